From an optimization exercise on the open Yosys and OpenROAD flow, aimed at small area; shortcuts taken in it are not production practice. RTL that was checked went through simulation tests only; none was proved equivalent to the original. Order is by start time. A run may have started before the one above it ended, and the first run may already hold edits. Some runs may be left out. An edit can pass the tests and still lose a function that they never use. No functional check of the RTL was part of runs 3 to 8, 11 and 12.

==> flow/design.v <==
module Debounce_Array #(
    parameter WIDTH = 8
)(
    input wire clk,
    input wire rst_n,
    input wire [WIDTH-1:0] btn_in,
    output reg [WIDTH-1:0] btn_out
);
    localparam CNT_MAX = 1000;
    reg [WIDTH-1:0] btn_prev;
    reg [19:0] cnt [WIDTH-1:0]; 
    genvar i;
    generate
        for (i = 0; i < WIDTH; i = i + 1) begin : db_loop
            always @(posedge clk or negedge rst_n) begin
                if (!rst_n) begin
                    cnt[i] <= 0;
                    btn_out[i] <= 0;
                    btn_prev[i] <= 0;
                end else begin
                    if (btn_in[i] != btn_prev[i]) begin
                        cnt[i] <= 0;
                        btn_prev[i] <= btn_in[i];
                    end else if (cnt[i] < CNT_MAX) begin
                        cnt[i] <= cnt[i] + 1;
                    end else begin
                        btn_out[i] <= btn_prev[i];
                    end
                end
            end
        end
    endgenerate
endmodule
module Debounce (
    input wire clk,
    input wire rst_n,
    input wire btn_in,
    output reg btn_out
);
    localparam CNT_MAX = 1000;  
    reg btn_prev;
    reg [19:0] cnt;
    always @(posedge clk or negedge rst_n) begin
        if (!rst_n) begin
            cnt <= 0;
            btn_out <= 0;
            btn_prev <= 0;
        end else begin
            if (btn_in != btn_prev) begin
                cnt <= 0;
                btn_prev <= btn_in;
            end else if (cnt < CNT_MAX) begin
                cnt <= cnt + 1;
            end else begin
                btn_out <= btn_prev;
            end
        end
    end
endmodule
module Reg1_Random_Gen (
    input clk,
    input rst_n,
    input en_gen,
    input [3:0] difficulty_k,
    output reg [31:0] answer_seq,
    output reg seq_ready
);
    reg [15:0] lfsr_reg;
    wire feedback;
    assign feedback = lfsr_reg[15] ^ lfsr_reg[13] ^ lfsr_reg[12] ^ lfsr_reg[10];
    always @(posedge clk or negedge rst_n) begin
        if (!rst_n) lfsr_reg <= 16'hACE1;
        else        lfsr_reg <= {lfsr_reg[14:0], feedback};
    end
    wire [3:0] random_val;
    assign random_val = {1'b0, lfsr_reg[2:0]} + 4'd1;
    reg [3:0] gen_cnt;
    reg [1:0] state;
    reg [3:0] last_val;
    reg [1:0] same_cnt;
    always @(posedge clk or negedge rst_n) begin
        if (!rst_n) begin
            answer_seq <= 32'd0; seq_ready <= 1'b0; gen_cnt <= 4'd0;
            state <= 2'd0; last_val <= 4'd0; same_cnt <= 2'd0;
        end else begin
            case (state)
                2'd0: begin
                    seq_ready <= 1'b0;
                    if (en_gen) begin
                        gen_cnt <= 4'd0; answer_seq <= 32'd0;
                        last_val <= 4'd0; same_cnt <= 2'd0;
                        state <= 2'd1;
                    end
                end
                2'd1: begin
                    if (gen_cnt < difficulty_k) begin
                        if ((gen_cnt > 0) && (random_val == last_val) && (same_cnt >= 2'd2)) begin
                        end else begin
                            if (gen_cnt == 0) same_cnt <= 2'd1;
                            else if (random_val == last_val) same_cnt <= same_cnt + 1;
                            else same_cnt <= 2'd1;
                            last_val <= random_val;
                            case (gen_cnt)
                                4'd0: answer_seq[3:0]   <= random_val;
                                4'd1: answer_seq[7:4]   <= random_val;
                                4'd2: answer_seq[11:8]  <= random_val;
                                4'd3: answer_seq[15:12] <= random_val;
                                4'd4: answer_seq[19:16] <= random_val;
                                4'd5: answer_seq[23:20] <= random_val;
                                4'd6: answer_seq[27:24] <= random_val;
                                4'd7: answer_seq[31:28] <= random_val;
                            endcase
                            gen_cnt <= gen_cnt + 1;
                        end
                    end else begin
                        seq_ready <= 1'b1; state <= 2'd0;
                    end
                end
            endcase
        end
    end
endmodule
module Reg2_Input_Sync (
    input clk,
    input rst_n,
    input [7:0] btn_clean,
    input enable_input,
    input start_clear,
    input [3:0] difficulty_k,
    input time_up,
    output reg [3:0] current_key,
    output reg key_valid,
    output reg [31:0] user_seq,
    output reg input_done,
    output reg [3:0] input_cnt
);
    reg [7:0] btn_prev;
    wire [7:0] btn_posedge;
    assign btn_posedge = btn_clean & ~btn_prev;
    always @(posedge clk or negedge rst_n) begin
        if (!rst_n) btn_prev <= 8'd0;
        else        btn_prev <= btn_clean;
    end
    reg enable_prev;
    wire enable_posedge;
    assign enable_posedge = enable_input & ~enable_prev;
    always @(posedge clk or negedge rst_n) begin
        if (!rst_n) enable_prev <= 1'b0;
        else        enable_prev <= enable_input;
    end
    always @(posedge clk or negedge rst_n) begin
        if (!rst_n) begin
            current_key <= 4'd0; key_valid <= 1'b0;
            user_seq <= 32'd0; input_done <= 1'b0; input_cnt <= 4'd0;
        end else begin
            key_valid <= 1'b0;
            if (start_clear || enable_posedge) begin
                input_cnt <= 4'd0;
                input_done <= 1'b0;
                user_seq <= 32'd0;
                current_key <= 4'd0;
            end
            else if (enable_input && !time_up && !input_done) begin
                if ((btn_posedge != 8'd0) && (input_cnt < difficulty_k)) begin
                    key_valid <= 1'b1;
                    if (btn_posedge[0]) save_sequence(input_cnt, 4'd1);
                    else if (btn_posedge[1]) save_sequence(input_cnt, 4'd2);
                    else if (btn_posedge[2]) save_sequence(input_cnt, 4'd3);
                    else if (btn_posedge[3]) save_sequence(input_cnt, 4'd4);
                    else if (btn_posedge[4]) save_sequence(input_cnt, 4'd5);
                    else if (btn_posedge[5]) save_sequence(input_cnt, 4'd6);
                    else if (btn_posedge[6]) save_sequence(input_cnt, 4'd7);
                    else if (btn_posedge[7]) save_sequence(input_cnt, 4'd8);
                    input_cnt <= input_cnt + 1;
                    if (input_cnt + 1 == difficulty_k) begin
                        input_done <= 1'b1;
                    end
                end
            end
            else if (enable_input && time_up) begin
                input_done <= 1'b1;  
            end
            else if (!enable_input) begin
                 input_done <= 1'b0;
            end
        end
    end
    task save_sequence;
        input [3:0] idx;
        input [3:0] val;
        begin
            case (idx)
                4'd0: user_seq[3:0]   <= val;
                4'd1: user_seq[7:4]   <= val;
                4'd2: user_seq[11:8]  <= val;
                4'd3: user_seq[15:12] <= val;
                4'd4: user_seq[19:16] <= val;
                4'd5: user_seq[23:20] <= val;
                4'd6: user_seq[27:24] <= val;
                4'd7: user_seq[31:28] <= val;
            endcase
        end
    endtask
endmodule
module Reg3_Game_State (
    input wire clk,
    input wire rst_n,
    input wire round_clear,
    input wire game_fail,
    input wire game_reset,
    output reg [2:0] current_round,
    output reg [3:0] difficulty_k,
    output reg [15:0] total_score
);
    reg game_fail_prev;
    wire game_fail_posedge;
    assign game_fail_posedge = game_fail & ~game_fail_prev;
    always @(posedge clk or negedge rst_n) begin
        if (!rst_n) game_fail_prev <= 0;
        else        game_fail_prev <= game_fail;
    end
    always @(posedge clk or negedge rst_n) begin
        if (!rst_n) begin
            current_round <= 3'd1;
            total_score <= 16'd0;
            difficulty_k <= 4'd4;
        end
        else if (game_reset) begin
            current_round <= 3'd1;
            total_score <= 16'd0;
            difficulty_k <= 4'd4;
        end
        else begin
            if (round_clear) begin
                if (current_round <= 5) begin
                    current_round <= current_round + 1;
                    difficulty_k <= difficulty_k + 1;
                end
                case (current_round)
                    3'd1: total_score <= total_score + 16'd10;  
                    3'd2: total_score <= total_score + 16'd15;  
                    3'd3: total_score <= total_score + 16'd20;  
                    3'd4: total_score <= total_score + 16'd25;  
                    3'd5: total_score <= total_score + 16'd30;  
                    default: total_score <= total_score + 16'd10;
                endcase
            end
            else if (game_fail_posedge) begin
                if (current_round <= 5) begin
                    current_round <= current_round + 1;
                    difficulty_k <= difficulty_k + 1;
                end
            end
        end
    end
endmodule
module Reg4_Servo_Timer (
    input wire clk,               
    input wire rst_n,
    input wire timer_run,         
    output reg time_up,          
    output reg pwm_servo          
);
    parameter PWM_PERIOD = 1000;
    parameter MIN_DUTY = 50;    
    parameter MAX_DUTY = 100;   
    parameter GAME_TIME_LIMIT = 500000;
    reg [31:0] main_counter;     
    reg [19:0] pwm_counter;       
    reg [19:0] current_duty;     
    always @(posedge clk or negedge rst_n) begin
        if (!rst_n) begin
            main_counter <= GAME_TIME_LIMIT;
            time_up <= 0;
        end
        else if (timer_run) begin
            if (main_counter > 0) begin
                main_counter <= main_counter - 1;
                time_up <= 0;
            end else begin
                main_counter <= 0;
                time_up <= 1;  
            end
        end
        else begin
            main_counter <= GAME_TIME_LIMIT;
            time_up <= 0;
        end
    end
    wire [31:0] elapsed_time;
    assign elapsed_time = GAME_TIME_LIMIT - main_counter; 
    always @(posedge clk) begin
        current_duty <= MIN_DUTY + (elapsed_time / 10000);
    end
    always @(posedge clk or negedge rst_n) begin
        if (!rst_n) begin
            pwm_counter <= 0;
            pwm_servo <= 0;
        end else begin
            if (pwm_counter < PWM_PERIOD - 1)
                pwm_counter <= pwm_counter + 1;
            else
                pwm_counter <= 0;
            if (pwm_counter < current_duty)
                pwm_servo <= 1;
            else
                pwm_servo <= 0;
        end
    end
endmodule
module Game_FSM (
    input wire clk,
    input wire rst_n,
    input wire seq_ready,
    input wire [31:0] answer_seq,
    input wire input_done,
    input wire [31:0] user_seq,
    input wire play_done,
    input wire time_up,
    input wire [2:0] current_round,
    output reg en_gen,
    output reg start_play,
    output reg enable_input,
    output reg timer_run,
    output wire [2:0] state_out,
    output reg round_clear,
    output reg game_fail,
    output reg game_clear,
    output reg is_correct
);
    localparam S_IDLE       = 3'd0;
    localparam S_GEN_SEQ    = 3'd1;
    localparam S_SHOW_SEQ   = 3'd2;
    localparam S_WAIT_INPUT = 3'd3;
    localparam S_CHECK      = 3'd4;
    localparam S_PASS       = 3'd5;
    localparam S_FAIL       = 3'd6;
    localparam S_DONE       = 3'd7;
    reg [2:0] state, next_state;
    assign state_out = state;
    reg [27:0] auto_timer;
    localparam TIME_3SEC = 150000;       
    localparam TIME_DELAY_CHECK = 25000;  
    always @(posedge clk or negedge rst_n) begin
        if(!rst_n) auto_timer <= 0;
        else begin
            if (state == S_IDLE || state == S_FAIL || state == S_PASS || state == S_CHECK) begin
                if (auto_timer < TIME_3SEC) auto_timer <= auto_timer + 1;
            end else begin
                auto_timer <= 0;
            end
        end
    end
    always @(posedge clk or negedge rst_n) begin
        if (!rst_n) state <= S_IDLE;
        else        state <= next_state;
    end
    always @(*) begin
        next_state = state;
        case (state)
            S_IDLE: begin
                if (auto_timer >= TIME_3SEC) next_state = S_GEN_SEQ;
            end
            S_GEN_SEQ: begin
                if (seq_ready) next_state = S_SHOW_SEQ;
            end
            S_SHOW_SEQ: begin
                if (play_done && !start_play) next_state = S_WAIT_INPUT;
            end
            S_WAIT_INPUT: begin
                if (time_up)         next_state = S_FAIL;
                else if (input_done) next_state = S_CHECK;
            end
            S_CHECK: begin
                if (auto_timer >= TIME_DELAY_CHECK) begin
                    if (answer_seq == user_seq) next_state = S_PASS;
                    else                        next_state = S_FAIL;
                end
            end
            S_PASS: begin
                if (auto_timer >= TIME_3SEC) begin
                    if (current_round >= 6) next_state = S_DONE;
                    else                    next_state = S_GEN_SEQ;
                end
            end
            S_FAIL: begin
                if (auto_timer >= TIME_3SEC) begin
                    if (current_round <= 5) next_state = S_GEN_SEQ;
                    else                    next_state = S_DONE;
                end
            end
            S_DONE: begin
                next_state = S_DONE;
            end
        endcase
    end
    always @(posedge clk or negedge rst_n) begin
        if(!rst_n) begin
            en_gen <= 0; start_play <= 0; enable_input <= 0;
            timer_run <= 0; round_clear <= 0; game_fail <= 0;
            game_clear <= 0; is_correct <= 0;
        end else begin
            en_gen <= 0; start_play <= 0;
            round_clear <= 0;
            game_fail <= 0;
            game_clear <= 0;
            case (next_state)
                S_GEN_SEQ: begin
                    if(state == S_IDLE || state == S_PASS || state == S_FAIL) en_gen <= 1;
                end
                S_SHOW_SEQ: begin
                    if(state == S_GEN_SEQ) start_play <= 1;
                end
                S_WAIT_INPUT: begin
                    enable_input <= 1; timer_run <= 1;
                end
                S_CHECK: begin
                    enable_input <= 0; timer_run <= 0;
                end
                S_PASS: begin
                    is_correct <= 1;
                    if (state == S_CHECK) round_clear <= 1;
                    else                  round_clear <= 0;
                end
                S_FAIL: begin
                    is_correct <= 0;
                    enable_input <= 0; timer_run <= 0;
                    if (state == S_CHECK || state == S_WAIT_INPUT) game_fail <= 1;
                    else                                           game_fail <= 0;
                end
                S_DONE: begin
                    is_correct <= 1;
                    game_clear <= 1;
                end
                S_IDLE: begin
                    game_fail <= 0; game_clear <= 0; is_correct <= 0;
                end
            endcase
        end
    end
endmodule
module LED_Player (
    input clk,
    input rst_n,
    input start_play,
    input [3:0] difficulty_k,
    input [31:0] answer_seq,
    input [2:0] current_round,
    output reg [7:0] led_out,
    output reg play_done
);
    reg [25:0] blink_period;
    reg [25:0] on_duration;
    always @(*) begin
        case (current_round)
            3'd1: blink_period = 26'd50000;  
            3'd2: blink_period = 26'd40000;
            3'd3: blink_period = 26'd30000;
            3'd4: blink_period = 26'd20000;
            3'd5: blink_period = 26'd10000;
            default: blink_period = 26'd50000;
        endcase
        on_duration = blink_period - (blink_period >> 2);  
    end
    reg [25:0] timer;
    reg [3:0] play_cnt;
    reg is_running;
    reg [3:0] target_num;
    always @(*) begin
        case (play_cnt)
            4'd0: target_num = answer_seq[3:0];
            4'd1: target_num = answer_seq[7:4];
            4'd2: target_num = answer_seq[11:8];
            4'd3: target_num = answer_seq[15:12];
            4'd4: target_num = answer_seq[19:16];
            4'd5: target_num = answer_seq[23:20];
            4'd6: target_num = answer_seq[27:24];
            4'd7: target_num = answer_seq[31:28];
            default: target_num = 4'd0;
        endcase
    end
    always @(posedge clk or negedge rst_n) begin
        if (!rst_n) begin
            led_out <= 8'd0;
            play_done <= 1'b0; timer <= 26'd0;
            play_cnt <= 4'd0; is_running <= 1'b0;
        end else begin
            if (start_play) begin
                is_running <= 1'b1; play_cnt <= 4'd0;
                timer <= 26'd0; play_done <= 1'b0;
                led_out <= 8'd0; 
            end
            if (is_running) begin
                if (timer < blink_period) begin
                    timer <= timer + 1;
                    if (timer < on_duration) begin
                        if (target_num != 0) led_out <= (1 << (target_num - 1));
                        else led_out <= 8'd0;
                    end else begin
                        led_out <= 8'd0;
                    end
                end else begin
                    timer <= 26'd0;
                    if (play_cnt < difficulty_k - 1) begin
                        play_cnt <= play_cnt + 1;
                    end else begin
                        is_running <= 1'b0;
                        play_done <= 1'b1;
                        led_out <= 8'd0;  
                    end
                end
            end else begin
                led_out <= 8'd0;
            end
        end
    end
endmodule
module Display_7Seg (
    input clk,
    input rst_n,
    input [31:0] user_seq,
    input [3:0] input_cnt,
    output reg [7:0] seg_data,
    output reg [7:0] seg_sel
);
    reg [19:0] scan_cnt;
    wire [2:0] scan_idx;
    always @(posedge clk or negedge rst_n) begin
        if (!rst_n) scan_cnt <= 20'd0;
        else        scan_cnt <= scan_cnt + 1;
    end
    assign scan_idx = scan_cnt[9:7];
    reg [3:0] display_num;
    always @(*) begin
        seg_sel = 8'hFF;
        display_num = 4'd15;  
        case (scan_idx)
            3'd0: begin
                seg_sel = ~8'b00000001;
                if (input_cnt >= 1) display_num = user_seq[3:0];
            end
            3'd1: begin
                seg_sel = ~8'b00000010;
                if (input_cnt >= 2) display_num = user_seq[7:4];
            end
            3'd2: begin
                seg_sel = ~8'b00000100;
                if (input_cnt >= 3) display_num = user_seq[11:8];
            end
            3'd3: begin
                seg_sel = ~8'b00001000;
                if (input_cnt >= 4) display_num = user_seq[15:12];
            end
            3'd4: begin
                seg_sel = ~8'b00010000;
                if (input_cnt >= 5) display_num = user_seq[19:16];
            end
            3'd5: begin
                seg_sel = ~8'b00100000;
                if (input_cnt >= 6) display_num = user_seq[23:20];
            end
            3'd6: begin
                seg_sel = ~8'b01000000;
                if (input_cnt >= 7) display_num = user_seq[27:24];
            end
            3'd7: begin
                seg_sel = ~8'b10000000;
                if (input_cnt >= 8) display_num = user_seq[31:28];
            end
        endcase
    end
    reg [7:0] decode_out;
    always @(*) begin
        case (display_num)
            4'd0: decode_out = 8'b1100_0000;
            4'd1: decode_out = 8'b1111_1001;
            4'd2: decode_out = 8'b1010_0100;
            4'd3: decode_out = 8'b1011_0000;
            4'd4: decode_out = 8'b1001_1001;
            4'd5: decode_out = 8'b1001_0010;
            4'd6: decode_out = 8'b1000_0010;
            4'd7: decode_out = 8'b1111_1000;
            4'd8: decode_out = 8'b1000_0000;
            4'd9: decode_out = 8'b1001_0000;
            default: decode_out = 8'b1111_1111;  
        endcase
        seg_data = ~decode_out;
    end
endmodule
module LCD_Text_Gen (
    input [2:0] state,             
    input [2:0] current_round,    
    input [15:0] total_score,     
    input is_success,              
    output reg [127:0] line_1,
    output reg [127:0] line_2
);
    wire [7:0] ascii_round;
    wire [7:0] ascii_score_100, ascii_score_10, ascii_score_1;
    assign ascii_round = {5'd0, current_round} + 8'h30;
    assign ascii_score_100 = ((total_score / 100) % 10) + 8'h30;
    assign ascii_score_10  = ((total_score / 10) % 10)  + 8'h30;
    assign ascii_score_1   = (total_score % 10)         + 8'h30;
    localparam S_IDLE       = 3'd0;
    localparam S_GEN_SEQ    = 3'd1;
    localparam S_SHOW_SEQ   = 3'd2;
    localparam S_WAIT_INPUT = 3'd3;
    localparam S_CHECK      = 3'd4;
    localparam S_PASS       = 3'd5;
    localparam S_FAIL       = 3'd6;
    localparam S_DONE       = 3'd7;
    always @(*) begin
        line_1 = "                ";
        line_2 = "                ";
        case (state)
            S_IDLE: begin
                line_1 = "   Game Start   ";
                line_2 = "                ";
            end
            S_GEN_SEQ, S_SHOW_SEQ, S_WAIT_INPUT, S_CHECK: begin
                line_1[127:96] = "Lv. ";
                line_1[95:88]  = ascii_round;
                line_2[127:72] = "Score: ";
                line_2[71:64]  = ascii_score_100;
                line_2[63:56]  = ascii_score_10;
                line_2[55:48]  = ascii_score_1;
            end
            S_PASS, S_FAIL: begin
                if (state == S_FAIL) begin
                    line_1 = "     Fail...    ";
                    line_2 = "  Try Again...  ";
                end else begin
                    line_1 = "    Success!    ";
                    line_2 = " Next Level...  ";
                end
            end
            S_DONE: begin
                line_1 = "  FINAL SCORE   ";
                line_2[127:72] = "    Total: ";
                line_2[71:64]  = ascii_score_100;
                line_2[63:56]  = ascii_score_10;
                line_2[55:48]  = ascii_score_1;
            end
            default: begin
                line_1 = "   System Err   ";
                line_2 = "  Check State   ";
            end
        endcase
    end
endmodule
module LCD_Display_Controller (
    input wire clk,              
    input wire rst_n,
    input wire [127:0] line_1,   
    input wire [127:0] line_2,   
    output reg lcd_rs,           
    output reg lcd_rw,           
    output reg lcd_en,           
    output reg [7:0] lcd_data    
);
    localparam S_IDLE       = 4'd0;
    localparam S_INIT       = 4'd1;  
    localparam S_LINE1      = 4'd2;  
    localparam S_LINE2      = 4'd3;  
    localparam S_DELAY      = 4'd4;  
    reg [3:0] state;
    reg [3:0] next_state;
    reg [2:0] init_idx;      
    reg [3:0] char_idx;       
    reg [19:0] delay_cnt;    
    localparam DELAY_TIME = 100;
    function [7:0] get_init_cmd;
        input [2:0] idx;
        begin
            case (idx)
                3'd0: get_init_cmd = 8'h38;  
                3'd1: get_init_cmd = 8'h0C;  
                3'd2: get_init_cmd = 8'h06;  
                3'd3: get_init_cmd = 8'h01;  
                3'd4: get_init_cmd = 8'h80;  
                default: get_init_cmd = 8'h00;
            endcase
        end
    endfunction
    always @(posedge clk or negedge rst_n) begin
        if (!rst_n) begin
            state <= S_INIT;
            init_idx <= 0;
            char_idx <= 0;
            lcd_en <= 0;
            lcd_rs <= 0;
            lcd_rw <= 0;
            lcd_data <= 0;
            delay_cnt <= 0;
        end else begin
            case (state)
                S_INIT: begin
                    lcd_rs <= 0; 
                    lcd_rw <= 0;
                    lcd_data <= get_init_cmd(init_idx); 
                    if (delay_cnt == 0) lcd_en <= 1;  
                    if (delay_cnt == 5) lcd_en <= 0;  
                    if (delay_cnt < DELAY_TIME) begin
                        delay_cnt <= delay_cnt + 1;
                    end else begin
                        delay_cnt <= 0;
                        if (init_idx < 4) begin
                            init_idx <= init_idx + 1;
                        end else begin
                            state <= S_LINE1;  
                            char_idx <= 0;
                        end
                    end
                end
                S_LINE1: begin
                    lcd_rs <= 1;  
                    lcd_rw <= 0;
                    lcd_data <= line_1[127 - (char_idx * 8) -: 8];
                    if (delay_cnt == 0) lcd_en <= 1;
                    if (delay_cnt == 2) lcd_en <= 0;
                    if (delay_cnt < 5) begin
                        delay_cnt <= delay_cnt + 1;
                    end else begin
                        delay_cnt <= 0;
                        if (char_idx < 15) begin
                            char_idx <= char_idx + 1;
                        end else begin
                            state <= S_DELAY;
                            next_state <= S_LINE2;
                            lcd_rs <= 0; 
                            lcd_data <= 8'hC0;
                        end
                    end
                end
                S_DELAY: begin
                      if (delay_cnt == 0) lcd_en <= 1;
                      if (delay_cnt == 5) lcd_en <= 0;
                      if (delay_cnt < DELAY_TIME) delay_cnt <= delay_cnt + 1;
                      else begin
                          delay_cnt <= 0;
                          state <= next_state;
                          char_idx <= 0;
                      end
                end
                S_LINE2: begin
                    lcd_rs <= 1;
                    lcd_data <= line_2[127 - (char_idx * 8) -: 8];
                    if (delay_cnt == 0) lcd_en <= 1;
                    if (delay_cnt == 2) lcd_en <= 0;
                    if (delay_cnt < 5) begin
                        delay_cnt <= delay_cnt + 1;
                    end else begin
                        delay_cnt <= 0;
                        if (char_idx < 15) begin
                            char_idx <= char_idx + 1;
                        end else begin
                            state <= S_DELAY;
                            next_state <= S_LINE1; 
                            lcd_rs <= 0;
                            lcd_data <= 8'h80;
                        end
                    end
                end
            endcase
        end
    end
endmodule
module Top_Memory_Game (
    input wire clk,
    input wire rst_n,
    input wire [7:0] btn_raw,
    output wire [7:0] led_out,
    output wire [7:0] seg_data,
    output wire [7:0] seg_sel,
    output wire pwm_servo,
    output wire lcd_rs,
    output wire lcd_rw,
    output wire lcd_en,
    output wire [7:0] lcd_data
);
    wire [7:0] btn_clean;
    wire en_gen, start_play, enable_input, timer_run;
    wire [2:0] state;
    wire round_clear, game_fail, game_clear, is_correct;
    wire [31:0] answer_seq, user_seq;
    wire seq_ready, input_done, key_valid, time_up, play_done;
    wire [3:0] input_cnt, current_key, difficulty_k;
    wire [2:0] current_round;
    wire [15:0] total_score;
    wire [127:0] w_line_1, w_line_2;
    Debounce_Array #(.WIDTH(8)) u_Debounce_Keys (
        .clk(clk), .rst_n(rst_n), .btn_in(~btn_raw), .btn_out(btn_clean)
    );
    Game_FSM u_FSM (
        .clk(clk), .rst_n(rst_n),
        .seq_ready(seq_ready), .answer_seq(answer_seq),
        .input_done(input_done), .user_seq(user_seq),
        .play_done(play_done), .time_up(time_up),
        .current_round(current_round),
        .en_gen(en_gen), .start_play(start_play), .enable_input(enable_input),
        .timer_run(timer_run), .state_out(state),
        .round_clear(round_clear), .game_fail(game_fail),
        .game_clear(game_clear), .is_correct(is_correct)
    );
    Reg1_Random_Gen u_Reg1 (
        .clk(clk), .rst_n(rst_n), .en_gen(en_gen),
        .difficulty_k(difficulty_k),
        .answer_seq(answer_seq), .seq_ready(seq_ready)
    );
    Reg2_Input_Sync u_Reg2 (
        .clk(clk), .rst_n(rst_n), .btn_clean(btn_clean),
        .enable_input(enable_input), .start_clear(en_gen),
        .difficulty_k(difficulty_k), .time_up(time_up),
        .user_seq(user_seq), .current_key(current_key),
        .input_done(input_done), .key_valid(key_valid), .input_cnt(input_cnt)
    );
    Reg3_Game_State u_Reg3 (
        .clk(clk), .rst_n(rst_n),
        .round_clear(round_clear),
        .game_fail(game_fail),        
        .game_reset(state == 3'd0),
        .current_round(current_round),
        .difficulty_k(difficulty_k),
        .total_score(total_score)
    );
    Reg4_Servo_Timer u_Reg4 (
        .clk(clk), .rst_n(rst_n), .timer_run(timer_run),
        .time_up(time_up), .pwm_servo(pwm_servo)
    );
    LED_Player u_LED_Player (
        .clk(clk), .rst_n(rst_n), .start_play(start_play),
        .difficulty_k(difficulty_k), .current_round(current_round),
        .answer_seq(answer_seq), .led_out(led_out), .play_done(play_done)
    );
    Display_7Seg u_Disp_7Seg (
        .clk(clk), .rst_n(rst_n), .user_seq(user_seq),
        .input_cnt(input_cnt),
        .seg_data(seg_data), .seg_sel(seg_sel)
    );
    LCD_Text_Gen u_LCD_Gen (
        .state(state), .current_round(current_round),
        .total_score(total_score), .is_success(is_correct),
        .line_1(w_line_1), .line_2(w_line_2)
    );
    LCD_Display_Controller u_LCD_Driver (
        .clk(clk), .rst_n(rst_n), .line_1(w_line_1), .line_2(w_line_2),
        .lcd_rs(lcd_rs), .lcd_rw(lcd_rw), .lcd_en(lcd_en), .lcd_data(lcd_data)
    );
endmodule
==> flow/run.sh <==
#!/bin/bash
# synth_recipe.tcl (not shown) runs the flow's synth.tcl, then flattens the netlist and writes it again
# the make line also repeats each setting of config.mk as NAME=value (left out here)
make -C /OpenROAD-flow-scripts/flow DESIGN_CONFIG=/design/flow/config.mk WORK_HOME=/design/flow/orfs CLKGATE_MAP_FILE= SYNTH_SCRIPT=/design/flow/synth_recipe.tcl finish
==> flow/config.mk <==
export PLATFORM = sky130hd
export DESIGN_NAME = Top_Memory_Game
export DESIGN_NICKNAME = Top_Memory_Game
export VERILOG_FILES = /design/flow/design.v
export SDC_FILE = /design/flow/constraint.sdc
export NUM_CORES = 4
export LEC_CHECK = 0
export CAP_MARGIN = 20
export CORE_MARGIN = 2
export CORE_UTILIZATION = 40
export SLEW_MARGIN = 20
==> flow/constraint.sdc <==
create_clock -name core_clock -period 25.0 [get_ports {clk}]
set_input_delay 5.0000 -clock core_clock [delete_from_list [all_inputs] [get_ports {clk}]]
set_output_delay 5.0000 -clock core_clock [all_outputs]
set_load 0.01 [all_outputs]
==> summary.md, run 1 <==
| Metric | Value |
|---|---|
| Kind of critical path | `flop to flop` |
| M1 WL | `a little over 50000 µm` |
| XOR/XNOR Fraction of Synth Area | `8.979%` |
| Fin area | `45730 µm²` |
| Die W | `327.7 µm` |
| WL/cell | `around 17 µm` |
| Hold buffer count at CTS | `0` |
| Synthesized area | `41900 µm²` |
| Status | `timing/DRC/antenna clean` |
| Clock root buffer | `clkbuf_16` |
| Worst Path Max Fanout | `13` |
| Vias | `38.83k` |
| Commonest non-fill, non-tap cells in the layout | `593 x nor2_1, 500 x nand2_1, 468 x dfrtp_1` |
| Highest clock rate | `around 0.048 GHz` |
| Post-DP HPWL | `81670 µm` |
| Setup Fix Bufs, Post-CTS | `0` |
| Antenna cells | `0` |
| Main synth FF type | `dfrtp_1` |
| Largest family of logic cells by synthesized area | `compound AO/OA/AOI/OAI gates` |
| Clk slew on worst S/H paths | `0.06 ns` |
| Routed wl met3 | `~4500 µm` |
| TritonCTS clock tree | `done` |
| R2R depth | `64` |
| Initial DRC Count | `2845` |
| Critical R2R Launch | `u_Reg4.main_counter[0]` |
| Post-route minimum period | `20.75 ns` |
| Slowest stage delay, CP | `roughly 0.83 ns` |
| Final hold violation count | `0` |
| Largest register FFs | `160` |
| Total Routing Usage GR | `20.17%` |
| Worst skew pair latency | `between 0.6 and 0.7 ns` |
| Highest routing layer actually used | `met4` |
| Max-slew violations | `0` |
| CORE AREA | `a little over 100000 µm²` |
| Synth cell types | `137` |
| Synth Area in Compound Gates | `25.23%` |
| Final period util | `82.98%` |
| Gr ovfl total | `0` |
| Port Buf Inserts | `between 40 and 50` |
| Detailed Routing Iterations Pass 1 | `6` |
| WL final | `111100 µm` |
| Largest net degree at the start of global routing | `between 150 and 200` |
| Adder and majority cell fraction of the synthesized area | `4.503%` |
| IO Pins | `46` |
| Die Y | `roughly 330 µm` |
| #FFs+latches synth | `507` |
| Simple-Gate Fraction of Synth Area | `24.58%` |
| CP startpoint kind | `flop` |
| Routability congestion estimate | `0.8965` |
| Synth Area per Inst | `7.984 µm²` |
| Hold WC Path Type | `flop to flop` |
| Routed vias/inst | `a little under 6` |
| Worst setup EP type | `flop` |
| Max-capacitance violation count | `0` |
| Worst path required time | `25.46 ns` |
| Initial antenna violation count | `0` |
| Max Root-Sink Buffers | `3` |
| Worst Max-Slew Pin Slew | `1.036 ns` |
| Worst EP arrival | `around 21 ns` |
| Setup TNS | `0 ns` |
| DRC violations left | `0` |
| Fraction of layout cells with a size suffix above 1 | `7.251%` |
| YS warnings | `11` |
| Area after DPL | `43590 µm²` |
| Final setup violation count | `0` |
| Area growth, synth to finish | `9.143%` |
| # nets final | `between 5k and 6k` |
| CTS sink cnt | `507` |
| Number of enable flip-flop cells after synthesis | `1` |
| CP Buf/Inv Count | `2` |
| Crit-path slowest cell | `a2111oi_0` |
| CTS Buf Count | `57` |
| CTS resizes | `0` |
| Sequential-to-total area share from yosys stat | `30.11%` |
| Async SR Flop Fraction | `95.86%` |
| Mux cell area share after synthesis | `under 10%` |
| Site Rows | `between 100 and 150` |
| Critical R2R Capture | `u_Reg4.current_duty[17]` |
| Worst Hold Path EP | `u_Reg1.lfsr_reg[4]` |
| First-pass GRT wire length | `185900 µm` |
| Worst Skew | `0.07517 ns` |
| Commonest non-fill, non-tap cell in the layout | `nor2_1` |
| Met2 WL | `52390 µm` |
| Reg with most FFs | `u_Debounce_Keys.cnt` |
| Max-Slew Margin vs Limit | `30.39%` |
| # H-tree levels | `2` |
| ANT nets after route | `0` |
| Hold Path Depth | `0` |
| CP delay by family, top | `compound AO/OA/AOI/OAI gates` |
| Initial Utilization | `40.43%` |
| Total die area | `approximately 110000 µm²` |
| Flop-to-flop setup slack | `4.25 ns` |
| Synth Instances | `~5.2k` |
| Vias in the first global route | `36.38k` |
| Unrepaired setup endpoints after global routing | `false` |
| Hold Path Origin | `u_Reg1.lfsr_reg[3]` |
[worst max-delay path by stage]
| stage | from | to | slack, ns | cells past startpoint |
|---|---|---|---|---|
| after floorplan | u_Reg4.main_counter[0] | u_Reg4.current_duty[13] | 7.75 | 67 |
| after global placement | u_Reg4.main_counter[9] | u_Reg4.current_duty[17] | 5.20 | 62 |
| after detailed placement | u_Reg4.main_counter[0] | u_Reg4.current_duty[17] | 4.67 | 64 |
| after CTS | u_Reg4.main_counter[0] | u_Reg4.current_duty[17] | 4.53 | 64 |
| after global routing | u_Reg4.main_counter[9] | u_Reg4.current_duty[17] | 2.77 | 62 |
| final | u_Reg4.main_counter[0] | u_Reg4.current_duty[17] | 4.25 | 64 |
[routing by layer]
metal | track usage, % | vias up
li1 | - | 19071
met1 | 27.82 | 18661
met2 | 33.90 | 923
met3 | 1.769 | 174
met4 | 5.275 | 0
met5 | 0 | -
[kinds of logic after synthesis]
| kind of cell | count (synthesis) |
|---|---|
| AND/OR/NAND/NOR | 2107 |
| other | 1 |
| multiplexers | 112 |
| XOR/XNOR | 421 |
| buffers and inverters | 402 |
| adder cells (fa/ha/maj) | 153 |
| AO/OA/AOI/OAI | 1545 |
| flip-flops | 507 |
[synth_stat cells (all sizes together) (75+ instances only)]
cell      n  area, µm²
nor2    594       2230
nand2   503       1901
dfrtp   468      11710
o21ai   455       2349
a21oi   332       1714
xnor2   233       2086
nand3   200       1001
clkbuf  191      716.9
xor2    188       1677
inv     167      626.9
nor3    144      740.7
ha      134       1677
nor2b    97      606.8
and2     91      569.3
nor4     81      555.5
a31oi    75      563.0
[through the flow]
stage	worst slack, ns	hold WS (ns)	std cells	utilization, %
floorplan	7.746	0.3312	5260	-
global placement	5.199	0.3361	6499	42.05
detailed placement	4.665	0.3347	6499	42.06
CTS	4.528	0.3504	6607	44.10
global route	2.770	0.3491	6607	44.12
finish	4.254	0.3486	6607	44.12
[cell type report]
| cell class | count | area, µm² |
|---|---|---|
| fill | 10344 | 57910 |
| clock inverter | 30 | 505.5 |
| multi-input combinational | 4351 | 27820 |
| sequential | 507 | 12610 |
| timing repair buffer | 88 | 798.3 |
| inverter | 173 | 649.4 |
| tap | 1380 | 1727 |
| clock buffer | 78 | 1615 |
Power of run 1 is not shown: the default activity estimate is doubtful for this run.
==> run 2, diff against run 1 <==
==> flow/design.v (replaced) <==
module Top_Memory_Game (
    input wire clk,
    input wire rst_n,
    input wire [7:0] btn_raw,
    output wire [7:0] led_out,
    output wire [7:0] seg_data,
    output wire [7:0] seg_sel,
    output reg pwm_servo,
    output wire lcd_rs,
    output wire lcd_rw,
    output wire lcd_en,
    output reg [7:0] lcd_data
);
    integer i;
    wire [7:0] btn_in = ~btn_raw;
    reg  [7:0] db_prev, db_out;
    reg  [9:0] db_cnt [0:7];
    wire [7:0] db_hit;
    genvar g;
    generate
        for (g = 0; g < 8; g = g + 1) begin : db
            assign db_hit[g] = (db_cnt[g] == 10'd712);
            always @(posedge clk)
                db_cnt[g] <= (btn_in[g] ^ db_prev[g]) ? 10'd0
                           : {db_cnt[g][8:0], ~(db_cnt[g][9] ^ db_cnt[g][6])};
        end
    endgenerate
    always @(posedge clk or negedge rst_n) begin
        if (!rst_n) begin
            db_prev <= 8'd0;
            db_out  <= 8'd0;
        end else begin
            db_prev <= btn_in;
            db_out  <= (db_hit & db_prev) | (~db_hit & db_out);
        end
    end
    wire [7:0] btn_pos = db_hit & db_prev & ~db_out;
    wire       any_key = |btn_pos;
    reg  [2:0] key;
    always @(*) begin
        casez (btn_pos)
            8'b???????1: key = 3'd0;
            8'b??????10: key = 3'd1;
            8'b?????100: key = 3'd2;
            8'b????1000: key = 3'd3;
            8'b???10000: key = 3'd4;
            8'b??100000: key = 3'd5;
            8'b?1000000: key = 3'd6;
            default:     key = 3'd7;
        endcase
    end
    reg [15:0] lfsr;
    always @(posedge clk or negedge rst_n) begin
        if (!rst_n) lfsr <= 16'hACE1;
        else        lfsr <= {lfsr[14:0], lfsr[15] ^ lfsr[13] ^ lfsr[12] ^ lfsr[10]};
    end
    wire [2:0] rv = lfsr[2:0];
    localparam S_IDLE = 4'd0;
    localparam S_GA   = 4'd1;    
    localparam S_GB   = 4'd2;    
    localparam S_GC   = 4'd3;    
    localparam S_SA   = 4'd4;    
    localparam S_SB   = 4'd5;    
    localparam S_SC   = 4'd6;    
    localparam S_WT   = 4'd7;    
    localparam S_CK   = 4'd8;
    localparam S_PS   = 4'd9;
    localparam S_FL   = 4'd10;
    localparam S_DN   = 4'd11;
    reg [3:0]  st;
    reg [11:0] ph;               
    reg [7:0]  cq;               
    reg [3:0]  idx;              
    reg [2:0]  round;            
    reg [4:0]  score;            
    reg [2:0]  ans [0:7];
    reg [2:0]  usr [0:7];
    reg [2:0]  last;
    reg        rep;
    reg        match;
    wire ph0    = (ph == 12'd0);
    wire phlast = (ph == 12'd2499);
    wire [11:0] ph_inc = phlast ? 12'd0 : ph + 12'd1;
    wire [7:0]  cq_inc = cq + {7'd0, phlast};
    wire [3:0] k     = {1'b0, round} + 4'd3;
    wire [2:0] a_cur = ans[idx[2:0]];
    reg [4:0] per_q, on_q;
    always @(*) begin
        case (round)
            3'd2: begin per_q = 5'd16; on_q = 5'd12; end
            3'd3: begin per_q = 5'd12; on_q = 5'd9;  end
            3'd4: begin per_q = 5'd8;  on_q = 5'd6;  end
            3'd5: begin per_q = 5'd4;  on_q = 5'd3;  end
            default: begin per_q = 5'd20; on_q = 5'd15; end
        endcase
    end
    wire t150  = (cq == 8'd60) && ph0;
    wire t25   = (cq == 8'd10) && ph0;
    wire tper  = (cq == {3'd0, per_q}) && ph0;
    wire tup   = (cq == 8'd200) && (ph == 12'd1);
    wire first = (cq == 8'd0) && ph0;
    wire skip  = (idx != 4'd0) && (rv == last) && rep;
    always @(posedge clk or negedge rst_n) begin
        if (!rst_n) begin
            st <= S_IDLE; ph <= 12'd0; cq <= 8'd0; idx <= 4'd0;
            round <= 3'd1; score <= 5'd0;
        end else begin
            ph <= ph_inc; cq <= cq_inc;
            case (st)
                S_IDLE: if (t150) st <= S_GA;
                S_GA: begin idx <= 4'd0; st <= S_GB; end
                S_GB: begin
                    if (idx == k) st <= S_GC;
                    else if (!skip) idx <= idx + 4'd1;
                end
                S_GC: st <= S_SA;
                S_SA: begin ph <= 12'd0; cq <= 8'd0; idx <= 4'd0; st <= S_SB; end
                S_SB: begin
                    if (tper) begin
                        ph <= 12'd0; cq <= 8'd0;
                        if (idx == k - 4'd1) st <= S_SC;
                        else idx <= idx + 4'd1;
                    end
                end
                S_SC: begin ph <= 12'd0; cq <= 8'd0; idx <= 4'd0; st <= S_WT; end
                S_WT: begin
                    if (tup) begin
                        ph <= 12'd0; cq <= 8'd0; round <= round + 3'd1; st <= S_FL;
                    end else if (idx == k) begin
                        ph <= 12'd0; cq <= 8'd0; st <= S_CK;
                    end else if (!first && any_key) begin
                        idx <= idx + 4'd1;
                    end
                end
                S_CK: if (t25) begin
                    round <= round + 3'd1;
                    if (match) begin
                        score <= score + {2'd0, round} + 5'd1;
                        st <= S_PS;
                    end else st <= S_FL;
                end
                S_PS, S_FL: if (t150) st <= (round == 3'd6) ? S_DN : S_GA;
                default: st <= S_DN;
            endcase
        end
    end
    always @(posedge clk) begin
        if (st == S_GB && idx != k && !skip) begin
            ans[idx[2:0]] <= rv;
            last <= rv;
            rep  <= (idx != 4'd0) && (rv == last);
        end
        if (st == S_SC) match <= 1'b1;
        if (st == S_WT && !tup && idx != k && !first && any_key) begin
            usr[idx[2:0]] <= key;
            match <= match & (key == a_cur);
        end
    end
    wire led_on = (st == S_SB) && !first &&
                  ((cq < {3'd0, on_q}) || ((cq == {3'd0, on_q}) && ph0));
    assign led_out = led_on ? (8'd1 << a_cur) : 8'd0;
    reg [9:0] pcnt;
    reg [5:0] e;
    reg       pre;
    always @(posedge clk or negedge rst_n) begin
        if (!rst_n) begin
            pcnt <= 10'd0;
            pwm_servo <= 1'b0;
        end else begin
            pcnt <= (pcnt == 10'd999) ? 10'd0 : pcnt + 10'd1;
            pwm_servo <= pre;
        end
    end
    always @(posedge clk) begin
        e   <= (st == S_WT) ? cq_inc[7:2] : 6'd0;
        pre <= (pcnt == 10'd999) || (pcnt < {4'd0, e} + 10'd49);
    end
    reg [9:0] scan;
    always @(posedge clk or negedge rst_n) begin
        if (!rst_n) scan <= 10'd0;
        else        scan <= scan + 10'd1;
    end
    wire [2:0] sidx = scan[9:7];
    assign seg_sel = ~(8'd1 << sidx);
    wire blank_st = (st == S_GB) || (st == S_GC) || (st == S_SA) ||
                    (st == S_SB) || (st == S_SC);
    wire show = !blank_st && (idx > {1'b0, sidx});
    reg [7:0] seg;
    always @(*) begin
        case (usr[sidx])
            3'd0: seg = 8'h06;
            3'd1: seg = 8'h5B;
            3'd2: seg = 8'h4F;
            3'd3: seg = 8'h66;
            3'd4: seg = 8'h6D;
            3'd5: seg = 8'h7D;
            3'd6: seg = 8'h07;
            default: seg = 8'h7F;
        endcase
    end
    assign seg_data = show ? seg : 8'h00;
    wire c_idle = (st == S_IDLE);
    wire c_ps   = (st == S_PS);
    wire c_fl   = (st == S_FL);
    wire c_dn   = (st == S_DN);
    wire [7:0] d_h = (score >= 5'd20) ? "1" : "0";
    wire [3:0] tens = (score >= 5'd20) ? 4'd0 : score[4:1];
    wire [7:0] d_t = {4'h3, tens};
    wire [7:0] d_o = score[0] ? "5" : "0";
    reg [1:0]  lph;              
    reg        lln;              
    reg [6:0]  dcnt;
    reg [3:0]  ci;
    reg [127:0] l1, l2;
    always @(*) begin
        if (c_idle) begin
            l1 = "   Game Start   ";
            l2 = "                ";
        end else if (c_ps) begin
            l1 = "    Success!    ";
            l2 = " Next Level...  ";
        end else if (c_fl) begin
            l1 = "     Fail...    ";
            l2 = "  Try Again...  ";
        end else if (c_dn) begin
            l1 = "  FINAL SCORE   ";
            l2 = {"Total: ", d_h, d_t, d_o, "      "};
        end else begin
            l1 = {"Lv. ", 5'd6, round, "           "};
            l2 = {"Score: ", d_h, d_t, d_o, "      "};
        end
    end
    wire [127:0] lsel = lln ? l2 : l1;
    wire [7:0] txt = lsel[127 - ci*8 -: 8];
    reg [7:0] icmd;
    always @(*) begin
        case (ci[2:0])
            3'd0: icmd = 8'h38;
            3'd1: icmd = 8'h0C;
            3'd2: icmd = 8'h06;
            3'd3: icmd = 8'h01;
            default: icmd = 8'h80;
        endcase
    end
    wire l_line = (lph == 2'd1);
    wire dend = l_line ? (dcnt == 7'd5) : (dcnt == 7'd100);
    always @(posedge clk or negedge rst_n) begin
        if (!rst_n) begin
            lph <= 2'd0; lln <= 1'b0; dcnt <= 7'd0; ci <= 4'd0; lcd_data <= 8'd0;
        end else begin
            dcnt <= dend ? 7'd0 : dcnt + 7'd1;
            case (lph)
                2'd0: begin
                    lcd_data <= icmd;
                    if (dend) begin
                        if (ci == 4'd4) begin ci <= 4'd0; lph <= 2'd1; end
                        else ci <= ci + 4'd1;
                    end
                end
                2'd1: begin
                    if (dend && ci == 4'd15) begin
                        lcd_data <= lln ? 8'h80 : 8'hC0;
                        lph <= 2'd2;
                    end else lcd_data <= txt;
                    if (dend) ci <= ci + 4'd1;
                end
                default: begin
                    if (dend) begin lph <= 2'd1; lln <= ~lln; end
                end
            endcase
        end
    end
    assign lcd_en = (dcnt != 7'd0) && (dcnt <= (l_line ? 7'd2 : 7'd5));
    assign lcd_rs = l_line && !(dcnt == 7'd0 && ci == 4'd0);
    assign lcd_rw = 1'b0;
endmodule
==> run 2 against run 1 <==
Clock skew decreased by 0.054 ns. Final cell count fell by 74%. Sequential cell count is 256 lower. Critical path depth is 53 lower. Synthesized cell count fell by 75%. Cell area shrank 68%.
==> summary.md, run 2 <==
| Metric | Value |
|---|---|
| Status | `timing/DRC/antenna clean` |
| Hold buffer count at CTS | `0 (unchanged)` |
| Routability congestion estimate | `0.9394 (+4.8%)` |
| Count leader, synth | `nor2_1` |
| # nets final | `1371 (-74%)` |
| Worst skew pair latency | `0.57 ns (-0.08 ns)` |
| Number of enable flip-flop cells after synthesis | `53 (+52)` |
| Max-capacitance violation count | `0 (unchanged)` |
| Initial DRC Count | `732 (-74%)` |
| Worst Max-Slew Pin Slew | `0.8951 ns (-0.1412 ns)` |
| Port Buf Inserts | `43 (unchanged)` |
| #FFs+latches synth | `251 (-50%)` |
| Final period util | `36.89% (-46 points)` |
| Routed vias/inst | `5.464 (-7.0%)` |
| IO Pins | `46 (unchanged)` |
| Die Y | `182.0 µm (-44%)` |
| Sequential-to-total area share from yosys stat | `48.33% (+18 points)` |
| Largest net degree at the start of global routing | `62 (-60%)` |
| Post-route minimum period | `9.222 ns (-11.52 ns)` |
| CORE AREA | `31390 µm² (-70%)` |
| Final setup violation count | `0 (unchanged)` |
| CP startpoint kind | `flop` |
| Non-filler cells, final | `1739 (-74%)` |
| WL/cell | `16.56 µm (-1.5%)` |
| Worst Skew | `0.02104 ns (-0.05413 ns)` |
| Async SR Flop Fraction | `44.22% (-52 points)` |
| TritonCTS clock tree | `done` |
| Max Root-Sink Buffers | `3 (unchanged)` |
| Vias in the first global route | `9325 (-74%)` |
| Worst path required time | `20.00 ns (-5.46 ns)` |
| First-pass GRT wire length | `48200 µm (-74%)` |
| Largest register FFs | `80 (-50%)` |
| Die W | `182.0 µm (-44%)` |
| Commonest non-fill, non-tap cells in the layout | `121 x nor2_1, 102 x dfrtp_1, 87 x and2_1, 87 x dfxtp_1, 80 x nand2_1` |
| YS warnings | `2 (-9)` |
| Hold WC Path Type | `flop to flop` |
| Final hold violation count | `0 (unchanged)` |
| Placement Setup Slack | `16.38 ns (+11.71 ns)` |
| Total placed cells including tap cells | `1686 (-74%)` |
| Initial Utilization | `40.35% (-0.073 points)` |
| Fraction of layout cells with a size suffix above 1 | `7.853% (+0.60 points)` |
| CTS sink cnt | `251 (-50%)` |
| Post-synth top cells | `121 x nor2_1, 102 x dfrtp_1, 87 x and2_1, 87 x dfxtp_1, 80 x nand2_1` |
| Share of the synthesized area in the top cell type | `20.15% (-7.8 points)` |
| Clock root buffer | `clkbuf_16` |
| Setup TNS | `0 ns (unchanged)` |
| Site Rows | `65 (-45%)` |
| Area growth, synth to finish | `14.44%` |
| Post-DP HPWL | `19820 µm (-76%)` |
| Worst EP arrival | `4.22 ns (-16.99 ns)` |
| Worst setup EP type | `primary output` |
| Max-Slew Margin vs Limit | `40.14% (+9.8 points)` |
| Synth Instances | `1290 (-75%)` |
| Commonest non-fill, non-tap cell in the layout | `nor2_1` |
| CTS Buf Count | `29 (-49%)` |
| Worst Path Max Fanout | `9 (-4)` |
| Main synth FF type | `dfrtp_1` |
| Setup Fix Bufs, Post-CTS | `0 (unchanged)` |
| Unrepaired setup endpoints after global routing | `false` |
| Synth area leaders | `dfrtp_1 20%, dfxtp_1 14%, edfxtp_1 13%` |
| Setup ws final | `15.78 ns (+11.52 ns)` |
| Synth cell types | `83 (-39%)` |
| Detailed Routing Iterations Pass 1 | `5 (-1)` |
| Synth area leader | `dfrtp_1` |
| Antenna cells | `0 (unchanged)` |
| Reg with most FFs | `db_cnt` |
| DRC violations left | `0 (unchanged)` |
| Highest clock rate | `0.1084 GHz (+120%)` |
| CTS resizes | `0 (unchanged)` |
| Synthesized area | `12670 µm² (-70%)` |
| Kind of critical path | `flop to primary output` |
| Gr ovfl total | `0 (unchanged)` |
| Worst hold slack | `0.3283 ns (-0.02034 ns)` |
| Clk slew on worst S/H paths | `0.06 ns (about the same)` |
| WL final | `28800 µm (-74%)` |
| # H-tree levels | `1 (-1)` |
| Total Routing Usage GR | `17.61% (-2.6 points)` |
| Max-slew violations | `0 (unchanged)` |
| Initial antenna violation count | `0 (unchanged)` |
| Synth Area per Inst | `9.820 µm² (+23%)` |
| ANT nets after route | `0 (unchanged)` |
| Total die area | `33110 µm² (-69%)` |
| Vias | `9502 (-76%)` |
-- run 2: changes by cell type in the layout (fill, tap and decap cells not counted), sizes merged, moves of 89 or more --
cell   before  now
nor2      594  121
nand2     503   80
o21ai     455   53
dfrtp     468  102
a21oi     332   57
xnor2     233   44
xor2      188   41
nand3     200   59
inv       170   47
nor3      144   29
ha        134   45
-- run 2: area by class of cell --
cell class / instances / area (µm²)
Sequential cell: 251 / 6122
Timing Repair Buffer: 56 / 525.5
Multi-Input combinational cell: 930 / 6122
Tap cell: 402 / 503.0
Fill cell: 2990 / 16900
Clock inverter: 13 / 230.2
Clock buffer: 40 / 818.3
Inverter: 47 / 176.4
-- run 2: path summary, 6_finish.rpt --
path / cells past startpoint / slack [ns] / to / start
hold reg to reg: 0 / 0.33 / pwm_servo / pre
max in group asynchronous: 2 / 19.26 / ph[8] / rst_n
min in group asynchronous: 1 / 4.54 / lcd_data[4] / rst_n
hold / removal: 0 / 0.33 / pwm_servo / pre
setup reg to reg: 8 / 21.66 / ans[1][1] / idx[1]
setup / recovery: 11 / 15.78 / led_out[3] / round[1]
-- run 2: worst max-delay path, cell delays in order, from the launching register on --
cell and delay [ns]:
dfrtp_1 0.55, inv_1 0.19, ha_1 0.39, a211oi_1 0.27, ha_1 0.29, o21a_1 0.11
o21a_1 0.16, o32a_1 0.17, a311oi_1 0.60, nand2_1 0.22, nor2_1 0.16, clkdlybuf4s50_1 0.54
-- run 2: cell families (layout without fill, tap and decap cells) --
logic type / Yosys count / after routing / synth area share (%)
and+or+nand+nor: 528 / 528 / 22.13
DFF: 251 / 251 / 48.33
AOI/OAI and AO/OA: 238 / 238 / 12.33
buffers and inverters: 110 / 156 / 3.427
xor gates and xnor gates: 85 / 85 / 5.877
adders and majority gates: 46 / 46 / 4.602
muxes: 31 / 31 / 3.279
other: 1 / 2 / 0.02960
-- run 2: routing by layer --
metal / vias to the layer above / global-route usage [%] / share of wire, %
met5: - / 0 / 0
met4: 0 / 6.484 / 3.8
met3: 76 / 2.948 / 5.3
met2: 260 / 28.34 / 45
met1: 4516 / 23.96 / 46
li1: 4650 / - / -
-- run 2: metrics by stage --
stage | cell area, µm² | util, %
2_1_floorplan | 12670 | -
3_3_place_gp | 13440 | 42.82
3_5_place_dp | 13450 | 42.84
4_1_cts | 14500 | 46.18
5_1_grt | 14500 | 46.18
6_report | 14500 | 46.18
Power of run 2 is not shown: the default activity estimate is doubtful for this run.
==> run 3, diff against run 2 <==
==> flow/design.v (replaced) <==
module Top_Memory_Game (
    input wire clk,
    input wire rst_n,
    input wire [7:0] btn_raw,
    output wire [7:0] led_out,
    output wire [7:0] seg_data,
    output wire [7:0] seg_sel,
    output wire pwm_servo,
    output wire lcd_rs,
    output wire lcd_rw,
    output wire lcd_en,
    output wire [7:0] lcd_data
);
    wire       any_key;
    wire [2:0] key;
    wire [2:0] sidx;
    wire [9:0] pcnt;
    wire [5:0] e;
    wire [2:0] cls;
    wire [2:0] round;
    wire [4:0] score;
    mg_debounce u_db (
        .clk(clk), .rst_n(rst_n), .btn_raw(btn_raw),
        .any_key(any_key), .key(key)
    );
    mg_timebase u_tb (
        .clk(clk), .rst_n(rst_n), .e(e),
        .sidx(sidx), .seg_sel(seg_sel), .pwm_servo(pwm_servo)
    );
    mg_core u_core (
        .clk(clk), .rst_n(rst_n), .any_key(any_key), .key(key), .sidx(sidx),
        .led_out(led_out), .seg_data(seg_data), .e(e),
        .cls(cls), .round(round), .score(score)
    );
    mg_lcd u_lcd (
        .clk(clk), .rst_n(rst_n), .cls(cls), .round(round), .score(score),
        .lcd_rs(lcd_rs), .lcd_rw(lcd_rw), .lcd_en(lcd_en), .lcd_data(lcd_data)
    );
endmodule
module mg_debounce (
    input wire clk,
    input wire rst_n,
    input wire [7:0] btn_raw,
    output wire any_key,
    output reg [2:0] key
);
    localparam [9:0] MASK = 10'b1010101010;
    localparam [9:0] HIT  = 10'd712;
    wire [7:0] btn_in = ~btn_raw;
    reg  [7:0] db_prev, db_out;
    wire [7:0] db_hit;
    genvar g;
    generate
        for (g = 0; g < 8; g = g + 1) begin : db
            reg  [9:0] d;            
            wire [9:0] c = d ^ MASK;
            wire       clr = btn_in[g] ^ db_prev[g];
            assign db_hit[g] = (d == (HIT ^ MASK));
            always @(posedge clk)
                d <= (clr ? 10'd0 : {c[8:0], ~(c[9] ^ c[6])}) ^ MASK;
        end
    endgenerate
    always @(posedge clk or negedge rst_n) begin
        if (!rst_n) begin
            db_prev <= 8'd0;
            db_out  <= 8'd0;
        end else begin
            db_prev <= btn_in;
            db_out  <= (db_hit & db_prev) | (~db_hit & db_out);
        end
    end
    wire [7:0] btn_pos = db_hit & db_prev & ~db_out;
    assign any_key = |btn_pos;
    always @(*) begin
        casez (btn_pos)
            8'b???????1: key = 3'd0;
            8'b??????10: key = 3'd1;
            8'b?????100: key = 3'd2;
            8'b????1000: key = 3'd3;
            8'b???10000: key = 3'd4;
            8'b??100000: key = 3'd5;
            8'b?1000000: key = 3'd6;
            default:     key = 3'd7;
        endcase
    end
endmodule
module mg_timebase (
    input wire clk,
    input wire rst_n,
    input wire [5:0] e,
    output wire [2:0] sidx,
    output wire [7:0] seg_sel,
    output reg pwm_servo
);
    reg [2:0] lo;
    reg [6:0] ph7;       
    reg [6:0] sh7;       
    reg       pre;
    wire [9:0] pcnt = {ph7, lo};
    wire p999 = (ph7 == 7'd124) && (lo == 3'd7);
    always @(posedge clk or negedge rst_n) begin
        if (!rst_n) begin
            lo <= 3'd0; ph7 <= 7'd0; sh7 <= 7'd0; pwm_servo <= 1'b0;
        end else begin
            lo <= lo + 3'd1;
            if (lo == 3'd7) begin
                ph7 <= (ph7 == 7'd124) ? 7'd0 : ph7 + 7'd1;
                sh7 <= sh7 + 7'd1;
            end
            pwm_servo <= pre;
        end
    end
    always @(posedge clk)
        pre <= p999 || (pcnt < {4'd0, e} + 10'd49);
    assign sidx = sh7[6:4];
    assign seg_sel = ~(8'd1 << sidx);
endmodule
module mg_core (
    input wire clk,
    input wire rst_n,
    input wire any_key,
    input wire [2:0] key,
    input wire [2:0] sidx,
    output wire [7:0] led_out,
    output wire [7:0] seg_data,
    output wire [5:0] e,
    output wire [2:0] cls,           
    output reg [2:0] round,
    output reg [4:0] score
);
    localparam S_IDLE = 4'd0;
    localparam S_GA   = 4'd1;    
    localparam S_GB   = 4'd2;    
    localparam S_GC   = 4'd3;    
    localparam S_SA   = 4'd4;    
    localparam S_SB   = 4'd5;    
    localparam S_SC   = 4'd6;    
    localparam S_WT   = 4'd7;    
    localparam S_XC   = 4'd8;    
    localparam S_XF   = 4'd9;    
    localparam S_CK   = 4'd10;
    localparam S_PS   = 4'd11;
    localparam S_FL   = 4'd12;
    localparam S_DN   = 4'd13;
    localparam [11:0] PH0 = 12'd0;
    localparam [11:0] PH1 = 12'd1;
    localparam [11:0] PHL = 12'd3386;    
    reg [3:0]  st;
    reg [11:0] ph;
    reg [7:0]  cq;
    reg [3:0]  idx;
    reg [2:0]  A [0:7];
    reg        rep;
    reg        match;
    wire ph0    = (ph == PH0);
    wire phlast = (ph == PHL);
    wire [11:0] ph_step = phlast ? PH0 : {ph[10:0], ~(ph[11] ^ ph[10] ^ ph[9] ^ ph[3])};
    wire [7:0]  cq_step = cq + {7'd0, phlast};
    wire [3:0] k     = {1'b0, round} + 4'd3;
    wire [2:0] a_cur = A[idx[2:0]];
    reg [4:0] per_q, on_q;
    always @(*) begin
        case (round)
            3'd2: begin per_q = 5'd16; on_q = 5'd12; end
            3'd3: begin per_q = 5'd12; on_q = 5'd9;  end
            3'd4: begin per_q = 5'd8;  on_q = 5'd6;  end
            3'd5: begin per_q = 5'd4;  on_q = 5'd3;  end
            default: begin per_q = 5'd20; on_q = 5'd15; end
        endcase
    end
    wire first   = (cq == 8'd0) && ph0;
    wire t_idle  = (cq == 8'd60) && ph0;             
    wire t_check = (cq == 8'd9) && phlast;           
    wire t_end   = (cq == 8'd59) && phlast;          
    wire t_per   = (cq == {3'd0, per_q}) && ph0;
    wire t_up    = (cq == 8'd200) && (ph == PH1);    
    wire g_first = (idx == 4'd15);
    wire rv_eq;
    wire skip    = !g_first && rv_eq && rep;
    reg [15:0] lfsr;
    always @(posedge clk or negedge rst_n) begin
        if (!rst_n) lfsr <= 16'hACE1;
        else        lfsr <= {lfsr[14:0], lfsr[15] ^ lfsr[13] ^ lfsr[12] ^ lfsr[10]};
    end
    wire [2:0] rv = lfsr[2:0];
    assign rv_eq = (rv == a_cur);
    wire gen_wr = (st == S_GB) && (idx != k - 4'd1) && !skip;
    wire key_wr = (st == S_WT) && !t_up && (idx != k) && !first && any_key;
    always @(posedge clk or negedge rst_n) begin
        if (!rst_n) begin
            st <= S_IDLE; ph <= PH0; cq <= 8'd0; idx <= 4'd0;
            round <= 3'd1; score <= 5'd0;
        end else begin
            ph <= ph_step; cq <= cq_step;
            case (st)
                S_IDLE: if (t_idle) st <= S_GA;
                S_GA: begin idx <= 4'd15; st <= S_GB; end
                S_GB: begin
                    if (idx == k - 4'd1) st <= S_GC;
                    else if (!skip) idx <= idx + 4'd1;
                end
                S_GC: st <= S_SA;
                S_SA: begin ph <= PH0; cq <= 8'd0; idx <= 4'd0; st <= S_SB; end
                S_SB: begin
                    if (t_per) begin
                        ph <= PH0; cq <= 8'd0;
                        if (idx == k - 4'd1) st <= S_SC;
                        else idx <= idx + 4'd1;
                    end
                end
                S_SC: begin ph <= PH0; cq <= 8'd0; idx <= 4'd0; st <= S_WT; end
                S_WT: begin
                    if (t_up) st <= S_XF;
                    else if (idx == k) st <= S_XC;
                    else if (key_wr) idx <= idx + 4'd1;
                end
                S_XC: begin ph <= PH0; cq <= 8'd0; st <= S_CK; end
                S_XF: begin ph <= PH0; cq <= 8'd0; round <= round + 3'd1; st <= S_FL; end
                S_CK: if (t_check) begin
                    round <= round + 3'd1;
                    if (match) begin
                        score <= score + {2'd0, round} + 5'd1;
                        st <= S_PS;
                    end else st <= S_FL;
                end
                S_PS, S_FL: if (t_end) st <= (round == 3'd6) ? S_DN : S_GA;
                default: st <= S_DN;
            endcase
        end
    end
    integer j;
    always @(posedge clk) begin
        for (j = 0; j < 8; j = j + 1) begin
            if (gen_wr && idx[2:0] == j[2:0] - 3'd1) A[j] <= rv;
            if (key_wr && idx[2:0] == j[2:0])        A[j] <= key;
        end
        if (gen_wr) rep <= !g_first && rv_eq;
        if (st == S_SC) match <= 1'b1;
        if (key_wr) match <= match & (key == a_cur);
    end
    wire led_on = (st == S_SB) && !first &&
                  ((cq < {3'd0, on_q}) || ((cq == {3'd0, on_q}) && ph0));
    assign led_out = led_on ? (8'd1 << a_cur) : 8'd0;
    assign e = (st == S_WT || st == S_XC || st == S_XF) ? cq[7:2] : 6'd0;
    wire blank_st = (st == S_GB) || (st == S_GC) || (st == S_SA) ||
                    (st == S_SB) || (st == S_SC);
    wire show = !blank_st && (idx > {1'b0, sidx});
    reg [7:0] seg;
    always @(*) begin
        case (A[sidx])
            3'd0: seg = 8'h06;
            3'd1: seg = 8'h5B;
            3'd2: seg = 8'h4F;
            3'd3: seg = 8'h66;
            3'd4: seg = 8'h6D;
            3'd5: seg = 8'h7D;
            3'd6: seg = 8'h07;
            default: seg = 8'h7F;
        endcase
    end
    assign seg_data = show ? seg : 8'h00;
    assign cls = (st == S_IDLE) ? 3'd1 :
                 (st == S_PS)   ? 3'd2 :
                 (st == S_FL || st == S_XF) ? 3'd3 :
                 (st == S_DN)   ? 3'd4 : 3'd0;
endmodule
module mg_lcd (
    input wire clk,
    input wire rst_n,
    input wire [2:0] cls,
    input wire [2:0] round,
    input wire [4:0] score,
    output wire lcd_rs,
    output wire lcd_rw,
    output wire lcd_en,
    output reg [7:0] lcd_data
);
    wire [7:0] d_h = (score >= 5'd20) ? "1" : "0";
    wire [3:0] tens = (score >= 5'd20) ? 4'd0 : score[4:1];
    wire [7:0] d_t = {4'h3, tens};
    wire [7:0] d_o = score[0] ? "5" : "0";
    reg [1:0]  lph;              
    reg        lln;              
    reg [2:0]  sub;
    reg [3:0]  ci;
    wire [7:0] rch = {5'd6, round};
    reg [7:0] txt;
    always @(*) begin
        case ({cls, lln, ci})
            {3'd0, 1'b0, 4'd0}: txt = 8'h4C;
            {3'd0, 1'b0, 4'd1}: txt = 8'h76;
            {3'd0, 1'b0, 4'd2}: txt = 8'h2E;
            {3'd0, 1'b0, 4'd3}: txt = 8'h20;
            {3'd0, 1'b0, 4'd4}: txt = rch;
            {3'd0, 1'b0, 4'd5}: txt = 8'h20;
            {3'd0, 1'b0, 4'd6}: txt = 8'h20;
            {3'd0, 1'b0, 4'd7}: txt = 8'h20;
            {3'd0, 1'b0, 4'd8}: txt = 8'h20;
            {3'd0, 1'b0, 4'd9}: txt = 8'h20;
            {3'd0, 1'b0, 4'd10}: txt = 8'h20;
            {3'd0, 1'b0, 4'd11}: txt = 8'h20;
            {3'd0, 1'b0, 4'd12}: txt = 8'h20;
            {3'd0, 1'b0, 4'd13}: txt = 8'h20;
            {3'd0, 1'b0, 4'd14}: txt = 8'h20;
            {3'd0, 1'b0, 4'd15}: txt = 8'h20;
            {3'd0, 1'b1, 4'd0}: txt = 8'h53;
            {3'd0, 1'b1, 4'd1}: txt = 8'h63;
            {3'd0, 1'b1, 4'd2}: txt = 8'h6F;
            {3'd0, 1'b1, 4'd3}: txt = 8'h72;
            {3'd0, 1'b1, 4'd4}: txt = 8'h65;
            {3'd0, 1'b1, 4'd5}: txt = 8'h3A;
            {3'd0, 1'b1, 4'd6}: txt = 8'h20;
            {3'd0, 1'b1, 4'd7}: txt = d_h;
            {3'd0, 1'b1, 4'd8}: txt = d_t;
            {3'd0, 1'b1, 4'd9}: txt = d_o;
            {3'd0, 1'b1, 4'd10}: txt = 8'h20;
            {3'd0, 1'b1, 4'd11}: txt = 8'h20;
            {3'd0, 1'b1, 4'd12}: txt = 8'h20;
            {3'd0, 1'b1, 4'd13}: txt = 8'h20;
            {3'd0, 1'b1, 4'd14}: txt = 8'h20;
            {3'd0, 1'b1, 4'd15}: txt = 8'h20;
            {3'd1, 1'b0, 4'd0}: txt = 8'h20;
            {3'd1, 1'b0, 4'd1}: txt = 8'h20;
            {3'd1, 1'b0, 4'd2}: txt = 8'h20;
            {3'd1, 1'b0, 4'd3}: txt = 8'h47;
            {3'd1, 1'b0, 4'd4}: txt = 8'h61;
            {3'd1, 1'b0, 4'd5}: txt = 8'h6D;
            {3'd1, 1'b0, 4'd6}: txt = 8'h65;
            {3'd1, 1'b0, 4'd7}: txt = 8'h20;
            {3'd1, 1'b0, 4'd8}: txt = 8'h53;
            {3'd1, 1'b0, 4'd9}: txt = 8'h74;
            {3'd1, 1'b0, 4'd10}: txt = 8'h61;
            {3'd1, 1'b0, 4'd11}: txt = 8'h72;
            {3'd1, 1'b0, 4'd12}: txt = 8'h74;
            {3'd1, 1'b0, 4'd13}: txt = 8'h20;
            {3'd1, 1'b0, 4'd14}: txt = 8'h20;
            {3'd1, 1'b0, 4'd15}: txt = 8'h20;
            {3'd1, 1'b1, 4'd0}: txt = 8'h20;
            {3'd1, 1'b1, 4'd1}: txt = 8'h20;
            {3'd1, 1'b1, 4'd2}: txt = 8'h20;
            {3'd1, 1'b1, 4'd3}: txt = 8'h20;
            {3'd1, 1'b1, 4'd4}: txt = 8'h20;
            {3'd1, 1'b1, 4'd5}: txt = 8'h20;
            {3'd1, 1'b1, 4'd6}: txt = 8'h20;
            {3'd1, 1'b1, 4'd7}: txt = 8'h20;
            {3'd1, 1'b1, 4'd8}: txt = 8'h20;
            {3'd1, 1'b1, 4'd9}: txt = 8'h20;
            {3'd1, 1'b1, 4'd10}: txt = 8'h20;
            {3'd1, 1'b1, 4'd11}: txt = 8'h20;
            {3'd1, 1'b1, 4'd12}: txt = 8'h20;
            {3'd1, 1'b1, 4'd13}: txt = 8'h20;
            {3'd1, 1'b1, 4'd14}: txt = 8'h20;
            {3'd1, 1'b1, 4'd15}: txt = 8'h20;
            {3'd2, 1'b0, 4'd0}: txt = 8'h20;
            {3'd2, 1'b0, 4'd1}: txt = 8'h20;
            {3'd2, 1'b0, 4'd2}: txt = 8'h20;
            {3'd2, 1'b0, 4'd3}: txt = 8'h20;
            {3'd2, 1'b0, 4'd4}: txt = 8'h53;
            {3'd2, 1'b0, 4'd5}: txt = 8'h75;
            {3'd2, 1'b0, 4'd6}: txt = 8'h63;
            {3'd2, 1'b0, 4'd7}: txt = 8'h63;
            {3'd2, 1'b0, 4'd8}: txt = 8'h65;
            {3'd2, 1'b0, 4'd9}: txt = 8'h73;
            {3'd2, 1'b0, 4'd10}: txt = 8'h73;
            {3'd2, 1'b0, 4'd11}: txt = 8'h21;
            {3'd2, 1'b0, 4'd12}: txt = 8'h20;
            {3'd2, 1'b0, 4'd13}: txt = 8'h20;
            {3'd2, 1'b0, 4'd14}: txt = 8'h20;
            {3'd2, 1'b0, 4'd15}: txt = 8'h20;
            {3'd2, 1'b1, 4'd0}: txt = 8'h20;
            {3'd2, 1'b1, 4'd1}: txt = 8'h4E;
            {3'd2, 1'b1, 4'd2}: txt = 8'h65;
            {3'd2, 1'b1, 4'd3}: txt = 8'h78;
            {3'd2, 1'b1, 4'd4}: txt = 8'h74;
            {3'd2, 1'b1, 4'd5}: txt = 8'h20;
            {3'd2, 1'b1, 4'd6}: txt = 8'h4C;
            {3'd2, 1'b1, 4'd7}: txt = 8'h65;
            {3'd2, 1'b1, 4'd8}: txt = 8'h76;
            {3'd2, 1'b1, 4'd9}: txt = 8'h65;
            {3'd2, 1'b1, 4'd10}: txt = 8'h6C;
            {3'd2, 1'b1, 4'd11}: txt = 8'h2E;
            {3'd2, 1'b1, 4'd12}: txt = 8'h2E;
            {3'd2, 1'b1, 4'd13}: txt = 8'h2E;
            {3'd2, 1'b1, 4'd14}: txt = 8'h20;
            {3'd2, 1'b1, 4'd15}: txt = 8'h20;
            {3'd3, 1'b0, 4'd0}: txt = 8'h20;
            {3'd3, 1'b0, 4'd1}: txt = 8'h20;
            {3'd3, 1'b0, 4'd2}: txt = 8'h20;
            {3'd3, 1'b0, 4'd3}: txt = 8'h20;
            {3'd3, 1'b0, 4'd4}: txt = 8'h20;
            {3'd3, 1'b0, 4'd5}: txt = 8'h46;
            {3'd3, 1'b0, 4'd6}: txt = 8'h61;
            {3'd3, 1'b0, 4'd7}: txt = 8'h69;
            {3'd3, 1'b0, 4'd8}: txt = 8'h6C;
            {3'd3, 1'b0, 4'd9}: txt = 8'h2E;
            {3'd3, 1'b0, 4'd10}: txt = 8'h2E;
            {3'd3, 1'b0, 4'd11}: txt = 8'h2E;
            {3'd3, 1'b0, 4'd12}: txt = 8'h20;
            {3'd3, 1'b0, 4'd13}: txt = 8'h20;
            {3'd3, 1'b0, 4'd14}: txt = 8'h20;
            {3'd3, 1'b0, 4'd15}: txt = 8'h20;
            {3'd3, 1'b1, 4'd0}: txt = 8'h20;
            {3'd3, 1'b1, 4'd1}: txt = 8'h20;
            {3'd3, 1'b1, 4'd2}: txt = 8'h54;
            {3'd3, 1'b1, 4'd3}: txt = 8'h72;
            {3'd3, 1'b1, 4'd4}: txt = 8'h79;
            {3'd3, 1'b1, 4'd5}: txt = 8'h20;
            {3'd3, 1'b1, 4'd6}: txt = 8'h41;
            {3'd3, 1'b1, 4'd7}: txt = 8'h67;
            {3'd3, 1'b1, 4'd8}: txt = 8'h61;
            {3'd3, 1'b1, 4'd9}: txt = 8'h69;
            {3'd3, 1'b1, 4'd10}: txt = 8'h6E;
            {3'd3, 1'b1, 4'd11}: txt = 8'h2E;
            {3'd3, 1'b1, 4'd12}: txt = 8'h2E;
            {3'd3, 1'b1, 4'd13}: txt = 8'h2E;
            {3'd3, 1'b1, 4'd14}: txt = 8'h20;
            {3'd3, 1'b1, 4'd15}: txt = 8'h20;
            {3'd4, 1'b0, 4'd0}: txt = 8'h20;
            {3'd4, 1'b0, 4'd1}: txt = 8'h20;
            {3'd4, 1'b0, 4'd2}: txt = 8'h46;
            {3'd4, 1'b0, 4'd3}: txt = 8'h49;
            {3'd4, 1'b0, 4'd4}: txt = 8'h4E;
            {3'd4, 1'b0, 4'd5}: txt = 8'h41;
            {3'd4, 1'b0, 4'd6}: txt = 8'h4C;
            {3'd4, 1'b0, 4'd7}: txt = 8'h20;
            {3'd4, 1'b0, 4'd8}: txt = 8'h53;
            {3'd4, 1'b0, 4'd9}: txt = 8'h43;
            {3'd4, 1'b0, 4'd10}: txt = 8'h4F;
            {3'd4, 1'b0, 4'd11}: txt = 8'h52;
            {3'd4, 1'b0, 4'd12}: txt = 8'h45;
            {3'd4, 1'b0, 4'd13}: txt = 8'h20;
            {3'd4, 1'b0, 4'd14}: txt = 8'h20;
            {3'd4, 1'b0, 4'd15}: txt = 8'h20;
            {3'd4, 1'b1, 4'd0}: txt = 8'h54;
            {3'd4, 1'b1, 4'd1}: txt = 8'h6F;
            {3'd4, 1'b1, 4'd2}: txt = 8'h74;
            {3'd4, 1'b1, 4'd3}: txt = 8'h61;
            {3'd4, 1'b1, 4'd4}: txt = 8'h6C;
            {3'd4, 1'b1, 4'd5}: txt = 8'h3A;
            {3'd4, 1'b1, 4'd6}: txt = 8'h20;
            {3'd4, 1'b1, 4'd7}: txt = d_h;
            {3'd4, 1'b1, 4'd8}: txt = d_t;
            {3'd4, 1'b1, 4'd9}: txt = d_o;
            {3'd4, 1'b1, 4'd10}: txt = 8'h20;
            {3'd4, 1'b1, 4'd11}: txt = 8'h20;
            {3'd4, 1'b1, 4'd12}: txt = 8'h20;
            {3'd4, 1'b1, 4'd13}: txt = 8'h20;
            {3'd4, 1'b1, 4'd14}: txt = 8'h20;
            {3'd4, 1'b1, 4'd15}: txt = 8'h20;
            default: txt = 8'h20;
        endcase
    end
    reg [7:0] icmd;
    always @(*) begin
        casez (lcd_data)
            8'b??1?????: icmd = 8'h0C;
            8'b????1???: icmd = 8'h06;
            8'b??????1?: icmd = 8'h01;
            8'b???????1: icmd = 8'h80;
            default:     icmd = 8'h38;
        endcase
    end
    wire is_line = (lph == 2'd1);
    wire lwrap = (sub == 3'd5);
    wire dend  = (ci == 4'd12) && (sub == 3'd4);
    wire pos0  = (ci == 4'd0) && (sub == 3'd0);
    always @(posedge clk or negedge rst_n) begin
        if (!rst_n) begin
            lph <= 2'd0; lln <= 1'b0; sub <= 3'd0; ci <= 4'd0; lcd_data <= 8'd0;
        end else begin
            case (lph)
                2'd1: begin
                    if (lwrap) begin
                        sub <= 3'd0; ci <= ci + 4'd1;
                        if (ci == 4'd15) lph <= 2'd2;
                    end else sub <= sub + 3'd1;
                    if (lwrap && ci == 4'd15) lcd_data <= lln ? 8'h80 : 8'hC0;
                    else lcd_data <= txt;
                end
                default: begin
                    if (lph == 2'd0 && pos0) lcd_data <= icmd;
                    if (dend) begin
                        sub <= 3'd0; ci <= 4'd0;
                        if (lph == 2'd2) begin lph <= 2'd1; lln <= ~lln; end
                        else if (lcd_data[7]) lph <= 2'd1;
                    end else begin
                        sub <= sub + 3'd1;
                        if (sub == 3'd7) ci <= ci + 4'd1;
                    end
                end
            endcase
        end
    end
    assign lcd_en = is_line ? (sub == 3'd1 || sub == 3'd2)
                            : (ci == 4'd0 && sub != 3'd0 && sub <= 3'd5);
    assign lcd_rs = is_line && !pos0;
    assign lcd_rw = 1'b0;
endmodule
--- a/flow/config.mk
+++ b/flow/config.mk
@@ -9,3 +9,5 @@
 export CORE_MARGIN = 2
-export CORE_UTILIZATION = 40
+export CORE_UTILIZATION = 60
+export CTS_BUF_LIST = sky130_fd_sc_hd__clkbuf_2 sky130_fd_sc_hd__clkbuf_4
+export CTS_CLUSTER_SIZE = 20
 export SLEW_MARGIN = 20
==> run 3 against run 2 <==
Still clean on timing, DRC and antenna. Clock skew up 0.032 ns. First-iteration DRC count increased by 18%. Cell area is 14% lower. Worst hold slack worse by 0.0080 ns. Die area decreased by 40%. Via count is 3.9% lower. Synthesized cell count down 7.7%. Count of clock-buffer cells in the layout is 36 higher. Critical path depth up 3. Critical path type unchanged. Highest routed layer unchanged.
==> summary.md, run 3 <==
| Metric | Value |
|---|---|
| Status | `timing/DRC/antenna clean` |
| Port Buf Inserts | `43 (unchanged)` |
| Sequential-to-total area share from yosys stat | `44.52% (-3.8 points)` |
| Worst Hold Path EP | `u_tb.pwm_servo` |
| Total die area | `19890 µm² (-40%)` |
| Worst Skew | `0.05324 ns (+0.03220 ns)` |
| CTS Buf Count | `53 (+83%)` |
| Max Root-Sink Buffers | `3 (unchanged)` |
| Synth cell types | `86 (+3.6%)` |
| Synthesized area | `11270 µm² (-11%)` |
| Reg with most FFs | `u_db.db.d` |
| Fill count | `1551 (-48%)` |
| IO Pins | `46 (unchanged)` |
| Detailed Routing Iterations Pass 1 | `6 (+1)` |
| Routed vias/inst | `5.975 (+9.4%)` |
| Final period util | `36.36% (-0.53 points)` |
| Initial Utilization | `60.64% (+20 points)` |
| Main synth FF type | `dfrtp_1` |
| Worst Path Max Fanout | `15 (+6)` |
| Clk slew on worst S/H paths | `0.07 ns (about the same)` |
| Post-route minimum period | `9.089 ns (-0.1329 ns)` |
| Max-capacitance violation count | `0 (unchanged)` |
| Critical R2R Launch | `u_core.idx[2]` |
| Share of the synthesized area in the top cell type | `21.10% (+0.95 points)` |
| Max-Slew Margin vs Limit | `38.47% (-1.7 points)` |
| WL final | `25630 µm (-11%)` |
| Unrepaired setup endpoints after global routing | `false` |
| #FFs+latches synth | `211 (-16%)` |
| Initial antenna violation count | `1 (+1)` |
| Area growth, synth to finish | `11.27%` |
| Final hold violation count | `0 (unchanged)` |
| Highest clock rate | `0.1100 GHz (+1.5%)` |
| Critical path origin | `u_core.round[0]` |
| Worst EP arrival | `4.09 ns (-0.13 ns)` |
| CTS sink cnt | `211 (-16%)` |
| Commonest non-fill, non-tap cells in the layout | `142 x nor2_1, 116 x nand2_1, 95 x dfrtp_1` |
| Vias in the first global route | `8767 (-6.0%)` |
| Synth area leaders | `dfrtp_1 21%, dfxtp_1 14%, edfxtp_1 6.9%` |
| Post-synth top cells | `142 x nor2_1, 116 x nand2_1, 95 x dfrtp_1, 81 x dfxtp_1, 52 x inv_1` |
| CORE AREA | `18580 µm² (-41%)` |
| WL/cell | `16.77 µm (+1.3%)` |
| Hold Path Depth | `0 (unchanged)` |
| Routability congestion estimate | `0.9355 (-0.42%)` |
| Count leader, synth | `nor2_1` |
| Post-DP HPWL | `18570 µm (-6.3%)` |
| Largest register FFs | `80 (unchanged)` |
| Flop-to-flop setup slack | `20.83 ns (-0.83 ns)` |
| Kind of critical path | `flop to primary output` |
| Final setup violation count | `0 (unchanged)` |
| Commonest non-fill, non-tap cell in the layout | `nor2_1` |
| Die Y | `141.0 µm (-22%)` |
| Hold WC Path Type | `flop to flop` |
| R2R depth | `10 (+2)` |
| # nets final | `1308 (-4.6%)` |
| ANT nets after route | `0 (unchanged)` |
| TritonCTS clock tree | `done` |
| YS warnings | `5 (+3)` |
| Worst path required time | `20.00 ns (about the same)` |
| Worst skew pair latency | `0.67 ns (+0.10 ns)` |
| Gr ovfl total | `0 (unchanged)` |
| Worst setup EP type | `primary output` |
| Number of enable flip-flop cells after synthesis | `26 (-51%)` |
| Seq. cell area | `5016 µm² (-18%)` |
| Synth area leader | `dfrtp_1` |
| Critical R2R Capture | `u_core.A[1][2]` |
| Worst Max-Slew Pin Slew | `0.8997 ns (+0.004623 ns)` |
| Setup TNS | `0 ns (unchanged)` |
| Max-slew violations | `0 (unchanged)` |
| DRC violations left | `0 (unchanged)` |
| Vias | `9130 (-3.9%)` |
| Synth Area per Inst | `9.460 µm² (-3.7%)` |
| Initial DRC Count | `865 (+18%)` |
| Async SR Flop Fraction | `49.29% (+5.1 points)` |
| Fraction of layout cells with a size suffix above 1 | `10.37% (+2.5 points)` |
| Hold buffer count at CTS | `0 (unchanged)` |
| Synth Instances | `1191 (-7.7%)` |
| Setup Fix Bufs, Post-CTS | `0 (unchanged)` |
| First-pass GRT wire length | `43210 µm (-10%)` |
| Die W | `141.0 µm (-22%)` |
| Total Routing Usage GR | `26.49% (+8.9 points)` |
| Multi-input logic area | `5863 µm² (-4.2%)` |
| Largest net degree at the start of global routing | `61 (-1.6%)` |
| CTS resizes | `0 (unchanged)` |
| Clock root buffer | `clkbuf_4` |
| # H-tree levels | `2 (+1)` |
| Fin util | `67.47% (+21 points)` |
| Site Rows | `50 (-23%)` |
| Hold Path Origin | `u_tb.pre` |
| CP startpoint kind | `flop` |
[run 3: final cells by class]
type / instances / share of cell area, %
multi-input cells: 881 / 46.77
flip-flops and latches: 211 / 40.01
clock buffers: 76 / 4.551
repair buffers: 48 / 3.713
well taps: 234 / 2.335
inverters: 52 / 1.557
clock inverters: 24 / 1.028
diodes: 2 / 0.03992
[run 3: cell families (layout without fill, tap and decap cells)]
| family | after synthesis | after routing | share of synthesized area, % |
|---|---|---|---|
| buffers and inverters | 100 | 200 | 3.476 |
| and+or+nand+nor | 498 | 498 | 23.20 |
| DFF | 211 | 211 | 44.52 |
| other | 1 | 4 | 0.03328 |
| muxes | 46 | 46 | 4.642 |
| adders and majority gates | 51 | 51 | 5.730 |
| AOI/OAI and AO/OA | 213 | 213 | 12.88 |
| xor gates and xnor gates | 71 | 71 | 5.519 |
[run 3: per-layer routing]
layer	vias up	global-route usage, %	part of all wire [%]
met5	-	0	0
met4	0	9.316	2.3
met3	59	5.707	6.8
met2	328	40.77	45
met1	4321	37.28	46
li1	4422	-	-
[run 3: worst max-delay path, cell delays in order, from the launching register on]
cell and delay [ns]:
dfstp_2 0.68, inv_1 0.13, ha_1 0.25, nor2b_1 0.19
a21oi_1 0.16, nor2_1 0.06, ha_1 0.29, nor2b_1 0.13
o21ai_0 0.15, nand2b_1 0.07, a21oi_1 0.14, o211ai_1 0.15
or2_2 0.36, nor2_1 0.11, clkdlybuf4s50_1 0.54
[run 3: worst max path at each step]
stage          cells past startpoint    endpoint
2_1_floorplan                     14  led_out[3]
3_3_place_gp                      14  led_out[3]
3_5_place_dp                      14  led_out[3]
4_1_cts                           14  led_out[3]
5_1_grt                           14  led_out[3]
6_report                          14  led_out[3]
[run 3: stage by stage]
step / setup slack [ns] / area [µm²] / std cells / hold WS (ns)
2_1_floorplan: 17.30 / 11270 / 1192 / 0.3163
4_1_cts: 15.87 / 12530 / 1526 / 0.3226
3_3_place_gp: 16.69 / 11830 / 1426 / 0.3240
5_1_grt: 15.57 / 12540 / 1528 / 0.3252
6_report: 15.91 / 12540 / 1528 / 0.3203
3_5_place_dp: 16.61 / 11830 / 1426 / 0.3204
Power of run 3 is not shown: the default activity estimate is doubtful for this run.
==> run 4, diff against run 3 <==
--- a/flow/config.mk
+++ b/flow/config.mk
@@ -10,4 +10,4 @@
 export CORE_UTILIZATION = 60
-export CTS_BUF_LIST = sky130_fd_sc_hd__clkbuf_2 sky130_fd_sc_hd__clkbuf_4
-export CTS_CLUSTER_SIZE = 20
+export CTS_BUF_LIST = sky130_fd_sc_hd__clkbuf_8 sky130_fd_sc_hd__clkbuf_16
+export CTS_CLUSTER_SIZE = 30
 export SLEW_MARGIN = 20
==> run 4 against run 3 <==
Still clean on timing, DRC and antenna. Worst setup slack gained 0.15 ns. Sequential share of layout area shrank 0.25 points. Die area is the same. Count of clock-buffer cells in the layout shrank 44. Final cell count shrank 4.0%. Critical endpoint unchanged.
==> summary.md, run 4 <==
| Metric | Value |
|---|---|
| Reg with most FFs | `u_db.db.d` |
| ANT nets after route | `0 (unchanged)` |
| Fraction of layout cells with a size suffix above 1 | `7.218% (-3.2 points)` |
| Gr ovfl total | `0 (unchanged)` |
| R2R depth | `10 (unchanged)` |
| CP startpoint kind | `flop` |
| Worst EP arrival | `3.94 ns (-0.15 ns)` |
| Worst Path Max Fanout | `15 (unchanged)` |
| Max-capacitance violation count | `0 (unchanged)` |
| #FFs+latches synth | `211 (unchanged)` |
| Post-route minimum period | `8.938 ns (-0.1517 ns)` |
| Commonest non-fill, non-tap cell in the layout | `nor2_1` |
| Initial antenna violation count | `0 (-1)` |
| First-pass GRT wire length | `42880 µm (-0.75%)` |
| Initial DRC Count | `848 (-2.0%)` |
| Fin area | `12620 µm² (+0.64%)` |
| Worst path cell trace | `inv_1 -> ha_1 -> nor2b_1 -> a21oi_1 -> nor2_1 -> ha_1 -> nor2b_1 -> o21ai_0 -> nand2b_1 -> a21oi_1 -> o211ai_1 -> or2_2 -> nor2_1 -> clkdlybuf4s50_1` |
| Slowest stage delay, CP | `0.68 ns (about the same)` |
| Commonest non-fill, non-tap cells in the layout | `142 x nor2_1, 116 x nand2_1, 95 x dfrtp_1` |
| IO Pins | `46 (unchanged)` |
| Max-slew violations | `0 (unchanged)` |
| Final setup violation count | `0 (unchanged)` |
| Hold Path Depth | `0 (unchanged)` |
| Hold buffer count at CTS | `0 (unchanged)` |
| Worst Skew | `0.01165 ns (-0.04159 ns)` |
| Area growth, synth to finish | `11.98%` |
| Unrepaired setup endpoints after global routing | `false` |
| Main synth FF type | `dfrtp_1` |
| Sequential-to-total area share from yosys stat | `44.52% (unchanged)` |
| Die W | `141.0 µm (unchanged)` |
| Total placed cells including tap cells | `1426 (unchanged)` |
| Detailed Routing Iterations Pass 1 | `6 (unchanged)` |
| Final period util | `35.75% (-0.61 points)` |
| Share of the synthesized area in the top cell type | `21.10% (unchanged)` |
| TritonCTS clock tree | `done` |
| Hold WC Path Type | `flop to flop` |
| Async SR Flop Fraction | `49.29% (unchanged)` |
| Largest register FFs | `80 (unchanged)` |
| Worst hold slack | `0.3268 ns (+0.006573 ns)` |
| Post-DP HPWL | `18570 µm (unchanged)` |
| Port Buf Inserts | `43 (unchanged)` |
| Synth cell types | `86 (unchanged)` |
| Largest net degree at the start of global routing | `61 (unchanged)` |
| Synth Area per Inst | `9.460 µm² (unchanged)` |
| Antenna cells | `0 (-2)` |
| Max Root-Sink Buffers | `3 (unchanged)` |
| # nets final | `1278 (-2.3%)` |
| Synth Instances | `1191 (unchanged)` |
| Fill count | `1519 (-2.1%)` |
| Clock root buffer | `clkbuf_16` |
| Total die area | `19890 µm² (unchanged)` |
| Synthesized area | `11270 µm² (unchanged)` |
| Clk slew on worst S/H paths | `0.06 ns (about the same)` |
| WL/cell | `17.52 µm (+4.4%)` |
| Number of enable flip-flop cells after synthesis | `26 (unchanged)` |
| WL final | `25700 µm (+0.26%)` |
| YS warnings | `5 (unchanged)` |
| Initial Utilization | `60.64% (unchanged)` |
| Max-Slew Margin vs Limit | `37.78% (-0.68 points)` |
| Total Routing Usage GR | `26.20% (-0.28 points)` |
| Area after DPL | `11830 µm² (unchanged)` |
| Worst skew pair latency | `0.51 ns (-0.16 ns)` |
| CTS Buf Count | `23 (-57%)` |
| Setup TNS | `0 ns (unchanged)` |
| Worst setup EP type | `primary output` |
| Status | `timing/DRC/antenna clean` |
| Synth area leader | `dfrtp_1` |
| Count leader, synth | `nor2_1` |
| # H-tree levels | `1 (-1)` |
| Site Rows | `50 (unchanged)` |
| Synth area leaders | `dfrtp_1 21%, dfxtp_1 14%, edfxtp_1 6.9%` |
| CORE AREA | `18580 µm² (unchanged)` |
| Highest clock rate | `0.1119 GHz (+1.7%)` |
| Setup Fix Bufs, Post-CTS | `0 (unchanged)` |
| Routability congestion estimate | `0.9355 (unchanged)` |
| Kind of critical path | `flop to primary output` |
| Final hold violation count | `0 (unchanged)` |
| Vias in the first global route | `8539 (-2.6%)` |
| Worst path required time | `20.00 ns (about the same)` |
| Crit-path slowest cell | `dfstp_2` |
| CTS sink cnt | `211 (unchanged)` |
| Worst Max-Slew Pin Slew | `0.9261 ns (+0.02641 ns)` |
| DRC violations left | `0 (unchanged)` |
| CTS resizes | `0 (unchanged)` |
| Routed vias/inst | `6.130 (+2.6%)` |
| Non-filler cells, final | `1467 (-4.0%)` |
| Post-synth top cells | `142 x nor2_1, 116 x nand2_1, 95 x dfrtp_1, 81 x dfxtp_1, 52 x inv_1` |
| Die Y | `141.0 µm (unchanged)` |
| Vias | `8992 (-1.5%)` |
==> run 4: changes by cell type in the layout (fill, tap and decap cells not counted), sizes merged <==
cell and delta:
bufinv -1, clkinvlp -1, clkinv -18, clkbuf -44, diode -2, inv +5
==> run 4: worst paths after layout <==
check                               endpoint             from  slack, ns
max in group asynchronous    u_core.lfsr[14]            rst_n      19.31
max                               led_out[3]  u_core.round[0]      16.06
max reg2reg                   u_core.A[1][1]    u_core.idx[2]      20.81
min                           u_tb.pwm_servo         u_tb.pre       0.33
min in group asynchronous  u_lcd.lcd_data[3]            rst_n       4.51
min reg2reg                   u_tb.pwm_servo         u_tb.pre       0.33
==> run 4: kinds of logic after synthesis <==
group	share of synthesized area, %
flip-flops	44.52
AND/OR/NAND/NOR	23.20
multiplexers	4.642
buffers and inverters	3.476
AO/OA/AOI/OAI	12.88
other	0.03328
adder cells (fa/ha/maj)	5.730
XOR/XNOR	5.519
==> run 4: metal layers <==
metal  part of all wire, %  GRT usage, %  wire length [µm]  vias up
li1                      -             -                 -     4314
met1                    45         37.19             11670     4262
met2                    45         41.21             11510      342
met3                   7.2         4.959              1855       74
met4                   2.6         7.789               661        0
met5                     0             0                 0        -
==> run 4: stage by stage <==
stage	utilization, %	setup WS (ns)
6_report	67.91	16.06
5_1_grt	67.91	15.75
4_1_cts	67.91	16.02
3_5_place_dp	63.68	16.61
3_3_place_gp	63.68	16.69
2_1_floorplan	-	17.30
==> run 4: area by class of cell <==
type	count	area (µm²)	share of cell area (%)
clock buffers	32	733.2	5.811
clock inverters	9	51.30	0.4066
inverters	52	195.2	1.547
multi-input cells	881	5863	46.47
flip-flops and latches	211	5016	39.76
well taps	234	292.8	2.321
repair buffers	48	465.4	3.689
==> run 4: worst max-delay path, delay by kind of cell, from the launching register on <==
kind	cells	cell delay, ns
buffers and inverters	2	0.66
DFF	1	0.68
AOI/OAI and AO/OA	4	0.62
adders and majority gates	2	0.54
and+or+nand+nor	6	0.93
Power of run 4 is not shown: the default activity estimate is doubtful for this run.
==> run 5, diff against run 4 <==
--- a/flow/config.mk
+++ b/flow/config.mk
@@ -10,4 +10,4 @@
 export CORE_UTILIZATION = 60
-export CTS_BUF_LIST = sky130_fd_sc_hd__clkbuf_8 sky130_fd_sc_hd__clkbuf_16
-export CTS_CLUSTER_SIZE = 30
+export CTS_BUF_LIST = sky130_fd_sc_hd__clkbuf_4 sky130_fd_sc_hd__clkbuf_8
+export CTS_CLUSTER_SIZE = 12
 export SLEW_MARGIN = 20
==> run 5 against run 4 <==
Worst hold slack worse by 0.00067 ns. Sequential share of layout area grew 0.067 points. Synthesized cell count unchanged. Core utilization shrank 0.11 points.
==> summary.md, run 5 <==
| Metric | Value |
|---|---|
| Status | `timing/DRC/antenna clean` |
| Synthesized area | `11270 µm² (unchanged)` |
| Async SR Flop Fraction | `49.29% (unchanged)` |
| Final setup violation count | `0 (unchanged)` |
| Antenna cells | `0 (unchanged)` |
| Worst EP arrival | `3.95 ns (about the same)` |
| Final hold violation count | `0 (unchanged)` |
| Port Buf Inserts | `43 (unchanged)` |
| Commonest non-fill, non-tap cells in the layout | `142 x nor2_1, 116 x nand2_1, 95 x dfrtp_1` |
| Initial antenna violation count | `0 (unchanged)` |
| WL final | `25850 µm (+0.60%)` |
| Critical path origin | `u_core.round[0]` |
| WL/cell | `17.35 µm (-0.95%)` |
| Reg with most FFs | `u_db.db.d` |
| Die Y | `141.0 µm (unchanged)` |
| ANT nets after route | `0 (unchanged)` |
| Sequential-to-total area share from yosys stat | `44.52% (unchanged)` |
| CTS Buf Count | `35 (+52%)` |
| # H-tree levels | `2 (+1)` |
| CTS resizes | `0 (unchanged)` |
| Synth Instances | `1191 (unchanged)` |
| Count leader, synth | `nor2_1` |
| TritonCTS clock tree | `done` |
| Die W | `141.0 µm (unchanged)` |
| Clock root buffer | `clkbuf_8` |
| Initial Utilization | `60.64% (unchanged)` |
| CTS sink cnt | `211 (unchanged)` |
| Share of the synthesized area in the top cell type | `21.10% (unchanged)` |
| Post-DP HPWL | `18570 µm (unchanged)` |
| CORE AREA | `18580 µm² (unchanged)` |
| Hold Path Origin | `u_tb.pre` |
| Fraction of layout cells with a size suffix above 1 | `9.076% (+1.9 points)` |
| Setup TNS | `0 ns (unchanged)` |
| CP startpoint kind | `flop` |
| Seq. cell area | `5016 µm² (unchanged)` |
| Kind of critical path | `flop to primary output` |
| Post-synth top cells | `142 x nor2_1, 116 x nand2_1, 95 x dfrtp_1, 81 x dfxtp_1, 52 x inv_1` |
| Unrepaired setup endpoints after global routing | `false` |
| Synth area leader | `dfrtp_1` |
| Routability congestion estimate | `0.9355 (unchanged)` |
| Total die area | `19890 µm² (unchanged)` |
| Commonest non-fill, non-tap cell in the layout | `nor2_1` |
| First-pass GRT wire length | `43300 µm (+0.98%)` |
| Highest clock rate | `0.1117 GHz (-0.15%)` |
| Hold buffer count at CTS | `0 (unchanged)` |
| #FFs+latches synth | `211 (unchanged)` |
| Max-slew violations | `0 (unchanged)` |
| # nets final | `1290 (+0.94%)` |
| Critical R2R Launch | `u_core.idx[2]` |
| Largest register FFs | `80 (unchanged)` |
| YS warnings | `5 (unchanged)` |
| Max Root-Sink Buffers | `3 (unchanged)` |
| Largest net degree at the start of global routing | `61 (unchanged)` |
| Detailed Routing Iterations Pass 1 | `6 (unchanged)` |
| Max-capacitance violation count | `0 (unchanged)` |
| Setup Fix Bufs, Post-CTS | `0 (unchanged)` |
| Gr ovfl total | `0 (unchanged)` |
| DRC violations left | `0 (unchanged)` |
| Multi-input logic area | `5863 µm² (unchanged)` |
| Number of enable flip-flop cells after synthesis | `26 (unchanged)` |
| Initial DRC Count | `862 (+1.7%)` |
| Routed vias/inst | `6.099 (-0.49%)` |
| Area growth, synth to finish | `11.79%` |
| Vias in the first global route | `8686 (+1.7%)` |
| Worst path required time | `20.00 ns (about the same)` |
| Total Routing Usage GR | `26.64% (+0.44 points)` |
| Main synth FF type | `dfrtp_1` |
| Fill count | `1539 (+1.3%)` |
| Worst skew pair latency | `0.53 ns (+0.02 ns)` |
| Synth area leaders | `dfrtp_1 21%, dfxtp_1 14%, edfxtp_1 6.9%` |
| Non-filler cells, final | `1490 (+1.6%)` |
| Hold WC Path Type | `flop to flop` |
| Total placed cells including tap cells | `1426 (unchanged)` |
| Worst Path Max Fanout | `15 (unchanged)` |
| Vias | `9088 (+1.1%)` |
| Final period util | `35.80% (+0.053 points)` |
| Max-Slew Margin vs Limit | `34.55% (-3.2 points)` |
| Synth Area per Inst | `9.460 µm² (unchanged)` |
| Worst Skew | `0.02732 ns (+0.01567 ns)` |
| Clk slew on worst S/H paths | `0.07 ns (about the same)` |
| Site Rows | `50 (unchanged)` |
| IO Pins | `46 (unchanged)` |
| Synth cell types | `86 (unchanged)` |
| Worst Max-Slew Pin Slew | `0.9570 ns (+0.03088 ns)` |
| Post-route minimum period | `8.951 ns (+0.01330 ns)` |
| Worst setup EP type | `primary output` |
==> run 5: cells by family (layout without fill, tap and decap cells) <==
kind of cell,after synthesis,count (layout),synth area share (%)
buffers and inverters,100,164,3.476
flip-flops,211,211,44.52
multiplexers,46,46,4.642
XOR/XNOR,71,71,5.519
AND/OR/NAND/NOR,498,498,23.20
other,1,2,0.03328
adder cells (fa/ha/maj),51,51,5.730
AO/OA/AOI/OAI,213,213,12.88
==> run 5: area by class of cell <==
| type | count | area share [%] |
|---|---|---|
| Clock inverter | 9 | 0.5960 |
| Tap cell | 234 | 2.324 |
| Inverter | 52 | 1.550 |
| Multi-Input combinational cell | 881 | 46.55 |
| Timing Repair Buffer | 48 | 3.695 |
| Sequential cell | 211 | 39.82 |
| Clock buffer | 55 | 5.463 |
==> run 5: critical path: stages (launching register included) <==
cell,delay (ns)
dfstp_2,0.69
inv_1,0.13
ha_1,0.26
nor2b_1,0.19
a21oi_1,0.16
nor2_1,0.06
ha_1,0.29
nor2b_1,0.13
o21ai_0,0.15
nand2b_1,0.07
a21oi_1,0.14
o211ai_1,0.15
or2_2,0.36
nor2_1,0.11
clkdlybuf4s50_1,0.54
==> run 5: worst paths after layout <==
path                                     endpoint  slack (ns)  depth (start not counted)
worst max-delay path                   led_out[3]       16.05                         14
worst min-delay path               u_tb.pwm_servo        0.33                          0
worst max register to register     u_core.A[1][2]       20.86                         10
worst min register to register     u_tb.pwm_servo        0.33                          0
max in group asynchronous         u_db.db_prev[1]       19.30                          2
min in group asynchronous       u_lcd.lcd_data[6]        4.49                          1
==> run 5: through the flow <==
stage          area [µm²]  utilization (%)  hold WS, ns  worst slack, ns
2_1_floorplan       11270                -       0.3163            17.30
3_3_place_gp        11830            63.68       0.3240            16.69
3_5_place_dp        11830            63.68       0.3204            16.61
4_1_cts             12600            67.79       0.3281            16.01
5_1_grt             12600            67.79       0.3413            15.70
6_report            12600            67.79       0.3262            16.05
==> run 5: routing by layer <==
layer	part of all wire (%)	vias up	track usage (%)	wire length, µm
li1	-	4349	-	-
met1	45	4329	37.66	11720
met2	45	341	41.64	11590
met3	7.4	69	5.231	1915
met4	2.4	0	8.474	625
met5	0	-	0	0
Power of run 5 is not shown: the default activity estimate is doubtful for this run.
==> run 6, diff against run 5 <==
==> flow/design.v (replaced) <==
module Top_Memory_Game (
    input wire clk,
    input wire rst_n,
    input wire [7:0] btn_raw,
    output wire [7:0] led_out,
    output wire [7:0] seg_data,
    output wire [7:0] seg_sel,
    output wire pwm_servo,
    output wire lcd_rs,
    output wire lcd_rw,
    output wire lcd_en,
    output wire [7:0] lcd_data
);
    wire       any_key;
    wire [2:0] key;
    wire [7:0] sdec;
    wire [5:0] e;
    wire [3:0] st;
    wire [2:0] round;
    wire [4:0] score;
    mg_debounce u_db (
        .clk(clk), .rst_n(rst_n), .btn_raw(btn_raw),
        .any_key(any_key), .key(key)
    );
    mg_timebase u_tb (
        .clk(clk), .rst_n(rst_n), .e(e),
        .sdec(sdec), .pwm_servo(pwm_servo)
    );
    assign seg_sel = ~sdec;
    mg_core u_core (
        .clk(clk), .rst_n(rst_n), .any_key(any_key), .key(key), .sdec(sdec),
        .led_out(led_out), .seg_data(seg_data), .e(e),
        .st(st), .round(round), .score(score)
    );
    mg_lcd u_lcd (
        .clk(clk), .rst_n(rst_n), .st(st), .round(round), .score(score),
        .lcd_rs(lcd_rs), .lcd_rw(lcd_rw), .lcd_en(lcd_en), .lcd_data(lcd_data)
    );
endmodule
module mg_debounce (
    input wire clk,
    input wire rst_n,
    input wire [7:0] btn_raw,
    output wire any_key,
    output reg [2:0] key
);
    localparam [9:0] MASK = 10'b1010101010;
    localparam [9:0] HIT  = 10'd712;
    wire [7:0] btn_in = ~btn_raw;
    reg  [7:0] db_prev, db_out;
    wire [7:0] db_hit;
    genvar g;
    generate
        for (g = 0; g < 8; g = g + 1) begin : db
            reg  [9:0] d;            
            wire [9:0] c = d ^ MASK;
            wire       clr = btn_in[g] ^ db_prev[g];
            assign db_hit[g] = (d == (HIT ^ MASK));
            always @(posedge clk)
                d <= (clr ? 10'd0 : {c[8:0], ~(c[9] ^ c[6])}) ^ MASK;
        end
    endgenerate
    always @(posedge clk or negedge rst_n) begin
        if (!rst_n) begin
            db_prev <= 8'd0;
            db_out  <= 8'd0;
        end else begin
            db_prev <= btn_in;
            db_out  <= (db_hit & db_prev) | (~db_hit & db_out);
        end
    end
    wire [7:0] btn_pos = db_hit & db_prev & ~db_out;
    assign any_key = |btn_pos;
    always @(*) begin
        casez (btn_pos)
            8'b???????1: key = 3'd0;
            8'b??????10: key = 3'd1;
            8'b?????100: key = 3'd2;
            8'b????1000: key = 3'd3;
            8'b???10000: key = 3'd4;
            8'b??100000: key = 3'd5;
            8'b?1000000: key = 3'd6;
            default:     key = 3'd7;
        endcase
    end
endmodule
module mg_timebase (
    input wire clk,
    input wire rst_n,
    input wire [5:0] e,
    output wire [7:0] sdec,      
    output reg pwm_servo
);
    reg [2:0] lo;
    reg [6:0] ph7;       
    reg [6:0] sh7;       
    reg       pre;
    wire [9:0] pcnt = {ph7, lo};
    wire p999 = (ph7 == 7'd124) && (lo == 3'd7);
    always @(posedge clk or negedge rst_n) begin
        if (!rst_n) begin
            lo <= 3'd0; ph7 <= 7'd0; sh7 <= 7'd0; pwm_servo <= 1'b0;
        end else begin
            lo <= lo + 3'd1;
            if (lo == 3'd7) begin
                ph7 <= (ph7 == 7'd124) ? 7'd0 : ph7 + 7'd1;
                sh7 <= sh7 + 7'd1;
            end
            pwm_servo <= pre;
        end
    end
    always @(posedge clk)
        pre <= p999 || (pcnt < {4'd0, e} + 10'd49);
    assign sdec = 8'd1 << sh7[6:4];
endmodule
module mg_core (
    input wire clk,
    input wire rst_n,
    input wire any_key,
    input wire [2:0] key,
    input wire [7:0] sdec,
    output wire [7:0] led_out,
    output wire [7:0] seg_data,
    output wire [5:0] e,
    output reg [3:0] st,
    output reg [2:0] round,
    output reg [4:0] score
);
    localparam S_GB   = 4'd0;    
    localparam S_GS   = 4'd1;    
    localparam S_SB   = 4'd2;    
    localparam S_SC   = 4'd3;    
    localparam S_GA   = 4'd4;    
    localparam S_WT   = 4'd5;    
    localparam S_XC   = 4'd6;    
    localparam S_CK   = 4'd7;
    localparam S_IDLE = 4'd8;
    localparam S_PS   = 4'd9;
    localparam S_FL   = 4'd10;
    localparam S_XF   = 4'd11;   
    localparam S_DN   = 4'd12;
    localparam [11:0] PH0 = 12'd0;
    localparam [11:0] PH1 = 12'd1;
    localparam [11:0] PHL = 12'd3386;    
    reg [11:0] ph;
    reg [7:0]  cq;
    reg [3:0]  idx;
    reg [2:0]  A [0:7];
    reg        rep;
    reg        match;
    wire ph0    = (ph == PH0);
    wire phlast = (ph == PHL);
    wire [3:0] k = {1'b0, round} + 4'd3;
    reg [4:0] per_q, on_q;
    always @(*) begin
        case (round)
            3'd2: begin per_q = 5'd16; on_q = 5'd12; end
            3'd3: begin per_q = 5'd12; on_q = 5'd9;  end
            3'd4: begin per_q = 5'd8;  on_q = 5'd6;  end
            3'd5: begin per_q = 5'd4;  on_q = 5'd3;  end
            default: begin per_q = 5'd20; on_q = 5'd15; end
        endcase
    end
    wire first   = (cq == 8'd0) && ph0;
    wire t_idle  = (cq == 8'd60) && ph0;             
    wire t_check = (cq == 8'd9) && phlast;           
    wire t_end   = (cq == 8'd59) && phlast;          
    wire t_per   = (cq == {3'd0, per_q}) && ph0;
    wire t_up    = (cq == 8'd200) && (ph == PH1);    
    wire last_i  = (idx == k - 4'd1);
    reg [15:0] lfsr;
    always @(posedge clk or negedge rst_n) begin
        if (!rst_n) lfsr <= 16'hACE1;
        else        lfsr <= {lfsr[14:0], lfsr[15] ^ lfsr[13] ^ lfsr[12] ^ lfsr[10]};
    end
    wire [2:0] rv = lfsr[2:0];
    wire [7:0] dec = 8'd1 << idx[2:0];
    reg  [2:0] a_cur, a_disp;
    integer j;
    always @(*) begin
        a_cur = 3'd0; a_disp = 3'd0;
        for (j = 0; j < 8; j = j + 1) begin
            a_cur  = a_cur  | ({3{dec[j]}}  & A[j]);
            a_disp = a_disp | ({3{sdec[j]}} & A[j]);
        end
    end
    wire g_first = (idx == 4'd15);
    wire skip    = !g_first && (rv == a_cur) && rep;
    wire gen_wr  = (st == S_GB) && !last_i && !skip;
    wire key_wr  = (st == S_WT) && !t_up && (idx != k) && !first && any_key;
    wire [2:0] wd = (st == S_GB) ? rv : key;
    wire [7:0] we = ({8{gen_wr}} & {dec[6:0], dec[7]}) | ({8{key_wr}} & dec);
    wire t_clr = (st == S_GB) || (st == S_SC) || (st == S_XC) || (st == S_XF) ||
                 ((st == S_SB) && t_per) || ((st == S_GS) && (ph == PH1));
    always @(posedge clk or negedge rst_n) begin
        if (!rst_n) begin
            st <= S_IDLE; ph <= PH0; cq <= 8'd0; idx <= 4'd0;
            round <= 3'd1; score <= 5'd0;
        end else begin
            if (t_clr) begin
                ph <= PH0; cq <= 8'd0;
            end else begin
                ph <= phlast ? PH0 : {ph[10:0], ~(ph[11] ^ ph[10] ^ ph[9] ^ ph[3])};
                cq <= cq + {7'd0, phlast};
            end
            case (st)
                S_IDLE: if (t_idle) st <= S_GA;
                S_GA: begin idx <= 4'd15; st <= S_GB; end
                S_GB: begin
                    if (last_i) st <= S_GS;
                    else if (!skip) idx <= idx + 4'd1;
                end
                S_GS: if (ph == PH1) begin idx <= 4'd0; st <= S_SB; end
                S_SB: if (t_per) begin
                    if (last_i) st <= S_SC;
                    else idx <= idx + 4'd1;
                end
                S_SC: begin idx <= 4'd0; st <= S_WT; end
                S_WT: begin
                    if (t_up) st <= S_XF;
                    else if (idx == k) st <= S_XC;
                    else if (key_wr) idx <= idx + 4'd1;
                end
                S_XC: st <= S_CK;
                S_XF: begin round <= round + 3'd1; st <= S_FL; end
                S_CK: if (t_check) begin
                    round <= round + 3'd1;
                    if (match) begin
                        score <= score + {2'd0, round} + 5'd1;
                        st <= S_PS;
                    end else st <= S_FL;
                end
                S_PS, S_FL: if (t_end) st <= (round == 3'd6) ? S_DN : S_GA;
                default: st <= S_DN;
            endcase
        end
    end
    always @(posedge clk) begin
        for (j = 0; j < 8; j = j + 1)
            if (we[j]) A[j] <= wd;
        if (gen_wr) rep <= !g_first && (rv == a_cur);
        if (st == S_SC) match <= 1'b1;
        if (key_wr) match <= match & (key == a_cur);
    end
    wire led_on = (st == S_SB) && !first &&
                  ((cq < {3'd0, on_q}) || ((cq == {3'd0, on_q}) && ph0));
    assign led_out = led_on ? (8'd1 << a_cur) : 8'd0;
    assign e = (st == S_WT || st == S_XC || st == S_XF) ? cq[7:2] : 6'd0;
    reg [7:0] cnt_gt;
    always @(*)
        for (j = 0; j < 8; j = j + 1)
            cnt_gt[j] = (idx > j);
    wire show = (st[3:2] != 2'b00) && |(cnt_gt & sdec);
    reg [7:0] seg;
    always @(*) begin
        case (a_disp)
            3'd0: seg = 8'h06;
            3'd1: seg = 8'h5B;
            3'd2: seg = 8'h4F;
            3'd3: seg = 8'h66;
            3'd4: seg = 8'h6D;
            3'd5: seg = 8'h7D;
            3'd6: seg = 8'h07;
            default: seg = 8'h7F;
        endcase
    end
    assign seg_data = show ? seg : 8'h00;
endmodule
module mg_lcd (
    input wire clk,
    input wire rst_n,
    input wire [3:0] st,
    input wire [2:0] round,
    input wire [4:0] score,
    output wire lcd_rs,
    output wire lcd_rw,
    output wire lcd_en,
    output reg [7:0] lcd_data
);
    reg [1:0]  lph;              
    reg        lln;              
    reg [2:0]  sub;
    reg [3:0]  ci;
    wire [2:0] scr = !st[3] ? 3'd0 :
                     st[2]  ? 3'd4 :
                     st[1]  ? 3'd3 :
                     st[0]  ? 3'd2 : 3'd1;
    reg [7:0] txt;
    reg [3:0] dsel;
    always @(*) begin
        dsel = 4'd0;
        case ({scr, lln, ci})
            {3'd0, 1'b0, 4'd0}: begin txt = 8'h4C; end
            {3'd0, 1'b0, 4'd1}: begin txt = 8'h76; end
            {3'd0, 1'b0, 4'd2}: begin txt = 8'h2E; end
            {3'd0, 1'b0, 4'd3}: begin txt = 8'h20; end
            {3'd0, 1'b0, 4'd4}: begin txt = 8'h30; dsel[0] = 1'b1; end
            {3'd0, 1'b0, 4'd5}: begin txt = 8'h20; end
            {3'd0, 1'b0, 4'd6}: begin txt = 8'h20; end
            {3'd0, 1'b0, 4'd7}: begin txt = 8'h20; end
            {3'd0, 1'b0, 4'd8}: begin txt = 8'h20; end
            {3'd0, 1'b0, 4'd9}: begin txt = 8'h20; end
            {3'd0, 1'b0, 4'd10}: begin txt = 8'h20; end
            {3'd0, 1'b0, 4'd11}: begin txt = 8'h20; end
            {3'd0, 1'b0, 4'd12}: begin txt = 8'h20; end
            {3'd0, 1'b0, 4'd13}: begin txt = 8'h20; end
            {3'd0, 1'b0, 4'd14}: begin txt = 8'h20; end
            {3'd0, 1'b0, 4'd15}: begin txt = 8'h20; end
            {3'd0, 1'b1, 4'd0}: begin txt = 8'h53; end
            {3'd0, 1'b1, 4'd1}: begin txt = 8'h63; end
            {3'd0, 1'b1, 4'd2}: begin txt = 8'h6F; end
            {3'd0, 1'b1, 4'd3}: begin txt = 8'h72; end
            {3'd0, 1'b1, 4'd4}: begin txt = 8'h65; end
            {3'd0, 1'b1, 4'd5}: begin txt = 8'h3A; end
            {3'd0, 1'b1, 4'd6}: begin txt = 8'h20; end
            {3'd0, 1'b1, 4'd7}: begin txt = 8'h30; dsel[1] = 1'b1; end
            {3'd0, 1'b1, 4'd8}: begin txt = 8'h30; dsel[2] = 1'b1; end
            {3'd0, 1'b1, 4'd9}: begin txt = 8'h30; dsel[3] = 1'b1; end
            {3'd0, 1'b1, 4'd10}: begin txt = 8'h20; end
            {3'd0, 1'b1, 4'd11}: begin txt = 8'h20; end
            {3'd0, 1'b1, 4'd12}: begin txt = 8'h20; end
            {3'd0, 1'b1, 4'd13}: begin txt = 8'h20; end
            {3'd0, 1'b1, 4'd14}: begin txt = 8'h20; end
            {3'd0, 1'b1, 4'd15}: begin txt = 8'h20; end
            {3'd1, 1'b0, 4'd0}: begin txt = 8'h20; end
            {3'd1, 1'b0, 4'd1}: begin txt = 8'h20; end
            {3'd1, 1'b0, 4'd2}: begin txt = 8'h20; end
            {3'd1, 1'b0, 4'd3}: begin txt = 8'h47; end
            {3'd1, 1'b0, 4'd4}: begin txt = 8'h61; end
            {3'd1, 1'b0, 4'd5}: begin txt = 8'h6D; end
            {3'd1, 1'b0, 4'd6}: begin txt = 8'h65; end
            {3'd1, 1'b0, 4'd7}: begin txt = 8'h20; end
            {3'd1, 1'b0, 4'd8}: begin txt = 8'h53; end
            {3'd1, 1'b0, 4'd9}: begin txt = 8'h74; end
            {3'd1, 1'b0, 4'd10}: begin txt = 8'h61; end
            {3'd1, 1'b0, 4'd11}: begin txt = 8'h72; end
            {3'd1, 1'b0, 4'd12}: begin txt = 8'h74; end
            {3'd1, 1'b0, 4'd13}: begin txt = 8'h20; end
            {3'd1, 1'b0, 4'd14}: begin txt = 8'h20; end
            {3'd1, 1'b0, 4'd15}: begin txt = 8'h20; end
            {3'd1, 1'b1, 4'd0}: begin txt = 8'h20; end
            {3'd1, 1'b1, 4'd1}: begin txt = 8'h20; end
            {3'd1, 1'b1, 4'd2}: begin txt = 8'h20; end
            {3'd1, 1'b1, 4'd3}: begin txt = 8'h20; end
            {3'd1, 1'b1, 4'd4}: begin txt = 8'h20; end
            {3'd1, 1'b1, 4'd5}: begin txt = 8'h20; end
            {3'd1, 1'b1, 4'd6}: begin txt = 8'h20; end
            {3'd1, 1'b1, 4'd7}: begin txt = 8'h20; end
            {3'd1, 1'b1, 4'd8}: begin txt = 8'h20; end
            {3'd1, 1'b1, 4'd9}: begin txt = 8'h20; end
            {3'd1, 1'b1, 4'd10}: begin txt = 8'h20; end
            {3'd1, 1'b1, 4'd11}: begin txt = 8'h20; end
            {3'd1, 1'b1, 4'd12}: begin txt = 8'h20; end
            {3'd1, 1'b1, 4'd13}: begin txt = 8'h20; end
            {3'd1, 1'b1, 4'd14}: begin txt = 8'h20; end
            {3'd1, 1'b1, 4'd15}: begin txt = 8'h20; end
            {3'd2, 1'b0, 4'd0}: begin txt = 8'h20; end
            {3'd2, 1'b0, 4'd1}: begin txt = 8'h20; end
            {3'd2, 1'b0, 4'd2}: begin txt = 8'h20; end
            {3'd2, 1'b0, 4'd3}: begin txt = 8'h20; end
            {3'd2, 1'b0, 4'd4}: begin txt = 8'h53; end
            {3'd2, 1'b0, 4'd5}: begin txt = 8'h75; end
            {3'd2, 1'b0, 4'd6}: begin txt = 8'h63; end
            {3'd2, 1'b0, 4'd7}: begin txt = 8'h63; end
            {3'd2, 1'b0, 4'd8}: begin txt = 8'h65; end
            {3'd2, 1'b0, 4'd9}: begin txt = 8'h73; end
            {3'd2, 1'b0, 4'd10}: begin txt = 8'h73; end
            {3'd2, 1'b0, 4'd11}: begin txt = 8'h21; end
            {3'd2, 1'b0, 4'd12}: begin txt = 8'h20; end
            {3'd2, 1'b0, 4'd13}: begin txt = 8'h20; end
            {3'd2, 1'b0, 4'd14}: begin txt = 8'h20; end
            {3'd2, 1'b0, 4'd15}: begin txt = 8'h20; end
            {3'd2, 1'b1, 4'd0}: begin txt = 8'h20; end
            {3'd2, 1'b1, 4'd1}: begin txt = 8'h4E; end
            {3'd2, 1'b1, 4'd2}: begin txt = 8'h65; end
            {3'd2, 1'b1, 4'd3}: begin txt = 8'h78; end
            {3'd2, 1'b1, 4'd4}: begin txt = 8'h74; end
            {3'd2, 1'b1, 4'd5}: begin txt = 8'h20; end
            {3'd2, 1'b1, 4'd6}: begin txt = 8'h4C; end
            {3'd2, 1'b1, 4'd7}: begin txt = 8'h65; end
            {3'd2, 1'b1, 4'd8}: begin txt = 8'h76; end
            {3'd2, 1'b1, 4'd9}: begin txt = 8'h65; end
            {3'd2, 1'b1, 4'd10}: begin txt = 8'h6C; end
            {3'd2, 1'b1, 4'd11}: begin txt = 8'h2E; end
            {3'd2, 1'b1, 4'd12}: begin txt = 8'h2E; end
            {3'd2, 1'b1, 4'd13}: begin txt = 8'h2E; end
            {3'd2, 1'b1, 4'd14}: begin txt = 8'h20; end
            {3'd2, 1'b1, 4'd15}: begin txt = 8'h20; end
            {3'd3, 1'b0, 4'd0}: begin txt = 8'h20; end
            {3'd3, 1'b0, 4'd1}: begin txt = 8'h20; end
            {3'd3, 1'b0, 4'd2}: begin txt = 8'h20; end
            {3'd3, 1'b0, 4'd3}: begin txt = 8'h20; end
            {3'd3, 1'b0, 4'd4}: begin txt = 8'h20; end
            {3'd3, 1'b0, 4'd5}: begin txt = 8'h46; end
            {3'd3, 1'b0, 4'd6}: begin txt = 8'h61; end
            {3'd3, 1'b0, 4'd7}: begin txt = 8'h69; end
            {3'd3, 1'b0, 4'd8}: begin txt = 8'h6C; end
            {3'd3, 1'b0, 4'd9}: begin txt = 8'h2E; end
            {3'd3, 1'b0, 4'd10}: begin txt = 8'h2E; end
            {3'd3, 1'b0, 4'd11}: begin txt = 8'h2E; end
            {3'd3, 1'b0, 4'd12}: begin txt = 8'h20; end
            {3'd3, 1'b0, 4'd13}: begin txt = 8'h20; end
            {3'd3, 1'b0, 4'd14}: begin txt = 8'h20; end
            {3'd3, 1'b0, 4'd15}: begin txt = 8'h20; end
            {3'd3, 1'b1, 4'd0}: begin txt = 8'h20; end
            {3'd3, 1'b1, 4'd1}: begin txt = 8'h20; end
            {3'd3, 1'b1, 4'd2}: begin txt = 8'h54; end
            {3'd3, 1'b1, 4'd3}: begin txt = 8'h72; end
            {3'd3, 1'b1, 4'd4}: begin txt = 8'h79; end
            {3'd3, 1'b1, 4'd5}: begin txt = 8'h20; end
            {3'd3, 1'b1, 4'd6}: begin txt = 8'h41; end
            {3'd3, 1'b1, 4'd7}: begin txt = 8'h67; end
            {3'd3, 1'b1, 4'd8}: begin txt = 8'h61; end
            {3'd3, 1'b1, 4'd9}: begin txt = 8'h69; end
            {3'd3, 1'b1, 4'd10}: begin txt = 8'h6E; end
            {3'd3, 1'b1, 4'd11}: begin txt = 8'h2E; end
            {3'd3, 1'b1, 4'd12}: begin txt = 8'h2E; end
            {3'd3, 1'b1, 4'd13}: begin txt = 8'h2E; end
            {3'd3, 1'b1, 4'd14}: begin txt = 8'h20; end
            {3'd3, 1'b1, 4'd15}: begin txt = 8'h20; end
            {3'd4, 1'b0, 4'd0}: begin txt = 8'h20; end
            {3'd4, 1'b0, 4'd1}: begin txt = 8'h20; end
            {3'd4, 1'b0, 4'd2}: begin txt = 8'h46; end
            {3'd4, 1'b0, 4'd3}: begin txt = 8'h49; end
            {3'd4, 1'b0, 4'd4}: begin txt = 8'h4E; end
            {3'd4, 1'b0, 4'd5}: begin txt = 8'h41; end
            {3'd4, 1'b0, 4'd6}: begin txt = 8'h4C; end
            {3'd4, 1'b0, 4'd7}: begin txt = 8'h20; end
            {3'd4, 1'b0, 4'd8}: begin txt = 8'h53; end
            {3'd4, 1'b0, 4'd9}: begin txt = 8'h43; end
            {3'd4, 1'b0, 4'd10}: begin txt = 8'h4F; end
            {3'd4, 1'b0, 4'd11}: begin txt = 8'h52; end
            {3'd4, 1'b0, 4'd12}: begin txt = 8'h45; end
            {3'd4, 1'b0, 4'd13}: begin txt = 8'h20; end
            {3'd4, 1'b0, 4'd14}: begin txt = 8'h20; end
            {3'd4, 1'b0, 4'd15}: begin txt = 8'h20; end
            {3'd4, 1'b1, 4'd0}: begin txt = 8'h54; end
            {3'd4, 1'b1, 4'd1}: begin txt = 8'h6F; end
            {3'd4, 1'b1, 4'd2}: begin txt = 8'h74; end
            {3'd4, 1'b1, 4'd3}: begin txt = 8'h61; end
            {3'd4, 1'b1, 4'd4}: begin txt = 8'h6C; end
            {3'd4, 1'b1, 4'd5}: begin txt = 8'h3A; end
            {3'd4, 1'b1, 4'd6}: begin txt = 8'h20; end
            {3'd4, 1'b1, 4'd7}: begin txt = 8'h30; dsel[1] = 1'b1; end
            {3'd4, 1'b1, 4'd8}: begin txt = 8'h30; dsel[2] = 1'b1; end
            {3'd4, 1'b1, 4'd9}: begin txt = 8'h30; dsel[3] = 1'b1; end
            {3'd4, 1'b1, 4'd10}: begin txt = 8'h20; end
            {3'd4, 1'b1, 4'd11}: begin txt = 8'h20; end
            {3'd4, 1'b1, 4'd12}: begin txt = 8'h20; end
            {3'd4, 1'b1, 4'd13}: begin txt = 8'h20; end
            {3'd4, 1'b1, 4'd14}: begin txt = 8'h20; end
            {3'd4, 1'b1, 4'd15}: begin txt = 8'h20; end
            default: txt = 8'h20;
        endcase
    end
    wire [7:0] d_h = (score >= 5'd20) ? 8'd1 : 8'd0;
    wire [3:0] tens = (score >= 5'd20) ? 4'd0 : score[4:1];
    wire [7:0] dig = ({8{dsel[0]}} & {5'd0, round}) |
                     ({8{dsel[1]}} & d_h) |
                     ({8{dsel[2]}} & {4'd0, tens}) |
                     ({8{dsel[3]}} & {5'd0, score[0], 1'b0, score[0]});
    wire [7:0] chr = txt | dig;
    reg [7:0] icmd;
    always @(*) begin
        casez (lcd_data)
            8'b??1?????: icmd = 8'h0C;
            8'b????1???: icmd = 8'h06;
            8'b??????1?: icmd = 8'h01;
            8'b???????1: icmd = 8'h80;
            default:     icmd = 8'h38;
        endcase
    end
    wire is_line = (lph == 2'd1);
    wire lwrap = (sub == 3'd5);
    wire dend  = (ci == 4'd12) && (sub == 3'd4);
    wire pos0  = (ci == 4'd0) && (sub == 3'd0);
    always @(posedge clk or negedge rst_n) begin
        if (!rst_n) begin
            lph <= 2'd0; lln <= 1'b0; sub <= 3'd0; ci <= 4'd0; lcd_data <= 8'd0;
        end else begin
            case (lph)
                2'd1: begin
                    if (lwrap) begin
                        sub <= 3'd0; ci <= ci + 4'd1;
                        if (ci == 4'd15) lph <= 2'd2;
                    end else sub <= sub + 3'd1;
                    if (lwrap && ci == 4'd15) lcd_data <= lln ? 8'h80 : 8'hC0;
                    else lcd_data <= chr;
                end
                default: begin
                    if (lph == 2'd0 && pos0) lcd_data <= icmd;
                    if (dend) begin
                        sub <= 3'd0; ci <= 4'd0;
                        if (lph == 2'd2) begin lph <= 2'd1; lln <= ~lln; end
                        else if (lcd_data[7]) lph <= 2'd1;
                    end else begin
                        sub <= sub + 3'd1;
                        if (sub == 3'd7) ci <= ci + 4'd1;
                    end
                end
            endcase
        end
    end
    assign lcd_en = is_line ? (sub == 3'd1 || sub == 3'd2)
                            : (ci == 4'd0 && sub != 3'd0 && sub <= 3'd5);
    assign lcd_rs = is_line && !pos0;
    assign lcd_rw = 1'b0;
endmodule
--- a/flow/config.mk
+++ b/flow/config.mk
@@ -10,4 +10,5 @@
 export CORE_UTILIZATION = 60
-export CTS_BUF_LIST = sky130_fd_sc_hd__clkbuf_4 sky130_fd_sc_hd__clkbuf_8
-export CTS_CLUSTER_SIZE = 12
+export CTS_BUF_LIST = sky130_fd_sc_hd__clkbuf_8
+export CTS_CLUSTER_DIAMETER = 40
+export CTS_CLUSTER_SIZE = 20
 export SLEW_MARGIN = 20
==> run 6 against run 5 <==
Sequential cell count unchanged. Cell area up 0.24%. First-iteration DRC count rose by 4.6%. Core utilization shrank 0.29 points. Area after synthesis is 1.5% higher. Maximum frequency is 2.6% lower. Sequential share of layout area is 0.085 points lower. Worst hold slack gained 0.0015 ns. Highest routed layer unchanged. Critical path depth shrank 1. Non-clock buffer count up 4.
==> summary.md, run 6 <==
| Metric | Value |
|---|---|
| Final hold violation count | `0 (unchanged)` |
| Setup Fix Bufs, Post-CTS | `0 (unchanged)` |
| Synth area leaders | `dfrtp_1 21%, dfxtp_1 14%, edfxtp_1 6.8%` |
| Site Rows | `50 (unchanged)` |
| Number of enable flip-flop cells after synthesis | `26 (unchanged)` |
| Worst skew pair latency | `0.58 ns (+0.05 ns)` |
| Max-capacitance violation count | `0 (unchanged)` |
| Hold buffer count at CTS | `0 (unchanged)` |
| Worst Skew | `0.03253 ns (+0.005210 ns)` |
| ANT nets after route | `0 (unchanged)` |
| First-pass GRT wire length | `41830 µm (-3.4%)` |
| Final setup violation count | `0 (unchanged)` |
| CTS sink cnt | `211 (unchanged)` |
| Total Routing Usage GR | `25.16% (-1.5 points)` |
| Main synth FF type | `dfrtp_1` |
| YS warnings | `5 (unchanged)` |
| Clk slew on worst S/H paths | `0.08 ns (about the same)` |
| Kind of critical path | `flop to primary output` |
| CP startpoint kind | `flop` |
| # H-tree levels | `1 (-1)` |
| Synth area leader | `dfrtp_1` |
| WL final | `25310 µm (-2.1%)` |
| Unrepaired setup endpoints after global routing | `false` |
| Initial DRC Count | `902 (+4.6%)` |
| Max-slew violations | `0 (unchanged)` |
| Async SR Flop Fraction | `49.29% (unchanged)` |
| Port Buf Inserts | `43 (unchanged)` |
| Initial antenna violation count | `0 (unchanged)` |
| Vias | `9056 (-0.35%)` |
| Worst Max-Slew Pin Slew | `1.002 ns (+0.04477 ns)` |
| IO Pins | `46 (unchanged)` |
| Met2 WL | `11440 µm (-1.3%)` |
| Count leader, synth | `nor2_1` |
| Highest clock rate | `0.1089 GHz (-2.6%)` |
| Hold WC Path Type | `flop to flop` |
| Highest routing layer actually used | `met4` |
| Area growth, synth to finish | `10.44%` |
| Initial Utilization | `61.12% (+0.48 points)` |
| Max-Slew Margin vs Limit | `32.51% (-2.0 points)` |
| Die Y | `142.0 µm (+0.71%)` |
| Seq. cell area | `5017 µm² (about the same)` |
| Share of the synthesized area in the top cell type | `20.58% (-0.52 points)` |
| Largest register FFs | `80 (unchanged)` |
| TritonCTS clock tree | `done` |
| Final period util | `36.74% (+0.94 points)` |
| # nets final | `1303 (+1.0%)` |
| Routed vias/inst | `6.082 (-0.29%)` |
| Worst EP arrival | `4.19 ns (+0.24 ns)` |
| Max Root-Sink Buffers | `3 (unchanged)` |
| Commonest non-fill, non-tap cells in the layout | `120 x nor2_1, 118 x nand2_1, 94 x dfrtp_1` |
| DRC violations left | `0 (unchanged)` |
| Detailed Routing Iterations Pass 1 | `6 (unchanged)` |
| Fill count | `1482 (-3.7%)` |
| Post-route minimum period | `9.185 ns (+0.2344 ns)` |
| Clock root buffer | `clkbuf_8` |
| Post-DP HPWL | `17830 µm (-4.0%)` |
| Synthesized area | `11430 µm² (+1.5%)` |
| Setup ws final | `15.81 ns (-0.2344 ns)` |
| Gr ovfl total | `0 (unchanged)` |
| Routed wl met3 | `1696 µm (-11%)` |
| #FFs+latches synth | `211 (unchanged)` |
| Worst setup EP type | `primary output` |
| Post-synth top cells | `120 x nor2_1, 118 x nand2_1, 94 x dfrtp_1, 81 x dfxtp_1, 62 x ha_1` |
| Placement Setup Slack | `16.42 ns (-0.1897 ns)` |
| Worst path required time | `20.00 ns (about the same)` |
| Routability congestion estimate | `0.9035 (-3.4%)` |
| Synth cell types | `101 (+17%)` |
| Vias in the first global route | `8439 (-2.8%)` |
| M1 WL | `11700 µm (-0.16%)` |
| Fraction of layout cells with a size suffix above 1 | `10.04% (+0.96 points)` |
| Worst hold slack | `0.3276 ns (+0.001454 ns)` |
| Status | `timing/DRC/antenna clean` |
| Total die area | `20170 µm² (+1.4%)` |
| CORE AREA | `18710 µm² (+0.67%)` |
| Die W | `142.0 µm (+0.71%)` |
| CTS Buf Count | `31 (-11%)` |
| Antenna cells | `0 (unchanged)` |
| Multi-input logic area | `5906 µm² (+0.73%)` |
| WL/cell | `17.00 µm (-2.0%)` |
| Commonest non-fill, non-tap cell in the layout | `nor2_1` |
| Setup TNS | `0 ns (unchanged)` |
| Synth Instances | `1201 (+0.84%)` |
| Worst Path Max Fanout | `10 (-5)` |
| Synth Area per Inst | `9.519 µm² (+0.62%)` |
| Largest net degree at the start of global routing | `69 (+13%)` |
| CTS resizes | `0 (unchanged)` |
| Sequential-to-total area share from yosys stat | `43.89% (-0.63 points)` |
| Reg with most FFs | `u_db.db.d` |
==> run 6: cell types whose count changed after synthesis, sizes merged, moves of 8 or more <==
| cell | change |
|---|---|
| ha | +12 |
| a21oi | +16 |
| nor2 | -22 |
| mux2 | -24 |
| nand4 | +9 |
| nor4 | -8 |
| clkbuf | +12 |
| and3 | +16 |
==> run 6: final timing paths <==
path	from	to	slack, ns	cells past startpoint
max	u_core.round[0]	led_out[1]	15.81	13
min	u_tb.pre	u_tb.pwm_servo	0.33	0
max reg2reg	u_core.idx[0]	u_core.A[7][2]	21.16	9
min reg2reg	u_tb.pre	u_tb.pwm_servo	0.33	0
min in group asynchronous	rst_n	u_core.idx[3]	4.40	1
max in group asynchronous	rst_n	u_lcd.lph[0]	19.35	2
==> run 6: layer usage <==
| metal | track usage, % | up-vias |
|---|---|---|
| li1 | - | 4372 |
| met1 | 36.60 | 4313 |
| met3 | 3.735 | 44 |
| met4 | 6.684 | 0 |
| met2 | 39.49 | 327 |
| met5 | 0 | - |
==> run 6: stage by stage <==
step                      util, %  area, µm²  cells
after global routing        67.50      12630   1489
after global placement      63.61      11900   1430
after CTS                   67.43      12610   1488
final                       67.50      12630   1489
after floorplan                 -      11440   1202
after detailed placement    63.61      11900   1430
==> run 6: logic make-up (layout without fill, tap and decap cells) <==
kind of cell,after synthesis,after routing,synth area share [%]
simple gates,473,473,21.56
compound gates,243,243,14.61
flops,211,211,43.89
buf+inv,111,164,4.553
xor+xnor,71,71,5.439
fa+ha+maj,63,63,6.961
mux,28,28,2.955
other cells,1,2,0.03280
==> run 6: final cells by class <==
cell class,count,share of cell area (%)
clock buffers,37,4.033
clock inverters,21,1.625
inverters,54,1.605
multi-input cells,880,46.77
flip-flops and latches,211,39.74
well taps,234,2.319
repair buffers,52,3.904
==> run 6: worst max-delay path: stages, from the launching register on <==
cell	delay (ns)
dfstp_2	0.65
inv_1	0.14
ha_1	0.25
ha_1	0.29
nor3_1	0.29
o22ai_1	0.16
ha_1	0.30
o21ai_0	0.07
nand2b_1	0.07
a21oi_1	0.15
o2111a_1	0.32
nand2_1	0.13
nor3b_1	0.23
clkdlybuf4s50_1	0.56
Power of run 6 is not shown: the default activity estimate is doubtful for this run.
==> run 7, diff against run 6 <==
--- a/flow/config.mk
+++ b/flow/config.mk
@@ -10,3 +10,3 @@
 export CORE_UTILIZATION = 60
-export CTS_BUF_LIST = sky130_fd_sc_hd__clkbuf_8
+export CTS_BUF_LIST = sky130_fd_sc_hd__clkbuf_8 sky130_fd_sc_hd__clkbuf_16
 export CTS_CLUSTER_DIAMETER = 40
==> run 7 against run 6 <==
Still clean. Die area is the same. Global-route usage grew 0.57 points. Routed wire length grew 1.9%. Area after synthesis is the same. Final cell count is the same. Count of clock-buffer cells in the layout is the same.
==> summary.md, run 7 <==
| Metric | Value |
|---|---|
| Post-synth top cells | `120 x nor2_1, 118 x nand2_1, 94 x dfrtp_1, 81 x dfxtp_1, 62 x ha_1` |
| Routed vias/inst | `6.077 (about the same)` |
| Max-Slew Margin vs Limit | `32.44% (-0.068 points)` |
| Final period util | `36.59% (-0.15 points)` |
| Clock root buffer | `clkbuf_16` |
| Count leader, synth | `nor2_1` |
| #FFs+latches synth | `211 (unchanged)` |
| First-pass GRT wire length | `42750 µm (+2.2%)` |
| Routability congestion estimate | `0.9035 (unchanged)` |
| WL final | `25780 µm (+1.9%)` |
| Post-route minimum period | `9.148 ns (-0.03730 ns)` |
| IO Pins | `46 (unchanged)` |
| Status | `timing/DRC/antenna clean` |
| Initial DRC Count | `924 (+2.4%)` |
| Kind of critical path | `flop to primary output` |
| CORE AREA | `18710 µm² (unchanged)` |
| YS warnings | `5 (unchanged)` |
| Reg with most FFs | `u_db.db.d` |
| Synth area leaders | `dfrtp_1 21%, dfxtp_1 14%, edfxtp_1 6.8%` |
| Die W | `142.0 µm (unchanged)` |
| Antenna cells | `0 (unchanged)` |
| CTS resizes | `0 (unchanged)` |
| Seq. cell area | `5017 µm² (unchanged)` |
| # nets final | `1303 (unchanged)` |
| WL/cell | `17.32 µm (+1.9%)` |
| Main synth FF type | `dfrtp_1` |
| Initial antenna violation count | `0 (unchanged)` |
| Multi-input logic area | `5906 µm² (unchanged)` |
| Synth cell types | `101 (unchanged)` |
| Worst Skew | `0.02311 ns (-0.009415 ns)` |
| Port Buf Inserts | `43 (unchanged)` |
| Site Rows | `50 (unchanged)` |
| Worst skew pair latency | `0.56 ns (-0.02 ns)` |
| Commonest non-fill, non-tap cell in the layout | `nor2_1` |
| Worst path required time | `20.00 ns (about the same)` |
| CTS Buf Count | `31 (unchanged)` |
| TritonCTS clock tree | `done` |
| Fraction of layout cells with a size suffix above 1 | `10.04% (unchanged)` |
| # H-tree levels | `1 (unchanged)` |
| Setup TNS | `0 ns (unchanged)` |
| Hold buffer count at CTS | `0 (unchanged)` |
| Detailed Routing Iterations Pass 1 | `8 (+2)` |
| Max-slew violations | `0 (unchanged)` |
| Area growth, synth to finish | `13.57%` |
| Synth area leader | `dfrtp_1` |
| Synth Instances | `1201 (unchanged)` |
| Hold WC Path Type | `flop to flop` |
| Largest register FFs | `80 (unchanged)` |
| CP startpoint kind | `flop` |
| Die Y | `142.0 µm (unchanged)` |
| Clk slew on worst S/H paths | `0.06 ns (-0.02 ns)` |
| Worst setup EP type | `primary output` |
| Fill count | `1439 (-2.9%)` |
| Initial Utilization | `61.12% (unchanged)` |
| DRC violations left | `0 (unchanged)` |
| Post-DP HPWL | `17830 µm (unchanged)` |
| Worst EP arrival | `4.15 ns (-0.04 ns)` |
| Vias | `9049 (-0.077%)` |
| Setup Fix Bufs, Post-CTS | `0 (unchanged)` |
| Max-capacitance violation count | `0 (unchanged)` |
| Async SR Flop Fraction | `49.29% (unchanged)` |
| Commonest non-fill, non-tap cells in the layout | `120 x nor2_1, 118 x nand2_1, 94 x dfrtp_1` |
| Synthesized area | `11430 µm² (unchanged)` |
| Synth Area per Inst | `9.519 µm² (unchanged)` |
| ANT nets after route | `0 (unchanged)` |
| Unrepaired setup endpoints after global routing | `false` |
| CTS sink cnt | `211 (unchanged)` |
| Total die area | `20170 µm² (unchanged)` |
| Share of the synthesized area in the top cell type | `20.58% (unchanged)` |
| Highest clock rate | `0.1093 GHz (+0.41%)` |
| Max Root-Sink Buffers | `3 (unchanged)` |
| Largest net degree at the start of global routing | `69 (unchanged)` |
| Final hold violation count | `0 (unchanged)` |
| Sequential-to-total area share from yosys stat | `43.89% (unchanged)` |
| Worst Max-Slew Pin Slew | `1.003 ns (+0.001013 ns)` |
| Vias in the first global route | `8625 (+2.2%)` |
| Final setup violation count | `0 (unchanged)` |
| Number of enable flip-flop cells after synthesis | `26 (unchanged)` |
| Gr ovfl total | `0 (unchanged)` |
| Total Routing Usage GR | `25.73% (+0.57 points)` |
| Worst Path Max Fanout | `10 (unchanged)` |
[run 7: cell counts after synthesis]
No cell type changed its count.
[run 7: cells by family (layout without fill, tap and decap cells)]
kind of cell    count (synthesis)  count (layout)  synth area share [%]
xor+xnor                       71              71                 5.439
compound gates                243             243                 14.61
buf+inv                       111             164                 4.553
other cells                     1               2               0.03280
flops                         211             211                 43.89
mux                            28              28                 2.955
simple gates                  473             473                 21.56
fa+ha+maj                      63              63                 6.961
[run 7: area by class of cell]
type                       instances  area share, %
clock buffer                      37          6.611
clock inverter                    21          1.648
inverter                          54          1.561
multi-input combinational        880          45.49
sequential                       211          38.64
tap                              234          2.255
timing repair buffer              52          3.797
[run 7: metrics by stage]
| step | std cells | util (%) | cell area (µm²) | hold slack [ns] | setup slack [ns] |
|---|---|---|---|---|---|
| 2_1_floorplan | 1202 | - | 11440 | 0.3163 | 17.09 |
| 3_3_place_gp | 1430 | 63.61 | 11900 | 0.3166 | 16.51 |
| 3_5_place_dp | 1430 | 63.61 | 11900 | 0.3195 | 16.42 |
| 4_1_cts | 1488 | 69.34 | 12970 | 0.3260 | 15.81 |
| 5_1_grt | 1489 | 69.41 | 12980 | 0.3287 | 15.50 |
| 6_report | 1489 | 69.41 | 12980 | 0.3259 | 15.85 |
[run 7: critical path: stages (launching register included)]
cell and delay (ns):
dfstp_2 0.64, inv_1 0.14, ha_1 0.25, ha_1 0.29, nor3_1 0.29, o22ai_1 0.16, ha_1 0.30, o21ai_0 0.07
nand2b_1 0.07, a21oi_1 0.15, o2111a_1 0.30, nand2_1 0.13, nor3b_1 0.23, clkdlybuf4s50_1 0.56
[run 7: routing by layer]
metal / GRT usage (%) / vias up / part of all wire (%)
met4: 7.000 / 0 / 2.2
met2: 41.19 / 313 / 46
met1: 36.70 / 4315 / 46
met3: 3.802 / 44 / 6.2
met5: 0 / - / 0
li1: - / 4377 / -
[run 7: final timing paths]
| check | slack, ns | from | cells after the start | to |
|---|---|---|---|---|
| setup / recovery | 15.85 | u_core.round[0] | 13 | led_out[1] |
| hold / removal | 0.33 | u_tb.pre | 0 | u_tb.pwm_servo |
| setup reg to reg | 21.19 | u_core.idx[0] | 9 | u_core.A[7][2] |
| hold reg to reg | 0.33 | u_tb.pre | 0 | u_tb.pwm_servo |
| max in group asynchronous | 19.34 | rst_n | 2 | u_lcd.lcd_data[6] |
| min in group asynchronous | 4.42 | rst_n | 1 | u_core.idx[3] |
Power of run 7 is not shown: the default activity estimate is doubtful for this run.
==> run 8, diff against run 7 <==
--- a/flow/config.mk
+++ b/flow/config.mk
@@ -10,5 +10,5 @@
 export CORE_UTILIZATION = 60
-export CTS_BUF_LIST = sky130_fd_sc_hd__clkbuf_8 sky130_fd_sc_hd__clkbuf_16
-export CTS_CLUSTER_DIAMETER = 40
-export CTS_CLUSTER_SIZE = 20
+export CTS_BUF_LIST = sky130_fd_sc_hd__clkbuf_8
+export CTS_CLUSTER_DIAMETER = 60
+export CTS_CLUSTER_SIZE = 16
 export SLEW_MARGIN = 20
==> run 8 against run 7 <==
Still clean on timing, DRC and antenna. Worst setup slack got worse by 0.038 ns. Die area unchanged. Clock skew increased by 0.0025 ns. Sequential share of layout area increased by 2.0 points. Highest routed layer unchanged.
==> summary.md, run 8 <==
| Metric | Value |
|---|---|
| Status | `timing/DRC/antenna clean` |
| Detailed Routing Iterations Pass 1 | `7 (-1)` |
| # H-tree levels | `1 (unchanged)` |
| Synth Instances | `1201 (unchanged)` |
| Main synth FF type | `dfrtp_1` |
| Final hold violation count | `0 (unchanged)` |
| Met2 WL | `11570 µm (-1.9%)` |
| Routability congestion estimate | `0.9035 (unchanged)` |
| Fill count | `1525 (+6.0%)` |
| Highest routing layer actually used | `met4` |
| Fraction of layout cells with a size suffix above 1 | `8.097% (-1.9 points)` |
| Max-capacitance violation count | `0 (unchanged)` |
| Die W | `142.0 µm (unchanged)` |
| Total die area | `20170 µm² (unchanged)` |
| Gr ovfl total | `0 (unchanged)` |
| Clk slew on worst S/H paths | `0.10 ns (+0.04 ns)` |
| Worst Skew | `0.02558 ns (+0.002471 ns)` |
| Slowest stage delay, CP | `0.65 ns (about the same)` |
| Total Routing Usage GR | `25.31% (-0.43 points)` |
| TritonCTS clock tree | `done` |
| Kind of critical path | `flop to primary output` |
| Reg with most FFs | `u_db.db.d` |
| Worst EP arrival | `4.19 ns (+0.04 ns)` |
| Vias | `8992 (-0.63%)` |
| Antenna cells | `0 (unchanged)` |
| Post-route minimum period | `9.186 ns (+0.03830 ns)` |
| CP startpoint kind | `flop` |
| Initial Utilization | `61.12% (unchanged)` |
| Highest clock rate | `0.1089 GHz (-0.42%)` |
| Worst path cell trace | `inv_1 -> ha_1 -> ha_1 -> nor3_1 -> o22ai_1 -> ha_1 -> o21ai_0 -> nand2b_1 -> a21oi_1 -> o2111a_1 -> nand2_1 -> nor3b_1 -> clkdlybuf4s50_1` |
| Initial DRC Count | `909 (-1.6%)` |
| Port Buf Inserts | `43 (unchanged)` |
| Routed vias/inst | `6.121 (+0.72%)` |
| Initial antenna violation count | `0 (unchanged)` |
| M1 WL | `11830 µm (+0.13%)` |
| Number of enable flip-flop cells after synthesis | `26 (unchanged)` |
| Final setup violation count | `0 (unchanged)` |
| CTS resizes | `0 (unchanged)` |
| Max-Slew Margin vs Limit | `32.78% (+0.33 points)` |
| Vias in the first global route | `8413 (-2.5%)` |
| CTS sink cnt | `211 (unchanged)` |
| Hold buffer count at CTS | `0 (unchanged)` |
| Commonest non-fill, non-tap cell in the layout | `nor2_1` |
| Max Root-Sink Buffers | `3 (unchanged)` |
| Synth Area per Inst | `9.519 µm² (unchanged)` |
| Largest net degree at the start of global routing | `69 (unchanged)` |
| Synth area leaders | `dfrtp_1 21%, dfxtp_1 14%, edfxtp_1 6.8%` |
| Synth area leader | `dfrtp_1` |
| WL/cell | `17.33 µm (about the same)` |
| Fin area | `12340 µm² (-4.9%)` |
| Commonest non-fill, non-tap cells in the layout | `120 x nor2_1, 118 x nand2_1, 94 x dfrtp_1` |
| Max-slew violations | `0 (unchanged)` |
| Site Rows | `50 (unchanged)` |
| Worst path required time | `20.00 ns (about the same)` |
| YS warnings | `5 (unchanged)` |
| Setup TNS | `0 ns (unchanged)` |
| Post-DP HPWL | `17830 µm (unchanged)` |
| Sequential-to-total area share from yosys stat | `43.89% (unchanged)` |
| Worst setup EP type | `primary output` |
| CORE AREA | `18710 µm² (unchanged)` |
| IO Pins | `46 (unchanged)` |
| Setup Fix Bufs, Post-CTS | `0 (unchanged)` |
| Final period util | `36.75% (+0.15 points)` |
| # nets final | `1293 (-0.77%)` |
| #FFs+latches synth | `211 (unchanged)` |
| Cell mode on critical path | `ha_1` |
| Worst Path Max Fanout | `10 (unchanged)` |
| Worst skew pair latency | `0.55 ns (about the same)` |
| Crit-path slowest cell | `dfstp_2` |
| Worst Max-Slew Pin Slew | `0.9978 ns (-0.004968 ns)` |
| Count leader, synth | `nor2_1` |
| First-pass GRT wire length | `41990 µm (-1.8%)` |
| Area after DPL | `11900 µm² (unchanged)` |
| Routed wl met3 | `1607 µm (about the same)` |
| WL final | `25450 µm (-1.3%)` |
| CTS Buf Count | `21 (-32%)` |
| DRC violations left | `0 (unchanged)` |
| Async SR Flop Fraction | `49.29% (unchanged)` |
| Area growth, synth to finish | `7.978%` |
| Die Y | `142.0 µm (unchanged)` |
| Hold WC Path Type | `flop to flop` |
| Synth cell types | `101 (unchanged)` |
| ANT nets after route | `0 (unchanged)` |
| Clock root buffer | `clkbuf_8` |
| Post-synth top cells | `120 x nor2_1, 118 x nand2_1, 94 x dfrtp_1, 81 x dfxtp_1, 62 x ha_1` |
| Unrepaired setup endpoints after global routing | `false` |
| Synthesized area | `11430 µm² (unchanged)` |
| Share of the synthesized area in the top cell type | `20.58% (unchanged)` |
| Largest register FFs | `80 (unchanged)` |
==> run 8: cell counts after synthesis <==
No cell type changed its count.
==> run 8: final timing paths <==
path	slack, ns	cells after the start	endpoint	startpoint
setup / recovery	15.81	13	led_out[1]	u_core.round[0]
hold / removal	0.35	0	u_tb.pwm_servo	u_tb.pre
setup reg to reg	21.15	9	u_core.A[7][0]	u_core.idx[0]
hold reg to reg	0.35	0	u_tb.pwm_servo	u_tb.pre
max in group asynchronous	19.31	2	asynchronous set/reset pin	rst_n
min in group asynchronous	4.40	1	u_tb.ph7[4]	rst_n
==> run 8: routing by layer <==
layer | track usage [%] | vias up
li1 | - | 4349
met1 | 36.78 | 4301
met2 | 39.94 | 302
met3 | 3.668 | 40
met4 | 6.474 | 0
met5 | 0 | -
==> run 8: cell type report <==
type	count	area [µm²]	share of cell area (%)
tap	234	292.8	2.372
timing repair buffer	52	493.0	3.994
multi-input combinational	880	5906	47.84
inverter	54	202.7	1.642
sequential	211	5017	40.64
clock buffer	21	289.0	2.341
clock inverter	17	143.9	1.166
==> run 8: per-stage QoR <==
stage	setup WS (ns)	cells	util [%]	hold WS, ns
2_1_floorplan	17.09	1202	-	0.3163
3_3_place_gp	16.51	1430	63.61	0.3166
3_5_place_dp	16.42	1430	63.61	0.3195
4_1_cts	15.78	1468	65.93	0.3416
5_1_grt	15.47	1469	65.99	0.3483
6_report	15.81	1469	65.99	0.3483
==> run 8: kinds of logic after synthesis <==
group	Yosys count	share of synthesized area [%]
other	1	0.03280
xor gates and xnor gates	71	5.439
DFF	211	43.89
muxes	28	2.955
adders and majority gates	63	6.961
AOI/OAI and AO/OA	243	14.61
and+or+nand+nor	473	21.56
buffers and inverters	111	4.553
==> run 8: worst max-delay path, delay by kind of cell (launching register included) <==
kind	cells	cell delay, ns
buffers and inverters	2	0.70
flip-flops	1	0.65
AND/OR/NAND/NOR	4	0.73
AO/OA/AOI/OAI	4	0.71
adder cells (fa/ha/maj)	3	0.86
Power of run 8 is not shown: the default activity estimate is doubtful for this run.
==> run 9, diff against run 8 <==
--- a/flow/design.v
+++ b/flow/design.v
@@ -7,3 +7,3 @@
     output wire [7:0] seg_sel,
-    output wire pwm_servo,
+    output reg pwm_servo,
     output wire lcd_rs,
@@ -11,39 +11,6 @@
     output wire lcd_en,
-    output wire [7:0] lcd_data
-);
-    wire       any_key;
-    wire [2:0] key;
-    wire [7:0] sdec;
-    wire [5:0] e;
-    wire [3:0] st;
-    wire [2:0] round;
-    wire [4:0] score;
-    mg_debounce u_db (
-        .clk(clk), .rst_n(rst_n), .btn_raw(btn_raw),
-        .any_key(any_key), .key(key)
-    );
-    mg_timebase u_tb (
-        .clk(clk), .rst_n(rst_n), .e(e),
-        .sdec(sdec), .pwm_servo(pwm_servo)
-    );
-    assign seg_sel = ~sdec;
-    mg_core u_core (
-        .clk(clk), .rst_n(rst_n), .any_key(any_key), .key(key), .sdec(sdec),
-        .led_out(led_out), .seg_data(seg_data), .e(e),
-        .st(st), .round(round), .score(score)
-    );
-    mg_lcd u_lcd (
-        .clk(clk), .rst_n(rst_n), .st(st), .round(round), .score(score),
-        .lcd_rs(lcd_rs), .lcd_rw(lcd_rw), .lcd_en(lcd_en), .lcd_data(lcd_data)
-    );
-endmodule
-module mg_debounce (
-    input wire clk,
-    input wire rst_n,
-    input wire [7:0] btn_raw,
-    output wire any_key,
-    output reg [2:0] key
+    output reg [7:0] lcd_data
 );
-    localparam [9:0] MASK = 10'b1010101010;
-    localparam [9:0] HIT  = 10'd712;
+    integer j;
+    localparam [9:0] DB_HIT = 10'd440;
     wire [7:0] btn_in = ~btn_raw;
@@ -55,7 +22,6 @@
             reg  [9:0] d;            
-            wire [9:0] c = d ^ MASK;
             wire       clr = btn_in[g] ^ db_prev[g];
-            assign db_hit[g] = (d == (HIT ^ MASK));
+            assign db_hit[g] = (d == DB_HIT);
             always @(posedge clk)
-                d <= (clr ? 10'd0 : {c[8:0], ~(c[9] ^ c[6])}) ^ MASK;
+                d <= clr ? 10'd0 : {~d[8:0], ~(d[9] ^ d[6])};
         end
@@ -72,3 +38,4 @@
     wire [7:0] btn_pos = db_hit & db_prev & ~db_out;
-    assign any_key = |btn_pos;
+    wire       any_key = |btn_pos;
+    reg  [2:0] key;
     always @(*) begin
@@ -85,10 +52,2 @@
     end
-endmodule
-module mg_timebase (
-    input wire clk,
-    input wire rst_n,
-    input wire [5:0] e,
-    output wire [7:0] sdec,      
-    output reg pwm_servo
-);
     reg [2:0] lo;
@@ -97,2 +56,3 @@
     reg       pre;
+    wire [5:0] e;
     wire [9:0] pcnt = {ph7, lo};
@@ -113,17 +73,4 @@
         pre <= p999 || (pcnt < {4'd0, e} + 10'd49);
-    assign sdec = 8'd1 << sh7[6:4];
-endmodule
-module mg_core (
-    input wire clk,
-    input wire rst_n,
-    input wire any_key,
-    input wire [2:0] key,
-    input wire [7:0] sdec,
-    output wire [7:0] led_out,
-    output wire [7:0] seg_data,
-    output wire [5:0] e,
-    output reg [3:0] st,
-    output reg [2:0] round,
-    output reg [4:0] score
-);
+    wire [7:0] sdec = 8'd1 << sh7[6:4];      
+    assign seg_sel = ~sdec;
     localparam S_GB   = 4'd0;    
@@ -144,2 +91,5 @@
     localparam [11:0] PHL = 12'd3386;    
+    reg [3:0]  st;
+    reg [2:0]  round;
+    reg [4:0]  score;
     reg [11:0] ph;
@@ -178,3 +128,2 @@
     reg  [2:0] a_cur, a_disp;
-    integer j;
     always @(*) begin
@@ -244,2 +193,3 @@
     end
+    assign e = (st == S_WT || st == S_XC || st == S_XF) ? cq[7:2] : 6'd0;
     wire led_on = (st == S_SB) && !first &&
@@ -247,3 +197,2 @@
     assign led_out = led_on ? (8'd1 << a_cur) : 8'd0;
-    assign e = (st == S_WT || st == S_XC || st == S_XF) ? cq[7:2] : 6'd0;
     reg [7:0] cnt_gt;
@@ -267,14 +216,2 @@
     assign seg_data = show ? seg : 8'h00;
-endmodule
-module mg_lcd (
-    input wire clk,
-    input wire rst_n,
-    input wire [3:0] st,
-    input wire [2:0] round,
-    input wire [4:0] score,
-    output wire lcd_rs,
-    output wire lcd_rw,
-    output wire lcd_en,
-    output reg [7:0] lcd_data
-);
     reg [1:0]  lph;              
==> flow/flow/run.sh (new file) <==
#!/bin/bash
# Own layout flow: the standard ORFS flow (standard.sh) with two changes:
#  - Yosys's ABC technology mapping uses an area-oriented script
#    (flow/abc_area_deep.script) in place of ORFS's delay-oriented one;
#  - the port buffers are buf_1 cells.
# Everything else (synthesis script, floorplan, power grid, CTS, routing) is
# ORFS's own. Each tool's output goes to its own log under orfs/logs/, and
# make's output to flow_make.log.
set -euo pipefail
W=$(pwd)
rm -rf "$W/orfs_scripts"
mkdir -p "$W/orfs_scripts"
cp -r "$FLOW_HOME/scripts/." "$W/orfs_scripts/"
cp "$W/flow/abc_area_deep.script" "$W/orfs_scripts/abc_speed.script"
bash "$W/standard.sh" "SCRIPTS_DIR=$W/orfs_scripts" \
    "BUFFER_PORTS_ARGS=-buffer_cell sky130_fd_sc_hd__buf_1" finish > "$W/flow_make.log" 2>&1
test -f "$W/out/final.def"
==> flow/flow/abc_area_deep.script (new file) <==
strash
&get -n
&deepsyn -T 120
&put
dch
amap
==> flow/standard.sh (new file) <==
#!/bin/bash
# synth_recipe.tcl (not shown) runs the flow's synth.tcl, then flattens the netlist and writes it again
# the make line also repeats each setting of config.mk as NAME=value (left out here)
make -C /OpenROAD-flow-scripts/flow DESIGN_CONFIG=/design/flow/config.mk WORK_HOME=/design/flow/orfs CLKGATE_MAP_FILE= SYNTH_SCRIPT=/design/flow/synth_recipe.tcl "${@:-finish}"
removed: flow/run.sh
==> run 9 against run 8 <==
Area after synthesis decreased by 11%. Via count is 4.5% lower. Count of clock-buffer cells in the layout is 1 lower. Critical endpoint is now led_out[5]. Still clean. First-iteration DRC count down 15%. Critical path depth is the same. Highest routed layer unchanged. Sequential share of layout area is 5.0 points higher. Die area down 11%.
==> summary.md, run 9 <==
| Metric | Value |
|---|---|
| Critical R2R Capture | `idx[3]` |
| Reg with most FFs | `db.d` |
| Clk slew on worst S/H paths | `0.10 ns (about the same)` |
| Commonest non-fill, non-tap cells in the layout | `265 x nor2_1, 146 x clkinv_1, 94 x dfrtp_1` |
| CP startpoint kind | `flop` |
| Post-DP HPWL | `17880 µm (+0.27%)` |
| Site Rows | `47 (-6.0%)` |
| Final period util | `35.38% (-1.4 points)` |
| Largest net degree at the start of global routing | `60 (-13%)` |
| Status | `timing/DRC/antenna clean` |
| Hold WC Path Type | `flop to flop` |
| WL/cell | `16.48 µm (-4.9%)` |
| Die W | `134.1 µm (-5.6%)` |
| Area growth, synth to finish | `8.332%` |
| Detailed Routing Iterations Pass 1 | `5 (-2)` |
| Highest clock rate | `0.1131 GHz (+3.9%)` |
| Critical R2R Launch | `idx[2]` |
| Synth cell types | `50 (-50%)` |
| Worst setup EP type | `primary output` |
| Synth area leaders | `dfrtp_1 23%, dfxtp_1 16%, nor2_1 9.8%` |
| DRC violations left | `0 (unchanged)` |
| ANT nets after route | `0 (unchanged)` |
| Critical path origin | `round[1]` |
| Fraction of layout cells with a size suffix above 1 | `3.393% (-4.7 points)` |
| Sequential-to-total area share from yosys stat | `49.43% (+5.5 points)` |
| Flop-to-flop setup slack | `19.84 ns (-1.31 ns)` |
| Setup TNS | `0 ns (unchanged)` |
| Commonest non-fill, non-tap cell in the layout | `nor2_1` |
| R2R depth | `17 (+8)` |
| WL final | `24040 µm (-5.6%)` |
| Total Routing Usage GR | `27.12% (+1.8 points)` |
| Routed vias/inst | `5.889 (-3.8%)` |
| Max Root-Sink Buffers | `3 (unchanged)` |
| Total die area | `17970 µm² (-11%)` |
| Hold buffer count at CTS | `0 (unchanged)` |
| Main synth FF type | `dfrtp_1` |
| Post-synth top cells | `265 x nor2_1, 146 x clkinv_1, 94 x dfrtp_1, 81 x dfxtp_1, 78 x nand2_1` |
| Worst EP arrival | `3.84 ns (-0.35 ns)` |
| CTS sink cnt | `211 (unchanged)` |
| Async SR Flop Fraction | `49.29% (unchanged)` |
| Post-route minimum period | `8.844 ns (-0.3421 ns)` |
| Fin area | `11000 µm² (-11%)` |
| Initial Utilization | `61.21% (+0.095 points)` |
| Vias in the first global route | `8045 (-4.4%)` |
| First-pass GRT wire length | `39810 µm (-5.2%)` |
| Worst Max-Slew Pin Slew | `0.9307 ns (-0.06712 ns)` |
| Die Y | `134.1 µm (-5.6%)` |
| Port Buf Inserts | `43 (unchanged)` |
| YS warnings | `2 (-3)` |
| Worst Path Max Fanout | `8 (-2)` |
| Synth Area per Inst | `8.766 µm² (-7.9%)` |
| Max-capacitance violation count | `0 (unchanged)` |
| Initial DRC Count | `774 (-15%)` |
| Worst path required time | `20.00 ns (about the same)` |
| CTS resizes | `0 (unchanged)` |
| Max-slew violations | `0 (unchanged)` |
| Final hold violation count | `0 (unchanged)` |
| Number of enable flip-flop cells after synthesis | `26 (unchanged)` |
| Setup Fix Bufs, Post-CTS | `0 (unchanged)` |
| Largest register FFs | `80 (unchanged)` |
| Synth Instances | `1158 (-3.6%)` |
| Vias | `8586 (-4.5%)` |
| Max-Slew Margin vs Limit | `37.30% (+4.5 points)` |
| Count leader, synth | `nor2_1` |
| CORE AREA | `16580 µm² (-11%)` |
| Unrepaired setup endpoints after global routing | `false` |
| #FFs+latches synth | `211 (unchanged)` |
| Kind of critical path | `flop to primary output` |
| Antenna cells | `0 (unchanged)` |
| Share of the synthesized area in the top cell type | `23.17% (+2.6 points)` |
| Worst skew pair latency | `0.53 ns (-0.02 ns)` |
| TritonCTS clock tree | `done` |
| Synth area leader | `dfrtp_1` |
| Critical Path End | `led_out[5]` |
| Final setup violation count | `0 (unchanged)` |
| # nets final | `1298 (+0.39%)` |
| Synthesized area | `10150 µm² (-11%)` |
| CTS Buf Count | `19 (-9.5%)` |
| Initial antenna violation count | `0 (unchanged)` |
| Gr ovfl total | `0 (unchanged)` |
| Worst Skew | `0.02278 ns (-0.002806 ns)` |
| Clock root buffer | `clkbuf_8` |
| IO Pins | `46 (unchanged)` |
| Area after DPL | `10610 µm² (-11%)` |
| Routability congestion estimate | `1.030 (+14%)` |
| # H-tree levels | `1 (unchanged)` |
[run 9: changes by cell type in the layout (fill, tap and decap cells not counted), sizes merged, moves of 13 or more]
| cell | before | now |
|---|---|---|
| buf | 9 | 46 |
| nand2b | 19 | 1 |
| o22ai | 5 | 30 |
| mux2 | 16 | 0 |
| and3 | 25 | 6 |
| nand3 | 34 | 19 |
| clkinv | 2 | 147 |
| xnor2 | 41 | 0 |
| nor2b | 25 | 12 |
| nor2 | 120 | 265 |
| clkdlybuf4s50 | 42 | 0 |
| xor2 | 30 | 1 |
| nand2 | 118 | 78 |
| inv | 67 | 10 |
[run 9: metal layers]
| layer | global-route usage [%] | wire [µm] | up-vias |
|---|---|---|---|
| li1 | - | - | 4197 |
| met1 | 38.86 | 10950 | 4039 |
| met2 | 42.54 | 10820 | 303 |
| met3 | 5.329 | 1685 | 47 |
| met4 | 7.368 | 575 | 0 |
| met5 | 0 | 0 | - |
[run 9: through the flow]
| step | setup slack [ns] | util [%] | std cells | hold WS [ns] |
|---|---|---|---|---|
| after floorplan | 17.11 | - | 1159 | 0.3163 |
| after global placement | 16.92 | 63.98 | 1424 | 0.3193 |
| after detailed placement | 16.71 | 63.98 | 1424 | 0.3215 |
| after CTS | 16.16 | 66.31 | 1458 | 0.3360 |
| after global routing | 15.76 | 66.31 | 1458 | 0.3427 |
| final | 16.16 | 66.31 | 1458 | 0.3345 |
[run 9: worst min-delay path by stage]
stage | start | to | slack, ns | cells after the start
floorplan | pre | pwm_servo | 0.32 | 0
global placement | pre | pwm_servo | 0.32 | 0
detailed placement | pre | pwm_servo | 0.32 | 0
CTS | pre | pwm_servo | 0.34 | 0
global route | pre | pwm_servo | 0.34 | 0
finish | pre | pwm_servo | 0.33 | 0
[run 9: kinds of logic after synthesis]
| family | after synthesis | synth area share (%) |
|---|---|---|
| DFF | 211 | 49.43 |
| AOI/OAI and AO/OA | 260 | 16.68 |
| buffers and inverters | 148 | 5.547 |
| adders and majority gates | 63 | 7.839 |
| xor gates and xnor gates | 1 | 0.08630 |
| other | 1 | 0.03694 |
| and+or+nand+nor | 474 | 20.39 |
[run 9: final cells by class]
cell class | instances | area (µm²)
Clock inverter | 14 | 111.4
Multi-Input combinational cell | 800 | 4574
Tap cell | 220 | 275.3
Sequential cell | 211 | 5017
Clock buffer | 20 | 275.3
Inverter | 146 | 548.0
Fill cell | 1407 | 5587
Timing Repair Buffer | 47 | 195.2
[run 9: worst max-delay path, stage by stage (launching register included)]
cell and delay [ns]:
dfrtp_1 0.57, clkinv_1 0.31, ha_1 0.42, a21oi_1 0.19, clkinv_1 0.11, a21oi_1 0.14
ha_1 0.16, nand4_1 0.10, nor3_1 0.20, a21oi_1 0.06, or3_1 0.37, or3_1 0.42
nor2_1 0.10, buf_1 0.17
Power of run 9 is not shown: the default activity estimate is doubtful for this run.
==> run 10, diff against run 9 <==
==> flow/run.sh (new file) <==
#!/bin/bash
# synth_recipe.tcl (not shown) runs the flow's synth.tcl, then flattens the netlist and writes it again
# the make line also repeats each setting of config.mk as NAME=value (left out here)
make -C /OpenROAD-flow-scripts/flow DESIGN_CONFIG=/design/flow/config.mk WORK_HOME=/design/flow/orfs CLKGATE_MAP_FILE= SYNTH_SCRIPT=/design/flow/synth_recipe.tcl finish
removed: flow/flow/run.sh
removed: flow/flow/abc_area_deep.script
removed: flow/standard.sh
==> run 10 against run 9 <==
Still clean on timing, DRC and antenna. Die area up 9.3%. Maximum frequency down 1.3%. First-iteration DRC count up 13%. Clock skew up 0.024 ns. Worst hold slack worse by 0.0082 ns. Area after synthesis up 9.5%. Via count down 1.2%. Count of clock-buffer cells in the layout unchanged. Cell area up 9.7%. Core utilization up 0.37 points. Non-clock buffer count up 1. Critical endpoint is now led_out[7].
==> summary.md, run 10 <==
| Metric | Value |
|---|---|
| Clock root buffer | `clkbuf_8` |
| Total Routing Usage GR | `25.28% (-1.8 points)` |
| Final period util | `35.85% (+0.47 points)` |
| Total die area | `19640 µm² (+9.3%)` |
| Port Buf Inserts | `43 (unchanged)` |
| # nets final | `1249 (-3.8%)` |
| Setup TNS | `0 ns (unchanged)` |
| Max-capacitance violation count | `0 (unchanged)` |
| CTS Buf Count | `20 (+1)` |
| Post-synth top cells | `159 x nor2_1, 94 x dfrtp_1, 81 x dfxtp_1, 80 x nand2_1, 62 x ha_1` |
| Setup Fix Bufs, Post-CTS | `0 (unchanged)` |
| Largest register FFs | `80 (unchanged)` |
| Flop-to-flop setup slack | `21.62 ns (+1.78 ns)` |
| Clk slew on worst S/H paths | `0.09 ns (about the same)` |
| Initial antenna violation count | `0 (unchanged)` |
| CORE AREA | `18090 µm² (+9.1%)` |
| Final setup violation count | `0 (unchanged)` |
| Worst EP arrival | `3.96 ns (+0.12 ns)` |
| WL/cell | `17.13 µm (+3.9%)` |
| Worst skew pair latency | `0.57 ns (+0.04 ns)` |
| ANT nets after route | `0 (unchanged)` |
| Number of enable flip-flop cells after synthesis | `26 (unchanged)` |
| R2R depth | `8 (-9)` |
| Gr ovfl total | `0 (unchanged)` |
| Vias in the first global route | `8071 (+0.32%)` |
| WL final | `24300 µm (+1.1%)` |
| CTS resizes | `0 (unchanged)` |
| Worst Path Max Fanout | `9 (+1)` |
| Hold Path Origin | `pre` |
| Area growth, synth to finish | `8.462%` |
| Synth Area per Inst | `9.577 µm² (+9.3%)` |
| Fraction of layout cells with a size suffix above 1 | `7.059% (+3.7 points)` |
| Synth area leader | `dfrtp_1` |
| Reg with most FFs | `db.d` |
| Hold buffer count at CTS | `0 (unchanged)` |
| Critical R2R Launch | `round[1]` |
| CP startpoint kind | `flop` |
| Synthesized area | `11120 µm² (+9.5%)` |
| Kind of critical path | `flop to primary output` |
| Async SR Flop Fraction | `49.29% (unchanged)` |
| Slowest stage delay, CP | `0.57 ns (about the same)` |
| Critical R2R Capture | `ph[4]` |
| Commonest non-fill, non-tap cells in the layout | `159 x nor2_1, 94 x dfrtp_1, 81 x dfxtp_1` |
| Synth cell types | `98 (+96%)` |
| Hold WC Path Type | `flop to flop` |
| DRC violations left | `0 (unchanged)` |
| Commonest non-fill, non-tap cell in the layout | `nor2_1` |
| Antenna cells | `0 (unchanged)` |
| Die W | `140.1 µm (+4.5%)` |
| Fin util | `66.68% (+0.37 points)` |
| Worst Skew | `0.04635 ns (+0.02357 ns)` |
| Worst Hold Path EP | `pwm_servo` |
| Unrepaired setup endpoints after global routing | `false` |
| #FFs+latches synth | `211 (unchanged)` |
| Max-slew violations | `0 (unchanged)` |
| Max Root-Sink Buffers | `3 (unchanged)` |
| Detailed Routing Iterations Pass 1 | `8 (+3)` |
| Status | `timing/DRC/antenna clean` |
| Main synth FF type | `dfrtp_1` |
| Worst Max-Slew Pin Slew | `0.9186 ns (-0.01211 ns)` |
| Share of the synthesized area in the top cell type | `21.15% (-2.0 points)` |
| Initial DRC Count | `872 (+13%)` |
| # H-tree levels | `1 (unchanged)` |
| Crit-path slowest cell | `dfrtp_1` |
| Highest clock rate | `0.1116 GHz (-1.3%)` |
| Cell mode on critical path | `ha_1` |
| Routability congestion estimate | `0.9646 (-6.3%)` |
| YS warnings | `2 (unchanged)` |
| Synth Instances | `1161 (+0.26%)` |
| Count leader, synth | `nor2_1` |
| Setup ws final | `16.04 ns (-0.1182 ns)` |
| CTS sink cnt | `211 (unchanged)` |
| Vias | `8486 (-1.2%)` |
| TritonCTS clock tree | `done` |
| Initial Utilization | `61.48% (+0.27 points)` |
| IO Pins | `46 (unchanged)` |
| Die Y | `140.1 µm (+4.5%)` |
| Largest net degree at the start of global routing | `72 (+20%)` |
| Worst path required time | `20.00 ns (about the same)` |
| CP delay by family, top | `simple AND/OR/NAND/NOR gates` |
| Routed vias/inst | `5.980 (+1.6%)` |
| Placement Setup Slack | `16.62 ns (-0.08590 ns)` |
| Max-Slew Margin vs Limit | `37.93% (+0.63 points)` |
| CP Buf/Inv Count | `2 (-1)` |
| Post-route minimum period | `8.962 ns (+0.1182 ns)` |
| Worst path cell trace | `inv_1 -> ha_1 -> a21o_1 -> or2_2 -> ha_1 -> nand4_1 -> o22ai_1 -> and3_1 -> o21ai_0 -> nor3_1 -> clkdlybuf4s50_1` |
| Hold Path Depth | `0 (unchanged)` |
| Post-DP HPWL | `17250 µm (-3.5%)` |
| Synth area leaders | `dfrtp_1 21%, dfxtp_1 15%, edfxtp_1 7.0%` |
| First-pass GRT wire length | `40940 µm (+2.9%)` |
| Final hold violation count | `0 (unchanged)` |
| Worst setup EP type | `primary output` |
| Site Rows | `49 (+4.3%)` |
| Sequential-to-total area share from yosys stat | `45.12% (-4.3 points)` |
run 10: changes by cell type after synthesis, sizes merged, moves of 17 or more:
cell    previous run  this run
buf                2        22
xnor2              0        31
xor2               1        30
nor2             265       160
o22ai             30         4
and2               0        22
nor3              37        20
clkinv           146         1
clkbuf             0        34
inv                0        56
run 10: worst max-delay path by stage:
stage	from	to	cells past startpoint
2_1_floorplan	round[1]	led_out[6]	10
3_3_place_gp	round[1]	led_out[7]	11
3_5_place_dp	round[1]	led_out[7]	11
4_1_cts	round[1]	led_out[7]	11
5_1_grt	round[1]	led_out[6]	11
6_report	round[1]	led_out[7]	11
run 10: worst reg2reg max path: stages, from the launching register on:
cell,delay [ns]
dfrtp_1,0.57
inv_1,0.19
ha_1,0.42
or3_1,0.45
a2111oi_2,0.43
a31oi_1,0.15
o21ai_2,0.63
nor2_1,0.21
and2_1,0.21
run 10: per-stage QoR:
stage / hold slack [ns] / cell area (µm²) / cells
after floorplan: 0.3163 / 11120 / 1162
after global placement: 0.3172 / 11610 / 1383
after detailed placement: 0.3276 / 11610 / 1383
after CTS: 0.3293 / 12060 / 1419
after global routing: 0.3434 / 12060 / 1419
final: 0.3263 / 12060 / 1419
run 10: metal layers:
| layer | global-route usage [%] | up-vias | share of wire, % |
|---|---|---|---|
| met3 | 3.966 | 65 | 5.5 |
| li1 | - | 4168 | - |
| met5 | 0 | - | 0 |
| met1 | 35.65 | 4001 | 45 |
| met2 | 40.16 | 252 | 46 |
| met4 | 8.612 | 0 | 2.9 |
run 10: cell families after synthesis:
logic type,Yosys count,synth area share (%)
other cells,1,0.03372
mux,23,2.397
xor+xnor,61,4.805
fa+ha+maj,63,7.156
buf+inv,113,4.287
compound gates,240,15.38
simple gates,449,20.82
flops,211,45.12
run 10: final cells by class:
type | instances | area [µm²]
multi-input combinational | 838 | 5629
inverter | 57 | 214.0
fill | 1477 | 6026
tap | 229 | 286.5
sequential | 211 | 5017
clock inverter | 16 | 172.7
clock buffer | 20 | 275.3
timing repair buffer | 48 | 465.4
Power of run 10 is not shown: the default activity estimate is doubtful for this run.
==> run 11, diff against run 10 <==
--- a/flow/design.v
+++ b/flow/design.v
@@ -59,11 +59,15 @@
     wire p999 = (ph7 == 7'd124) && (lo == 3'd7);
-    always @(posedge clk or negedge rst_n) begin
+    always @(posedge clk) begin
         if (!rst_n) begin
-            lo <= 3'd0; ph7 <= 7'd0; sh7 <= 7'd0; pwm_servo <= 1'b0;
+            lo <= 3'd0; ph7 <= 7'd0;
         end else begin
             lo <= lo + 3'd1;
-            if (lo == 3'd7) begin
-                ph7 <= (ph7 == 7'd124) ? 7'd0 : ph7 + 7'd1;
-                sh7 <= sh7 + 7'd1;
-            end
+            if (lo == 3'd7) ph7 <= (ph7 == 7'd124) ? 7'd0 : ph7 + 7'd1;
+        end
+    end
+    always @(posedge clk or negedge rst_n) begin
+        if (!rst_n) begin
+            sh7 <= 7'd0; pwm_servo <= 1'b0;
+        end else begin
+            if (lo == 3'd7) sh7 <= sh7 + 7'd1;
             pwm_servo <= pre;
@@ -143,13 +147,15 @@
                  ((st == S_SB) && t_per) || ((st == S_GS) && (ph == PH1));
+    always @(posedge clk) begin
+        if (t_clr || !rst_n) begin
+            ph <= PH0; cq <= 8'd0;
+        end else begin
+            ph <= phlast ? PH0 : {ph[10:0], ~(ph[11] ^ ph[10] ^ ph[9] ^ ph[3])};
+            cq <= cq + {7'd0, phlast};
+        end
+    end
     always @(posedge clk or negedge rst_n) begin
         if (!rst_n) begin
-            st <= S_IDLE; ph <= PH0; cq <= 8'd0; idx <= 4'd0;
+            st <= S_IDLE; idx <= 4'd0;
             round <= 3'd1; score <= 5'd0;
         end else begin
-            if (t_clr) begin
-                ph <= PH0; cq <= 8'd0;
-            end else begin
-                ph <= phlast ? PH0 : {ph[10:0], ~(ph[11] ^ ph[10] ^ ph[9] ^ ph[3])};
-                cq <= cq + {7'd0, phlast};
-            end
             case (st)
==> flow/flow/run.sh (new file) <==
#!/bin/bash
# Own layout flow: the standard ORFS flow (standard.sh) with three changes:
#  - Yosys's ABC technology mapping uses an area-oriented script
#    (flow/abc_area.script) in place of ORFS's delay-oriented one;
#  - adders are left to ABC (no ORFS half/full-adder cell mapping);
#  - the port buffers are buf_1 cells.
# Everything else (synthesis script, floorplan, power grid, CTS, routing) is
# ORFS's own. Each tool's output goes to its own log under orfs/logs/, and
# make's output to flow_make.log.
set -euo pipefail
W=$(pwd)
rm -rf "$W/orfs_scripts"
mkdir -p "$W/orfs_scripts"
cp -r "$FLOW_HOME/scripts/." "$W/orfs_scripts/"
cp "$W/flow/abc_area.script" "$W/orfs_scripts/abc_speed.script"
bash "$W/standard.sh" "SCRIPTS_DIR=$W/orfs_scripts" "ADDER_MAP_FILE=" \
    "BUFFER_PORTS_ARGS=-buffer_cell sky130_fd_sc_hd__buf_1" finish > "$W/flow_make.log" 2>&1
test -f "$W/out/final.def"
==> flow/flow/abc_area.script (new file) <==
strash
&get -n
&deepsyn -T 60
&put
dch
&get -n
&nf -a -R 200
&put
==> flow/standard.sh (new file) <==
#!/bin/bash
# synth_recipe.tcl (not shown) runs the flow's synth.tcl, then flattens the netlist and writes it again
# the make line also repeats each setting of config.mk as NAME=value (left out here)
make -C /OpenROAD-flow-scripts/flow DESIGN_CONFIG=/design/flow/config.mk WORK_HOME=/design/flow/orfs CLKGATE_MAP_FILE= SYNTH_SCRIPT=/design/flow/synth_recipe.tcl "${@:-finish}"
removed: flow/run.sh
==> run 11 against run 10 <==
Still clean. Via count is 12% lower. Global-route usage fell by 0.55 points. Register-to-register slack worse by 1.1 ns. Die area shrank 17%. Highest routed layer unchanged.
==> summary.md, run 11 <==
| Metric | Value |
|---|---|
| Total die area | `16250 µm² (-17%)` |
| Share of the synthesized area in the top cell type | `24.29% (+3.1 points)` |
| Kind of critical path | `flop to primary output` |
| Crit-path slowest cell | `dfrtp_1` |
| Critical path origin | `idx[1]` |
| CORE AREA | `15030 µm² (-17%)` |
| Hold WC Path Type | `flop to flop` |
| # nets final | `1068 (-14%)` |
| Async SR Flop Fraction | `35.07% (-14 points)` |
| Port Buf Inserts | `43 (unchanged)` |
| Synth Instances | `995 (-14%)` |
| Worst Path Max Fanout | `21 (+12)` |
| Die W | `127.5 µm (-9.0%)` |
| Synth area leaders | `dfxtp_1 24%, dfrtp_1 18%, edfxtp_1 8.5%` |
| Status | `timing/DRC/antenna clean` |
| Vias | `7480 (-12%)` |
| Final setup violation count | `0 (unchanged)` |
| Worst path cell trace | `clkinv_1 -> nor2_1 -> a22oi_1 -> nand2_1 -> a311oi_1 -> a41o_1 -> or2_0 -> nor2_1 -> buf_1` |
| WL/cell | `16.00 µm (-6.6%)` |
| Synth area leader | `dfxtp_1` |
| Main synth FF type | `dfxtp_1` |
| Busiest metal layer after global routing | `met2` |
| Gr ovfl total | `0 (unchanged)` |
| Hold buffer count at CTS | `0 (unchanged)` |
| WL final | `20110 µm (-17%)` |
| Final hold violation count | `0 (unchanged)` |
| Largest register FFs | `80 (unchanged)` |
| # H-tree levels | `1 (unchanged)` |
| Antenna cells | `0 (unchanged)` |
| Worst skew pair latency | `0.54 ns (-0.03 ns)` |
| Initial Utilization | `60.86% (-0.62 points)` |
| Max Root-Sink Buffers | `3 (unchanged)` |
| Fill count | `1285 (-13%)` |
| Unrepaired setup endpoints after global routing | `false` |
| Largest net degree at the start of global routing | `58 (-19%)` |
| IO Pins | `46 (unchanged)` |
| ANT nets after route | `0 (unchanged)` |
| Placement Setup Slack | `17.60 ns (+0.9817 ns)` |
| Die Y | `127.5 µm (-9.0%)` |
| GR Util met1 | `34.97% (-0.68 points)` |
| Setup TNS | `0 ns (unchanged)` |
| CP startpoint kind | `flop` |
| First-pass GRT wire length | `33320 µm (-19%)` |
| Hold Path Origin | `pre` |
| Slowest stage delay, CP | `0.76 ns (+0.19 ns)` |
| Highest clock rate | `0.1250 GHz (+12%)` |
| Worst setup EP type | `primary output` |
| Detailed Routing Iterations Pass 1 | `6 (-2)` |
| Commonest non-fill, non-tap cell in the layout | `nor2_1` |
| Commonest non-fill, non-tap cells in the layout | `191 x nor2_1, 111 x dfxtp_1, 76 x nand2_1` |
| Initial DRC Count | `705 (-19%)` |
| Synth Area per Inst | `9.195 µm² (-4.0%)` |
| Grt met3 use | `4.355% (+0.39 points)` |
| Reg with most FFs | `db.d` |
| Routability congestion estimate | `1.026 (+6.4%)` |
| Post-DP HPWL | `14460 µm (-16%)` |
| DRC violations left | `0 (unchanged)` |
| Post-synth top cells | `191 x nor2_1, 111 x dfxtp_1, 76 x nand2_1, 64 x dfrtp_1, 53 x o21ai_0` |
| Clock root buffer | `clkbuf_8` |
| Site Rows | `45 (-8.2%)` |
| Max-capacitance violation count | `0 (unchanged)` |
| Final period util | `32.01% (-3.8 points)` |
| Clk slew on worst S/H paths | `0.10 ns (about the same)` |
| YS warnings | `2 (unchanged)` |
| Max-slew violations | `0 (unchanged)` |
| Area growth, synth to finish | `7.919%` |
| Vias in the first global route | `6922 (-14%)` |
| Setup Fix Bufs, Post-CTS | `0 (unchanged)` |
| Setup ws final | `17.00 ns (+0.9601 ns)` |
| TritonCTS clock tree | `done` |
| Sequential-to-total area share from yosys stat | `53.20% (+8.1 points)` |
| Worst path required time | `20.00 ns (about the same)` |
| Number of enable flip-flop cells after synthesis | `26 (unchanged)` |
| CTS resizes | `0 (unchanged)` |
| GR met2 Demand/Resource | `38.88% (-1.3 points)` |
| Count leader, synth | `nor2_1` |
| Fraction of layout cells with a size suffix above 1 | `3.368% (-3.7 points)` |
| Post-route minimum period | `8.002 ns (-0.9601 ns)` |
| Critical R2R Launch | `idx[1]` |
| Worst EP arrival | `3.00 ns (-0.96 ns)` |
| CTS Buf Count | `18 (-10%)` |
| Max-Slew Margin vs Limit | `44.35% (+6.4 points)` |
| Synth cell types | `62 (-37%)` |
| CTS sink cnt | `211 (unchanged)` |
| Total Routing Usage GR | `24.73% (-0.55 points)` |
| Cell mode on critical path | `nor2_1` |
| Fin util | `65.68% (-1.0 points)` |
| Worst Max-Slew Pin Slew | `0.8137 ns (-0.1048 ns)` |
| Initial antenna violation count | `0 (unchanged)` |
| Routed vias/inst | `5.951 (-0.49%)` |
| #FFs+latches synth | `211 (unchanged)` |
| Worst Skew | `0.04772 ns (+0.001369 ns)` |
| Synthesized area | `9149 µm² (-18%)` |
## run 11: kinds of logic after synthesis
logic type / count (synthesis) / synth area share, %
muxes: 2 / 0.2188
buffers and inverters: 51 / 2.174
other: 1 / 0.04099
AOI/OAI and AO/OA: 204 / 14.63
xor gates and xnor gates: 44 / 4.212
DFF: 211 / 53.20
adders and majority gates: 2 / 0.2188
and+or+nand+nor: 480 / 25.30
## run 11: final cells by class
type	count	area (µm²)	share of cell area, %
clock buffers	18	247.7	2.509
clock inverters	13	80.08	0.8111
inverters	49	183.9	1.863
multi-input cells	734	4086	41.39
flip-flops and latches	211	4867	49.30
well taps	188	235.2	2.382
repair buffers	44	172.7	1.749
## run 11: worst paths after layout
path | endpoint | cells past startpoint | slack, ns
hold / removal | pwm_servo | 0 | 0.35
setup reg to reg | A[3][0] | 11 | 20.51
max in group asynchronous | sh7[4] | 2 | 19.56
hold reg to reg | pwm_servo | 0 | 0.35
min in group asynchronous | db_prev[6] | 1 | 4.39
setup / recovery | led_out[4] | 9 | 17.00
## run 11: stage by stage
| stage | cells | cell area [µm²] | hold WS, ns |
|---|---|---|---|
| floorplan | 996 | 9153 | 0.3163 |
| global placement | 1226 | 9545 | 0.3183 |
| detailed placement | 1226 | 9545 | 0.3454 |
| CTS | 1257 | 9873 | 0.3542 |
| global route | 1257 | 9873 | 0.3686 |
| finish | 1257 | 9873 | 0.3503 |
## run 11: critical path: cells and delay by family, from the launching register on
kind | cells | cell delay [ns]
AOI/OAI and AO/OA | 3 | 0.46
buffers and inverters | 2 | 0.52
and+or+nand+nor | 4 | 0.73
DFF | 1 | 0.76
## run 11: routing by layer
layer | wire length (µm) | vias up
met1 | 9299 | 3438
met5 | 0 | -
met4 | 630 | 0
met2 | 8840 | 298
li1 | - | 3692
met3 | 1339 | 52
Power of run 11 is not shown: the default activity estimate is doubtful for this run.
==> run 12, diff against run 11 <==
--- a/flow/config.mk
+++ b/flow/config.mk
@@ -10,5 +10,5 @@
 export CORE_UTILIZATION = 60
-export CTS_BUF_LIST = sky130_fd_sc_hd__clkbuf_8
-export CTS_CLUSTER_DIAMETER = 60
-export CTS_CLUSTER_SIZE = 16
+export CTS_BUF_LIST = sky130_fd_sc_hd__clkbuf_16
+export CTS_CLUSTER_DIAMETER = 80
+export CTS_CLUSTER_SIZE = 30
 export SLEW_MARGIN = 20
==> run 12 against run 11 <==
Global-route usage is 0.066 points lower. Critical endpoint unchanged. Register-to-register slack gained 0.09 ns. Die area unchanged. Final cell count shrank 0.88%. Core utilization rose by 0.67 points. Routed wire length is 0.38% lower. Maximum frequency is 1.2% higher. Worst setup slack gained 0.094 ns. Still clean. Clock skew shrank 0.030 ns. Critical path depth is the same. Worst hold slack worse by 0.0099 ns.
==> summary.md, run 12 <==
| Metric | Value |
|---|---|
| Status | `timing/DRC/antenna clean` |
| Worst EP arrival | `2.91 ns (-0.09 ns)` |
| CTS Buf Count | `12 (-6)` |
| Fill count | `1261 (-1.9%)` |
| Slowest stage delay, CP | `0.75 ns (about the same)` |
| Critical Path End | `led_out[4]` |
| Main synth FF type | `dfxtp_1` |
| First-pass GRT wire length | `33290 µm (-0.11%)` |
| Synth area leaders | `dfxtp_1 24%, dfrtp_1 18%, edfxtp_1 8.5%` |
| Highest clock rate | `0.1265 GHz (+1.2%)` |
| R2R depth | `11 (unchanged)` |
| CP Buf/Inv Count | `2 (unchanged)` |
| Worst Path Max Fanout | `21 (unchanged)` |
| CORE AREA | `15030 µm² (unchanged)` |
| Worst setup EP type | `primary output` |
| Worst skew pair latency | `0.47 ns (-0.07 ns)` |
| WL final | `20030 µm (-0.38%)` |
| Antenna cells | `0 (unchanged)` |
| Worst Skew | `0.01816 ns (-0.02956 ns)` |
| Critical path origin | `idx[1]` |
| Largest net degree at the start of global routing | `58 (unchanged)` |
| YS warnings | `2 (unchanged)` |
| CTS resizes | `0 (unchanged)` |
| Fraction of layout cells with a size suffix above 1 | `2.836% (-0.53 points)` |
| CP startpoint kind | `flop` |
| Largest register FFs | `80 (unchanged)` |
| Hold WC Path Type | `flop to flop` |
| Die W | `127.5 µm (unchanged)` |
| Final hold violation count | `0 (unchanged)` |
| TritonCTS clock tree | `done` |
| Max-slew violations | `0 (unchanged)` |
| Synth area leader | `dfxtp_1` |
| #FFs+latches synth | `211 (unchanged)` |
| WL/cell | `16.08 µm (+0.50%)` |
| Setup Fix Bufs, Post-CTS | `0 (unchanged)` |
| Initial Utilization | `60.86% (unchanged)` |
| Routability congestion estimate | `1.026 (unchanged)` |
| # H-tree levels | `1 (unchanged)` |
| Total die area | `16250 µm² (unchanged)` |
| Clk slew on worst S/H paths | `0.11 ns (about the same)` |
| Critical R2R Capture | `A[3][0]` |
| Hold buffer count at CTS | `0 (unchanged)` |
| Initial DRC Count | `711 (+0.85%)` |
| Share of the synthesized area in the top cell type | `24.29% (unchanged)` |
| Max Root-Sink Buffers | `3 (unchanged)` |
| Synthesized area | `9149 µm² (unchanged)` |
| Vias | `7431 (-0.66%)` |
| Commonest non-fill, non-tap cell in the layout | `nor2_1` |
| Area growth, synth to finish | `9.026%` |
| DRC violations left | `0 (unchanged)` |
| Hold Path Origin | `pre` |
| Synth Instances | `995 (unchanged)` |
| Max-Slew Margin vs Limit | `45.47% (+1.1 points)` |
| Async SR Flop Fraction | `35.07% (unchanged)` |
| Post-route minimum period | `7.908 ns (-0.09430 ns)` |
| Flop-to-flop setup slack | `20.60 ns (+0.09 ns)` |
| Number of enable flip-flop cells after synthesis | `26 (unchanged)` |
| IO Pins | `46 (unchanged)` |
| # nets final | `1062 (-0.56%)` |
| Final setup violation count | `0 (unchanged)` |
| Final period util | `31.63% (-0.38 points)` |
| Detailed Routing Iterations Pass 1 | `5 (-1)` |
| Setup TNS | `0 ns (unchanged)` |
| ANT nets after route | `0 (unchanged)` |
| Gr ovfl total | `0 (unchanged)` |
| Critical R2R Launch | `idx[1]` |
| Vias in the first global route | `6848 (-1.1%)` |
| Commonest non-fill, non-tap cells in the layout | `191 x nor2_1, 111 x dfxtp_1, 76 x nand2_1` |
| Worst path cell trace | `clkinv_1 -> nor2_1 -> a22oi_1 -> nand2_1 -> a311oi_1 -> a41o_1 -> or2_0 -> nor2_1 -> buf_1` |
| Cell mode on critical path | `nor2_1` |
| Post-DP HPWL | `14460 µm (unchanged)` |
| Reg with most FFs | `db.d` |
| Port Buf Inserts | `43 (unchanged)` |
| Worst Max-Slew Pin Slew | `0.7974 ns (-0.01634 ns)` |
| Count leader, synth | `nor2_1` |
| Unrepaired setup endpoints after global routing | `false` |
| Post-synth top cells | `191 x nor2_1, 111 x dfxtp_1, 76 x nand2_1, 64 x dfrtp_1, 53 x o21ai_0` |
| Synth Area per Inst | `9.195 µm² (unchanged)` |
| Max-capacitance violation count | `0 (unchanged)` |
| Total Routing Usage GR | `24.67% (-0.066 points)` |
| Die Y | `127.5 µm (unchanged)` |
| CP delay by family, top | `flip-flops` |
| Sequential-to-total area share from yosys stat | `53.20% (unchanged)` |
| Crit-path slowest cell | `dfrtp_1` |
| Routed vias/inst | `5.964 (+0.22%)` |
| CTS sink cnt | `211 (unchanged)` |
| CP Depth | `9 (unchanged)` |
| Synth cell types | `62 (unchanged)` |
| Clock root buffer | `clkbuf_16` |
| Site Rows | `45 (unchanged)` |
| Kind of critical path | `flop to primary output` |
| Initial antenna violation count | `0 (unchanged)` |
| Worst path required time | `20.00 ns (about the same)` |
## run 12: changes by cell type in the layout (fill, tap and decap cells not counted)
cell	previous run	this run
bufinv_16	0	1
clkbuf_16	0	14
clkbuf_8	18	0
clkinvlp_2	1	0
inv_1	7	2
inv_12	0	1
inv_4	1	0
inv_6	2	0
## run 12: cell families after synthesis
logic type	Yosys count	share of synthesized area [%]
simple gates	480	25.30
fa+ha+maj	2	0.2188
xor+xnor	44	4.212
other cells	1	0.04099
flops	211	53.20
mux	2	0.2188
compound gates	204	14.63
buf+inv	51	2.174
## run 12: how the worst min path moves through the flow
stage / end / slack [ns] / cells past startpoint
2_1_floorplan: pwm_servo / 0.32 / 0
3_3_place_gp: pwm_servo / 0.32 / 0
3_5_place_dp: pwm_servo / 0.35 / 0
4_1_cts: pwm_servo / 0.35 / 0
5_1_grt: pwm_servo / 0.37 / 0
6_report: pwm_servo / 0.34 / 0
## run 12: final cells by class
type	instances	area [µm²]	share of cell area [%]
well taps	188	235.2	2.358
inverters	49	183.9	1.844
repair buffers	44	172.7	1.731
multi-input cells	734	4086	40.97
flip-flops and latches	211	4867	48.80
clock inverters	6	78.83	0.7903
clock buffers	14	350.3	3.512
## run 12: worst reg2reg max path: stages (launching register included)
cell	delay, ns
dfrtp_1	0.75
clkinv_1	0.36
nand2_1	0.19
o21ai_0	0.10
nor3_1	0.44
nor2_1	0.18
a21oi_1	0.16
o21ai_0	0.09
a2111oi_0	0.73
a211oi_1	0.31
o21ai_0	0.56
nor3_1	0.21
## run 12: per-stage QoR
stage	cells	instance area (µm²)	hold WS, ns	setup slack [ns]	util, %
6_report	1246	9975	0.3405	17.09	66.35
5_1_grt	1246	9975	0.3663	16.76	66.35
4_1_cts	1246	9975	0.3476	17.08	66.35
3_5_place_dp	1226	9545	0.3454	17.60	63.50
3_3_place_gp	1226	9545	0.3183	17.71	63.50
2_1_floorplan	996	9153	0.3163	17.76	-
## run 12: layer usage
metal	share of wire, %	vias to the layer above	global-route usage (%)
met1	46	3444	35.30
met3	6.8	50	3.727
met5	0	-	0
met2	44	267	38.88
li1	-	3670	-
met4	2.7	0	8.016
Power of run 12 is not shown: the default activity estimate is doubtful for this run.
==> run 13, diff against run 12 <==
--- a/flow/design.v
+++ b/flow/design.v
@@ -34,3 +34,4 @@
             db_prev <= btn_in;
-            db_out  <= (db_hit & db_prev) | (~db_hit & db_out);
+            for (j = 0; j < 8; j = j + 1)
+                if (db_hit[j]) db_out[j] <= db_prev[j];
         end
@@ -234,163 +235,163 @@
         dsel = 4'd0;
-        case ({scr, lln, ci})
-            {3'd0, 1'b0, 4'd0}: begin txt = 8'h4C; end
-            {3'd0, 1'b0, 4'd1}: begin txt = 8'h76; end
-            {3'd0, 1'b0, 4'd2}: begin txt = 8'h2E; end
-            {3'd0, 1'b0, 4'd3}: begin txt = 8'h20; end
-            {3'd0, 1'b0, 4'd4}: begin txt = 8'h30; dsel[0] = 1'b1; end
-            {3'd0, 1'b0, 4'd5}: begin txt = 8'h20; end
-            {3'd0, 1'b0, 4'd6}: begin txt = 8'h20; end
-            {3'd0, 1'b0, 4'd7}: begin txt = 8'h20; end
-            {3'd0, 1'b0, 4'd8}: begin txt = 8'h20; end
-            {3'd0, 1'b0, 4'd9}: begin txt = 8'h20; end
-            {3'd0, 1'b0, 4'd10}: begin txt = 8'h20; end
-            {3'd0, 1'b0, 4'd11}: begin txt = 8'h20; end
-            {3'd0, 1'b0, 4'd12}: begin txt = 8'h20; end
-            {3'd0, 1'b0, 4'd13}: begin txt = 8'h20; end
-            {3'd0, 1'b0, 4'd14}: begin txt = 8'h20; end
-            {3'd0, 1'b0, 4'd15}: begin txt = 8'h20; end
-            {3'd0, 1'b1, 4'd0}: begin txt = 8'h53; end
-            {3'd0, 1'b1, 4'd1}: begin txt = 8'h63; end
-            {3'd0, 1'b1, 4'd2}: begin txt = 8'h6F; end
-            {3'd0, 1'b1, 4'd3}: begin txt = 8'h72; end
-            {3'd0, 1'b1, 4'd4}: begin txt = 8'h65; end
-            {3'd0, 1'b1, 4'd5}: begin txt = 8'h3A; end
-            {3'd0, 1'b1, 4'd6}: begin txt = 8'h20; end
-            {3'd0, 1'b1, 4'd7}: begin txt = 8'h30; dsel[1] = 1'b1; end
-            {3'd0, 1'b1, 4'd8}: begin txt = 8'h30; dsel[2] = 1'b1; end
-            {3'd0, 1'b1, 4'd9}: begin txt = 8'h30; dsel[3] = 1'b1; end
-            {3'd0, 1'b1, 4'd10}: begin txt = 8'h20; end
-            {3'd0, 1'b1, 4'd11}: begin txt = 8'h20; end
-            {3'd0, 1'b1, 4'd12}: begin txt = 8'h20; end
-            {3'd0, 1'b1, 4'd13}: begin txt = 8'h20; end
-            {3'd0, 1'b1, 4'd14}: begin txt = 8'h20; end
-            {3'd0, 1'b1, 4'd15}: begin txt = 8'h20; end
-            {3'd1, 1'b0, 4'd0}: begin txt = 8'h20; end
-            {3'd1, 1'b0, 4'd1}: begin txt = 8'h20; end
-            {3'd1, 1'b0, 4'd2}: begin txt = 8'h20; end
-            {3'd1, 1'b0, 4'd3}: begin txt = 8'h47; end
-            {3'd1, 1'b0, 4'd4}: begin txt = 8'h61; end
-            {3'd1, 1'b0, 4'd5}: begin txt = 8'h6D; end
-            {3'd1, 1'b0, 4'd6}: begin txt = 8'h65; end
-            {3'd1, 1'b0, 4'd7}: begin txt = 8'h20; end
-            {3'd1, 1'b0, 4'd8}: begin txt = 8'h53; end
-            {3'd1, 1'b0, 4'd9}: begin txt = 8'h74; end
-            {3'd1, 1'b0, 4'd10}: begin txt = 8'h61; end
-            {3'd1, 1'b0, 4'd11}: begin txt = 8'h72; end
-            {3'd1, 1'b0, 4'd12}: begin txt = 8'h74; end
-            {3'd1, 1'b0, 4'd13}: begin txt = 8'h20; end
-            {3'd1, 1'b0, 4'd14}: begin txt = 8'h20; end
-            {3'd1, 1'b0, 4'd15}: begin txt = 8'h20; end
-            {3'd1, 1'b1, 4'd0}: begin txt = 8'h20; end
-            {3'd1, 1'b1, 4'd1}: begin txt = 8'h20; end
-            {3'd1, 1'b1, 4'd2}: begin txt = 8'h20; end
-            {3'd1, 1'b1, 4'd3}: begin txt = 8'h20; end
-            {3'd1, 1'b1, 4'd4}: begin txt = 8'h20; end
-            {3'd1, 1'b1, 4'd5}: begin txt = 8'h20; end
-            {3'd1, 1'b1, 4'd6}: begin txt = 8'h20; end
-            {3'd1, 1'b1, 4'd7}: begin txt = 8'h20; end
-            {3'd1, 1'b1, 4'd8}: begin txt = 8'h20; end
-            {3'd1, 1'b1, 4'd9}: begin txt = 8'h20; end
-            {3'd1, 1'b1, 4'd10}: begin txt = 8'h20; end
-            {3'd1, 1'b1, 4'd11}: begin txt = 8'h20; end
-            {3'd1, 1'b1, 4'd12}: begin txt = 8'h20; end
-            {3'd1, 1'b1, 4'd13}: begin txt = 8'h20; end
-            {3'd1, 1'b1, 4'd14}: begin txt = 8'h20; end
-            {3'd1, 1'b1, 4'd15}: begin txt = 8'h20; end
-            {3'd2, 1'b0, 4'd0}: begin txt = 8'h20; end
-            {3'd2, 1'b0, 4'd1}: begin txt = 8'h20; end
-            {3'd2, 1'b0, 4'd2}: begin txt = 8'h20; end
-            {3'd2, 1'b0, 4'd3}: begin txt = 8'h20; end
-            {3'd2, 1'b0, 4'd4}: begin txt = 8'h53; end
-            {3'd2, 1'b0, 4'd5}: begin txt = 8'h75; end
-            {3'd2, 1'b0, 4'd6}: begin txt = 8'h63; end
-            {3'd2, 1'b0, 4'd7}: begin txt = 8'h63; end
-            {3'd2, 1'b0, 4'd8}: begin txt = 8'h65; end
-            {3'd2, 1'b0, 4'd9}: begin txt = 8'h73; end
-            {3'd2, 1'b0, 4'd10}: begin txt = 8'h73; end
-            {3'd2, 1'b0, 4'd11}: begin txt = 8'h21; end
-            {3'd2, 1'b0, 4'd12}: begin txt = 8'h20; end
-            {3'd2, 1'b0, 4'd13}: begin txt = 8'h20; end
-            {3'd2, 1'b0, 4'd14}: begin txt = 8'h20; end
-            {3'd2, 1'b0, 4'd15}: begin txt = 8'h20; end
-            {3'd2, 1'b1, 4'd0}: begin txt = 8'h20; end
-            {3'd2, 1'b1, 4'd1}: begin txt = 8'h4E; end
-            {3'd2, 1'b1, 4'd2}: begin txt = 8'h65; end
-            {3'd2, 1'b1, 4'd3}: begin txt = 8'h78; end
-            {3'd2, 1'b1, 4'd4}: begin txt = 8'h74; end
-            {3'd2, 1'b1, 4'd5}: begin txt = 8'h20; end
-            {3'd2, 1'b1, 4'd6}: begin txt = 8'h4C; end
-            {3'd2, 1'b1, 4'd7}: begin txt = 8'h65; end
-            {3'd2, 1'b1, 4'd8}: begin txt = 8'h76; end
-            {3'd2, 1'b1, 4'd9}: begin txt = 8'h65; end
-            {3'd2, 1'b1, 4'd10}: begin txt = 8'h6C; end
-            {3'd2, 1'b1, 4'd11}: begin txt = 8'h2E; end
-            {3'd2, 1'b1, 4'd12}: begin txt = 8'h2E; end
-            {3'd2, 1'b1, 4'd13}: begin txt = 8'h2E; end
-            {3'd2, 1'b1, 4'd14}: begin txt = 8'h20; end
-            {3'd2, 1'b1, 4'd15}: begin txt = 8'h20; end
-            {3'd3, 1'b0, 4'd0}: begin txt = 8'h20; end
-            {3'd3, 1'b0, 4'd1}: begin txt = 8'h20; end
-            {3'd3, 1'b0, 4'd2}: begin txt = 8'h20; end
-            {3'd3, 1'b0, 4'd3}: begin txt = 8'h20; end
-            {3'd3, 1'b0, 4'd4}: begin txt = 8'h20; end
-            {3'd3, 1'b0, 4'd5}: begin txt = 8'h46; end
-            {3'd3, 1'b0, 4'd6}: begin txt = 8'h61; end
-            {3'd3, 1'b0, 4'd7}: begin txt = 8'h69; end
-            {3'd3, 1'b0, 4'd8}: begin txt = 8'h6C; end
-            {3'd3, 1'b0, 4'd9}: begin txt = 8'h2E; end
-            {3'd3, 1'b0, 4'd10}: begin txt = 8'h2E; end
-            {3'd3, 1'b0, 4'd11}: begin txt = 8'h2E; end
-            {3'd3, 1'b0, 4'd12}: begin txt = 8'h20; end
-            {3'd3, 1'b0, 4'd13}: begin txt = 8'h20; end
-            {3'd3, 1'b0, 4'd14}: begin txt = 8'h20; end
-            {3'd3, 1'b0, 4'd15}: begin txt = 8'h20; end
-            {3'd3, 1'b1, 4'd0}: begin txt = 8'h20; end
-            {3'd3, 1'b1, 4'd1}: begin txt = 8'h20; end
-            {3'd3, 1'b1, 4'd2}: begin txt = 8'h54; end
-            {3'd3, 1'b1, 4'd3}: begin txt = 8'h72; end
-            {3'd3, 1'b1, 4'd4}: begin txt = 8'h79; end
-            {3'd3, 1'b1, 4'd5}: begin txt = 8'h20; end
-            {3'd3, 1'b1, 4'd6}: begin txt = 8'h41; end
-            {3'd3, 1'b1, 4'd7}: begin txt = 8'h67; end
-            {3'd3, 1'b1, 4'd8}: begin txt = 8'h61; end
-            {3'd3, 1'b1, 4'd9}: begin txt = 8'h69; end
-            {3'd3, 1'b1, 4'd10}: begin txt = 8'h6E; end
-            {3'd3, 1'b1, 4'd11}: begin txt = 8'h2E; end
-            {3'd3, 1'b1, 4'd12}: begin txt = 8'h2E; end
-            {3'd3, 1'b1, 4'd13}: begin txt = 8'h2E; end
-            {3'd3, 1'b1, 4'd14}: begin txt = 8'h20; end
-            {3'd3, 1'b1, 4'd15}: begin txt = 8'h20; end
-            {3'd4, 1'b0, 4'd0}: begin txt = 8'h20; end
-            {3'd4, 1'b0, 4'd1}: begin txt = 8'h20; end
-            {3'd4, 1'b0, 4'd2}: begin txt = 8'h46; end
-            {3'd4, 1'b0, 4'd3}: begin txt = 8'h49; end
-            {3'd4, 1'b0, 4'd4}: begin txt = 8'h4E; end
-            {3'd4, 1'b0, 4'd5}: begin txt = 8'h41; end
-            {3'd4, 1'b0, 4'd6}: begin txt = 8'h4C; end
-            {3'd4, 1'b0, 4'd7}: begin txt = 8'h20; end
-            {3'd4, 1'b0, 4'd8}: begin txt = 8'h53; end
-            {3'd4, 1'b0, 4'd9}: begin txt = 8'h43; end
-            {3'd4, 1'b0, 4'd10}: begin txt = 8'h4F; end
-            {3'd4, 1'b0, 4'd11}: begin txt = 8'h52; end
-            {3'd4, 1'b0, 4'd12}: begin txt = 8'h45; end
-            {3'd4, 1'b0, 4'd13}: begin txt = 8'h20; end
-            {3'd4, 1'b0, 4'd14}: begin txt = 8'h20; end
-            {3'd4, 1'b0, 4'd15}: begin txt = 8'h20; end
-            {3'd4, 1'b1, 4'd0}: begin txt = 8'h54; end
-            {3'd4, 1'b1, 4'd1}: begin txt = 8'h6F; end
-            {3'd4, 1'b1, 4'd2}: begin txt = 8'h74; end
-            {3'd4, 1'b1, 4'd3}: begin txt = 8'h61; end
-            {3'd4, 1'b1, 4'd4}: begin txt = 8'h6C; end
-            {3'd4, 1'b1, 4'd5}: begin txt = 8'h3A; end
-            {3'd4, 1'b1, 4'd6}: begin txt = 8'h20; end
-            {3'd4, 1'b1, 4'd7}: begin txt = 8'h30; dsel[1] = 1'b1; end
-            {3'd4, 1'b1, 4'd8}: begin txt = 8'h30; dsel[2] = 1'b1; end
-            {3'd4, 1'b1, 4'd9}: begin txt = 8'h30; dsel[3] = 1'b1; end
-            {3'd4, 1'b1, 4'd10}: begin txt = 8'h20; end
-            {3'd4, 1'b1, 4'd11}: begin txt = 8'h20; end
-            {3'd4, 1'b1, 4'd12}: begin txt = 8'h20; end
-            {3'd4, 1'b1, 4'd13}: begin txt = 8'h20; end
-            {3'd4, 1'b1, 4'd14}: begin txt = 8'h20; end
-            {3'd4, 1'b1, 4'd15}: begin txt = 8'h20; end
+        casez ({st, lln, ci})
+            {4'b0???, 1'b0, 4'd0}: begin txt = 8'h4C; end
+            {4'b0???, 1'b0, 4'd1}: begin txt = 8'h76; end
+            {4'b0???, 1'b0, 4'd2}: begin txt = 8'h2E; end
+            {4'b0???, 1'b0, 4'd3}: begin txt = 8'h20; end
+            {4'b0???, 1'b0, 4'd4}: begin txt = 8'h30; dsel[0] = 1'b1; end
+            {4'b0???, 1'b0, 4'd5}: begin txt = 8'h20; end
+            {4'b0???, 1'b0, 4'd6}: begin txt = 8'h20; end
+            {4'b0???, 1'b0, 4'd7}: begin txt = 8'h20; end
+            {4'b0???, 1'b0, 4'd8}: begin txt = 8'h20; end
+            {4'b0???, 1'b0, 4'd9}: begin txt = 8'h20; end
+            {4'b0???, 1'b0, 4'd10}: begin txt = 8'h20; end
+            {4'b0???, 1'b0, 4'd11}: begin txt = 8'h20; end
+            {4'b0???, 1'b0, 4'd12}: begin txt = 8'h20; end
+            {4'b0???, 1'b0, 4'd13}: begin txt = 8'h20; end
+            {4'b0???, 1'b0, 4'd14}: begin txt = 8'h20; end
+            {4'b0???, 1'b0, 4'd15}: begin txt = 8'h20; end
+            {4'b0???, 1'b1, 4'd0}: begin txt = 8'h53; end
+            {4'b0???, 1'b1, 4'd1}: begin txt = 8'h63; end
+            {4'b0???, 1'b1, 4'd2}: begin txt = 8'h6F; end
+            {4'b0???, 1'b1, 4'd3}: begin txt = 8'h72; end
+            {4'b0???, 1'b1, 4'd4}: begin txt = 8'h65; end
+            {4'b0???, 1'b1, 4'd5}: begin txt = 8'h3A; end
+            {4'b0???, 1'b1, 4'd6}: begin txt = 8'h20; end
+            {4'b0???, 1'b1, 4'd7}: begin txt = 8'h30; dsel[1] = 1'b1; end
+            {4'b0???, 1'b1, 4'd8}: begin txt = 8'h30; dsel[2] = 1'b1; end
+            {4'b0???, 1'b1, 4'd9}: begin txt = 8'h30; dsel[3] = 1'b1; end
+            {4'b0???, 1'b1, 4'd10}: begin txt = 8'h20; end
+            {4'b0???, 1'b1, 4'd11}: begin txt = 8'h20; end
+            {4'b0???, 1'b1, 4'd12}: begin txt = 8'h20; end
+            {4'b0???, 1'b1, 4'd13}: begin txt = 8'h20; end
+            {4'b0???, 1'b1, 4'd14}: begin txt = 8'h20; end
+            {4'b0???, 1'b1, 4'd15}: begin txt = 8'h20; end
+            {4'b1000, 1'b0, 4'd0}: begin txt = 8'h20; end
+            {4'b1000, 1'b0, 4'd1}: begin txt = 8'h20; end
+            {4'b1000, 1'b0, 4'd2}: begin txt = 8'h20; end
+            {4'b1000, 1'b0, 4'd3}: begin txt = 8'h47; end
+            {4'b1000, 1'b0, 4'd4}: begin txt = 8'h61; end
+            {4'b1000, 1'b0, 4'd5}: begin txt = 8'h6D; end
+            {4'b1000, 1'b0, 4'd6}: begin txt = 8'h65; end
+            {4'b1000, 1'b0, 4'd7}: begin txt = 8'h20; end
+            {4'b1000, 1'b0, 4'd8}: begin txt = 8'h53; end
+            {4'b1000, 1'b0, 4'd9}: begin txt = 8'h74; end
+            {4'b1000, 1'b0, 4'd10}: begin txt = 8'h61; end
+            {4'b1000, 1'b0, 4'd11}: begin txt = 8'h72; end
+            {4'b1000, 1'b0, 4'd12}: begin txt = 8'h74; end
+            {4'b1000, 1'b0, 4'd13}: begin txt = 8'h20; end
+            {4'b1000, 1'b0, 4'd14}: begin txt = 8'h20; end
+            {4'b1000, 1'b0, 4'd15}: begin txt = 8'h20; end
+            {4'b1000, 1'b1, 4'd0}: begin txt = 8'h20; end
+            {4'b1000, 1'b1, 4'd1}: begin txt = 8'h20; end
+            {4'b1000, 1'b1, 4'd2}: begin txt = 8'h20; end
+            {4'b1000, 1'b1, 4'd3}: begin txt = 8'h20; end
+            {4'b1000, 1'b1, 4'd4}: begin txt = 8'h20; end
+            {4'b1000, 1'b1, 4'd5}: begin txt = 8'h20; end
+            {4'b1000, 1'b1, 4'd6}: begin txt = 8'h20; end
+            {4'b1000, 1'b1, 4'd7}: begin txt = 8'h20; end
+            {4'b1000, 1'b1, 4'd8}: begin txt = 8'h20; end
+            {4'b1000, 1'b1, 4'd9}: begin txt = 8'h20; end
+            {4'b1000, 1'b1, 4'd10}: begin txt = 8'h20; end
+            {4'b1000, 1'b1, 4'd11}: begin txt = 8'h20; end
+            {4'b1000, 1'b1, 4'd12}: begin txt = 8'h20; end
+            {4'b1000, 1'b1, 4'd13}: begin txt = 8'h20; end
+            {4'b1000, 1'b1, 4'd14}: begin txt = 8'h20; end
+            {4'b1000, 1'b1, 4'd15}: begin txt = 8'h20; end
+            {4'b1001, 1'b0, 4'd0}: begin txt = 8'h20; end
+            {4'b1001, 1'b0, 4'd1}: begin txt = 8'h20; end
+            {4'b1001, 1'b0, 4'd2}: begin txt = 8'h20; end
+            {4'b1001, 1'b0, 4'd3}: begin txt = 8'h20; end
+            {4'b1001, 1'b0, 4'd4}: begin txt = 8'h53; end
+            {4'b1001, 1'b0, 4'd5}: begin txt = 8'h75; end
+            {4'b1001, 1'b0, 4'd6}: begin txt = 8'h63; end
+            {4'b1001, 1'b0, 4'd7}: begin txt = 8'h63; end
+            {4'b1001, 1'b0, 4'd8}: begin txt = 8'h65; end
+            {4'b1001, 1'b0, 4'd9}: begin txt = 8'h73; end
+            {4'b1001, 1'b0, 4'd10}: begin txt = 8'h73; end
+            {4'b1001, 1'b0, 4'd11}: begin txt = 8'h21; end
+            {4'b1001, 1'b0, 4'd12}: begin txt = 8'h20; end
+            {4'b1001, 1'b0, 4'd13}: begin txt = 8'h20; end
+            {4'b1001, 1'b0, 4'd14}: begin txt = 8'h20; end
+            {4'b1001, 1'b0, 4'd15}: begin txt = 8'h20; end
+            {4'b1001, 1'b1, 4'd0}: begin txt = 8'h20; end
+            {4'b1001, 1'b1, 4'd1}: begin txt = 8'h4E; end
+            {4'b1001, 1'b1, 4'd2}: begin txt = 8'h65; end
+            {4'b1001, 1'b1, 4'd3}: begin txt = 8'h78; end
+            {4'b1001, 1'b1, 4'd4}: begin txt = 8'h74; end
+            {4'b1001, 1'b1, 4'd5}: begin txt = 8'h20; end
+            {4'b1001, 1'b1, 4'd6}: begin txt = 8'h4C; end
+            {4'b1001, 1'b1, 4'd7}: begin txt = 8'h65; end
+            {4'b1001, 1'b1, 4'd8}: begin txt = 8'h76; end
+            {4'b1001, 1'b1, 4'd9}: begin txt = 8'h65; end
+            {4'b1001, 1'b1, 4'd10}: begin txt = 8'h6C; end
+            {4'b1001, 1'b1, 4'd11}: begin txt = 8'h2E; end
+            {4'b1001, 1'b1, 4'd12}: begin txt = 8'h2E; end
+            {4'b1001, 1'b1, 4'd13}: begin txt = 8'h2E; end
+            {4'b1001, 1'b1, 4'd14}: begin txt = 8'h20; end
+            {4'b1001, 1'b1, 4'd15}: begin txt = 8'h20; end
+            {4'b1010, 1'b0, 4'd0}, {4'b1011, 1'b0, 4'd0}: begin txt = 8'h20; end
+            {4'b1010, 1'b0, 4'd1}, {4'b1011, 1'b0, 4'd1}: begin txt = 8'h20; end
+            {4'b1010, 1'b0, 4'd2}, {4'b1011, 1'b0, 4'd2}: begin txt = 8'h20; end
+            {4'b1010, 1'b0, 4'd3}, {4'b1011, 1'b0, 4'd3}: begin txt = 8'h20; end
+            {4'b1010, 1'b0, 4'd4}, {4'b1011, 1'b0, 4'd4}: begin txt = 8'h20; end
+            {4'b1010, 1'b0, 4'd5}, {4'b1011, 1'b0, 4'd5}: begin txt = 8'h46; end
+            {4'b1010, 1'b0, 4'd6}, {4'b1011, 1'b0, 4'd6}: begin txt = 8'h61; end
+            {4'b1010, 1'b0, 4'd7}, {4'b1011, 1'b0, 4'd7}: begin txt = 8'h69; end
+            {4'b1010, 1'b0, 4'd8}, {4'b1011, 1'b0, 4'd8}: begin txt = 8'h6C; end
+            {4'b1010, 1'b0, 4'd9}, {4'b1011, 1'b0, 4'd9}: begin txt = 8'h2E; end
+            {4'b1010, 1'b0, 4'd10}, {4'b1011, 1'b0, 4'd10}: begin txt = 8'h2E; end
+            {4'b1010, 1'b0, 4'd11}, {4'b1011, 1'b0, 4'd11}: begin txt = 8'h2E; end
+            {4'b1010, 1'b0, 4'd12}, {4'b1011, 1'b0, 4'd12}: begin txt = 8'h20; end
+            {4'b1010, 1'b0, 4'd13}, {4'b1011, 1'b0, 4'd13}: begin txt = 8'h20; end
+            {4'b1010, 1'b0, 4'd14}, {4'b1011, 1'b0, 4'd14}: begin txt = 8'h20; end
+            {4'b1010, 1'b0, 4'd15}, {4'b1011, 1'b0, 4'd15}: begin txt = 8'h20; end
+            {4'b1010, 1'b1, 4'd0}, {4'b1011, 1'b1, 4'd0}: begin txt = 8'h20; end
+            {4'b1010, 1'b1, 4'd1}, {4'b1011, 1'b1, 4'd1}: begin txt = 8'h20; end
+            {4'b1010, 1'b1, 4'd2}, {4'b1011, 1'b1, 4'd2}: begin txt = 8'h54; end
+            {4'b1010, 1'b1, 4'd3}, {4'b1011, 1'b1, 4'd3}: begin txt = 8'h72; end
+            {4'b1010, 1'b1, 4'd4}, {4'b1011, 1'b1, 4'd4}: begin txt = 8'h79; end
+            {4'b1010, 1'b1, 4'd5}, {4'b1011, 1'b1, 4'd5}: begin txt = 8'h20; end
+            {4'b1010, 1'b1, 4'd6}, {4'b1011, 1'b1, 4'd6}: begin txt = 8'h41; end
+            {4'b1010, 1'b1, 4'd7}, {4'b1011, 1'b1, 4'd7}: begin txt = 8'h67; end
+            {4'b1010, 1'b1, 4'd8}, {4'b1011, 1'b1, 4'd8}: begin txt = 8'h61; end
+            {4'b1010, 1'b1, 4'd9}, {4'b1011, 1'b1, 4'd9}: begin txt = 8'h69; end
+            {4'b1010, 1'b1, 4'd10}, {4'b1011, 1'b1, 4'd10}: begin txt = 8'h6E; end
+            {4'b1010, 1'b1, 4'd11}, {4'b1011, 1'b1, 4'd11}: begin txt = 8'h2E; end
+            {4'b1010, 1'b1, 4'd12}, {4'b1011, 1'b1, 4'd12}: begin txt = 8'h2E; end
+            {4'b1010, 1'b1, 4'd13}, {4'b1011, 1'b1, 4'd13}: begin txt = 8'h2E; end
+            {4'b1010, 1'b1, 4'd14}, {4'b1011, 1'b1, 4'd14}: begin txt = 8'h20; end
+            {4'b1010, 1'b1, 4'd15}, {4'b1011, 1'b1, 4'd15}: begin txt = 8'h20; end
+            {4'b1100, 1'b0, 4'd0}: begin txt = 8'h20; end
+            {4'b1100, 1'b0, 4'd1}: begin txt = 8'h20; end
+            {4'b1100, 1'b0, 4'd2}: begin txt = 8'h46; end
+            {4'b1100, 1'b0, 4'd3}: begin txt = 8'h49; end
+            {4'b1100, 1'b0, 4'd4}: begin txt = 8'h4E; end
+            {4'b1100, 1'b0, 4'd5}: begin txt = 8'h41; end
+            {4'b1100, 1'b0, 4'd6}: begin txt = 8'h4C; end
+            {4'b1100, 1'b0, 4'd7}: begin txt = 8'h20; end
+            {4'b1100, 1'b0, 4'd8}: begin txt = 8'h53; end
+            {4'b1100, 1'b0, 4'd9}: begin txt = 8'h43; end
+            {4'b1100, 1'b0, 4'd10}: begin txt = 8'h4F; end
+            {4'b1100, 1'b0, 4'd11}: begin txt = 8'h52; end
+            {4'b1100, 1'b0, 4'd12}: begin txt = 8'h45; end
+            {4'b1100, 1'b0, 4'd13}: begin txt = 8'h20; end
+            {4'b1100, 1'b0, 4'd14}: begin txt = 8'h20; end
+            {4'b1100, 1'b0, 4'd15}: begin txt = 8'h20; end
+            {4'b1100, 1'b1, 4'd0}: begin txt = 8'h54; end
+            {4'b1100, 1'b1, 4'd1}: begin txt = 8'h6F; end
+            {4'b1100, 1'b1, 4'd2}: begin txt = 8'h74; end
+            {4'b1100, 1'b1, 4'd3}: begin txt = 8'h61; end
+            {4'b1100, 1'b1, 4'd4}: begin txt = 8'h6C; end
+            {4'b1100, 1'b1, 4'd5}: begin txt = 8'h3A; end
+            {4'b1100, 1'b1, 4'd6}: begin txt = 8'h20; end
+            {4'b1100, 1'b1, 4'd7}: begin txt = 8'h30; dsel[1] = 1'b1; end
+            {4'b1100, 1'b1, 4'd8}: begin txt = 8'h30; dsel[2] = 1'b1; end
+            {4'b1100, 1'b1, 4'd9}: begin txt = 8'h30; dsel[3] = 1'b1; end
+            {4'b1100, 1'b1, 4'd10}: begin txt = 8'h20; end
+            {4'b1100, 1'b1, 4'd11}: begin txt = 8'h20; end
+            {4'b1100, 1'b1, 4'd12}: begin txt = 8'h20; end
+            {4'b1100, 1'b1, 4'd13}: begin txt = 8'h20; end
+            {4'b1100, 1'b1, 4'd14}: begin txt = 8'h20; end
+            {4'b1100, 1'b1, 4'd15}: begin txt = 8'h20; end
             default: txt = 8'h20;
--- a/flow/config.mk
+++ b/flow/config.mk
@@ -10,5 +10,5 @@
 export CORE_UTILIZATION = 60
-export CTS_BUF_LIST = sky130_fd_sc_hd__clkbuf_16
-export CTS_CLUSTER_DIAMETER = 80
-export CTS_CLUSTER_SIZE = 30
+export CTS_BUF_LIST = sky130_fd_sc_hd__clkbuf_8
+export CTS_CLUSTER_DIAMETER = 60
+export CTS_CLUSTER_SIZE = 16
 export SLEW_MARGIN = 20
==> run 13 against run 12 <==
Sequential share of layout area is 0.68 points higher. Critical path type unchanged. Worst hold slack worse by 0.018 ns. Worst setup slack worse by 0.33 ns. First-iteration DRC count shrank 7.3%. Highest routed layer unchanged. Critical path depth is 1 lower.
==> summary.md, run 13 <==
| Metric | Value |
|---|---|
| Status | `timing/DRC/antenna clean` |
| Sequential-to-total area share from yosys stat | `53.65% (+0.45 points)` |
| Routed vias/inst | `5.911 (-0.89%)` |
| Vias | `7359 (-0.97%)` |
| WL final | `19790 µm (-1.2%)` |
| CORE AREA | `14640 µm² (-2.6%)` |
| Post-route minimum period | `8.243 ns (+0.3350 ns)` |
| Reg with most FFs | `db.d` |
| Worst path required time | `20.00 ns (about the same)` |
| Setup TNS | `0 ns (unchanged)` |
| Worst EP arrival | `3.24 ns (+0.33 ns)` |
| Synth Instances | `986 (-0.90%)` |
| Multi-input logic area | `4040 µm² (-1.1%)` |
| # nets final | `1060 (-0.19%)` |
| Antenna cells | `0 (unchanged)` |
| Number of enable flip-flop cells after synthesis | `26 (unchanged)` |
| Site Rows | `44 (-2.2%)` |
| Fill count | `1234 (-2.1%)` |
| WL/cell | `15.90 µm (-1.1%)` |
| Die W | `127.0 µm (-0.40%)` |
| CTS sink cnt | `211 (unchanged)` |
| Setup Fix Bufs, Post-CTS | `0 (unchanged)` |
| Kind of critical path | `flop to primary output` |
| IO Pins | `46 (unchanged)` |
| Largest net degree at the start of global routing | `58 (unchanged)` |
| TritonCTS clock tree | `done` |
| YS warnings | `2 (unchanged)` |
| Count leader, synth | `nor2_1` |
| Final setup violation count | `0 (unchanged)` |
| Largest register FFs | `80 (unchanged)` |
| Highest clock rate | `0.1213 GHz (-4.1%)` |
| Max Root-Sink Buffers | `3 (unchanged)` |
| Worst Max-Slew Pin Slew | `0.9539 ns (+0.1565 ns)` |
| Share of the synthesized area in the top cell type | `24.49% (+0.20 points)` |
| Initial antenna violation count | `0 (unchanged)` |
| Synth area leader | `dfxtp_1` |
| Post-synth top cells | `184 x nor2_1, 111 x dfxtp_1, 89 x nand2_1, 64 x dfrtp_1, 53 x o21ai_0` |
| Max-Slew Margin vs Limit | `35.73% (-9.7 points)` |
| Fraction of layout cells with a size suffix above 1 | `3.487% (+0.65 points)` |
| Worst Path Max Fanout | `12 (-43%)` |
| Commonest non-fill, non-tap cell in the layout | `nor2_1` |
| GR met2 Demand/Resource | `39.56% (+0.68 points)` |
| Routability congestion estimate | `0.9681 (-5.6%)` |
| Synth area leaders | `dfxtp_1 24%, dfrtp_1 18%, edfxtp_1 8.6%` |
| Initial DRC Count | `659 (-7.3%)` |
| Synth cell types | `61 (-1.6%)` |
| R2R depth | `11 (unchanged)` |
| Commonest non-fill, non-tap cells in the layout | `184 x nor2_1, 111 x dfxtp_1, 89 x nand2_1` |
| Initial Utilization | `61.95% (+1.1 points)` |
| Gr ovfl total | `0 (unchanged)` |
| Hold WC Path Type | `flop to flop` |
| Area growth, synth to finish | `8.426%` |
| Max-slew violations | `0 (unchanged)` |
| Max-capacitance violation count | `0 (unchanged)` |
| Synthesized area | `9072 µm² (-0.83%)` |
| Worst skew pair latency | `0.51 ns (+0.04 ns)` |
| Seq. cell area | `4867 µm² (unchanged)` |
| Hold Path Depth | `0 (unchanged)` |
| Port Buf Inserts | `43 (unchanged)` |
| ANT nets after route | `0 (unchanged)` |
| #FFs+latches synth | `211 (unchanged)` |
| Final period util | `32.97% (+1.3 points)` |
| Worst Skew | `0.02360 ns (+0.005439 ns)` |
| CP startpoint kind | `flop` |
| Vias in the first global route | `6808 (-0.58%)` |
| CTS Buf Count | `18 (+6)` |
| Grt met3 use | `3.796% (+0.069 points)` |
| Final hold violation count | `0 (unchanged)` |
| # H-tree levels | `1 (unchanged)` |
| Worst setup EP type | `primary output` |
| Clock root buffer | `clkbuf_8` |
| GR Util met1 | `35.89% (+0.59 points)` |
| Main synth FF type | `dfxtp_1` |
| Clk slew on worst S/H paths | `0.11 ns (about the same)` |
| DRC violations left | `0 (unchanged)` |
| Async SR Flop Fraction | `35.07% (unchanged)` |
| Detailed Routing Iterations Pass 1 | `6 (+1)` |
| Unrepaired setup endpoints after global routing | `false` |
| CTS resizes | `0 (unchanged)` |
| Total Routing Usage GR | `24.93% (+0.26 points)` |
| Hold buffer count at CTS | `0 (unchanged)` |
| Post-DP HPWL | `14280 µm (-1.3%)` |
| Total die area | `16120 µm² (-0.81%)` |
| Busiest metal layer after global routing | `met2` |
| Synth Area per Inst | `9.201 µm² (about the same)` |
| First-pass GRT wire length | `33280 µm (about the same)` |
| Die Y | `127.0 µm (-0.40%)` |
run 13: changes by cell type in the layout (fill, tap and decap cells not counted), sizes merged, moves of 5 or more:
cell,change
nand2,+13
o22ai,+11
clkbuf,+6
a221oi,-5
nor4,+8
xnor2,+5
clkinv,-7
nand2b,-5
nor2,-7
a21oi,-6
run 13: worst paths after layout:
path,start,slack [ns],to
setup / recovery,round[1],16.76,led_out[3]
hold / removal,pre,0.32,pwm_servo
setup reg to reg,st[3],21.03,lcd_data[5]
hold reg to reg,pre,0.32,pwm_servo
max in group asynchronous,rst_n,19.48,lcd_data[0]
min in group asynchronous,rst_n,4.42,idx[0]
run 13: area by class of cell:
cell class                      instances  share of cell area [%]
Sequential cell                       211                   49.48
Multi-Input combinational cell        733                   41.07
Clock buffer                           20                   2.798
Tap cell                              184                   2.340
Timing Repair Buffer                   45                   1.832
Inverter                               41                   1.564
Clock inverter                         11                  0.9158
run 13: worst max-delay path, cell delays in order, from the launching register on:
cell,delay [ns]
dfrtp_1,0.56
nor2b_1,0.40
o21ai_0,0.13
a32oi_1,0.27
nor4b_1,0.11
or4_1,0.58
or3_1,0.40
nor2_1,0.13
buf_1,0.16
run 13: logic make-up after synthesis:
group / after synthesis / share of synthesized area, %
and+or+nand+nor: 491 / 26.12
DFF: 211 / 53.65
AOI/OAI and AO/OA: 187 / 13.12
xor gates and xnor gates: 47 / 4.537
buffers and inverters: 43 / 1.862
muxes: 4 / 0.4551
adders and majority gates: 2 / 0.2207
other: 1 / 0.04133
run 13: per-layer routing:
metal / vias to the layer above / wire [µm]
li1: 3635 / -
met1: 3405 / 9085
met4: 0 / 394
met2: 277 / 8941
met3: 42 / 1370
met5: - / 0
run 13: per-stage QoR:
stage / util (%) / area, µm² / hold WS [ns] / instances / setup WS, ns
floorplan: - / 9076 / 0.3163 / 987 / 17.71
global placement: 64.68 / 9472 / 0.3205 / 1214 / 17.41
detailed placement: 64.68 / 9472 / 0.3209 / 1214 / 17.32
CTS: 67.17 / 9837 / 0.3272 / 1245 / 16.76
global route: 67.17 / 9837 / 0.3317 / 1245 / 16.55
finish: 67.17 / 9837 / 0.3225 / 1245 / 16.76
Power of run 13 is not shown: the default activity estimate is doubtful for this run.
==> run 14, diff against run 13 <==
--- a/flow/config.mk
+++ b/flow/config.mk
@@ -9,6 +9,6 @@
 export CORE_MARGIN = 2
-export CORE_UTILIZATION = 60
+export CORE_UTILIZATION = 75
 export CTS_BUF_LIST = sky130_fd_sc_hd__clkbuf_8
-export CTS_CLUSTER_DIAMETER = 60
-export CTS_CLUSTER_SIZE = 16
+export CTS_CLUSTER_DIAMETER = 50
+export CTS_CLUSTER_SIZE = 20
 export SLEW_MARGIN = 20
==> run 14 against run 13 <==
Still clean. Cell area decreased by 0.81%. Via count increased by 6.9%. Sequential cell count unchanged. Highest routed layer unchanged.
==> summary.md, run 14 <==
| Metric | Value |
|---|---|
| Status | `timing/DRC/antenna clean` |
| Worst setup EP type | `primary output` |
| Synth Area per Inst | `9.364 µm² (+1.8%)` |
| Post-route minimum period | `7.974 ns (-0.2691 ns)` |
| Share of the synthesized area in the top cell type | `24.54% (+0.047 points)` |
| CORE AREA | `11910 µm² (-19%)` |
| Slowest stage delay, CP | `0.53 ns (-0.05 ns)` |
| Max Root-Sink Buffers | `3 (unchanged)` |
| Routability congestion estimate | `1.013 (+4.6%)` |
| Largest family of logic cells by synthesized area | `simple AND/OR/NAND/NOR gates` |
| Post-DP HPWL | `15710 µm (+10%)` |
| Synth area leader | `dfxtp_1` |
| Largest net degree at the start of global routing | `50 (-14%)` |
| Routed vias/inst | `6.621 (+12%)` |
| Die W | `113.9 µm (-10%)` |
| Initial Utilization | `76.02% (+14 points)` |
| Total die area | `12970 µm² (-20%)` |
| Synth area leaders | `dfxtp_1 25%, dfrtp_1 18%, edfxtp_1 8.6%` |
| Vias in the first global route | `7524 (+11%)` |
| Synthesized area | `9055 µm² (-0.19%)` |
| Number of enable flip-flop cells after synthesis | `26 (unchanged)` |
| Highest clock rate | `0.1254 GHz (+3.4%)` |
| Worst Max-Slew Pin Slew | `0.9434 ns (-0.01056 ns)` |
| Max-slew violations | `0 (unchanged)` |
| Unrepaired setup endpoints after global routing | `false` |
| Site Rows | `40 (-9.1%)` |
| First-pass GRT wire length | `37380 µm (+12%)` |
| Async SR Flop Fraction | `35.07% (unchanged)` |
| Detailed Routing Iterations Pass 1 | `6 (unchanged)` |
| Synth Instances | `967 (-1.9%)` |
| Die Y | `113.9 µm (-10%)` |
| Hold WC Path Type | `flop to flop` |
| Worst Path Max Fanout | `9 (-3)` |
| Antenna cells | `0 (unchanged)` |
| Clock root buffer | `clkbuf_8` |
| Worst EP arrival | `2.97 ns (-0.27 ns)` |
| Fraction of layout cells with a size suffix above 1 | `3.746% (+0.26 points)` |
| Crit-path slowest cell | `nor2_1` |
| #FFs+latches synth | `211 (unchanged)` |
| CTS sink cnt | `211 (unchanged)` |
| Non-filler cells, final | `1188 (-4.6%)` |
| ANT nets after route | `0 (unchanged)` |
| Final hold violation count | `0 (unchanged)` |
| WL/cell | `19.15 µm (+20%)` |
| Worst path cell trace | `clkinv_1 -> nor2_1 -> a222oi_1 -> a22o_1 -> or2_0 -> nor2_1 -> buf_1` |
| Gr ovfl total | `0 (unchanged)` |
| Total Routing Usage GR | `35.77% (+11 points)` |
| Final setup violation count | `0 (unchanged)` |
| CTS Buf Count | `17 (-1)` |
| Hold buffer count at CTS | `0 (unchanged)` |
| Mux cell area share after synthesis | `0.1244% (-0.33 points)` |
| Largest register FFs | `80 (unchanged)` |
| Post-synth top cells | `173 x nor2_1, 111 x dfxtp_1, 86 x nand2_1, 64 x dfrtp_1, 45 x a21oi_1` |
| Simple-Gate Fraction of Synth Area | `25.55% (-0.57 points)` |
| Worst skew pair latency | `0.53 ns (+0.02 ns)` |
| Synth Area in Compound Gates | `13.82% (+0.70 points)` |
| CP startpoint kind | `flop` |
| Commonest non-fill, non-tap cells in the layout | `173 x nor2_1, 111 x dfxtp_1, 86 x nand2_1` |
| Reg with most FFs | `db.d` |
| Adder and majority cell fraction of the synthesized area | `0.1105% (-0.11 points)` |
| Total placed cells including tap cells | `1158 (-4.6%)` |
| TritonCTS clock tree | `done` |
| Clk slew on worst S/H paths | `0.11 ns (about the same)` |
| Worst hold slack | `0.3567 ns (+0.03420 ns)` |
| Main synth FF type | `dfxtp_1` |
| IO Pins | `46 (unchanged)` |
| CTS resizes | `0 (unchanged)` |
| CP delay by family, top | `simple AND/OR/NAND/NOR gates` |
| Flop-to-flop setup slack | `21.05 ns (+0.02 ns)` |
| Final period util | `31.90% (-1.1 points)` |
| # nets final | `1040 (-1.9%)` |
| Max-Slew Margin vs Limit | `36.53% (+0.80 points)` |
| Worst Skew | `0.03736 ns (+0.01376 ns)` |
| Initial DRC Count | `1358 (+110%)` |
| Area growth, synth to finish | `7.752%` |
| YS warnings | `2 (unchanged)` |
| Cell mode on critical path | `nor2_1` |
| Sequential-to-total area share from yosys stat | `53.75% (+0.10 points)` |
| Initial antenna violation count | `0 (unchanged)` |
| Count leader, synth | `nor2_1` |
| Kind of critical path | `flop to primary output` |
| XOR/XNOR Fraction of Synth Area | `4.740% (+0.20 points)` |
| Commonest non-fill, non-tap cell in the layout | `nor2_1` |
| Setup Fix Bufs, Post-CTS | `0 (unchanged)` |
| WL final | `22760 µm (+15%)` |
| # H-tree levels | `1 (unchanged)` |
| Worst path required time | `20.00 ns (about the same)` |
| Synth cell types | `65 (+6.6%)` |
| DRC violations left | `0 (unchanged)` |
| Max-capacitance violation count | `0 (unchanged)` |
| Fin util | `81.91% (+15 points)` |
| Setup TNS | `0 ns (unchanged)` |
| CP Buf/Inv Count | `2 (+1)` |
| Vias | `7866 (+6.9%)` |
| Port Buf Inserts | `43 (unchanged)` |
run 14: changes by cell type after synthesis, moves of 4 or more:
cell | before | now
o21ai_0 | 53 | 41
nor2_1 | 184 | 173
nor2b_1 | 22 | 12
a22o_1 | 1 | 7
and3_1 | 12 | 18
o22ai_1 | 15 | 9
a221oi_1 | 2 | 7
a222oi_1 | 2 | 6
run 14: cell type report:
type	count	area [µm²]
clock buffer	19	261.5
clock inverter	11	87.58
fill	692	2155
inverter	41	153.9
multi-input combinational	714	4023
sequential	211	4867
tap	147	183.9
timing repair buffer	45	180.2
run 14: cells by family after synthesis:
family / Yosys count
adders and majority gates: 1
other: 1
DFF: 211
buffers and inverters: 43
AOI/OAI and AO/OA: 186
muxes: 1
and+or+nand+nor: 475
xor gates and xnor gates: 49
run 14: per-layer routing:
metal	vias up	track usage, %	part of all wire (%)
li1	3601	-	-
met1	3664	47.86	39
met4	0	14.80	4.5
met2	496	58.92	48
met3	105	5.685	8.4
met5	-	0	0
run 14: path summary, 6_finish.rpt:
kind                       startpoint    endpoint  depth (start not counted)
setup / recovery               idx[1]  led_out[7]                          7
hold / removal                    pre   pwm_servo                          0
setup reg to reg           db[2].d[2]     A[0][1]                         11
hold reg to reg                   pre   pwm_servo                          0
max in group asynchronous       rst_n      sh7[6]                          2
min in group asynchronous       rst_n   db_out[3]                          1
run 14: per-stage QoR:
step | cell area (µm²) | setup WS [ns]
finish | 9757 | 17.03
detailed placement | 9408 | 17.68
global placement | 9408 | 17.81
floorplan | 9059 | 18.11
CTS | 9757 | 17.06
global route | 9757 | 16.88
Power of run 14 is not shown: the default activity estimate is doubtful for this run.
==> run 15, diff against run 14 <==
--- a/flow/config.mk
+++ b/flow/config.mk
@@ -11,4 +11,4 @@
 export CTS_BUF_LIST = sky130_fd_sc_hd__clkbuf_8
-export CTS_CLUSTER_DIAMETER = 50
-export CTS_CLUSTER_SIZE = 20
+export CTS_CLUSTER_DIAMETER = 60
+export CTS_CLUSTER_SIZE = 16
 export SLEW_MARGIN = 20
==> run 15 against run 14 <==
Die area unchanged. Critical path type unchanged. Critical endpoint unchanged. Global-route usage decreased by 1.2 points. Sequential share of layout area increased by 0.096 points. Still clean on timing, DRC and antenna. Maximum frequency increased by 0.15%. Cell area decreased by 0.19%. Via count decreased by 1.7%. First-iteration DRC count decreased by 16%.
==> summary.md, run 15 <==
| Metric | Value |
|---|---|
| Status | `timing/DRC/antenna clean` |
| Cell mode on critical path | `nor2_1` |
| First-pass GRT wire length | `36290 µm (-2.9%)` |
| Async SR Flop Fraction | `35.07% (unchanged)` |
| Synth Area per Inst | `9.364 µm² (unchanged)` |
| CTS resizes | `0 (unchanged)` |
| Largest net degree at the start of global routing | `50 (unchanged)` |
| Post-synth top cells | `173 x nor2_1, 111 x dfxtp_1, 86 x nand2_1, 64 x dfrtp_1, 45 x a21oi_1` |
| Crit-path slowest cell | `nor2_1` |
| Max-slew violations | `0 (unchanged)` |
| ANT nets after route | `0 (unchanged)` |
| IO Pins | `46 (unchanged)` |
| CTS Buf Count | `18 (+1)` |
| Slowest stage delay, CP | `0.51 ns (-0.02 ns)` |
| Die Y | `113.9 µm (unchanged)` |
| Clk slew on worst S/H paths | `0.10 ns (about the same)` |
| Main synth FF type | `dfxtp_1` |
| Die W | `113.9 µm (unchanged)` |
| Total die area | `12970 µm² (unchanged)` |
| Synth area leaders | `dfxtp_1 25%, dfrtp_1 18%, edfxtp_1 8.6%` |
| Area growth, synth to finish | `7.545%` |
| Fraction of layout cells with a size suffix above 1 | `3.554% (-0.19 points)` |
| Max-capacitance violation count | `0 (unchanged)` |
| # nets final | `1041 (+0.096%)` |
| Worst setup EP type | `primary output` |
| Clock root buffer | `clkbuf_8` |
| Worst hold slack | `0.3599 ns (+0.003144 ns)` |
| WL/cell | `18.53 µm (-3.2%)` |
| Commonest non-fill, non-tap cell in the layout | `nor2_1` |
| Reg with most FFs | `db.d` |
| Worst skew pair latency | `0.53 ns (about the same)` |
| Routed vias/inst | `6.508 (-1.7%)` |
| Worst Path Max Fanout | `9 (unchanged)` |
| Share of the synthesized area in the top cell type | `24.54% (unchanged)` |
| Hold WC Path Type | `flop to flop` |
| Worst EP arrival | `2.96 ns (about the same)` |
| Site Rows | `40 (unchanged)` |
| Detailed Routing Iterations Pass 1 | `6 (unchanged)` |
| WL final | `22020 µm (-3.2%)` |
| Number of enable flip-flop cells after synthesis | `26 (unchanged)` |
| Total Routing Usage GR | `34.56% (-1.2 points)` |
| Synthesized area | `9055 µm² (unchanged)` |
| Synth cell types | `65 (unchanged)` |
| Kind of critical path | `flop to primary output` |
| Worst Max-Slew Pin Slew | `0.9326 ns (-0.01071 ns)` |
| Setup ws final | `17.04 ns (+0.01220 ns)` |
| Multi-input logic area | `4023 µm² (unchanged)` |
| Port Buf Inserts | `43 (unchanged)` |
| Seq. cell area | `4867 µm² (unchanged)` |
| Unrepaired setup endpoints after global routing | `false` |
| CTS sink cnt | `211 (unchanged)` |
| Worst Skew | `0.03205 ns (-0.005308 ns)` |
| Initial antenna violation count | `0 (unchanged)` |
| Worst path required time | `20.00 ns (about the same)` |
| Highest clock rate | `0.1256 GHz (+0.15%)` |
| Routability congestion estimate | `1.013 (unchanged)` |
| Synth Instances | `967 (unchanged)` |
| Synth area leader | `dfxtp_1` |
| Antenna cells | `0 (unchanged)` |
| Max Root-Sink Buffers | `3 (unchanged)` |
| Vias in the first global route | `7383 (-1.9%)` |
| Area after DPL | `9408 µm² (unchanged)` |
| Setup Fix Bufs, Post-CTS | `0 (unchanged)` |
| Setup TNS | `0 ns (unchanged)` |
| Initial DRC Count | `1140 (-16%)` |
| Sequential-to-total area share from yosys stat | `53.75% (unchanged)` |
| CORE AREA | `11910 µm² (unchanged)` |
| Max-Slew Margin vs Limit | `37.25% (+0.72 points)` |
| Placement Setup Slack | `17.68 ns (unchanged)` |
| Final setup violation count | `0 (unchanged)` |
| Hold buffer count at CTS | `0 (unchanged)` |
| Count leader, synth | `nor2_1` |
| Post-DP HPWL | `15710 µm (unchanged)` |
| Final hold violation count | `0 (unchanged)` |
| YS warnings | `2 (unchanged)` |
| Vias | `7732 (-1.7%)` |
| Gr ovfl total | `0 (unchanged)` |
| Commonest non-fill, non-tap cells in the layout | `173 x nor2_1, 111 x dfxtp_1, 86 x nand2_1` |
| Fill count | `702 (+1.4%)` |
| Initial Utilization | `76.02% (unchanged)` |
| Final period util | `31.85% (-0.049 points)` |
| Largest register FFs | `80 (unchanged)` |
| Fin area | `9738 µm² (-0.19%)` |
| Post-route minimum period | `7.962 ns (-0.01220 ns)` |
| # H-tree levels | `1 (unchanged)` |
| Worst path cell trace | `clkinv_1 -> nor2_1 -> a222oi_1 -> a22o_1 -> or2_0 -> nor2_1 -> buf_1` |
| #FFs+latches synth | `211 (unchanged)` |
| DRC violations left | `0 (unchanged)` |
| TritonCTS clock tree | `done` |
| CP startpoint kind | `flop` |
[run 15: final cells by class]
| type | count | share of cell area (%) |
|---|---|---|
| Sequential cell | 211 | 49.98 |
| Clock buffer | 20 | 2.827 |
| Clock inverter | 10 | 0.5653 |
| Multi-Input combinational cell | 714 | 41.31 |
| Inverter | 41 | 1.580 |
| Timing Repair Buffer | 45 | 1.850 |
| Tap cell | 147 | 1.889 |
[run 15: kinds of logic after synthesis]
kind of cell / share of synthesized area (%)
flops: 53.75
buf+inv: 1.865
xor+xnor: 4.740
compound gates: 13.82
other cells: 0.04141
fa+ha+maj: 0.1105
mux: 0.1244
simple gates: 25.55
[run 15: final timing paths]
kind | start | endpoint | slack, ns | depth (start not counted)
worst max-delay path | idx[1] | led_out[7] | 17.04 | 7
worst min-delay path | lfsr[8] | lfsr[9] | 0.36 | 0
worst max register to register | db[1].d[2] | A[0][2] | 21.16 | 11
worst min register to register | lfsr[8] | lfsr[9] | 0.36 | 0
max in group asynchronous | rst_n | ci[3] | 19.57 | 2
min in group asynchronous | rst_n | db_prev[2] | 4.44 | 1
[run 15: through the flow]
stage	utilization (%)	instances
3_5_place_dp	78.98	1158
5_1_grt	81.75	1188
4_1_cts	81.75	1188
3_3_place_gp	78.98	1158
6_report	81.75	1188
2_1_floorplan	-	968
[run 15: worst max-delay path, delay by kind of cell (launching register included)]
family,cells,cell delay (ns)
simple gates,3,0.88
compound gates,2,0.62
buf+inv,2,0.43
flops,1,0.50
[run 15: per-layer routing]
layer	global-route usage (%)	wire length, µm
met5	0	0
met4	14.55	886
met3	5.048	1639
met2	57.37	10590
met1	46.01	8903
Power of run 15 is not shown: the default activity estimate is doubtful for this run.
==> run 16, diff against run 15 <==
--- a/flow/config.mk
+++ b/flow/config.mk
@@ -9,6 +9,6 @@
 export CORE_MARGIN = 2
-export CORE_UTILIZATION = 75
+export CORE_UTILIZATION = 80
 export CTS_BUF_LIST = sky130_fd_sc_hd__clkbuf_8
-export CTS_CLUSTER_DIAMETER = 60
-export CTS_CLUSTER_SIZE = 16
+export CTS_CLUSTER_DIAMETER = 35
+export CTS_CLUSTER_SIZE = 20
 export SLEW_MARGIN = 20
==> run 16 against run 15 <==
Final cell count rose by 2.7%. Worst hold slack improved by 0.0033 ns. Core utilization rose by 9.8 points. Die area fell by 5.9%. Largest cell class unchanged.
==> summary.md, run 16 <==
| Metric | Value |
|---|---|
| Post-synth top cells | `184 x nor2_1, 111 x dfxtp_1, 89 x nand2_1, 64 x dfrtp_1, 53 x o21ai_0` |
| Share of the synthesized area in the top cell type | `24.49% (-0.047 points)` |
| Commonest non-fill, non-tap cell in the layout | `nor2_1` |
| Vias | `8619 (+11%)` |
| Hold Path Depth | `0 (unchanged)` |
| Worst hold slack | `0.3631 ns (+0.003277 ns)` |
| First-pass GRT wire length | `44800 µm (+23%)` |
| Synthesized area | `9072 µm² (+0.19%)` |
| Worst skew pair latency | `0.59 ns (+0.06 ns)` |
| Cell mode on critical path | `or3_1` |
| Critical R2R Capture | `A[1][0]` |
| Initial antenna violation count | `0 (unchanged)` |
| Critical R2R Launch | `db[1].d[2]` |
| Total die area | `12210 µm² (-5.9%)` |
| Total Routing Usage GR | `45.44% (+11 points)` |
| Reg with most FFs | `db.d` |
| Flop-to-flop setup slack | `20.75 ns (-0.41 ns)` |
| Hold Path Origin | `pre` |
| Port Buf Inserts | `43 (unchanged)` |
| Status | `timing/DRC/antenna clean` |
| Sequential-to-total area share from yosys stat | `53.65% (-0.10 points)` |
| Initial Utilization | `82.96% (+6.9 points)` |
| Area growth, synth to finish | `10.33%` |
| Worst EP arrival | `3.56 ns (+0.60 ns)` |
| DRC violations left | `0 (unchanged)` |
| Synth cell types | `61 (-6.2%)` |
| Worst Skew | `0.03884 ns (+0.006786 ns)` |
| Die Y | `110.5 µm (-3.0%)` |
| Synth area leaders | `dfxtp_1 24%, dfrtp_1 18%, edfxtp_1 8.6%` |
| CTS sink cnt | `211 (unchanged)` |
| Fill count | `409 (-42%)` |
| Crit-path slowest cell | `or4_1` |
| Clock root buffer | `clkbuf_8` |
| Max-Slew Margin vs Limit | `21.58% (-16 points)` |
| WL/cell | `22.65 µm (+22%)` |
| Main synth FF type | `dfxtp_1` |
| Critical path origin | `ph[6]` |
| Synth Instances | `986 (+2.0%)` |
| Worst setup EP type | `primary output` |
| Slowest stage delay, CP | `0.60 ns (+0.09 ns)` |
| Setup Fix Bufs, Post-CTS | `0 (unchanged)` |
| Setup ws final | `16.44 ns (-0.5947 ns)` |
| Largest net degree at the start of global routing | `48 (-4.0%)` |
| Fin area | `10010 µm² (+2.8%)` |
| Seq. cell area | `4867 µm² (unchanged)` |
| Fraction of layout cells with a size suffix above 1 | `5.741% (+2.2 points)` |
| Async SR Flop Fraction | `35.07% (unchanged)` |
| Max Root-Sink Buffers | `3 (unchanged)` |
| ANT nets after route | `0 (unchanged)` |
| TritonCTS clock tree | `done` |
| Worst Hold Path EP | `pwm_servo` |
| IO Pins | `46 (unchanged)` |
| Max-capacitance violation count | `0 (unchanged)` |
| Unrepaired setup endpoints after global routing | `false` |
| # H-tree levels | `1 (unchanged)` |
| Placement Setup Slack | `17.31 ns (-0.3701 ns)` |
| #FFs+latches synth | `211 (unchanged)` |
| Die W | `110.5 µm (-3.0%)` |
| Synth area leader | `dfxtp_1` |
| # nets final | `1069 (+2.7%)` |
| Number of enable flip-flop cells after synthesis | `26 (unchanged)` |
| Detailed Routing Iterations Pass 1 | `13 (+7)` |
| Synth Area per Inst | `9.201 µm² (-1.7%)` |
| Final setup violation count | `0 (unchanged)` |
| Highest routing layer actually used | `met4` |
| Setup TNS | `0 ns (unchanged)` |
| Kind of critical path | `flop to primary output` |
| CTS resizes | `0 (unchanged)` |
| Clk slew on worst S/H paths | `0.10 ns (about the same)` |
| Commonest non-fill, non-tap cells in the layout | `184 x nor2_1, 111 x dfxtp_1, 89 x nand2_1` |
| R2R depth | `12 (+1)` |
| Hold WC Path Type | `flop to flop` |
| Site Rows | `38 (-5.0%)` |
| Routed wl met3 | `3382 µm (+110%)` |
| CP startpoint kind | `flop` |
| Area after DPL | `9417 µm² (about the same)` |
| CORE AREA | `10940 µm² (-8.2%)` |
| Count leader, synth | `nor2_1` |
| Final hold violation count | `0 (unchanged)` |
| Routability congestion estimate | `1.094 (+7.9%)` |
| Final period util | `34.23% (+2.4 points)` |
| Worst path cell trace | `nor4_1 -> nand3_1 -> or3_1 -> nand2_1 -> a311oi_1 -> or4_1 -> or3_1 -> nor2_1 -> buf_1` |
| Gr ovfl total | `0 (unchanged)` |
| Antenna cells | `0 (unchanged)` |
| M1 WL | `9438 µm (+6.0%)` |
| Multi-input logic area | `4040 µm² (+0.44%)` |
| Met2 WL | `12800 µm (+21%)` |
| Routed vias/inst | `7.065 (+8.5%)` |
| WL final | `27640 µm (+26%)` |
| Highest clock rate | `0.1169 GHz (-7.0%)` |
| Worst Max-Slew Pin Slew | `1.166 ns (+0.2329 ns)` |
| Worst Path Max Fanout | `4 (-5)` |
| Post-route minimum period | `8.557 ns (+0.5947 ns)` |
| Vias in the first global route | `8510 (+15%)` |
| Post-DP HPWL | `16250 µm (+3.4%)` |
| Max-slew violations | `0 (unchanged)` |
| Worst path required time | `20.00 ns (about the same)` |
| Hold buffer count at CTS | `0 (unchanged)` |
| CTS Buf Count | `27 (+9)` |
| Initial DRC Count | `1656 (+45%)` |
| YS warnings | `2 (unchanged)` |
| Largest register FFs | `80 (unchanged)` |
run 16: cell type report:
| type | instances | area share (%) |
|---|---|---|
| Timing Repair Buffer | 45 | 1.800 |
| Multi-Input combinational cell | 733 | 40.36 |
| Clock inverter | 22 | 2.075 |
| Clock buffer | 28 | 3.850 |
| Tap cell | 140 | 1.750 |
| Sequential cell | 211 | 48.63 |
| Inverter | 41 | 1.538 |
run 16: worst max path at each step:
stage                            end  slack (ns)  cells past startpoint
after floorplan           led_out[3]       17.71                      8
after global placement    led_out[3]       17.44                      9
after detailed placement  led_out[1]       17.31                      9
after CTS                 led_out[1]       16.55                      9
after global routing      led_out[1]       16.38                      9
final                     led_out[1]       16.44                      9
run 16: worst max-delay path, delay by kind of cell, from the launching register on:
kind | cells | cell delay [ns]
DFF | 1 | 0.34
buffers and inverters | 1 | 0.20
AOI/OAI and AO/OA | 1 | 0.09
and+or+nand+nor | 7 | 2.37
run 16: layer usage:
layer,vias to the layer above,GRT usage (%)
met5,-,0
met4,0,24.58
met3,240,10.43
met2,802,74.23
met1,3916,56.44
li1,3661,-
run 16: kinds of logic (layout without fill, tap and decap cells):
kind of cell,Yosys count,count (layout),synth area share [%]
DFF,211,211,53.65
muxes,4,4,0.4551
buffers and inverters,43,136,1.862
AOI/OAI and AO/OA,187,187,13.12
adders and majority gates,2,2,0.2207
and+or+nand+nor,491,491,26.12
other,1,2,0.04133
xor gates and xnor gates,47,47,4.537
run 16: per-stage QoR:
stage               util [%]  instances
floorplan                  -        987
global placement       86.11       1170
detailed placement     86.11       1170
CTS                    91.53       1220
global route           91.53       1220
finish                 91.53       1220
Power of run 16 is not shown: the default activity estimate is doubtful for this run.
==> run 17, diff against run 16 <==
--- a/flow/config.mk
+++ b/flow/config.mk
@@ -9,6 +9,6 @@
 export CORE_MARGIN = 2
-export CORE_UTILIZATION = 80
+export CORE_UTILIZATION = 75
 export CTS_BUF_LIST = sky130_fd_sc_hd__clkbuf_8
-export CTS_CLUSTER_DIAMETER = 35
-export CTS_CLUSTER_SIZE = 20
+export CTS_CLUSTER_DIAMETER = 40
+export CTS_CLUSTER_SIZE = 24
 export SLEW_MARGIN = 20
==> run 17 against run 16 <==
Die area increased by 6.2%. Global-route usage decreased by 9.5 points. Clock skew increased by 0.0080 ns. Synthesized cell count decreased by 1.9%. Worst hold slack got worse by 0.018 ns. Final cell count decreased by 1.5%. Core utilization decreased by 8.0 points. First-iteration DRC count decreased by 24%. Non-clock buffer count unchanged. Maximum frequency increased by 7.4%. Critical path depth decreased by 2.
==> summary.md, run 17 <==
| Metric | Value |
|---|---|
| Worst skew pair latency | `0.58 ns (about the same)` |
| Post-synth top cells | `173 x nor2_1, 111 x dfxtp_1, 86 x nand2_1, 64 x dfrtp_1, 45 x a21oi_1` |
| DRC violations left | `0 (unchanged)` |
| Sequential-to-total area share from yosys stat | `53.75% (+0.10 points)` |
| Critical R2R Launch | `db[1].d[2]` |
| Routability congestion estimate | `1.013 (-7.4%)` |
| Hold Path Origin | `pre` |
| Worst Max-Slew Pin Slew | `0.9498 ns (-0.2158 ns)` |
| Clock root buffer | `clkbuf_8` |
| # nets final | `1047 (-2.1%)` |
| Final period util | `31.88% (-2.3 points)` |
| Worst Path Max Fanout | `9 (+5)` |
| Largest net degree at the start of global routing | `50 (+4.2%)` |
| Gr ovfl total | `0 (unchanged)` |
| Max-slew violations | `0 (unchanged)` |
| TritonCTS clock tree | `done` |
| Vias in the first global route | `7533 (-11%)` |
| Max-capacitance violation count | `0 (unchanged)` |
| Commonest non-fill, non-tap cell in the layout | `nor2_1` |
| Worst setup EP type | `primary output` |
| #FFs+latches synth | `211 (unchanged)` |
| Synth area leader | `dfxtp_1` |
| Die W | `113.9 µm (+3.1%)` |
| Worst hold slack | `0.3452 ns (-0.01790 ns)` |
| Worst Skew | `0.04684 ns (+0.008009 ns)` |
| Antenna cells | `0 (unchanged)` |
| Setup TNS | `0 ns (unchanged)` |
| Fill count | `633 (+55%)` |
| Fraction of layout cells with a size suffix above 1 | `5.308% (-0.43 points)` |
| YS warnings | `2 (unchanged)` |
| Hold buffer count at CTS | `0 (unchanged)` |
| Hold WC Path Type | `flop to flop` |
| Status | `timing/DRC/antenna clean` |
| Initial Utilization | `76.02% (-6.9 points)` |
| WL/cell | `19.07 µm (-16%)` |
| Total Routing Usage GR | `35.91% (-9.5 points)` |
| Initial antenna violation count | `0 (unchanged)` |
| Vias | `7890 (-8.5%)` |
| Highest clock rate | `0.1255 GHz (+7.4%)` |
| WL final | `22920 µm (-17%)` |
| Port Buf Inserts | `43 (unchanged)` |
| Reg with most FFs | `db.d` |
| Seq. cell area | `4867 µm² (unchanged)` |
| Synth Area per Inst | `9.364 µm² (+1.8%)` |
| Max Root-Sink Buffers | `3 (unchanged)` |
| Total die area | `12970 µm² (+6.2%)` |
| Commonest non-fill, non-tap cells in the layout | `173 x nor2_1, 111 x dfxtp_1, 86 x nand2_1` |
| # H-tree levels | `1 (unchanged)` |
| Kind of critical path | `flop to primary output` |
| Worst path required time | `20.00 ns (about the same)` |
| First-pass GRT wire length | `37450 µm (-16%)` |
| Site Rows | `40 (+5.3%)` |
| Final hold violation count | `0 (unchanged)` |
| Area growth, synth to finish | `9.894%` |
| Detailed Routing Iterations Pass 1 | `6 (-7)` |
| Synthesized area | `9055 µm² (-0.19%)` |
| Synth Instances | `967 (-1.9%)` |
| Main synth FF type | `dfxtp_1` |
| Critical path origin | `idx[1]` |
| Synth area leaders | `dfxtp_1 25%, dfrtp_1 18%, edfxtp_1 8.6%` |
| Synth cell types | `65 (+6.6%)` |
| Die Y | `113.9 µm (+3.1%)` |
| Post-route minimum period | `7.970 ns (-0.5861 ns)` |
| Unrepaired setup endpoints after global routing | `false` |
| ANT nets after route | `0 (unchanged)` |
| Initial DRC Count | `1259 (-24%)` |
| Post-DP HPWL | `15710 µm (-3.3%)` |
| Count leader, synth | `nor2_1` |
| Final setup violation count | `0 (unchanged)` |
| Setup Fix Bufs, Post-CTS | `0 (unchanged)` |
| Routed vias/inst | `6.564 (-7.1%)` |
| CTS Buf Count | `24 (-11%)` |
| Clk slew on worst S/H paths | `0.10 ns (about the same)` |
| Worst EP arrival | `2.97 ns (-0.59 ns)` |
| Max-Slew Margin vs Limit | `36.10% (+15 points)` |
| CORE AREA | `11910 µm² (+8.9%)` |
| Multi-input logic area | `4023 µm² (-0.43%)` |
| CTS resizes | `0 (unchanged)` |
| CP startpoint kind | `flop` |
| IO Pins | `46 (unchanged)` |
| Share of the synthesized area in the top cell type | `24.54% (+0.047 points)` |
| CTS sink cnt | `211 (unchanged)` |
| Async SR Flop Fraction | `35.07% (unchanged)` |
| Number of enable flip-flop cells after synthesis | `26 (unchanged)` |
| Largest register FFs | `80 (unchanged)` |
-- run 17: cell types whose count changed after synthesis, sizes merged, moves of 4 or more --
cell / change
o21ai: -12
nor2: -11
nor2b: -10
a22o: +6
and3: +6
o22ai: -6
a221oi: +5
a222oi: +4
-- run 17: cell families (layout without fill, tap and decap cells) --
family	count (synthesis)	count (layout)	synth area share, %
adder cells (fa/ha/maj)	1	1	0.1105
AND/OR/NAND/NOR	475	475	25.55
flip-flops	211	211	53.75
XOR/XNOR	49	49	4.740
buffers and inverters	43	130	1.865
AO/OA/AOI/OAI	186	186	13.82
multiplexers	1	1	0.1244
other	1	2	0.04141
-- run 17: path summary, 6_finish.rpt --
check / to / slack, ns / cells after the start
min: pwm_servo / 0.35 / 0
max reg2reg: A[0][1] / 21.02 / 11
min in group asynchronous: db_out[7] / 4.39 / 1
min reg2reg: pwm_servo / 0.35 / 0
max: led_out[7] / 17.03 / 7
max in group asynchronous: ci[0] / 19.58 / 2
-- run 17: layout make-up --
cell class                 instances  share of cell area, %
timing repair buffer              45                  1.811
sequential                       211                  48.91
inverter                          41                  1.547
multi-input combinational        714                  40.43
clock inverter                    20                  2.138
tap                              147                  1.848
clock buffer                      24                  3.320
-- run 17: worst max-delay path: stages (launching register included) --
cell	delay, ns
dfrtp_1	0.50
clkinv_1	0.27
nor2_1	0.51
a222oi_1	0.22
a22o_1	0.34
or2_0	0.29
nor2_1	0.12
buf_1	0.16
-- run 17: routing by layer --
layer  track usage [%]  vias to the layer above  wire length [µm]
met5                 0                        -                 0
met4             15.77                        0              1069
met3             6.111                      124              1854
met2             59.28                      487             10910
met1             47.23                     3663              9085
li1                  -                     3616                 -
-- run 17: per-stage QoR --
stage               utilization (%)  cell area [µm²]  std cells  setup WS, ns
CTS                           83.54             9951       1202         17.05
detailed placement            78.98             9408       1158         17.68
global route                  83.54             9951       1202         16.83
global placement              78.98             9408       1158         17.81
finish                        83.54             9951       1202         17.03
floorplan                         -             9059        968         18.11
Power of run 17 is not shown: the default activity estimate is doubtful for this run.
==> run 18, diff against run 17 <==
--- a/flow/config.mk
+++ b/flow/config.mk
@@ -7,8 +7,8 @@
 export LEC_CHECK = 0
-export CAP_MARGIN = 20
+export CAP_MARGIN = 0
 export CORE_MARGIN = 2
-export CORE_UTILIZATION = 75
+export CORE_UTILIZATION = 80
 export CTS_BUF_LIST = sky130_fd_sc_hd__clkbuf_8
-export CTS_CLUSTER_DIAMETER = 40
-export CTS_CLUSTER_SIZE = 24
-export SLEW_MARGIN = 20
+export CTS_CLUSTER_DIAMETER = 60
+export CTS_CLUSTER_SIZE = 16
+export SLEW_MARGIN = 0
==> run 18 against run 17 <==
Still clean. Non-clock buffer count down 1. Critical path type unchanged. Worst setup slack worse by 0.061 ns. Synthesized cell count unchanged. Highest routed layer unchanged. Count of clock-buffer cells in the layout down 7. Largest cell class unchanged.
==> summary.md, run 18 <==
| Metric | Value |
|---|---|
| Status | `timing/DRC/antenna clean` |
| Worst setup EP type | `primary output` |
| WL/cell | `21.08 µm (+11%)` |
| # nets final | `1039 (-0.76%)` |
| Die W | `110.4 µm (-3.1%)` |
| Synth area leaders | `dfxtp_1 25%, dfrtp_1 18%, edfxtp_1 8.6%` |
| Initial antenna violation count | `0 (unchanged)` |
| Fill count | `508 (-20%)` |
| Commonest non-fill, non-tap cell in the layout | `nor2_1` |
| Largest register FFs | `80 (unchanged)` |
| Final hold violation count | `0 (unchanged)` |
| Port Buf Inserts | `43 (unchanged)` |
| Worst Max-Slew Pin Slew | `1.076 ns (+0.1258 ns)` |
| Worst Skew | `0.02976 ns (-0.01709 ns)` |
| Synth area leader | `dfxtp_1` |
| #FFs+latches synth | `211 (unchanged)` |
| Async SR Flop Fraction | `35.07% (unchanged)` |
| Post-synth top cells | `173 x nor2_1, 111 x dfxtp_1, 86 x nand2_1, 64 x dfrtp_1, 45 x a21oi_1` |
| Site Rows | `38 (-5.0%)` |
| Setup TNS | `0 ns (unchanged)` |
| Multi-input logic area | `4023 µm² (unchanged)` |
| Hold buffer count at CTS | `0 (unchanged)` |
| CORE AREA | `10940 µm² (-8.2%)` |
| Max-Slew Margin vs Limit | `26.44% (-9.7 points)` |
| Vias | `8300 (+5.2%)` |
| Initial Utilization | `82.80% (+6.8 points)` |
| Clk slew on worst S/H paths | `0.11 ns (about the same)` |
| Seq. cell area | `4867 µm² (unchanged)` |
| ANT nets after route | `0 (unchanged)` |
| Sequential-to-total area share from yosys stat | `53.75% (unchanged)` |
| Post-DP HPWL | `15820 µm (+0.68%)` |
| Hold WC Path Type | `flop to flop` |
| Synth Instances | `967 (unchanged)` |
| Reg with most FFs | `db.d` |
| Worst EP arrival | `3.03 ns (+0.06 ns)` |
| CTS sink cnt | `211 (unchanged)` |
| Die Y | `110.4 µm (-3.1%)` |
| Cell mode on critical path | `nor2_1` |
| First-pass GRT wire length | `39060 µm (+4.3%)` |
| Share of the synthesized area in the top cell type | `24.54% (unchanged)` |
| Vias in the first global route | `7874 (+4.5%)` |
| WL final | `24870 µm (+8.5%)` |
| Worst skew pair latency | `0.52 ns (-0.06 ns)` |
| Routability congestion estimate | `1.095 (+8.1%)` |
| Worst path required time | `20.00 ns (about the same)` |
| CTS resizes | `0 (unchanged)` |
| Worst Path Max Fanout | `11 (+2)` |
| Post-route minimum period | `8.032 ns (+0.06120 ns)` |
| Worst path cell trace | `clkinv_1 -> nor2_1 -> a222oi_1 -> a22o_1 -> or2_0 -> nor2_1 -> buf_1` |
| Final setup violation count | `0 (unchanged)` |
| Crit-path slowest cell | `dfrtp_1` |
| Slowest stage delay, CP | `0.55 ns (+0.04 ns)` |
| YS warnings | `2 (unchanged)` |
| DRC violations left | `0 (unchanged)` |
| Main synth FF type | `dfxtp_1` |
| Max-slew violations | `0 (unchanged)` |
| Largest net degree at the start of global routing | `50 (unchanged)` |
| Antenna cells | `0 (unchanged)` |
| CP Buf/Inv Count | `2 (unchanged)` |
| CTS Buf Count | `17 (-29%)` |
| Count leader, synth | `nor2_1` |
| IO Pins | `46 (unchanged)` |
| Kind of critical path | `flop to primary output` |
| TritonCTS clock tree | `done` |
| Highest clock rate | `0.1245 GHz (-0.76%)` |
| Initial DRC Count | `1370 (+8.8%)` |
| Fraction of layout cells with a size suffix above 1 | `3.077% (-2.2 points)` |
| Total die area | `12190 µm² (-6.0%)` |
| Unrepaired setup endpoints after global routing | `false` |
| Total Routing Usage GR | `41.40% (+5.5 points)` |
| CP startpoint kind | `flop` |
| Setup Fix Bufs, Post-CTS | `0 (unchanged)` |
| Gr ovfl total | `0 (unchanged)` |
| Detailed Routing Iterations Pass 1 | `10 (+4)` |
| Number of enable flip-flop cells after synthesis | `26 (unchanged)` |
| Max-capacitance violation count | `0 (unchanged)` |
| Synth cell types | `65 (unchanged)` |
| Area growth, synth to finish | `6.978%` |
| Synthesized area | `9055 µm² (unchanged)` |
| Final period util | `32.13% (+0.24 points)` |
| Routed vias/inst | `7.034 (+7.2%)` |
| Commonest non-fill, non-tap cells in the layout | `173 x nor2_1, 111 x dfxtp_1, 86 x nand2_1` |
| Max Root-Sink Buffers | `3 (unchanged)` |
| Synth Area per Inst | `9.364 µm² (unchanged)` |
| # H-tree levels | `1 (unchanged)` |
| Clock root buffer | `clkbuf_8` |
| CP delay by family, top | `simple AND/OR/NAND/NOR gates` |
[run 18: changes by cell type in the layout (fill, tap and decap cells not counted), moves of 2 or more]
| cell | delta |
|---|---|
| clkbuf_8 | -7 |
| inv_1 | +8 |
| clkinv_2 | -2 |
| inv_6 | -5 |
| clkinv_8 | -3 |
| inv_8 | -4 |
[run 18: worst paths after layout]
kind | start | to | slack (ns) | cells after the start
worst max-delay path | idx[0] | led_out[5] | 16.97 | 7
worst min-delay path | pre | pwm_servo | 0.34 | 0
worst max register to register | idx[0] | idx[0] | 20.85 | 13
worst min register to register | pre | pwm_servo | 0.34 | 0
max in group asynchronous | rst_n | db_out[7] | 19.56 | 2
min in group asynchronous | rst_n | lfsr[14] | 4.44 | 1
[run 18: stage by stage]
step           hold slack, ns  setup WS (ns)  utilization (%)  instances  cell area (µm²)
5_1_grt                0.3384          16.83            88.58       1180             9687
3_5_place_dp           0.3202          17.65            85.88       1150             9392
3_3_place_gp           0.3203          17.78            85.88       1150             9392
4_1_cts                0.3335          17.05            88.58       1180             9687
6_report               0.3358          16.97            88.58       1180             9687
2_1_floorplan          0.3163          18.11                -        968             9059
[run 18: final cells by class]
class	instances	area share (%)
Sequential cell	211	50.25
Multi-Input combinational cell	714	41.53
Clock buffer	17	2.415
Tap cell	140	1.808
Timing Repair Buffer	44	1.782
Inverter	41	1.589
Clock inverter	13	0.6329
[run 18: per-layer routing]
layer	vias to the layer above	GRT usage [%]	wire, µm
li1	3593	-	-
met1	3846	52.60	9229
met2	673	66.21	11380
met3	188	9.759	2668
met4	0	21.96	1593
met5	-	0	0
[run 18: cells by family (layout without fill, tap and decap cells)]
logic type               Yosys count  in the layout  share of synthesized area [%]
AO/OA/AOI/OAI                    186            186                          13.82
XOR/XNOR                          49             49                          4.740
adder cells (fa/ha/maj)            1              1                         0.1105
buffers and inverters             43            115                          1.865
flip-flops                       211            211                          53.75
multiplexers                       1              1                         0.1244
other                              1              2                        0.04141
AND/OR/NAND/NOR                  475            475                          25.55
[run 18: worst reg2reg max path, stage by stage (launching register included)]
cell and delay (ns):
dfrtp_1 0.55, clkinv_1 0.24, nor2_1 0.51, a222oi_1 0.25, a22o_1 0.39, a32o_1 0.25
a2111oi_0 0.69, and2_0 0.28, nand2_1 0.09, nand3_1 0.08, nand2_1 0.14, nand2_1 0.19
clkinv_1 0.09, nor3_1 0.29
Power of run 18 is not shown: the default activity estimate is doubtful for this run.
==> run 19, diff against run 18 <==
--- a/flow/config.mk
+++ b/flow/config.mk
@@ -7,8 +7,8 @@
 export LEC_CHECK = 0
-export CAP_MARGIN = 0
+export CAP_MARGIN = 20
 export CORE_MARGIN = 2
-export CORE_UTILIZATION = 80
+export CORE_UTILIZATION = 75
 export CTS_BUF_LIST = sky130_fd_sc_hd__clkbuf_8
 export CTS_CLUSTER_DIAMETER = 60
-export CTS_CLUSTER_SIZE = 16
-export SLEW_MARGIN = 0
+export CTS_CLUSTER_SIZE = 14
+export SLEW_MARGIN = 20
==> run 19 against run 18 <==
Sequential cell count unchanged. First-iteration DRC count decreased by 33%. Sequential share of layout area decreased by 0.18 points. Via count decreased by 7.9%. Critical path depth increased by 2. Global-route usage decreased by 7.8 points.
==> summary.md, run 19 <==
| Metric | Value |
|---|---|
| Status | `timing/DRC/antenna clean` |
| Antenna cells | `0 (unchanged)` |
| Sequential-to-total area share from yosys stat | `53.77% (about the same)` |
| Initial Utilization | `75.99% (-6.8 points)` |
| Worst setup EP type | `primary output` |
| Worst Max-Slew Pin Slew | `0.8809 ns (-0.1947 ns)` |
| CTS sink cnt | `211 (unchanged)` |
| Worst skew pair latency | `0.52 ns (about the same)` |
| CTS Buf Count | `19 (+2)` |
| Setup ws final | `16.68 ns (-0.2905 ns)` |
| WL/cell | `18.04 µm (-14%)` |
| Fraction of layout cells with a size suffix above 1 | `3.343% (+0.27 points)` |
| Vias in the first global route | `7080 (-10%)` |
| Max Root-Sink Buffers | `3 (unchanged)` |
| Worst Path Max Fanout | `4 (-7)` |
| Detailed Routing Iterations Pass 1 | `5 (-5)` |
| Synth area leaders | `dfxtp_1 25%, dfrtp_1 18%, edfxtp_1 8.6%` |
| Final period util | `33.29% (+1.2 points)` |
| Critical R2R Launch | `db[0].d[1]` |
| YS warnings | `2 (unchanged)` |
| Count leader, synth | `nor2_1` |
| Reg with most FFs | `db.d` |
| #FFs+latches synth | `211 (unchanged)` |
| CORE AREA | `11910 µm² (+8.9%)` |
| Post-synth top cells | `176 x nor2_1, 111 x dfxtp_1, 79 x nand2_1, 64 x dfrtp_1, 47 x o21ai_0` |
| # nets final | `1045 (+0.58%)` |
| Post-DP HPWL | `14910 µm (-5.7%)` |
| CP startpoint kind | `flop` |
| IO Pins | `46 (unchanged)` |
| WL final | `21540 µm (-13%)` |
| Die Y | `113.9 µm (+3.1%)` |
| Final setup violation count | `0 (unchanged)` |
| Worst EP arrival | `3.32 ns (+0.29 ns)` |
| Synth cell types | `61 (-6.2%)` |
| Synth area leader | `dfxtp_1` |
| Gr ovfl total | `0 (unchanged)` |
| Hold Path Origin | `pre` |
| First-pass GRT wire length | `35140 µm (-10%)` |
| CTS resizes | `0 (unchanged)` |
| Unrepaired setup endpoints after global routing | `false` |
| Hold buffer count at CTS | `0 (unchanged)` |
| Placement Setup Slack | `17.40 ns (-0.2428 ns)` |
| Commonest non-fill, non-tap cell in the layout | `nor2_1` |
| Max-slew violations | `0 (unchanged)` |
| Site Rows | `40 (+5.3%)` |
| Fill count | `746 (+47%)` |
| # H-tree levels | `1 (unchanged)` |
| Kind of critical path | `flop to primary output` |
| Initial antenna violation count | `0 (unchanged)` |
| TritonCTS clock tree | `done` |
| Highest clock rate | `0.1202 GHz (-3.5%)` |
| Worst hold slack | `0.3336 ns (-0.002192 ns)` |
| Clk slew on worst S/H paths | `0.09 ns (-0.02 ns)` |
| Commonest non-fill, non-tap cells in the layout | `176 x nor2_1, 111 x dfxtp_1, 79 x nand2_1` |
| Total Routing Usage GR | `33.58% (-7.8 points)` |
| Post-route minimum period | `8.322 ns (+0.2905 ns)` |
| Largest register FFs | `80 (unchanged)` |
| Worst Skew | `0.01259 ns (-0.01717 ns)` |
| Total die area | `12960 µm² (+6.4%)` |
| Clock root buffer | `clkbuf_8` |
| Routability congestion estimate | `0.9878 (-9.8%)` |
| Synth Area per Inst | `9.322 µm² (-0.45%)` |
| Synth Instances | `971 (+0.41%)` |
| Hold WC Path Type | `flop to flop` |
| Main synth FF type | `dfxtp_1` |
| Largest net degree at the start of global routing | `54 (+8.0%)` |
| Worst path required time | `20.00 ns (about the same)` |
| Critical path origin | `ph[3]` |
| Share of the synthesized area in the top cell type | `24.55% (about the same)` |
| Port Buf Inserts | `43 (unchanged)` |
| Die W | `113.9 µm (+3.1%)` |
| Max-capacitance violation count | `0 (unchanged)` |
| DRC violations left | `0 (unchanged)` |
| Number of enable flip-flop cells after synthesis | `26 (unchanged)` |
| ANT nets after route | `0 (unchanged)` |
| Final hold violation count | `0 (unchanged)` |
| Vias | `7647 (-7.9%)` |
| Synthesized area | `9051 µm² (about the same)` |
| Setup Fix Bufs, Post-CTS | `0 (unchanged)` |
| Async SR Flop Fraction | `35.07% (unchanged)` |
| Fin area | `9722 µm² (+0.36%)` |
| Max-Slew Margin vs Limit | `40.85% (+14 points)` |
| Initial DRC Count | `914 (-33%)` |
| Setup TNS | `0 ns (unchanged)` |
| Area after DPL | `9397 µm² (about the same)` |
| Area growth, synth to finish | `7.409%` |
| Routed vias/inst | `6.405 (-8.9%)` |
## run 19: path summary, 6_finish.rpt
check	end	slack, ns	depth (start not counted)
max	led_out[5]	16.68	9
min	pwm_servo	0.33	0
max reg2reg	A[7][0]	21.19	12
min reg2reg	pwm_servo	0.33	0
max in group asynchronous	lfsr[12]	19.55	2
min in group asynchronous	sh7[2]	4.42	1
## run 19: final cells by class
type                            instances  area, µm²  area share (%)
Multi-Input combinational cell        714       4004           41.18
Inverter                               45      168.9           1.737
Clock buffer                           19      261.5           2.690
Clock inverter                         14      63.81          0.6564
Sequential cell                       211       4867           50.06
Timing Repair Buffer                   44      172.7           1.776
Tap cell                              147      183.9           1.892
## run 19: per-stage QoR
| stage | instances | util [%] |
|---|---|---|
| after CTS | 1194 | 81.62 |
| after global routing | 1194 | 81.62 |
| final | 1194 | 81.62 |
| after floorplan | 972 | - |
| after detailed placement | 1161 | 78.89 |
| after global placement | 1161 | 78.89 |
## run 19: worst max-delay path: stages, from the launching register on
cell and delay (ns):
dfxtp_1 0.35, nor4_1 0.32, nand4_1 0.19, or3_1 0.40, o211ai_1 0.11, a311oi_1 0.13, nor4_1 0.64, o21ai_0 0.33
nor2_1 0.17, buf_1 0.17
## run 19: logic make-up after synthesis
kind of cell / count (synthesis) / share of synthesized area, %
simple gates: 467 / 25.08
flops: 211 / 53.77
compound gates: 194 / 14.02
buf+inv: 47 / 2.032
xor+xnor: 44 / 4.258
mux: 6 / 0.6912
fa+ha+maj: 1 / 0.1106
other cells: 1 / 0.04143
## run 19: metal layers
metal,track usage (%),share of wire [%]
met5,0,0
met4,11.38,3.4
met3,4.942,8.0
met2,56.13,47
met1,45.49,41
Power of run 19 is not shown: the default activity estimate is doubtful for this run.
==> run 20, diff against run 19 <==
--- a/flow/design.v
+++ b/flow/design.v
@@ -28,3 +28,3 @@
     endgenerate
-    always @(posedge clk or negedge rst_n) begin
+    always @(posedge clk) begin
         if (!rst_n) begin
--- a/flow/config.mk
+++ b/flow/config.mk
@@ -12,3 +12,3 @@
 export CTS_CLUSTER_DIAMETER = 60
-export CTS_CLUSTER_SIZE = 14
+export CTS_CLUSTER_SIZE = 16
 export SLEW_MARGIN = 20
==> run 20 against run 19 <==
First-iteration DRC count shrank 30%. Sequential share of layout area is 0.72 points lower. Area after synthesis hardly changed. Count of clock-buffer cells in the layout decreased by 2. Sequential cell count unchanged. Highest routed layer unchanged. Largest cell class unchanged. Routed wire length is 0.74% higher. Still clean.
==> summary.md, run 20 <==
| Metric | Value |
|---|---|
| Status | `timing/DRC/antenna clean` |
| Kind of critical path | `flop to primary output` |
| Vias | `7691 (+0.58%)` |
| # nets final | `1047 (+0.19%)` |
| Count leader, synth | `nor2_1` |
| Max-capacitance violation count | `0 (unchanged)` |
| Cell mode on critical path | `o22ai_1` |
| Hold Path Depth | `0 (unchanged)` |
| Setup Fix Bufs, Post-CTS | `0 (unchanged)` |
| Vias in the first global route | `7226 (+2.1%)` |
| Setup ws final | `17.10 ns (+0.4211 ns)` |
| Worst Path Max Fanout | `20 (+16)` |
| Post-DP HPWL | `15160 µm (+1.6%)` |
| Synthesized area | `9057 µm² (about the same)` |
| Fin util | `81.45% (-0.17 points)` |
| Worst Hold Path EP | `pwm_servo` |
| Worst Skew | `0.03139 ns (+0.01880 ns)` |
| Number of enable flip-flop cells after synthesis | `26 (unchanged)` |
| Worst path required time | `20.00 ns (about the same)` |
| Non-filler cells, final | `1194 (unchanged)` |
| Crit-path slowest cell | `dfrtp_1` |
| Clock root buffer | `clkbuf_8` |
| Simple-Gate Fraction of Synth Area | `25.24% (+0.16 points)` |
| Highest clock rate | `0.1266 GHz (+5.3%)` |
| Site Rows | `40 (unchanged)` |
| Max-slew violations | `0 (unchanged)` |
| # H-tree levels | `1 (unchanged)` |
| Initial DRC Count | `638 (-30%)` |
| Sequential-to-total area share from yosys stat | `52.85% (-0.92 points)` |
| CP startpoint kind | `flop` |
| Gr ovfl total | `0 (unchanged)` |
| CTS sink cnt | `211 (unchanged)` |
| Routability congestion estimate | `1.019 (+3.2%)` |
| Die W | `113.9 µm (about the same)` |
| Fraction of layout cells with a size suffix above 1 | `3.152% (-0.19 points)` |
| Clk slew on worst S/H paths | `0.11 ns (+0.02 ns)` |
| CTS Buf Count | `17 (-2)` |
| Worst path cell trace | `clkinv_1 -> maj3_1 -> a21oi_1 -> o22ai_1 -> a21o_1 -> o22ai_1 -> and2_0 -> buf_1` |
| ANT nets after route | `0 (unchanged)` |
| R2R depth | `11 (-1)` |
| Hold Path Origin | `pre` |
| IO Pins | `46 (unchanged)` |
| #FFs+latches synth | `211 (unchanged)` |
| Hold buffer count at CTS | `0 (unchanged)` |
| First-pass GRT wire length | `35450 µm (+0.89%)` |
| Worst skew pair latency | `0.53 ns (about the same)` |
| Post-route minimum period | `7.901 ns (-0.4211 ns)` |
| Worst EP arrival | `2.90 ns (-0.42 ns)` |
| Synth Area in Compound Gates | `14.68% (+0.67 points)` |
| CORE AREA | `11910 µm² (unchanged)` |
| Synth cell types | `62 (+1.6%)` |
| Port Buf Inserts | `43 (unchanged)` |
| Placement Setup Slack | `17.67 ns (+0.2619 ns)` |
| Commonest non-fill, non-tap cell in the layout | `nor2_1` |
| Total Routing Usage GR | `33.54% (-0.043 points)` |
| Flop-to-flop setup slack | `21.11 ns (-0.08 ns)` |
| Final hold violation count | `0 (unchanged)` |
| Commonest non-fill, non-tap cells in the layout | `176 x nor2_1, 127 x dfxtp_1, 77 x nand2_1` |
| Synth Area per Inst | `9.299 µm² (-0.24%)` |
| Adder and majority cell fraction of the synthesized area | `0.2210% (+0.11 points)` |
| Initial Utilization | `76.04% (about the same)` |
| Largest family of logic cells by synthesized area | `simple AND/OR/NAND/NOR gates` |
| Largest net degree at the start of global routing | `45 (-17%)` |
| Worst setup EP type | `primary output` |
| Setup TNS | `0 ns (unchanged)` |
| Async SR Flop Fraction | `27.49% (-7.6 points)` |
| YS warnings | `2 (unchanged)` |
| Largest register FFs | `80 (unchanged)` |
| Critical R2R Launch | `idx[2]` |
| Detailed Routing Iterations Pass 1 | `5 (unchanged)` |
| Post-synth top cells | `176 x nor2_1, 127 x dfxtp_1, 77 x nand2_1, 50 x a21oi_1, 48 x dfrtp_1` |
| Critical R2R Capture | `A[0][1]` |
| Max Root-Sink Buffers | `3 (unchanged)` |
| Initial antenna violation count | `0 (unchanged)` |
| DRC violations left | `0 (unchanged)` |
| Unrepaired setup endpoints after global routing | `false` |
| Share of the synthesized area in the top cell type | `28.07% (+3.5 points)` |
| WL/cell | `18.17 µm (+0.74%)` |
| CTS resizes | `0 (unchanged)` |
| Hold WC Path Type | `flop to flop` |
| XOR/XNOR Fraction of Synth Area | `4.835% (+0.58 points)` |
| Antenna cells | `0 (unchanged)` |
| Area growth, synth to finish | `7.114%` |
| Synth Instances | `974 (+0.31%)` |
| WL final | `21700 µm (+0.74%)` |
| Main synth FF type | `dfxtp_1` |
| Synth area leader | `dfxtp_1` |
| Routed vias/inst | `6.441 (+0.58%)` |
| Reg with most FFs | `db.d` |
| Mux cell area share after synthesis | `0.4697% (-0.22 points)` |
| TritonCTS clock tree | `done` |
| Total die area | `12970 µm² (about the same)` |
| Final setup violation count | `0 (unchanged)` |
| Die Y | `113.9 µm (about the same)` |
| Worst Max-Slew Pin Slew | `0.7991 ns (-0.08179 ns)` |
| Total placed cells including tap cells | `1165 (+0.34%)` |
| Final period util | `31.60% (-1.7 points)` |
| Max-Slew Margin vs Limit | `45.35% (+4.5 points)` |
| Slowest stage delay, CP | `0.73 ns (+0.09 ns)` |
| Synth area leaders | `dfxtp_1 28%, dfrtp_1 13%, edfxtp_1 8.6%` |
==> run 20: cell count changes after synthesis, sizes merged, moves of 8 or more <==
cell and delta:
a21bo +8, dfrtp -16, or4b -8, o21ai -17, clkinv -9, dfxtp +16, nor2b +8, nor4 -9
and3 +10
==> run 20: stage by stage <==
step / hold WS, ns / cell area [µm²]
floorplan: 0.3163 / 9061
global placement: 0.3272 / 9410
detailed placement: 0.3394 / 9410
CTS: 0.3464 / 9702
global route: 0.3549 / 9702
finish: 0.3465 / 9702
==> run 20: kinds of logic (layout without fill, tap and decap cells) <==
family                   Yosys count  after routing
AND/OR/NAND/NOR                  470            470
flip-flops                       211            211
AO/OA/AOI/OAI                    198            198
XOR/XNOR                          50             50
buffers and inverters             38            110
multiplexers                       4              4
adder cells (fa/ha/maj)            2              2
other                              1              2
==> run 20: critical path, delay by kind of cell, from the launching register on <==
| kind | cells | cell delay [ns] |
|---|---|---|
| AOI/OAI and AO/OA | 4 | 0.66 |
| adders and majority gates | 1 | 0.40 |
| buffers and inverters | 2 | 0.45 |
| DFF | 1 | 0.73 |
| and+or+nand+nor | 1 | 0.15 |
==> run 20: final cells by class <==
type                       instances  area, µm²
timing repair buffer              45      180.2
clock buffer                      17      234.0
inverter                          36      135.1
sequential                       211       4787
clock inverter                    12      57.56
fill                             729       2210
tap                              147      183.9
multi-input combinational        726       4124
==> run 20: worst max path at each step <==
stage | from | end | cells past startpoint
detailed placement | idx[1] | seg_data[3] | 8
finish | idx[1] | seg_data[3] | 8
CTS | ph[5] | led_out[3] | 9
global placement | idx[1] | seg_data[3] | 8
global route | ph[5] | led_out[3] | 9
floorplan | idx[1] | seg_data[3] | 7
==> run 20: routing by layer <==
metal | vias to the layer above | track usage (%) | share of wire [%] | wire (µm)
met1 | 3659 | 44.70 | 42 | 9153
met4 | 0 | 11.38 | 3.2 | 689
met3 | 59 | 5.632 | 6.8 | 1483
li1 | 3621 | - | - | -
met2 | 352 | 56.21 | 48 | 10370
met5 | - | 0 | 0 | 0
Power of run 20 is not shown: the default activity estimate is doubtful for this run.
==> run 21, diff against run 20 <==
==> flow/flow/run.sh (replaced) <==
#!/bin/bash
# Own layout flow: the standard ORFS flow (standard.sh) with these changes:
#  - Yosys's ABC technology mapping uses an area-oriented script
#    (flow/abc_area.script) in place of ORFS's delay-oriented one;
#  - adders are left to ABC (no ORFS half/full-adder cell mapping);
#  - the port buffers are buf_1 cells;
#  - clock tree synthesis adds no dummy loads (same clustering settings
#    as config.mk's CTS_* values).
# Everything else (synthesis script, floorplan, power grid, placement,
# routing) is ORFS's own. Each tool's output goes to its own log under
# orfs/logs/, and make's output to flow_make.log.
set -euo pipefail
W=$(pwd)
rm -rf "$W/orfs_scripts"
mkdir -p "$W/orfs_scripts"
cp -r "$FLOW_HOME/scripts/." "$W/orfs_scripts/"
cp "$W/flow/abc_area.script" "$W/orfs_scripts/abc_speed.script"
CTS="-sink_clustering_enable -repair_clock_nets -dont_use_dummy_load"
CTS="$CTS -sink_clustering_size 14 -sink_clustering_max_diameter 60"
CTS="$CTS -buf_list sky130_fd_sc_hd__clkbuf_8"
bash "$W/standard.sh" "SCRIPTS_DIR=$W/orfs_scripts" "ADDER_MAP_FILE=" \
    "BUFFER_PORTS_ARGS=-buffer_cell sky130_fd_sc_hd__buf_1" \
    "CTS_ARGS=$CTS" finish > "$W/flow_make.log" 2>&1
test -f "$W/out/final.def"
--- a/flow/config.mk
+++ b/flow/config.mk
@@ -12,3 +12,3 @@
 export CTS_CLUSTER_DIAMETER = 60
-export CTS_CLUSTER_SIZE = 16
+export CTS_CLUSTER_SIZE = 14
 export SLEW_MARGIN = 20
==> run 21 against run 20 <==
Count of clock-buffer cells in the layout rose by 2. Final cell count fell by 0.84%. Maximum frequency barely moved. Critical path type unchanged. Largest cell class unchanged. Cell area decreased by 0.31%. Still clean on timing, DRC and antenna. Synthesized cell count stayed put. Clock skew is 0.012 ns higher.
==> summary.md, run 21 <==
| Metric | Value |
|---|---|
| Status | `timing/DRC/antenna clean` |
| Vias in the first global route | `7300 (+1.0%)` |
| Synth area leader | `dfxtp_1` |
| Critical Path End | `seg_data[3]` |
| Critical R2R Capture | `A[0][1]` |
| Slowest stage delay, CP | `0.55 ns (-0.18 ns)` |
| Placement Setup Slack | `17.67 ns (unchanged)` |
| Worst path cell trace | `nor3b_1 -> a22o_1 -> a221oi_1 -> and3_1 -> xnor2_1 -> a21o_1 -> o22ai_1 -> and2_0 -> buf_1` |
| Share of the synthesized area in the top cell type | `28.07% (unchanged)` |
| First-pass GRT wire length | `35820 µm (+1.0%)` |
| Worst EP arrival | `2.90 ns (about the same)` |
| WL final | `21960 µm (+1.2%)` |
| Vias | `7607 (-1.1%)` |
| Synth Area per Inst | `9.299 µm² (unchanged)` |
| YS warnings | `2 (unchanged)` |
| Gr ovfl total | `0 (unchanged)` |
| Max-slew violations | `0 (unchanged)` |
| Clk slew on worst S/H paths | `0.09 ns (-0.02 ns)` |
| Max-Slew Margin vs Limit | `44.17% (-1.2 points)` |
| Final setup violation count | `0 (unchanged)` |
| Reg with most FFs | `db.d` |
| Worst setup EP type | `primary output` |
| Critical path origin | `sh7[6]` |
| Synth cell types | `62 (unchanged)` |
| Routed vias/inst | `6.425 (-0.26%)` |
| Total die area | `12970 µm² (unchanged)` |
| Worst Path Max Fanout | `11 (-45%)` |
| # H-tree levels | `1 (unchanged)` |
| Final period util | `31.59% (about the same)` |
| Fraction of layout cells with a size suffix above 1 | `3.086% (-0.066 points)` |
| WL/cell | `18.55 µm (+2.1%)` |
| Hold buffer count at CTS | `0 (unchanged)` |
| Largest net degree at the start of global routing | `45 (unchanged)` |
| ANT nets after route | `0 (unchanged)` |
| Post-route minimum period | `7.898 ns (-0.003500 ns)` |
| Total Routing Usage GR | `34.16% (+0.62 points)` |
| Site Rows | `40 (unchanged)` |
| Detailed Routing Iterations Pass 1 | `7 (+2)` |
| Worst skew pair latency | `0.52 ns (about the same)` |
| Sequential-to-total area share from yosys stat | `52.85% (unchanged)` |
| Setup ws final | `17.10 ns (+0.003500 ns)` |
| IO Pins | `46 (unchanged)` |
| DRC violations left | `0 (unchanged)` |
| Crit-path slowest cell | `nor3b_1` |
| Post-synth top cells | `176 x nor2_1, 127 x dfxtp_1, 77 x nand2_1, 50 x a21oi_1, 48 x dfrtp_1` |
| Max-capacitance violation count | `0 (unchanged)` |
| Setup TNS | `0 ns (unchanged)` |
| Area growth, synth to finish | `6.783%` |
| Initial Utilization | `76.04% (unchanged)` |
| TritonCTS clock tree | `done` |
| Clock root buffer | `clkbuf_8` |
| Die Y | `113.9 µm (unchanged)` |
| Max Root-Sink Buffers | `3 (unchanged)` |
| CTS sink cnt | `211 (unchanged)` |
| Kind of critical path | `flop to primary output` |
| CORE AREA | `11910 µm² (unchanged)` |
| Die W | `113.9 µm (unchanged)` |
| Unrepaired setup endpoints after global routing | `false` |
| Main synth FF type | `dfxtp_1` |
| CTS resizes | `0 (unchanged)` |
| #FFs+latches synth | `211 (unchanged)` |
| Routability congestion estimate | `1.019 (unchanged)` |
| Highest clock rate | `0.1266 GHz (about the same)` |
| Worst path required time | `20.00 ns (about the same)` |
| Worst Skew | `0.04379 ns (+0.01240 ns)` |
| Largest register FFs | `80 (unchanged)` |
| Commonest non-fill, non-tap cell in the layout | `nor2_1` |
| Worst Max-Slew Pin Slew | `0.8315 ns (+0.03237 ns)` |
| Number of enable flip-flop cells after synthesis | `26 (unchanged)` |
| Post-DP HPWL | `15160 µm (unchanged)` |
| Hold WC Path Type | `flop to flop` |
| Critical R2R Launch | `idx[2]` |
| Async SR Flop Fraction | `27.49% (unchanged)` |
| Initial antenna violation count | `0 (unchanged)` |
| Synth Instances | `974 (unchanged)` |
| Port Buf Inserts | `43 (unchanged)` |
| Flop-to-flop setup slack | `21.08 ns (-0.03 ns)` |
| R2R depth | `11 (unchanged)` |
| CTS Buf Count | `19 (+2)` |
| # nets final | `1049 (+0.19%)` |
| Count leader, synth | `nor2_1` |
| Final hold violation count | `0 (unchanged)` |
| CP startpoint kind | `flop` |
| Antenna cells | `0 (unchanged)` |
| Commonest non-fill, non-tap cells in the layout | `176 x nor2_1, 127 x dfxtp_1, 77 x nand2_1` |
| Synth area leaders | `dfxtp_1 28%, dfrtp_1 13%, edfxtp_1 8.6%` |
| Initial DRC Count | `767 (+20%)` |
| Synthesized area | `9057 µm² (unchanged)` |
| Hold Path Origin | `lfsr[8]` |
| Setup Fix Bufs, Post-CTS | `0 (unchanged)` |
[run 21: changes by cell type in the layout (fill, tap and decap cells not counted), sizes merged]
| cell | change |
|---|---|
| inv | -10 |
| clkbuf | +2 |
| clkinv | -1 |
| clkinvlp | -1 |
[run 21: logic make-up (layout without fill, tap and decap cells)]
group / count (synthesis) / in the layout / share of synthesized area (%)
multiplexers: 4 / 4 / 0.4697
buffers and inverters: 38 / 100 / 1.658
adder cells (fa/ha/maj): 2 / 2 / 0.2210
flip-flops: 211 / 211 / 52.85
AO/OA/AOI/OAI: 198 / 198 / 14.68
XOR/XNOR: 50 / 50 / 4.835
other: 1 / 2 / 0.04140
AND/OR/NAND/NOR: 470 / 470 / 25.24
[run 21: worst min path at each step]
stage / endpoint / slack [ns] / depth (start not counted)
CTS: lfsr[9] / 0.33 / 0
floorplan: pwm_servo / 0.32 / 0
global placement: pwm_servo / 0.33 / 0
global route: pwm_servo / 0.35 / 0
detailed placement: lfsr[5] / 0.34 / 0
finish: lfsr[9] / 0.34 / 0
[run 21: critical path, delay by kind of cell, from the launching register on]
kind / cells / cell delay, ns
xor+xnor: 1 / 0.15
buf+inv: 1 / 0.15
flops: 1 / 0.51
compound gates: 4 / 0.64
simple gates: 3 / 0.96
[run 21: through the flow]
stage          instances  instance area (µm²)  utilization [%]  hold slack (ns)
2_1_floorplan        975                 9061                -           0.3163
3_3_place_gp        1165                 9410            79.00           0.3272
3_5_place_dp        1165                 9410            79.00           0.3394
4_1_cts             1184                 9672            81.20           0.3332
5_1_grt             1184                 9672            81.20           0.3482
6_report            1184                 9672            81.20           0.3372
[run 21: layout make-up]
class                           instances  area [µm²]
Sequential cell                       211        4787
Inverter                               36       135.1
Timing Repair Buffer                   45       180.2
Multi-Input combinational cell        726        4124
Clock buffer                           19       261.5
Fill cell                             743        2240
Tap cell                              147       183.9
[run 21: layer usage]
layer / global-route usage [%] / vias to the layer above / part of all wire [%] / wire, µm
li1: - / 3610 / - / -
met1: 44.35 / 3566 / 41 / 9074
met2: 58.72 / 365 / 49 / 10730
met3: 5.579 / 66 / 6.7 / 1471
met4: 11.54 / 0 / 3.1 / 678
met5: 0 / - / 0 / 0
Power of run 21 is not shown: the default activity estimate is doubtful for this run.
==> run 22, diff against run 21 <==
--- a/flow/flow/run.sh
+++ b/flow/flow/run.sh
@@ -18,3 +18,3 @@
 CTS="-sink_clustering_enable -repair_clock_nets -dont_use_dummy_load"
-CTS="$CTS -sink_clustering_size 14 -sink_clustering_max_diameter 60"
+CTS="$CTS -sink_clustering_size 20 -sink_clustering_max_diameter 45"
 CTS="$CTS -buf_list sky130_fd_sc_hd__clkbuf_8"
--- a/flow/config.mk
+++ b/flow/config.mk
@@ -11,4 +11,4 @@
 export CTS_BUF_LIST = sky130_fd_sc_hd__clkbuf_8
-export CTS_CLUSTER_DIAMETER = 60
-export CTS_CLUSTER_SIZE = 14
+export CTS_CLUSTER_DIAMETER = 45
+export CTS_CLUSTER_SIZE = 20
 export SLEW_MARGIN = 20
==> run 22 against run 21 <==
Synthesized cell count stayed put. Sequential share of layout area is 0.14 points lower. Routed wire length is 2.8% lower. Worst setup slack worse by 0.017 ns. Global-route usage is 1.4 points lower. Critical path depth stayed put. Maximum frequency is 0.21% lower. Highest routed layer unchanged. Cell area is 0.28% higher. Sequential cell count stayed put.
==> summary.md, run 22 <==
| Metric | Value |
|---|---|
| Gr ovfl total | `0 (unchanged)` |
| CP Buf/Inv Count | `1 (unchanged)` |
| Initial DRC Count | `707 (-7.8%)` |
| Simple-Gate Fraction of Synth Area | `25.24% (unchanged)` |
| Clock root buffer | `clkbuf_8` |
| Initial Utilization | `76.04% (unchanged)` |
| Synth cell types | `62 (unchanged)` |
| Total die area | `12970 µm² (unchanged)` |
| Post-route minimum period | `7.914 ns (+0.01680 ns)` |
| Adder and majority cell fraction of the synthesized area | `0.2210% (unchanged)` |
| Worst Skew | `0.08458 ns (+0.04079 ns)` |
| Antenna cells | `0 (unchanged)` |
| First-pass GRT wire length | `34710 µm (-3.1%)` |
| Share of the synthesized area in the top cell type | `28.07% (unchanged)` |
| Highest routing layer actually used | `met4` |
| Detailed Routing Iterations Pass 1 | `8 (+1)` |
| Largest net degree at the start of global routing | `45 (unchanged)` |
| Routability congestion estimate | `1.019 (unchanged)` |
| Max Root-Sink Buffers | `3 (unchanged)` |
| Critical path origin | `ph[9]` |
| Final period util | `31.66% (+0.067 points)` |
| # H-tree levels | `1 (unchanged)` |
| # nets final | `1051 (+0.19%)` |
| Worst Max-Slew Pin Slew | `0.8065 ns (-0.02498 ns)` |
| Worst Path Max Fanout | `4 (-7)` |
| Unrepaired setup endpoints after global routing | `false` |
| Sequential-to-total area share from yosys stat | `52.85% (unchanged)` |
| Multi-input logic area | `4124 µm² (unchanged)` |
| Max-capacitance violation count | `0 (unchanged)` |
| XOR/XNOR Fraction of Synth Area | `4.835% (unchanged)` |
| Worst path cell trace | `nor4_1 -> nand3_1 -> or3_1 -> o21ai_0 -> a31oi_1 -> nor3_1 -> nand2_1 -> nor2_1 -> buf_1` |
| TritonCTS clock tree | `done` |
| Worst skew pair latency | `0.55 ns (+0.03 ns)` |
| CTS sink cnt | `211 (unchanged)` |
| Total Routing Usage GR | `32.79% (-1.4 points)` |
| Slowest stage delay, CP | `0.38 ns (-0.17 ns)` |
| Setup TNS | `0 ns (unchanged)` |
| Port Buf Inserts | `43 (unchanged)` |
| Fill count | `747 (+0.54%)` |
| CP delay by family, top | `simple AND/OR/NAND/NOR gates` |
| CTS resizes | `0 (unchanged)` |
| Hold buffer count at CTS | `0 (unchanged)` |
| Synth Area in Compound Gates | `14.68% (unchanged)` |
| Synth area leaders | `dfxtp_1 28%, dfrtp_1 13%, edfxtp_1 8.6%` |
| Routed wl met3 | `1342 µm (-8.8%)` |
| Final hold violation count | `0 (unchanged)` |
| Area growth, synth to finish | `7.087%` |
| DRC violations left | `0 (unchanged)` |
| Routed vias/inst | `6.374 (-0.79%)` |
| CORE AREA | `11910 µm² (unchanged)` |
| Worst path required time | `20.00 ns (about the same)` |
| Post-DP HPWL | `15160 µm (unchanged)` |
| Seq. cell area | `4787 µm² (unchanged)` |
| YS warnings | `2 (unchanged)` |
| Critical R2R Launch | `idx[2]` |
| Initial antenna violation count | `0 (unchanged)` |
| Worst EP arrival | `2.91 ns (about the same)` |
| Vias | `7560 (-0.62%)` |
| #FFs+latches synth | `211 (unchanged)` |
| CP startpoint kind | `flop` |
| Largest register FFs | `80 (unchanged)` |
| Worst setup EP type | `primary output` |
| Kind of critical path | `flop to primary output` |
| Mux cell area share after synthesis | `0.4697% (unchanged)` |
| Met2 WL | `10240 µm (-4.6%)` |
| Post-synth top cells | `176 x nor2_1, 127 x dfxtp_1, 77 x nand2_1, 50 x a21oi_1, 48 x dfrtp_1` |
| Site Rows | `40 (unchanged)` |
| Final setup violation count | `0 (unchanged)` |
| Commonest non-fill, non-tap cell in the layout | `nor2_1` |
| Synth area leader | `dfxtp_1` |
| Synthesized area | `9057 µm² (unchanged)` |
| Vias in the first global route | `7151 (-2.0%)` |
| Hold WC Path Type | `flop to flop` |
| Die Y | `113.9 µm (unchanged)` |
| Highest clock rate | `0.1264 GHz (-0.21%)` |
| Commonest non-fill, non-tap cells in the layout | `176 x nor2_1, 127 x dfxtp_1, 77 x nand2_1` |
| Clk slew on worst S/H paths | `0.11 ns (+0.02 ns)` |
| Async SR Flop Fraction | `27.49% (unchanged)` |
| Largest family of logic cells by synthesized area | `simple AND/OR/NAND/NOR gates` |
| IO Pins | `46 (unchanged)` |
| Main synth FF type | `dfxtp_1` |
| Max-Slew Margin vs Limit | `44.84% (+0.67 points)` |
| CTS Buf Count | `21 (+2)` |
| Reg with most FFs | `db.d` |
| WL/cell | `17.99 µm (-3.0%)` |
| Status | `timing/DRC/antenna clean` |
| ANT nets after route | `0 (unchanged)` |
| Max-slew violations | `0 (unchanged)` |
| WL final | `21340 µm (-2.8%)` |
| Hold Path Origin | `lfsr[9]` |
| Crit-path slowest cell | `nor3_1` |
| M1 WL | `9097 µm (+0.25%)` |
| Number of enable flip-flop cells after synthesis | `26 (unchanged)` |
| Die W | `113.9 µm (unchanged)` |
| Count leader, synth | `nor2_1` |
| Synth Area per Inst | `9.299 µm² (unchanged)` |
| Fraction of layout cells with a size suffix above 1 | `3.272% (+0.19 points)` |
| Setup Fix Bufs, Post-CTS | `0 (unchanged)` |
| Synth Instances | `974 (unchanged)` |
[run 22: path summary, 6_finish.rpt]
| check | cells past startpoint | slack [ns] | to |
|---|---|---|---|
| max | 9 | 17.09 | led_out[2] |
| min | 0 | 0.35 | lfsr[10] |
| max reg2reg | 11 | 21.13 | A[0][0] |
| min reg2reg | 0 | 0.35 | lfsr[10] |
| max in group asynchronous | 2 | 19.56 | score[0] |
| min in group asynchronous | 1 | 4.50 | st[0] |
[run 22: cell type report]
cell class / instances / area share (%)
flip-flops and latches: 211 / 49.36
clock buffers: 21 / 2.980
multi-input cells: 726 / 42.52
repair buffers: 45 / 1.858
inverters: 36 / 1.393
well taps: 147 / 1.896
[run 22: logic make-up (layout without fill, tap and decap cells)]
| group | Yosys count | in the layout |
|---|---|---|
| buffers and inverters | 38 | 102 |
| muxes | 4 | 4 |
| DFF | 211 | 211 |
| and+or+nand+nor | 470 | 470 |
| AOI/OAI and AO/OA | 198 | 198 |
| other | 1 | 2 |
| adders and majority gates | 2 | 2 |
| xor gates and xnor gates | 50 | 50 |
[run 22: through the flow]
step | worst slack (ns) | utilization, % | area (µm²) | hold slack [ns] | std cells
6_report | 17.09 | 81.43 | 9699 | 0.3453 | 1186
5_1_grt | 16.79 | 81.43 | 9699 | 0.3563 | 1186
4_1_cts | 17.07 | 81.43 | 9699 | 0.3444 | 1186
3_5_place_dp | 17.67 | 79.00 | 9410 | 0.3394 | 1165
3_3_place_gp | 17.75 | 79.00 | 9410 | 0.3272 | 1165
2_1_floorplan | 17.89 | - | 9061 | 0.3163 | 975
[run 22: layer usage]
metal	track usage [%]	vias up
met5	0	-
met2	54.93	327
met1	44.28	3564
li1	-	3609
met3	5.207	60
met4	10.33	0
Power of run 22 is not shown: the default activity estimate is doubtful for this run.
==> run 23, diff against run 22 <==
--- a/flow/flow/run.sh
+++ b/flow/flow/run.sh
@@ -18,3 +18,3 @@
 CTS="-sink_clustering_enable -repair_clock_nets -dont_use_dummy_load"
-CTS="$CTS -sink_clustering_size 20 -sink_clustering_max_diameter 45"
+CTS="$CTS -sink_clustering_size 16 -sink_clustering_max_diameter 60"
 CTS="$CTS -buf_list sky130_fd_sc_hd__clkbuf_8"
--- a/flow/config.mk
+++ b/flow/config.mk
@@ -11,4 +11,4 @@
 export CTS_BUF_LIST = sky130_fd_sc_hd__clkbuf_8
-export CTS_CLUSTER_DIAMETER = 45
-export CTS_CLUSTER_SIZE = 20
+export CTS_CLUSTER_DIAMETER = 60
+export CTS_CLUSTER_SIZE = 16
 export SLEW_MARGIN = 20
==> run 23 against run 22 <==
Still clean. Worst setup slack worse by 0.0086 ns. Non-clock buffer count unchanged. Maximum frequency down 0.11%. Count of clock-buffer cells in the layout down 4. Synthesized cell count unchanged. Critical path depth unchanged. Clock skew down 0.032 ns. Die area unchanged. Via count up 1.3%. Register-to-register slack about the same. Routed wire length up 1.9%. Critical path type unchanged.
==> summary.md, run 23 <==
| Metric | Value |
|---|---|
| Status | `timing/DRC/antenna clean` |
| Port Buf Inserts | `43 (unchanged)` |
| Commonest non-fill, non-tap cells in the layout | `176 x nor2_1, 127 x dfxtp_1, 77 x nand2_1` |
| Synth Area per Inst | `9.299 µm² (unchanged)` |
| Fraction of layout cells with a size suffix above 1 | `2.899% (-0.37 points)` |
| Max-Slew Margin vs Limit | `46.01% (+1.2 points)` |
| Routability congestion estimate | `1.019 (unchanged)` |
| Hold buffer count at CTS | `0 (unchanged)` |
| Initial Utilization | `76.04% (unchanged)` |
| Worst skew pair latency | `0.52 ns (-0.03 ns)` |
| First-pass GRT wire length | `35290 µm (+1.7%)` |
| Die Y | `113.9 µm (unchanged)` |
| Synth Instances | `974 (unchanged)` |
| Vias in the first global route | `7227 (+1.1%)` |
| TritonCTS clock tree | `done` |
| Setup TNS | `0 ns (unchanged)` |
| Share of the synthesized area in the top cell type | `28.07% (unchanged)` |
| Largest net degree at the start of global routing | `45 (unchanged)` |
| Clk slew on worst S/H paths | `0.10 ns (about the same)` |
| Worst EP arrival | `2.92 ns (about the same)` |
| CTS Buf Count | `17 (-19%)` |
| Largest register FFs | `80 (unchanged)` |
| Total Routing Usage GR | `33.48% (+0.69 points)` |
| Initial DRC Count | `670 (-5.2%)` |
| Worst setup EP type | `primary output` |
| ANT nets after route | `0 (unchanged)` |
| Detailed Routing Iterations Pass 1 | `5 (-3)` |
| Gr ovfl total | `0 (unchanged)` |
| Post-synth top cells | `176 x nor2_1, 127 x dfxtp_1, 77 x nand2_1, 50 x a21oi_1, 48 x dfrtp_1` |
| Worst Skew | `0.05300 ns (-0.03159 ns)` |
| Antenna cells | `0 (unchanged)` |
| Async SR Flop Fraction | `27.49% (unchanged)` |
| Final hold violation count | `0 (unchanged)` |
| Number of enable flip-flop cells after synthesis | `26 (unchanged)` |
| Kind of critical path | `flop to primary output` |
| Synth area leaders | `dfxtp_1 28%, dfrtp_1 13%, edfxtp_1 8.6%` |
| Setup Fix Bufs, Post-CTS | `0 (unchanged)` |
| CTS resizes | `0 (unchanged)` |
| CP Buf/Inv Count | `1 (unchanged)` |
| #FFs+latches synth | `211 (unchanged)` |
| YS warnings | `2 (unchanged)` |
| Max Root-Sink Buffers | `3 (unchanged)` |
| Count leader, synth | `nor2_1` |
| WL final | `21740 µm (+1.9%)` |
| Max-slew violations | `0 (unchanged)` |
| Final setup violation count | `0 (unchanged)` |
| Worst Max-Slew Pin Slew | `0.8040 ns (-0.002470 ns)` |
| # H-tree levels | `1 (unchanged)` |
| Commonest non-fill, non-tap cell in the layout | `nor2_1` |
| Total die area | `12970 µm² (unchanged)` |
| Hold WC Path Type | `flop to flop` |
| Area growth, synth to finish | `6.479%` |
| Crit-path slowest cell | `nor4_1` |
| Synth cell types | `62 (unchanged)` |
| Die W | `113.9 µm (unchanged)` |
| Clock root buffer | `clkbuf_8` |
| CORE AREA | `11910 µm² (unchanged)` |
| WL/cell | `18.39 µm (+2.2%)` |
| Synth area leader | `dfxtp_1` |
| Highest clock rate | `0.1262 GHz (-0.11%)` |
| CP startpoint kind | `flop` |
| Synthesized area | `9057 µm² (unchanged)` |
| Post-route minimum period | `7.923 ns (+0.008600 ns)` |
| Worst path cell trace | `nor4_1 -> nand3_1 -> or3_1 -> o21ai_0 -> a31oi_1 -> nor3_1 -> nand2_1 -> nor2_1 -> buf_1` |
| Routed vias/inst | `6.481 (+1.7%)` |
| Sequential-to-total area share from yosys stat | `52.85% (unchanged)` |
| Worst path required time | `20.00 ns (about the same)` |
| DRC violations left | `0 (unchanged)` |
| # nets final | `1047 (-0.38%)` |
| CP delay by family, top | `simple AND/OR/NAND/NOR gates` |
| Main synth FF type | `dfxtp_1` |
| Site Rows | `40 (unchanged)` |
| Slowest stage delay, CP | `0.43 ns (+0.05 ns)` |
| Fill count | `748 (+0.13%)` |
| Initial antenna violation count | `0 (unchanged)` |
| CTS sink cnt | `211 (unchanged)` |
| Max-capacitance violation count | `0 (unchanged)` |
| Post-DP HPWL | `15160 µm (unchanged)` |
| Unrepaired setup endpoints after global routing | `false` |
| Reg with most FFs | `db.d` |
| Vias | `7660 (+1.3%)` |
| Fin util | `80.97% (-0.46 points)` |
| Worst Path Max Fanout | `4 (unchanged)` |
| Final period util | `31.69% (+0.034 points)` |
| IO Pins | `46 (unchanged)` |
[run 23: cell types whose count changed in the layout (fill, tap and decap cells not counted)]
cell	before	now
clkbuf_8	21	17
[run 23: layer usage]
| layer | track usage, % | up-vias | routed length, µm | part of all wire (%) |
|---|---|---|---|---|
| li1 | - | 3597 | - | - |
| met1 | 44.71 | 3649 | 9124 | 42 |
| met2 | 55.73 | 344 | 10500 | 48 |
| met3 | 5.739 | 70 | 1405 | 6.5 |
| met4 | 11.79 | 0 | 711 | 3.3 |
| met5 | 0 | - | 0 | 0 |
[run 23: logic make-up (layout without fill, tap and decap cells)]
| kind of cell | count (synthesis) | after routing | share of synthesized area, % |
|---|---|---|---|
| fa+ha+maj | 2 | 2 | 0.2210 |
| other cells | 1 | 2 | 0.04140 |
| flops | 211 | 211 | 52.85 |
| mux | 4 | 4 | 0.4697 |
| compound gates | 198 | 198 | 14.68 |
| buf+inv | 38 | 98 | 1.658 |
| simple gates | 470 | 470 | 25.24 |
| xor+xnor | 50 | 50 | 4.835 |
[run 23: metrics by stage]
step	area, µm²	setup slack [ns]	instances	hold WS, ns
3_3_place_gp	9410	17.75	1165	0.3272
5_1_grt	9644	16.86	1182	0.3568
2_1_floorplan	9061	17.89	975	0.3163
4_1_cts	9644	17.09	1182	0.3366
3_5_place_dp	9410	17.67	1165	0.3394
6_report	9644	17.08	1182	0.3433
[run 23: path summary, 6_finish.rpt]
kind	slack (ns)	endpoint	depth (start not counted)	start
worst max-delay path	17.08	led_out[2]	9	ph[1]
worst min-delay path	0.34	lfsr[5]	0	lfsr[4]
worst max register to register	21.12	A[0][1]	11	idx[2]
worst min register to register	0.34	lfsr[5]	0	lfsr[4]
max in group asynchronous	19.56	lln	2	rst_n
min in group asynchronous	4.49	lfsr[2]	1	rst_n
[run 23: layout make-up]
class | instances | area [µm²] | share of cell area [%]
tap | 147 | 183.9 | 1.907
sequential | 211 | 4787 | 49.64
inverter | 36 | 135.1 | 1.401
multi-input combinational | 726 | 4124 | 42.76
timing repair buffer | 45 | 180.2 | 1.868
clock buffer | 17 | 234.0 | 2.426
Power of run 23 is not shown: the default activity estimate is doubtful for this run.
==> run 24, diff against run 23 <==
--- a/flow/flow/run.sh
+++ b/flow/flow/run.sh
@@ -18,3 +18,3 @@
 CTS="-sink_clustering_enable -repair_clock_nets -dont_use_dummy_load"
-CTS="$CTS -sink_clustering_size 16 -sink_clustering_max_diameter 60"
+CTS="$CTS -sink_clustering_size 20 -sink_clustering_max_diameter 60"
 CTS="$CTS -buf_list sky130_fd_sc_hd__clkbuf_8"
--- a/flow/config.mk
+++ b/flow/config.mk
@@ -12,3 +12,3 @@
 export CTS_CLUSTER_DIAMETER = 60
-export CTS_CLUSTER_SIZE = 16
+export CTS_CLUSTER_SIZE = 20
 export SLEW_MARGIN = 20
==> run 24 against run 23 <==
Critical endpoint is now led_out[5]. Register-to-register slack lost 0.02 ns. Non-clock buffer count stayed put. Still clean on timing, DRC and antenna. Critical path depth is the same. Core utilization down 0.23 points.
==> summary.md, run 24 <==
| Metric | Value |
|---|---|
| Kind of critical path | `flop to primary output` |
| Critical R2R Launch | `idx[2]` |
| TritonCTS clock tree | `done` |
| WL/cell | `18.25 µm (-0.75%)` |
| Commonest non-fill, non-tap cell in the layout | `nor2_1` |
| Final period util | `31.63% (-0.060 points)` |
| Reg with most FFs | `db.d` |
| Total placed cells including tap cells | `1165 (unchanged)` |
| Unrepaired setup endpoints after global routing | `false` |
| Max Root-Sink Buffers | `3 (unchanged)` |
| Port Buf Inserts | `43 (unchanged)` |
| Share of the synthesized area in the top cell type | `28.07% (unchanged)` |
| CP startpoint kind | `flop` |
| Fraction of layout cells with a size suffix above 1 | `2.711% (-0.19 points)` |
| R2R depth | `11 (unchanged)` |
| Fill count | `763 (+2.0%)` |
| Highest clock rate | `0.1265 GHz (+0.19%)` |
| Antenna cells | `0 (unchanged)` |
| Crit-path slowest cell | `nor4_1` |
| Async SR Flop Fraction | `27.49% (unchanged)` |
| Non-filler cells, final | `1180 (-0.17%)` |
| CP Depth | `9 (unchanged)` |
| Synth area leaders | `dfxtp_1 28%, dfrtp_1 13%, edfxtp_1 8.6%` |
| Critical R2R Capture | `A[0][0]` |
| CP delay by family, top | `simple AND/OR/NAND/NOR gates` |
| Setup TNS | `0 ns (unchanged)` |
| Max-Slew Margin vs Limit | `44.53% (-1.5 points)` |
| Sequential-to-total area share from yosys stat | `52.85% (unchanged)` |
| Max-slew violations | `0 (unchanged)` |
| Multi-input logic area | `4124 µm² (unchanged)` |
| Vias | `7596 (-0.84%)` |
| # nets final | `1045 (-0.19%)` |
| IO Pins | `46 (unchanged)` |
| Worst path cell trace | `nor4_1 -> nand3_1 -> or3_1 -> o21ai_0 -> a31oi_1 -> nor3_1 -> nand2_1 -> nor2_1 -> buf_1` |
| Post-DP HPWL | `15160 µm (unchanged)` |
| Final hold violation count | `0 (unchanged)` |
| WL final | `21540 µm (-0.92%)` |
| Gr ovfl total | `0 (unchanged)` |
| # H-tree levels | `1 (unchanged)` |
| Routability congestion estimate | `1.019 (unchanged)` |
| Synthesized area | `9057 µm² (unchanged)` |
| Hold WC Path Type | `flop to flop` |
| YS warnings | `2 (unchanged)` |
| Clock root buffer | `clkbuf_8` |
| Worst setup EP type | `primary output` |
| Setup Fix Bufs, Post-CTS | `0 (unchanged)` |
| Final setup violation count | `0 (unchanged)` |
| Status | `timing/DRC/antenna clean` |
| Total die area | `12970 µm² (unchanged)` |
| CP Buf/Inv Count | `1 (unchanged)` |
| Site Rows | `40 (unchanged)` |
| Vias in the first global route | `7122 (-1.5%)` |
| Synth area leader | `dfxtp_1` |
| Worst EP arrival | `2.91 ns (about the same)` |
| Largest register FFs | `80 (unchanged)` |
| DRC violations left | `0 (unchanged)` |
| Grt met3 use | `5.313% (-0.43 points)` |
| #FFs+latches synth | `211 (unchanged)` |
| Busiest metal layer after global routing | `met2` |
| Commonest non-fill, non-tap cells in the layout | `176 x nor2_1, 127 x dfxtp_1, 77 x nand2_1` |
| Critical path origin | `ph[9]` |
| Total Routing Usage GR | `33.78% (+0.31 points)` |
| Critical Path End | `led_out[5]` |
| Seq. cell area | `4787 µm² (unchanged)` |
| Largest net degree at the start of global routing | `45 (unchanged)` |
| Fin area | `9617 µm² (-0.29%)` |
| First-pass GRT wire length | `35560 µm (+0.76%)` |
| GR met2 Demand/Resource | `57.45% (+1.7 points)` |
| Worst skew pair latency | `0.51 ns (about the same)` |
| Post-route minimum period | `7.908 ns (-0.01490 ns)` |
| Flop-to-flop setup slack | `21.10 ns (-0.02 ns)` |
| Max-capacitance violation count | `0 (unchanged)` |
| Slowest stage delay, CP | `0.41 ns (-0.02 ns)` |
| Worst Max-Slew Pin Slew | `0.8110 ns (+0.006979 ns)` |
| ANT nets after route | `0 (unchanged)` |
| Synth Area per Inst | `9.299 µm² (unchanged)` |
| Worst Skew | `0.06795 ns (+0.01496 ns)` |
| Initial antenna violation count | `0 (unchanged)` |
| Number of enable flip-flop cells after synthesis | `26 (unchanged)` |
| Post-synth top cells | `176 x nor2_1, 127 x dfxtp_1, 77 x nand2_1, 50 x a21oi_1, 48 x dfrtp_1` |
| CTS resizes | `0 (unchanged)` |
| Area growth, synth to finish | `6.175%` |
| CTS Buf Count | `15 (-2)` |
| Die W | `113.9 µm (unchanged)` |
| Detailed Routing Iterations Pass 1 | `7 (+2)` |
| Routed vias/inst | `6.437 (-0.67%)` |
| Area after DPL | `9410 µm² (unchanged)` |
| Synth Instances | `974 (unchanged)` |
| GR Util met1 | `45.29% (+0.57 points)` |
| CTS sink cnt | `211 (unchanged)` |
| CORE AREA | `11910 µm² (unchanged)` |
| Hold buffer count at CTS | `0 (unchanged)` |
| Placement Setup Slack | `17.67 ns (unchanged)` |
| Initial Utilization | `76.04% (unchanged)` |
| Die Y | `113.9 µm (unchanged)` |
| Clk slew on worst S/H paths | `0.11 ns (about the same)` |
| Worst Path Max Fanout | `4 (unchanged)` |
| Main synth FF type | `dfxtp_1` |
| Setup ws final | `17.09 ns (+0.01490 ns)` |
| Initial DRC Count | `743 (+11%)` |
| Worst path required time | `20.00 ns (about the same)` |
| Count leader, synth | `nor2_1` |
| Synth cell types | `62 (unchanged)` |
[run 24: cell counts after synthesis]
Identical to the previous run, type by type.
[run 24: final cells by class]
cell class / count / share of cell area, %
Sequential cell: 211 / 49.78
Multi-Input combinational cell: 726 / 42.88
Tap cell: 147 / 1.913
Inverter: 36 / 1.405
Timing Repair Buffer: 45 / 1.874
Clock buffer: 15 / 2.147
[run 24: cell families after synthesis]
logic type      after synthesis  synth area share [%]
mux                           4                0.4697
xor+xnor                     50                 4.835
flops                       211                 52.85
buf+inv                      38                 1.658
other cells                   1               0.04140
compound gates              198                 14.68
simple gates                470                 25.24
fa+ha+maj                     2                0.2210
[run 24: how the worst min path moves through the flow]
stage	start	to	slack [ns]	cells past startpoint
2_1_floorplan	pre	pwm_servo	0.32	0
5_1_grt	pre	pwm_servo	0.37	0
6_report	pre	pwm_servo	0.37	0
3_3_place_gp	pre	pwm_servo	0.33	0
3_5_place_dp	lfsr[4]	lfsr[5]	0.34	0
4_1_cts	pre	pwm_servo	0.36	0
[run 24: through the flow]
stage | hold WS [ns] | utilization, %
after floorplan | 0.3163 | -
after global placement | 0.3272 | 79.00
after detailed placement | 0.3394 | 79.00
after CTS | 0.3615 | 80.74
after global routing | 0.3652 | 80.74
final | 0.3652 | 80.74
[run 24: worst register-to-register path: stages, from the launching register on]
cell and delay [ns]:
dfrtp_1 0.74, clkinv_1 0.36, nand2_1 0.17, a21oi_1 0.09
a31oi_1 0.31, nor3b_1 0.09, or4_1 0.59, a21oi_1 0.14
o31ai_1 0.19, or2_0 0.30, or3_1 0.32, o21ai_0 0.23
[run 24: routing by layer]
metal  vias to the layer above  wire length [µm]
met2                       310             10490
met1                      3620              9114
met3                        55              1367
met4                         0               566
li1                       3611                 -
met5                         -                 0
Power of run 24 is not shown: the default activity estimate is doubtful for this run.
==> run 25, diff against run 24 <==
--- a/flow/flow/run.sh
+++ b/flow/flow/run.sh
@@ -19,3 +19,3 @@
 CTS="$CTS -sink_clustering_size 20 -sink_clustering_max_diameter 60"
-CTS="$CTS -buf_list sky130_fd_sc_hd__clkbuf_8"
+CTS="$CTS -buf_list sky130_fd_sc_hd__clkbuf_8 -root_buf sky130_fd_sc_hd__clkbuf_4 -tree_buf sky130_fd_sc_hd__clkbuf_4"
 bash "$W/standard.sh" "SCRIPTS_DIR=$W/orfs_scripts" "ADDER_MAP_FILE=" \
==> run 25 against run 24 <==
First-iteration DRC count shrank 14%. Non-clock buffer count is the same. Core utilization shrank 0.16 points. Highest routed layer unchanged.
==> summary.md, run 25 <==
| Metric | Value |
|---|---|
| Status | `timing/DRC/antenna clean` |
| Highest routing layer actually used | `met4` |
| Total die area | `12970 µm² (unchanged)` |
| Max-capacitance violation count | `0 (unchanged)` |
| Met2 WL | `10400 µm (-0.89%)` |
| Initial DRC Count | `640 (-14%)` |
| YS warnings | `2 (unchanged)` |
| CP Buf/Inv Count | `1 (unchanged)` |
| Commonest non-fill, non-tap cells in the layout | `176 x nor2_1, 127 x dfxtp_1, 77 x nand2_1` |
| Initial antenna violation count | `0 (unchanged)` |
| Routed wl met3 | `1503 µm (+9.9%)` |
| Synth area leaders | `dfxtp_1 28%, dfrtp_1 13%, edfxtp_1 8.6%` |
| Final period util | `31.91% (+0.27 points)` |
| Reg with most FFs | `db.d` |
| CP delay by family, top | `simple AND/OR/NAND/NOR gates` |
| Clk slew on worst S/H paths | `0.11 ns (about the same)` |
| Fill count | `768 (+0.66%)` |
| Largest family of logic cells by synthesized area | `simple AND/OR/NAND/NOR gates` |
| TritonCTS clock tree | `done` |
| Worst Skew | `0.07189 ns (+0.003933 ns)` |
| Max Root-Sink Buffers | `3 (unchanged)` |
| Worst Path Max Fanout | `11 (+7)` |
| # H-tree levels | `1 (unchanged)` |
| DRC violations left | `0 (unchanged)` |
| Mux cell area share after synthesis | `0.4697% (unchanged)` |
| # nets final | `1045 (unchanged)` |
| Worst EP arrival | `2.98 ns (+0.07 ns)` |
| Largest net degree at the start of global routing | `45 (unchanged)` |
| Initial Utilization | `76.04% (unchanged)` |
| Synthesized area | `9057 µm² (unchanged)` |
| Routed vias/inst | `6.433 (about the same)` |
| ANT nets after route | `0 (unchanged)` |
| WL final | `21570 µm (+0.13%)` |
| IO Pins | `46 (unchanged)` |
| Gr ovfl total | `0 (unchanged)` |
| Synth Area per Inst | `9.299 µm² (unchanged)` |
| Unrepaired setup endpoints after global routing | `false` |
| Async SR Flop Fraction | `27.49% (unchanged)` |
| Hold WC Path Type | `flop to flop` |
| Final hold violation count | `0 (unchanged)` |
| CTS sink cnt | `211 (unchanged)` |
| Fraction of layout cells with a size suffix above 1 | `2.711% (unchanged)` |
| Commonest non-fill, non-tap cell in the layout | `nor2_1` |
| XOR/XNOR Fraction of Synth Area | `4.835% (unchanged)` |
| Final setup violation count | `0 (unchanged)` |
| Setup TNS | `0 ns (unchanged)` |
| Synth Area in Compound Gates | `14.68% (unchanged)` |
| CTS Buf Count | `15 (unchanged)` |
| First-pass GRT wire length | `35540 µm (about the same)` |
| Synth cell types | `62 (unchanged)` |
| Vias | `7591 (-0.066%)` |
| Worst path required time | `20.00 ns (about the same)` |
| Antenna cells | `0 (unchanged)` |
| Post-DP HPWL | `15160 µm (unchanged)` |
| Site Rows | `40 (unchanged)` |
| Number of enable flip-flop cells after synthesis | `26 (unchanged)` |
| Post-synth top cells | `176 x nor2_1, 127 x dfxtp_1, 77 x nand2_1, 50 x a21oi_1, 48 x dfrtp_1` |
| Slowest stage delay, CP | `0.56 ns (+0.15 ns)` |
| Synth area leader | `dfxtp_1` |
| Port Buf Inserts | `43 (unchanged)` |
| Die W | `113.9 µm (unchanged)` |
| Max-slew violations | `0 (unchanged)` |
| CORE AREA | `11910 µm² (unchanged)` |
| Simple-Gate Fraction of Synth Area | `25.24% (unchanged)` |
| CP startpoint kind | `flop` |
| Worst setup EP type | `primary output` |
| Routability congestion estimate | `1.019 (unchanged)` |
| Post-route minimum period | `7.977 ns (+0.06870 ns)` |
| CTS resizes | `0 (unchanged)` |
| Total Routing Usage GR | `33.79% (about the same)` |
| Synth Instances | `974 (unchanged)` |
| Highest clock rate | `0.1254 GHz (-0.86%)` |
| Worst Max-Slew Pin Slew | `0.8087 ns (-0.002358 ns)` |
| Max-Slew Margin vs Limit | `44.69% (+0.16 points)` |
| M1 WL | `9059 µm (-0.60%)` |
| Main synth FF type | `dfxtp_1` |
| Largest register FFs | `80 (unchanged)` |
| Hold buffer count at CTS | `0 (unchanged)` |
| Die Y | `113.9 µm (unchanged)` |
| Detailed Routing Iterations Pass 1 | `6 (-1)` |
| Worst skew pair latency | `0.61 ns (+0.10 ns)` |
| Area growth, synth to finish | `5.968%` |
| Vias in the first global route | `7115 (-0.098%)` |
| Crit-path slowest cell | `nor3b_1` |
| WL/cell | `18.28 µm (+0.13%)` |
| Share of the synthesized area in the top cell type | `28.07% (unchanged)` |
| Worst path cell trace | `nor3b_1 -> a22o_1 -> a221oi_1 -> and3_1 -> xnor2_1 -> a21o_1 -> o22ai_1 -> and2_0 -> buf_1` |
| Sequential-to-total area share from yosys stat | `52.85% (unchanged)` |
| Clock root buffer | `clkbuf_4` |
| Kind of critical path | `flop to primary output` |
| Count leader, synth | `nor2_1` |
| Adder and majority cell fraction of the synthesized area | `0.2210% (unchanged)` |
| #FFs+latches synth | `211 (unchanged)` |
| Setup Fix Bufs, Post-CTS | `0 (unchanged)` |
run 25: cell type report:
| class | instances | area [µm²] | share of cell area, % |
|---|---|---|---|
| Clock buffer | 15 | 187.7 | 1.955 |
| Inverter | 36 | 135.1 | 1.408 |
| Multi-Input combinational cell | 726 | 4124 | 42.97 |
| Sequential cell | 211 | 4787 | 49.88 |
| Tap cell | 147 | 183.9 | 1.916 |
| Timing Repair Buffer | 45 | 180.2 | 1.877 |
run 25: path summary, 6_finish.rpt:
kind | from | to | slack (ns) | cells past startpoint
min reg2reg | pre | pwm_servo | 0.37 | 0
max in group asynchronous | rst_n | lln | 19.64 | 2
max | sh7[6] | seg_data[3] | 17.02 | 9
max reg2reg | idx[2] | A[0][0] | 21.11 | 11
min | pre | pwm_servo | 0.37 | 0
min in group asynchronous | rst_n | lfsr[2] | 4.40 | 1
run 25: logic make-up after synthesis:
logic type	count (synthesis)
AND/OR/NAND/NOR	470
flip-flops	211
AO/OA/AOI/OAI	198
XOR/XNOR	50
buffers and inverters	38
multiplexers	4
adder cells (fa/ha/maj)	2
other	1
run 25: metal layers:
metal | GRT usage (%) | vias up
met4 | 10.00 | 0
met3 | 5.685 | 63
li1 | - | 3600
met1 | 45.15 | 3569
met5 | 0 | -
met2 | 57.25 | 359
run 25: through the flow:
| stage | area [µm²] | hold slack (ns) | std cells | util [%] | setup slack, ns |
|---|---|---|---|---|---|
| 2_1_floorplan | 9061 | 0.3163 | 975 | - | 17.89 |
| 3_3_place_gp | 9410 | 0.3272 | 1165 | 79.00 | 17.75 |
| 3_5_place_dp | 9410 | 0.3394 | 1165 | 79.00 | 17.67 |
| 4_1_cts | 9598 | 0.3616 | 1180 | 80.58 | 17.04 |
| 5_1_grt | 9598 | 0.3652 | 1180 | 80.58 | 16.75 |
| 6_report | 9598 | 0.3652 | 1180 | 80.58 | 17.02 |
Power of run 25 is not shown: the default activity estimate is doubtful for this run.
==> run 26, diff against run 25 <==
--- a/flow/flow/run.sh
+++ b/flow/flow/run.sh
@@ -19,3 +19,3 @@
 CTS="$CTS -sink_clustering_size 20 -sink_clustering_max_diameter 60"
-CTS="$CTS -buf_list sky130_fd_sc_hd__clkbuf_8 -root_buf sky130_fd_sc_hd__clkbuf_4 -tree_buf sky130_fd_sc_hd__clkbuf_4"
+CTS="$CTS -buf_list sky130_fd_sc_hd__clkbuf_8 -root_buf sky130_fd_sc_hd__clkbuf_2 -tree_buf sky130_fd_sc_hd__clkbuf_2"
 bash "$W/standard.sh" "SCRIPTS_DIR=$W/orfs_scripts" "ADDER_MAP_FILE=" \
==> run 26 against run 25 <==
Clock skew grew 0.029 ns. First-iteration DRC count grew 18%. Largest cell class unchanged. Sequential share of layout area hardly changed. Core utilization shrank 0.063 points. Routed wire length grew 0.21%. Count of clock-buffer cells in the layout did not move. Worst setup slack worse by 0.091 ns.
==> summary.md, run 26 <==
| Metric | Value |
|---|---|
| YS warnings | `2 (unchanged)` |
| Clk slew on worst S/H paths | `0.11 ns (about the same)` |
| # nets final | `1045 (unchanged)` |
| Routed vias/inst | `6.425 (-0.12%)` |
| Worst Skew | `0.1013 ns (+0.02946 ns)` |
| DRC violations left | `0 (unchanged)` |
| Total Routing Usage GR | `33.71% (-0.081 points)` |
| Post-DP HPWL | `15160 µm (unchanged)` |
| Unrepaired setup endpoints after global routing | `false` |
| Synthesized area | `9057 µm² (unchanged)` |
| Synth cell types | `62 (unchanged)` |
| Routability congestion estimate | `1.019 (unchanged)` |
| Main synth FF type | `dfxtp_1` |
| Clock root buffer | `clkbuf_2` |
| CP Buf/Inv Count | `1 (unchanged)` |
| Max Root-Sink Buffers | `3 (unchanged)` |
| Synth Instances | `974 (unchanged)` |
| WL/cell | `18.31 µm (+0.21%)` |
| First-pass GRT wire length | `35490 µm (-0.14%)` |
| Setup Fix Bufs, Post-CTS | `0 (unchanged)` |
| #FFs+latches synth | `211 (unchanged)` |
| Total placed cells including tap cells | `1165 (unchanged)` |
| Initial DRC Count | `752 (+18%)` |
| IO Pins | `46 (unchanged)` |
| Fill count | `768 (unchanged)` |
| Site Rows | `40 (unchanged)` |
| Initial antenna violation count | `0 (unchanged)` |
| Synth area leader | `dfxtp_1` |
| Reg with most FFs | `db.d` |
| Detailed Routing Iterations Pass 1 | `7 (+1)` |
| Largest register FFs | `80 (unchanged)` |
| Largest net degree at the start of global routing | `45 (unchanged)` |
| Final period util | `32.27% (+0.36 points)` |
| Area growth, synth to finish | `5.885% (about the same)` |
| CP delay by family, top | `simple AND/OR/NAND/NOR gates` |
| Synth area leaders | `dfxtp_1 28%, dfrtp_1 13%, edfxtp_1 8.6%` |
| Max-Slew Margin vs Limit | `45.19% (+0.50 points)` |
| Worst path required time | `20.00 ns (about the same)` |
| TritonCTS clock tree | `done` |
| Worst Path Max Fanout | `11 (unchanged)` |
| Worst Max-Slew Pin Slew | `0.8014 ns (-0.007286 ns)` |
| Worst skew pair latency | `0.73 ns (+0.12 ns)` |
| Synth Area per Inst | `9.299 µm² (unchanged)` |
| Fraction of layout cells with a size suffix above 1 | `2.711% (unchanged)` |
| Count leader, synth | `nor2_1` |
| CTS sink cnt | `211 (unchanged)` |
| ANT nets after route | `0 (unchanged)` |
| Max-capacitance violation count | `0 (unchanged)` |
| Vias in the first global route | `7117 (+0.028%)` |
| Post-route minimum period | `8.067 ns (+0.09070 ns)` |
| Initial Utilization | `76.04% (unchanged)` |
| CTS resizes | `0 (unchanged)` |
| Commonest non-fill, non-tap cells in the layout | `176 x nor2_1, 127 x dfxtp_1, 77 x nand2_1` |
| Highest clock rate | `0.1240 GHz (-1.1%)` |
| Final setup violation count | `0 (unchanged)` |
| CP startpoint kind | `flop` |
| WL final | `21610 µm (+0.21%)` |
| Die Y | `113.9 µm (unchanged)` |
| Crit-path slowest cell | `nor3b_1` |
| Final hold violation count | `0 (unchanged)` |
| Hold buffer count at CTS | `0 (unchanged)` |
| Sequential-to-total area share from yosys stat | `52.85% (unchanged)` |
| Die W | `113.9 µm (unchanged)` |
| Hold WC Path Type | `flop to flop` |
| CTS Buf Count | `15 (unchanged)` |
| Worst EP arrival | `3.07 ns (+0.09 ns)` |
| Worst path cell trace | `nor3b_1 -> a22o_1 -> a221oi_1 -> and3_1 -> xnor2_1 -> a21o_1 -> o22ai_1 -> and2_0 -> buf_1` |
| Slowest stage delay, CP | `0.56 ns (about the same)` |
| # H-tree levels | `1 (unchanged)` |
| Commonest non-fill, non-tap cell in the layout | `nor2_1` |
| Total die area | `12970 µm² (unchanged)` |
| Async SR Flop Fraction | `27.49% (unchanged)` |
| Non-filler cells, final | `1180 (unchanged)` |
| Number of enable flip-flop cells after synthesis | `26 (unchanged)` |
| Post-synth top cells | `176 x nor2_1, 127 x dfxtp_1, 77 x nand2_1, 50 x a21oi_1, 48 x dfrtp_1` |
| Antenna cells | `0 (unchanged)` |
| Status | `timing/DRC/antenna clean` |
| CORE AREA | `11910 µm² (unchanged)` |
| Fin util | `80.51% (about the same)` |
| Port Buf Inserts | `43 (unchanged)` |
| Max-slew violations | `0 (unchanged)` |
| Setup TNS | `0 ns (unchanged)` |
| Kind of critical path | `flop to primary output` |
| Share of the synthesized area in the top cell type | `28.07% (unchanged)` |
| Worst setup EP type | `primary output` |
| Gr ovfl total | `0 (unchanged)` |
| Vias | `7582 (-0.12%)` |
run 26: worst reg2reg max path: stages, from the launching register on:
cell and delay (ns):
dfrtp_1 0.74, clkinv_1 0.36, nand2_1 0.17, a21oi_1 0.09, a31oi_1 0.30, nor3b_1 0.09, or4_1 0.59, a21oi_1 0.15
o31ai_1 0.19, or2_0 0.30, or3_1 0.31, o21ai_0 0.23
run 26: layout make-up:
type / count / area (µm²) / area share, %
inverter: 36 / 135.1 / 1.409
sequential: 211 / 4787 / 49.92
tap: 147 / 183.9 / 1.918
clock buffer: 15 / 180.2 / 1.879
timing repair buffer: 45 / 180.2 / 1.879
multi-input combinational: 726 / 4124 / 43.00
run 26: through the flow:
step / hold WS (ns) / instance area, µm² / setup slack (ns)
2_1_floorplan: 0.3163 / 9061 / 17.89
3_3_place_gp: 0.3272 / 9410 / 17.75
3_5_place_dp: 0.3394 / 9410 / 17.67
4_1_cts: 0.3619 / 9590 / 16.92
5_1_grt: 0.3655 / 9590 / 16.63
6_report: 0.3658 / 9590 / 16.93
run 26: logic make-up (layout without fill, tap and decap cells):
family                     after synthesis  in the layout  share of synthesized area [%]
muxes                                    4              4                         0.4697
other                                    1              2                        0.04140
xor gates and xnor gates                50             50                          4.835
and+or+nand+nor                        470            470                          25.24
DFF                                    211            211                          52.85
adders and majority gates                2              2                         0.2210
AOI/OAI and AO/OA                      198            198                          14.68
buffers and inverters                   38             96                          1.658
run 26: per-layer routing:
layer / vias to the layer above / GRT usage [%] / routed length (µm) / part of all wire [%]
met2: 343 / 57.09 / 10440 / 48
met4: 0 / 10.00 / 602 / 2.8
met1: 3578 / 45.15 / 9206 / 43
met3: 60 / 5.526 / 1357 / 6.3
met5: - / 0 / 0 / 0
li1: 3601 / - / - / -
run 26: path summary, 6_finish.rpt:
kind	cells past startpoint	to	slack (ns)	start
max in group asynchronous	2	lln	19.74	rst_n
max reg2reg	11	A[0][0]	21.13	idx[2]
min in group asynchronous	1	lfsr[2]	4.28	rst_n
min reg2reg	0	lfsr[6]	0.37	lfsr[5]
min	0	lfsr[6]	0.37	lfsr[5]
max	9	seg_data[3]	16.93	sh7[6]
Power of run 26 is not shown: the default activity estimate is doubtful for this run.
==> run 27, diff against run 26 <==
--- a/flow/flow/run.sh
+++ b/flow/flow/run.sh
@@ -6,4 +6,4 @@
 #  - the port buffers are buf_1 cells;
-#  - clock tree synthesis adds no dummy loads (same clustering settings
-#    as config.mk's CTS_* values).
+#  - clock tree synthesis adds no dummy loads and uses small buffers above
+#    the leaf level (clustering settings as config.mk's CTS_* values).
 # Everything else (synthesis script, floorplan, power grid, placement,
==> run 27 against run 26 <==
Still clean on timing, DRC and antenna. Routed wire length did not move. First-iteration DRC count did not move. Clock skew did not move. Core utilization did not move. Area after synthesis did not move. Critical endpoint unchanged.
==> summary.md, run 27 <==
| Metric | Value |
|---|---|
| Status | `timing/DRC/antenna clean` |
| Vias | `7582 (unchanged)` |
| Fill count | `768 (unchanged)` |
| Hold buffer count at CTS | `0 (unchanged)` |
| GR met2 Demand/Resource | `57.09% (unchanged)` |
| Reg with most FFs | `db.d` |
| Worst setup EP type | `primary output` |
| Site Rows | `40 (unchanged)` |
| Post-route minimum period | `8.067 ns (unchanged)` |
| Hold Path Origin | `lfsr[5]` |
| Initial DRC Count | `752 (unchanged)` |
| Max Root-Sink Buffers | `3 (unchanged)` |
| CP startpoint kind | `flop` |
| Vias in the first global route | `7117 (unchanged)` |
| Routed vias/inst | `6.425 (unchanged)` |
| Worst path required time | `20.00 ns (about the same)` |
| Clk slew on worst S/H paths | `0.11 ns (about the same)` |
| Slowest stage delay, CP | `0.56 ns (about the same)` |
| Largest register FFs | `80 (unchanged)` |
| WL final | `21610 µm (unchanged)` |
| Synth Area per Inst | `9.299 µm² (unchanged)` |
| CORE AREA | `11910 µm² (unchanged)` |
| Initial antenna violation count | `0 (unchanged)` |
| Synth cell types | `62 (unchanged)` |
| Worst Max-Slew Pin Slew | `0.8014 ns (unchanged)` |
| Number of enable flip-flop cells after synthesis | `26 (unchanged)` |
| Seq. cell area | `4787 µm² (unchanged)` |
| Grt met3 use | `5.526% (unchanged)` |
| Async SR Flop Fraction | `27.49% (unchanged)` |
| Max-slew violations | `0 (unchanged)` |
| Unrepaired setup endpoints after global routing | `false` |
| CTS Buf Count | `15 (unchanged)` |
| Synthesized area | `9057 µm² (unchanged)` |
| Multi-input logic area | `4124 µm² (unchanged)` |
| Antenna cells | `0 (unchanged)` |
| YS warnings | `2 (unchanged)` |
| Commonest non-fill, non-tap cells in the layout | `176 x nor2_1, 127 x dfxtp_1, 77 x nand2_1` |
| Count leader, synth | `nor2_1` |
| Clock root buffer | `clkbuf_2` |
| #FFs+latches synth | `211 (unchanged)` |
| TritonCTS clock tree | `done` |
| Die Y | `113.9 µm (unchanged)` |
| CP Buf/Inv Count | `1 (unchanged)` |
| Total Routing Usage GR | `33.71% (unchanged)` |
| # H-tree levels | `1 (unchanged)` |
| Setup TNS | `0 ns (unchanged)` |
| Worst Hold Path EP | `lfsr[6]` |
| # nets final | `1045 (unchanged)` |
| Synth area leaders | `dfxtp_1 28%, dfrtp_1 13%, edfxtp_1 8.6%` |
| Final hold violation count | `0 (unchanged)` |
| Detailed Routing Iterations Pass 1 | `7 (unchanged)` |
| Initial Utilization | `76.04% (unchanged)` |
| Worst EP arrival | `3.07 ns (about the same)` |
| Kind of critical path | `flop to primary output` |
| CTS sink cnt | `211 (unchanged)` |
| Share of the synthesized area in the top cell type | `28.07% (unchanged)` |
| Worst Skew | `0.1013 ns (unchanged)` |
| Main synth FF type | `dfxtp_1` |
| GR Util met1 | `45.15% (unchanged)` |
| Worst Path Max Fanout | `11 (unchanged)` |
| Worst path cell trace | `nor3b_1 -> a22o_1 -> a221oi_1 -> and3_1 -> xnor2_1 -> a21o_1 -> o22ai_1 -> and2_0 -> buf_1` |
| Critical R2R Capture | `A[0][0]` |
| Area growth, synth to finish | `5.885% (unchanged)` |
| Max-capacitance violation count | `0 (unchanged)` |
| Crit-path slowest cell | `nor3b_1` |
| Post-synth top cells | `176 x nor2_1, 127 x dfxtp_1, 77 x nand2_1, 50 x a21oi_1, 48 x dfrtp_1` |
| Fraction of layout cells with a size suffix above 1 | `2.711% (unchanged)` |
| Routability congestion estimate | `1.019 (unchanged)` |
| Final period util | `32.27% (unchanged)` |
| Sequential-to-total area share from yosys stat | `52.85% (unchanged)` |
| Hold WC Path Type | `flop to flop` |
| Busiest metal layer after global routing | `met2` |
| Final setup violation count | `0 (unchanged)` |
| Max-Slew Margin vs Limit | `45.19% (unchanged)` |
| IO Pins | `46 (unchanged)` |
| Gr ovfl total | `0 (unchanged)` |
| First-pass GRT wire length | `35490 µm (unchanged)` |
| Highest clock rate | `0.1240 GHz (unchanged)` |
| Worst skew pair latency | `0.73 ns (about the same)` |
| Commonest non-fill, non-tap cell in the layout | `nor2_1` |
| Synth Instances | `974 (unchanged)` |
| Hold Path Depth | `0 (unchanged)` |
| Critical R2R Launch | `idx[2]` |
| CP delay by family, top | `simple AND/OR/NAND/NOR gates` |
| Setup Fix Bufs, Post-CTS | `0 (unchanged)` |
| Total die area | `12970 µm² (unchanged)` |
| Post-DP HPWL | `15160 µm (unchanged)` |
| ANT nets after route | `0 (unchanged)` |
| DRC violations left | `0 (unchanged)` |
| WL/cell | `18.31 µm (unchanged)` |
| Largest net degree at the start of global routing | `45 (unchanged)` |
| R2R depth | `11 (unchanged)` |
| Flop-to-flop setup slack | `21.13 ns (about the same)` |
| Port Buf Inserts | `43 (unchanged)` |
| CTS resizes | `0 (unchanged)` |
| Die W | `113.9 µm (unchanged)` |
| Synth area leader | `dfxtp_1` |
run 27: cell counts after synthesis:
No cell type changed its count.
run 27: final cells by class:
cell class                      instances  share of cell area [%]
Multi-Input combinational cell        726                   43.00
Clock buffer                           15                   1.879
Sequential cell                       211                   49.92
Tap cell                              147                   1.918
Timing Repair Buffer                   45                   1.879
Inverter                               36                   1.409
run 27: worst max path at each step:
stage / start / endpoint / depth (start not counted)
floorplan: idx[1] / seg_data[3] / 7
global placement: idx[1] / seg_data[3] / 8
detailed placement: idx[1] / seg_data[3] / 8
CTS: ph[5] / led_out[3] / 9
global route: ph[5] / led_out[3] / 9
finish: sh7[6] / seg_data[3] / 9
run 27: worst reg2reg max path: stages (launching register included):
cell and delay, ns:
dfrtp_1 0.74, clkinv_1 0.36, nand2_1 0.17, a21oi_1 0.09, a31oi_1 0.30, nor3b_1 0.09
or4_1 0.59, a21oi_1 0.15, o31ai_1 0.19, or2_0 0.30, or3_1 0.31, o21ai_0 0.23
run 27: cells by family (layout without fill, tap and decap cells):
group	count (synthesis)	in the layout	synth area share (%)
AOI/OAI and AO/OA	198	198	14.68
xor gates and xnor gates	50	50	4.835
adders and majority gates	2	2	0.2210
buffers and inverters	38	96	1.658
DFF	211	211	52.85
muxes	4	4	0.4697
other	1	2	0.04140
and+or+nand+nor	470	470	25.24
run 27: through the flow:
step / worst slack (ns) / area (µm²) / std cells / hold WS (ns) / util, %
6_report: 16.93 / 9590 / 1180 / 0.3658 / 80.51
5_1_grt: 16.63 / 9590 / 1180 / 0.3655 / 80.51
4_1_cts: 16.92 / 9590 / 1180 / 0.3619 / 80.51
3_5_place_dp: 17.67 / 9410 / 1165 / 0.3394 / 79.00
3_3_place_gp: 17.75 / 9410 / 1165 / 0.3272 / 79.00
2_1_floorplan: 17.89 / 9061 / 975 / 0.3163 / -
run 27: per-layer routing:
layer	vias to the layer above	wire [µm]
li1	3601	-
met1	3578	9206
met2	343	10440
met3	60	1357
met4	0	602
met5	-	0
Power of run 27 is not shown: the default activity estimate is doubtful for this run.
==> run 28, diff against run 27 <==
--- a/flow/design.v
+++ b/flow/design.v
@@ -159,3 +159,2 @@
             st <= S_IDLE; idx <= 4'd0;
-            round <= 3'd1; score <= 5'd0;
         end else begin
@@ -180,10 +179,4 @@
                 S_XC: st <= S_CK;
-                S_XF: begin round <= round + 3'd1; st <= S_FL; end
-                S_CK: if (t_check) begin
-                    round <= round + 3'd1;
-                    if (match) begin
-                        score <= score + {2'd0, round} + 5'd1;
-                        st <= S_PS;
-                    end else st <= S_FL;
-                end
+                S_XF: st <= S_FL;
+                S_CK: if (t_check) st <= match ? S_PS : S_FL;
                 S_PS, S_FL: if (t_end) st <= (round == 3'd6) ? S_DN : S_GA;
@@ -192,2 +185,10 @@
         end
+    end
+    always @(posedge clk) begin
+        if (!rst_n) begin
+            round <= 3'd1; score <= 5'd0;
+        end else if (st == S_XF || (st == S_CK && t_check)) begin
+            round <= round + 3'd1;
+            if (st == S_CK && match) score <= score + {2'd0, round} + 5'd1;
+        end
     end
==> run 28 against run 27 <==
Routed wire length down 0.71%. Cell area down 1.1%. Final cell count down 0.25%. Sequential cell count unchanged. Via count up 2.3%. Worst setup slack worse by 0.43 ns. Sequential share of layout area up 0.098 points. Clock skew down 0.063 ns. Core utilization up 1.5 points. Critical path depth up 2. First-iteration DRC count up 39%. Synthesized cell count up 0.21%.
==> summary.md, run 28 <==
| Metric | Value |
|---|---|
| Status | `timing/DRC/antenna clean` |
| Highest clock rate | `0.1177 GHz (-5.0%)` |
| DRC violations left | `0 (unchanged)` |
| Final hold violation count | `0 (unchanged)` |
| Gr ovfl total | `0 (unchanged)` |
| Main synth FF type | `dfxtp_1` |
| Commonest non-fill, non-tap cell in the layout | `nor2_1` |
| Post-synth top cells | `175 x nor2_1, 135 x dfxtp_1, 91 x nand2_1, 51 x a21oi_1, 47 x nor3_1` |
| CTS sink cnt | `211 (unchanged)` |
| Synth area leaders | `dfxtp_1 30%, dfrtp_1 11%, edfxtp_1 8.7%` |
| Initial DRC Count | `1043 (+39%)` |
| TritonCTS clock tree | `done` |
| First-pass GRT wire length | `35470 µm (about the same)` |
| Synth Area in Compound Gates | `16.10% (+1.4 points)` |
| Synthesized area | `8969 µm² (-0.98%)` |
| Share of the synthesized area in the top cell type | `30.13% (+2.1 points)` |
| Setup ws final | `16.50 ns (-0.4280 ns)` |
| Max-capacitance violation count | `0 (unchanged)` |
| # nets final | `1046 (+0.096%)` |
| Fraction of layout cells with a size suffix above 1 | `2.515% (-0.20 points)` |
| Max-slew violations | `0 (unchanged)` |
| Number of enable flip-flop cells after synthesis | `26 (unchanged)` |
| YS warnings | `2 (unchanged)` |
| Mux cell area share after synthesis | `0.1256% (-0.34 points)` |
| Worst path required time | `20.00 ns (about the same)` |
| Final setup violation count | `0 (unchanged)` |
| Worst setup EP type | `primary output` |
| WL final | `21460 µm (-0.71%)` |
| Setup Fix Bufs, Post-CTS | `0 (unchanged)` |
| Antenna cells | `0 (unchanged)` |
| Largest register FFs | `80 (unchanged)` |
| Synth cell types | `58 (-6.5%)` |
| Worst skew pair latency | `0.68 ns (-0.05 ns)` |
| Vias in the first global route | `7420 (+4.3%)` |
| Reg with most FFs | `db.d` |
| Routed vias/inst | `6.587 (+2.5%)` |
| CTS Buf Count | `15 (unchanged)` |
| Site Rows | `39 (-2.5%)` |
| Hold WC Path Type | `flop to flop` |
| Count leader, synth | `nor2_1` |
| Largest net degree at the start of global routing | `59 (+31%)` |
| ANT nets after route | `0 (unchanged)` |
| Die W | `113.4 µm (-0.47%)` |
| Setup TNS | `0 ns (unchanged)` |
| Max Root-Sink Buffers | `3 (unchanged)` |
| Worst Skew | `0.03857 ns (-0.06278 ns)` |
| Synth Instances | `976 (+0.21%)` |
| Worst Path Max Fanout | `13 (+2)` |
| Worst EP arrival | `3.50 ns (+0.43 ns)` |
| Worst Max-Slew Pin Slew | `0.8421 ns (+0.04071 ns)` |
| Total Routing Usage GR | `33.70% (about the same)` |
| Commonest non-fill, non-tap cells in the layout | `175 x nor2_1, 135 x dfxtp_1, 91 x nand2_1` |
| Initial Utilization | `77.55% (+1.5 points)` |
| # H-tree levels | `1 (unchanged)` |
| Clk slew on worst S/H paths | `0.11 ns (about the same)` |
| XOR/XNOR Fraction of Synth Area | `4.199% (-0.64 points)` |
| Adder and majority cell fraction of the synthesized area | `0.1116% (-0.11 points)` |
| Largest family of logic cells by synthesized area | `simple AND/OR/NAND/NOR gates` |
| Hold buffer count at CTS | `0 (unchanged)` |
| Synth Area per Inst | `9.189 µm² (-1.2%)` |
| Worst hold slack | `0.3360 ns (-0.02985 ns)` |
| Vias | `7753 (+2.3%)` |
| Initial antenna violation count | `0 (unchanged)` |
| Post-route minimum period | `8.495 ns (+0.4280 ns)` |
| Detailed Routing Iterations Pass 1 | `8 (+1)` |
| Total die area | `12850 µm² (-0.95%)` |
| CORE AREA | `11560 µm² (-2.9%)` |
| WL/cell | `18.23 µm (-0.46%)` |
| CP startpoint kind | `flop` |
| Area growth, synth to finish | `5.804% (about the same)` |
| Clock root buffer | `clkbuf_2` |
| Max-Slew Margin vs Limit | `43.46% (-1.7 points)` |
| Unrepaired setup endpoints after global routing | `false` |
| Simple-Gate Fraction of Synth Area | `25.21% (-0.029 points)` |
| Kind of critical path | `flop to primary output` |
| Final period util | `33.98% (+1.7 points)` |
| Fin util | `82.05% (+1.5 points)` |
| Async SR Flop Fraction | `23.70% (-3.8 points)` |
| Placement Setup Slack | `17.28 ns (-0.3839 ns)` |
| Sequential-to-total area share from yosys stat | `52.92% (+0.063 points)` |
| Routability congestion estimate | `1.061 (+4.0%)` |
| Die Y | `113.4 µm (-0.47%)` |
| Port Buf Inserts | `43 (unchanged)` |
| #FFs+latches synth | `211 (unchanged)` |
| IO Pins | `46 (unchanged)` |
| Synth area leader | `dfxtp_1` |
| Post-DP HPWL | `15270 µm (+0.73%)` |
| CTS resizes | `0 (unchanged)` |
-- run 28: cell count changes in the layout (fill, tap and decap cells not counted), sizes merged, moves of 7 or more --
cell / previous run / this run
nor3: 40 / 47
and2: 17 / 24
and3: 20 / 10
nand3: 26 / 33
dfxtp: 127 / 135
clkinv: 36 / 27
o21ai: 30 / 39
nand2: 77 / 91
dfrtp: 48 / 41
xnor2: 34 / 26
-- run 28: area by class of cell --
cell class	count	area, µm²
well taps	143	178.9
inverters	27	101.3
fillers	686	2076
multi-input cells	737	4110
flip-flops and latches	211	4746
repair buffers	44	172.7
clock buffers	15	180.2
-- run 28: cell families after synthesis --
kind of cell | Yosys count
compound gates | 213
xor+xnor | 43
fa+ha+maj | 1
buf+inv | 29
flops | 211
mux | 1
other cells | 1
simple gates | 477
-- run 28: metrics by stage --
step	cells	cell area [µm²]
3_5_place_dp	1162	9309
2_1_floorplan	977	8972
6_report	1177	9489
4_1_cts	1177	9489
3_3_place_gp	1162	9309
5_1_grt	1177	9489
-- run 28: worst paths after layout --
| path | from | to | slack (ns) | cells past startpoint |
|---|---|---|---|---|
| max reg2reg | round[1] | idx[3] | 21.44 | 13 |
| min in group asynchronous | rst_n | sh7[6] | 4.27 | 1 |
| min reg2reg | pre | pwm_servo | 0.34 | 0 |
| max | sh7[5] | seg_data[6] | 16.50 | 11 |
| max in group asynchronous | rst_n | sh7[0] | 19.73 | 2 |
| min | pre | pwm_servo | 0.34 | 0 |
-- run 28: routing by layer --
layer	GRT usage, %	routed length, µm	vias up
met4	12.68	831	0
met1	44.17	8915	3621
met2	56.81	10140	408
li1	-	-	3634
met5	0	0	-
met3	5.463	1572	90
-- run 28: critical path, cell delays in order, from the launching register on --
cell	delay, ns
dfrtp_1	0.56
nor2b_1	0.48
nand2_1	0.13
o221ai_1	0.20
a21oi_1	0.06
a221o_1	0.32
nor2_1	0.19
clkinv_1	0.09
a31oi_1	0.22
a21boi_0	0.29
or2_0	0.14
buf_1	0.15
Power of run 28 is not shown: the default activity estimate is doubtful for this run.

## afterwards: timing with drivers on the ports
Ports are ideal in the flow. The routed layouts listed here were re-timed in OpenROAD. Step 1, drivers: a clkbuf_16 drives clk and a buf_2 each remaining input, both assumed. Step 2 moves the port delays by t, midway between the first and last clock arrival at a register: inputs arrive t later, outputs are due t later. That takes back most of the time a late clock gives input paths. Slacks: no drivers / after step 1 / after step 2; pairs: no drivers / after step 1.
| run | t (ns) | setup WS [ns] | latest minus earliest clock arrival (ns) | slew at the worst register clock pin (ns) |
|---|---|---|---|---|
| run 1 | 0.684 | 4.254 / 4.254 / 4.254 | 0.077 / 0.076 | 0.07 / 0.07 |
| run 2 | 0.605 | 15.778 / 15.730 / 16.335 | 0.022 / 0.021 | 0.07 / 0.07 |
| run 3 | 0.681 | 15.911 / 15.873 / 16.554 | 0.055 / 0.055 | 0.08 / 0.08 |
| run 4 | 0.544 | 16.062 / 16.017 / 16.561 | 0.012 / 0.012 | 0.06 / 0.06 |
| run 5 | 0.551 | 16.049 / 16.009 / 16.560 | 0.031 / 0.031 | 0.07 / 0.07 |
| run 6 | 0.607 | 15.815 / 15.769 / 16.375 | 0.032 / 0.033 | 0.08 / 0.08 |
| run 7 | 0.597 | 15.852 / 15.805 / 16.401 | 0.023 / 0.023 | 0.06 / 0.06 |
| run 8 | 0.583 | 15.814 / 15.770 / 16.353 | 0.030 / 0.029 | 0.10 / 0.10 |
| run 9 | 0.564 | 16.156 / 16.115 / 16.678 | 0.022 / 0.023 | 0.10 / 0.10 |
| run 10 | 0.586 | 16.038 / 15.995 / 16.581 | 0.048 / 0.049 | 0.10 / 0.10 |
| run 11 | 0.552 | 16.998 / 16.960 / 17.512 | 0.048 / 0.048 | 0.10 / 0.10 |
| run 12 | 0.506 | 17.092 / 17.049 / 17.555 | 0.019 / 0.018 | 0.11 / 0.11 |
| run 13 | 0.534 | 16.757 / 16.717 / 17.251 | 0.023 / 0.024 | 0.11 / 0.11 |
| run 14 | 0.546 | 17.026 / 16.987 / 17.533 | 0.037 / 0.037 | 0.11 / 0.11 |
| run 15 | 0.546 | 17.038 / 17.001 / 17.548 | 0.033 / 0.033 | 0.10 / 0.10 |
| run 16 | 0.611 | 16.444 / 16.404 / 17.014 | 0.039 / 0.039 | 0.10 / 0.10 |
| run 17 | 0.591 | 17.030 / 16.995 / 17.587 | 0.048 / 0.047 | 0.11 / 0.11 |
| run 18 | 0.540 | 16.968 / 16.934 / 17.473 | 0.030 / 0.029 | 0.11 / 0.11 |
| run 19 | 0.551 | 16.678 / 16.640 / 17.191 | 0.014 / 0.014 | 0.10 / 0.10 |
| run 20 | 0.550 | 17.099 / 17.062 / 17.612 | 0.031 / 0.032 | 0.11 / 0.11 |
| run 21 | 0.537 | 17.103 / 17.064 / 17.601 | 0.044 / 0.044 | 0.09 / 0.09 |
| run 22 | 0.539 | 17.086 / 17.051 / 17.590 | 0.085 / 0.084 | 0.11 / 0.11 |
| run 23 | 0.530 | 17.077 / 17.041 / 17.571 | 0.053 / 0.053 | 0.10 / 0.10 |
| run 24 | 0.517 | 17.092 / 17.055 / 17.572 | 0.068 / 0.068 | 0.12 / 0.12 |
| run 25 | 0.606 | 17.023 / 16.988 / 17.594 | 0.072 / 0.072 | 0.12 / 0.12 |
| run 26 | 0.714 | 16.933 / 16.899 / 17.613 | 0.102 / 0.101 | 0.12 / 0.12 |
| run 27 | 0.714 | 16.933 / 16.899 / 17.613 | 0.102 / 0.101 | 0.12 / 0.12 |
| run 28 | 0.693 | 16.505 / 16.468 / 17.161 | 0.040 / 0.040 | 0.12 / 0.12 |
After both steps setup and hold are still met in every run listed.
